Context: an optimization exercise on an open-source flow, tuned for small area, a short achievable clock period and few clock cycles per item. The choices shown serve that exercise and are no tape-out recipe. Where RTL was checked, it was by simulation tests only, not by an equivalence proof against the original. The runs stand in the order in which they began. Some may have run side by side, so a run need not build on the results above it, and the first need not be the original design. Not every run is shown, and edits may drop behaviour that the tests do not exercise. Only the layout flow was run in run 4; the RTL was not checked for function there.

==> flow/design.v <==
module MAC #(parameter N = 2, parameter QM = 12, parameter QN = 20, parameter WM = 6, parameter WN = 10)(
    input logic signed [QM + QN - 1:0] in,
    input logic signed [WM + WN - 1:0] weights,
    input logic signed [QM + QN + WM + WN + N - 1 : 0] feedback,
    output logic signed [QM + QN + WM + WN + N - 1:0] out
);
localparam SF = 2.0**-QN;
logic signed [QM + QN + WM + WN - 1 : 0] prod;
always_comb begin
    prod = in * weights;
    out = prod + feedback;
end
endmodule
module ReLU #(parameter N = 2, parameter QM = 12, parameter QN = 20) (
  input logic [QM + QN - 1:0] in,
  output logic [QM + QN - 1:0] out
);
  always_comb begin
    out = in[QM + QN - 1] ? 0 : in;
  end
endmodule
module fully_serial #(
    parameter N  = 2,
    parameter QM = 12,
    parameter QN = 20,
    parameter WM = 6,
    parameter WN = 10
) (
    input logic clk,
    rst_n,
    input logic [N-1:0][QM + QN - 1:0] in,
    input logic [N-1:0][WM + WN - 1:0] weights,
    input logic signed [QM + QN - 1:0] bias,
    output logic [QM + QN - 1:0] out,
    output logic done
);
  logic signed [QM + QN + WM + WN + N - 1 : 0] feedback_reg, feedback_next, mac_out;
  logic [$clog2(N):0] i_reg, i_next;
  logic done_next;
  logic [QM + QN - 1:0] out_next;
  enum logic [1:0] {
    MultAcc = 2'b00,
    Bias = 2'b01,
    ActFunc = 2'b10
  }
      curr_state, next_state;
  logic signed [QM + QN - 1:0] mac_in;
  logic signed [WM + WN - 1:0] mac_weight;
  logic no_overflow, no_underflow;
  logic [QM + QN - 1:0] mac_final;
  logic [QM + QN - 1:0] out_not_registered;
  MAC #(N, QM, QN, WM, WN) mac (
      mac_in,
      mac_weight,
      feedback_reg,
      mac_out
  );
  ReLU #(N, QM, QN) my_func (
      mac_final,
      out_not_registered
  );
  always_comb begin
    next_state = curr_state;
    i_next = i_reg;
    done_next = 0;
    case (curr_state)
      MultAcc: begin
        if (i_reg == N - 1) begin
          next_state = Bias;
        end else begin
          next_state = MultAcc;
          i_next = i_reg + 1;
        end
      end
      Bias: begin
        next_state = ActFunc;
      end
      ActFunc: begin
        next_state = MultAcc;
        i_next = 0;
        done_next = 1;
      end
      default: begin
        next_state = MultAcc;
        i_next = 0;
      end
    endcase
  end
  always_comb begin
    no_overflow  = ~|feedback_reg[QM+QN+WM+WN+N-1 : QM+QN+WN-1];
    no_underflow = &feedback_reg[QM+QN+WM+WN+N-1 : QM+QN+WN-1];
    if (no_overflow | no_underflow) begin
      mac_final = feedback_reg[QM+QN+WN-1 : WN];
    end else begin
      if (feedback_reg[QM+QN+WM+WN+N-1]) mac_final = -(2 ** (QM + QN - 1));
      else mac_final = 2 ** (QM + QN - 1) - 1;
    end
  end
  always_comb begin
    out_next = 0;
    mac_in = 0;
    mac_weight = 0;
    feedback_next = feedback_reg;
    case (curr_state)
      MultAcc: begin
        mac_in = in[i_reg];
        mac_weight = weights[i_reg];
        feedback_next = mac_out;
      end
      Bias: begin
        mac_in = bias;
        mac_weight = 1 << WN;
        feedback_next = mac_out;
      end
      ActFunc: begin
        feedback_next = 0;
        out_next = out_not_registered;
      end
      default: begin
        feedback_next = 0;
      end
    endcase
  end
  always_ff @(posedge clk, negedge rst_n) begin
    if (!rst_n) begin
      curr_state <= MultAcc;
      feedback_reg <= 0;
      i_reg <= 0;
      done <= 0;
      out <= 0;
    end else begin
      curr_state <= next_state;
      feedback_reg <= feedback_next;
      i_reg <= i_next;
      done <= done_next;
      out <= out_next;
    end
  end
endmodule
module neuron_top (
    input  logic         clk,
    input  logic         rst_n,
    input  logic [511:0] in_vec,
    input  logic [255:0] weights_vec,
    input  logic [31:0]  bias,
    output logic [31:0]  out,
    output logic         done
);
  localparam int N  = 16;
  localparam int QM = 12;
  localparam int QN = 20;
  localparam int WM = 6;
  localparam int WN = 10;
  logic [N-1:0][QM + QN - 1:0] in_arr;
  logic [N-1:0][WM + WN - 1:0] w_arr;
  assign in_arr = in_vec;
  assign w_arr  = weights_vec;
  fully_serial #(
      .N (N),
      .QM(QM),
      .QN(QN),
      .WM(WM),
      .WN(WN)
  ) u_neuron (
      .clk    (clk),
      .rst_n  (rst_n),
      .in     (in_arr),
      .weights(w_arr),
      .bias   (bias),
      .out    (out),
      .done   (done)
  );
endmodule
==> flow/run.sh <==
#!/bin/bash
# synth_recipe.tcl (not shown) runs the flow's synth.tcl, then flattens the netlist and writes it again
# the make line also repeats each setting of config.mk as NAME=value (left out here)
make -C /OpenROAD-flow-scripts/flow DESIGN_CONFIG=/design/flow/config.mk WORK_HOME=/design/flow/orfs CLKGATE_MAP_FILE= SYNTH_SCRIPT=/design/flow/synth_recipe.tcl finish
==> flow/config.mk <==
export PLATFORM = sky130hd
export DESIGN_NAME = neuron_top
export DESIGN_NICKNAME = neuron_top
export VERILOG_FILES = /design/flow/design.v
export SDC_FILE = /design/flow/constraint.sdc
export NUM_CORES = 4
export LEC_CHECK = 0
export CAP_MARGIN = 20
export CORE_MARGIN = 2
export CORE_UTILIZATION = 40
export SLEW_MARGIN = 20
==> flow/constraint.sdc <==
create_clock -name core_clock -period 12.0 [get_ports {clk}]
set_input_delay 2.4000 -clock core_clock [delete_from_list [all_inputs] [get_ports {clk}]]
set_output_delay 2.4000 -clock core_clock [all_outputs]
set_load 0.01 [all_outputs]
==> flow_summary.yaml, run 1 <==
cts:
  cts_tree: "yes"
  cts_resized: 0
  holdBufCountCts: 0
  cts_inserted_buffers: 9
  clk_path_buf_depth: 2
  h-tree-depth: 3
  postCtsSetupBuffers: 0
  root_buffer: "clkbuf_16"
  clk_pin_slew_ns: 0.08
  clk_latency_ns: 0.39
  clkSinkCount: 103
logic_synthesis:
  synth_edf_count: 0
  async_reset_ff_frac: 1.00
  synthDominantCellAreaShare: 0.381
  ys_top_cells_by_area: "fa_1 38%, mux4_2 17%, dfrtp_1 8.1%"
  syn-instance-count: 3117
  ys_warn_count: 3
  avgSynthCellArea_um2: 10.2
  netlist_top_cells_count: "684 x inv_1, 603 x fa_1, 343 x nor2_1"
  ys_ff_latch: 103
  synth_ff_type: "dfrtp_1"
  yosysMostFrequentCell: "inv_1"
  yosysUniqueCellTypes: 69
  netlist_area_um2: 31700
  seq_area_frac_synth: 0.0813
  synth_top_area_cell: "fa_1"
timing:
  tns_ns: 0
  post-route-min-period_ns: 11.02
  rsz0062_at_grt: "no"
  fin_crit_sh: 0.919
  setup_viol: 0
  max_freq_mhz: 90.7
  slew_headroom: 0.372
  worst_slew_pin_slew_ns: 0.942
  final.setup_skew_ns: 0.0180
  finalHoldViolCount: 0
  drv_slew: 0
global_routing:
  grt_start_max_net_pins: 87
  grt_first_pass_wirelength_mm: 218
  grt_antenna_before_repair: 82
  grt.total_usage: 0.384
  grt-ovfl-total: 0
  grt_pass1_vias: 29500
die:
  core_area_um2: 78700
  die_x_um: 286
  die_height_um: 286
  rows: 103
  io_pins: 835
  start_util: 0.403
  die_area_um2: 81600
detailed_routing:
  drt-pass1-iter-count: 5
  wl_per_cell_um: 31.0
  drtIter0Drc: 2281
  drc: 0
  ant_nets: 0
  vias_per_cell: 5.62
  totalWireLength_mm: 153
  vias: 27700
finish:
  regArea_um2: 2590
  num-fill-cells: 7213
  syn_to_final_growth_pct: 30.9
  fin_util: 0.527
  layout-drive-gt1-share: 0.0944
  largest_register_ffs: 64
  layoutNonFillerInstCount: 4939
  multiInputGateArea_um2: 25800
  finalNetCount: 5418
critical_path:
  r2r-end: "u_neuron.feedback_reg[36]"
  timing.rr.start: "u_neuron.i_reg[0]"
  critical_path_class: "in2reg"
  required_ns: 12.25
  cp.arrival_ns: 11.28
  worst_setup_path_start_kind: "primary input"
  crit_path_max_fanout: 10
  r2r_cells: 25
  ff2ff_setup_slack_ns: 1.87
  endpoint_kind: "register"
flow_run:
  drv_cap: 0
min_path:
  min_path_type: "reg2reg"
  min_to: "u_neuron.out[1]"
  hold-path-cell-count: 1
  holdCritStartpoint: "u_neuron.feedback_reg[11]"
run_status:
  status: "no timing/DRC/antenna violations"
place:
  place_congestion: 0.979
  port_buffers: 833
  dp_cells: 4888
  dp_hpwl_mm: 133
[worst max path at each step]
stage / startpoint / to / slack, ns / depth (start not counted)
after floorplan: in_vec[447] / u_neuron.feedback_reg[62] / 2.08 / 25
after global placement: weights_vec[180] / u_neuron.feedback_reg[36] / 0.70 / 26
after detailed placement: weights_vec[180] / u_neuron.feedback_reg[36] / 0.72 / 26
after CTS: weights_vec[180] / u_neuron.feedback_reg[36] / 1.06 / 26
after global routing: in_vec[389] / u_neuron.feedback_reg[44] / 0.49 / 25
final: weights_vec[180] / u_neuron.feedback_reg[36] / 0.98 / 26
[placed cells by master (no fill, tap or decap), types with 47 or more instances in the layout]
master	instances
clkdlybuf4s50_1	832
buf_4	47
ha_1	164
nor2b_1	51
a21oi_1	62
fa_1	603
mux4_2	239
nand3_1	52
inv_1	683
dfrtp_1	98
nor2_1	343
nand2_1	224
[per-layer routing]
metal  up-vias  GRT usage  share of wire
li1      11500          -              -
met1     14300      0.455           0.36
met2      1484      0.619           0.47
met3       354      0.114          0.095
met4        46      0.229          0.076
met5         -          0         0.0020
[critical path, stage by stage]
cell and delay [ns]:
clkdlybuf4s50_1 0.48, mux4_2 0.55, mux4_2 0.54, nand2_1 0.64, buf_4 0.28, nor2_1 0.07, fa_1 0.56, inv_1 0.05
fa_1 0.39, fa_1 0.52, fa_1 0.56, inv_1 0.06, fa_1 0.49, inv_1 0.06, fa_1 0.49, inv_1 0.05
ha_1 0.36, a21oi_1 0.11, o21ai_0 0.46, nor3_1 0.09, a211oi_1 0.69, o21ai_0 0.41, o21ai_1 0.50, a41oi_1 0.19
xor2_1 0.21, nor2_1 0.06
[cells by family after synthesis]
| group | synth area share |
|---|---|
| AO/OA/AOI/OAI | 0.0733 |
| AND/OR/NAND/NOR | 0.107 |
| other | 0.000118 |
| XOR/XNOR | 0.0165 |
| buffers and inverters | 0.105 |
| multiplexers | 0.171 |
| adder cells (fa/ha/maj) | 0.445 |
| flip-flops | 0.0813 |
[final cells by class]
type	count	area share
Timing Repair Buffer	886	0.212
Inverter	685	0.0619
Clock buffer	9	0.00542
Antenna cell	35	0.00211
Tap cell	1050	0.0316
Sequential cell	103	0.0624
Multi-Input combinational cell	2164	0.622
Clock inverter	7	0.00190
[stage by stage]
| step | setup WS (ns) | area [um^2] | hold WS (ns) |
|---|---|---|---|
| 2_1_floorplan | 2.08 | 31700 | 0.471 |
| 3_3_place_gp | 0.702 | 41100 | 0.543 |
| 3_5_place_dp | 0.717 | 41100 | 0.528 |
| 4_1_cts | 1.06 | 41400 | 0.553 |
| 5_1_grt | 0.493 | 41500 | 0.582 |
| 6_report | 0.977 | 41500 | 0.560 |
Testbench counts, summed over its fixed seeds: cycles 17,280, items 960.
Power of run 1 is not shown: default switching activity piles up to over one toggle a cycle in this logic, so the estimate is an artifact.
--- run 2: outline of the changes from run 1 ---
flow/design.v: 173 -> 1764 lines; modules unchanged: 0
  csa_fa: new, 10 lines
  csa_ha: new, 9 lines
  ReLU: edited, 8 -> 17 lines
  fully_serial: edited, 118 -> 1709 lines, shown in part
  neuron_top: edited, 34 -> 19 lines
  removed: MAC
==> module csa_fa as of run 2 <==
module csa_fa (
    input  logic a,
    input  logic b,
    input  logic ci,
    output logic s,
    output logic co
);
  assign s  = a ^ b ^ ci;
  assign co = (a & b) | (a & ci) | (b & ci);
endmodule
==> module csa_ha as of run 2 <==
module csa_ha (
    input  logic a,
    input  logic b,
    output logic s,
    output logic co
);
  assign s  = a ^ b;
  assign co = a & b;
endmodule
==> module ReLU as of run 2 <==
module ReLU #(parameter AW = 39, parameter M = 38) (
  input  logic [AW-1:0] s,
  input  logic [AW-1:0] c,
  input  logic [3:0] low,
  output logic [31:0] out
);
  logic [AW-1:0] t;
  logic negative, big;
  assign t = s + c;
  assign negative = ~t[M];
  assign big = t[M] & (|t[M-1:27]);
  always_comb begin
    if (negative) out = 32'd0;
    else if (big) out = 32'h7fffffff;
    else out = {1'b0, t[26:0], low};
  end
endmodule
==> module fully_serial, changes in run 2, first 67 of 1816 lines <==
@@ -1,118 +1,1709 @@
-module fully_serial #(
-    parameter N  = 2,
-    parameter QM = 12,
-    parameter QN = 20,
-    parameter WM = 6,
-    parameter WN = 10
-) (
-    input logic clk,
-    rst_n,
-    input logic [N-1:0][QM + QN - 1:0] in,
-    input logic [N-1:0][WM + WN - 1:0] weights,
-    input logic signed [QM + QN - 1:0] bias,
-    output logic [QM + QN - 1:0] out,
-    output logic done
+module fully_serial (
+    input  logic         clk,
+    input  logic         rst_n,
+    input  logic [511:0] in_vec,
+    input  logic [255:0] weights_vec,
+    input  logic [31:0]  bias,
+    output logic [31:0]  out,
+    output logic         done
 );
-  logic signed [QM + QN + WM + WN + N - 1 : 0] feedback_reg, feedback_next, mac_out;
-  logic [$clog2(N):0] i_reg, i_next;
-  logic done_next;
-  logic [QM + QN - 1:0] out_next;
-  enum logic [1:0] {
-    MultAcc = 2'b00,
-    Bias = 2'b01,
-    ActFunc = 2'b10
-  }
-      curr_state, next_state;
-  logic signed [QM + QN - 1:0] mac_in;
-  logic signed [WM + WN - 1:0] mac_weight;
-  logic no_overflow, no_underflow;
-  logic [QM + QN - 1:0] mac_final;
-  logic [QM + QN - 1:0] out_not_registered;
-  MAC #(N, QM, QN, WM, WN) mac (
-      mac_in,
-      mac_weight,
-      feedback_reg,
-      mac_out
-  );
-  ReLU #(N, QM, QN) my_func (
-      mac_final,
-      out_not_registered
-  );
-  always_comb begin
-    next_state = curr_state;
-    i_next = i_reg;
-    done_next = 0;
-    case (curr_state)
-      MultAcc: begin
-        if (i_reg == N - 1) begin
-          next_state = Bias;
-        end else begin
-          next_state = MultAcc;
-          i_next = i_reg + 1;
-        end
-      end
-      Bias: begin
-        next_state = ActFunc;
-      end
-      ActFunc: begin
-        next_state = MultAcc;
==> module neuron_top as of run 2 <==
module neuron_top (
    input  logic         clk,
    input  logic         rst_n,
    input  logic [511:0] in_vec,
    input  logic [255:0] weights_vec,
    input  logic [31:0]  bias,
    output logic [31:0]  out,
    output logic         done
);
  fully_serial u_neuron (
      .clk        (clk),
      .rst_n      (rst_n),
      .in_vec     (in_vec),
      .weights_vec(weights_vec),
      .bias       (bias),
      .out        (out),
      .done       (done)
  );
endmodule
--- a/flow/config.mk
+++ b/flow/config.mk
@@ -7,5 +7,6 @@
 export LEC_CHECK = 0
 export CAP_MARGIN = 20
 export CORE_MARGIN = 2
-export CORE_UTILIZATION = 40
+export CORE_UTILIZATION = 50
 export SLEW_MARGIN = 20
+export SYNTH_HIERARCHICAL = 1
==> flow_summary.yaml, run 2 <==
run_status:
  status: "no timing/DRC/antenna violations"
timing:
  worst_slew_pin_slew_ns: 1.22
  drv_slew: 0
  finalHoldViolCount: 0
  final.setup_skew_ns: 0.0203
  slew_headroom: 0.186
  max_freq_mhz: 129
  post-route-min-period_ns: 7.76
  rsz0062_at_grt: "no"
  timing.final.ws_setup_ns: 4.24
  tns_ns: 0
  setup_viol: 0
  fin_crit_sh: 0.647
global_routing:
  grt.total_usage: 0.451
  grt_pass1_vias: 35100
  busiest_layer: "met2"
  grt-ovfl-total: 0
  grtUsageMet3: 0.128
  grt_start_max_net_pins: 60
  grt_first_pass_wirelength_mm: 247
  gr-usage-met2: 0.725
  grt.met1_usage: 0.542
  grt_antenna_before_repair: 48
logic_synthesis:
  avgSynthCellArea_um2: 10.4
  synthAdderAreaFrac: 0.436
  synth_ff_type: "dfxtp_1"
  ys_ff_latch: 144
  synth_compound_area_frac: 0.180
  yosys.area_share.simple: 0.0565
  netlist_area_um2: 37100
  yosysMostFrequentCell: "fa_1"
  synth_top_area_cell: "fa_1"
  netlist_top_cells_count: "621 x fa_1, 558 x xnor2_1, 530 x a22oi_1"
  yosys.area_share.xor_xnor: 0.134
  synth_top_family_by_area: "adder cells"
  seq_area_frac_synth: 0.0783
  synthDominantCellAreaShare: 0.335
  async_reset_ff_frac: 0.0278
  ys_top_cells_by_area: "fa_1 34%, xnor2_1 13%, a22oi_1 11%"
  ys_warn_count: 9
  syn-instance-count: 3579
  yosysUniqueCellTypes: 80
  synth_edf_count: 0
  yosys-mux-area-fraction: 0.0571
critical_path:
  r2r_cells: 14
  critical_path_class: "in2reg"
  cp.arrival_ns: 8.11
  required_ns: 12.35
  endpoint_kind: "register"
  ff2ff_setup_slack_ns: 4.35
  r2r-end: "u_neuron.ac_q[33]"
  timing.rr.start: "u_neuron.ph[2]"
  crit_path_max_fanout: 32
  worst_setup_path_start_kind: "primary input"
min_path:
  hold-path-cell-count: 0
  min_path_type: "reg2reg"
  min_to: "u_neuron.low_q[1]"
  holdCritStartpoint: "u_neuron.low_q[3]"
detailed_routing:
  wl_per_cell_um: 33.3
  totalWireLength_mm: 174
  ant_nets: 0
  drtIter0Drc: 4377
  drc: 0
  vias: 33900
  drt-pass1-iter-count: 9
  vias_per_cell: 6.47
finish:
  finalNetCount: 5955
  syn_to_final_growth_pct: 25.4
  layout-drive-gt1-share: 0.0565
  largest_register_ffs: 39
  layout_common_cells: "833 x clkdlybuf4s50_1, 621 x fa_1, 557 x xnor2_1"
  layout_commonest_cell: "clkdlybuf4s50_1"
cts:
  clk_pin_slew_ns: 0.07
  clk_path_buf_depth: 2
  cts_inserted_buffers: 17
  holdBufCountCts: 0
  cts_tree: "yes"
  clk_latency_ns: 0.48
  h-tree-depth: 4
  clkSinkCount: 144
  postCtsSetupBuffers: 0
  root_buffer: "clkbuf_16"
  cts_resized: 0
place:
  post-place-ws_ns: 3.85
  place_congestion: 1.04
  port_buffers: 833
  dp_hpwl_mm: 140
die:
  die_x_um: 276
  rows: 99
  start_util: 0.506
  die_area_um2: 76300
  io_pins: 835
  core_area_um2: 73200
  die_height_um: 276
flow_run:
  drv_cap: 0
[run 2: cell types whose count changed after synthesis, sizes merged, moves of 100 or more]
cell / previous run / this run
buf: 73 / 173
inv: 685 / 255
ha: 164 / 298
a22oi: 27 / 530
xnor2: 38 / 558
nor2: 343 / 72
nand2: 224 / 100
mux4: 240 / 0
dfxtp: 0 / 140
[run 2: layout make-up]
type                       count  area, um^2
multi-input combinational   2945       32100
sequential                   144        2910
fill                        6246       26700
tap                          959        1200
inverter                     255         957
clock buffer                  20         447
clock inverter                12         158
timing repair buffer         871        8620
antenna                       35        87.6
[run 2: through the flow]
stage           util  hold WS [ns]  cell area [um^2]  instances
2_1_floorplan      -         0.331             37100       3585
6_report       0.635         0.358             46500       5241
5_1_grt        0.635         0.367             46500       5237
4_1_cts        0.634         0.358             46400       5206
3_5_place_dp   0.625         0.339             45800       5174
3_3_place_gp   0.625         0.338             45800       5174
[run 2: kinds of logic after synthesis]
kind of cell    count (synthesis)
flops                         144
simple gates                  399
fa+ha+maj                     919
buf+inv                       496
xor+xnor                      567
compound gates                859
other cells                     2
mux                           193
[run 2: worst max-delay path, cell delays in order]
cell and delay (ns):
clkdlybuf4s50_1 0.55, nor2b_1 0.15, mux2_2 0.87, o21ai_0 0.60
xnor2_1 0.57, fa_1 0.51, fa_1 0.52, fa_1 0.41
fa_1 0.58, fa_1 0.46, fa_1 0.48
[run 2: how the worst max path moves through the flow]
stage | start | to
floorplan | u_neuron.ph[0] | u_neuron.ac_q[5]
global placement | weights_vec[33] | u_neuron.ac_q[34]
detailed placement | weights_vec[33] | u_neuron.ac_q[34]
CTS | weights_vec[33] | u_neuron.ac_q[34]
global route | u_neuron.ph[2] | u_neuron.ac_q[33]
finish | weights_vec[33] | u_neuron.ac_q[34]
[run 2: Yosys stat by module, one instance, submodules excluded, a selection]
module	cell area (um^2)	flip-flops and latches	times used	cells
fully_serial	21000	144	1	2489
csa_ha	12.5	0	29	1
csa_fa	20.0	0	620	1
[run 2: layer usage]
layer  part of all wire  up-vias
li1                   -    13800
met3               0.11      568
met2               0.46     2431
met5            0.00093        -
met1               0.36    17100
met4              0.067       26
Testbench counts for the RTL of run 2, summed over its fixed seeds: cycles 7,680, items 960.
Power of run 2 is not shown: the default activity estimate is doubtful for this run.
==> run 3: changes to the inputs <==
--- a/flow/design.v
+++ b/flow/design.v
@@ -23,7 +23,7 @@
   input  logic [3:0] low,
   output logic [31:0] out
 );
-  logic [AW-1:0] t;
+  logic [AW-1:0] t, g, p;
   logic negative, big;
   assign t = s + c;
   assign negative = ~t[M];
@@ -45,216 +45,249 @@
 );
   logic [2:0] ph;
   logic first, is_last, is_bias, is_prelast;
-  assign first      = (ph == 3'd0);
   assign is_last    = (ph == 3'd7);
   assign is_prelast = (ph == 3'd6);
   assign is_bias    = (ph == 3'd5);
   always_ff @(posedge clk or negedge rst_n) begin
     if (!rst_n) begin
-      ph   <= '0;
-      done <= 1'b0;
+      ph    <= '0;
+      done  <= 1'b0;
+      first <= 1'b1;
     end else begin
-      ph   <= is_last ? 3'd0 : ph + 3'd1;
-      done <= is_last;
+      ph    <= is_last ? 3'd0 : ph + 3'd1;
+      done  <= is_last;
+      first <= is_last;
     end
   end
-  logic [2:0] ctl_cur_0_0, ctl_nxt_0_0, ctl_r_0_0;
-  logic [2:0] ctl_cur_1_0, ctl_nxt_1_0, ctl_r_1_0;
-  logic [2:0] ctl_cur_2_0, ctl_nxt_2_0, ctl_r_2_0;
-  logic [2:0] ctl_cur_3_0, ctl_nxt_3_0, ctl_r_3_0;
-  logic [2:0] ctl_cur_4_0, ctl_nxt_4_0, ctl_r_4_0;
-  logic [2:0] ctl_cur_5_0, ctl_nxt_5_0, ctl_r_5_0;
-  logic [2:0] ctl_cur_6_0, ctl_nxt_6_0, ctl_r_6_0;
-  logic [2:0] ctl_cur_7_0, ctl_nxt_7_0, ctl_r_7_0;
-  logic [2:0] ctl_cur_8_0, ctl_nxt_8_0, ctl_r_8_0;
-  logic [2:0] ctl_cur_9_0, ctl_nxt_9_0, ctl_r_9_0;
-  logic [2:0] ctl_cur_10_0, ctl_nxt_10_0, ctl_r_10_0;
-  logic [2:0] ctl_cur_11_0, ctl_nxt_11_0, ctl_r_11_0;
-  logic [2:0] ctl_cur_12_0, ctl_nxt_12_0, ctl_r_12_0;
-  logic [2:0] ctl_cur_13_0, ctl_nxt_13_0, ctl_r_13_0;
-  logic [2:0] ctl_cur_14_0, ctl_nxt_14_0, ctl_r_14_0;
-  logic [2:0] ctl_cur_15_0, ctl_nxt_15_0, ctl_r_15_0;
-  assign ctl_cur_0_0 = first ? booth_enc({weights_vec[1], weights_vec[0], 1'b0}) : ctl_r_0_0;
-  assign ctl_cur_1_0 = first ? booth_enc({weights_vec[17], weights_vec[16], 1'b0}) : ctl_r_1_0;
-  assign ctl_cur_2_0 = first ? booth_enc({weights_vec[33], weights_vec[32], 1'b0}) : ctl_r_2_0;
-  assign ctl_cur_3_0 = first ? booth_enc({weights_vec[49], weights_vec[48], 1'b0}) : ctl_r_3_0;
-  assign ctl_cur_4_0 = first ? booth_enc({weights_vec[65], weights_vec[64], 1'b0}) : ctl_r_4_0;
-  assign ctl_cur_5_0 = first ? booth_enc({weights_vec[81], weights_vec[80], 1'b0}) : ctl_r_5_0;
-  assign ctl_cur_6_0 = first ? booth_enc({weights_vec[97], weights_vec[96], 1'b0}) : ctl_r_6_0;
-  assign ctl_cur_7_0 = first ? booth_enc({weights_vec[113], weights_vec[112], 1'b0}) : ctl_r_7_0;
-  assign ctl_cur_8_0 = first ? booth_enc({weights_vec[129], weights_vec[128], 1'b0}) : ctl_r_8_0;
-  assign ctl_cur_9_0 = first ? booth_enc({weights_vec[145], weights_vec[144], 1'b0}) : ctl_r_9_0;
-  assign ctl_cur_10_0 = first ? booth_enc({weights_vec[161], weights_vec[160], 1'b0}) : ctl_r_10_0;
-  assign ctl_cur_11_0 = first ? booth_enc({weights_vec[177], weights_vec[176], 1'b0}) : ctl_r_11_0;
-  assign ctl_cur_12_0 = first ? booth_enc({weights_vec[193], weights_vec[192], 1'b0}) : ctl_r_12_0;
-  assign ctl_cur_13_0 = first ? booth_enc({weights_vec[209], weights_vec[208], 1'b0}) : ctl_r_13_0;
-  assign ctl_cur_14_0 = first ? booth_enc({weights_vec[225], weights_vec[224], 1'b0}) : ctl_r_14_0;
-  assign ctl_cur_15_0 = first ? booth_enc({weights_vec[241], weights_vec[240], 1'b0}) : ctl_r_15_0;
+  logic [2:0] ctl_cur_0_0, win_nxt_0_0, win_r_0_0;
+  logic [2:0] ctl_nxt_0_0;
+  logic [2:0] ctl_cur_1_0, win_nxt_1_0, win_r_1_0;
+  logic [2:0] ctl_nxt_1_0;
+  logic [2:0] ctl_cur_2_0, win_nxt_2_0, win_r_2_0;
+  logic [2:0] ctl_nxt_2_0;
+  logic [2:0] ctl_cur_3_0, win_nxt_3_0, win_r_3_0;
+  logic [2:0] ctl_nxt_3_0;
+  logic [2:0] ctl_cur_4_0, win_nxt_4_0, win_r_4_0;
+  logic [2:0] ctl_nxt_4_0;
+  logic [2:0] ctl_cur_5_0, win_nxt_5_0, win_r_5_0;
+  logic [2:0] ctl_nxt_5_0;
+  logic [2:0] ctl_cur_6_0, win_nxt_6_0, win_r_6_0;
+  logic [2:0] ctl_nxt_6_0;
+  logic [2:0] ctl_cur_7_0, win_nxt_7_0, win_r_7_0;
+  logic [2:0] ctl_nxt_7_0;
+  logic [2:0] ctl_cur_8_0, win_nxt_8_0, win_r_8_0;
+  logic [2:0] ctl_nxt_8_0;
+  logic [2:0] ctl_cur_9_0, win_nxt_9_0, win_r_9_0;
+  logic [2:0] ctl_nxt_9_0;
+  logic [2:0] ctl_cur_10_0, win_nxt_10_0, win_r_10_0;
+  logic [2:0] ctl_nxt_10_0;
+  logic [2:0] ctl_cur_11_0, win_nxt_11_0, win_r_11_0;
+  logic [2:0] ctl_nxt_11_0;
+  logic [2:0] ctl_cur_12_0, win_nxt_12_0, win_r_12_0;
+  logic [2:0] ctl_nxt_12_0;
+  logic [2:0] ctl_cur_13_0, win_nxt_13_0, win_r_13_0;
+  logic [2:0] ctl_nxt_13_0;
+  logic [2:0] ctl_cur_14_0, win_nxt_14_0, win_r_14_0;
+  logic [2:0] ctl_nxt_14_0;
+  logic [2:0] ctl_cur_15_0, win_nxt_15_0, win_r_15_0;
+  logic [2:0] ctl_nxt_15_0;
+  assign ctl_cur_0_0 = first ? booth_enc({weights_vec[1], weights_vec[0], 1'b0}) : booth_enc(win_r_0_0);
+  assign ctl_nxt_0_0 = booth_enc(win_nxt_0_0);
+  assign ctl_cur_1_0 = first ? booth_enc({weights_vec[17], weights_vec[16], 1'b0}) : booth_enc(win_r_1_0);
+  assign ctl_nxt_1_0 = booth_enc(win_nxt_1_0);
+  assign ctl_cur_2_0 = first ? booth_enc({weights_vec[33], weights_vec[32], 1'b0}) : booth_enc(win_r_2_0);
+  assign ctl_nxt_2_0 = booth_enc(win_nxt_2_0);
+  assign ctl_cur_3_0 = first ? booth_enc({weights_vec[49], weights_vec[48], 1'b0}) : booth_enc(win_r_3_0);
+  assign ctl_nxt_3_0 = booth_enc(win_nxt_3_0);
+  assign ctl_cur_4_0 = first ? booth_enc({weights_vec[65], weights_vec[64], 1'b0}) : booth_enc(win_r_4_0);
+  assign ctl_nxt_4_0 = booth_enc(win_nxt_4_0);
+  assign ctl_cur_5_0 = first ? booth_enc({weights_vec[81], weights_vec[80], 1'b0}) : booth_enc(win_r_5_0);
+  assign ctl_nxt_5_0 = booth_enc(win_nxt_5_0);
+  assign ctl_cur_6_0 = first ? booth_enc({weights_vec[97], weights_vec[96], 1'b0}) : booth_enc(win_r_6_0);
+  assign ctl_nxt_6_0 = booth_enc(win_nxt_6_0);
+  assign ctl_cur_7_0 = first ? booth_enc({weights_vec[113], weights_vec[112], 1'b0}) : booth_enc(win_r_7_0);
+  assign ctl_nxt_7_0 = booth_enc(win_nxt_7_0);
+  assign ctl_cur_8_0 = first ? booth_enc({weights_vec[129], weights_vec[128], 1'b0}) : booth_enc(win_r_8_0);
+  assign ctl_nxt_8_0 = booth_enc(win_nxt_8_0);
+  assign ctl_cur_9_0 = first ? booth_enc({weights_vec[145], weights_vec[144], 1'b0}) : booth_enc(win_r_9_0);
+  assign ctl_nxt_9_0 = booth_enc(win_nxt_9_0);
+  assign ctl_cur_10_0 = first ? booth_enc({weights_vec[161], weights_vec[160], 1'b0}) : booth_enc(win_r_10_0);
+  assign ctl_nxt_10_0 = booth_enc(win_nxt_10_0);
+  assign ctl_cur_11_0 = first ? booth_enc({weights_vec[177], weights_vec[176], 1'b0}) : booth_enc(win_r_11_0);
+  assign ctl_nxt_11_0 = booth_enc(win_nxt_11_0);
+  assign ctl_cur_12_0 = first ? booth_enc({weights_vec[193], weights_vec[192], 1'b0}) : booth_enc(win_r_12_0);
+  assign ctl_nxt_12_0 = booth_enc(win_nxt_12_0);
+  assign ctl_cur_13_0 = first ? booth_enc({weights_vec[209], weights_vec[208], 1'b0}) : booth_enc(win_r_13_0);
+  assign ctl_nxt_13_0 = booth_enc(win_nxt_13_0);
+  assign ctl_cur_14_0 = first ? booth_enc({weights_vec[225], weights_vec[224], 1'b0}) : booth_enc(win_r_14_0);
+  assign ctl_nxt_14_0 = booth_enc(win_nxt_14_0);
+  assign ctl_cur_15_0 = first ? booth_enc({weights_vec[241], weights_vec[240], 1'b0}) : booth_enc(win_r_15_0);
+  assign ctl_nxt_15_0 = booth_enc(win_nxt_15_0);
   always_comb begin
     case (ph)
       3'd0: begin
-        ctl_nxt_0_0 = booth_enc({weights_vec[3], weights_vec[2], weights_vec[1]});
-        ctl_nxt_1_0 = booth_enc({weights_vec[19], weights_vec[18], weights_vec[17]});
-        ctl_nxt_2_0 = booth_enc({weights_vec[35], weights_vec[34], weights_vec[33]});
-        ctl_nxt_3_0 = booth_enc({weights_vec[51], weights_vec[50], weights_vec[49]});
-        ctl_nxt_4_0 = booth_enc({weights_vec[67], weights_vec[66], weights_vec[65]});
-        ctl_nxt_5_0 = booth_enc({weights_vec[83], weights_vec[82], weights_vec[81]});
-        ctl_nxt_6_0 = booth_enc({weights_vec[99], weights_vec[98], weights_vec[97]});
-        ctl_nxt_7_0 = booth_enc({weights_vec[115], weights_vec[114], weights_vec[113]});
-        ctl_nxt_8_0 = booth_enc({weights_vec[131], weights_vec[130], weights_vec[129]});
-        ctl_nxt_9_0 = booth_enc({weights_vec[147], weights_vec[146], weights_vec[145]});
-        ctl_nxt_10_0 = booth_enc({weights_vec[163], weights_vec[162], weights_vec[161]});
-        ctl_nxt_11_0 = booth_enc({weights_vec[179], weights_vec[178], weights_vec[177]});
-        ctl_nxt_12_0 = booth_enc({weights_vec[195], weights_vec[194], weights_vec[193]});
-        ctl_nxt_13_0 = booth_enc({weights_vec[211], weights_vec[210], weights_vec[209]});
-        ctl_nxt_14_0 = booth_enc({weights_vec[227], weights_vec[226], weights_vec[225]});
-        ctl_nxt_15_0 = booth_enc({weights_vec[243], weights_vec[242], weights_vec[241]});
+        win_nxt_0_0 = {weights_vec[3], weights_vec[2], weights_vec[1]};
+        win_nxt_1_0 = {weights_vec[19], weights_vec[18], weights_vec[17]};
+        win_nxt_2_0 = {weights_vec[35], weights_vec[34], weights_vec[33]};
+        win_nxt_3_0 = {weights_vec[51], weights_vec[50], weights_vec[49]};
+        win_nxt_4_0 = {weights_vec[67], weights_vec[66], weights_vec[65]};
+        win_nxt_5_0 = {weights_vec[83], weights_vec[82], weights_vec[81]};
+        win_nxt_6_0 = {weights_vec[99], weights_vec[98], weights_vec[97]};
+        win_nxt_7_0 = {weights_vec[115], weights_vec[114], weights_vec[113]};
+        win_nxt_8_0 = {weights_vec[131], weights_vec[130], weights_vec[129]};
+        win_nxt_9_0 = {weights_vec[147], weights_vec[146], weights_vec[145]};
+        win_nxt_10_0 = {weights_vec[163], weights_vec[162], weights_vec[161]};
+        win_nxt_11_0 = {weights_vec[179], weights_vec[178], weights_vec[177]};
+        win_nxt_12_0 = {weights_vec[195], weights_vec[194], weights_vec[193]};
+        win_nxt_13_0 = {weights_vec[211], weights_vec[210], weights_vec[209]};
+        win_nxt_14_0 = {weights_vec[227], weights_vec[226], weights_vec[225]};
+        win_nxt_15_0 = {weights_vec[243], weights_vec[242], weights_vec[241]};
       end
       3'd1: begin
-        ctl_nxt_0_0 = booth_enc({weights_vec[5], weights_vec[4], weights_vec[3]});
-        ctl_nxt_1_0 = booth_enc({weights_vec[21], weights_vec[20], weights_vec[19]});
-        ctl_nxt_2_0 = booth_enc({weights_vec[37], weights_vec[36], weights_vec[35]});
-        ctl_nxt_3_0 = booth_enc({weights_vec[53], weights_vec[52], weights_vec[51]});
-        ctl_nxt_4_0 = booth_enc({weights_vec[69], weights_vec[68], weights_vec[67]});
-        ctl_nxt_5_0 = booth_enc({weights_vec[85], weights_vec[84], weights_vec[83]});
-        ctl_nxt_6_0 = booth_enc({weights_vec[101], weights_vec[100], weights_vec[99]});
-        ctl_nxt_7_0 = booth_enc({weights_vec[117], weights_vec[116], weights_vec[115]});
-        ctl_nxt_8_0 = booth_enc({weights_vec[133], weights_vec[132], weights_vec[131]});
-        ctl_nxt_9_0 = booth_enc({weights_vec[149], weights_vec[148], weights_vec[147]});
-        ctl_nxt_10_0 = booth_enc({weights_vec[165], weights_vec[164], weights_vec[163]});
-        ctl_nxt_11_0 = booth_enc({weights_vec[181], weights_vec[180], weights_vec[179]});
-        ctl_nxt_12_0 = booth_enc({weights_vec[197], weights_vec[196], weights_vec[195]});
-        ctl_nxt_13_0 = booth_enc({weights_vec[213], weights_vec[212], weights_vec[211]});
-        ctl_nxt_14_0 = booth_enc({weights_vec[229], weights_vec[228], weights_vec[227]});
-        ctl_nxt_15_0 = booth_enc({weights_vec[245], weights_vec[244], weights_vec[243]});
+        win_nxt_0_0 = {weights_vec[5], weights_vec[4], win_r_0_0[2]};
+        win_nxt_1_0 = {weights_vec[21], weights_vec[20], win_r_1_0[2]};
+        win_nxt_2_0 = {weights_vec[37], weights_vec[36], win_r_2_0[2]};
+        win_nxt_3_0 = {weights_vec[53], weights_vec[52], win_r_3_0[2]};
+        win_nxt_4_0 = {weights_vec[69], weights_vec[68], win_r_4_0[2]};
+        win_nxt_5_0 = {weights_vec[85], weights_vec[84], win_r_5_0[2]};
+        win_nxt_6_0 = {weights_vec[101], weights_vec[100], win_r_6_0[2]};
+        win_nxt_7_0 = {weights_vec[117], weights_vec[116], win_r_7_0[2]};
+        win_nxt_8_0 = {weights_vec[133], weights_vec[132], win_r_8_0[2]};
+        win_nxt_9_0 = {weights_vec[149], weights_vec[148], win_r_9_0[2]};
+        win_nxt_10_0 = {weights_vec[165], weights_vec[164], win_r_10_0[2]};
+        win_nxt_11_0 = {weights_vec[181], weights_vec[180], win_r_11_0[2]};
+        win_nxt_12_0 = {weights_vec[197], weights_vec[196], win_r_12_0[2]};
+        win_nxt_13_0 = {weights_vec[213], weights_vec[212], win_r_13_0[2]};
+        win_nxt_14_0 = {weights_vec[229], weights_vec[228], win_r_14_0[2]};
+        win_nxt_15_0 = {weights_vec[245], weights_vec[244], win_r_15_0[2]};
       end
       3'd2: begin
-        ctl_nxt_0_0 = booth_enc({weights_vec[7], weights_vec[6], weights_vec[5]});
-        ctl_nxt_1_0 = booth_enc({weights_vec[23], weights_vec[22], weights_vec[21]});
-        ctl_nxt_2_0 = booth_enc({weights_vec[39], weights_vec[38], weights_vec[37]});
-        ctl_nxt_3_0 = booth_enc({weights_vec[55], weights_vec[54], weights_vec[53]});
-        ctl_nxt_4_0 = booth_enc({weights_vec[71], weights_vec[70], weights_vec[69]});
-        ctl_nxt_5_0 = booth_enc({weights_vec[87], weights_vec[86], weights_vec[85]});
-        ctl_nxt_6_0 = booth_enc({weights_vec[103], weights_vec[102], weights_vec[101]});
-        ctl_nxt_7_0 = booth_enc({weights_vec[119], weights_vec[118], weights_vec[117]});
-        ctl_nxt_8_0 = booth_enc({weights_vec[135], weights_vec[134], weights_vec[133]});
-        ctl_nxt_9_0 = booth_enc({weights_vec[151], weights_vec[150], weights_vec[149]});
-        ctl_nxt_10_0 = booth_enc({weights_vec[167], weights_vec[166], weights_vec[165]});
-        ctl_nxt_11_0 = booth_enc({weights_vec[183], weights_vec[182], weights_vec[181]});
-        ctl_nxt_12_0 = booth_enc({weights_vec[199], weights_vec[198], weights_vec[197]});
-        ctl_nxt_13_0 = booth_enc({weights_vec[215], weights_vec[214], weights_vec[213]});
-        ctl_nxt_14_0 = booth_enc({weights_vec[231], weights_vec[230], weights_vec[229]});
-        ctl_nxt_15_0 = booth_enc({weights_vec[247], weights_vec[246], weights_vec[245]});
+        win_nxt_0_0 = {weights_vec[7], weights_vec[6], win_r_0_0[2]};
+        win_nxt_1_0 = {weights_vec[23], weights_vec[22], win_r_1_0[2]};
+        win_nxt_2_0 = {weights_vec[39], weights_vec[38], win_r_2_0[2]};
+        win_nxt_3_0 = {weights_vec[55], weights_vec[54], win_r_3_0[2]};
+        win_nxt_4_0 = {weights_vec[71], weights_vec[70], win_r_4_0[2]};
+        win_nxt_5_0 = {weights_vec[87], weights_vec[86], win_r_5_0[2]};
+        win_nxt_6_0 = {weights_vec[103], weights_vec[102], win_r_6_0[2]};
+        win_nxt_7_0 = {weights_vec[119], weights_vec[118], win_r_7_0[2]};
+        win_nxt_8_0 = {weights_vec[135], weights_vec[134], win_r_8_0[2]};
+        win_nxt_9_0 = {weights_vec[151], weights_vec[150], win_r_9_0[2]};
+        win_nxt_10_0 = {weights_vec[167], weights_vec[166], win_r_10_0[2]};
+        win_nxt_11_0 = {weights_vec[183], weights_vec[182], win_r_11_0[2]};
+        win_nxt_12_0 = {weights_vec[199], weights_vec[198], win_r_12_0[2]};
+        win_nxt_13_0 = {weights_vec[215], weights_vec[214], win_r_13_0[2]};
+        win_nxt_14_0 = {weights_vec[231], weights_vec[230], win_r_14_0[2]};
+        win_nxt_15_0 = {weights_vec[247], weights_vec[246], win_r_15_0[2]};
       end
       3'd3: begin
-        ctl_nxt_0_0 = booth_enc({weights_vec[9], weights_vec[8], weights_vec[7]});
-        ctl_nxt_1_0 = booth_enc({weights_vec[25], weights_vec[24], weights_vec[23]});
-        ctl_nxt_2_0 = booth_enc({weights_vec[41], weights_vec[40], weights_vec[39]});
-        ctl_nxt_3_0 = booth_enc({weights_vec[57], weights_vec[56], weights_vec[55]});
-        ctl_nxt_4_0 = booth_enc({weights_vec[73], weights_vec[72], weights_vec[71]});
-        ctl_nxt_5_0 = booth_enc({weights_vec[89], weights_vec[88], weights_vec[87]});
-        ctl_nxt_6_0 = booth_enc({weights_vec[105], weights_vec[104], weights_vec[103]});
-        ctl_nxt_7_0 = booth_enc({weights_vec[121], weights_vec[120], weights_vec[119]});
-        ctl_nxt_8_0 = booth_enc({weights_vec[137], weights_vec[136], weights_vec[135]});
-        ctl_nxt_9_0 = booth_enc({weights_vec[153], weights_vec[152], weights_vec[151]});
-        ctl_nxt_10_0 = booth_enc({weights_vec[169], weights_vec[168], weights_vec[167]});
-        ctl_nxt_11_0 = booth_enc({weights_vec[185], weights_vec[184], weights_vec[183]});
-        ctl_nxt_12_0 = booth_enc({weights_vec[201], weights_vec[200], weights_vec[199]});
-        ctl_nxt_13_0 = booth_enc({weights_vec[217], weights_vec[216], weights_vec[215]});
-        ctl_nxt_14_0 = booth_enc({weights_vec[233], weights_vec[232], weights_vec[231]});
-        ctl_nxt_15_0 = booth_enc({weights_vec[249], weights_vec[248], weights_vec[247]});
+        win_nxt_0_0 = {weights_vec[9], weights_vec[8], win_r_0_0[2]};
+        win_nxt_1_0 = {weights_vec[25], weights_vec[24], win_r_1_0[2]};
+        win_nxt_2_0 = {weights_vec[41], weights_vec[40], win_r_2_0[2]};
+        win_nxt_3_0 = {weights_vec[57], weights_vec[56], win_r_3_0[2]};
+        win_nxt_4_0 = {weights_vec[73], weights_vec[72], win_r_4_0[2]};
+        win_nxt_5_0 = {weights_vec[89], weights_vec[88], win_r_5_0[2]};
+        win_nxt_6_0 = {weights_vec[105], weights_vec[104], win_r_6_0[2]};
+        win_nxt_7_0 = {weights_vec[121], weights_vec[120], win_r_7_0[2]};
+        win_nxt_8_0 = {weights_vec[137], weights_vec[136], win_r_8_0[2]};
+        win_nxt_9_0 = {weights_vec[153], weights_vec[152], win_r_9_0[2]};
+        win_nxt_10_0 = {weights_vec[169], weights_vec[168], win_r_10_0[2]};
+        win_nxt_11_0 = {weights_vec[185], weights_vec[184], win_r_11_0[2]};
+        win_nxt_12_0 = {weights_vec[201], weights_vec[200], win_r_12_0[2]};
+        win_nxt_13_0 = {weights_vec[217], weights_vec[216], win_r_13_0[2]};
+        win_nxt_14_0 = {weights_vec[233], weights_vec[232], win_r_14_0[2]};
+        win_nxt_15_0 = {weights_vec[249], weights_vec[248], win_r_15_0[2]};
       end
       3'd4: begin
-        ctl_nxt_0_0 = booth_enc({weights_vec[11], weights_vec[10], weights_vec[9]});
-        ctl_nxt_1_0 = booth_enc({weights_vec[27], weights_vec[26], weights_vec[25]});
-        ctl_nxt_2_0 = booth_enc({weights_vec[43], weights_vec[42], weights_vec[41]});
-        ctl_nxt_3_0 = booth_enc({weights_vec[59], weights_vec[58], weights_vec[57]});
-        ctl_nxt_4_0 = booth_enc({weights_vec[75], weights_vec[74], weights_vec[73]});
-        ctl_nxt_5_0 = booth_enc({weights_vec[91], weights_vec[90], weights_vec[89]});
-        ctl_nxt_6_0 = booth_enc({weights_vec[107], weights_vec[106], weights_vec[105]});
-        ctl_nxt_7_0 = booth_enc({weights_vec[123], weights_vec[122], weights_vec[121]});
-        ctl_nxt_8_0 = booth_enc({weights_vec[139], weights_vec[138], weights_vec[137]});
-        ctl_nxt_9_0 = booth_enc({weights_vec[155], weights_vec[154], weights_vec[153]});
-        ctl_nxt_10_0 = booth_enc({weights_vec[171], weights_vec[170], weights_vec[169]});
-        ctl_nxt_11_0 = booth_enc({weights_vec[187], weights_vec[186], weights_vec[185]});
-        ctl_nxt_12_0 = booth_enc({weights_vec[203], weights_vec[202], weights_vec[201]});
-        ctl_nxt_13_0 = booth_enc({weights_vec[219], weights_vec[218], weights_vec[217]});
-        ctl_nxt_14_0 = booth_enc({weights_vec[235], weights_vec[234], weights_vec[233]});
-        ctl_nxt_15_0 = booth_enc({weights_vec[251], weights_vec[250], weights_vec[249]});
+        win_nxt_0_0 = {weights_vec[11], weights_vec[10], win_r_0_0[2]};
+        win_nxt_1_0 = {weights_vec[27], weights_vec[26], win_r_1_0[2]};
+        win_nxt_2_0 = {weights_vec[43], weights_vec[42], win_r_2_0[2]};
+        win_nxt_3_0 = {weights_vec[59], weights_vec[58], win_r_3_0[2]};
+        win_nxt_4_0 = {weights_vec[75], weights_vec[74], win_r_4_0[2]};
+        win_nxt_5_0 = {weights_vec[91], weights_vec[90], win_r_5_0[2]};
+        win_nxt_6_0 = {weights_vec[107], weights_vec[106], win_r_6_0[2]};
+        win_nxt_7_0 = {weights_vec[123], weights_vec[122], win_r_7_0[2]};
+        win_nxt_8_0 = {weights_vec[139], weights_vec[138], win_r_8_0[2]};
+        win_nxt_9_0 = {weights_vec[155], weights_vec[154], win_r_9_0[2]};
+        win_nxt_10_0 = {weights_vec[171], weights_vec[170], win_r_10_0[2]};
+        win_nxt_11_0 = {weights_vec[187], weights_vec[186], win_r_11_0[2]};
+        win_nxt_12_0 = {weights_vec[203], weights_vec[202], win_r_12_0[2]};
+        win_nxt_13_0 = {weights_vec[219], weights_vec[218], win_r_13_0[2]};
+        win_nxt_14_0 = {weights_vec[235], weights_vec[234], win_r_14_0[2]};
+        win_nxt_15_0 = {weights_vec[251], weights_vec[250], win_r_15_0[2]};
       end
       3'd5: begin
-        ctl_nxt_0_0 = booth_enc({weights_vec[13], weights_vec[12], weights_vec[11]});
-        ctl_nxt_1_0 = booth_enc({weights_vec[29], weights_vec[28], weights_vec[27]});
-        ctl_nxt_2_0 = booth_enc({weights_vec[45], weights_vec[44], weights_vec[43]});
-        ctl_nxt_3_0 = booth_enc({weights_vec[61], weights_vec[60], weights_vec[59]});
-        ctl_nxt_4_0 = booth_enc({weights_vec[77], weights_vec[76], weights_vec[75]});
-        ctl_nxt_5_0 = booth_enc({weights_vec[93], weights_vec[92], weights_vec[91]});
-        ctl_nxt_6_0 = booth_enc({weights_vec[109], weights_vec[108], weights_vec[107]});
-        ctl_nxt_7_0 = booth_enc({weights_vec[125], weights_vec[124], weights_vec[123]});
-        ctl_nxt_8_0 = booth_enc({weights_vec[141], weights_vec[140], weights_vec[139]});
-        ctl_nxt_9_0 = booth_enc({weights_vec[157], weights_vec[156], weights_vec[155]});
-        ctl_nxt_10_0 = booth_enc({weights_vec[173], weights_vec[172], weights_vec[171]});
-        ctl_nxt_11_0 = booth_enc({weights_vec[189], weights_vec[188], weights_vec[187]});
-        ctl_nxt_12_0 = booth_enc({weights_vec[205], weights_vec[204], weights_vec[203]});
-        ctl_nxt_13_0 = booth_enc({weights_vec[221], weights_vec[220], weights_vec[219]});
-        ctl_nxt_14_0 = booth_enc({weights_vec[237], weights_vec[236], weights_vec[235]});
-        ctl_nxt_15_0 = booth_enc({weights_vec[253], weights_vec[252], weights_vec[251]});
+        win_nxt_0_0 = {weights_vec[13], weights_vec[12], win_r_0_0[2]};
+        win_nxt_1_0 = {weights_vec[29], weights_vec[28], win_r_1_0[2]};
+        win_nxt_2_0 = {weights_vec[45], weights_vec[44], win_r_2_0[2]};
+        win_nxt_3_0 = {weights_vec[61], weights_vec[60], win_r_3_0[2]};
+        win_nxt_4_0 = {weights_vec[77], weights_vec[76], win_r_4_0[2]};
+        win_nxt_5_0 = {weights_vec[93], weights_vec[92], win_r_5_0[2]};
+        win_nxt_6_0 = {weights_vec[109], weights_vec[108], win_r_6_0[2]};
+        win_nxt_7_0 = {weights_vec[125], weights_vec[124], win_r_7_0[2]};
+        win_nxt_8_0 = {weights_vec[141], weights_vec[140], win_r_8_0[2]};
+        win_nxt_9_0 = {weights_vec[157], weights_vec[156], win_r_9_0[2]};
+        win_nxt_10_0 = {weights_vec[173], weights_vec[172], win_r_10_0[2]};
+        win_nxt_11_0 = {weights_vec[189], weights_vec[188], win_r_11_0[2]};
+        win_nxt_12_0 = {weights_vec[205], weights_vec[204], win_r_12_0[2]};
+        win_nxt_13_0 = {weights_vec[221], weights_vec[220], win_r_13_0[2]};
+        win_nxt_14_0 = {weights_vec[237], weights_vec[236], win_r_14_0[2]};
+        win_nxt_15_0 = {weights_vec[253], weights_vec[252], win_r_15_0[2]};
       end
       3'd6: begin
-        ctl_nxt_0_0 = booth_enc({weights_vec[15], weights_vec[14], weights_vec[13]});
-        ctl_nxt_1_0 = booth_enc({weights_vec[31], weights_vec[30], weights_vec[29]});
-        ctl_nxt_2_0 = booth_enc({weights_vec[47], weights_vec[46], weights_vec[45]});
-        ctl_nxt_3_0 = booth_enc({weights_vec[63], weights_vec[62], weights_vec[61]});
-        ctl_nxt_4_0 = booth_enc({weights_vec[79], weights_vec[78], weights_vec[77]});
-        ctl_nxt_5_0 = booth_enc({weights_vec[95], weights_vec[94], weights_vec[93]});
-        ctl_nxt_6_0 = booth_enc({weights_vec[111], weights_vec[110], weights_vec[109]});
-        ctl_nxt_7_0 = booth_enc({weights_vec[127], weights_vec[126], weights_vec[125]});
-        ctl_nxt_8_0 = booth_enc({weights_vec[143], weights_vec[142], weights_vec[141]});
-        ctl_nxt_9_0 = booth_enc({weights_vec[159], weights_vec[158], weights_vec[157]});
-        ctl_nxt_10_0 = booth_enc({weights_vec[175], weights_vec[174], weights_vec[173]});
-        ctl_nxt_11_0 = booth_enc({weights_vec[191], weights_vec[190], weights_vec[189]});
-        ctl_nxt_12_0 = booth_enc({weights_vec[207], weights_vec[206], weights_vec[205]});
-        ctl_nxt_13_0 = booth_enc({weights_vec[223], weights_vec[222], weights_vec[221]});
-        ctl_nxt_14_0 = booth_enc({weights_vec[239], weights_vec[238], weights_vec[237]});
-        ctl_nxt_15_0 = booth_enc({weights_vec[255], weights_vec[254], weights_vec[253]});
+        win_nxt_0_0 = {weights_vec[15], weights_vec[14], win_r_0_0[2]};
+        win_nxt_1_0 = {weights_vec[31], weights_vec[30], win_r_1_0[2]};
+        win_nxt_2_0 = {weights_vec[47], weights_vec[46], win_r_2_0[2]};
+        win_nxt_3_0 = {weights_vec[63], weights_vec[62], win_r_3_0[2]};
+        win_nxt_4_0 = {weights_vec[79], weights_vec[78], win_r_4_0[2]};
+        win_nxt_5_0 = {weights_vec[95], weights_vec[94], win_r_5_0[2]};
+        win_nxt_6_0 = {weights_vec[111], weights_vec[110], win_r_6_0[2]};
+        win_nxt_7_0 = {weights_vec[127], weights_vec[126], win_r_7_0[2]};
+        win_nxt_8_0 = {weights_vec[143], weights_vec[142], win_r_8_0[2]};
+        win_nxt_9_0 = {weights_vec[159], weights_vec[158], win_r_9_0[2]};
+        win_nxt_10_0 = {weights_vec[175], weights_vec[174], win_r_10_0[2]};
+        win_nxt_11_0 = {weights_vec[191], weights_vec[190], win_r_11_0[2]};
+        win_nxt_12_0 = {weights_vec[207], weights_vec[206], win_r_12_0[2]};
+        win_nxt_13_0 = {weights_vec[223], weights_vec[222], win_r_13_0[2]};
+        win_nxt_14_0 = {weights_vec[239], weights_vec[238], win_r_14_0[2]};
+        win_nxt_15_0 = {weights_vec[255], weights_vec[254], win_r_15_0[2]};
       end
       default: begin
-        ctl_nxt_0_0 = 3'b000;
-        ctl_nxt_1_0 = 3'b000;
-        ctl_nxt_2_0 = 3'b000;
-        ctl_nxt_3_0 = 3'b000;
-        ctl_nxt_4_0 = 3'b000;
-        ctl_nxt_5_0 = 3'b000;
-        ctl_nxt_6_0 = 3'b000;
-        ctl_nxt_7_0 = 3'b000;
-        ctl_nxt_8_0 = 3'b000;
-        ctl_nxt_9_0 = 3'b000;
-        ctl_nxt_10_0 = 3'b000;
-        ctl_nxt_11_0 = 3'b000;
-        ctl_nxt_12_0 = 3'b000;
-        ctl_nxt_13_0 = 3'b000;
-        ctl_nxt_14_0 = 3'b000;
-        ctl_nxt_15_0 = 3'b000;
+        win_nxt_0_0 = 3'b000;
+        win_nxt_1_0 = 3'b000;
+        win_nxt_2_0 = 3'b000;
+        win_nxt_3_0 = 3'b000;
+        win_nxt_4_0 = 3'b000;
+        win_nxt_5_0 = 3'b000;
+        win_nxt_6_0 = 3'b000;
+        win_nxt_7_0 = 3'b000;
+        win_nxt_8_0 = 3'b000;
+        win_nxt_9_0 = 3'b000;
+        win_nxt_10_0 = 3'b000;
+        win_nxt_11_0 = 3'b000;
+        win_nxt_12_0 = 3'b000;
+        win_nxt_13_0 = 3'b000;
+        win_nxt_14_0 = 3'b000;
+        win_nxt_15_0 = 3'b000;
       end
     endcase
   end
   always_ff @(posedge clk) begin
-    ctl_r_0_0 <= ctl_nxt_0_0;
-    ctl_r_1_0 <= ctl_nxt_1_0;
-    ctl_r_2_0 <= ctl_nxt_2_0;
-    ctl_r_3_0 <= ctl_nxt_3_0;
-    ctl_r_4_0 <= ctl_nxt_4_0;
-    ctl_r_5_0 <= ctl_nxt_5_0;
-    ctl_r_6_0 <= ctl_nxt_6_0;
-    ctl_r_7_0 <= ctl_nxt_7_0;
-    ctl_r_8_0 <= ctl_nxt_8_0;
-    ctl_r_9_0 <= ctl_nxt_9_0;
-    ctl_r_10_0 <= ctl_nxt_10_0;
-    ctl_r_11_0 <= ctl_nxt_11_0;
-    ctl_r_12_0 <= ctl_nxt_12_0;
-    ctl_r_13_0 <= ctl_nxt_13_0;
-    ctl_r_14_0 <= ctl_nxt_14_0;
-    ctl_r_15_0 <= ctl_nxt_15_0;
+    win_r_0_0 <= win_nxt_0_0;
+    win_r_1_0 <= win_nxt_1_0;
+    win_r_2_0 <= win_nxt_2_0;
+    win_r_3_0 <= win_nxt_3_0;
+    win_r_4_0 <= win_nxt_4_0;
+    win_r_5_0 <= win_nxt_5_0;
+    win_r_6_0 <= win_nxt_6_0;
+    win_r_7_0 <= win_nxt_7_0;
+    win_r_8_0 <= win_nxt_8_0;
+    win_r_9_0 <= win_nxt_9_0;
+    win_r_10_0 <= win_nxt_10_0;
+    win_r_11_0 <= win_nxt_11_0;
+    win_r_12_0 <= win_nxt_12_0;
+    win_r_13_0 <= win_nxt_13_0;
+    win_r_14_0 <= win_nxt_14_0;
+    win_r_15_0 <= win_nxt_15_0;
   end
   logic [7:0] rs_n, rc_n, rs_q, rc_q, rs_g, rc_g;
   logic [15:0] negn_g;
@@ -1011,8 +1044,8 @@
   csa_ha u_ha1 (.a(fs15), .b(fc8), .s(hs1), .co(hc1));
   csa_fa u_fa17 (.a(fc9), .b(fc10), .ci(fc11), .s(fs17), .co(fc17));
   csa_fa u_fa18 (.a(fc12), .b(fc13), .ci(fc14), .s(fs18), .co(fc18));
-  csa_fa u_fa19 (.a(fc15), .b(fs17), .ci(fc16), .s(fs19), .co(fc19));
-  csa_ha u_ha2 (.a(hc1), .b(fs18), .s(hs2), .co(hc2));
+  csa_fa u_fa19 (.a(fc15), .b(fs17), .ci(hc1), .s(fs19), .co(fc19));
+  csa_ha u_ha2 (.a(fc16), .b(fs18), .s(hs2), .co(hc2));
   csa_fa u_fa20 (.a(fc17), .b(fc18), .ci(hc2), .s(fs20), .co(fc20));
   assign rs_n[0] = fs5;
   assign rc_n[0] = fs6;
@@ -1063,8 +1096,8 @@
   csa_fa u_fa49 (.a(fs45), .b(fs46), .ci(fs47), .s(fs49), .co(fc49));
   csa_fa u_fa50 (.a(as_g[4]), .b(ac_g[4]), .ci(rs_g[4]), .s(fs50), .co(fc50));
   csa_fa u_fa51 (.a(rc_g[4]), .b(fc35), .ci(fs50), .s(fs51), .co(fc51));
-  csa_fa u_fa52 (.a(fc36), .b(fs51), .ci(fc37), .s(fs52), .co(fc52));
-  csa_fa u_fa53 (.a(bias_g[2]), .b(pp0_0[2]), .ci(pp1_0[2]), .s(fs53), .co(fc53));
+  csa_fa u_fa52 (.a(fc36), .b(fs51), .ci(bias_g[2]), .s(fs52), .co(fc52));
+  csa_fa u_fa53 (.a(fc37), .b(pp0_0[2]), .ci(pp1_0[2]), .s(fs53), .co(fc53));
   csa_fa u_fa54 (.a(pp2_0[2]), .b(pp3_0[2]), .ci(pp4_0[2]), .s(fs54), .co(fc54));
   csa_fa u_fa55 (.a(pp5_0[2]), .b(pp6_0[2]), .ci(pp7_0[2]), .s(fs55), .co(fc55));
   csa_fa u_fa56 (.a(pp8_0[2]), .b(pp9_0[2]), .ci(pp10_0[2]), .s(fs56), .co(fc56));
@@ -1092,10 +1125,10 @@
   csa_fa u_fa78 (.a(fs71), .b(fs72), .ci(fs73), .s(fs78), .co(fc78));
   csa_fa u_fa79 (.a(fs74), .b(fc58), .ci(fs75), .s(fs79), .co(fc79));
   csa_fa u_fa80 (.a(fc59), .b(fc60), .ci(fc61), .s(fs80), .co(fc80));
-  csa_fa u_fa81 (.a(fs76), .b(fc62), .ci(fs77), .s(fs81), .co(fc81));
-  csa_fa u_fa82 (.a(fs78), .b(fs79), .ci(fc63), .s(fs82), .co(fc82));
+  csa_fa u_fa81 (.a(fs76), .b(fs77), .ci(fs78), .s(fs81), .co(fc81));
+  csa_fa u_fa82 (.a(fc62), .b(fs79), .ci(fc63), .s(fs82), .co(fc82));
   csa_fa u_fa83 (.a(fc64), .b(fs80), .ci(fs81), .s(fs83), .co(fc83));
-  csa_fa u_fa84 (.a(fc65), .b(fc66), .ci(fs82), .s(fs84), .co(fc84));
+  csa_fa u_fa84 (.a(fc65), .b(fs82), .ci(fc66), .s(fs84), .co(fc84));
   csa_fa u_fa85 (.a(as_g[6]), .b(ac_g[6]), .ci(rs_g[6]), .s(fs85), .co(fc85));
   csa_fa u_fa86 (.a(rc_g[6]), .b(fc67), .ci(fs85), .s(fs86), .co(fc86));
   csa_fa u_fa87 (.a(fc68), .b(fs86), .ci(bias_g[4]), .s(fs87), .co(fc87));
@@ -1135,7 +1168,7 @@
   csa_fa u_fa120 (.a(fc100), .b(fs118), .ci(fc101), .s(fs120), .co(fc120));
   csa_fa u_fa121 (.a(fs119), .b(fc102), .ci(fs120), .s(fs121), .co(fc121));
   csa_fa u_fa122 (.a(as_g[8]), .b(ac_g[8]), .ci(fc103), .s(fs122), .co(fc122));
-  csa_fa u_fa123 (.a(fc104), .b(fs122), .ci(bias_g[6]), .s(fs123), .co(fc123));
+  csa_fa u_fa123 (.a(fs122), .b(fc104), .ci(bias_g[6]), .s(fs123), .co(fc123));
   csa_fa u_fa124 (.a(pp0_0[6]), .b(pp1_0[6]), .ci(pp2_0[6]), .s(fs124), .co(fc124));
   csa_fa u_fa125 (.a(pp3_0[6]), .b(pp4_0[6]), .ci(pp5_0[6]), .s(fs125), .co(fc125));
   csa_fa u_fa126 (.a(pp6_0[6]), .b(pp7_0[6]), .ci(pp8_0[6]), .s(fs126), .co(fc126));
@@ -1171,7 +1204,7 @@
   csa_fa u_fa156 (.a(fc137), .b(fs154), .ci(fs155), .s(fs156), .co(fc156));
   csa_ha u_ha6 (.a(fc138), .b(fs156), .s(hs6), .co(hc6));
   csa_fa u_fa157 (.a(as_g[10]), .b(ac_g[10]), .ci(fc140), .s(fs157), .co(fc157));
-  csa_fa u_fa158 (.a(fs157), .b(bias_g[8]), .ci(pp0_0[8]), .s(fs158), .co(fc158));
+  csa_fa u_fa158 (.a(bias_g[8]), .b(fs157), .ci(pp0_0[8]), .s(fs158), .co(fc158));
   csa_fa u_fa159 (.a(pp1_0[8]), .b(pp2_0[8]), .ci(pp3_0[8]), .s(fs159), .co(fc159));
   csa_fa u_fa160 (.a(pp4_0[8]), .b(pp5_0[8]), .ci(pp6_0[8]), .s(fs160), .co(fc160));
   csa_fa u_fa161 (.a(pp7_0[8]), .b(pp8_0[8]), .ci(pp9_0[8]), .s(fs161), .co(fc161));
@@ -1188,13 +1221,13 @@
   csa_fa u_fa172 (.a(fc153), .b(fc154), .ci(fs170), .s(fs172), .co(fc172));
   csa_fa u_fa173 (.a(fs171), .b(fc155), .ci(fs172), .s(fs173), .co(fc173));
   csa_ha u_ha7 (.a(fc156), .b(fs173), .s(hs7), .co(hc7));
-  csa_fa u_fa174 (.a(as_g[11]), .b(ac_g[11]), .ci(fc157), .s(fs174), .co(fc174));
-  csa_fa u_fa175 (.a(bias_g[9]), .b(fs174), .ci(pp0_0[9]), .s(fs175), .co(fc175));
-  csa_fa u_fa176 (.a(pp1_0[9]), .b(pp2_0[9]), .ci(pp3_0[9]), .s(fs176), .co(fc176));
-  csa_fa u_fa177 (.a(pp4_0[9]), .b(pp5_0[9]), .ci(pp6_0[9]), .s(fs177), .co(fc177));
-  csa_fa u_fa178 (.a(pp7_0[9]), .b(pp8_0[9]), .ci(pp9_0[9]), .s(fs178), .co(fc178));
-  csa_fa u_fa179 (.a(pp10_0[9]), .b(pp11_0[9]), .ci(pp12_0[9]), .s(fs179), .co(fc179));
-  csa_fa u_fa180 (.a(pp13_0[9]), .b(pp14_0[9]), .ci(pp15_0[9]), .s(fs180), .co(fc180));
+  csa_fa u_fa174 (.a(as_g[11]), .b(ac_g[11]), .ci(bias_g[9]), .s(fs174), .co(fc174));
+  csa_fa u_fa175 (.a(fc157), .b(pp0_0[9]), .ci(pp1_0[9]), .s(fs175), .co(fc175));
+  csa_fa u_fa176 (.a(pp2_0[9]), .b(pp3_0[9]), .ci(pp4_0[9]), .s(fs176), .co(fc176));
+  csa_fa u_fa177 (.a(pp5_0[9]), .b(pp6_0[9]), .ci(pp7_0[9]), .s(fs177), .co(fc177));
+  csa_fa u_fa178 (.a(pp8_0[9]), .b(pp9_0[9]), .ci(pp10_0[9]), .s(fs178), .co(fc178));
+  csa_fa u_fa179 (.a(pp11_0[9]), .b(pp12_0[9]), .ci(pp13_0[9]), .s(fs179), .co(fc179));
+  csa_fa u_fa180 (.a(pp14_0[9]), .b(pp15_0[9]), .ci(fs174), .s(fs180), .co(fc180));
   csa_fa u_fa181 (.a(fc158), .b(fc159), .ci(fc160), .s(fs181), .co(fc181));
   csa_fa u_fa182 (.a(fc161), .b(fc162), .ci(fc163), .s(fs182), .co(fc182));
   csa_fa u_fa183 (.a(fs175), .b(fs176), .ci(fs177), .s(fs183), .co(fc183));
@@ -1203,25 +1236,25 @@
   csa_fa u_fa186 (.a(fc167), .b(fs181), .ci(fs182), .s(fs186), .co(fc186));
   csa_fa u_fa187 (.a(fs183), .b(fs184), .ci(fc168), .s(fs187), .co(fc187));
   csa_fa u_fa188 (.a(fc169), .b(fs185), .ci(fs186), .s(fs188), .co(fc188));
-  csa_fa u_fa189 (.a(fc170), .b(fc171), .ci(fs187), .s(fs189), .co(fc189));
+  csa_fa u_fa189 (.a(fc170), .b(fs187), .ci(fc171), .s(fs189), .co(fc189));
   csa_fa u_fa190 (.a(fs188), .b(fc172), .ci(fs189), .s(fs190), .co(fc190));
   csa_ha u_ha8 (.a(fc173), .b(fs190), .s(hs8), .co(hc8));
   csa_fa u_fa191 (.a(as_g[12]), .b(ac_g[12]), .ci(bias_g[10]), .s(fs191), .co(fc191));
-  csa_fa u_fa192 (.a(fc174), .b(pp0_0[10]), .ci(pp1_0[10]), .s(fs192), .co(fc192));
-  csa_fa u_fa193 (.a(pp2_0[10]), .b(pp3_0[10]), .ci(pp4_0[10]), .s(fs193), .co(fc193));
-  csa_fa u_fa194 (.a(pp5_0[10]), .b(pp6_0[10]), .ci(pp7_0[10]), .s(fs194), .co(fc194));
-  csa_fa u_fa195 (.a(pp8_0[10]), .b(pp9_0[10]), .ci(pp10_0[10]), .s(fs195), .co(fc195));
-  csa_fa u_fa196 (.a(pp11_0[10]), .b(pp12_0[10]), .ci(pp13_0[10]), .s(fs196), .co(fc196));
-  csa_fa u_fa197 (.a(pp14_0[10]), .b(pp15_0[10]), .ci(fs191), .s(fs197), .co(fc197));
+  csa_fa u_fa192 (.a(pp0_0[10]), .b(pp1_0[10]), .ci(pp2_0[10]), .s(fs192), .co(fc192));
+  csa_fa u_fa193 (.a(pp3_0[10]), .b(pp4_0[10]), .ci(pp5_0[10]), .s(fs193), .co(fc193));
+  csa_fa u_fa194 (.a(pp6_0[10]), .b(pp7_0[10]), .ci(pp8_0[10]), .s(fs194), .co(fc194));
+  csa_fa u_fa195 (.a(pp9_0[10]), .b(pp10_0[10]), .ci(pp11_0[10]), .s(fs195), .co(fc195));
+  csa_fa u_fa196 (.a(pp12_0[10]), .b(pp13_0[10]), .ci(pp14_0[10]), .s(fs196), .co(fc196));
+  csa_fa u_fa197 (.a(pp15_0[10]), .b(fc174), .ci(fs191), .s(fs197), .co(fc197));
   csa_fa u_fa198 (.a(fc175), .b(fc176), .ci(fc177), .s(fs198), .co(fc198));
-  csa_fa u_fa199 (.a(fc178), .b(fc179), .ci(fc180), .s(fs199), .co(fc199));
-  csa_fa u_fa200 (.a(fs192), .b(fs193), .ci(fs194), .s(fs200), .co(fc200));
-  csa_fa u_fa201 (.a(fs195), .b(fs196), .ci(fs197), .s(fs201), .co(fc201));
+  csa_fa u_fa199 (.a(fc178), .b(fc179), .ci(fs192), .s(fs199), .co(fc199));
+  csa_fa u_fa200 (.a(fs193), .b(fs194), .ci(fs195), .s(fs200), .co(fc200));
+  csa_fa u_fa201 (.a(fs196), .b(fc180), .ci(fs197), .s(fs201), .co(fc201));
   csa_fa u_fa202 (.a(fc181), .b(fc182), .ci(fc183), .s(fs202), .co(fc202));
-  csa_fa u_fa203 (.a(fc184), .b(fs198), .ci(fs199), .s(fs203), .co(fc203));
-  csa_fa u_fa204 (.a(fs200), .b(fs201), .ci(fc185), .s(fs204), .co(fc204));
+  csa_fa u_fa203 (.a(fs198), .b(fs199), .ci(fs200), .s(fs203), .co(fc203));
+  csa_fa u_fa204 (.a(fc184), .b(fs201), .ci(fc185), .s(fs204), .co(fc204));
   csa_fa u_fa205 (.a(fc186), .b(fs202), .ci(fs203), .s(fs205), .co(fc205));
-  csa_fa u_fa206 (.a(fc187), .b(fc188), .ci(fs204), .s(fs206), .co(fc206));
+  csa_fa u_fa206 (.a(fc187), .b(fs204), .ci(fc188), .s(fs206), .co(fc206));
   csa_fa u_fa207 (.a(fs205), .b(fc189), .ci(fs206), .s(fs207), .co(fc207));
   csa_ha u_ha9 (.a(fc190), .b(fs207), .s(hs9), .co(hc9));
   csa_fa u_fa208 (.a(as_g[13]), .b(ac_g[13]), .ci(bias_g[11]), .s(fs208), .co(fc208));
@@ -1239,7 +1272,7 @@
   csa_fa u_fa220 (.a(fs215), .b(fs216), .ci(fs217), .s(fs220), .co(fc220));
   csa_fa u_fa221 (.a(fc201), .b(fs218), .ci(fc202), .s(fs221), .co(fc221));
   csa_fa u_fa222 (.a(fc203), .b(fs219), .ci(fs220), .s(fs222), .co(fc222));
-  csa_fa u_fa223 (.a(fc204), .b(fc205), .ci(fs221), .s(fs223), .co(fc223));
+  csa_fa u_fa223 (.a(fc204), .b(fs221), .ci(fc205), .s(fs223), .co(fc223));
   csa_fa u_fa224 (.a(fs222), .b(fc206), .ci(fs223), .s(fs224), .co(fc224));
   csa_ha u_ha10 (.a(fc207), .b(fs224), .s(hs10), .co(hc10));
   csa_fa u_fa225 (.a(as_g[14]), .b(ac_g[14]), .ci(bias_g[12]), .s(fs225), .co(fc225));
==> flow/flow/run.sh (new file) <==
#!/bin/bash
# Own layout flow: the standard flow (standard.sh, unchanged synthesis and
# steps), except that the port buffers are plain buffers
# (sky130_fd_sc_hd__buf_2) rather than the delay buffers that buffer_ports
# picks by itself.  Each step's full output goes to a log file here.
set -euo pipefail
export BUFFER_PORTS_ARGS="-buffer_cell sky130_fd_sc_hd__buf_2"
bash standard.sh synth > flow_synth.log 2>&1
bash standard.sh finish > flow_finish.log 2>&1
==> flow/standard.sh (new file) <==
#!/bin/bash
# synth_recipe.tcl (not shown) runs the flow's synth.tcl, then flattens the netlist and writes it again
# the make line also repeats each setting of config.mk as NAME=value (left out here)
make -C /OpenROAD-flow-scripts/flow DESIGN_CONFIG=/design/flow/config.mk WORK_HOME=/design/flow/orfs CLKGATE_MAP_FILE= SYNTH_SCRIPT=/design/flow/synth_recipe.tcl "${@:-finish}"
removed: flow/run.sh
==> flow_summary.yaml, run 3 <==
timing:
  finalHoldViolCount: 0
  tns_ns: 0
  fin_crit_sh: 0.586
  worst_slew_pin_slew_ns: 0.949
  drv_slew: 0
  max_freq_mhz: 142
  setup_viol: 0
  final.setup_skew_ns: 0.0139
  rsz0062_at_grt: "no"
  slew_headroom: 0.368
  post-route-min-period_ns: 7.03
  timing.final.ws_setup_ns: 4.97
finish:
  layout_commonest_cell: "buf_2"
  layout-drive-gt1-share: 0.293
  num-fill-cells: 5691
  fin_util: 0.579
  layoutNonFillerInstCount: 4615
  largest_register_ffs: 39
  layout_common_cells: "833 x buf_2, 621 x fa_1, 557 x xnor2_1"
  finalNetCount: 5231
  syn_to_final_growth_pct: 14.8
die:
  die_x_um: 261
  core_area_um2: 65600
  die_area_um2: 68300
  io_pins: 835
  die_height_um: 261
  start_util: 0.505
  rows: 94
critical_path:
  r2r_cells: 12
  ff2ff_setup_slack_ns: 4.97
  worst_setup_path_start_kind: "register"
  required_ns: 12.36
  slowest_stage: "dfstp_4"
  crit_end: "u_neuron.ac_q[12]"
  max_stage_delay_ns: 1.19
  timing.rr.start: "u_neuron.first"
  r2r-end: "u_neuron.ac_q[12]"
  cp.arrival_ns: 7.39
  worstPathCellList: "buf_4, buf_16, mux2_4, a22oi_1, xnor2_1, fa_1, fa_1, fa_1, fa_1, fa_1, fa_1, ha_1"
  critical_path_class: "reg2reg"
  cp-startpoint: "u_neuron.first"
  path_common_cell: "fa_1"
  crit_path_max_fanout: 92
  endpoint_kind: "register"
min_path:
  min_path_type: "reg2reg"
logic_synthesis:
  async_reset_ff_frac: 0.0345
  ys_warn_count: 9
  ys_ff_latch: 145
  synth_top_area_cell: "fa_1"
  syn-instance-count: 3027
  netlist_top_cells_count: "621 x fa_1, 558 x xnor2_1, 523 x a22oi_1"
  ys_top_cells_by_area: "fa_1 38%, xnor2_1 15%, a22oi_1 12%"
  seq_area_frac_synth: 0.0884
  synthDominantCellAreaShare: 0.375
  yosysUniqueCellTypes: 86
  avgSynthCellArea_um2: 10.9
  synth_ff_type: "dfxtp_1"
  yosysMostFrequentCell: "fa_1"
  synth_edf_count: 0
  netlist_area_um2: 33100
cts:
  cts_resized: 0
  h-tree-depth: 4
  clk_pin_slew_ns: 0.08
  cts_tree: "yes"
  holdBufCountCts: 0
  cts_inserted_buffers: 17
  clk_path_buf_depth: 2
  clk_latency_ns: 0.47
  root_buffer: "clkbuf_16"
  postCtsSetupBuffers: 0
  clkSinkCount: 145
global_routing:
  grtUsageMet3: 0.142
  busiest_layer: "met2"
  grt_pass1_vias: 31900
  gr-usage-met2: 0.701
  grt-ovfl-total: 0
  grt_start_max_net_pins: 93
  grt_antenna_before_repair: 53
  grt.met1_usage: 0.558
  grt_first_pass_wirelength_mm: 220
  grt.total_usage: 0.457
detailed_routing:
  drtIter0Drc: 4233
  drc: 0
  totalWireLength_mm: 159
  wl_per_cell_um: 34.5
  drt-pass1-iter-count: 10
  vias: 30900
  ant_nets: 0
  vias_per_cell: 6.71
flow_run:
  drv_cap: 0
place:
  post-place-ws_ns: 4.75
  place_congestion: 1.06
  port_buffers: 833
  dp_hpwl_mm: 128
  dp_cells: 4547
run_status:
  status: "no timing/DRC/antenna violations"
[run 3: cell types whose count changed after synthesis, moves of 32 or more]
cell	change
and2_1	-88
inv_1	-185
ha_1	-193
mux2i_1	-64
buf_6	+55
o22ai_1	-32
clkbuf_1	-32
nor2b_1	+57
buf_2	-63
[run 3: modules after synthesis (local to each module, per instance), excerpt]
module | cells inside | copies in the design
csa_fa | 1 | 620
csa_ha | 1 | 29
fully_serial | 1937 | 1
[run 3: worst min-delay path by stage]
| stage | start | to | cells after the start |
|---|---|---|---|
| 2_1_floorplan | u_neuron.low_q[2] | u_neuron.low_q[0] | 0 |
| 3_3_place_gp | u_neuron.low_q[2] | u_neuron.low_q[0] | 0 |
| 3_5_place_dp | u_neuron.low_q[2] | u_neuron.low_q[0] | 0 |
| 4_1_cts | u_neuron.low_q[2] | u_neuron.low_q[0] | 0 |
| 5_1_grt | u_neuron.low_q[3] | u_neuron.low_q[1] | 0 |
| 6_report | u_neuron.low_q[2] | u_neuron.low_q[0] | 0 |
[run 3: cells by family after synthesis]
kind of cell / after synthesis / share of synthesized area
DFF: 145 / 0.0884
xor gates and xnor gates: 567 / 0.150
adders and majority gates: 726 / 0.415
other: 2 / 0.000227
buffers and inverters: 298 / 0.0558
AOI/OAI and AO/OA: 798 / 0.190
and+or+nand+nor: 373 / 0.0596
muxes: 118 / 0.0408
[run 3: layout make-up]
cell class	instances	area, um^2	area share
timing repair buffer	878	4530	0.119
inverter	71	267	0.00701
antenna	35	87.6	0.00230
sequential	145	2940	0.0772
tap	864	1080	0.0284
multi-input combinational	2590	28500	0.750
clock inverter	13	155	0.00408
clock buffer	19	454	0.0119
[run 3: metrics by stage]
stage	hold slack, ns	cell area [um^2]
after global routing	0.395	38000
final	0.397	38000
after floorplan	0.331	33100
after detailed placement	0.366	37300
after global placement	0.351	37300
after CTS	0.385	37900
[run 3: per-layer routing]
metal | wire length [um] | up-vias
met4 | 12200 | 16
met2 | 71200 | 2670
met3 | 20400 | 685
li1 | - | 12100
met1 | 55600 | 15500
met5 | 109 | -
[run 3: worst max-delay path: cells and delay by family (launching register included)]
kind | cells | cell delay (ns)
AOI/OAI and AO/OA | 1 | 0.60
xor gates and xnor gates | 1 | 0.18
adders and majority gates | 7 | 3.35
buffers and inverters | 2 | 0.88
DFF | 1 | 1.19
muxes | 1 | 0.54
Testbench counts for the RTL of run 3, summed over its fixed seeds: cycles 7,680, items 960.
Power of run 3 is not shown: the default activity estimate is doubtful for this run.
## Run 4: large edit since run 3, in outline
flow/design.v: 1797 -> 3089 lines; modules unchanged: 3
  ReLU: edited, 17 -> 17 lines
  fully_serial: edited, 1742 -> 3034 lines, shown in part
==> module ReLU as of run 4 <==
module ReLU #(parameter AW = 41, parameter M = 40) (
  input  logic [AW-1:0] s,
  input  logic [AW-1:0] c,
  input  logic [1:0] low,
  output logic [31:0] out
);
  logic [AW-1:0] t, g, p;
  logic negative, big;
  assign t = s + c;
  assign negative = ~t[M];
  assign big = t[M] & (|t[M-1:29]);
  always_comb begin
    if (negative) out = 32'd0;
    else if (big) out = 32'h7fffffff;
    else out = {1'b0, t[28:0], low};
  end
endmodule
==> module fully_serial, changes in run 4, first 52 of 3548 lines <==
@@ -7,254 +7,326 @@
     output logic [31:0]  out,
     output logic         done
 );
-  logic [2:0] ph;
+  logic [1:0] ph;
   logic first, is_last, is_bias, is_prelast;
-  assign is_last    = (ph == 3'd7);
-  assign is_prelast = (ph == 3'd6);
-  assign is_bias    = (ph == 3'd5);
+  assign is_last    = (ph == 2'd3);
+  assign is_prelast = (ph == 2'd2);
+  assign is_bias    = (ph == 2'd2);
   always_ff @(posedge clk or negedge rst_n) begin
     if (!rst_n) begin
       ph    <= '0;
       done  <= 1'b0;
       first <= 1'b1;
     end else begin
-      ph    <= is_last ? 3'd0 : ph + 3'd1;
+      ph    <= is_last ? 2'd0 : ph + 2'd1;
       done  <= is_last;
       first <= is_last;
     end
   end
   logic [2:0] ctl_cur_0_0, win_nxt_0_0, win_r_0_0;
   logic [2:0] ctl_nxt_0_0;
+  logic [2:0] ctl_cur_0_1, win_nxt_0_1, win_r_0_1;
+  logic [2:0] ctl_nxt_0_1;
   logic [2:0] ctl_cur_1_0, win_nxt_1_0, win_r_1_0;
   logic [2:0] ctl_nxt_1_0;
+  logic [2:0] ctl_cur_1_1, win_nxt_1_1, win_r_1_1;
+  logic [2:0] ctl_nxt_1_1;
   logic [2:0] ctl_cur_2_0, win_nxt_2_0, win_r_2_0;
   logic [2:0] ctl_nxt_2_0;
+  logic [2:0] ctl_cur_2_1, win_nxt_2_1, win_r_2_1;
+  logic [2:0] ctl_nxt_2_1;
   logic [2:0] ctl_cur_3_0, win_nxt_3_0, win_r_3_0;
   logic [2:0] ctl_nxt_3_0;
+  logic [2:0] ctl_cur_3_1, win_nxt_3_1, win_r_3_1;
+  logic [2:0] ctl_nxt_3_1;
   logic [2:0] ctl_cur_4_0, win_nxt_4_0, win_r_4_0;
   logic [2:0] ctl_nxt_4_0;
+  logic [2:0] ctl_cur_4_1, win_nxt_4_1, win_r_4_1;
+  logic [2:0] ctl_nxt_4_1;
   logic [2:0] ctl_cur_5_0, win_nxt_5_0, win_r_5_0;
   logic [2:0] ctl_nxt_5_0;
+  logic [2:0] ctl_cur_5_1, win_nxt_5_1, win_r_5_1;
+  logic [2:0] ctl_nxt_5_1;
   logic [2:0] ctl_cur_6_0, win_nxt_6_0, win_r_6_0;
   logic [2:0] ctl_nxt_6_0;
+  logic [2:0] ctl_cur_6_1, win_nxt_6_1, win_r_6_1;
==> flow_summary.yaml, run 4 <==
logic_synthesis:
  ys_ff_latch: 185
  ys_top_cells_by_area: "fa_1 43%, xnor2_1 17%, a22oi_1 13%"
  ys_warn_count: 9
  netlist_area_um2: 56200
  synth_ff_type: "dfxtp_1"
  synth_top_area_cell: "fa_1"
  synth_edf_count: 0
  yosysMostFrequentCell: "fa_1"
  syn-instance-count: 5089
  synthDominantCellAreaShare: 0.426
  yosysUniqueCellTypes: 67
  avgSynthCellArea_um2: 11.0
  async_reset_ff_frac: 0.0216
  seq_area_frac_synth: 0.0663
  netlist_top_cells_count: "1196 x fa_1, 1104 x xnor2_1, 1009 x a22oi_1"
global_routing:
  grt_antenna_before_repair: 57
  grt.total_usage: 0.493
  grt_pass1_vias: 51600
  grt_first_pass_wirelength_mm: 393
  grt_start_max_net_pins: 143
  grt-ovfl-total: 0
critical_path:
  cp.arrival_ns: 8.63
  critical_path_class: "in2reg"
  timing.rr.start: "u_neuron.first"
  cp-startpoint: "weights_vec[33]"
  endpoint_kind: "register"
  required_ns: 12.41
  r2r-end: "u_neuron.ac_q[15]"
  worst_setup_path_start_kind: "primary input"
  crit_end: "u_neuron.ac_q[22]"
  r2r_cells: 14
  crit_path_max_fanout: 16
  ff2ff_setup_slack_ns: 3.84
timing:
  drv_slew: 0
  fin_crit_sh: 0.685
  finalHoldViolCount: 0
  final.setup_skew_ns: 0.0189
  post-route-min-period_ns: 8.22
  setup_viol: 0
  tns_ns: 0
  timing.final.ws_setup_ns: 3.78
  slew_headroom: 0.228
  rsz0062_at_grt: "no"
  max_freq_mhz: 122
  worst_slew_pin_slew_ns: 1.16
place:
  place_congestion: 1.03
  dp_hpwl_mm: 227
  port_buffers: 833
  post-place-ws_ns: 3.39
cts:
  clk_pin_slew_ns: 0.08
  cts_inserted_buffers: 17
  clkSinkCount: 185
  clk_latency_ns: 0.52
  holdBufCountCts: 0
  cts_resized: 0
  h-tree-depth: 4
  cts_tree: "yes"
  clk_path_buf_depth: 2
  postCtsSetupBuffers: 0
  root_buffer: "clkbuf_16"
finish:
  regArea_um2: 3730
  finalNetCount: 7824
  multiInputGateArea_um2: 49800
  num-fill-cells: 10400
  syn_to_final_growth_pct: 9.11
  layout_common_cells: "1196 x fa_1, 1103 x xnor2_1, 1009 x a22oi_1"
  layout-drive-gt1-share: 0.189
  layout_commonest_cell: "fa_1"
detailed_routing:
  wl_per_cell_um: 40.2
  drtIter0Drc: 7802
  totalWireLength_mm: 289
  drc: 0
  ant_nets: 0
  vias_per_cell: 6.99
  vias: 50200
  drt-pass1-iter-count: 11
die:
  die_height_um: 339
  start_util: 0.502
  rows: 123
  die_x_um: 339
  die_area_um2: 115000
  core_area_um2: 112000
  io_pins: 835
run_status:
  status: "no timing/DRC/antenna violations"
min_path:
  min_path_type: "reg2reg"
  holdCritStartpoint: "u_neuron.ph[0]"
flow_run:
  drv_cap: 0
## run 4: cell types whose count changed after synthesis, sizes merged, moves of 44 or more
cell    before   now
mux2i       33    96
ha         105   174
a222oi      20    64
inv         70   143
fa         621  1196
mux2        85    32
nor2        76   158
xnor2      558  1104
a22oi      528  1009
buf        191   320
## run 4: modules after synthesis, one instance, submodules excluded, a selection
| module | flops+latches | area (um^2) | cells inside |
|---|---|---|---|
| csa_fa | 0 | 20.0 | 1 |
| csa_ha | 0 | 12.5 | 1 |
| fully_serial | 185 | 29100 | 3451 |
## run 4: critical path, stage by stage
cell     delay, ns
buf_2         0.13
inv_1         0.07
ha_1          0.15
mux2i_1       0.18
mux2i_4       0.78
buf_4         0.45
a22oi_1       0.15
xnor2_1       0.25
fa_1          0.48
fa_1          0.45
fa_1          0.47
fa_1          0.49
fa_1          0.49
fa_1          0.44
fa_1          0.52
fa_1          0.42
ha_1          0.29
## run 4: through the flow
stage               hold slack (ns)  utilization  instance area [um^2]  cells
floorplan                     0.474            -                 56300   5097
finish                        0.526        0.548                 61300   7191
detailed placement            0.518        0.542                 60700   7133
CTS                           0.530        0.547                 61300   7165
global placement              0.507        0.542                 60700   7133
global route                  0.578        0.547                 61300   7181
## run 4: worst min path at each step
| stage | to | slack [ns] | depth (start not counted) |
|---|---|---|---|
| after global routing | u_neuron.ph[0] | 0.58 | 1 |
| after CTS | u_neuron.ph[0] | 0.53 | 1 |
| final | u_neuron.ph[0] | 0.53 | 1 |
| after global placement | u_neuron.ph[0] | 0.51 | 1 |
| after detailed placement | u_neuron.ph[0] | 0.52 | 1 |
| after floorplan | u_neuron.ph[0] | 0.47 | 1 |
## run 4: layout make-up
type | instances | area share
diodes | 26 | 0.00106
clock buffers | 18 | 0.00700
clock inverters | 14 | 0.00275
inverters | 143 | 0.00875
multi-input cells | 4395 | 0.811
flip-flops and latches | 185 | 0.0608
well taps | 1500 | 0.0306
repair buffers | 910 | 0.0776
## run 4: kinds of logic (layout without fill, tap and decap cells)
group / count (synthesis) / in the layout / share of synthesized area
adders and majority gates: 1370 / 1370 / 0.465
other: 2 / 36 / 0.000134
AOI/OAI and AO/OA: 1277 / 1277 / 0.170
DFF: 185 / 185 / 0.0663
buffers and inverters: 517 / 1085 / 0.0551
and+or+nand+nor: 489 / 489 / 0.0440
xor gates and xnor gates: 1121 / 1121 / 0.175
muxes: 128 / 128 / 0.0256
## run 4: routing by layer
| metal | share of wire | vias up | GRT usage |
|---|---|---|---|
| met5 | 0.0010 | - | 0.00204 |
| met4 | 0.080 | 44 | 0.322 |
| met3 | 0.14 | 1153 | 0.192 |
| met2 | 0.43 | 4560 | 0.723 |
| met1 | 0.36 | 25600 | 0.604 |
| li1 | - | 18900 | - |
Power of run 4 is not shown: default switching activity piles up to over one toggle a cycle in this logic, so the estimate is an artifact.
==> run 5: too many edits to list; what changed since run 4 <==
flow/design.v: 3089 -> 1890 lines; modules unchanged: 3
  booth_ctl: new, 12 lines
  ReLU: edited, 17 -> 17 lines
  fully_serial: edited, 3034 -> 1823 lines, shown in part
==> module booth_ctl as of run 5 <==
module booth_ctl (
    input  logic       first,
    input  logic [2:0] ctl0,
    input  logic [2:0] winr,
    output logic [2:0] ctl
);
  logic [2:0] ctlr;
  assign ctlr[2] = winr[1] ^ winr[0];
  assign ctlr[1] = winr[2] ? (~winr[1] & ~winr[0]) : (winr[1] & winr[0]);
  assign ctlr[0] = winr[2];
  assign ctl     = first ? ctl0 : ctlr;
endmodule
==> module ReLU as of run 5 <==
module ReLU #(parameter AW = 39, parameter M = 38) (
  input  logic [AW-1:0] s,
  input  logic [AW-1:0] c,
  input  logic [3:0] low,
  output logic [31:0] out
);
  logic [AW-1:0] t, g, p;
  logic negative, big;
  assign t = s + c;
  assign negative = ~t[M];
  assign big = t[M] & (|t[M-1:27]);
  always_comb begin
    if (negative) out = 32'd0;
    else if (big) out = 32'h7fffffff;
    else out = {1'b0, t[26:0], low};
  end
endmodule
==> module fully_serial, changes in run 5, first 51 of 3652 lines <==
@@ -7,376 +7,289 @@
     output logic [31:0]  out,
     output logic         done
 );
-  logic [1:0] ph;
-  logic first, is_last, is_bias, is_prelast;
-  assign is_last    = (ph == 2'd3);
-  assign is_prelast = (ph == 2'd2);
-  assign is_bias    = (ph == 2'd2);
+  logic [2:0] ph;
+  logic first, ph_zero, is_last, is_bias, is_prelast;
+  assign ph_zero    = (ph == 3'd0);
+  assign is_last    = (ph == 3'd7);
+  assign is_prelast = (ph == 3'd6);
+  assign is_bias    = (ph == 3'd5);
   always_ff @(posedge clk or negedge rst_n) begin
     if (!rst_n) begin
       ph    <= '0;
       done  <= 1'b0;
       first <= 1'b1;
     end else begin
-      ph    <= is_last ? 2'd0 : ph + 2'd1;
+      ph    <= is_last ? 3'd0 : ph + 3'd1;
       done  <= is_last;
       first <= is_last;
     end
   end
   logic [2:0] ctl_cur_0_0, win_nxt_0_0, win_r_0_0;
   logic [2:0] ctl_nxt_0_0;
-  logic [2:0] ctl_cur_0_1, win_nxt_0_1, win_r_0_1;
-  logic [2:0] ctl_nxt_0_1;
   logic [2:0] ctl_cur_1_0, win_nxt_1_0, win_r_1_0;
   logic [2:0] ctl_nxt_1_0;
-  logic [2:0] ctl_cur_1_1, win_nxt_1_1, win_r_1_1;
-  logic [2:0] ctl_nxt_1_1;
   logic [2:0] ctl_cur_2_0, win_nxt_2_0, win_r_2_0;
   logic [2:0] ctl_nxt_2_0;
-  logic [2:0] ctl_cur_2_1, win_nxt_2_1, win_r_2_1;
-  logic [2:0] ctl_nxt_2_1;
   logic [2:0] ctl_cur_3_0, win_nxt_3_0, win_r_3_0;
   logic [2:0] ctl_nxt_3_0;
-  logic [2:0] ctl_cur_3_1, win_nxt_3_1, win_r_3_1;
-  logic [2:0] ctl_nxt_3_1;
   logic [2:0] ctl_cur_4_0, win_nxt_4_0, win_r_4_0;
   logic [2:0] ctl_nxt_4_0;
-  logic [2:0] ctl_cur_4_1, win_nxt_4_1, win_r_4_1;
-  logic [2:0] ctl_nxt_4_1;
   logic [2:0] ctl_cur_5_0, win_nxt_5_0, win_r_5_0;
   logic [2:0] ctl_nxt_5_0;
-  logic [2:0] ctl_cur_5_1, win_nxt_5_1, win_r_5_1;
-  logic [2:0] ctl_nxt_5_1;
==> flow_summary.yaml, run 5 <==
run_status:
  status: "no timing/DRC/antenna violations"
detailed_routing:
  wl_per_cell_um: 37.1
  vias: 32600
  drc: 0
  drt-pass1-iter-count: 10
  vias_per_cell: 6.88
  drtIter0Drc: 4731
  totalWireLength_mm: 176
  ant_nets: 0
finish:
  fin_util: 0.588
  syn_to_final_growth_pct: 15.8
  num-fill-cells: 5564
  layout_commonest_cell: "buf_2"
  layout-drive-gt1-share: 0.278
  finalNetCount: 5400
  regArea_um2: 2940
  multiInputGateArea_um2: 29200
  layout_common_cells: "835 x buf_2, 621 x fa_1, 541 x xnor2_1"
  stdcell_area_um2: 38800
  largest_register_ffs: 39
logic_synthesis:
  yosysUniqueCellTypes: 84
  synthDominantCellAreaShare: 0.371
  synth_top_area_cell: "fa_1"
  ys_ff_latch: 145
  yosysMostFrequentCell: "fa_1"
  syn-instance-count: 3174
  seq_area_frac_synth: 0.0875
  synth_ff_type: "dfxtp_1"
  async_reset_ff_frac: 0.0345
  netlist_top_cells_count: "621 x fa_1, 542 x xnor2_1, 515 x a22oi_1"
  avgSynthCellArea_um2: 10.6
  ys_warn_count: 9
  ys_top_cells_by_area: "fa_1 37%, xnor2_1 14%, a22oi_1 12%"
  synth_edf_count: 0
  netlist_area_um2: 33500
critical_path:
  cp.arrival_ns: 7.68
  critical_path_class: "reg2reg"
  worst_setup_path_start_kind: "register"
  ff2ff_setup_slack_ns: 4.69
  endpoint_kind: "register"
  required_ns: 12.37
  r2r_cells: 16
  crit_path_max_fanout: 93
timing:
  drv_slew: 0
  worst_slew_pin_slew_ns: 1.14
  fin_crit_sh: 0.609
  slew_headroom: 0.242
  rsz0062_at_grt: "no"
  max_freq_mhz: 137
  post-route-min-period_ns: 7.31
  finalHoldViolCount: 0
  setup_viol: 0
  final.setup_skew_ns: 0.0120
  tns_ns: 0
die:
  core_area_um2: 66000
  die_height_um: 263
  die_area_um2: 69100
  die_x_um: 263
  rows: 94
  start_util: 0.508
  io_pins: 835
cts:
  cts_tree: "yes"
  cts_resized: 0
  cts_inserted_buffers: 17
  clk_pin_slew_ns: 0.07
  holdBufCountCts: 0
  clk_latency_ns: 0.48
  h-tree-depth: 4
  root_buffer: "clkbuf_16"
  clkSinkCount: 145
  postCtsSetupBuffers: 0
  clk_path_buf_depth: 2
place:
  place_congestion: 1.12
  dp_hpwl_mm: 153
  dpl-instance-area_um2: 38100
  port_buffers: 833
global_routing:
  grt_start_max_net_pins: 94
  grt_first_pass_wirelength_mm: 245
  grt_antenna_before_repair: 36
  grt-ovfl-total: 0
  grt.total_usage: 0.502
  grt_pass1_vias: 33800
min_path:
  min_path_type: "reg2reg"
  hold-path-cell-count: 0
flow_run:
  drv_cap: 0
run 5: changes by cell type in the layout (fill, tap and decap cells not counted), sizes merged, moves of 37 or more:
cell	before	now
inv	152	97
nor2	158	82
mux2	32	102
mux2i	96	33
fa	1196	621
ha	174	137
a22oi	1009	515
dfxtp	181	140
xnor2	1104	542
run 5: per-stage QoR:
step           setup WS [ns]  std cells  hold WS (ns)
2_1_floorplan           5.28       3180         0.331
3_3_place_gp            4.94       4681         0.344
3_5_place_dp            4.74       4684         0.357
4_1_cts                 4.72       4714         0.365
5_1_grt                 4.45       4729         0.371
6_report                4.69       4739         0.374
run 5: final timing paths:
path                              startpoint                 to
setup reg to reg              u_neuron.ph[0]  u_neuron.ac_q[10]
hold / removal             u_neuron.low_q[3]  u_neuron.low_q[1]
setup / recovery              u_neuron.ph[0]  u_neuron.ac_q[10]
min in group asynchronous              rst_n      u_neuron.done
hold reg to reg            u_neuron.low_q[3]  u_neuron.low_q[1]
max in group asynchronous              rst_n     u_neuron.first
run 5: kinds of logic (layout without fill, tap and decap cells):
| group | after synthesis | count (layout) | synth area share |
|---|---|---|---|
| xor+xnor | 551 | 551 | 0.144 |
| compound gates | 842 | 842 | 0.195 |
| fa+ha+maj | 758 | 758 | 0.422 |
| flops | 145 | 145 | 0.0875 |
| other cells | 2 | 32 | 0.000224 |
| buf+inv | 337 | 1008 | 0.0437 |
| simple gates | 404 | 404 | 0.0619 |
| mux | 135 | 135 | 0.0447 |
run 5: routing by layer:
metal / share of wire / vias up / routed length (um) / track usage
met5: 0.00055 / - / 97 / 0
met4: 0.087 / 12 / 15300 / 0.359
met3: 0.13 / 713 / 22800 / 0.172
met2: 0.44 / 3041 / 77200 / 0.774
met1: 0.34 / 16200 / 60300 / 0.587
li1: - / 12600 / - / -
run 5: layout make-up:
cell class / instances / area share
Antenna cell: 24 / 0.00155
Clock buffer: 19 / 0.0123
Timing Repair Buffer: 883 / 0.117
Clock inverter: 11 / 0.00390
Sequential cell: 145 / 0.0757
Multi-Input combinational cell: 2698 / 0.753
Inverter: 95 / 0.00919
Tap cell: 864 / 0.0279
run 5: worst max-delay path: stages, from the launching register on:
cell and delay [ns]:
dfrtp_1 0.45, inv_1 0.12, ha_2 0.19, nor2b_4 0.45, buf_4 0.80, nor2b_1 0.17, fa_1 0.47, fa_1 0.43
fa_1 0.44, fa_1 0.53, fa_1 0.45, fa_1 0.46, fa_1 0.47, fa_1 0.43, fa_1 0.51, fa_1 0.45
ha_1 0.29
run 5: Yosys stat by module, one instance, submodules excluded, a selection:
module        area [um^2]  flip-flops and latches  cells  copies in the design
booth_ctl            73.8                       0      9                    32
fully_serial        15000                     145   1796                     1
csa_fa               20.0                       0      1                   620
csa_ha               12.5                       0      1                    29
Testbench counts for the RTL of run 5, summed over its fixed seeds: cycles 7,680, items 960.
Power of run 5 is not shown: the default activity estimate is doubtful for this run.
--- run 6: outline of the changes from run 5 ---
flow/design.v: 1890 -> 1931 lines; modules unchanged: 4
  ReLU: edited, 17 -> 19 lines
  fully_serial: edited, 1823 -> 1862 lines, shown in part
==> module ReLU as of run 6 <==
module ReLU #(parameter AW = 39, parameter M = 38, parameter NR = 3) (
  input  logic [NR*AW-1:0] rows,
  input  logic [3:0] low,
  output logic [31:0] out
);
  logic [AW-1:0] t, g, p;
  logic negative, big;
  always_comb begin
    t = '0;
    for (int r = 0; r < NR; r++) t = t + rows[r*AW +: AW];
  end
  assign negative = ~t[M];
  assign big = t[M] & (|t[M-1:27]);
  always_comb begin
    if (negative) out = 32'd0;
    else if (big) out = 32'h7fffffff;
    else out = {1'b0, t[26:0], low};
  end
endmodule
==> module fully_serial, changes in run 6, first 67 of 1743 lines <==
@@ -278,14 +278,16 @@
   assign negn_g[13] = is_prelast & ctl_nxt_13_0[0];
   assign negn_g[14] = is_prelast & ctl_nxt_14_0[0];
   assign negn_g[15] = is_prelast & ctl_nxt_15_0[0];
-  logic [38:0] as_q, ac_q, as_g, ac_g, as_n, ac_n;
   logic [1:0] res;
-  assign as_g = ph_zero ? '0 : as_q;
-  assign ac_g = ph_zero ? '0 : ac_q;
-  always_ff @(posedge clk) begin
-    as_q <= as_n;
-    ac_q <= ac_n;
-  end
+  logic [38:0] a0_q, a0_g, a0_n;
+  assign a0_g = ph_zero ? '0 : a0_q;
+  always_ff @(posedge clk) a0_q <= a0_n;
+  logic [38:0] a1_q, a1_g, a1_n;
+  assign a1_g = ph_zero ? '0 : a1_q;
+  always_ff @(posedge clk) a1_q <= a1_n;
+  logic [38:0] a2_q, a2_g, a2_n;
+  assign a2_g = ph_zero ? '0 : a2_q;
+  always_ff @(posedge clk) a2_q <= a2_n;
   logic [31:0] bias_g;
   assign bias_g = is_bias ? {~bias[31], bias[30:0]} : 32'd0;
   logic [3:0] low_q;
@@ -444,10 +446,8 @@
   logic hs2, hc2;
   logic fs20, fc20;
   logic fs21, fc21;
-  logic hs3, hc3;
   logic fs22, fc22;
   logic fs23, fc23;
-  logic hs4, hc4;
   logic fs24, fc24;
   logic fs25, fc25;
   logic fs26, fc26;
@@ -527,9 +527,9 @@
   logic fs100, fc100;
   logic fs101, fc101;
   logic fs102, fc102;
-  logic hs5, hc5;
   logic fs103, fc103;
   logic fs104, fc104;
+  logic hs3, hc3;
   logic fs105, fc105;
   logic fs106, fc106;
   logic fs107, fc107;
@@ -582,9 +582,9 @@
   logic fs154, fc154;
   logic fs155, fc155;
   logic fs156, fc156;
-  logic hs6, hc6;
   logic fs157, fc157;
   logic fs158, fc158;
+  logic hs4, hc4;
   logic fs159, fc159;
   logic fs160, fc160;
   logic fs161, fc161;
@@ -600,9 +600,9 @@
   logic fs171, fc171;
   logic fs172, fc172;
   logic fs173, fc173;
-  logic hs7, hc7;
   logic fs174, fc174;
   logic fs175, fc175;
+  logic hs5, hc5;
   logic fs176, fc176;
   logic fs177, fc177;
==> flow_summary.yaml, run 6 <==
logic_synthesis:
  yosysUniqueCellTypes: 67
  yosysMostFrequentCell: "fa_1"
  async_reset_ff_frac: 0.0275
  synthDominantCellAreaShare: 0.380
  ys_ff_latch: 182
  synth_ff_type: "dfxtp_1"
  seq_area_frac_synth: 0.105
  synth_edf_count: 0
  ys_top_cells_by_area: "fa_1 38%, xnor2_1 14%, a22oi_1 11%"
  syn-instance-count: 3275
  netlist_top_cells_count: "661 x fa_1, 546 x xnor2_1, 513 x a22oi_1"
  netlist_area_um2: 34800
  ys_warn_count: 9
  synth_top_area_cell: "fa_1"
  avgSynthCellArea_um2: 10.6
timing:
  max_freq_mhz: 135
  rsz0062_at_grt: "no"
  post-route-min-period_ns: 7.39
  drv_slew: 0
  worst_slew_pin_slew_ns: 1.30
  finalHoldViolCount: 0
  slew_headroom: 0.133
  timing.final.ws_setup_ns: 4.61
  setup_viol: 0
  fin_crit_sh: 0.616
  tns_ns: 0
  final.setup_skew_ns: 0.0220
detailed_routing:
  vias_per_cell: 6.67
  drtIter0Drc: 4531
  totalWireLength_mm: 176
  wl_per_cell_um: 35.9
  vias: 32700
  ant_nets: 0
  drc: 0
  drt-pass1-iter-count: 10
global_routing:
  grt_pass1_vias: 33500
  grt-ovfl-total: 0
  grt_start_max_net_pins: 79
  grt_antenna_before_repair: 33
  grt.total_usage: 0.488
  grt_first_pass_wirelength_mm: 242
cts:
  postCtsSetupBuffers: 0
  holdBufCountCts: 0
  root_buffer: "clkbuf_16"
  cts_inserted_buffers: 17
  cts_resized: 0
  clk_path_buf_depth: 2
  cts_tree: "yes"
  h-tree-depth: 4
  clk_latency_ns: 0.50
  clkSinkCount: 182
  clk_pin_slew_ns: 0.09
die:
  die_height_um: 268
  start_util: 0.507
  die_x_um: 268
  core_area_um2: 68700
  io_pins: 835
  die_area_um2: 71700
  rows: 96
critical_path:
  critical_path_class: "reg2reg"
  crit_path_max_fanout: 78
  worst_setup_path_start_kind: "register"
  endpoint_kind: "register"
  required_ns: 12.36
  cp.arrival_ns: 7.76
finish:
  layout_commonest_cell: "buf_2"
  num-fill-cells: 5971
  stdcell_area_um2: 40100
  layout-drive-gt1-share: 0.263
  layout_common_cells: "834 x buf_2, 661 x fa_1, 544 x xnor2_1"
  finalNetCount: 5533
  syn_to_final_growth_pct: 15.3
flow_run:
  drv_cap: 0
place:
  dp_hpwl_mm: 154
  dpl-instance-area_um2: 39500
  place_congestion: 1.10
  port_buffers: 833
  post-place-ws_ns: 4.75
min_path:
  min_path_type: "reg2reg"
run_status:
  status: "no timing/DRC/antenna violations"
[run 6: cell types whose count changed in the layout (fill, tap and decap cells not counted), sizes merged, moves of 5 or more]
| cell | before | now |
|---|---|---|
| fa | 621 | 661 |
| dfxtp | 140 | 177 |
| nor2b | 117 | 147 |
| inv | 97 | 112 |
| a21o | 10 | 20 |
| o21ai | 70 | 78 |
| nand3 | 11 | 4 |
| and3 | 38 | 32 |
| a31oi | 10 | 5 |
| nor2 | 82 | 77 |
| o21a | 7 | 12 |
[run 6: cell families (layout without fill, tap and decap cells)]
family,count (synthesis),after routing,synth area share
buffers and inverters,352,1017,0.0438
multiplexers,133,133,0.0418
AND/OR/NAND/NOR,413,413,0.0604
XOR/XNOR,559,559,0.141
flip-flops,182,182,0.105
AO/OA/AOI/OAI,840,840,0.180
adder cells (fa/ha/maj),794,794,0.428
other,2,37,0.000216
[run 6: worst max-delay path, cell delays in order (launching register included)]
cell	delay, ns
dfrtp_1	0.45
inv_1	0.12
ha_2	0.64
nor2b_4	0.45
buf_4	0.69
buf_4	0.65
nor2b_1	0.16
fa_1	0.49
fa_1	0.46
fa_1	0.46
fa_1	0.50
fa_1	0.58
fa_1	0.48
fa_1	0.59
fa_1	0.44
[run 6: modules after synthesis (local to each module, per instance), excerpt]
| module | flip-flops and latches | times used |
|---|---|---|
| fully_serial | 182 | 1 |
| booth_ctl | 0 | 32 |
| csa_fa | 0 | 622 |
| csa_ha | 0 | 26 |
[run 6: stage by stage]
stage,cells,hold WS [ns],utilization
final,4906,0.415,0.584
after global routing,4895,0.406,0.584
after CTS,4880,0.395,0.583
after detailed placement,4848,0.378,0.575
after global placement,4848,0.368,0.575
after floorplan,3285,0.331,-
[run 6: per-layer routing]
metal,global-route usage,share of wire,vias to the layer above
met5,0,0.0013,-
met4,0.303,0.074,10
met3,0.163,0.13,594
met2,0.728,0.43,2900
met1,0.612,0.36,16400
li1,-,-,12800
[run 6: worst paths after layout]
kind / cells after the start / end / from / slack, ns
setup / recovery: 14 / u_neuron.a2_q[5] / u_neuron.ph[0] / 4.61
max in group asynchronous: 1 / u_neuron.first / rst_n / 10.03
setup reg to reg: 14 / u_neuron.a2_q[5] / u_neuron.ph[0] / 4.61
hold / removal: 0 / u_neuron.low_q[0] / u_neuron.low_q[2] / 0.41
hold reg to reg: 0 / u_neuron.low_q[0] / u_neuron.low_q[2] / 0.41
min in group asynchronous: 1 / u_neuron.ph[2] / rst_n / 1.74
[run 6: area by class of cell]
type | count | area (um^2) | share of cell area
multi-input combinational | 2751 | 29700 | 0.741
timing repair buffer | 881 | 4530 | 0.113
sequential | 182 | 3680 | 0.0916
tap | 931 | 1160 | 0.0290
clock buffer | 17 | 425 | 0.0106
inverter | 104 | 390 | 0.00973
clock inverter | 15 | 160 | 0.00399
antenna | 25 | 62.6 | 0.00156
Testbench counts for the RTL of run 6, summed over its fixed seeds: cycles 7,680, items 960.
Power of run 6 is not shown: the default activity estimate is doubtful for this run.
==> run 7: changes to the inputs <==
--- a/flow/design.v
+++ b/flow/design.v
@@ -58,8 +58,7 @@
     output logic         done
 );
   logic [2:0] ph;
-  logic first, ph_zero, is_last, is_bias, is_prelast;
-  assign ph_zero    = (ph == 3'd0);
+  logic first, nfirst, keep, is_last, is_bias, is_prelast;
   assign is_last    = (ph == 3'd7);
   assign is_prelast = (ph == 3'd6);
   assign is_bias    = (ph == 3'd5);
@@ -68,10 +67,14 @@
       ph    <= '0;
       done  <= 1'b0;
       first <= 1'b1;
+      nfirst <= 1'b0;
+      keep  <= 1'b0;
     end else begin
       ph    <= is_last ? 3'd0 : ph + 3'd1;
       done  <= is_last;
       first <= is_last;
+      nfirst <= ~is_last;
+      keep  <= ~is_last;
     end
   end
   logic [2:0] ctl_cur_0_0, win_nxt_0_0, win_r_0_0;
@@ -310,8 +313,8 @@
     rs_q <= rs_n;
     rc_q <= rc_n;
   end
-  assign rs_g = ph_zero ? '0 : rs_q;
-  assign rc_g = ph_zero ? '0 : rc_q;
+  assign rs_g = keep ? rs_q : '0;
+  assign rc_g = keep ? rc_q : '0;
   assign negn_g[0] = is_prelast & ctl_nxt_0_0[0];
   assign negn_g[1] = is_prelast & ctl_nxt_1_0[0];
   assign negn_g[2] = is_prelast & ctl_nxt_2_0[0];
@@ -330,13 +333,13 @@
   assign negn_g[15] = is_prelast & ctl_nxt_15_0[0];
   logic [1:0] res;
   logic [38:0] a0_q, a0_g, a0_n;
-  assign a0_g = ph_zero ? '0 : a0_q;
+  assign a0_g = keep ? a0_q : '0;
   always_ff @(posedge clk) a0_q <= a0_n;
   logic [38:0] a1_q, a1_g, a1_n;
-  assign a1_g = ph_zero ? '0 : a1_q;
+  assign a1_g = keep ? a1_q : '0;
   always_ff @(posedge clk) a1_q <= a1_n;
   logic [38:0] a2_q, a2_g, a2_n;
-  assign a2_g = ph_zero ? '0 : a2_q;
+  assign a2_g = keep ? a2_q : '0;
   always_ff @(posedge clk) a2_q <= a2_n;
   logic [31:0] bias_g;
   assign bias_g = is_bias ? {~bias[31], bias[30:0]} : 32'd0;
@@ -362,115 +365,67 @@
   logic [33:0] pp0_0;
   logic [2:0] c0_0_0;
   booth_ctl u_bc0_0_0 (.first(first), .ctl0(booth_enc({weights_vec[1], weights_vec[0], 1'b0})), .winr(win_r_0_0), .ctl(c0_0_0));
-  assign pp0_0[16:0] = ((({17{c0_0_0[2]}} & xs[0][17:1]) | ({17{c0_0_0[1]}} & xs[0][16:0])) ^ {17{c0_0_0[0]}});
-  logic [2:0] c0_0_1;
-  booth_ctl u_bc0_0_1 (.first(first), .ctl0(booth_enc({weights_vec[1], weights_vec[0], 1'b0})), .winr(win_r_0_0), .ctl(c0_0_1));
-  assign pp0_0[33:17] = ((({17{c0_0_1[2]}} & xs[0][34:18]) | ({17{c0_0_1[1]}} & xs[0][33:17])) ^ {17{c0_0_1[0]}}) ^ (17'd1 << 16);
+  assign pp0_0[33:0] = ((({34{c0_0_0[2]}} & xs[0][34:1]) | ({34{c0_0_0[1]}} & xs[0][33:0])) ^ {34{c0_0_0[0]}}) ^ (34'd1 << 33);
   logic [33:0] pp1_0;
   logic [2:0] c1_0_0;
   booth_ctl u_bc1_0_0 (.first(first), .ctl0(booth_enc({weights_vec[17], weights_vec[16], 1'b0})), .winr(win_r_1_0), .ctl(c1_0_0));
-  assign pp1_0[16:0] = ((({17{c1_0_0[2]}} & xs[1][17:1]) | ({17{c1_0_0[1]}} & xs[1][16:0])) ^ {17{c1_0_0[0]}});
-  logic [2:0] c1_0_1;
-  booth_ctl u_bc1_0_1 (.first(first), .ctl0(booth_enc({weights_vec[17], weights_vec[16], 1'b0})), .winr(win_r_1_0), .ctl(c1_0_1));
-  assign pp1_0[33:17] = ((({17{c1_0_1[2]}} & xs[1][34:18]) | ({17{c1_0_1[1]}} & xs[1][33:17])) ^ {17{c1_0_1[0]}}) ^ (17'd1 << 16);
+  assign pp1_0[33:0] = ((({34{c1_0_0[2]}} & xs[1][34:1]) | ({34{c1_0_0[1]}} & xs[1][33:0])) ^ {34{c1_0_0[0]}}) ^ (34'd1 << 33);
   logic [33:0] pp2_0;
   logic [2:0] c2_0_0;
   booth_ctl u_bc2_0_0 (.first(first), .ctl0(booth_enc({weights_vec[33], weights_vec[32], 1'b0})), .winr(win_r_2_0), .ctl(c2_0_0));
-  assign pp2_0[16:0] = ((({17{c2_0_0[2]}} & xs[2][17:1]) | ({17{c2_0_0[1]}} & xs[2][16:0])) ^ {17{c2_0_0[0]}});
-  logic [2:0] c2_0_1;
-  booth_ctl u_bc2_0_1 (.first(first), .ctl0(booth_enc({weights_vec[33], weights_vec[32], 1'b0})), .winr(win_r_2_0), .ctl(c2_0_1));
-  assign pp2_0[33:17] = ((({17{c2_0_1[2]}} & xs[2][34:18]) | ({17{c2_0_1[1]}} & xs[2][33:17])) ^ {17{c2_0_1[0]}}) ^ (17'd1 << 16);
+  assign pp2_0[33:0] = ((({34{c2_0_0[2]}} & xs[2][34:1]) | ({34{c2_0_0[1]}} & xs[2][33:0])) ^ {34{c2_0_0[0]}}) ^ (34'd1 << 33);
   logic [33:0] pp3_0;
   logic [2:0] c3_0_0;
   booth_ctl u_bc3_0_0 (.first(first), .ctl0(booth_enc({weights_vec[49], weights_vec[48], 1'b0})), .winr(win_r_3_0), .ctl(c3_0_0));
-  assign pp3_0[16:0] = ((({17{c3_0_0[2]}} & xs[3][17:1]) | ({17{c3_0_0[1]}} & xs[3][16:0])) ^ {17{c3_0_0[0]}});
-  logic [2:0] c3_0_1;
-  booth_ctl u_bc3_0_1 (.first(first), .ctl0(booth_enc({weights_vec[49], weights_vec[48], 1'b0})), .winr(win_r_3_0), .ctl(c3_0_1));
-  assign pp3_0[33:17] = ((({17{c3_0_1[2]}} & xs[3][34:18]) | ({17{c3_0_1[1]}} & xs[3][33:17])) ^ {17{c3_0_1[0]}}) ^ (17'd1 << 16);
+  assign pp3_0[33:0] = ((({34{c3_0_0[2]}} & xs[3][34:1]) | ({34{c3_0_0[1]}} & xs[3][33:0])) ^ {34{c3_0_0[0]}}) ^ (34'd1 << 33);
   logic [33:0] pp4_0;
   logic [2:0] c4_0_0;
   booth_ctl u_bc4_0_0 (.first(first), .ctl0(booth_enc({weights_vec[65], weights_vec[64], 1'b0})), .winr(win_r_4_0), .ctl(c4_0_0));
-  assign pp4_0[16:0] = ((({17{c4_0_0[2]}} & xs[4][17:1]) | ({17{c4_0_0[1]}} & xs[4][16:0])) ^ {17{c4_0_0[0]}});
-  logic [2:0] c4_0_1;
-  booth_ctl u_bc4_0_1 (.first(first), .ctl0(booth_enc({weights_vec[65], weights_vec[64], 1'b0})), .winr(win_r_4_0), .ctl(c4_0_1));
-  assign pp4_0[33:17] = ((({17{c4_0_1[2]}} & xs[4][34:18]) | ({17{c4_0_1[1]}} & xs[4][33:17])) ^ {17{c4_0_1[0]}}) ^ (17'd1 << 16);
+  assign pp4_0[33:0] = ((({34{c4_0_0[2]}} & xs[4][34:1]) | ({34{c4_0_0[1]}} & xs[4][33:0])) ^ {34{c4_0_0[0]}}) ^ (34'd1 << 33);
   logic [33:0] pp5_0;
   logic [2:0] c5_0_0;
   booth_ctl u_bc5_0_0 (.first(first), .ctl0(booth_enc({weights_vec[81], weights_vec[80], 1'b0})), .winr(win_r_5_0), .ctl(c5_0_0));
-  assign pp5_0[16:0] = ((({17{c5_0_0[2]}} & xs[5][17:1]) | ({17{c5_0_0[1]}} & xs[5][16:0])) ^ {17{c5_0_0[0]}});
-  logic [2:0] c5_0_1;
-  booth_ctl u_bc5_0_1 (.first(first), .ctl0(booth_enc({weights_vec[81], weights_vec[80], 1'b0})), .winr(win_r_5_0), .ctl(c5_0_1));
-  assign pp5_0[33:17] = ((({17{c5_0_1[2]}} & xs[5][34:18]) | ({17{c5_0_1[1]}} & xs[5][33:17])) ^ {17{c5_0_1[0]}}) ^ (17'd1 << 16);
+  assign pp5_0[33:0] = ((({34{c5_0_0[2]}} & xs[5][34:1]) | ({34{c5_0_0[1]}} & xs[5][33:0])) ^ {34{c5_0_0[0]}}) ^ (34'd1 << 33);
   logic [33:0] pp6_0;
   logic [2:0] c6_0_0;
   booth_ctl u_bc6_0_0 (.first(first), .ctl0(booth_enc({weights_vec[97], weights_vec[96], 1'b0})), .winr(win_r_6_0), .ctl(c6_0_0));
-  assign pp6_0[16:0] = ((({17{c6_0_0[2]}} & xs[6][17:1]) | ({17{c6_0_0[1]}} & xs[6][16:0])) ^ {17{c6_0_0[0]}});
-  logic [2:0] c6_0_1;
-  booth_ctl u_bc6_0_1 (.first(first), .ctl0(booth_enc({weights_vec[97], weights_vec[96], 1'b0})), .winr(win_r_6_0), .ctl(c6_0_1));
-  assign pp6_0[33:17] = ((({17{c6_0_1[2]}} & xs[6][34:18]) | ({17{c6_0_1[1]}} & xs[6][33:17])) ^ {17{c6_0_1[0]}}) ^ (17'd1 << 16);
+  assign pp6_0[33:0] = ((({34{c6_0_0[2]}} & xs[6][34:1]) | ({34{c6_0_0[1]}} & xs[6][33:0])) ^ {34{c6_0_0[0]}}) ^ (34'd1 << 33);
   logic [33:0] pp7_0;
   logic [2:0] c7_0_0;
   booth_ctl u_bc7_0_0 (.first(first), .ctl0(booth_enc({weights_vec[113], weights_vec[112], 1'b0})), .winr(win_r_7_0), .ctl(c7_0_0));
-  assign pp7_0[16:0] = ((({17{c7_0_0[2]}} & xs[7][17:1]) | ({17{c7_0_0[1]}} & xs[7][16:0])) ^ {17{c7_0_0[0]}});
-  logic [2:0] c7_0_1;
-  booth_ctl u_bc7_0_1 (.first(first), .ctl0(booth_enc({weights_vec[113], weights_vec[112], 1'b0})), .winr(win_r_7_0), .ctl(c7_0_1));
-  assign pp7_0[33:17] = ((({17{c7_0_1[2]}} & xs[7][34:18]) | ({17{c7_0_1[1]}} & xs[7][33:17])) ^ {17{c7_0_1[0]}}) ^ (17'd1 << 16);
+  assign pp7_0[33:0] = ((({34{c7_0_0[2]}} & xs[7][34:1]) | ({34{c7_0_0[1]}} & xs[7][33:0])) ^ {34{c7_0_0[0]}}) ^ (34'd1 << 33);
   logic [33:0] pp8_0;
   logic [2:0] c8_0_0;
   booth_ctl u_bc8_0_0 (.first(first), .ctl0(booth_enc({weights_vec[129], weights_vec[128], 1'b0})), .winr(win_r_8_0), .ctl(c8_0_0));
-  assign pp8_0[16:0] = ((({17{c8_0_0[2]}} & xs[8][17:1]) | ({17{c8_0_0[1]}} & xs[8][16:0])) ^ {17{c8_0_0[0]}});
-  logic [2:0] c8_0_1;
-  booth_ctl u_bc8_0_1 (.first(first), .ctl0(booth_enc({weights_vec[129], weights_vec[128], 1'b0})), .winr(win_r_8_0), .ctl(c8_0_1));
-  assign pp8_0[33:17] = ((({17{c8_0_1[2]}} & xs[8][34:18]) | ({17{c8_0_1[1]}} & xs[8][33:17])) ^ {17{c8_0_1[0]}}) ^ (17'd1 << 16);
+  assign pp8_0[33:0] = ((({34{c8_0_0[2]}} & xs[8][34:1]) | ({34{c8_0_0[1]}} & xs[8][33:0])) ^ {34{c8_0_0[0]}}) ^ (34'd1 << 33);
   logic [33:0] pp9_0;
   logic [2:0] c9_0_0;
   booth_ctl u_bc9_0_0 (.first(first), .ctl0(booth_enc({weights_vec[145], weights_vec[144], 1'b0})), .winr(win_r_9_0), .ctl(c9_0_0));
-  assign pp9_0[16:0] = ((({17{c9_0_0[2]}} & xs[9][17:1]) | ({17{c9_0_0[1]}} & xs[9][16:0])) ^ {17{c9_0_0[0]}});
-  logic [2:0] c9_0_1;
-  booth_ctl u_bc9_0_1 (.first(first), .ctl0(booth_enc({weights_vec[145], weights_vec[144], 1'b0})), .winr(win_r_9_0), .ctl(c9_0_1));
-  assign pp9_0[33:17] = ((({17{c9_0_1[2]}} & xs[9][34:18]) | ({17{c9_0_1[1]}} & xs[9][33:17])) ^ {17{c9_0_1[0]}}) ^ (17'd1 << 16);
+  assign pp9_0[33:0] = ((({34{c9_0_0[2]}} & xs[9][34:1]) | ({34{c9_0_0[1]}} & xs[9][33:0])) ^ {34{c9_0_0[0]}}) ^ (34'd1 << 33);
   logic [33:0] pp10_0;
   logic [2:0] c10_0_0;
   booth_ctl u_bc10_0_0 (.first(first), .ctl0(booth_enc({weights_vec[161], weights_vec[160], 1'b0})), .winr(win_r_10_0), .ctl(c10_0_0));
-  assign pp10_0[16:0] = ((({17{c10_0_0[2]}} & xs[10][17:1]) | ({17{c10_0_0[1]}} & xs[10][16:0])) ^ {17{c10_0_0[0]}});
-  logic [2:0] c10_0_1;
-  booth_ctl u_bc10_0_1 (.first(first), .ctl0(booth_enc({weights_vec[161], weights_vec[160], 1'b0})), .winr(win_r_10_0), .ctl(c10_0_1));
-  assign pp10_0[33:17] = ((({17{c10_0_1[2]}} & xs[10][34:18]) | ({17{c10_0_1[1]}} & xs[10][33:17])) ^ {17{c10_0_1[0]}}) ^ (17'd1 << 16);
+  assign pp10_0[33:0] = ((({34{c10_0_0[2]}} & xs[10][34:1]) | ({34{c10_0_0[1]}} & xs[10][33:0])) ^ {34{c10_0_0[0]}}) ^ (34'd1 << 33);
   logic [33:0] pp11_0;
   logic [2:0] c11_0_0;
   booth_ctl u_bc11_0_0 (.first(first), .ctl0(booth_enc({weights_vec[177], weights_vec[176], 1'b0})), .winr(win_r_11_0), .ctl(c11_0_0));
-  assign pp11_0[16:0] = ((({17{c11_0_0[2]}} & xs[11][17:1]) | ({17{c11_0_0[1]}} & xs[11][16:0])) ^ {17{c11_0_0[0]}});
-  logic [2:0] c11_0_1;
-  booth_ctl u_bc11_0_1 (.first(first), .ctl0(booth_enc({weights_vec[177], weights_vec[176], 1'b0})), .winr(win_r_11_0), .ctl(c11_0_1));
-  assign pp11_0[33:17] = ((({17{c11_0_1[2]}} & xs[11][34:18]) | ({17{c11_0_1[1]}} & xs[11][33:17])) ^ {17{c11_0_1[0]}}) ^ (17'd1 << 16);
+  assign pp11_0[33:0] = ((({34{c11_0_0[2]}} & xs[11][34:1]) | ({34{c11_0_0[1]}} & xs[11][33:0])) ^ {34{c11_0_0[0]}}) ^ (34'd1 << 33);
   logic [33:0] pp12_0;
   logic [2:0] c12_0_0;
   booth_ctl u_bc12_0_0 (.first(first), .ctl0(booth_enc({weights_vec[193], weights_vec[192], 1'b0})), .winr(win_r_12_0), .ctl(c12_0_0));
-  assign pp12_0[16:0] = ((({17{c12_0_0[2]}} & xs[12][17:1]) | ({17{c12_0_0[1]}} & xs[12][16:0])) ^ {17{c12_0_0[0]}});
-  logic [2:0] c12_0_1;
-  booth_ctl u_bc12_0_1 (.first(first), .ctl0(booth_enc({weights_vec[193], weights_vec[192], 1'b0})), .winr(win_r_12_0), .ctl(c12_0_1));
-  assign pp12_0[33:17] = ((({17{c12_0_1[2]}} & xs[12][34:18]) | ({17{c12_0_1[1]}} & xs[12][33:17])) ^ {17{c12_0_1[0]}}) ^ (17'd1 << 16);
+  assign pp12_0[33:0] = ((({34{c12_0_0[2]}} & xs[12][34:1]) | ({34{c12_0_0[1]}} & xs[12][33:0])) ^ {34{c12_0_0[0]}}) ^ (34'd1 << 33);
   logic [33:0] pp13_0;
   logic [2:0] c13_0_0;
   booth_ctl u_bc13_0_0 (.first(first), .ctl0(booth_enc({weights_vec[209], weights_vec[208], 1'b0})), .winr(win_r_13_0), .ctl(c13_0_0));
-  assign pp13_0[16:0] = ((({17{c13_0_0[2]}} & xs[13][17:1]) | ({17{c13_0_0[1]}} & xs[13][16:0])) ^ {17{c13_0_0[0]}});
-  logic [2:0] c13_0_1;
-  booth_ctl u_bc13_0_1 (.first(first), .ctl0(booth_enc({weights_vec[209], weights_vec[208], 1'b0})), .winr(win_r_13_0), .ctl(c13_0_1));
-  assign pp13_0[33:17] = ((({17{c13_0_1[2]}} & xs[13][34:18]) | ({17{c13_0_1[1]}} & xs[13][33:17])) ^ {17{c13_0_1[0]}}) ^ (17'd1 << 16);
+  assign pp13_0[33:0] = ((({34{c13_0_0[2]}} & xs[13][34:1]) | ({34{c13_0_0[1]}} & xs[13][33:0])) ^ {34{c13_0_0[0]}}) ^ (34'd1 << 33);
   logic [33:0] pp14_0;
   logic [2:0] c14_0_0;
   booth_ctl u_bc14_0_0 (.first(first), .ctl0(booth_enc({weights_vec[225], weights_vec[224], 1'b0})), .winr(win_r_14_0), .ctl(c14_0_0));
-  assign pp14_0[16:0] = ((({17{c14_0_0[2]}} & xs[14][17:1]) | ({17{c14_0_0[1]}} & xs[14][16:0])) ^ {17{c14_0_0[0]}});
-  logic [2:0] c14_0_1;
-  booth_ctl u_bc14_0_1 (.first(first), .ctl0(booth_enc({weights_vec[225], weights_vec[224], 1'b0})), .winr(win_r_14_0), .ctl(c14_0_1));
-  assign pp14_0[33:17] = ((({17{c14_0_1[2]}} & xs[14][34:18]) | ({17{c14_0_1[1]}} & xs[14][33:17])) ^ {17{c14_0_1[0]}}) ^ (17'd1 << 16);
+  assign pp14_0[33:0] = ((({34{c14_0_0[2]}} & xs[14][34:1]) | ({34{c14_0_0[1]}} & xs[14][33:0])) ^ {34{c14_0_0[0]}}) ^ (34'd1 << 33);
   logic [33:0] pp15_0;
   logic [2:0] c15_0_0;
   booth_ctl u_bc15_0_0 (.first(first), .ctl0(booth_enc({weights_vec[241], weights_vec[240], 1'b0})), .winr(win_r_15_0), .ctl(c15_0_0));
-  assign pp15_0[16:0] = ((({17{c15_0_0[2]}} & xs[15][17:1]) | ({17{c15_0_0[1]}} & xs[15][16:0])) ^ {17{c15_0_0[0]}});
-  logic [2:0] c15_0_1;
-  booth_ctl u_bc15_0_1 (.first(first), .ctl0(booth_enc({weights_vec[241], weights_vec[240], 1'b0})), .winr(win_r_15_0), .ctl(c15_0_1));
-  assign pp15_0[33:17] = ((({17{c15_0_1[2]}} & xs[15][34:18]) | ({17{c15_0_1[1]}} & xs[15][33:17])) ^ {17{c15_0_1[0]}}) ^ (17'd1 << 16);
+  assign pp15_0[33:0] = ((({34{c15_0_0[2]}} & xs[15][34:1]) | ({34{c15_0_0[1]}} & xs[15][33:0])) ^ {34{c15_0_0[0]}}) ^ (34'd1 << 33);
   logic fs0, fc0;
   logic fs1, fc1;
   logic fs2, fc2;
@@ -1167,7 +1122,7 @@
   csa_fa u_fa26 (.a(a0_g[2]), .b(a1_g[2]), .ci(a2_g[2]), .s(fs26), .co(fc26));
   csa_fa u_fa27 (.a(rs_g[2]), .b(rc_g[2]), .ci(fc23), .s(fs27), .co(fc27));
   csa_fa u_fa28 (.a(fs26), .b(fc24), .ci(fs27), .s(fs28), .co(fc28));
-  csa_fa u_fa29 (.a(fc25), .b(fs28), .ci(bias_g[0]), .s(fs29), .co(fc29));
+  csa_fa u_fa29 (.a(bias_g[0]), .b(fc25), .ci(fs28), .s(fs29), .co(fc29));
   csa_fa u_fa30 (.a(pp0_0[0]), .b(pp1_0[0]), .ci(pp2_0[0]), .s(fs30), .co(fc30));
   csa_fa u_fa31 (.a(pp3_0[0]), .b(pp4_0[0]), .ci(pp5_0[0]), .s(fs31), .co(fc31));
   csa_fa u_fa32 (.a(pp6_0[0]), .b(pp7_0[0]), .ci(pp8_0[0]), .s(fs32), .co(fc32));
@@ -1178,7 +1133,7 @@
   csa_fa u_fa37 (.a(a0_g[3]), .b(a1_g[3]), .ci(a2_g[3]), .s(fs37), .co(fc37));
   csa_fa u_fa38 (.a(rs_g[3]), .b(rc_g[3]), .ci(fc26), .s(fs38), .co(fc38));
   csa_fa u_fa39 (.a(fs37), .b(fc27), .ci(fs38), .s(fs39), .co(fc39));
-  csa_fa u_fa40 (.a(fc28), .b(fs39), .ci(bias_g[1]), .s(fs40), .co(fc40));
+  csa_fa u_fa40 (.a(bias_g[1]), .b(fc28), .ci(fs39), .s(fs40), .co(fc40));
   csa_fa u_fa41 (.a(pp0_0[1]), .b(pp1_0[1]), .ci(pp2_0[1]), .s(fs41), .co(fc41));
   csa_fa u_fa42 (.a(pp3_0[1]), .b(pp4_0[1]), .ci(pp5_0[1]), .s(fs42), .co(fc42));
   csa_fa u_fa43 (.a(pp6_0[1]), .b(pp7_0[1]), .ci(pp8_0[1]), .s(fs43), .co(fc43));
@@ -1193,7 +1148,7 @@
   csa_fa u_fa52 (.a(a0_g[4]), .b(a1_g[4]), .ci(a2_g[4]), .s(fs52), .co(fc52));
   csa_fa u_fa53 (.a(rs_g[4]), .b(rc_g[4]), .ci(fc37), .s(fs53), .co(fc53));
   csa_fa u_fa54 (.a(fs52), .b(fc38), .ci(fs53), .s(fs54), .co(fc54));
-  csa_fa u_fa55 (.a(fc39), .b(fs54), .ci(bias_g[2]), .s(fs55), .co(fc55));
+  csa_fa u_fa55 (.a(bias_g[2]), .b(fc39), .ci(fs54), .s(fs55), .co(fc55));
   csa_fa u_fa56 (.a(pp0_0[2]), .b(pp1_0[2]), .ci(pp2_0[2]), .s(fs56), .co(fc56));
   csa_fa u_fa57 (.a(pp3_0[2]), .b(pp4_0[2]), .ci(pp5_0[2]), .s(fs57), .co(fc57));
   csa_fa u_fa58 (.a(pp6_0[2]), .b(pp7_0[2]), .ci(pp8_0[2]), .s(fs58), .co(fc58));
@@ -1210,7 +1165,7 @@
   csa_fa u_fa69 (.a(a0_g[5]), .b(a1_g[5]), .ci(a2_g[5]), .s(fs69), .co(fc69));
   csa_fa u_fa70 (.a(rs_g[5]), .b(rc_g[5]), .ci(fc52), .s(fs70), .co(fc70));
   csa_fa u_fa71 (.a(fs69), .b(fc53), .ci(fs70), .s(fs71), .co(fc71));
-  csa_fa u_fa72 (.a(fc54), .b(fs71), .ci(bias_g[3]), .s(fs72), .co(fc72));
+  csa_fa u_fa72 (.a(bias_g[3]), .b(fc54), .ci(fs71), .s(fs72), .co(fc72));
   csa_fa u_fa73 (.a(pp0_0[3]), .b(pp1_0[3]), .ci(pp2_0[3]), .s(fs73), .co(fc73));
   csa_fa u_fa74 (.a(pp3_0[3]), .b(pp4_0[3]), .ci(pp5_0[3]), .s(fs74), .co(fc74));
   csa_fa u_fa75 (.a(pp6_0[3]), .b(pp7_0[3]), .ci(pp8_0[3]), .s(fs75), .co(fc75));
@@ -1228,7 +1183,7 @@
   csa_fa u_fa87 (.a(a0_g[6]), .b(a1_g[6]), .ci(a2_g[6]), .s(fs87), .co(fc87));
   csa_fa u_fa88 (.a(rs_g[6]), .b(rc_g[6]), .ci(fc69), .s(fs88), .co(fc88));
   csa_fa u_fa89 (.a(fs87), .b(fc70), .ci(fs88), .s(fs89), .co(fc89));
-  csa_fa u_fa90 (.a(fc71), .b(fs89), .ci(bias_g[4]), .s(fs90), .co(fc90));
+  csa_fa u_fa90 (.a(bias_g[4]), .b(fc71), .ci(fs89), .s(fs90), .co(fc90));
   csa_fa u_fa91 (.a(pp0_0[4]), .b(pp1_0[4]), .ci(pp2_0[4]), .s(fs91), .co(fc91));
   csa_fa u_fa92 (.a(pp3_0[4]), .b(pp4_0[4]), .ci(pp5_0[4]), .s(fs92), .co(fc92));
   csa_fa u_fa93 (.a(pp6_0[4]), .b(pp7_0[4]), .ci(pp8_0[4]), .s(fs93), .co(fc93));
@@ -1247,7 +1202,7 @@
   csa_fa u_fa105 (.a(a0_g[7]), .b(a1_g[7]), .ci(a2_g[7]), .s(fs105), .co(fc105));
   csa_fa u_fa106 (.a(rs_g[7]), .b(rc_g[7]), .ci(fc87), .s(fs106), .co(fc106));
   csa_fa u_fa107 (.a(fs105), .b(fc88), .ci(fs106), .s(fs107), .co(fc107));
-  csa_fa u_fa108 (.a(fc89), .b(fs107), .ci(bias_g[5]), .s(fs108), .co(fc108));
+  csa_fa u_fa108 (.a(bias_g[5]), .b(fc89), .ci(fs107), .s(fs108), .co(fc108));
   csa_fa u_fa109 (.a(pp0_0[5]), .b(pp1_0[5]), .ci(pp2_0[5]), .s(fs109), .co(fc109));
   csa_fa u_fa110 (.a(pp3_0[5]), .b(pp4_0[5]), .ci(pp5_0[5]), .s(fs110), .co(fc110));
   csa_fa u_fa111 (.a(pp6_0[5]), .b(pp7_0[5]), .ci(pp8_0[5]), .s(fs111), .co(fc111));
@@ -1265,7 +1220,7 @@
   csa_fa u_fa123 (.a(fc103), .b(fs121), .ci(fc104), .s(fs123), .co(fc123));
   csa_fa u_fa124 (.a(a0_g[8]), .b(a1_g[8]), .ci(a2_g[8]), .s(fs124), .co(fc124));
   csa_fa u_fa125 (.a(fc105), .b(fs124), .ci(fc106), .s(fs125), .co(fc125));
-  csa_fa u_fa126 (.a(fc107), .b(fs125), .ci(bias_g[6]), .s(fs126), .co(fc126));
+  csa_fa u_fa126 (.a(bias_g[6]), .b(fc107), .ci(fs125), .s(fs126), .co(fc126));
   csa_fa u_fa127 (.a(pp0_0[6]), .b(pp1_0[6]), .ci(pp2_0[6]), .s(fs127), .co(fc127));
   csa_fa u_fa128 (.a(pp3_0[6]), .b(pp4_0[6]), .ci(pp5_0[6]), .s(fs128), .co(fc128));
   csa_fa u_fa129 (.a(pp6_0[6]), .b(pp7_0[6]), .ci(pp8_0[6]), .s(fs129), .co(fc129));
@@ -1282,13 +1237,13 @@
   csa_fa u_fa140 (.a(fc120), .b(fs137), .ci(fs138), .s(fs140), .co(fc140));
   csa_fa u_fa141 (.a(fc121), .b(fs139), .ci(fc122), .s(fs141), .co(fc141));
   csa_fa u_fa142 (.a(a0_g[9]), .b(a1_g[9]), .ci(a2_g[9]), .s(fs142), .co(fc142));
-  csa_fa u_fa143 (.a(fc124), .b(fs142), .ci(fc125), .s(fs143), .co(fc143));
-  csa_fa u_fa144 (.a(bias_g[7]), .b(fs143), .ci(pp0_0[7]), .s(fs144), .co(fc144));
-  csa_fa u_fa145 (.a(pp1_0[7]), .b(pp2_0[7]), .ci(pp3_0[7]), .s(fs145), .co(fc145));
-  csa_fa u_fa146 (.a(pp4_0[7]), .b(pp5_0[7]), .ci(pp6_0[7]), .s(fs146), .co(fc146));
-  csa_fa u_fa147 (.a(pp7_0[7]), .b(pp8_0[7]), .ci(pp9_0[7]), .s(fs147), .co(fc147));
-  csa_fa u_fa148 (.a(pp10_0[7]), .b(pp11_0[7]), .ci(pp12_0[7]), .s(fs148), .co(fc148));
-  csa_fa u_fa149 (.a(pp13_0[7]), .b(pp14_0[7]), .ci(pp15_0[7]), .s(fs149), .co(fc149));
+  csa_fa u_fa143 (.a(fc124), .b(fs142), .ci(bias_g[7]), .s(fs143), .co(fc143));
+  csa_fa u_fa144 (.a(fc125), .b(pp0_0[7]), .ci(pp1_0[7]), .s(fs144), .co(fc144));
+  csa_fa u_fa145 (.a(pp2_0[7]), .b(pp3_0[7]), .ci(pp4_0[7]), .s(fs145), .co(fc145));
+  csa_fa u_fa146 (.a(pp5_0[7]), .b(pp6_0[7]), .ci(pp7_0[7]), .s(fs146), .co(fc146));
+  csa_fa u_fa147 (.a(pp8_0[7]), .b(pp9_0[7]), .ci(pp10_0[7]), .s(fs147), .co(fc147));
+  csa_fa u_fa148 (.a(pp11_0[7]), .b(pp12_0[7]), .ci(pp13_0[7]), .s(fs148), .co(fc148));
+  csa_fa u_fa149 (.a(pp14_0[7]), .b(pp15_0[7]), .ci(fs143), .s(fs149), .co(fc149));
   csa_fa u_fa150 (.a(fc126), .b(fc127), .ci(fc128), .s(fs150), .co(fc150));
   csa_fa u_fa151 (.a(fc129), .b(fc130), .ci(fc131), .s(fs151), .co(fc151));
   csa_fa u_fa152 (.a(fs144), .b(fs145), .ci(fs146), .s(fs152), .co(fc152));
@@ -1301,19 +1256,19 @@
   csa_ha u_ha4 (.a(fc140), .b(fs157), .s(hs4), .co(hc4));
   csa_fa u_fa159 (.a(a0_g[10]), .b(a1_g[10]), .ci(a2_g[10]), .s(fs159), .co(fc159));
   csa_fa u_fa160 (.a(fc142), .b(fs159), .ci(bias_g[8]), .s(fs160), .co(fc160));
-  csa_fa u_fa161 (.a(fc143), .b(pp0_0[8]), .ci(pp1_0[8]), .s(fs161), .co(fc161));
-  csa_fa u_fa162 (.a(pp2_0[8]), .b(pp3_0[8]), .ci(pp4_0[8]), .s(fs162), .co(fc162));
-  csa_fa u_fa163 (.a(pp5_0[8]), .b(pp6_0[8]), .ci(pp7_0[8]), .s(fs163), .co(fc163));
-  csa_fa u_fa164 (.a(pp8_0[8]), .b(pp9_0[8]), .ci(pp10_0[8]), .s(fs164), .co(fc164));
-  csa_fa u_fa165 (.a(pp11_0[8]), .b(pp12_0[8]), .ci(pp13_0[8]), .s(fs165), .co(fc165));
-  csa_fa u_fa166 (.a(pp14_0[8]), .b(pp15_0[8]), .ci(fs160), .s(fs166), .co(fc166));
+  csa_fa u_fa161 (.a(pp0_0[8]), .b(pp1_0[8]), .ci(pp2_0[8]), .s(fs161), .co(fc161));
+  csa_fa u_fa162 (.a(pp3_0[8]), .b(pp4_0[8]), .ci(pp5_0[8]), .s(fs162), .co(fc162));
+  csa_fa u_fa163 (.a(pp6_0[8]), .b(pp7_0[8]), .ci(pp8_0[8]), .s(fs163), .co(fc163));
+  csa_fa u_fa164 (.a(pp9_0[8]), .b(pp10_0[8]), .ci(pp11_0[8]), .s(fs164), .co(fc164));
+  csa_fa u_fa165 (.a(pp12_0[8]), .b(pp13_0[8]), .ci(pp14_0[8]), .s(fs165), .co(fc165));
+  csa_fa u_fa166 (.a(pp15_0[8]), .b(fc143), .ci(fs160), .s(fs166), .co(fc166));
   csa_fa u_fa167 (.a(fc144), .b(fc145), .ci(fc146), .s(fs167), .co(fc167));
-  csa_fa u_fa168 (.a(fc147), .b(fc148), .ci(fc149), .s(fs168), .co(fc168));
-  csa_fa u_fa169 (.a(fs161), .b(fs162), .ci(fs163), .s(fs169), .co(fc169));
-  csa_fa u_fa170 (.a(fs164), .b(fs165), .ci(fs166), .s(fs170), .co(fc170));
+  csa_fa u_fa168 (.a(fc147), .b(fc148), .ci(fs161), .s(fs168), .co(fc168));
+  csa_fa u_fa169 (.a(fs162), .b(fs163), .ci(fs164), .s(fs169), .co(fc169));
+  csa_fa u_fa170 (.a(fs165), .b(fc149), .ci(fs166), .s(fs170), .co(fc170));
   csa_fa u_fa171 (.a(fc150), .b(fc151), .ci(fc152), .s(fs171), .co(fc171));
-  csa_fa u_fa172 (.a(fc153), .b(fs167), .ci(fs168), .s(fs172), .co(fc172));
-  csa_fa u_fa173 (.a(fs169), .b(fs170), .ci(fc154), .s(fs173), .co(fc173));
+  csa_fa u_fa172 (.a(fs167), .b(fs168), .ci(fs169), .s(fs172), .co(fc172));
+  csa_fa u_fa173 (.a(fc153), .b(fs170), .ci(fc154), .s(fs173), .co(fc173));
   csa_fa u_fa174 (.a(fc155), .b(fs171), .ci(fs172), .s(fs174), .co(fc174));
   csa_fa u_fa175 (.a(fc156), .b(fc157), .ci(fs173), .s(fs175), .co(fc175));
   csa_ha u_ha5 (.a(fs174), .b(hc4), .s(hs5), .co(hc5));
@@ -1607,7 +1562,7 @@
   csa_fa u_fa449 (.a(fc429), .b(fs447), .ci(fs448), .s(fs449), .co(fc449));
   csa_fa u_fa450 (.a(a0_g[27]), .b(a1_g[27]), .ci(a2_g[27]), .s(fs450), .co(fc450));
   csa_fa u_fa451 (.a(fc432), .b(fs450), .ci(fc433), .s(fs451), .co(fc451));
-  csa_fa u_fa452 (.a(fs451), .b(bias_g[25]), .ci(pp0_0[25]), .s(fs452), .co(fc452));
+  csa_fa u_fa452 (.a(bias_g[25]), .b(fs451), .ci(pp0_0[25]), .s(fs452), .co(fc452));
   csa_fa u_fa453 (.a(pp1_0[25]), .b(pp2_0[25]), .ci(pp3_0[25]), .s(fs453), .co(fc453));
   csa_fa u_fa454 (.a(pp4_0[25]), .b(pp5_0[25]), .ci(pp6_0[25]), .s(fs454), .co(fc454));
   csa_fa u_fa455 (.a(pp7_0[25]), .b(pp8_0[25]), .ci(pp9_0[25]), .s(fs455), .co(fc455));
@@ -1625,7 +1580,7 @@
   csa_ha u_ha20 (.a(fc448), .b(fs465), .s(hs20), .co(hc20));
   csa_fa u_fa467 (.a(a0_g[28]), .b(a1_g[28]), .ci(a2_g[28]), .s(fs467), .co(fc467));
   csa_fa u_fa468 (.a(is_last), .b(fc450), .ci(fs467), .s(fs468), .co(fc468));
-  csa_fa u_fa469 (.a(fs468), .b(fc451), .ci(bias_g[26]), .s(fs469), .co(fc469));
+  csa_fa u_fa469 (.a(fs468), .b(bias_g[26]), .ci(fc451), .s(fs469), .co(fc469));
   csa_fa u_fa470 (.a(pp0_0[26]), .b(pp1_0[26]), .ci(pp2_0[26]), .s(fs470), .co(fc470));
   csa_fa u_fa471 (.a(pp3_0[26]), .b(pp4_0[26]), .ci(pp5_0[26]), .s(fs471), .co(fc471));
   csa_fa u_fa472 (.a(pp6_0[26]), .b(pp7_0[26]), .ci(pp8_0[26]), .s(fs472), .co(fc472));
@@ -1649,7 +1604,7 @@
   csa_fa u_fa490 (.a(pp6_0[27]), .b(pp7_0[27]), .ci(pp8_0[27]), .s(fs490), .co(fc490));
   csa_fa u_fa491 (.a(pp9_0[27]), .b(pp10_0[27]), .ci(pp11_0[27]), .s(fs491), .co(fc491));
   csa_fa u_fa492 (.a(pp12_0[27]), .b(pp13_0[27]), .ci(pp14_0[27]), .s(fs492), .co(fc492));
-  csa_fa u_fa493 (.a(pp15_0[27]), .b(fc469), .ci(fs487), .s(fs493), .co(fc493));
+  csa_fa u_fa493 (.a(pp15_0[27]), .b(fs487), .ci(fc469), .s(fs493), .co(fc493));
   csa_fa u_fa494 (.a(fc470), .b(fc471), .ci(fc472), .s(fs494), .co(fc494));
   csa_fa u_fa495 (.a(fc473), .b(fc474), .ci(fs488), .s(fs495), .co(fc495));
   csa_fa u_fa496 (.a(fs489), .b(fs490), .ci(fs491), .s(fs496), .co(fc496));
@@ -1661,7 +1616,7 @@
   csa_fa u_fa502 (.a(fc482), .b(fs500), .ci(fs501), .s(fs502), .co(fc502));
   csa_fa u_fa503 (.a(a0_g[30]), .b(a1_g[30]), .ci(a2_g[30]), .s(fs503), .co(fc503));
   csa_fa u_fa504 (.a(fc485), .b(fs503), .ci(fc486), .s(fs504), .co(fc504));
-  csa_fa u_fa505 (.a(fs504), .b(bias_g[28]), .ci(pp0_0[28]), .s(fs505), .co(fc505));
+  csa_fa u_fa505 (.a(bias_g[28]), .b(fs504), .ci(pp0_0[28]), .s(fs505), .co(fc505));
   csa_fa u_fa506 (.a(pp1_0[28]), .b(pp2_0[28]), .ci(pp3_0[28]), .s(fs506), .co(fc506));
   csa_fa u_fa507 (.a(pp4_0[28]), .b(pp5_0[28]), .ci(pp6_0[28]), .s(fs507), .co(fc507));
   csa_fa u_fa508 (.a(pp7_0[28]), .b(pp8_0[28]), .ci(pp9_0[28]), .s(fs508), .co(fc508));
@@ -1678,13 +1633,13 @@
   csa_fa u_fa519 (.a(fs516), .b(fc500), .ci(fs517), .s(fs519), .co(fc519));
   csa_ha u_ha21 (.a(fc501), .b(fs518), .s(hs21), .co(hc21));
   csa_fa u_fa520 (.a(a0_g[31]), .b(a1_g[31]), .ci(a2_g[31]), .s(fs520), .co(fc520));
-  csa_fa u_fa521 (.a(fc503), .b(fs520), .ci(fc504), .s(fs521), .co(fc521));
-  csa_fa u_fa522 (.a(bias_g[29]), .b(fs521), .ci(pp0_0[29]), .s(fs522), .co(fc522));
-  csa_fa u_fa523 (.a(pp1_0[29]), .b(pp2_0[29]), .ci(pp3_0[29]), .s(fs523), .co(fc523));
-  csa_fa u_fa524 (.a(pp4_0[29]), .b(pp5_0[29]), .ci(pp6_0[29]), .s(fs524), .co(fc524));
-  csa_fa u_fa525 (.a(pp7_0[29]), .b(pp8_0[29]), .ci(pp9_0[29]), .s(fs525), .co(fc525));
-  csa_fa u_fa526 (.a(pp10_0[29]), .b(pp11_0[29]), .ci(pp12_0[29]), .s(fs526), .co(fc526));
-  csa_fa u_fa527 (.a(pp13_0[29]), .b(pp14_0[29]), .ci(pp15_0[29]), .s(fs527), .co(fc527));
+  csa_fa u_fa521 (.a(fc503), .b(fs520), .ci(bias_g[29]), .s(fs521), .co(fc521));
+  csa_fa u_fa522 (.a(fc504), .b(pp0_0[29]), .ci(pp1_0[29]), .s(fs522), .co(fc522));
+  csa_fa u_fa523 (.a(pp2_0[29]), .b(pp3_0[29]), .ci(pp4_0[29]), .s(fs523), .co(fc523));
+  csa_fa u_fa524 (.a(pp5_0[29]), .b(pp6_0[29]), .ci(pp7_0[29]), .s(fs524), .co(fc524));
+  csa_fa u_fa525 (.a(pp8_0[29]), .b(pp9_0[29]), .ci(pp10_0[29]), .s(fs525), .co(fc525));
+  csa_fa u_fa526 (.a(pp11_0[29]), .b(pp12_0[29]), .ci(pp13_0[29]), .s(fs526), .co(fc526));
+  csa_fa u_fa527 (.a(pp14_0[29]), .b(pp15_0[29]), .ci(fs521), .s(fs527), .co(fc527));
   csa_fa u_fa528 (.a(fc505), .b(fc506), .ci(fc507), .s(fs528), .co(fc528));
   csa_fa u_fa529 (.a(fc508), .b(fc509), .ci(fc510), .s(fs529), .co(fc529));
   csa_fa u_fa530 (.a(fs522), .b(fs523), .ci(fs524), .s(fs530), .co(fc530));
@@ -1697,25 +1652,25 @@
   csa_ha u_ha22 (.a(fs535), .b(hc21), .s(hs22), .co(hc22));
   csa_fa u_fa537 (.a(a0_g[32]), .b(a1_g[32]), .ci(a2_g[32]), .s(fs537), .co(fc537));
   csa_fa u_fa538 (.a(is_last), .b(fc520), .ci(fs537), .s(fs538), .co(fc538));
-  csa_fa u_fa539 (.a(fs538), .b(bias_g[30]), .ci(fc521), .s(fs539), .co(fc539));
-  csa_fa u_fa540 (.a(pp0_0[30]), .b(pp1_0[30]), .ci(pp2_0[30]), .s(fs540), .co(fc540));
-  csa_fa u_fa541 (.a(pp3_0[30]), .b(pp4_0[30]), .ci(pp5_0[30]), .s(fs541), .co(fc541));
-  csa_fa u_fa542 (.a(pp6_0[30]), .b(pp7_0[30]), .ci(pp8_0[30]), .s(fs542), .co(fc542));
-  csa_fa u_fa543 (.a(pp9_0[30]), .b(pp10_0[30]), .ci(pp11_0[30]), .s(fs543), .co(fc543));
-  csa_fa u_fa544 (.a(pp12_0[30]), .b(pp13_0[30]), .ci(pp14_0[30]), .s(fs544), .co(fc544));
-  csa_fa u_fa545 (.a(pp15_0[30]), .b(fs539), .ci(fc522), .s(fs545), .co(fc545));
-  csa_fa u_fa546 (.a(fc523), .b(fc524), .ci(fc525), .s(fs546), .co(fc546));
-  csa_fa u_fa547 (.a(fc526), .b(fc527), .ci(fs540), .s(fs547), .co(fc547));
-  csa_fa u_fa548 (.a(fs541), .b(fs542), .ci(fs543), .s(fs548), .co(fc548));
-  csa_fa u_fa549 (.a(fs544), .b(fc528), .ci(fc529), .s(fs549), .co(fc549));
-  csa_fa u_fa550 (.a(fc530), .b(fc531), .ci(fs545), .s(fs550), .co(fc550));
-  csa_fa u_fa551 (.a(fs546), .b(fs547), .ci(fs548), .s(fs551), .co(fc551));
+  csa_fa u_fa539 (.a(fs538), .b(bias_g[30]), .ci(pp0_0[30]), .s(fs539), .co(fc539));
+  csa_fa u_fa540 (.a(pp1_0[30]), .b(pp2_0[30]), .ci(pp3_0[30]), .s(fs540), .co(fc540));
+  csa_fa u_fa541 (.a(pp4_0[30]), .b(pp5_0[30]), .ci(pp6_0[30]), .s(fs541), .co(fc541));
+  csa_fa u_fa542 (.a(pp7_0[30]), .b(pp8_0[30]), .ci(pp9_0[30]), .s(fs542), .co(fc542));
+  csa_fa u_fa543 (.a(pp10_0[30]), .b(pp11_0[30]), .ci(pp12_0[30]), .s(fs543), .co(fc543));
+  csa_fa u_fa544 (.a(pp13_0[30]), .b(pp14_0[30]), .ci(pp15_0[30]), .s(fs544), .co(fc544));
+  csa_fa u_fa545 (.a(fc521), .b(fc522), .ci(fc523), .s(fs545), .co(fc545));
+  csa_fa u_fa546 (.a(fc524), .b(fc525), .ci(fc526), .s(fs546), .co(fc546));
+  csa_fa u_fa547 (.a(fs539), .b(fs540), .ci(fs541), .s(fs547), .co(fc547));
+  csa_fa u_fa548 (.a(fs542), .b(fs543), .ci(fs544), .s(fs548), .co(fc548));
+  csa_fa u_fa549 (.a(fc527), .b(fc528), .ci(fc529), .s(fs549), .co(fc549));
+  csa_fa u_fa550 (.a(fc530), .b(fs545), .ci(fs546), .s(fs550), .co(fc550));
+  csa_fa u_fa551 (.a(fs547), .b(fs548), .ci(fc531), .s(fs551), .co(fc551));
   csa_fa u_fa552 (.a(fc532), .b(fc533), .ci(fs549), .s(fs552), .co(fc552));
   csa_fa u_fa553 (.a(fs550), .b(fs551), .ci(fc534), .s(fs553), .co(fc553));
   csa_fa u_fa554 (.a(fc535), .b(fs552), .ci(fc536), .s(fs554), .co(fc554));
   csa_fa u_fa555 (.a(a0_g[33]), .b(a1_g[33]), .ci(a2_g[33]), .s(fs555), .co(fc555));
   csa_fa u_fa556 (.a(fc537), .b(fs555), .ci(fc538), .s(fs556), .co(fc556));
-  csa_fa u_fa557 (.a(fs556), .b(bias_g[31]), .ci(pp0_0[31]), .s(fs557), .co(fc557));
+  csa_fa u_fa557 (.a(bias_g[31]), .b(fs556), .ci(pp0_0[31]), .s(fs557), .co(fc557));
   csa_fa u_fa558 (.a(pp1_0[31]), .b(pp2_0[31]), .ci(pp3_0[31]), .s(fs558), .co(fc558));
   csa_fa u_fa559 (.a(pp4_0[31]), .b(pp5_0[31]), .ci(pp6_0[31]), .s(fs559), .co(fc559));
   csa_fa u_fa560 (.a(pp7_0[31]), .b(pp8_0[31]), .ci(pp9_0[31]), .s(fs560), .co(fc560));
@@ -1728,8 +1683,8 @@
   csa_fa u_fa567 (.a(fc545), .b(fc546), .ci(fc547), .s(fs567), .co(fc567));
   csa_fa u_fa568 (.a(fc548), .b(fs563), .ci(fs564), .s(fs568), .co(fc568));
   csa_fa u_fa569 (.a(fs565), .b(fs566), .ci(fc549), .s(fs569), .co(fc569));
-  csa_fa u_fa570 (.a(fc550), .b(fc551), .ci(fs567), .s(fs570), .co(fc570));
-  csa_fa u_fa571 (.a(fs568), .b(fc552), .ci(fs569), .s(fs571), .co(fc571));
+  csa_fa u_fa570 (.a(fc550), .b(fs567), .ci(fs568), .s(fs570), .co(fc570));
+  csa_fa u_fa571 (.a(fc551), .b(fc552), .ci(fs569), .s(fs571), .co(fc571));
   csa_ha u_ha23 (.a(fs570), .b(fc553), .s(hs23), .co(hc23));
   csa_fa u_fa572 (.a(a0_g[34]), .b(a1_g[34]), .ci(a2_g[34]), .s(fs572), .co(fc572));
   csa_fa u_fa573 (.a(is_last), .b(fc555), .ci(fs572), .s(fs573), .co(fc573));
@@ -1747,7 +1702,7 @@
   csa_fa u_fa585 (.a(fc566), .b(fs580), .ci(fs581), .s(fs585), .co(fc585));
   csa_fa u_fa586 (.a(fs582), .b(fs583), .ci(fc567), .s(fs586), .co(fc586));
   csa_fa u_fa587 (.a(fc568), .b(fs584), .ci(fs585), .s(fs587), .co(fc587));
-  csa_fa u_fa588 (.a(fc569), .b(fc570), .ci(fs586), .s(fs588), .co(fc588));
+  csa_fa u_fa588 (.a(fc569), .b(fs586), .ci(fc570), .s(fs588), .co(fc588));
   csa_ha u_ha24 (.a(fs587), .b(fc571), .s(hs24), .co(hc24));
   csa_fa u_fa589 (.a(a0_g[35]), .b(a1_g[35]), .ci(a2_g[35]), .s(fs589), .co(fc589));
   csa_fa u_fa590 (.a(fc572), .b(fs589), .ci(fc573), .s(fs590), .co(fc590));
@@ -1765,7 +1720,7 @@
   csa_fa u_fa602 (.a(fs597), .b(fs598), .ci(fs599), .s(fs602), .co(fc602));
   csa_fa u_fa603 (.a(fc584), .b(fc585), .ci(fs600), .s(fs603), .co(fc603));
   csa_fa u_fa604 (.a(fs601), .b(fs602), .ci(fc586), .s(fs604), .co(fc604));
-  csa_fa u_fa605 (.a(fc587), .b(fs603), .ci(fc588), .s(fs605), .co(fc605));
+  csa_fa u_fa605 (.a(fc587), .b(fs603), .ci(fs604), .s(fs605), .co(fc605));
   csa_fa u_fa606 (.a(a0_g[36]), .b(a1_g[36]), .ci(a2_g[36]), .s(fs606), .co(fc606));
   csa_fa u_fa607 (.a(is_last), .b(fc589), .ci(fs606), .s(fs607), .co(fc607));
   csa_fa u_fa608 (.a(fs607), .b(fc590), .ci(fc591), .s(fs608), .co(fc608));
@@ -1812,8 +1767,8 @@
   assign a0_n[8] = fc158;
   assign a1_n[8] = fs175;
   assign a2_n[8] = hs5;
-  assign a0_n[9] = fs192;
-  assign a1_n[9] = hc5;
+  assign a0_n[9] = hc5;
+  assign a1_n[9] = fs192;
   assign a2_n[9] = hs6;
   assign a0_n[10] = fs209;
   assign a1_n[10] = hc6;
@@ -1884,7 +1839,7 @@
   assign a0_n[32] = fs588;
   assign a1_n[32] = hc23;
   assign a2_n[32] = hs24;
-  assign a0_n[33] = fs604;
+  assign a0_n[33] = fc588;
   assign a1_n[33] = hc24;
   assign a2_n[33] = fs605;
   assign a0_n[34] = fc604;
==> flow_summary.yaml, run 7 <==
min_path:
  min_to: "u_neuron.low_q[1]"
  holdCritStartpoint: "u_neuron.low_q[3]"
  min_path_type: "reg2reg"
  hold-path-cell-count: 0
timing:
  tns_ns: 0
  worst_slew_pin_slew_ns: 1.29
  post-route-min-period_ns: 7.29
  max_freq_mhz: 137
  setup_viol: 0
  fin_crit_sh: 0.608
  slew_headroom: 0.137
  final.setup_skew_ns: 0.0167
  drv_slew: 0
  rsz0062_at_grt: "no"
  finalHoldViolCount: 0
logic_synthesis:
  ys_top_cells_by_area: "fa_1 40%, xnor2_1 14%, a22oi_1 12%"
  synth_top_area_cell: "fa_1"
  seq_area_frac_synth: 0.111
  synthAdderAreaFrac: 0.435
  yosysMostFrequentCell: "fa_1"
  avgSynthCellArea_um2: 10.8
  yosys.area_share.xor_xnor: 0.147
  ys_ff_latch: 183
  yosys.area_share.simple: 0.0598
  netlist_area_um2: 33300
  yosysUniqueCellTypes: 64
  synthDominantCellAreaShare: 0.397
  netlist_top_cells_count: "661 x fa_1, 543 x xnor2_1, 513 x a22oi_1"
  ys_warn_count: 9
  synth_ff_type: "dfxtp_1"
  async_reset_ff_frac: 0.0328
  syn-instance-count: 3100
  synth_compound_area_frac: 0.175
  yosys-mux-area-fraction: 0.0306
  synth_edf_count: 0
  synth_top_family_by_area: "adder cells"
detailed_routing:
  wl_per_cell_um: 33.8
  vias_per_cell: 6.56
  vias: 30500
  drtIter0Drc: 3855
  drc: 0
  ant_nets: 0
  drt-pass1-iter-count: 9
  totalWireLength_mm: 157
cts:
  holdBufCountCts: 0
  root_buffer: "clkbuf_16"
  h-tree-depth: 4
  cts_inserted_buffers: 17
  cts_resized: 0
  clk_path_buf_depth: 2
  clkSinkCount: 183
  postCtsSetupBuffers: 0
  clk_pin_slew_ns: 0.09
  clk_latency_ns: 0.48
  cts_tree: "yes"
die:
  io_pins: 835
  die_area_um2: 68800
  start_util: 0.506
  core_area_um2: 65900
  die_height_um: 262
  die_x_um: 262
  rows: 94
finish:
  layout_commonest_cell: "buf_2"
  syn_to_final_growth_pct: 16.3
  layout_common_cells: "833 x buf_2, 661 x fa_1, 543 x xnor2_1"
  layout-drive-gt1-share: 0.270
  finalNetCount: 5318
place:
  port_buffers: 833
  place_congestion: 1.06
  dp_hpwl_mm: 129
critical_path:
  cp.arrival_ns: 4.89
  timing.rr.start: "u_neuron.first"
  ff2ff_setup_slack_ns: 5.77
  worst_setup_path_start_kind: "register"
  crit_path_max_fanout: 31
  endpoint_kind: "primary output"
  r2r-end: "u_neuron.a2_q[33]"
  r2r_cells: 10
  critical_path_class: "reg2out"
  required_ns: 9.60
global_routing:
  grt_pass1_vias: 32400
  grt_start_max_net_pins: 126
  grt.total_usage: 0.450
  grt_antenna_before_repair: 34
  grt_first_pass_wirelength_mm: 223
  grt-ovfl-total: 0
flow_run:
  drv_cap: 0
run_status:
  status: "no timing/DRC/antenna violations"
## run 7: changes by cell type in the layout (fill, tap and decap cells not counted), sizes merged, moves of 15 or more
cell   change
inv       -27
o21ai     -23
mux2      -26
a41oi     -28
a21oi     +31
nor2b    -122
and2     +127
mux2i     -15
nor2      -47
ha        -32
## run 7: worst max path at each step
stage / from / end
6_report: u_neuron.a0_q[2] / out[6]
5_1_grt: u_neuron.a0_q[2] / out[3]
4_1_cts: u_neuron.a0_q[2] / out[6]
3_5_place_dp: weights_vec[32] / u_neuron.a2_q[33]
3_3_place_gp: weights_vec[32] / u_neuron.a2_q[30]
2_1_floorplan: weights_vec[1] / u_neuron.a2_q[30]
## run 7: per-layer routing
| layer | vias up | track usage | routed length (um) |
|---|---|---|---|
| li1 | 12100 | - | - |
| met1 | 15500 | 0.550 | 56900 |
| met3 | 522 | 0.144 | 18100 |
| met4 | 16 | 0.275 | 11100 |
| met2 | 2357 | 0.694 | 71000 |
| met5 | - | 0 | 102 |
## run 7: cells by family (layout without fill, tap and decap cells)
family	Yosys count	count (layout)
compound gates	802	802
fa+ha+maj	762	762
xor+xnor	558	558
simple gates	371	371
buf+inv	330	987
flops	183	183
mux	92	92
other cells	2	36
## run 7: area by class of cell
| type | instances | area, um^2 |
|---|---|---|
| Clock buffer | 17 | 425 |
| Fill cell | 5732 | 27100 |
| Timing Repair Buffer | 878 | 4530 |
| Multi-Input combinational cell | 2597 | 28500 |
| Clock inverter | 15 | 191 |
| Antenna cell | 24 | 60.1 |
| Tap cell | 864 | 1080 |
| Sequential cell | 183 | 3700 |
| Inverter | 77 | 289 |
## run 7: worst max-delay path, stage by stage (launching register included)
cell       delay [ns]
dfxtp_1          0.35
inv_1            0.07
fa_1             0.59
inv_1            0.06
ha_1             0.28
a21oi_1          0.08
nand4b_1         0.26
a2111oi_2        0.52
o2111ai_1        0.17
nand2_1          0.22
a311o_1          0.26
a2111o_1         0.16
nand3_2          0.65
a21oi_1          0.51
buf_2            0.21
## run 7: through the flow
step           hold WS [ns]   util  worst slack, ns  area, um^2  std cells
3_3_place_gp          0.344  0.578             5.15       38100       4598
2_1_floorplan         0.331      -             5.90       33400       3110
4_1_cts               0.364  0.588             4.80       38700       4631
5_1_grt               0.370  0.589             4.53       38800       4654
6_report              0.366  0.589             4.71       38800       4655
3_5_place_dp          0.352  0.578             5.18       38100       4599
## run 7: modules after synthesis, one instance, submodules excluded, a selection
module | flip-flops and latches | cell area (um^2) | cells | copies in the design
booth_ctl | 0 | 73.8 | 9 | 16
csa_ha | 0 | 12.5 | 1 | 26
fully_serial | 183 | 16100 | 1896 | 1
csa_fa | 0 | 20.0 | 1 | 622
Testbench counts for the RTL of run 7, summed over its fixed seeds: cycles 7,680, items 960.
Power of run 7 is not shown: the default activity estimate is doubtful for this run.
==> run 8: changes to the inputs <==
--- a/flow/design.v
+++ b/flow/design.v
@@ -365,67 +365,115 @@
   logic [33:0] pp0_0;
   logic [2:0] c0_0_0;
   booth_ctl u_bc0_0_0 (.first(first), .ctl0(booth_enc({weights_vec[1], weights_vec[0], 1'b0})), .winr(win_r_0_0), .ctl(c0_0_0));
-  assign pp0_0[33:0] = ((({34{c0_0_0[2]}} & xs[0][34:1]) | ({34{c0_0_0[1]}} & xs[0][33:0])) ^ {34{c0_0_0[0]}}) ^ (34'd1 << 33);
+  assign pp0_0[16:0] = ((({17{c0_0_0[2]}} & xs[0][17:1]) | ({17{c0_0_0[1]}} & xs[0][16:0])) ^ {17{c0_0_0[0]}});
+  logic [2:0] c0_0_1;
+  booth_ctl u_bc0_0_1 (.first(~nfirst), .ctl0(booth_enc({weights_vec[1], weights_vec[0], 1'b0})), .winr(win_r_0_0), .ctl(c0_0_1));
+  assign pp0_0[33:17] = ((({17{c0_0_1[2]}} & xs[0][34:18]) | ({17{c0_0_1[1]}} & xs[0][33:17])) ^ {17{c0_0_1[0]}}) ^ (17'd1 << 16);
   logic [33:0] pp1_0;
   logic [2:0] c1_0_0;
   booth_ctl u_bc1_0_0 (.first(first), .ctl0(booth_enc({weights_vec[17], weights_vec[16], 1'b0})), .winr(win_r_1_0), .ctl(c1_0_0));
-  assign pp1_0[33:0] = ((({34{c1_0_0[2]}} & xs[1][34:1]) | ({34{c1_0_0[1]}} & xs[1][33:0])) ^ {34{c1_0_0[0]}}) ^ (34'd1 << 33);
+  assign pp1_0[16:0] = ((({17{c1_0_0[2]}} & xs[1][17:1]) | ({17{c1_0_0[1]}} & xs[1][16:0])) ^ {17{c1_0_0[0]}});
+  logic [2:0] c1_0_1;
+  booth_ctl u_bc1_0_1 (.first(~nfirst), .ctl0(booth_enc({weights_vec[17], weights_vec[16], 1'b0})), .winr(win_r_1_0), .ctl(c1_0_1));
+  assign pp1_0[33:17] = ((({17{c1_0_1[2]}} & xs[1][34:18]) | ({17{c1_0_1[1]}} & xs[1][33:17])) ^ {17{c1_0_1[0]}}) ^ (17'd1 << 16);
   logic [33:0] pp2_0;
   logic [2:0] c2_0_0;
   booth_ctl u_bc2_0_0 (.first(first), .ctl0(booth_enc({weights_vec[33], weights_vec[32], 1'b0})), .winr(win_r_2_0), .ctl(c2_0_0));
-  assign pp2_0[33:0] = ((({34{c2_0_0[2]}} & xs[2][34:1]) | ({34{c2_0_0[1]}} & xs[2][33:0])) ^ {34{c2_0_0[0]}}) ^ (34'd1 << 33);
+  assign pp2_0[16:0] = ((({17{c2_0_0[2]}} & xs[2][17:1]) | ({17{c2_0_0[1]}} & xs[2][16:0])) ^ {17{c2_0_0[0]}});
+  logic [2:0] c2_0_1;
+  booth_ctl u_bc2_0_1 (.first(~nfirst), .ctl0(booth_enc({weights_vec[33], weights_vec[32], 1'b0})), .winr(win_r_2_0), .ctl(c2_0_1));
+  assign pp2_0[33:17] = ((({17{c2_0_1[2]}} & xs[2][34:18]) | ({17{c2_0_1[1]}} & xs[2][33:17])) ^ {17{c2_0_1[0]}}) ^ (17'd1 << 16);
   logic [33:0] pp3_0;
   logic [2:0] c3_0_0;
   booth_ctl u_bc3_0_0 (.first(first), .ctl0(booth_enc({weights_vec[49], weights_vec[48], 1'b0})), .winr(win_r_3_0), .ctl(c3_0_0));
-  assign pp3_0[33:0] = ((({34{c3_0_0[2]}} & xs[3][34:1]) | ({34{c3_0_0[1]}} & xs[3][33:0])) ^ {34{c3_0_0[0]}}) ^ (34'd1 << 33);
+  assign pp3_0[16:0] = ((({17{c3_0_0[2]}} & xs[3][17:1]) | ({17{c3_0_0[1]}} & xs[3][16:0])) ^ {17{c3_0_0[0]}});
+  logic [2:0] c3_0_1;
+  booth_ctl u_bc3_0_1 (.first(~nfirst), .ctl0(booth_enc({weights_vec[49], weights_vec[48], 1'b0})), .winr(win_r_3_0), .ctl(c3_0_1));
+  assign pp3_0[33:17] = ((({17{c3_0_1[2]}} & xs[3][34:18]) | ({17{c3_0_1[1]}} & xs[3][33:17])) ^ {17{c3_0_1[0]}}) ^ (17'd1 << 16);
   logic [33:0] pp4_0;
   logic [2:0] c4_0_0;
   booth_ctl u_bc4_0_0 (.first(first), .ctl0(booth_enc({weights_vec[65], weights_vec[64], 1'b0})), .winr(win_r_4_0), .ctl(c4_0_0));
-  assign pp4_0[33:0] = ((({34{c4_0_0[2]}} & xs[4][34:1]) | ({34{c4_0_0[1]}} & xs[4][33:0])) ^ {34{c4_0_0[0]}}) ^ (34'd1 << 33);
+  assign pp4_0[16:0] = ((({17{c4_0_0[2]}} & xs[4][17:1]) | ({17{c4_0_0[1]}} & xs[4][16:0])) ^ {17{c4_0_0[0]}});
+  logic [2:0] c4_0_1;
+  booth_ctl u_bc4_0_1 (.first(~nfirst), .ctl0(booth_enc({weights_vec[65], weights_vec[64], 1'b0})), .winr(win_r_4_0), .ctl(c4_0_1));
+  assign pp4_0[33:17] = ((({17{c4_0_1[2]}} & xs[4][34:18]) | ({17{c4_0_1[1]}} & xs[4][33:17])) ^ {17{c4_0_1[0]}}) ^ (17'd1 << 16);
   logic [33:0] pp5_0;
   logic [2:0] c5_0_0;
   booth_ctl u_bc5_0_0 (.first(first), .ctl0(booth_enc({weights_vec[81], weights_vec[80], 1'b0})), .winr(win_r_5_0), .ctl(c5_0_0));
-  assign pp5_0[33:0] = ((({34{c5_0_0[2]}} & xs[5][34:1]) | ({34{c5_0_0[1]}} & xs[5][33:0])) ^ {34{c5_0_0[0]}}) ^ (34'd1 << 33);
+  assign pp5_0[16:0] = ((({17{c5_0_0[2]}} & xs[5][17:1]) | ({17{c5_0_0[1]}} & xs[5][16:0])) ^ {17{c5_0_0[0]}});
+  logic [2:0] c5_0_1;
+  booth_ctl u_bc5_0_1 (.first(~nfirst), .ctl0(booth_enc({weights_vec[81], weights_vec[80], 1'b0})), .winr(win_r_5_0), .ctl(c5_0_1));
+  assign pp5_0[33:17] = ((({17{c5_0_1[2]}} & xs[5][34:18]) | ({17{c5_0_1[1]}} & xs[5][33:17])) ^ {17{c5_0_1[0]}}) ^ (17'd1 << 16);
   logic [33:0] pp6_0;
   logic [2:0] c6_0_0;
   booth_ctl u_bc6_0_0 (.first(first), .ctl0(booth_enc({weights_vec[97], weights_vec[96], 1'b0})), .winr(win_r_6_0), .ctl(c6_0_0));
-  assign pp6_0[33:0] = ((({34{c6_0_0[2]}} & xs[6][34:1]) | ({34{c6_0_0[1]}} & xs[6][33:0])) ^ {34{c6_0_0[0]}}) ^ (34'd1 << 33);
+  assign pp6_0[16:0] = ((({17{c6_0_0[2]}} & xs[6][17:1]) | ({17{c6_0_0[1]}} & xs[6][16:0])) ^ {17{c6_0_0[0]}});
+  logic [2:0] c6_0_1;
+  booth_ctl u_bc6_0_1 (.first(~nfirst), .ctl0(booth_enc({weights_vec[97], weights_vec[96], 1'b0})), .winr(win_r_6_0), .ctl(c6_0_1));
+  assign pp6_0[33:17] = ((({17{c6_0_1[2]}} & xs[6][34:18]) | ({17{c6_0_1[1]}} & xs[6][33:17])) ^ {17{c6_0_1[0]}}) ^ (17'd1 << 16);
   logic [33:0] pp7_0;
   logic [2:0] c7_0_0;
   booth_ctl u_bc7_0_0 (.first(first), .ctl0(booth_enc({weights_vec[113], weights_vec[112], 1'b0})), .winr(win_r_7_0), .ctl(c7_0_0));
-  assign pp7_0[33:0] = ((({34{c7_0_0[2]}} & xs[7][34:1]) | ({34{c7_0_0[1]}} & xs[7][33:0])) ^ {34{c7_0_0[0]}}) ^ (34'd1 << 33);
+  assign pp7_0[16:0] = ((({17{c7_0_0[2]}} & xs[7][17:1]) | ({17{c7_0_0[1]}} & xs[7][16:0])) ^ {17{c7_0_0[0]}});
+  logic [2:0] c7_0_1;
+  booth_ctl u_bc7_0_1 (.first(~nfirst), .ctl0(booth_enc({weights_vec[113], weights_vec[112], 1'b0})), .winr(win_r_7_0), .ctl(c7_0_1));
+  assign pp7_0[33:17] = ((({17{c7_0_1[2]}} & xs[7][34:18]) | ({17{c7_0_1[1]}} & xs[7][33:17])) ^ {17{c7_0_1[0]}}) ^ (17'd1 << 16);
   logic [33:0] pp8_0;
   logic [2:0] c8_0_0;
   booth_ctl u_bc8_0_0 (.first(first), .ctl0(booth_enc({weights_vec[129], weights_vec[128], 1'b0})), .winr(win_r_8_0), .ctl(c8_0_0));
-  assign pp8_0[33:0] = ((({34{c8_0_0[2]}} & xs[8][34:1]) | ({34{c8_0_0[1]}} & xs[8][33:0])) ^ {34{c8_0_0[0]}}) ^ (34'd1 << 33);
+  assign pp8_0[16:0] = ((({17{c8_0_0[2]}} & xs[8][17:1]) | ({17{c8_0_0[1]}} & xs[8][16:0])) ^ {17{c8_0_0[0]}});
+  logic [2:0] c8_0_1;
+  booth_ctl u_bc8_0_1 (.first(~nfirst), .ctl0(booth_enc({weights_vec[129], weights_vec[128], 1'b0})), .winr(win_r_8_0), .ctl(c8_0_1));
+  assign pp8_0[33:17] = ((({17{c8_0_1[2]}} & xs[8][34:18]) | ({17{c8_0_1[1]}} & xs[8][33:17])) ^ {17{c8_0_1[0]}}) ^ (17'd1 << 16);
   logic [33:0] pp9_0;
   logic [2:0] c9_0_0;
   booth_ctl u_bc9_0_0 (.first(first), .ctl0(booth_enc({weights_vec[145], weights_vec[144], 1'b0})), .winr(win_r_9_0), .ctl(c9_0_0));
-  assign pp9_0[33:0] = ((({34{c9_0_0[2]}} & xs[9][34:1]) | ({34{c9_0_0[1]}} & xs[9][33:0])) ^ {34{c9_0_0[0]}}) ^ (34'd1 << 33);
+  assign pp9_0[16:0] = ((({17{c9_0_0[2]}} & xs[9][17:1]) | ({17{c9_0_0[1]}} & xs[9][16:0])) ^ {17{c9_0_0[0]}});
+  logic [2:0] c9_0_1;
+  booth_ctl u_bc9_0_1 (.first(~nfirst), .ctl0(booth_enc({weights_vec[145], weights_vec[144], 1'b0})), .winr(win_r_9_0), .ctl(c9_0_1));
+  assign pp9_0[33:17] = ((({17{c9_0_1[2]}} & xs[9][34:18]) | ({17{c9_0_1[1]}} & xs[9][33:17])) ^ {17{c9_0_1[0]}}) ^ (17'd1 << 16);
   logic [33:0] pp10_0;
   logic [2:0] c10_0_0;
   booth_ctl u_bc10_0_0 (.first(first), .ctl0(booth_enc({weights_vec[161], weights_vec[160], 1'b0})), .winr(win_r_10_0), .ctl(c10_0_0));
-  assign pp10_0[33:0] = ((({34{c10_0_0[2]}} & xs[10][34:1]) | ({34{c10_0_0[1]}} & xs[10][33:0])) ^ {34{c10_0_0[0]}}) ^ (34'd1 << 33);
+  assign pp10_0[16:0] = ((({17{c10_0_0[2]}} & xs[10][17:1]) | ({17{c10_0_0[1]}} & xs[10][16:0])) ^ {17{c10_0_0[0]}});
+  logic [2:0] c10_0_1;
+  booth_ctl u_bc10_0_1 (.first(~nfirst), .ctl0(booth_enc({weights_vec[161], weights_vec[160], 1'b0})), .winr(win_r_10_0), .ctl(c10_0_1));
+  assign pp10_0[33:17] = ((({17{c10_0_1[2]}} & xs[10][34:18]) | ({17{c10_0_1[1]}} & xs[10][33:17])) ^ {17{c10_0_1[0]}}) ^ (17'd1 << 16);
   logic [33:0] pp11_0;
   logic [2:0] c11_0_0;
   booth_ctl u_bc11_0_0 (.first(first), .ctl0(booth_enc({weights_vec[177], weights_vec[176], 1'b0})), .winr(win_r_11_0), .ctl(c11_0_0));
-  assign pp11_0[33:0] = ((({34{c11_0_0[2]}} & xs[11][34:1]) | ({34{c11_0_0[1]}} & xs[11][33:0])) ^ {34{c11_0_0[0]}}) ^ (34'd1 << 33);
+  assign pp11_0[16:0] = ((({17{c11_0_0[2]}} & xs[11][17:1]) | ({17{c11_0_0[1]}} & xs[11][16:0])) ^ {17{c11_0_0[0]}});
+  logic [2:0] c11_0_1;
+  booth_ctl u_bc11_0_1 (.first(~nfirst), .ctl0(booth_enc({weights_vec[177], weights_vec[176], 1'b0})), .winr(win_r_11_0), .ctl(c11_0_1));
+  assign pp11_0[33:17] = ((({17{c11_0_1[2]}} & xs[11][34:18]) | ({17{c11_0_1[1]}} & xs[11][33:17])) ^ {17{c11_0_1[0]}}) ^ (17'd1 << 16);
   logic [33:0] pp12_0;
   logic [2:0] c12_0_0;
   booth_ctl u_bc12_0_0 (.first(first), .ctl0(booth_enc({weights_vec[193], weights_vec[192], 1'b0})), .winr(win_r_12_0), .ctl(c12_0_0));
-  assign pp12_0[33:0] = ((({34{c12_0_0[2]}} & xs[12][34:1]) | ({34{c12_0_0[1]}} & xs[12][33:0])) ^ {34{c12_0_0[0]}}) ^ (34'd1 << 33);
+  assign pp12_0[16:0] = ((({17{c12_0_0[2]}} & xs[12][17:1]) | ({17{c12_0_0[1]}} & xs[12][16:0])) ^ {17{c12_0_0[0]}});
+  logic [2:0] c12_0_1;
+  booth_ctl u_bc12_0_1 (.first(~nfirst), .ctl0(booth_enc({weights_vec[193], weights_vec[192], 1'b0})), .winr(win_r_12_0), .ctl(c12_0_1));
+  assign pp12_0[33:17] = ((({17{c12_0_1[2]}} & xs[12][34:18]) | ({17{c12_0_1[1]}} & xs[12][33:17])) ^ {17{c12_0_1[0]}}) ^ (17'd1 << 16);
   logic [33:0] pp13_0;
   logic [2:0] c13_0_0;
   booth_ctl u_bc13_0_0 (.first(first), .ctl0(booth_enc({weights_vec[209], weights_vec[208], 1'b0})), .winr(win_r_13_0), .ctl(c13_0_0));
-  assign pp13_0[33:0] = ((({34{c13_0_0[2]}} & xs[13][34:1]) | ({34{c13_0_0[1]}} & xs[13][33:0])) ^ {34{c13_0_0[0]}}) ^ (34'd1 << 33);
+  assign pp13_0[16:0] = ((({17{c13_0_0[2]}} & xs[13][17:1]) | ({17{c13_0_0[1]}} & xs[13][16:0])) ^ {17{c13_0_0[0]}});
+  logic [2:0] c13_0_1;
+  booth_ctl u_bc13_0_1 (.first(~nfirst), .ctl0(booth_enc({weights_vec[209], weights_vec[208], 1'b0})), .winr(win_r_13_0), .ctl(c13_0_1));
+  assign pp13_0[33:17] = ((({17{c13_0_1[2]}} & xs[13][34:18]) | ({17{c13_0_1[1]}} & xs[13][33:17])) ^ {17{c13_0_1[0]}}) ^ (17'd1 << 16);
   logic [33:0] pp14_0;
   logic [2:0] c14_0_0;
   booth_ctl u_bc14_0_0 (.first(first), .ctl0(booth_enc({weights_vec[225], weights_vec[224], 1'b0})), .winr(win_r_14_0), .ctl(c14_0_0));
-  assign pp14_0[33:0] = ((({34{c14_0_0[2]}} & xs[14][34:1]) | ({34{c14_0_0[1]}} & xs[14][33:0])) ^ {34{c14_0_0[0]}}) ^ (34'd1 << 33);
+  assign pp14_0[16:0] = ((({17{c14_0_0[2]}} & xs[14][17:1]) | ({17{c14_0_0[1]}} & xs[14][16:0])) ^ {17{c14_0_0[0]}});
+  logic [2:0] c14_0_1;
+  booth_ctl u_bc14_0_1 (.first(~nfirst), .ctl0(booth_enc({weights_vec[225], weights_vec[224], 1'b0})), .winr(win_r_14_0), .ctl(c14_0_1));
+  assign pp14_0[33:17] = ((({17{c14_0_1[2]}} & xs[14][34:18]) | ({17{c14_0_1[1]}} & xs[14][33:17])) ^ {17{c14_0_1[0]}}) ^ (17'd1 << 16);
   logic [33:0] pp15_0;
   logic [2:0] c15_0_0;
   booth_ctl u_bc15_0_0 (.first(first), .ctl0(booth_enc({weights_vec[241], weights_vec[240], 1'b0})), .winr(win_r_15_0), .ctl(c15_0_0));
-  assign pp15_0[33:0] = ((({34{c15_0_0[2]}} & xs[15][34:1]) | ({34{c15_0_0[1]}} & xs[15][33:0])) ^ {34{c15_0_0[0]}}) ^ (34'd1 << 33);
+  assign pp15_0[16:0] = ((({17{c15_0_0[2]}} & xs[15][17:1]) | ({17{c15_0_0[1]}} & xs[15][16:0])) ^ {17{c15_0_0[0]}});
+  logic [2:0] c15_0_1;
+  booth_ctl u_bc15_0_1 (.first(~nfirst), .ctl0(booth_enc({weights_vec[241], weights_vec[240], 1'b0})), .winr(win_r_15_0), .ctl(c15_0_1));
+  assign pp15_0[33:17] = ((({17{c15_0_1[2]}} & xs[15][34:18]) | ({17{c15_0_1[1]}} & xs[15][33:17])) ^ {17{c15_0_1[0]}}) ^ (17'd1 << 16);
   logic fs0, fc0;
   logic fs1, fc1;
   logic fs2, fc2;
==> flow_summary.yaml, run 8 <==
cts:
  cts_resized: 0
  cts_tree: "yes"
  clk_pin_slew_ns: 0.09
  root_buffer: "clkbuf_16"
  clk_latency_ns: 0.49
  clk_path_buf_depth: 2
  h-tree-depth: 4
  postCtsSetupBuffers: 0
  holdBufCountCts: 0
  clkSinkCount: 183
  cts_inserted_buffers: 17
global_routing:
  grt_antenna_before_repair: 41
  grt-ovfl-total: 0
  grt_pass1_vias: 33400
  grt_start_max_net_pins: 96
  grt_first_pass_wirelength_mm: 241
  grt.total_usage: 0.485
timing:
  drv_slew: 0
  worst_slew_pin_slew_ns: 1.20
  timing.final.ws_setup_ns: 4.79
  setup_viol: 0
  rsz0062_at_grt: "no"
  finalHoldViolCount: 0
  slew_headroom: 0.195
  tns_ns: 0
  fin_crit_sh: 0.601
  max_freq_mhz: 139
  post-route-min-period_ns: 7.21
  final.setup_skew_ns: 0.0241
logic_synthesis:
  ys_ff_latch: 183
  ys_warn_count: 9
  yosysMostFrequentCell: "fa_1"
  yosys.area_share.xor_xnor: 0.140
  avgSynthCellArea_um2: 10.6
  synthDominantCellAreaShare: 0.379
  netlist_top_cells_count: "661 x fa_1, 546 x xnor2_1, 514 x a22oi_1"
  netlist_area_um2: 34900
  synthAdderAreaFrac: 0.427
  syn-instance-count: 3280
  seq_area_frac_synth: 0.106
  ys_top_cells_by_area: "fa_1 38%, xnor2_1 14%, a22oi_1 11%"
  synth_top_family_by_area: "adder cells"
  yosys-mux-area-fraction: 0.0438
  async_reset_ff_frac: 0.0328
  yosysUniqueCellTypes: 67
  synth_top_area_cell: "fa_1"
  synth_compound_area_frac: 0.178
  yosys.area_share.simple: 0.0607
  synth_ff_type: "dfxtp_1"
  synth_edf_count: 0
flow_run:
  drv_cap: 0
detailed_routing:
  wl_met3_mm: 25.9
  ant_nets: 0
  totalWireLength_mm: 177
  routed.top_layer: "met5"
  wl_per_cell_um: 36.0
  wl_met2_mm: 74.7
  drt-pass1-iter-count: 10
  vias: 33000
  met1Wirelength_mm: 64.0
  drc: 0
  vias_per_cell: 6.73
  drtIter0Drc: 4841
finish:
  layout-drive-gt1-share: 0.265
  finalNetCount: 5535
  layout_commonest_cell: "buf_2"
  syn_to_final_growth_pct: 15.3
  layout_common_cells: "833 x buf_2, 661 x fa_1, 544 x xnor2_1"
  stdcell_area_um2: 40200
  num-fill-cells: 5984
critical_path:
  endpoint_kind: "primary output"
  crit_path_max_fanout: 31
  cp-startpoint: "u_neuron.a0_q[0]"
  cp.arrival_ns: 4.81
  timing.rr.start: "u_neuron.nfirst"
  critical_path_class: "reg2out"
  worst_setup_path_start_kind: "register"
  required_ns: 9.60
place:
  place_congestion: 1.09
  post-place-ws_ns: 5.04
  port_buffers: 833
  dp_hpwl_mm: 153
  dpl-instance-area_um2: 39500
die:
  core_area_um2: 68800
  start_util: 0.507
  rows: 96
  die_height_um: 268
  io_pins: 835
  die_area_um2: 71900
  die_x_um: 268
run_status:
  status: "no timing/DRC/antenna violations"
min_path:
  min_path_type: "reg2reg"
  holdCritStartpoint: "u_neuron.low_q[3]"
## run 8: cell count changes in the layout (fill, tap and decap cells not counted), moves of 20 or more
cell,previous run,this run
nor2_1,30,76
a21oi_1,93,62
ha_1,98,129
inv_1,77,105
mux2_2,70,97
o21ai_1,1,26
a41oi_1,2,22
## run 8: Yosys stat by module, one instance, submodules excluded, a selection
module        times used  area, um^2  flops+latches  cells
fully_serial           1       16100            183   1878
booth_ctl             32        73.8              0      9
csa_fa               622        20.0              0      1
csa_ha                26        12.5              0      1
## run 8: stage by stage
stage	util	cells	hold slack, ns
after CTS	0.583	4882	0.365
after global routing	0.584	4895	0.374
final	0.584	4906	0.365
after global placement	0.574	4850	0.360
after floorplan	-	3290	0.331
after detailed placement	0.574	4850	0.365
## run 8: area by class of cell
class,count,area (um^2),share of cell area
Clock inverter,15,184,0.00457
Sequential cell,183,3700,0.0920
Multi-Input combinational cell,2753,29800,0.740
Clock buffer,17,425,0.0106
Tap cell,931,1160,0.0290
Inverter,106,398,0.00990
Antenna cell,23,57.6,0.00143
Timing Repair Buffer,878,4510,0.112
## run 8: per-layer routing
layer / vias to the layer above / global-route usage
met3: 643 / 0.198
met2: 2915 / 0.718
met4: 28 / 0.271
met1: 16600 / 0.602
met5: - / 0
li1: 12800 / -
## run 8: cell families (layout without fill, tap and decap cells)
family                     after synthesis  after routing
AOI/OAI and AO/OA                      834            834
xor gates and xnor gates               559            559
adders and majority gates              794            794
buffers and inverters                  354           1016
DFF                                    183            183
muxes                                  137            137
other                                    2             35
and+or+nand+nor                        417            417
## run 8: worst paths after layout
check                               endpoint  slack (ns)  cells after the start
setup / recovery                     out[16]        4.79                     17
min in group asynchronous      u_neuron.done        1.74                      1
hold / removal             u_neuron.low_q[1]        0.37                      0
max in group asynchronous     u_neuron.first       10.00                      1
hold reg to reg            u_neuron.low_q[1]        0.37                      0
setup reg to reg           u_neuron.a2_q[33]        6.06                     11
## run 8: worst max-delay path, stage by stage, from the launching register on
cell	delay (ns)
dfxtp_1	0.33
inv_1	0.06
fa_1	0.42
inv_1	0.09
ha_1	0.16
inv_1	0.06
fa_1	0.42
nand2b_1	0.22
a21o_1	0.23
a31o_1	0.28
a211o_1	0.37
a2111oi_0	0.58
a311oi_1	0.11
o2111ai_1	0.21
a2111oi_4	0.08
buf_4	0.25
a41oi_1	0.25
buf_2	0.18
Testbench counts for the RTL of run 8, summed over its fixed seeds: cycles 7,680, items 960.
Power of run 8 is not shown: the default activity estimate is doubtful for this run.
## Run 9: large edit since run 8, in outline
flow/design.v: 1934 -> 3364 lines; modules unchanged: 4
  ReLU: edited, 19 -> 19 lines
  fully_serial: edited, 1865 -> 3295 lines, shown in part
==> module ReLU as of run 9 <==
module ReLU #(parameter AW = 41, parameter M = 40, parameter NR = 4) (
  input  logic [NR*AW-1:0] rows,
  input  logic [1:0] low,
  output logic [31:0] out
);
  logic [AW-1:0] t, g, p;
  logic negative, big;
  always_comb begin
    t = '0;
    for (int r = 0; r < NR; r++) t = t + rows[r*AW +: AW];
  end
  assign negative = ~t[M];
  assign big = t[M] & (|t[M-1:29]);
  always_comb begin
    if (negative) out = 32'd0;
    else if (big) out = 32'h7fffffff;
    else out = {1'b0, t[28:0], low};
  end
endmodule
==> module fully_serial, changes in run 9, first 52 of 3822 lines <==
@@ -7,11 +7,11 @@
     output logic [31:0]  out,
     output logic         done
 );
-  logic [2:0] ph;
+  logic [1:0] ph;
   logic first, nfirst, keep, is_last, is_bias, is_prelast;
-  assign is_last    = (ph == 3'd7);
-  assign is_prelast = (ph == 3'd6);
-  assign is_bias    = (ph == 3'd5);
+  assign is_last    = (ph == 2'd3);
+  assign is_prelast = (ph == 2'd2);
+  assign is_bias    = (ph == 2'd2);
   always_ff @(posedge clk or negedge rst_n) begin
     if (!rst_n) begin
       ph    <= '0;
@@ -20,7 +20,7 @@
       nfirst <= 1'b0;
       keep  <= 1'b0;
     end else begin
-      ph    <= is_last ? 3'd0 : ph + 3'd1;
+      ph    <= is_last ? 2'd0 : ph + 2'd1;
       done  <= is_last;
       first <= is_last;
       nfirst <= ~is_last;
@@ -29,236 +29,308 @@
   end
   logic [2:0] ctl_cur_0_0, win_nxt_0_0, win_r_0_0;
   logic [2:0] ctl_nxt_0_0;
+  logic [2:0] ctl_cur_0_1, win_nxt_0_1, win_r_0_1;
+  logic [2:0] ctl_nxt_0_1;
   logic [2:0] ctl_cur_1_0, win_nxt_1_0, win_r_1_0;
   logic [2:0] ctl_nxt_1_0;
+  logic [2:0] ctl_cur_1_1, win_nxt_1_1, win_r_1_1;
+  logic [2:0] ctl_nxt_1_1;
   logic [2:0] ctl_cur_2_0, win_nxt_2_0, win_r_2_0;
   logic [2:0] ctl_nxt_2_0;
+  logic [2:0] ctl_cur_2_1, win_nxt_2_1, win_r_2_1;
+  logic [2:0] ctl_nxt_2_1;
   logic [2:0] ctl_cur_3_0, win_nxt_3_0, win_r_3_0;
   logic [2:0] ctl_nxt_3_0;
+  logic [2:0] ctl_cur_3_1, win_nxt_3_1, win_r_3_1;
+  logic [2:0] ctl_nxt_3_1;
   logic [2:0] ctl_cur_4_0, win_nxt_4_0, win_r_4_0;
   logic [2:0] ctl_nxt_4_0;
+  logic [2:0] ctl_cur_4_1, win_nxt_4_1, win_r_4_1;
+  logic [2:0] ctl_nxt_4_1;
   logic [2:0] ctl_cur_5_0, win_nxt_5_0, win_r_5_0;
   logic [2:0] ctl_nxt_5_0;
+  logic [2:0] ctl_cur_5_1, win_nxt_5_1, win_r_5_1;
+  logic [2:0] ctl_nxt_5_1;
   logic [2:0] ctl_cur_6_0, win_nxt_6_0, win_r_6_0;
--- a/flow/config.mk
+++ b/flow/config.mk
@@ -8,5 +8,6 @@
 export CAP_MARGIN = 20
 export CORE_MARGIN = 2
 export CORE_UTILIZATION = 50
+export SETUP_SLACK_MARGIN = 5
 export SLEW_MARGIN = 20
 export SYNTH_HIERARCHICAL = 1
==> flow_summary.yaml, run 9 <==
run_status:
  status: "no timing/DRC/antenna violations"
cts:
  clk_path_buf_depth: 3
  cts_tree: "yes"
  clk_latency_ns: 0.62
  clk_pin_slew_ns: 0.07
  clkSinkCount: 263
  root_buffer: "clkbuf_16"
  cts_inserted_buffers: 38
  h-tree-depth: 2
logic_synthesis:
  yosysUniqueCellTypes: 63
  seq_area_frac_synth: 0.0849
  netlist_top_cells_count: "1280 x fa_1, 1081 x xnor2_1, 992 x a22oi_1"
  syn-instance-count: 5809
  ys_warn_count: 9
  netlist_area_um2: 62300
  synth_ff_type: "dfxtp_1"
  ys_ff_latch: 263
  yosysMostFrequentCell: "fa_1"
  synth_top_area_cell: "fa_1"
  avgSynthCellArea_um2: 10.7
  synth_edf_count: 0
  ys_top_cells_by_area: "fa_1 41%, xnor2_1 15%, a22oi_1 12%"
  async_reset_ff_frac: 0.0190
  synthDominantCellAreaShare: 0.411
global_routing:
  grt_pass1_vias: 54800
  grt.total_usage: 0.506
  grt_first_pass_wirelength_mm: 439
  grt_antenna_before_repair: 91
  grt_start_max_net_pins: 97
  grt-ovfl-total: 0
critical_path:
  timing.rr.start: "u_neuron.nfirst"
  worst_setup_path_start_kind: "register"
  r2r_cells: 11
  critical_path_class: "reg2out"
  required_ns: 9.60
  cp.arrival_ns: 5.12
  crit_path_max_fanout: 31
  ff2ff_setup_slack_ns: 5.01
  r2r-end: "u_neuron.a3_q[10]"
  endpoint_kind: "primary output"
timing:
  rsz0062_at_grt: "yes"
  post-route-min-period_ns: 7.52
  final.setup_skew_ns: 0.0451
  slew_headroom: 0.194
  drv_slew: 0
  worst_slew_pin_slew_ns: 1.21
  finalHoldViolCount: 0
  setup_viol: 0
  tns_ns: 0
  max_freq_mhz: 133
  fin_crit_sh: 0.627
min_path:
  hold-path-cell-count: 2
  holdCritStartpoint: "u_neuron.win_r_7_1[2]"
  min_to: "u_neuron.win_r_7_0[0]"
  min_path_type: "reg2reg"
die:
  core_area_um2: 124000
  rows: 129
  start_util: 0.504
  die_area_um2: 127000
  die_height_um: 357
  io_pins: 835
  die_x_um: 357
flow_run:
  drv_cap: 0
finish:
  finalNetCount: 8725
  layout-drive-gt1-share: 0.202
  layout_commonest_cell: "fa_1"
  layout_common_cells: "1273 x fa_1, 1077 x xnor2_1, 992 x a22oi_1"
  largest_register_ffs: 40
  syn_to_final_growth_pct: 11.9
detailed_routing:
  vias_per_cell: 6.77
  vias: 54900
  ant_nets: 0
  drt-pass1-iter-count: 10
  drtIter0Drc: 8280
  wl_per_cell_um: 40.3
  drc: 0
  totalWireLength_mm: 327
place:
  place_congestion: 1.07
  port_buffers: 833
  dp_hpwl_mm: 274
[run 9: cell count changes in the layout (fill, tap and decap cells not counted), moves of 74 or more]
cell     change
fa_1       +612
xnor2_1    +533
a22oi_1    +478
inv_1      +250
ha_1        +91
and2_1      +81
mux2_2      +77
dfxtp_1     +74
[run 9: worst max-delay path by stage]
stage,start,end,slack [ns],cells after the start
global route,u_neuron.a0_q[19],out[15],4.35,18
CTS,u_neuron.a2_q[1],out[27],4.66,20
detailed placement,u_neuron.a0_q[1],out[15],4.66,18
floorplan,u_neuron.nfirst,u_neuron.a3_q[25],5.12,12
finish,u_neuron.a0_q[23],out[16],4.48,17
global placement,u_neuron.a0_q[5],out[17],4.73,16
[run 9: per-stage QoR]
step	hold WS, ns	area [um^2]	worst slack (ns)	instances	util
detailed placement	0.586	67300	4.66	7965	0.544
CTS	0.591	69300	4.66	8065	0.560
global route	0.628	69700	4.35	8095	0.563
finish	0.601	69700	4.48	8112	0.564
global placement	0.568	67300	4.73	7965	0.544
floorplan	0.485	62400	5.12	5827	-
[run 9: cells by family after synthesis]
| family | count (synthesis) | share of synthesized area |
|---|---|---|
| adders and majority gates | 1518 | 0.459 |
| AOI/OAI and AO/OA | 1341 | 0.158 |
| xor gates and xnor gates | 1128 | 0.159 |
| buffers and inverters | 769 | 0.0535 |
| and+or+nand+nor | 548 | 0.0434 |
| DFF | 263 | 0.0849 |
| muxes | 240 | 0.0421 |
| other | 2 | 0.000121 |
[run 9: layer usage]
| layer | GRT usage | wire length [um] | vias to the layer above |
|---|---|---|---|
| met2 | 0.726 | 135000 | 4622 |
| met3 | 0.197 | 45600 | 1206 |
| met1 | 0.620 | 116000 | 27900 |
| met4 | 0.364 | 29500 | 82 |
| li1 | - | - | 21100 |
| met5 | 0.00296 | 542 | - |
[run 9: final cells by class]
| cell class | instances | area, um^2 |
|---|---|---|
| antenna | 40 | 100 |
| clock buffer | 51 | 1110 |
| clock inverter | 19 | 314 |
| fill | 11100 | 53900 |
| inverter | 360 | 1350 |
| multi-input combinational | 4795 | 54200 |
| sequential | 263 | 5320 |
| tap | 1637 | 2050 |
| timing repair buffer | 947 | 5220 |
[run 9: repair_timing]
item                                    CTS  global route
setup buffers                            27             5
hold buffers                              0             0
gates cloned                              3             2
pin swaps                                33            17
endpoints found under the setup margin   31            38
resized for setup                        77            35
[run 9: modules after synthesis (local to each module, per instance), a selection]
module,flops+latches,times used,area [um^2]
booth_ctl,0,64,73.8
csa_fa,0,1200,20.0
csa_ha,0,33,12.5
fully_serial,263,1,28100
[run 9: critical path, stage by stage (launching register included)]
cell and delay, ns:
dfxtp_1 0.40, inv_1 0.09, fa_1 0.51, fa_1 0.61
inv_1 0.06, ha_1 0.42, and3_2 0.34, a311oi_2 0.14
o31ai_1 0.33, a31oi_1 0.07, buf_4 0.17, o31ai_2 0.26
buf_4 0.20, o21a_1 0.15, xnor2_2 0.12, buf_6 0.33
a41oi_1 0.11, buf_2 0.17
Testbench counts for the RTL of run 9, summed over its fixed seeds: cycles 3,840, items 960.
Power of run 9 is not shown: default switching activity piles up to over one toggle a cycle in this logic, so the estimate is an artifact.
==> run 10: changes to the inputs <==
==> flow/design.v: back to that of run 3 <==
==> flow_summary.yaml, run 10 <==
critical_path:
  worstPathCellList: "buf_2, nand3b_1, o21ai_4, buf_4, a22oi_1, xnor2_1, fa_1, fa_1, fa_1, fa_1, fa_1, fa_1, ha_1"
  critical_path_class: "in2reg"
  cp.arrival_ns: 7.26
  crit_path_max_fanout: 32
  slowest_stage: "fa_1"
  max_stage_delay_ns: 0.58
  endpoint_kind: "register"
  path_buf_inv: 2
  path_delay_family: "adder cells"
  required_ns: 12.34
  worst_setup_path_start_kind: "primary input"
  path_common_cell: "fa_1"
logic_synthesis:
  ys_warn_count: 9
  yosysUniqueCellTypes: 86
  synth_edf_count: 0
  synthDominantCellAreaShare: 0.375
  seq_area_frac_synth: 0.0884
  netlist_top_cells_count: "621 x fa_1, 558 x xnor2_1, 523 x a22oi_1"
  synth_top_area_cell: "fa_1"
  synth_ff_type: "dfxtp_1"
  ys_ff_latch: 145
  syn-instance-count: 3027
  ys_top_cells_by_area: "fa_1 38%, xnor2_1 15%, a22oi_1 12%"
  netlist_area_um2: 33100
  async_reset_ff_frac: 0.0345
  avgSynthCellArea_um2: 10.9
  yosysMostFrequentCell: "fa_1"
timing:
  drv_slew: 0
  max_freq_mhz: 145
  setup_viol: 0
  finalHoldViolCount: 0
  tns_ns: 0
  worst_slew_pin_slew_ns: 0.953
  timing.final.ws_setup_ns: 5.08
  fin_crit_sh: 0.577
  post-route-min-period_ns: 6.92
  rsz0062_at_grt: "no"
  slew_headroom: 0.365
  final.setup_skew_ns: 0.0219
die:
  die_x_um: 261
  rows: 94
  core_area_um2: 65600
  die_area_um2: 68300
  start_util: 0.505
  io_pins: 835
  die_height_um: 261
detailed_routing:
  vias: 31000
  vias_per_cell: 6.71
  wl_per_cell_um: 34.7
  drc: 0
  drt-pass1-iter-count: 9
  drtIter0Drc: 4351
  ant_nets: 0
  totalWireLength_mm: 160
cts:
  clk_pin_slew_ns: 0.08
  clkSinkCount: 145
  clk_path_buf_depth: 2
  cts_tree: "yes"
  root_buffer: "clkbuf_16"
  h-tree-depth: 4
  clk_latency_ns: 0.47
  cts_inserted_buffers: 17
global_routing:
  grt.total_usage: 0.457
  grt-ovfl-total: 0
  grt_start_max_net_pins: 93
  grt_antenna_before_repair: 53
  grt_first_pass_wirelength_mm: 220
  grt_pass1_vias: 31900
flow_run:
  drv_cap: 0
place:
  place_congestion: 1.06
  dp_hpwl_mm: 128
  port_buffers: 833
  post-place-ws_ns: 4.75
finish:
  finalNetCount: 5231
  layout_common_cells: "833 x buf_2, 621 x fa_1, 557 x xnor2_1"
  largest_register_ffs: 39
  syn_to_final_growth_pct: 14.8
  layout_commonest_cell: "buf_2"
  num-fill-cells: 5692
  layout-drive-gt1-share: 0.293
run_status:
  status: "no timing/DRC/antenna violations"
min_path:
  min_path_type: "reg2reg"
run 10: through the flow:
| step | hold slack [ns] | cell area (um^2) | instances | util |
|---|---|---|---|---|
| floorplan | 0.331 | 33100 | 3033 | - |
| global placement | 0.351 | 37300 | 4547 | 0.568 |
| detailed placement | 0.366 | 37300 | 4547 | 0.568 |
| CTS | 0.385 | 37900 | 4579 | 0.578 |
| global route | 0.395 | 38000 | 4610 | 0.579 |
| finish | 0.405 | 38000 | 4612 | 0.579 |
run 10: path summary, 6_finish.rpt:
check	start	endpoint	slack (ns)	depth (start not counted)
max reg2reg	u_neuron.first	u_neuron.ac_q[15]	5.31	13
min	u_neuron.low_q[3]	u_neuron.low_q[1]	0.40	0
max in group asynchronous	rst_n	u_neuron.first	10.05	1
min reg2reg	u_neuron.low_q[3]	u_neuron.low_q[1]	0.40	0
max	weights_vec[80]	u_neuron.ac_q[15]	5.08	13
min in group asynchronous	rst_n	u_neuron.ph[1]	1.73	1
run 10: layer usage:
metal | share of wire | track usage
met1 | 0.35 | 0.558
met2 | 0.45 | 0.701
met3 | 0.13 | 0.142
met4 | 0.076 | 0.297
met5 | 0.00097 | 0
run 10: kinds of logic after synthesis:
| kind of cell | Yosys count | synth area share |
|---|---|---|
| AO/OA/AOI/OAI | 798 | 0.190 |
| XOR/XNOR | 567 | 0.150 |
| adder cells (fa/ha/maj) | 726 | 0.415 |
| buffers and inverters | 298 | 0.0558 |
| flip-flops | 145 | 0.0884 |
| multiplexers | 118 | 0.0408 |
| other | 2 | 0.000227 |
| AND/OR/NAND/NOR | 373 | 0.0596 |
run 10: repair_timing:
| action | CTS | global route |
|---|---|---|
| resized for setup | 1 | 0 |
| pin swaps | 0 | 0 |
| hold buffers | 0 | 0 |
| buffers inserted | 0 | 1 |
| setup endpoints to repair | 24 | 10 |
run 10: cell type report:
type                            instances  area [um^2]  share of cell area
Antenna cell                           32         80.1             0.00211
Clock buffer                           19          454              0.0119
Multi-Input combinational cell       2590        28500               0.750
Clock inverter                         13          155             0.00408
Timing Repair Buffer                  878         4530               0.119
Inverter                               71          267             0.00701
Tap cell                              864         1080              0.0284
Sequential cell                       145         2940              0.0772
run 10: modules after synthesis (local to each module, per instance), excerpt:
module,times used,cells inside,flip-flops and latches,cell area [um^2]
csa_fa,620,1,0,20.0
csa_ha,29,1,0,12.5
fully_serial,1,1937,145,17000
Testbench counts for the RTL of run 10, summed over its fixed seeds: cycles 7,680, items 960.
Power of run 10 is not shown: the default activity estimate is doubtful for this run.
--- run 11: outline of the changes from run 10 ---
flow/design.v: 1797 -> 1901 lines; modules unchanged: 3
  booth_ctl: new, 12 lines
  ReLU: edited, 17 -> 34 lines
  fully_serial: edited, 1742 -> 1817 lines, shown in part
==> module booth_ctl as of run 11 <==
module booth_ctl (
    input  logic       first,
    input  logic [2:0] ctl0,
    input  logic [2:0] winr,
    output logic [2:0] ctl
);
  logic [2:0] ctlr;
  assign ctlr[2] = winr[1] ^ winr[0];
  assign ctlr[1] = winr[2] ? (~winr[1] & ~winr[0]) : (winr[1] & winr[0]);
  assign ctlr[0] = winr[2];
  assign ctl     = first ? ctl0 : ctlr;
endmodule
==> module ReLU as of run 11 <==
module ReLU #(parameter AW = 39, parameter M = 38, parameter NR = 3) (
  input  logic [NR*AW-1:0] rows,
  input  logic [3:0] low,
  output logic [31:0] out
);
  logic [AW-1:0] t, g, p;
  logic negative, big;
  logic [AW-1:0] s2, c2;
  logic [AW-1:0] ra, rb, rc, cy;
  assign ra = rows[AW-1:0];
  assign rb = rows[2*AW-1:AW];
  assign rc = rows[3*AW-1:2*AW];
  assign s2 = ra ^ rb ^ rc;
  assign cy = (ra & rb) | (ra & rc) | (rb & rc);
  assign c2 = {cy[AW-2:0], 1'b0};
  assign t = s2 + c2;
  logic [M:0] cm;        
  logic [27:0] cl;
  assign cm = {1'b0, s2[M-1:0]} + {1'b0, c2[M-1:0]};
  assign cl = {1'b0, s2[26:0]} + {1'b0, c2[26:0]};
  logic [M-1:27] hx, ho;
  logic e, zero;
  assign hx = s2[M-1:27] ^ c2[M-1:27];
  assign ho = s2[M-1:27] | c2[M-1:27];
  assign e = &(hx[M-1:28] ~^ ho[M-2:27]);
  assign zero = e & ~(hx[27] ^ cl[27]);
  assign negative = ~(s2[M] ^ c2[M] ^ cm[M]);
  assign big = ~negative & ~zero;
  always_comb begin
    if (negative) out = 32'd0;
    else if (big) out = 32'h7fffffff;
    else out = {1'b0, t[26:0], low};
  end
endmodule
==> module fully_serial, changes in run 11, first 57 of 1865 lines <==
@@ -8,7 +8,7 @@
     output logic         done
 );
   logic [2:0] ph;
-  logic first, is_last, is_bias, is_prelast;
+  logic first, nfirst, keep, is_last, is_bias, is_prelast;
   assign is_last    = (ph == 3'd7);
   assign is_prelast = (ph == 3'd6);
   assign is_bias    = (ph == 3'd5);
@@ -17,10 +17,14 @@
       ph    <= '0;
       done  <= 1'b0;
       first <= 1'b1;
+      nfirst <= 1'b0;
+      keep  <= 1'b0;
     end else begin
       ph    <= is_last ? 3'd0 : ph + 3'd1;
       done  <= is_last;
       first <= is_last;
+      nfirst <= ~is_last;
+      keep  <= ~is_last;
     end
   end
   logic [2:0] ctl_cur_0_0, win_nxt_0_0, win_r_0_0;
@@ -259,8 +263,8 @@
     rs_q <= rs_n;
     rc_q <= rc_n;
   end
-  assign rs_g = first ? '0 : rs_q;
-  assign rc_g = first ? '0 : rc_q;
+  assign rs_g = keep ? rs_q : '0;
+  assign rc_g = keep ? rc_q : '0;
   assign negn_g[0] = is_prelast & ctl_nxt_0_0[0];
   assign negn_g[1] = is_prelast & ctl_nxt_1_0[0];
   assign negn_g[2] = is_prelast & ctl_nxt_2_0[0];
@@ -277,14 +281,16 @@
   assign negn_g[13] = is_prelast & ctl_nxt_13_0[0];
   assign negn_g[14] = is_prelast & ctl_nxt_14_0[0];
   assign negn_g[15] = is_prelast & ctl_nxt_15_0[0];
-  logic [38:0] as_q, ac_q, as_g, ac_g, as_n, ac_n;
   logic [1:0] res;
-  assign as_g = first ? '0 : as_q;
-  assign ac_g = first ? '0 : ac_q;
-  always_ff @(posedge clk) begin
-    as_q <= as_n;
-    ac_q <= ac_n;
-  end
+  logic [38:0] a0_q, a0_g, a0_n;
+  assign a0_g = keep ? a0_q : '0;
+  always_ff @(posedge clk) a0_q <= a0_n;
+  logic [38:0] a1_q, a1_g, a1_n;
+  assign a1_g = keep ? a1_q : '0;
+  always_ff @(posedge clk) a1_q <= a1_n;
+  logic [38:0] a2_q, a2_g, a2_n;
+  assign a2_g = keep ? a2_q : '0;
+  always_ff @(posedge clk) a2_q <= a2_n;
   logic [31:0] bias_g;
==> flow_summary.yaml, run 11 <==
run_status:
  status: "no timing/DRC/antenna violations"
detailed_routing:
  vias: 30700
  drtIter0Drc: 4640
  drt-pass1-iter-count: 10
  vias_per_cell: 6.65
  wl_per_cell_um: 35.1
  totalWireLength_mm: 162
  drc: 0
  ant_nets: 0
timing:
  whs_ns: 0.382
  finalHoldViolCount: 0
  timing.final.ws_setup_ns: 5.06
  rsz0062_at_grt: "no"
  drv_slew: 0
  max_freq_mhz: 144
  post-route-min-period_ns: 6.94
  fin_crit_sh: 0.578
  tns_ns: 0
  final.setup_skew_ns: 0.0312
  slew_headroom: 0.231
  worst_slew_pin_slew_ns: 1.15
  setup_viol: 0
global_routing:
  grt-ovfl-total: 0
  grt.total_usage: 0.468
  grt_start_max_net_pins: 126
  grt_antenna_before_repair: 29
  grt_pass1_vias: 31800
  grt_first_pass_wirelength_mm: 224
critical_path:
  crit_path_max_fanout: 30
  cp.arrival_ns: 4.54
  worst_setup_path_start_kind: "register"
  required_ns: 9.60
  critical_path_class: "reg2out"
  endpoint_kind: "primary output"
logic_synthesis:
  synth_top_area_cell: "fa_1"
  ys_ff_latch: 183
  synth_ff_type: "dfxtp_1"
  syn-instance-count: 3060
  yosysUniqueCellTypes: 63
  avgSynthCellArea_um2: 10.9
  netlist_area_um2: 33300
  synth_edf_count: 0
  synthDominantCellAreaShare: 0.397
  seq_area_frac_synth: 0.111
  yosysMostFrequentCell: "fa_1"
  ys_top_cells_by_area: "fa_1 40%, xnor2_1 15%, a22oi_1 12%"
  ys_warn_count: 9
  async_reset_ff_frac: 0.0328
  netlist_top_cells_count: "661 x fa_1, 552 x xnor2_1, 513 x a22oi_1"
cts:
  root_buffer: "clkbuf_16"
  clk_pin_slew_ns: 0.09
  cts_tree: "yes"
  h-tree-depth: 4
  holdBufCountCts: 0
  clkSinkCount: 183
  clk_path_buf_depth: 2
  cts_inserted_buffers: 17
  clk_latency_ns: 0.52
min_path:
  min_path_type: "reg2reg"
finish:
  num-fill-cells: 5686
  layoutNonFillerInstCount: 4621
  finalNetCount: 5297
  multiInputGateArea_um2: 28400
  layout-drive-gt1-share: 0.281
  syn_to_final_growth_pct: 16.7
  regArea_um2: 3700
  layout_common_cells: "833 x buf_2, 661 x fa_1, 551 x xnor2_1"
  layout_commonest_cell: "buf_2"
die:
  core_area_um2: 65900
  start_util: 0.506
  rows: 94
  die_area_um2: 68700
  die_x_um: 262
  io_pins: 835
  die_height_um: 262
place:
  place_congestion: 1.09
  dp_hpwl_mm: 134
  post-place-ws_ns: 5.27
  dp_cells: 4566
  port_buffers: 833
flow_run:
  drv_cap: 0
run 11: path summary, 6_finish.rpt:
check,start,end,slack [ns],depth (start not counted)
worst min register to register,u_neuron.low_q[3],u_neuron.low_q[1],0.38,0
max in group asynchronous,rst_n,u_neuron.first,10.07,1
worst max register to register,u_neuron.first,u_neuron.a2_q[19],5.75,10
min in group asynchronous,rst_n,u_neuron.ph[0],1.70,1
worst min-delay path,u_neuron.low_q[3],u_neuron.low_q[1],0.38,0
worst max-delay path,u_neuron.a0_q[1],out[5],5.06,16
run 11: worst max-delay path, stage by stage (launching register included):
cell      delay [ns]
dfxtp_1         0.39
inv_1           0.08
fa_1            0.46
inv_1           0.10
ha_1            0.21
inv_1           0.07
fa_1            0.45
nand2b_1        0.25
a211oi_4        0.40
nor2_1          0.20
o21ai_2         0.25
o21ai_2         0.17
xnor2_2         0.19
nor2_4          0.10
clkbuf_8        0.36
a21oi_2         0.10
buf_2           0.17
run 11: per-layer routing:
metal | track usage | routed length, um | vias up
met5 | 0 | 266 | -
met4 | 0.285 | 11800 | 16
met3 | 0.168 | 21200 | 656
met2 | 0.698 | 70900 | 2733
met1 | 0.581 | 58100 | 15400
li1 | - | - | 12000
run 11: layout make-up:
type | instances | area share
repair buffers | 879 | 0.118
diodes | 21 | 0.00135
clock inverters | 15 | 0.00589
well taps | 864 | 0.0278
multi-input cells | 2546 | 0.731
clock buffers | 17 | 0.0109
inverters | 96 | 0.00927
flip-flops and latches | 183 | 0.0953
run 11: Yosys stat by module (local to each module, per instance), excerpt:
module / flip-flops and latches / copies in the design / area, um^2
csa_ha: 0 / 26 / 12.5
csa_fa: 0 / 622 / 20.0
fully_serial: 183 / 1 / 16100
booth_ctl: 0 / 16 / 73.8
run 11: kinds of logic (layout without fill, tap and decap cells):
group,Yosys count,after routing,share of synthesized area
AOI/OAI and AO/OA,776,776,0.174
adders and majority gates,772,772,0.439
xor gates and xnor gates,566,566,0.149
buffers and inverters,341,1007,0.0438
and+or+nand+nor,334,334,0.0542
DFF,183,183,0.111
muxes,86,86,0.0285
other,2,33,0.000226
run 11: timing repair:
action	CTS	global route
gates cloned	0	0
gates resized for setup	2	5
setup endpoints to repair	31	31
pin swaps	0	0
endpoints found under the hold margin	0	0
buffers inserted	0	0
run 11: metrics by stage:
step / utilization / instance area [um^2]
after global routing: 0.590 / 38800
final: 0.590 / 38900
after CTS: 0.588 / 38700
after global placement: 0.577 / 38000
after detailed placement: 0.578 / 38100
after floorplan: - / 33300
Testbench counts for the RTL of run 11, summed over its fixed seeds: cycles 7,680, items 960.
Power of run 11 is not shown: the default activity estimate is doubtful for this run.
==> run 12: too many edits to list; what changed since run 11 <==
flow/design.v: 1901 -> 3382 lines; modules unchanged: 4
  ReLU: edited, 34 -> 37 lines
  fully_serial: edited, 1817 -> 3295 lines, shown in part
==> module ReLU as of run 12 <==
module ReLU #(parameter AW = 41, parameter M = 40, parameter NR = 4) (
  input  logic [NR*AW-1:0] rows,
  input  logic [1:0] low,
  output logic [31:0] out
);
  logic [AW-1:0] t, g, p;
  logic negative, big;
  logic [AW-1:0] s2, c2;
  logic [AW-1:0] ra, rb, rc, rd, sa, ca, cb;
  assign ra = rows[AW-1:0];
  assign rb = rows[2*AW-1:AW];
  assign rc = rows[3*AW-1:2*AW];
  assign rd = rows[4*AW-1:3*AW];
  assign sa = ra ^ rb ^ rc;
  assign ca = {((ra[AW-2:0] & rb[AW-2:0]) | (ra[AW-2:0] & rc[AW-2:0]) | (rb[AW-2:0] & rc[AW-2:0])), 1'b0};
  assign s2 = sa ^ ca ^ rd;
  assign cb = (sa & ca) | (sa & rd) | (ca & rd);
  assign c2 = {cb[AW-2:0], 1'b0};
  assign t = s2 + c2;
  logic [M:0] cm;        
  logic [29:0] cl;
  assign cm = {1'b0, s2[M-1:0]} + {1'b0, c2[M-1:0]};
  assign cl = {1'b0, s2[28:0]} + {1'b0, c2[28:0]};
  logic [M-1:29] hx, ho;
  logic e, zero;
  assign hx = s2[M-1:29] ^ c2[M-1:29];
  assign ho = s2[M-1:29] | c2[M-1:29];
  assign e = &(hx[M-1:30] ~^ ho[M-2:29]);
  assign zero = e & ~(hx[29] ^ cl[29]);
  assign negative = ~(s2[M] ^ c2[M] ^ cm[M]);
  assign big = ~negative & ~zero;
  always_comb begin
    if (negative) out = 32'd0;
    else if (big) out = 32'h7fffffff;
    else out = {1'b0, t[28:0], low};
  end
endmodule
==> module fully_serial, changes in run 12, first 52 of 3842 lines <==
@@ -7,11 +7,11 @@
     output logic [31:0]  out,
     output logic         done
 );
-  logic [2:0] ph;
+  logic [1:0] ph;
   logic first, nfirst, keep, is_last, is_bias, is_prelast;
-  assign is_last    = (ph == 3'd7);
-  assign is_prelast = (ph == 3'd6);
-  assign is_bias    = (ph == 3'd5);
+  assign is_last    = (ph == 2'd3);
+  assign is_prelast = (ph == 2'd2);
+  assign is_bias    = (ph == 2'd2);
   always_ff @(posedge clk or negedge rst_n) begin
     if (!rst_n) begin
       ph    <= '0;
@@ -20,7 +20,7 @@
       nfirst <= 1'b0;
       keep  <= 1'b0;
     end else begin
-      ph    <= is_last ? 3'd0 : ph + 3'd1;
+      ph    <= is_last ? 2'd0 : ph + 2'd1;
       done  <= is_last;
       first <= is_last;
       nfirst <= ~is_last;
@@ -29,236 +29,308 @@
   end
   logic [2:0] ctl_cur_0_0, win_nxt_0_0, win_r_0_0;
   logic [2:0] ctl_nxt_0_0;
+  logic [2:0] ctl_cur_0_1, win_nxt_0_1, win_r_0_1;
+  logic [2:0] ctl_nxt_0_1;
   logic [2:0] ctl_cur_1_0, win_nxt_1_0, win_r_1_0;
   logic [2:0] ctl_nxt_1_0;
+  logic [2:0] ctl_cur_1_1, win_nxt_1_1, win_r_1_1;
+  logic [2:0] ctl_nxt_1_1;
   logic [2:0] ctl_cur_2_0, win_nxt_2_0, win_r_2_0;
   logic [2:0] ctl_nxt_2_0;
+  logic [2:0] ctl_cur_2_1, win_nxt_2_1, win_r_2_1;
+  logic [2:0] ctl_nxt_2_1;
   logic [2:0] ctl_cur_3_0, win_nxt_3_0, win_r_3_0;
   logic [2:0] ctl_nxt_3_0;
+  logic [2:0] ctl_cur_3_1, win_nxt_3_1, win_r_3_1;
+  logic [2:0] ctl_nxt_3_1;
   logic [2:0] ctl_cur_4_0, win_nxt_4_0, win_r_4_0;
   logic [2:0] ctl_nxt_4_0;
+  logic [2:0] ctl_cur_4_1, win_nxt_4_1, win_r_4_1;
+  logic [2:0] ctl_nxt_4_1;
   logic [2:0] ctl_cur_5_0, win_nxt_5_0, win_r_5_0;
   logic [2:0] ctl_nxt_5_0;
+  logic [2:0] ctl_cur_5_1, win_nxt_5_1, win_r_5_1;
+  logic [2:0] ctl_nxt_5_1;
   logic [2:0] ctl_cur_6_0, win_nxt_6_0, win_r_6_0;
==> flow_summary.yaml, run 12 <==
global_routing:
  grtUsageMet3: 0.142
  grt.total_usage: 0.500
  grt_pass1_vias: 54800
  busiest_layer: "met2"
  gr-usage-met2: 0.740
  grt_first_pass_wirelength_mm: 434
  grt-ovfl-total: 0
  grt.met1_usage: 0.606
  grt_start_max_net_pins: 109
  grt_antenna_before_repair: 71
die:
  die_height_um: 356
  die_x_um: 356
  die_area_um2: 127000
  core_area_um2: 123000
  rows: 129
  io_pins: 835
  start_util: 0.502
critical_path:
  worstPathCellList: "inv_2, fa_2, inv_2, fa_2, ha_4, fa_2, a211oi_2, o21ai_2, buf_6, o21a_4, o22ai_4, o21a_4, xnor2_4, nor2_8, buf_12, a21oi_2, buf_2"
  critical_path_class: "reg2out"
  r2r-end: "u_neuron.a3_q[12]"
  crit_end: "out[1]"
  slowest_stage: "fa_2"
  cp-startpoint: "u_neuron.a0_q[1]"
  r2r_cells: 10
  required_ns: 9.60
  timing.rr.start: "u_neuron.first"
  endpoint_kind: "primary output"
  max_stage_delay_ns: 0.56
  ff2ff_setup_slack_ns: 5.12
  path_buf_inv: 5
  cp.arrival_ns: 4.55
  path_depth: 17
  crit_path_max_fanout: 16
  path_delay_family: "adder cells"
  path_common_cell: "fa_2"
  worst_setup_path_start_kind: "register"
logic_synthesis:
  avgSynthCellArea_um2: 10.9
  yosys-mux-area-fraction: 0.0423
  yosys.area_share.simple: 0.0402
  ys_warn_count: 9
  synth_top_family_by_area: "adder cells"
  async_reset_ff_frac: 0.0190
  yosysMostFrequentCell: "fa_1"
  synth_compound_area_frac: 0.156
  ys_top_cells_by_area: "fa_1 41%, xnor2_1 15%, a22oi_1 12%"
  synthAdderAreaFrac: 0.463
  yosysUniqueCellTypes: 65
  synth_ff_type: "dfxtp_1"
  ys_ff_latch: 263
  yosys.area_share.xor_xnor: 0.160
  seq_area_frac_synth: 0.0853
  netlist_area_um2: 62000
  syn-instance-count: 5710
  netlist_top_cells_count: "1280 x fa_1, 1084 x xnor2_1, 992 x a22oi_1"
  synth_top_area_cell: "fa_1"
  synth_edf_count: 0
  synthDominantCellAreaShare: 0.413
timing:
  max_freq_mhz: 144
  finalHoldViolCount: 0
  whs_ns: 0.594
  tns_ns: 0
  worst_slew_pin_slew_ns: 1.36
  post-route-min-period_ns: 6.95
  drv_slew: 0
  rsz0062_at_grt: "yes"
  final.setup_skew_ns: 0.0594
  slew_headroom: 0.0964
  setup_viol: 0
  fin_crit_sh: 0.579
min_path:
  min_path_type: "reg2reg"
  holdCritStartpoint: "u_neuron.ph[0]"
finish:
  stdcell_area_um2: 68900
  layout_commonest_cell: "fa_1"
  finalNetCount: 8623
  syn_to_final_growth_pct: 11.0
  largest_register_ffs: 40
  layout-drive-gt1-share: 0.201
  layout_common_cells: "1275 x fa_1, 1084 x xnor2_1, 992 x a22oi_1"
  num-fill-cells: 11100
detailed_routing:
  drc: 0
  totalWireLength_mm: 322
  ant_nets: 0
  drt-pass1-iter-count: 10
  drtIter0Drc: 8397
  vias_per_cell: 6.76
  wl_per_cell_um: 40.2
  vias: 54200
run_status:
  status: "no timing/DRC/antenna violations"
cts:
  clkSinkCount: 263
  root_buffer: "clkbuf_16"
  clk_path_buf_depth: 3
  clk_pin_slew_ns: 0.06
  clk_latency_ns: 0.64
  cts_tree: "yes"
  h-tree-depth: 2
  cts_inserted_buffers: 37
place:
  place_congestion: 1.09
  dp_hpwl_mm: 269
  port_buffers: 833
  dpl-instance-area_um2: 67000
flow_run:
  drv_cap: 0
## run 12: metrics by stage
| step | setup WS [ns] | utilization | std cells |
|---|---|---|---|
| final | 5.05 | 0.558 | 8011 |
| after detailed placement | 4.78 | 0.543 | 7869 |
| after CTS | 4.99 | 0.554 | 7947 |
| after global placement | 4.78 | 0.542 | 7868 |
| after global routing | 4.96 | 0.557 | 7983 |
| after floorplan | 5.12 | - | 5728 |
## run 12: Yosys stat by module, one instance, submodules excluded, a selection
module        area (um^2)  cells
fully_serial        28100   3348
booth_ctl            73.8      9
csa_ha               12.5      1
csa_fa               20.0      1
## run 12: kinds of logic after synthesis
kind of cell,count (synthesis)
adders and majority gates,1528
AOI/OAI and AO/OA,1308
xor gates and xnor gates,1131
buffers and inverters,737
and+or+nand+nor,501
DFF,263
muxes,240
other,2
## run 12: final cells by class
class,instances,area (um^2),area share
multi-input cells,4729,53900,0.783
diodes,54,135,0.00196
inverters,339,1270,0.0185
well taps,1637,2050,0.0297
repair buffers,923,4970,0.0722
clock inverters,13,173,0.00251
clock buffers,53,1050,0.0152
flip-flops and latches,263,5300,0.0770
## run 12: timing repair
| item | CTS | global route |
|---|---|---|
| resized for setup | 18 | 32 |
| buffers inserted | 11 | 7 |
| endpoints found under the setup margin | 31 | 31 |
| cloned | 1 | 3 |
| hold buffers | 0 | 0 |
| pin swaps | 8 | 21 |
## run 12: worst min path at each step
stage	depth (start not counted)	slack (ns)	end
6_report	1	0.59	u_neuron.ph[0]
5_1_grt	1	0.62	u_neuron.ph[0]
4_1_cts	1	0.58	u_neuron.ph[0]
3_5_place_dp	1	0.57	u_neuron.ph[0]
3_3_place_gp	1	0.56	u_neuron.ph[0]
2_1_floorplan	1	0.49	u_neuron.ph[0]
## run 12: routing by layer
layer / wire (um) / share of wire / up-vias
met2: 136000 / 0.42 / 4691
met3: 38000 / 0.12 / 1357
met1: 113000 / 0.35 / 27500
met5: 322 / 0.0010 / -
li1: - / - / 20700
met4: 34600 / 0.11 / 36
Testbench counts for the RTL of run 12, summed over its fixed seeds: cycles 3,840, items 960.
Power of run 12 is left out: the tool's default activity adds up to more than one toggle a clock period on the data nets, which glitch-free logic cannot reach.
==> run 13: changes to the inputs <==
==> flow/design.v: back to that of run 11 <==
==> flow/flow/run.sh (replaced) <==
#!/bin/bash
set -euo pipefail
export BUFFER_PORTS_ARGS="-buffer_cell sky130_fd_sc_hd__buf_2"
export SETUP_SLACK_MARGIN=5.8
bash standard.sh synth > flow_synth.log 2>&1
bash standard.sh finish > flow_finish.log 2>&1
--- a/flow/config.mk
+++ b/flow/config.mk
@@ -8,6 +8,5 @@
 export CAP_MARGIN = 20
 export CORE_MARGIN = 2
 export CORE_UTILIZATION = 50
-export SETUP_SLACK_MARGIN = 5
 export SLEW_MARGIN = 20
 export SYNTH_HIERARCHICAL = 1
==> flow_summary.yaml, run 13 <==
run_status:
  status: "no timing/DRC/antenna violations"
logic_synthesis:
  ys_ff_latch: 183
  synth_edf_count: 0
  yosysMostFrequentCell: "fa_1"
  async_reset_ff_frac: 0.0328
  synth_ff_type: "dfxtp_1"
  netlist_top_cells_count: "661 x fa_1, 552 x xnor2_1, 513 x a22oi_1"
  ys_top_cells_by_area: "fa_1 40%, xnor2_1 15%, a22oi_1 12%"
  seq_area_frac_synth: 0.111
  netlist_area_um2: 33300
  synthDominantCellAreaShare: 0.397
  synth_top_area_cell: "fa_1"
  yosysUniqueCellTypes: 63
  syn-instance-count: 3060
  avgSynthCellArea_um2: 10.9
  ys_warn_count: 9
finish:
  layout-drive-gt1-share: 0.295
  layout_commonest_cell: "buf_2"
  finalNetCount: 5331
  fin_util: 0.601
  layout_common_cells: "829 x buf_2, 658 x fa_1, 550 x xnor2_1"
  syn_to_final_growth_pct: 18.9
detailed_routing:
  totalWireLength_mm: 166
  drc: 0
  ant_nets: 0
  wl_per_cell_um: 35.6
  drtIter0Drc: 4686
  drt-pass1-iter-count: 9
  vias_per_cell: 6.64
  vias: 30900
cts:
  clk_latency_ns: 0.52
  clk_path_buf_depth: 2
  clkSinkCount: 183
  root_buffer: "clkbuf_16"
  cts_inserted_buffers: 17
  h-tree-depth: 4
  clk_pin_slew_ns: 0.09
  cts_tree: "yes"
global_routing:
  grt.total_usage: 0.472
  grt-ovfl-total: 0
  gr-usage-met2: 0.699
  grt_pass1_vias: 31900
  busiest_layer: "met2"
  grt_start_max_net_pins: 126
  grt.met1_usage: 0.584
  grt_antenna_before_repair: 31
  grtUsageMet3: 0.170
  grt_first_pass_wirelength_mm: 225
critical_path:
  max_stage_delay_ns: 0.47
  crit_path_max_fanout: 8
  path_common_cell: "nand3_4"
  worstPathCellList: "fa_1, ha_1, a21oi_1, o21ai_0, a22oi_1, nand3b_1, nand3_4, nand3_4, xnor2_4, buf_6, clkbuf_16, a21oi_4, buf_2"
  critical_path_class: "reg2out"
  required_ns: 9.60
  endpoint_kind: "primary output"
  slowest_stage: "a22oi_1"
  worst_setup_path_start_kind: "register"
  cp.arrival_ns: 3.90
place:
  dp_hpwl_mm: 134
  place_congestion: 1.09
  port_buffers: 833
die:
  rows: 94
  die_area_um2: 68700
  core_area_um2: 65900
  io_pins: 835
  start_util: 0.506
  die_x_um: 262
  die_height_um: 262
timing:
  max_freq_mhz: 159
  setup_viol: 0
  tns_ns: 0
  fin_crit_sh: 0.525
  rsz0062_at_grt: "yes"
  slew_headroom: 0.191
  whs_ns: 0.379
  post-route-min-period_ns: 6.30
  drv_slew: 0
  worst_slew_pin_slew_ns: 1.18
  final.setup_skew_ns: 0.0312
  finalHoldViolCount: 0
flow_run:
  drv_cap: 0
min_path:
  min_path_type: "reg2reg"
==> run 13: cell count changes after synthesis, moves of 104 or more <==
cell,delta
fa_1,-619
xnor2_1,-532
a22oi_1,-479
inv_1,-244
buf_2,-224
ha_1,-137
mux2_2,-104
==> run 13: worst paths after layout <==
path / startpoint / end / slack [ns] / cells past startpoint
min: u_neuron.low_q[3] / u_neuron.low_q[1] / 0.38 / 0
max reg2reg: u_neuron.first / u_neuron.a2_q[19] / 5.89 / 10
max: u_neuron.a1_q[7] / out[12] / 5.70 / 13
max in group asynchronous: rst_n / u_neuron.first / 10.08 / 1
min reg2reg: u_neuron.low_q[3] / u_neuron.low_q[1] / 0.38 / 0
min in group asynchronous: rst_n / u_neuron.ph[0] / 1.70 / 1
==> run 13: cells by family after synthesis <==
logic type / after synthesis / synth area share
other cells: 2 / 0.000226
compound gates: 776 / 0.174
mux: 86 / 0.0285
simple gates: 334 / 0.0542
fa+ha+maj: 772 / 0.439
buf+inv: 341 / 0.0438
xor+xnor: 566 / 0.149
flops: 183 / 0.111
==> run 13: area by class of cell <==
type	count	area, um^2
timing repair buffer	912	5080
clock inverter	15	229
sequential	183	3710
inverter	96	360
fill	5622	26300
antenna	23	57.6
tap	864	1080
multi-input combinational	2547	28700
clock buffer	17	425
==> run 13: metrics by stage <==
stage / setup WS (ns) / cells / area [um^2]
after global placement: 5.26 / 4564 / 38000
final: 5.70 / 4657 / 39600
after floorplan: 5.90 / 3070 / 33300
after CTS: 5.68 / 4610 / 39000
after global routing: 5.67 / 4652 / 39600
after detailed placement: 5.27 / 4566 / 38100
==> run 13: critical path, delay by kind of cell (launching register included) <==
| family | cells | cell delay [ns] |
|---|---|---|
| compound gates | 4 | 0.91 |
| buf+inv | 3 | 0.48 |
| simple gates | 3 | 0.61 |
| fa+ha+maj | 2 | 0.80 |
| flops | 1 | 0.40 |
| xor+xnor | 1 | 0.16 |
==> run 13: layer usage <==
layer	part of all wire	wire [um]
met5	0.00075	125
met4	0.078	12900
met3	0.14	22800
met2	0.43	71800
met1	0.35	58000
==> run 13: modules after synthesis, one instance, submodules excluded, excerpt <==
module / cells inside / flip-flops and latches / copies in the design / area [um^2]
booth_ctl: 9 / 0 / 16 / 73.8
csa_fa: 1 / 0 / 622 / 20.0
csa_ha: 1 / 0 / 26 / 12.5
fully_serial: 1893 / 183 / 1 / 16100
==> run 13: what timing repair did <==
item,4_1_cts,5_1_grt
buffers inserted,9,18
cloned,3,4
hold buffers,0,0
resized for setup,37,48
pin swaps,16,23
endpoints found under the setup margin,32,52
Testbench counts for the RTL of run 13, summed over its fixed seeds: cycles 7,680, items 960.
Power of run 13 is not shown: the default activity estimate is doubtful for this run.
==> run 14: changes to the inputs <==
==> flow/flow/run.sh (replaced) <==
#!/bin/bash
set -euo pipefail
export BUFFER_PORTS_ARGS="-buffer_cell sky130_fd_sc_hd__buf_2"
export SETUP_SLACK_MARGIN=6.4
bash standard.sh synth > flow_synth.log 2>&1
bash standard.sh finish > flow_finish.log 2>&1
==> flow_summary.yaml, run 14 <==
run_status:
  status: "no timing/DRC/antenna violations"
detailed_routing:
  totalWireLength_mm: 181
  drtIter0Drc: 4741
  ant_nets: 0
  wl_per_cell_um: 37.7
  vias_per_cell: 6.82
  drc: 0
  vias: 32800
  drt-pass1-iter-count: 10
die:
  rows: 94
  start_util: 0.506
  die_x_um: 262
  die_area_um2: 68700
  core_area_um2: 65900
  die_height_um: 262
  io_pins: 835
critical_path:
  critical_path_class: "reg2out"
  r2r-end: "u_neuron.a2_q[33]"
  required_ns: 9.60
  timing.rr.start: "u_neuron.first"
  worst_setup_path_start_kind: "register"
  cp.arrival_ns: 3.96
  ff2ff_setup_slack_ns: 6.40
  r2r_cells: 9
  crit_path_max_fanout: 3
  endpoint_kind: "primary output"
timing:
  max_freq_mhz: 157
  worst_slew_pin_slew_ns: 1.04
  slew_headroom: 0.305
  drv_slew: 0
  rsz0062_at_grt: "yes"
  setup_viol: 0
  final.setup_skew_ns: 0.0275
  timing.final.ws_setup_ns: 5.64
  post-route-min-period_ns: 6.36
  whs_ns: 0.372
  fin_crit_sh: 0.530
  finalHoldViolCount: 0
  tns_ns: 0
cts:
  clk_path_buf_depth: 2
  cts_tree: "yes"
  cts_inserted_buffers: 17
  h-tree-depth: 4
  clkSinkCount: 183
  root_buffer: "clkbuf_16"
  clk_latency_ns: 0.51
  holdBufCountCts: 0
  clk_pin_slew_ns: 0.09
finish:
  layout-drive-gt1-share: 0.477
  layout_commonest_cell: "buf_2"
  layoutNonFillerInstCount: 4813
  num-fill-cells: 4908
  layout_common_cells: "804 x buf_2, 432 x fa_1, 431 x xnor2_1"
  finalNetCount: 5477
  syn_to_final_growth_pct: 36.3
global_routing:
  grt_pass1_vias: 33300
  grt_first_pass_wirelength_mm: 239
  grt-ovfl-total: 0
  grt_start_max_net_pins: 126
  grt.total_usage: 0.505
  grt_antenna_before_repair: 41
flow_run:
  drv_cap: 0
min_path:
  holdCritStartpoint: "u_neuron.low_q[3]"
  hold-path-cell-count: 0
  min_to: "u_neuron.low_q[1]"
  min_path_type: "reg2reg"
logic_synthesis:
  netlist_area_um2: 33300
  yosysMostFrequentCell: "fa_1"
  syn-instance-count: 3060
  async_reset_ff_frac: 0.0328
  synth_ff_type: "dfxtp_1"
  ys_warn_count: 9
  synthDominantCellAreaShare: 0.397
  avgSynthCellArea_um2: 10.9
  synth_edf_count: 0
  ys_ff_latch: 183
  ys_top_cells_by_area: "fa_1 40%, xnor2_1 15%, a22oi_1 12%"
  synth_top_area_cell: "fa_1"
  seq_area_frac_synth: 0.111
  yosysUniqueCellTypes: 63
  netlist_top_cells_count: "661 x fa_1, 552 x xnor2_1, 513 x a22oi_1"
place:
  place_congestion: 1.07
  post-place-ws_ns: 5.14
  dp_cells: 4568
  port_buffers: 833
  dp_hpwl_mm: 130
run 14: changes by cell type in the layout (fill, tap and decap cells not counted), sizes merged:
cell,delta
bufbuf,+1
clkbuf,+8
bufinv,-1
o21ai,-1
clkinv,-3
diode,+10
inv,+1
clkinvlp,+1
buf,+138
mux2,+2
run 14: per-module statistics from Yosys, one instance, submodules excluded, excerpt:
module        times used  flip-flops and latches
booth_ctl             16                       0
csa_fa               622                       0
fully_serial           1                     183
csa_ha                26                       0
run 14: cells by family (layout without fill, tap and decap cells):
kind of cell               after synthesis  in the layout  synth area share
AOI/OAI and AO/OA                      776            776             0.174
xor gates and xnor gates               566            566             0.149
adders and majority gates              772            772             0.439
buffers and inverters                  341           1185            0.0438
DFF                                    183            183             0.111
muxes                                   86             88            0.0285
other                                    2             45          0.000226
and+or+nand+nor                        334            334            0.0542
run 14: per-stage QoR:
stage	utilization	cell area, um^2
after floorplan	-	34900
after global placement	0.593	39100
after detailed placement	0.594	39100
after CTS	0.653	43000
after global routing	0.689	45400
final	0.689	45400
run 14: area by class of cell:
type	instances	area (um^2)	area share
antenna	33	82.6	0.00182
clock buffer	19	453	0.00998
clock inverter	13	171	0.00378
inverter	96	362	0.00797
multi-input combinational	2548	31800	0.701
sequential	183	3700	0.0817
tap	864	1080	0.0238
timing repair buffer	1057	7720	0.170
run 14: worst max-delay path by stage:
| stage | from | endpoint | slack [ns] |
|---|---|---|---|
| after global placement | weights_vec[96] | u_neuron.a2_q[16] | 5.18 |
| after detailed placement | weights_vec[96] | u_neuron.a2_q[17] | 5.14 |
| after floorplan | weights_vec[0] | u_neuron.a2_q[18] | 6.14 |
| after CTS | u_neuron.a2_q[1] | out[28] | 5.72 |
| final | u_neuron.a2_q[1] | out[19] | 5.64 |
| after global routing | u_neuron.a2_q[1] | out[10] | 5.65 |
run 14: routing by layer:
layer / track usage / wire length [um] / vias up
li1: - / - / 12400
met5: 0.00556 / 139 / -
met3: 0.188 / 27200 / 835
met2: 0.722 / 75700 / 3097
met1: 0.625 / 61800 / 16500
met4: 0.374 / 16600 / 16
run 14: critical path, stage by stage (launching register included):
cell	delay (ns)
dfxtp_2	0.35
inv_2	0.04
fa_1	0.50
inv_2	0.11
ha_4	0.14
inv_2	0.04
fa_2	0.36
nand2b_4	0.16
a211oi_4	0.34
buf_4	0.17
o21ai_1	0.16
nand2_1	0.19
a31oi_1	0.17
xor2_1	0.46
a21oi_2	0.11
buf_2	0.15
run 14: repair_timing:
action | in CTS | in global routing
pin swaps | 196 | 229
buffers inserted | 84 | 64
setup endpoints to repair | 132 | 107
resized for setup | 377 | 281
gates cloned | 23 | 9
Power of run 14 is not shown: the default activity estimate is doubtful for this run.
==> run 15: changes to the inputs <==
==> flow/design.v: back to that of run 12 <==
==> flow/flow/run.sh (replaced) <==
#!/bin/bash
set -euo pipefail
export BUFFER_PORTS_ARGS="-buffer_cell sky130_fd_sc_hd__buf_2"
export SETUP_SLACK_MARGIN=5.6
bash standard.sh synth > flow_synth.log 2>&1
bash standard.sh finish > flow_finish.log 2>&1
==> flow_summary.yaml, run 15 <==
finish:
  finalNetCount: 8643
  layout-drive-gt1-share: 0.286
  layoutNonFillerInstCount: 8048
  layout_commonest_cell: "xnor2_1"
  largest_register_ffs: 40
  layout_common_cells: "1081 x xnor2_1, 978 x fa_1, 830 x buf_2"
  syn_to_final_growth_pct: 15.1
critical_path:
  max_stage_delay_ns: 0.52
  critical_path_class: "reg2out"
  ff2ff_setup_slack_ns: 5.56
  endpoint_kind: "primary output"
  required_ns: 9.60
  worst_setup_path_start_kind: "register"
  cp.arrival_ns: 4.64
  slowest_stage: "fa_1"
  crit_path_max_fanout: 8
  worstPathCellList: "inv_2, fa_1, inv_1, fa_2, ha_4, fa_2, a211oi_4, o21ai_4, o21a_4, o22ai_4, o21a_4, xnor2_4, nor2_8, buf_12, buf_16, a21oi_2, buf_2"
cts:
  clk_latency_ns: 0.65
  cts_inserted_buffers: 38
  cts_tree: "yes"
  holdBufCountCts: 0
  h-tree-depth: 2
  clkSinkCount: 263
  root_buffer: "clkbuf_16"
  clk_path_buf_depth: 3
  clk_pin_slew_ns: 0.06
timing:
  rsz0062_at_grt: "yes"
  tns_ns: 0
  setup_viol: 0
  final.setup_skew_ns: 0.0388
  finalHoldViolCount: 0
  max_freq_mhz: 142
  worst_slew_pin_slew_ns: 1.40
  post-route-min-period_ns: 7.04
  slew_headroom: 0.0390
  fin_crit_sh: 0.587
  drv_slew: 0
place:
  place_congestion: 1.10
  port_buffers: 833
  dp_hpwl_mm: 265
  dp_cells: 7863
global_routing:
  grt.total_usage: 0.501
  grt_start_max_net_pins: 88
  grt_first_pass_wirelength_mm: 434
  grt_antenna_before_repair: 91
  grt_pass1_vias: 54900
  grt-ovfl-total: 0
die:
  core_area_um2: 123000
  die_area_um2: 127000
  die_height_um: 356
  io_pins: 835
  rows: 129
  start_util: 0.502
  die_x_um: 356
logic_synthesis:
  synth_edf_count: 0
  avgSynthCellArea_um2: 10.9
  synth_top_area_cell: "fa_1"
  netlist_top_cells_count: "1280 x fa_1, 1084 x xnor2_1, 992 x a22oi_1"
  ys_ff_latch: 263
  ys_top_cells_by_area: "fa_1 41%, xnor2_1 15%, a22oi_1 12%"
  synthDominantCellAreaShare: 0.413
  ys_warn_count: 9
  async_reset_ff_frac: 0.0190
  syn-instance-count: 5710
  yosysUniqueCellTypes: 65
  yosysMostFrequentCell: "fa_1"
  synth_ff_type: "dfxtp_1"
  seq_area_frac_synth: 0.0853
  netlist_area_um2: 62000
detailed_routing:
  ant_nets: 0
  totalWireLength_mm: 322
  wl_met3_mm: 38.6
  wl_per_cell_um: 40.0
  vias_per_cell: 6.73
  routed.top_layer: "met5"
  met1Wirelength_mm: 111
  wl_met2_mm: 137
  vias: 54100
  drtIter0Drc: 7499
  drt-pass1-iter-count: 10
  drc: 0
run_status:
  status: "no timing/DRC/antenna violations"
flow_run:
  drv_cap: 0
min_path:
  min_path_type: "reg2reg"
[run 15: changes by cell type in the layout (fill, tap and decap cells not counted), sizes merged, moves of 37 or more]
cell | before | now
a22oi | 513 | 992
and2 | 129 | 210
buf | 1048 | 933
dfxtp | 177 | 258
diode | 33 | 70
fa | 661 | 1280
ha | 111 | 248
inv | 102 | 343
mux2 | 72 | 176
mux2i | 16 | 64
nand2 | 87 | 137
nor2 | 31 | 125
o21ai | 57 | 129
xnor2 | 553 | 1086
[run 15: per-layer routing]
metal	global-route usage	vias up
met5	0	-
met4	0.422	48
met3	0.161	1328
met2	0.743	4413
met1	0.592	27600
li1	-	20700
[run 15: cell families (layout without fill, tap and decap cells)]
logic type,Yosys count,in the layout,synth area share
other,2,90,0.000121
and+or+nand+nor,501,502,0.0402
buffers and inverters,737,1348,0.0528
muxes,240,240,0.0423
DFF,263,263,0.0853
adders and majority gates,1528,1528,0.463
AOI/OAI and AO/OA,1308,1309,0.156
xor gates and xnor gates,1131,1131,0.160
[run 15: timing repair]
item	4_1_cts	5_1_grt
resized for setup	79	114
pin swaps	34	16
endpoints found under the setup margin	133	104
cloned	5	3
buffers inserted	19	18
[run 15: worst max-delay path, delay by kind of cell (launching register included)]
| kind | cells | cell delay (ns) |
|---|---|---|
| compound gates | 6 | 1.33 |
| xor+xnor | 1 | 0.16 |
| fa+ha+maj | 4 | 1.53 |
| buf+inv | 5 | 0.57 |
| flops | 1 | 0.33 |
| simple gates | 1 | 0.06 |
[run 15: layout make-up]
cell class | count | area (um^2)
clock inverters | 18 | 131
well taps | 1637 | 2050
repair buffers | 940 | 5340
inverters | 339 | 1330
multi-input cells | 4730 | 56000
flip-flops and latches | 263 | 5310
fillers | 10800 | 52100
repair inverters | 1 | 5.00
clock buffers | 50 | 1070
diodes | 70 | 175
[run 15: final timing paths]
kind,start,end,cells after the start
worst max-delay path,u_neuron.a2_q[1],out[0],17
worst min-delay path,u_neuron.ph[0],u_neuron.ph[0],1
worst max register to register,u_neuron.nfirst,u_neuron.a2_q[10],11
worst min register to register,u_neuron.ph[0],u_neuron.ph[0],1
max in group asynchronous,rst_n,u_neuron.first,1
min in group asynchronous,rst_n,u_neuron.nfirst,1
[run 15: per-module statistics from Yosys (local to each module, per instance), excerpt]
module	area, um^2	cells inside	flip-flops and latches
booth_ctl	73.8	9	0
csa_fa	20.0	1	0
csa_ha	12.5	1	0
fully_serial	28100	3348	263
[run 15: stage by stage]
step	hold WS [ns]	instance area, um^2	utilization	setup slack (ns)
global route	0.615	71300	0.577	4.89
global placement	0.557	68600	0.556	4.81
CTS	0.584	70600	0.572	5.01
floorplan	0.485	63900	-	5.44
detailed placement	0.578	68600	0.556	4.75
finish	0.584	71400	0.578	4.96
Testbench counts for the RTL of run 15, summed over its fixed seeds: cycles 3,840, items 960.
Power of run 15 is left out: the tool's default activity adds up to more than one toggle a clock period on the data nets, which glitch-free logic cannot reach.
--- run 16: outline of the changes from run 15 ---
flow/design.v: 3382 -> 6070 lines; modules unchanged: 4
  ReLU: edited, 37 -> 37 lines
  fully_serial: edited, 3295 -> 5983 lines, shown in part
==> module ReLU as of run 16 <==
module ReLU #(parameter AW = 45, parameter M = 44, parameter NR = 4) (
  input  logic [NR*AW-1:0] rows,
  input  logic low,
  output logic [31:0] out
);
  logic [AW-1:0] t, g, p;
  logic negative, big;
  logic [AW-1:0] s2, c2;
  logic [AW-1:0] ra, rb, rc, rd, sa, ca, cb;
  assign ra = rows[AW-1:0];
  assign rb = rows[2*AW-1:AW];
  assign rc = rows[3*AW-1:2*AW];
  assign rd = rows[4*AW-1:3*AW];
  assign sa = ra ^ rb ^ rc;
  assign ca = {((ra[AW-2:0] & rb[AW-2:0]) | (ra[AW-2:0] & rc[AW-2:0]) | (rb[AW-2:0] & rc[AW-2:0])), 1'b0};
  assign s2 = sa ^ ca ^ rd;
  assign cb = (sa & ca) | (sa & rd) | (ca & rd);
  assign c2 = {cb[AW-2:0], 1'b0};
  assign t = s2 + c2;
  logic [M:0] cm;        
  logic [33:0] cl;
  assign cm = {1'b0, s2[M-1:0]} + {1'b0, c2[M-1:0]};
  assign cl = {1'b0, s2[32:0]} + {1'b0, c2[32:0]};
  logic [M-1:33] hx, ho;
  logic e, zero;
  assign hx = s2[M-1:33] ^ c2[M-1:33];
  assign ho = s2[M-1:33] | c2[M-1:33];
  assign e = &(hx[M-1:34] ~^ ho[M-2:33]);
  assign zero = e & ~(hx[33] ^ cl[33]);
  assign negative = ~(s2[M] ^ c2[M] ^ cm[M]);
  assign big = ~negative & ~zero;
  always_comb begin
    if (negative) out = 32'd0;
    else if (big) out = 32'h7fffffff;
    else out = {1'b0, t[32:2]};
  end
endmodule
==> module fully_serial, changes in run 16, first 51 of 6448 lines <==
@@ -7,11 +7,11 @@
     output logic [31:0]  out,
     output logic         done
 );
-  logic [1:0] ph;
+  logic [0:0] ph;
   logic first, nfirst, keep, is_last, is_bias, is_prelast;
-  assign is_last    = (ph == 2'd3);
-  assign is_prelast = (ph == 2'd2);
-  assign is_bias    = (ph == 2'd2);
+  assign is_last    = (ph == 1'd1);
+  assign is_prelast = (ph == 1'd0);
+  assign is_bias    = (ph == 1'd1);
   always_ff @(posedge clk or negedge rst_n) begin
     if (!rst_n) begin
       ph    <= '0;
@@ -20,7 +20,7 @@
       nfirst <= 1'b0;
       keep  <= 1'b0;
     end else begin
-      ph    <= is_last ? 2'd0 : ph + 2'd1;
+      ph    <= is_last ? 1'd0 : ph + 1'd1;
       done  <= is_last;
       first <= is_last;
       nfirst <= ~is_last;
@@ -31,306 +31,396 @@
   logic [2:0] ctl_nxt_0_0;
   logic [2:0] ctl_cur_0_1, win_nxt_0_1, win_r_0_1;
   logic [2:0] ctl_nxt_0_1;
+  logic [2:0] ctl_cur_0_2, win_nxt_0_2, win_r_0_2;
+  logic [2:0] ctl_nxt_0_2;
+  logic [2:0] ctl_cur_0_3, win_nxt_0_3, win_r_0_3;
+  logic [2:0] ctl_nxt_0_3;
   logic [2:0] ctl_cur_1_0, win_nxt_1_0, win_r_1_0;
   logic [2:0] ctl_nxt_1_0;
   logic [2:0] ctl_cur_1_1, win_nxt_1_1, win_r_1_1;
   logic [2:0] ctl_nxt_1_1;
+  logic [2:0] ctl_cur_1_2, win_nxt_1_2, win_r_1_2;
+  logic [2:0] ctl_nxt_1_2;
+  logic [2:0] ctl_cur_1_3, win_nxt_1_3, win_r_1_3;
+  logic [2:0] ctl_nxt_1_3;
   logic [2:0] ctl_cur_2_0, win_nxt_2_0, win_r_2_0;
   logic [2:0] ctl_nxt_2_0;
   logic [2:0] ctl_cur_2_1, win_nxt_2_1, win_r_2_1;
   logic [2:0] ctl_nxt_2_1;
+  logic [2:0] ctl_cur_2_2, win_nxt_2_2, win_r_2_2;
+  logic [2:0] ctl_nxt_2_2;
+  logic [2:0] ctl_cur_2_3, win_nxt_2_3, win_r_2_3;
+  logic [2:0] ctl_nxt_2_3;
   logic [2:0] ctl_cur_3_0, win_nxt_3_0, win_r_3_0;
   logic [2:0] ctl_nxt_3_0;
==> flow/flow/run.sh (replaced) <==
#!/bin/bash
set -euo pipefail
export BUFFER_PORTS_ARGS="-buffer_cell sky130_fd_sc_hd__buf_2"
export SETUP_SLACK_MARGIN=5.0
bash standard.sh synth > flow_synth.log 2>&1
bash standard.sh finish > flow_finish.log 2>&1
==> flow_summary.yaml, run 16 <==
critical_path:
  crit_path_max_fanout: 8
  cp.arrival_ns: 5.09
  timing.rr.start: "u_neuron.ph"
  cp-startpoint: "u_neuron.a2_q[35]"
  critical_path_class: "reg2out"
  worst_setup_path_start_kind: "register"
  required_ns: 9.60
  endpoint_kind: "primary output"
detailed_routing:
  vias_per_cell: 6.80
  wl_per_cell_um: 43.9
  drc: 0
  drt-pass1-iter-count: 7
  vias: 94600
  totalWireLength_mm: 610
  ant_nets: 0
  drtIter0Drc: 14000
place:
  dp_hpwl_mm: 515
  port_buffers: 833
  place_congestion: 1.09
cts:
  clkSinkCount: 353
  h-tree-depth: 2
  cts_inserted_buffers: 53
  clk_path_buf_depth: 3
  clk_pin_slew_ns: 0.07
  root_buffer: "clkbuf_16"
  holdBufCountCts: 0
  clk_latency_ns: 0.78
  cts_tree: "yes"
timing:
  max_freq_mhz: 133
  slew_headroom: 0.0665
  worst_slew_pin_slew_ns: 1.39
  drv_slew: 0
  fin_crit_sh: 0.624
  tns_ns: 0
  whs_ns: 0.976
  setup_viol: 0
  finalHoldViolCount: 0
  final.setup_skew_ns: 0.0535
  post-route-min-period_ns: 7.49
  rsz0062_at_grt: "yes"
logic_synthesis:
  netlist_top_cells_count: "2438 x fa_1, 2137 x xnor2_1, 1366 x a22oi_1"
  synthDominantCellAreaShare: 0.408
  yosysMostFrequentCell: "fa_1"
  synth_edf_count: 0
  async_reset_ff_frac: 0.00850
  yosysUniqueCellTypes: 65
  avgSynthCellArea_um2: 11.3
  synth_compound_area_frac: 0.166
  synth_ff_type: "dfxtp_1"
  netlist_area_um2: 120000
  yosys.area_share.xor_xnor: 0.162
  yosys-mux-area-fraction: 0.0454
  synthAdderAreaFrac: 0.454
  yosys.area_share.simple: 0.0264
  syn-instance-count: 10600
  seq_area_frac_synth: 0.0592
  ys_top_cells_by_area: "fa_1 41%, xnor2_1 16%, a22oi_1 8.6%"
  ys_ff_latch: 353
  synth_top_family_by_area: "adder cells"
  synth_top_area_cell: "fa_1"
  ys_warn_count: 9
finish:
  fin_util: 0.549
  layout_commonest_cell: "xnor2_1"
  layout_common_cells: "2068 x xnor2_1, 1429 x fa_1, 1212 x a22oi_1"
  multiInputGateArea_um2: 108000
  regArea_um2: 7110
  num-fill-cells: 20400
  syn_to_final_growth_pct: 9.08
  layout-drive-gt1-share: 0.346
  finalNetCount: 14300
die:
  core_area_um2: 238000
  io_pins: 835
  die_area_um2: 243000
  rows: 179
  die_x_um: 493
  die_height_um: 493
  start_util: 0.503
global_routing:
  grt_pass1_vias: 95900
  grt_antenna_before_repair: 178
  grt_start_max_net_pins: 113
  grt.total_usage: 0.485
  grt-ovfl-total: 0
  grt_first_pass_wirelength_mm: 804
min_path:
  min_path_type: "reg2reg"
  holdCritStartpoint: "u_neuron.ph"
run_status:
  status: "no timing/DRC/antenna violations"
flow_run:
  drv_cap: 0
## run 16: cell types whose count changed in the layout (fill, tap and decap cells not counted), moves of 87 or more
cell,previous run,this run
a22oi_1,817,1212
mux2_2,141,290
nor2_1,122,35
a22oi_2,175,772
fa_1,978,1429
ha_1,218,405
inv_1,325,528
fa_2,302,1009
xnor2_1,1081,2068
## run 16: area by class of cell
cell class,count,area share
multi-input cells,8538,0.827
repair buffers,1104,0.0559
flip-flops and latches,353,0.0544
well taps,3167,0.0303
inverters,547,0.0159
clock buffers,58,0.0105
clock inverters,41,0.00393
diodes,113,0.00216
## run 16: worst paths after layout
path	cells after the start	endpoint	slack [ns]
max in group asynchronous	1	u_neuron.first	10.36
setup / recovery	14	out[13]	4.51
hold reg to reg	1	u_neuron.done	0.98
hold / removal	1	u_neuron.done	0.98
min in group asynchronous	1	u_neuron.done	1.44
setup reg to reg	13	u_neuron.a3_q[34]	5.01
## run 16: kinds of logic (layout without fill, tap and decap cells)
| family | Yosys count | after routing |
|---|---|---|
| compound gates | 2314 | 2318 |
| xor+xnor | 2220 | 2220 |
| fa+ha+maj | 2879 | 2879 |
| buf+inv | 1737 | 1750 |
| flops | 353 | 353 |
| mux | 497 | 497 |
| other cells | 2 | 137 |
| simple gates | 600 | 600 |
## run 16: Yosys stat by module (local to each module, per instance), a selection
module / times used / flip-flops and latches / cell area (um^2)
csa_ha: 37 / 0 / 12.5
csa_fa: 2350 / 0 / 20.0
fully_serial: 1 / 353 / 57700
booth_ctl: 128 / 0 / 73.8
## run 16: critical path: stages (launching register included)
cell and delay, ns:
dfxtp_1 0.37, fa_1 0.61, inv_1 0.08, fa_1 0.54
inv_1 0.05, ha_2 0.42, xnor2_4 0.14, nor4_2 0.33
nand4_1 0.69, a21oi_4 0.40, buf_12 0.19, buf_12 0.13
buf_16 0.14, a21oi_2 0.06, buf_2 0.16
## run 16: repair_timing
action	CTS	global route
setup buffers	20	98
endpoints found under the setup margin	152	139
pin swaps	62	381
gates resized for setup	349	798
gates cloned	5	16
## run 16: through the flow
step	std cells	setup slack, ns	instance area (um^2)
finish	13900	4.51	131000
global route	13900	4.56	131000
CTS	13700	4.62	126000
detailed placement	13600	3.77	123000
global placement	13600	3.42	123000
floorplan	10600	3.31	122000
## run 16: layer usage
layer / vias to the layer above / track usage / share of wire
met3: 2299 / 0.101 / 0.10
met1: 48800 / 0.556 / 0.33
met2: 7889 / 0.718 / 0.43
li1: 35500 / - / -
met4: 72 / 0.545 / 0.14
met5: - / 0 / 0.00074
Testbench counts for the RTL of run 16, summed over its fixed seeds: cycles 1,920, items 960.
Power of run 16 is left out for the same reason.
==> run 17: too many edits to list; what changed since run 16 <==
flow/design.v: 6070 -> 3382 lines; modules unchanged: 4
  ReLU: edited, 37 -> 37 lines
  fully_serial: edited, 5983 -> 3295 lines, shown in part
==> module ReLU as of run 17 <==
module ReLU #(parameter AW = 41, parameter M = 40, parameter NR = 4) (
  input  logic [NR*AW-1:0] rows,
  input  logic [1:0] low,
  output logic [31:0] out
);
  logic [AW-1:0] t, g, p;
  logic negative, big;
  logic [AW-1:0] s2, c2;
  logic [AW-1:0] ra, rb, rc, rd, sa, ca, cb;
  assign ra = rows[AW-1:0];
  assign rb = rows[2*AW-1:AW];
  assign rc = rows[3*AW-1:2*AW];
  assign rd = rows[4*AW-1:3*AW];
  assign sa = ra ^ rb ^ rc;
  assign ca = {((ra[AW-2:0] & rb[AW-2:0]) | (ra[AW-2:0] & rc[AW-2:0]) | (rb[AW-2:0] & rc[AW-2:0])), 1'b0};
  assign s2 = sa ^ ca ^ rd;
  assign cb = (sa & ca) | (sa & rd) | (ca & rd);
  assign c2 = {cb[AW-2:0], 1'b0};
  assign t = s2 + c2;
  logic [M:0] cm;        
  logic [29:0] cl;
  assign cm = {1'b0, s2[M-1:0]} + {1'b0, c2[M-1:0]};
  assign cl = {1'b0, s2[28:0]} + {1'b0, c2[28:0]};
  logic [M-1:29] hx, ho;
  logic e, zero;
  assign hx = s2[M-1:29] ^ c2[M-1:29];
  assign ho = s2[M-1:29] | c2[M-1:29];
  assign e = &(hx[M-1:30] ~^ ho[M-2:29]);
  assign zero = e & ~(hx[29] ^ cl[29]);
  assign negative = ~(s2[M] ^ c2[M] ^ cm[M]);
  assign big = ~negative & ~zero;
  always_comb begin
    if (negative) out = 32'd0;
    else if (big) out = 32'h7fffffff;
    else out = {1'b0, t[28:0], low};
  end
endmodule
==> module fully_serial, changes in run 17, first 51 of 6448 lines <==
@@ -7,11 +7,11 @@
     output logic [31:0]  out,
     output logic         done
 );
-  logic [0:0] ph;
+  logic [1:0] ph;
   logic first, nfirst, keep, is_last, is_bias, is_prelast;
-  assign is_last    = (ph == 1'd1);
-  assign is_prelast = (ph == 1'd0);
-  assign is_bias    = (ph == 1'd1);
+  assign is_last    = (ph == 2'd3);
+  assign is_prelast = (ph == 2'd2);
+  assign is_bias    = (ph == 2'd2);
   always_ff @(posedge clk or negedge rst_n) begin
     if (!rst_n) begin
       ph    <= '0;
@@ -20,7 +20,7 @@
       nfirst <= 1'b0;
       keep  <= 1'b0;
     end else begin
-      ph    <= is_last ? 1'd0 : ph + 1'd1;
+      ph    <= is_last ? 2'd0 : ph + 2'd1;
       done  <= is_last;
       first <= is_last;
       nfirst <= ~is_last;
@@ -31,396 +31,306 @@
   logic [2:0] ctl_nxt_0_0;
   logic [2:0] ctl_cur_0_1, win_nxt_0_1, win_r_0_1;
   logic [2:0] ctl_nxt_0_1;
-  logic [2:0] ctl_cur_0_2, win_nxt_0_2, win_r_0_2;
-  logic [2:0] ctl_nxt_0_2;
-  logic [2:0] ctl_cur_0_3, win_nxt_0_3, win_r_0_3;
-  logic [2:0] ctl_nxt_0_3;
   logic [2:0] ctl_cur_1_0, win_nxt_1_0, win_r_1_0;
   logic [2:0] ctl_nxt_1_0;
   logic [2:0] ctl_cur_1_1, win_nxt_1_1, win_r_1_1;
   logic [2:0] ctl_nxt_1_1;
-  logic [2:0] ctl_cur_1_2, win_nxt_1_2, win_r_1_2;
-  logic [2:0] ctl_nxt_1_2;
-  logic [2:0] ctl_cur_1_3, win_nxt_1_3, win_r_1_3;
-  logic [2:0] ctl_nxt_1_3;
   logic [2:0] ctl_cur_2_0, win_nxt_2_0, win_r_2_0;
   logic [2:0] ctl_nxt_2_0;
   logic [2:0] ctl_cur_2_1, win_nxt_2_1, win_r_2_1;
   logic [2:0] ctl_nxt_2_1;
-  logic [2:0] ctl_cur_2_2, win_nxt_2_2, win_r_2_2;
-  logic [2:0] ctl_nxt_2_2;
-  logic [2:0] ctl_cur_2_3, win_nxt_2_3, win_r_2_3;
-  logic [2:0] ctl_nxt_2_3;
   logic [2:0] ctl_cur_3_0, win_nxt_3_0, win_r_3_0;
   logic [2:0] ctl_nxt_3_0;
==> flow/flow/run.sh (replaced) <==
#!/bin/bash
set -euo pipefail
export BUFFER_PORTS_ARGS="-buffer_cell sky130_fd_sc_hd__buf_1"
export SETUP_SLACK_MARGIN=5.0
bash standard.sh synth > flow_synth.log 2>&1
bash standard.sh finish > flow_finish.log 2>&1
==> flow_summary.yaml, run 17 <==
die:
  rows: 130
  die_x_um: 360
  core_area_um2: 126000
  io_pins: 835
  die_height_um: 360
  die_area_um2: 129000
  start_util: 0.504
timing:
  setup_viol: 0
  final.setup_skew_ns: 0.0334
  post-route-min-period_ns: 7.05
  max_freq_mhz: 142
  fin_crit_sh: 0.587
  timing.final.ws_setup_ns: 4.95
  worst_slew_pin_slew_ns: 1.30
  rsz0062_at_grt: "yes"
  slew_headroom: 0.132
  tns_ns: 0
  drv_slew: 0
  whs_ns: 0.559
  finalHoldViolCount: 0
critical_path:
  crit_path_max_fanout: 71
  cp.arrival_ns: 7.53
  max_stage_delay_ns: 0.76
  critical_path_class: "reg2reg"
  worstPathCellList: "clkinvlp_4, buf_4, buf_4, mux2_2, a22oi_1, xnor2_1, fa_1, fa_1, fa_1, fa_1, fa_1, fa_1"
  worst_setup_path_start_kind: "register"
  path_buf_inv: 3
  endpoint_kind: "register"
  ff2ff_setup_slack_ns: 4.95
  path_delay_family: "adder cells"
  required_ns: 12.48
  path_common_cell: "fa_1"
  slowest_stage: "xnor2_1"
finish:
  largest_register_ffs: 40
  finalNetCount: 8716
  layoutNonFillerInstCount: 8145
  layout-drive-gt1-share: 0.0712
  syn_to_final_growth_pct: 8.36
  layout_common_cells: "1276 x fa_1, 1083 x xnor2_1, 1024 x a22oi_1"
  layout_commonest_cell: "fa_1"
global_routing:
  grt-ovfl-total: 0
  grt_antenna_before_repair: 121
  grt_first_pass_wirelength_mm: 432
  grt_start_max_net_pins: 101
  grt.total_usage: 0.485
  grt_pass1_vias: 53400
logic_synthesis:
  ys_top_cells_by_area: "fa_1 40%, xnor2_1 15%, a22oi_1 12%"
  netlist_area_um2: 63300
  seq_area_frac_synth: 0.0836
  ys_warn_count: 9
  synth_top_area_cell: "fa_1"
  ys_ff_latch: 263
  yosysUniqueCellTypes: 67
  synth_edf_count: 0
  syn-instance-count: 5811
  synthDominantCellAreaShare: 0.405
  netlist_top_cells_count: "1280 x fa_1, 1084 x xnor2_1, 1024 x a22oi_1"
  yosysMostFrequentCell: "fa_1"
  avgSynthCellArea_um2: 10.9
  synth_ff_type: "dfxtp_1"
  async_reset_ff_frac: 0.0190
run_status:
  status: "no timing/DRC/antenna violations"
cts:
  clk_path_buf_depth: 3
  clk_pin_slew_ns: 0.06
  clkSinkCount: 263
  h-tree-depth: 2
  cts_inserted_buffers: 37
  clk_latency_ns: 0.62
  root_buffer: "clkbuf_16"
  cts_tree: "yes"
place:
  post-place-ws_ns: 4.65
  place_congestion: 1.08
  dp_hpwl_mm: 272
  port_buffers: 833
  dp_cells: 7984
flow_run:
  drv_cap: 0
detailed_routing:
  vias: 53800
  drtIter0Drc: 7727
  ant_nets: 0
  totalWireLength_mm: 319
  drt-pass1-iter-count: 6
  wl_per_cell_um: 39.1
  vias_per_cell: 6.61
  drc: 0
min_path:
  min_path_type: "reg2reg"
-- run 17: cell count changes after synthesis, sizes merged, moves of 38 or more --
cell	change
ha	-195
clkbuf	-193
buf	-592
mux2i	-65
mux2	-192
inv	-207
xnor2	-1051
dfxtp	-92
a22oi	-960
fa	-1158
a211oi	+38
xor2	-38
nand2	-40
-- run 17: final timing paths --
path / cells past startpoint / from / endpoint
worst max register to register: 12 / u_neuron.nfirst / u_neuron.a1_q[20]
worst min-delay path: 1 / u_neuron.ph[0] / u_neuron.ph[0]
worst min register to register: 1 / u_neuron.ph[0] / u_neuron.ph[0]
max in group asynchronous: 1 / rst_n / u_neuron.nfirst
min in group asynchronous: 1 / rst_n / u_neuron.done
worst max-delay path: 12 / u_neuron.nfirst / u_neuron.a1_q[20]
-- run 17: modules after synthesis (local to each module, per instance), a selection --
module / cells inside / flops+latches
csa_ha: 1 / 0
csa_fa: 1 / 0
fully_serial: 3449 / 263
booth_ctl: 9 / 0
-- run 17: layer usage --
metal  wire, um  track usage
met1     117000        0.609
met2     135000        0.711
met3      42700        0.182
met4      23600        0.293
met5        575            0
-- run 17: through the flow --
step | cell area, um^2 | util
after floorplan | 63400 | -
after global placement | 66800 | 0.532
after detailed placement | 66800 | 0.532
after CTS | 68200 | 0.543
after global routing | 68500 | 0.546
final | 68600 | 0.546
-- run 17: area by class of cell --
| type | instances | area [um^2] |
|---|---|---|
| diodes | 80 | 200 |
| clock buffers | 48 | 1020 |
| clock inverters | 18 | 164 |
| fillers | 11500 | 57000 |
| inverters | 340 | 1280 |
| multi-input cells | 4822 | 54600 |
| flip-flops and latches | 263 | 5300 |
| well taps | 1650 | 2060 |
| repair buffers | 924 | 3930 |
-- run 17: cell families after synthesis --
kind of cell               Yosys count  share of synthesized area
adders and majority gates         1526                      0.453
buffers and inverters              745                     0.0586
muxes                              240                     0.0414
other                                2                   0.000119
AOI/OAI and AO/OA                 1372                      0.160
and+or+nand+nor                    532                     0.0453
DFF                                263                     0.0836
xor gates and xnor gates          1131                      0.157
-- run 17: worst reg2reg max path, cell delays in order (launching register included) --
cell and delay [ns]:
dfrtp_4 0.65, clkinvlp_4 0.17, buf_4 0.67, buf_4 0.72, mux2_2 0.71, a22oi_1 0.23, xnor2_1 0.76, fa_1 0.60
fa_1 0.43, fa_1 0.46, fa_1 0.47, fa_1 0.63, fa_1 0.42
-- run 17: what timing repair did --
item | CTS | global route
hold endpoints to repair | 0 | 0
hold buffers | 0 | 0
setup endpoints to repair | 31 | 31
setup buffers | 10 | 4
pin swaps | 6 | 11
cloned | 1 | 0
gates resized for setup | 14 | 49
Testbench counts for the RTL of run 17, summed over its fixed seeds: cycles 3,840, items 960.
Power of run 17 is left out for the same reason.
==> run 18: changes to the inputs <==
--- a/flow/config.mk
+++ b/flow/config.mk
@@ -7,6 +7,6 @@
 export LEC_CHECK = 0
 export CAP_MARGIN = 20
 export CORE_MARGIN = 2
-export CORE_UTILIZATION = 50
+export CORE_UTILIZATION = 60
 export SLEW_MARGIN = 20
 export SYNTH_HIERARCHICAL = 1
==> flow_summary.yaml, run 18 <==
logic_synthesis:
  yosys.area_share.xor_xnor: 0.157
  seq_area_frac_synth: 0.0836
  synth_top_family_by_area: "adder cells"
  yosys-mux-area-fraction: 0.0414
  synth_compound_area_frac: 0.160
  synth_top_area_cell: "fa_1"
  ys_warn_count: 9
  synth_ff_type: "dfxtp_1"
  synthDominantCellAreaShare: 0.405
  ys_ff_latch: 263
  netlist_top_cells_count: "1280 x fa_1, 1084 x xnor2_1, 1024 x a22oi_1"
  synth_edf_count: 0
  syn-instance-count: 5811
  async_reset_ff_frac: 0.0190
  netlist_area_um2: 63300
  avgSynthCellArea_um2: 10.9
  synthAdderAreaFrac: 0.453
  yosysMostFrequentCell: "fa_1"
  yosys.area_share.simple: 0.0453
  yosysUniqueCellTypes: 67
  ys_top_cells_by_area: "fa_1 40%, xnor2_1 15%, a22oi_1 12%"
timing:
  drv_slew: 0
  fin_crit_sh: 0.603
  final.setup_skew_ns: 0.0519
  finalHoldViolCount: 0
  tns_ns: 0
  whs_ns: 0.582
  rsz0062_at_grt: "yes"
  post-route-min-period_ns: 7.24
  setup_viol: 0
  slew_headroom: 0.135
  max_freq_mhz: 138
  worst_slew_pin_slew_ns: 1.30
global_routing:
  grt_first_pass_wirelength_mm: 422
  grt.total_usage: 0.570
  grt_start_max_net_pins: 107
  grt_antenna_before_repair: 124
  grt_pass1_vias: 55700
  grt-ovfl-total: 0
place:
  dp_hpwl_mm: 258
  place_congestion: 1.09
  port_buffers: 833
finish:
  finalNetCount: 8718
  layout_common_cells: "1275 x fa_1, 1084 x xnor2_1, 1023 x a22oi_1"
  layout_commonest_cell: "fa_1"
  syn_to_final_growth_pct: 8.14
  layout-drive-gt1-share: 0.0718
  multiInputGateArea_um2: 54600
  largest_register_ffs: 40
  num-fill-cells: 8495
  regArea_um2: 5310
critical_path:
  required_ns: 9.60
  worst_setup_path_start_kind: "register"
  critical_path_class: "reg2out"
  cp.arrival_ns: 4.84
  crit_path_max_fanout: 16
  endpoint_kind: "primary output"
cts:
  h-tree-depth: 2
  clk_latency_ns: 0.68
  cts_tree: "yes"
  cts_inserted_buffers: 38
  holdBufCountCts: 0
  clk_pin_slew_ns: 0.06
  clk_path_buf_depth: 3
  clkSinkCount: 263
  root_buffer: "clkbuf_16"
detailed_routing:
  drt-pass1-iter-count: 12
  ant_nets: 0
  drc: 0
  drtIter0Drc: 9066
  vias_per_cell: 7.11
  wl_per_cell_um: 39.5
  vias: 56100
  totalWireLength_mm: 311
die:
  io_pins: 835
  die_area_um2: 108000
  start_util: 0.603
  die_height_um: 329
  core_area_um2: 105000
  rows: 119
  die_x_um: 329
flow_run:
  drv_cap: 0
min_path:
  min_path_type: "reg2reg"
run_status:
  status: "no timing/DRC/antenna violations"
[run 18: logic make-up after synthesis]
group,Yosys count
adder cells (fa/ha/maj),1526
AO/OA/AOI/OAI,1372
XOR/XNOR,1131
buffers and inverters,745
AND/OR/NAND/NOR,532
flip-flops,263
multiplexers,240
other,2
[run 18: per-layer routing]
layer,share of wire,track usage
met1,0.32,0.652
met2,0.40,0.791
met3,0.17,0.314
met4,0.10,0.433
met5,0.0020,0.00311
[run 18: per-stage QoR]
stage	util	area (um^2)	setup slack [ns]	cells
final	0.652	68500	4.76	7894
after global routing	0.651	68400	4.82	7857
after CTS	0.648	68000	5.01	7797
after detailed placement	0.633	66400	4.73	7719
after global placement	0.633	66400	4.56	7719
after floorplan	-	63400	5.30	5829
[run 18: timing repair]
item / in CTS / in global routing
endpoints found under the setup margin: 31 / 44
pin swaps: 8 / 10
buffers inserted: 10 / 8
resized for setup: 17 / 67
cloned: 1 / 2
[run 18: critical path, stage by stage (launching register included)]
cell and delay [ns]:
dfxtp_2 0.35, fa_2 0.22, clkinvlp_4 0.31, fa_2 0.90
inv_2 0.09, ha_4 0.32, nand4_1 0.14, a21oi_2 0.18
o21a_4 0.35, o22ai_4 0.13, o21a_4 0.25, xnor2_4 0.28
nor2_8 0.05, buf_12 0.18, a21oi_2 0.17, buf_1 0.17
[run 18: per-module statistics from Yosys, one instance, submodules excluded, excerpt]
module,times used,flip-flops and latches,cells,area [um^2]
csa_fa,1200,0,1,20.0
csa_ha,33,0,1,12.5
booth_ctl,64,0,9,73.8
fully_serial,1,263,3449,29400
[run 18: worst paths after layout]
kind	start	depth (start not counted)	end	slack (ns)
worst min register to register	u_neuron.win_r_5_1[2]	2	u_neuron.win_r_5_0[0]	0.58
worst min-delay path	u_neuron.win_r_5_1[2]	2	u_neuron.win_r_5_0[0]	0.58
worst max-delay path	u_neuron.a2_q[10]	15	out[6]	4.76
worst max register to register	u_neuron.nfirst	12	u_neuron.a3_q[35]	5.19
min in group asynchronous	rst_n	1	u_neuron.done	1.66
max in group asynchronous	rst_n	1	u_neuron.nfirst	9.98
[run 18: final cells by class]
type,instances,share of cell area
clock inverter,20,0.00450
timing repair buffer,925,0.0579
antenna,86,0.00314
multi-input combinational,4822,0.798
clock buffer,47,0.0147
inverter,340,0.0188
sequential,263,0.0776
tap,1391,0.0254
Power of run 18 is left out for the same reason.
==> run 19: changes to the inputs <==
==> flow/design.v: back to that of run 12 <==
==> flow/flow/run.sh (replaced) <==
#!/bin/bash
set -euo pipefail
export BUFFER_PORTS_ARGS="-buffer_cell sky130_fd_sc_hd__buf_2"
export SETUP_SLACK_MARGIN=5.3
bash standard.sh synth > flow_synth.log 2>&1
bash standard.sh finish > flow_finish.log 2>&1
--- a/flow/config.mk
+++ b/flow/config.mk
@@ -7,6 +7,6 @@
 export LEC_CHECK = 0
 export CAP_MARGIN = 20
 export CORE_MARGIN = 2
-export CORE_UTILIZATION = 60
+export CORE_UTILIZATION = 50
 export SLEW_MARGIN = 20
 export SYNTH_HIERARCHICAL = 1
==> flow_summary.yaml, run 19 <==
timing:
  rsz0062_at_grt: "yes"
  fin_crit_sh: 0.580
  slew_headroom: 0.197
  finalHoldViolCount: 0
  drv_slew: 0
  worst_slew_pin_slew_ns: 1.20
  final.setup_skew_ns: 0.0501
  max_freq_mhz: 144
  whs_ns: 0.588
  setup_viol: 0
  tns_ns: 0
  post-route-min-period_ns: 6.95
die:
  io_pins: 835
  core_area_um2: 123000
  rows: 129
  start_util: 0.502
  die_height_um: 356
  die_x_um: 356
  die_area_um2: 127000
global_routing:
  grt_start_max_net_pins: 100
  grt_antenna_before_repair: 90
  grt_pass1_vias: 54800
  grt_first_pass_wirelength_mm: 433
  grt.total_usage: 0.500
  grt-ovfl-total: 0
finish:
  layoutNonFillerInstCount: 8033
  layout_common_cells: "1269 x fa_1, 1082 x xnor2_1, 991 x a22oi_1"
  finalNetCount: 8634
  layout_commonest_cell: "fa_1"
  layout-drive-gt1-share: 0.205
  largest_register_ffs: 40
  syn_to_final_growth_pct: 11.5
logic_synthesis:
  ys_ff_latch: 263
  avgSynthCellArea_um2: 10.9
  yosysMostFrequentCell: "fa_1"
  ys_top_cells_by_area: "fa_1 41%, xnor2_1 15%, a22oi_1 12%"
  netlist_area_um2: 62000
  synth_ff_type: "dfxtp_1"
  synthDominantCellAreaShare: 0.413
  yosysUniqueCellTypes: 65
  async_reset_ff_frac: 0.0190
  ys_warn_count: 9
  netlist_top_cells_count: "1280 x fa_1, 1084 x xnor2_1, 992 x a22oi_1"
  synth_edf_count: 0
  syn-instance-count: 5710
  synth_top_area_cell: "fa_1"
  seq_area_frac_synth: 0.0853
detailed_routing:
  ant_nets: 0
  drc: 0
  totalWireLength_mm: 321
  vias_per_cell: 6.75
  drtIter0Drc: 8508
  vias: 54200
  drt-pass1-iter-count: 20
  wl_per_cell_um: 40.0
cts:
  clk_latency_ns: 0.64
  cts_inserted_buffers: 37
  clkSinkCount: 263
  holdBufCountCts: 0
  cts_tree: "yes"
  h-tree-depth: 2
  clk_pin_slew_ns: 0.07
  root_buffer: "clkbuf_16"
  clk_path_buf_depth: 3
critical_path:
  r2r_cells: 10
  crit_path_max_fanout: 16
  worst_setup_path_start_kind: "register"
  critical_path_class: "reg2out"
  cp.arrival_ns: 4.55
  required_ns: 9.60
  endpoint_kind: "primary output"
place:
  dp_hpwl_mm: 266
  dp_cells: 7874
  port_buffers: 833
  place_congestion: 1.07
run_status:
  status: "no timing/DRC/antenna violations"
min_path:
  min_path_type: "reg2reg"
  hold-path-cell-count: 2
flow_run:
  drv_cap: 0
==> run 19: layout make-up <==
| type | instances | area (um^2) |
|---|---|---|
| Antenna cell | 70 | 175 |
| Clock buffer | 47 | 1010 |
| Clock inverter | 14 | 229 |
| Fill cell | 11000 | 54300 |
| Inverter | 339 | 1280 |
| Multi-Input combinational cell | 4729 | 54000 |
| Sequential cell | 263 | 5300 |
| Tap cell | 1637 | 2050 |
| Timing Repair Buffer | 934 | 5090 |
==> run 19: logic make-up after synthesis <==
group / count (synthesis) / share of synthesized area
adder cells (fa/ha/maj): 1528 / 0.463
AO/OA/AOI/OAI: 1308 / 0.156
XOR/XNOR: 1131 / 0.160
buffers and inverters: 737 / 0.0528
AND/OR/NAND/NOR: 501 / 0.0402
flip-flops: 263 / 0.0853
multiplexers: 240 / 0.0423
other: 2 / 0.000121
==> run 19: worst max-delay path, stage by stage (launching register included) <==
cell	delay (ns)
dfxtp_1	0.32
inv_1	0.06
fa_1	0.51
fa_1	0.53
inv_1	0.07
ha_4	0.35
o211ai_1	0.17
o21ai_4	0.30
o21a_4	0.26
o22ai_4	0.09
buf_12	0.15
o21a_4	0.21
xnor2_4	0.29
nor2_8	0.04
buf_12	0.18
a21oi_2	0.16
buf_2	0.16
==> run 19: final timing paths <==
check                                              to  slack [ns]                  start
worst max-delay path                           out[8]        5.05       u_neuron.a2_q[6]
worst min-delay path            u_neuron.win_r_4_0[0]        0.59  u_neuron.win_r_4_1[2]
worst max register to register      u_neuron.a2_q[10]        5.40         u_neuron.first
worst min register to register  u_neuron.win_r_4_0[0]        0.59  u_neuron.win_r_4_1[2]
max in group asynchronous              u_neuron.first       10.17                  rst_n
min in group asynchronous             u_neuron.nfirst        1.62                  rst_n
==> run 19: modules after synthesis (local to each module, per instance), a selection <==
module	flops+latches	cell area, um^2	cells inside
csa_fa	0	20.0	1
booth_ctl	0	73.8	9
csa_ha	0	12.5	1
fully_serial	263	28100	3348
==> run 19: routing by layer <==
metal	track usage	vias up	wire length [um]
li1	-	20700	-
met1	0.605	27400	111000
met2	0.738	4685	137000
met3	0.150	1301	39600
met4	0.413	50	33500
met5	0	-	341
==> run 19: through the flow <==
| stage | utilization | worst slack [ns] | cell area [um^2] |
|---|---|---|---|
| after floorplan | - | 5.31 | 62100 |
| after CTS | 0.557 | 5.09 | 68700 |
| final | 0.560 | 5.05 | 69200 |
| after detailed placement | 0.543 | 4.74 | 67000 |
| after global routing | 0.559 | 4.98 | 69100 |
| after global placement | 0.543 | 4.78 | 67000 |
==> run 19: what timing repair did <==
item	in CTS	in global routing
gates resized for setup	43	41
endpoints found under the setup margin	35	76
pin swaps	19	23
gates cloned	3	0
setup buffers	17	8
Testbench counts for the RTL of run 19, summed over its fixed seeds: cycles 3,840, items 960.
Power of run 19 is left out for the same reason.
==> run 20: changes to the inputs <==
--- a/flow/design.v
+++ b/flow/design.v
@@ -474,227 +474,131 @@
   logic [33:0] pp0_0;
   logic [2:0] c0_0_0;
   booth_ctl u_bc0_0_0 (.first(first), .ctl0(booth_enc({weights_vec[1], weights_vec[0], 1'b0})), .winr(win_r_0_0), .ctl(c0_0_0));
-  assign pp0_0[16:0] = ((({17{c0_0_0[2]}} & xs[0][17:1]) | ({17{c0_0_0[1]}} & xs[0][16:0])) ^ {17{c0_0_0[0]}});
-  logic [2:0] c0_0_1;
-  booth_ctl u_bc0_0_1 (.first(~nfirst), .ctl0(booth_enc({weights_vec[1], weights_vec[0], 1'b0})), .winr(win_r_0_0), .ctl(c0_0_1));
-  assign pp0_0[33:17] = ((({17{c0_0_1[2]}} & xs[0][34:18]) | ({17{c0_0_1[1]}} & xs[0][33:17])) ^ {17{c0_0_1[0]}}) ^ (17'd1 << 16);
+  assign pp0_0[33:0] = ((({34{c0_0_0[2]}} & xs[0][34:1]) | ({34{c0_0_0[1]}} & xs[0][33:0])) ^ {34{c0_0_0[0]}}) ^ (34'd1 << 33);
   logic [33:0] pp0_1;
   logic [2:0] c0_1_0;
   booth_ctl u_bc0_1_0 (.first(first), .ctl0(booth_enc({weights_vec[3], weights_vec[2], weights_vec[1]})), .winr(win_r_0_1), .ctl(c0_1_0));
-  assign pp0_1[16:0] = ((({17{c0_1_0[2]}} & xs[0][17:1]) | ({17{c0_1_0[1]}} & xs[0][16:0])) ^ {17{c0_1_0[0]}});
-  logic [2:0] c0_1_1;
-  booth_ctl u_bc0_1_1 (.first(~nfirst), .ctl0(booth_enc({weights_vec[3], weights_vec[2], weights_vec[1]})), .winr(win_r_0_1), .ctl(c0_1_1));
-  assign pp0_1[33:17] = ((({17{c0_1_1[2]}} & xs[0][34:18]) | ({17{c0_1_1[1]}} & xs[0][33:17])) ^ {17{c0_1_1[0]}}) ^ (17'd1 << 16);
+  assign pp0_1[33:0] = ((({34{c0_1_0[2]}} & xs[0][34:1]) | ({34{c0_1_0[1]}} & xs[0][33:0])) ^ {34{c0_1_0[0]}}) ^ (34'd1 << 33);
   logic [33:0] pp1_0;
   logic [2:0] c1_0_0;
   booth_ctl u_bc1_0_0 (.first(first), .ctl0(booth_enc({weights_vec[17], weights_vec[16], 1'b0})), .winr(win_r_1_0), .ctl(c1_0_0));
-  assign pp1_0[16:0] = ((({17{c1_0_0[2]}} & xs[1][17:1]) | ({17{c1_0_0[1]}} & xs[1][16:0])) ^ {17{c1_0_0[0]}});
-  logic [2:0] c1_0_1;
-  booth_ctl u_bc1_0_1 (.first(~nfirst), .ctl0(booth_enc({weights_vec[17], weights_vec[16], 1'b0})), .winr(win_r_1_0), .ctl(c1_0_1));
-  assign pp1_0[33:17] = ((({17{c1_0_1[2]}} & xs[1][34:18]) | ({17{c1_0_1[1]}} & xs[1][33:17])) ^ {17{c1_0_1[0]}}) ^ (17'd1 << 16);
+  assign pp1_0[33:0] = ((({34{c1_0_0[2]}} & xs[1][34:1]) | ({34{c1_0_0[1]}} & xs[1][33:0])) ^ {34{c1_0_0[0]}}) ^ (34'd1 << 33);
   logic [33:0] pp1_1;
   logic [2:0] c1_1_0;
   booth_ctl u_bc1_1_0 (.first(first), .ctl0(booth_enc({weights_vec[19], weights_vec[18], weights_vec[17]})), .winr(win_r_1_1), .ctl(c1_1_0));
-  assign pp1_1[16:0] = ((({17{c1_1_0[2]}} & xs[1][17:1]) | ({17{c1_1_0[1]}} & xs[1][16:0])) ^ {17{c1_1_0[0]}});
-  logic [2:0] c1_1_1;
-  booth_ctl u_bc1_1_1 (.first(~nfirst), .ctl0(booth_enc({weights_vec[19], weights_vec[18], weights_vec[17]})), .winr(win_r_1_1), .ctl(c1_1_1));
-  assign pp1_1[33:17] = ((({17{c1_1_1[2]}} & xs[1][34:18]) | ({17{c1_1_1[1]}} & xs[1][33:17])) ^ {17{c1_1_1[0]}}) ^ (17'd1 << 16);
+  assign pp1_1[33:0] = ((({34{c1_1_0[2]}} & xs[1][34:1]) | ({34{c1_1_0[1]}} & xs[1][33:0])) ^ {34{c1_1_0[0]}}) ^ (34'd1 << 33);
   logic [33:0] pp2_0;
   logic [2:0] c2_0_0;
   booth_ctl u_bc2_0_0 (.first(first), .ctl0(booth_enc({weights_vec[33], weights_vec[32], 1'b0})), .winr(win_r_2_0), .ctl(c2_0_0));
-  assign pp2_0[16:0] = ((({17{c2_0_0[2]}} & xs[2][17:1]) | ({17{c2_0_0[1]}} & xs[2][16:0])) ^ {17{c2_0_0[0]}});
-  logic [2:0] c2_0_1;
-  booth_ctl u_bc2_0_1 (.first(~nfirst), .ctl0(booth_enc({weights_vec[33], weights_vec[32], 1'b0})), .winr(win_r_2_0), .ctl(c2_0_1));
-  assign pp2_0[33:17] = ((({17{c2_0_1[2]}} & xs[2][34:18]) | ({17{c2_0_1[1]}} & xs[2][33:17])) ^ {17{c2_0_1[0]}}) ^ (17'd1 << 16);
+  assign pp2_0[33:0] = ((({34{c2_0_0[2]}} & xs[2][34:1]) | ({34{c2_0_0[1]}} & xs[2][33:0])) ^ {34{c2_0_0[0]}}) ^ (34'd1 << 33);
   logic [33:0] pp2_1;
   logic [2:0] c2_1_0;
   booth_ctl u_bc2_1_0 (.first(first), .ctl0(booth_enc({weights_vec[35], weights_vec[34], weights_vec[33]})), .winr(win_r_2_1), .ctl(c2_1_0));
-  assign pp2_1[16:0] = ((({17{c2_1_0[2]}} & xs[2][17:1]) | ({17{c2_1_0[1]}} & xs[2][16:0])) ^ {17{c2_1_0[0]}});
-  logic [2:0] c2_1_1;
-  booth_ctl u_bc2_1_1 (.first(~nfirst), .ctl0(booth_enc({weights_vec[35], weights_vec[34], weights_vec[33]})), .winr(win_r_2_1), .ctl(c2_1_1));
-  assign pp2_1[33:17] = ((({17{c2_1_1[2]}} & xs[2][34:18]) | ({17{c2_1_1[1]}} & xs[2][33:17])) ^ {17{c2_1_1[0]}}) ^ (17'd1 << 16);
+  assign pp2_1[33:0] = ((({34{c2_1_0[2]}} & xs[2][34:1]) | ({34{c2_1_0[1]}} & xs[2][33:0])) ^ {34{c2_1_0[0]}}) ^ (34'd1 << 33);
   logic [33:0] pp3_0;
   logic [2:0] c3_0_0;
   booth_ctl u_bc3_0_0 (.first(first), .ctl0(booth_enc({weights_vec[49], weights_vec[48], 1'b0})), .winr(win_r_3_0), .ctl(c3_0_0));
-  assign pp3_0[16:0] = ((({17{c3_0_0[2]}} & xs[3][17:1]) | ({17{c3_0_0[1]}} & xs[3][16:0])) ^ {17{c3_0_0[0]}});
-  logic [2:0] c3_0_1;
-  booth_ctl u_bc3_0_1 (.first(~nfirst), .ctl0(booth_enc({weights_vec[49], weights_vec[48], 1'b0})), .winr(win_r_3_0), .ctl(c3_0_1));
-  assign pp3_0[33:17] = ((({17{c3_0_1[2]}} & xs[3][34:18]) | ({17{c3_0_1[1]}} & xs[3][33:17])) ^ {17{c3_0_1[0]}}) ^ (17'd1 << 16);
+  assign pp3_0[33:0] = ((({34{c3_0_0[2]}} & xs[3][34:1]) | ({34{c3_0_0[1]}} & xs[3][33:0])) ^ {34{c3_0_0[0]}}) ^ (34'd1 << 33);
   logic [33:0] pp3_1;
   logic [2:0] c3_1_0;
   booth_ctl u_bc3_1_0 (.first(first), .ctl0(booth_enc({weights_vec[51], weights_vec[50], weights_vec[49]})), .winr(win_r_3_1), .ctl(c3_1_0));
-  assign pp3_1[16:0] = ((({17{c3_1_0[2]}} & xs[3][17:1]) | ({17{c3_1_0[1]}} & xs[3][16:0])) ^ {17{c3_1_0[0]}});
-  logic [2:0] c3_1_1;
-  booth_ctl u_bc3_1_1 (.first(~nfirst), .ctl0(booth_enc({weights_vec[51], weights_vec[50], weights_vec[49]})), .winr(win_r_3_1), .ctl(c3_1_1));
-  assign pp3_1[33:17] = ((({17{c3_1_1[2]}} & xs[3][34:18]) | ({17{c3_1_1[1]}} & xs[3][33:17])) ^ {17{c3_1_1[0]}}) ^ (17'd1 << 16);
+  assign pp3_1[33:0] = ((({34{c3_1_0[2]}} & xs[3][34:1]) | ({34{c3_1_0[1]}} & xs[3][33:0])) ^ {34{c3_1_0[0]}}) ^ (34'd1 << 33);
   logic [33:0] pp4_0;
   logic [2:0] c4_0_0;
   booth_ctl u_bc4_0_0 (.first(first), .ctl0(booth_enc({weights_vec[65], weights_vec[64], 1'b0})), .winr(win_r_4_0), .ctl(c4_0_0));
-  assign pp4_0[16:0] = ((({17{c4_0_0[2]}} & xs[4][17:1]) | ({17{c4_0_0[1]}} & xs[4][16:0])) ^ {17{c4_0_0[0]}});
-  logic [2:0] c4_0_1;
-  booth_ctl u_bc4_0_1 (.first(~nfirst), .ctl0(booth_enc({weights_vec[65], weights_vec[64], 1'b0})), .winr(win_r_4_0), .ctl(c4_0_1));
-  assign pp4_0[33:17] = ((({17{c4_0_1[2]}} & xs[4][34:18]) | ({17{c4_0_1[1]}} & xs[4][33:17])) ^ {17{c4_0_1[0]}}) ^ (17'd1 << 16);
+  assign pp4_0[33:0] = ((({34{c4_0_0[2]}} & xs[4][34:1]) | ({34{c4_0_0[1]}} & xs[4][33:0])) ^ {34{c4_0_0[0]}}) ^ (34'd1 << 33);
   logic [33:0] pp4_1;
   logic [2:0] c4_1_0;
   booth_ctl u_bc4_1_0 (.first(first), .ctl0(booth_enc({weights_vec[67], weights_vec[66], weights_vec[65]})), .winr(win_r_4_1), .ctl(c4_1_0));
-  assign pp4_1[16:0] = ((({17{c4_1_0[2]}} & xs[4][17:1]) | ({17{c4_1_0[1]}} & xs[4][16:0])) ^ {17{c4_1_0[0]}});
-  logic [2:0] c4_1_1;
-  booth_ctl u_bc4_1_1 (.first(~nfirst), .ctl0(booth_enc({weights_vec[67], weights_vec[66], weights_vec[65]})), .winr(win_r_4_1), .ctl(c4_1_1));
-  assign pp4_1[33:17] = ((({17{c4_1_1[2]}} & xs[4][34:18]) | ({17{c4_1_1[1]}} & xs[4][33:17])) ^ {17{c4_1_1[0]}}) ^ (17'd1 << 16);
+  assign pp4_1[33:0] = ((({34{c4_1_0[2]}} & xs[4][34:1]) | ({34{c4_1_0[1]}} & xs[4][33:0])) ^ {34{c4_1_0[0]}}) ^ (34'd1 << 33);
   logic [33:0] pp5_0;
   logic [2:0] c5_0_0;
   booth_ctl u_bc5_0_0 (.first(first), .ctl0(booth_enc({weights_vec[81], weights_vec[80], 1'b0})), .winr(win_r_5_0), .ctl(c5_0_0));
-  assign pp5_0[16:0] = ((({17{c5_0_0[2]}} & xs[5][17:1]) | ({17{c5_0_0[1]}} & xs[5][16:0])) ^ {17{c5_0_0[0]}});
-  logic [2:0] c5_0_1;
-  booth_ctl u_bc5_0_1 (.first(~nfirst), .ctl0(booth_enc({weights_vec[81], weights_vec[80], 1'b0})), .winr(win_r_5_0), .ctl(c5_0_1));
-  assign pp5_0[33:17] = ((({17{c5_0_1[2]}} & xs[5][34:18]) | ({17{c5_0_1[1]}} & xs[5][33:17])) ^ {17{c5_0_1[0]}}) ^ (17'd1 << 16);
+  assign pp5_0[33:0] = ((({34{c5_0_0[2]}} & xs[5][34:1]) | ({34{c5_0_0[1]}} & xs[5][33:0])) ^ {34{c5_0_0[0]}}) ^ (34'd1 << 33);
   logic [33:0] pp5_1;
   logic [2:0] c5_1_0;
   booth_ctl u_bc5_1_0 (.first(first), .ctl0(booth_enc({weights_vec[83], weights_vec[82], weights_vec[81]})), .winr(win_r_5_1), .ctl(c5_1_0));
-  assign pp5_1[16:0] = ((({17{c5_1_0[2]}} & xs[5][17:1]) | ({17{c5_1_0[1]}} & xs[5][16:0])) ^ {17{c5_1_0[0]}});
-  logic [2:0] c5_1_1;
-  booth_ctl u_bc5_1_1 (.first(~nfirst), .ctl0(booth_enc({weights_vec[83], weights_vec[82], weights_vec[81]})), .winr(win_r_5_1), .ctl(c5_1_1));
-  assign pp5_1[33:17] = ((({17{c5_1_1[2]}} & xs[5][34:18]) | ({17{c5_1_1[1]}} & xs[5][33:17])) ^ {17{c5_1_1[0]}}) ^ (17'd1 << 16);
+  assign pp5_1[33:0] = ((({34{c5_1_0[2]}} & xs[5][34:1]) | ({34{c5_1_0[1]}} & xs[5][33:0])) ^ {34{c5_1_0[0]}}) ^ (34'd1 << 33);
   logic [33:0] pp6_0;
   logic [2:0] c6_0_0;
   booth_ctl u_bc6_0_0 (.first(first), .ctl0(booth_enc({weights_vec[97], weights_vec[96], 1'b0})), .winr(win_r_6_0), .ctl(c6_0_0));
-  assign pp6_0[16:0] = ((({17{c6_0_0[2]}} & xs[6][17:1]) | ({17{c6_0_0[1]}} & xs[6][16:0])) ^ {17{c6_0_0[0]}});
-  logic [2:0] c6_0_1;
-  booth_ctl u_bc6_0_1 (.first(~nfirst), .ctl0(booth_enc({weights_vec[97], weights_vec[96], 1'b0})), .winr(win_r_6_0), .ctl(c6_0_1));
-  assign pp6_0[33:17] = ((({17{c6_0_1[2]}} & xs[6][34:18]) | ({17{c6_0_1[1]}} & xs[6][33:17])) ^ {17{c6_0_1[0]}}) ^ (17'd1 << 16);
+  assign pp6_0[33:0] = ((({34{c6_0_0[2]}} & xs[6][34:1]) | ({34{c6_0_0[1]}} & xs[6][33:0])) ^ {34{c6_0_0[0]}}) ^ (34'd1 << 33);
   logic [33:0] pp6_1;
   logic [2:0] c6_1_0;
   booth_ctl u_bc6_1_0 (.first(first), .ctl0(booth_enc({weights_vec[99], weights_vec[98], weights_vec[97]})), .winr(win_r_6_1), .ctl(c6_1_0));
-  assign pp6_1[16:0] = ((({17{c6_1_0[2]}} & xs[6][17:1]) | ({17{c6_1_0[1]}} & xs[6][16:0])) ^ {17{c6_1_0[0]}});
-  logic [2:0] c6_1_1;
-  booth_ctl u_bc6_1_1 (.first(~nfirst), .ctl0(booth_enc({weights_vec[99], weights_vec[98], weights_vec[97]})), .winr(win_r_6_1), .ctl(c6_1_1));
-  assign pp6_1[33:17] = ((({17{c6_1_1[2]}} & xs[6][34:18]) | ({17{c6_1_1[1]}} & xs[6][33:17])) ^ {17{c6_1_1[0]}}) ^ (17'd1 << 16);
+  assign pp6_1[33:0] = ((({34{c6_1_0[2]}} & xs[6][34:1]) | ({34{c6_1_0[1]}} & xs[6][33:0])) ^ {34{c6_1_0[0]}}) ^ (34'd1 << 33);
   logic [33:0] pp7_0;
   logic [2:0] c7_0_0;
   booth_ctl u_bc7_0_0 (.first(first), .ctl0(booth_enc({weights_vec[113], weights_vec[112], 1'b0})), .winr(win_r_7_0), .ctl(c7_0_0));
-  assign pp7_0[16:0] = ((({17{c7_0_0[2]}} & xs[7][17:1]) | ({17{c7_0_0[1]}} & xs[7][16:0])) ^ {17{c7_0_0[0]}});
-  logic [2:0] c7_0_1;
-  booth_ctl u_bc7_0_1 (.first(~nfirst), .ctl0(booth_enc({weights_vec[113], weights_vec[112], 1'b0})), .winr(win_r_7_0), .ctl(c7_0_1));
-  assign pp7_0[33:17] = ((({17{c7_0_1[2]}} & xs[7][34:18]) | ({17{c7_0_1[1]}} & xs[7][33:17])) ^ {17{c7_0_1[0]}}) ^ (17'd1 << 16);
+  assign pp7_0[33:0] = ((({34{c7_0_0[2]}} & xs[7][34:1]) | ({34{c7_0_0[1]}} & xs[7][33:0])) ^ {34{c7_0_0[0]}}) ^ (34'd1 << 33);
   logic [33:0] pp7_1;
   logic [2:0] c7_1_0;
   booth_ctl u_bc7_1_0 (.first(first), .ctl0(booth_enc({weights_vec[115], weights_vec[114], weights_vec[113]})), .winr(win_r_7_1), .ctl(c7_1_0));
-  assign pp7_1[16:0] = ((({17{c7_1_0[2]}} & xs[7][17:1]) | ({17{c7_1_0[1]}} & xs[7][16:0])) ^ {17{c7_1_0[0]}});
-  logic [2:0] c7_1_1;
-  booth_ctl u_bc7_1_1 (.first(~nfirst), .ctl0(booth_enc({weights_vec[115], weights_vec[114], weights_vec[113]})), .winr(win_r_7_1), .ctl(c7_1_1));
-  assign pp7_1[33:17] = ((({17{c7_1_1[2]}} & xs[7][34:18]) | ({17{c7_1_1[1]}} & xs[7][33:17])) ^ {17{c7_1_1[0]}}) ^ (17'd1 << 16);
+  assign pp7_1[33:0] = ((({34{c7_1_0[2]}} & xs[7][34:1]) | ({34{c7_1_0[1]}} & xs[7][33:0])) ^ {34{c7_1_0[0]}}) ^ (34'd1 << 33);
   logic [33:0] pp8_0;
   logic [2:0] c8_0_0;
   booth_ctl u_bc8_0_0 (.first(first), .ctl0(booth_enc({weights_vec[129], weights_vec[128], 1'b0})), .winr(win_r_8_0), .ctl(c8_0_0));
-  assign pp8_0[16:0] = ((({17{c8_0_0[2]}} & xs[8][17:1]) | ({17{c8_0_0[1]}} & xs[8][16:0])) ^ {17{c8_0_0[0]}});
-  logic [2:0] c8_0_1;
-  booth_ctl u_bc8_0_1 (.first(~nfirst), .ctl0(booth_enc({weights_vec[129], weights_vec[128], 1'b0})), .winr(win_r_8_0), .ctl(c8_0_1));
-  assign pp8_0[33:17] = ((({17{c8_0_1[2]}} & xs[8][34:18]) | ({17{c8_0_1[1]}} & xs[8][33:17])) ^ {17{c8_0_1[0]}}) ^ (17'd1 << 16);
+  assign pp8_0[33:0] = ((({34{c8_0_0[2]}} & xs[8][34:1]) | ({34{c8_0_0[1]}} & xs[8][33:0])) ^ {34{c8_0_0[0]}}) ^ (34'd1 << 33);
   logic [33:0] pp8_1;
   logic [2:0] c8_1_0;
   booth_ctl u_bc8_1_0 (.first(first), .ctl0(booth_enc({weights_vec[131], weights_vec[130], weights_vec[129]})), .winr(win_r_8_1), .ctl(c8_1_0));
-  assign pp8_1[16:0] = ((({17{c8_1_0[2]}} & xs[8][17:1]) | ({17{c8_1_0[1]}} & xs[8][16:0])) ^ {17{c8_1_0[0]}});
-  logic [2:0] c8_1_1;
-  booth_ctl u_bc8_1_1 (.first(~nfirst), .ctl0(booth_enc({weights_vec[131], weights_vec[130], weights_vec[129]})), .winr(win_r_8_1), .ctl(c8_1_1));
-  assign pp8_1[33:17] = ((({17{c8_1_1[2]}} & xs[8][34:18]) | ({17{c8_1_1[1]}} & xs[8][33:17])) ^ {17{c8_1_1[0]}}) ^ (17'd1 << 16);
+  assign pp8_1[33:0] = ((({34{c8_1_0[2]}} & xs[8][34:1]) | ({34{c8_1_0[1]}} & xs[8][33:0])) ^ {34{c8_1_0[0]}}) ^ (34'd1 << 33);
   logic [33:0] pp9_0;
   logic [2:0] c9_0_0;
   booth_ctl u_bc9_0_0 (.first(first), .ctl0(booth_enc({weights_vec[145], weights_vec[144], 1'b0})), .winr(win_r_9_0), .ctl(c9_0_0));
-  assign pp9_0[16:0] = ((({17{c9_0_0[2]}} & xs[9][17:1]) | ({17{c9_0_0[1]}} & xs[9][16:0])) ^ {17{c9_0_0[0]}});
-  logic [2:0] c9_0_1;
-  booth_ctl u_bc9_0_1 (.first(~nfirst), .ctl0(booth_enc({weights_vec[145], weights_vec[144], 1'b0})), .winr(win_r_9_0), .ctl(c9_0_1));
-  assign pp9_0[33:17] = ((({17{c9_0_1[2]}} & xs[9][34:18]) | ({17{c9_0_1[1]}} & xs[9][33:17])) ^ {17{c9_0_1[0]}}) ^ (17'd1 << 16);
+  assign pp9_0[33:0] = ((({34{c9_0_0[2]}} & xs[9][34:1]) | ({34{c9_0_0[1]}} & xs[9][33:0])) ^ {34{c9_0_0[0]}}) ^ (34'd1 << 33);
   logic [33:0] pp9_1;
   logic [2:0] c9_1_0;
   booth_ctl u_bc9_1_0 (.first(first), .ctl0(booth_enc({weights_vec[147], weights_vec[146], weights_vec[145]})), .winr(win_r_9_1), .ctl(c9_1_0));
-  assign pp9_1[16:0] = ((({17{c9_1_0[2]}} & xs[9][17:1]) | ({17{c9_1_0[1]}} & xs[9][16:0])) ^ {17{c9_1_0[0]}});
-  logic [2:0] c9_1_1;
-  booth_ctl u_bc9_1_1 (.first(~nfirst), .ctl0(booth_enc({weights_vec[147], weights_vec[146], weights_vec[145]})), .winr(win_r_9_1), .ctl(c9_1_1));
-  assign pp9_1[33:17] = ((({17{c9_1_1[2]}} & xs[9][34:18]) | ({17{c9_1_1[1]}} & xs[9][33:17])) ^ {17{c9_1_1[0]}}) ^ (17'd1 << 16);
+  assign pp9_1[33:0] = ((({34{c9_1_0[2]}} & xs[9][34:1]) | ({34{c9_1_0[1]}} & xs[9][33:0])) ^ {34{c9_1_0[0]}}) ^ (34'd1 << 33);
   logic [33:0] pp10_0;
   logic [2:0] c10_0_0;
   booth_ctl u_bc10_0_0 (.first(first), .ctl0(booth_enc({weights_vec[161], weights_vec[160], 1'b0})), .winr(win_r_10_0), .ctl(c10_0_0));
-  assign pp10_0[16:0] = ((({17{c10_0_0[2]}} & xs[10][17:1]) | ({17{c10_0_0[1]}} & xs[10][16:0])) ^ {17{c10_0_0[0]}});
-  logic [2:0] c10_0_1;
-  booth_ctl u_bc10_0_1 (.first(~nfirst), .ctl0(booth_enc({weights_vec[161], weights_vec[160], 1'b0})), .winr(win_r_10_0), .ctl(c10_0_1));
-  assign pp10_0[33:17] = ((({17{c10_0_1[2]}} & xs[10][34:18]) | ({17{c10_0_1[1]}} & xs[10][33:17])) ^ {17{c10_0_1[0]}}) ^ (17'd1 << 16);
+  assign pp10_0[33:0] = ((({34{c10_0_0[2]}} & xs[10][34:1]) | ({34{c10_0_0[1]}} & xs[10][33:0])) ^ {34{c10_0_0[0]}}) ^ (34'd1 << 33);
   logic [33:0] pp10_1;
   logic [2:0] c10_1_0;
   booth_ctl u_bc10_1_0 (.first(first), .ctl0(booth_enc({weights_vec[163], weights_vec[162], weights_vec[161]})), .winr(win_r_10_1), .ctl(c10_1_0));
-  assign pp10_1[16:0] = ((({17{c10_1_0[2]}} & xs[10][17:1]) | ({17{c10_1_0[1]}} & xs[10][16:0])) ^ {17{c10_1_0[0]}});
-  logic [2:0] c10_1_1;
-  booth_ctl u_bc10_1_1 (.first(~nfirst), .ctl0(booth_enc({weights_vec[163], weights_vec[162], weights_vec[161]})), .winr(win_r_10_1), .ctl(c10_1_1));
-  assign pp10_1[33:17] = ((({17{c10_1_1[2]}} & xs[10][34:18]) | ({17{c10_1_1[1]}} & xs[10][33:17])) ^ {17{c10_1_1[0]}}) ^ (17'd1 << 16);
+  assign pp10_1[33:0] = ((({34{c10_1_0[2]}} & xs[10][34:1]) | ({34{c10_1_0[1]}} & xs[10][33:0])) ^ {34{c10_1_0[0]}}) ^ (34'd1 << 33);
   logic [33:0] pp11_0;
   logic [2:0] c11_0_0;
   booth_ctl u_bc11_0_0 (.first(first), .ctl0(booth_enc({weights_vec[177], weights_vec[176], 1'b0})), .winr(win_r_11_0), .ctl(c11_0_0));
-  assign pp11_0[16:0] = ((({17{c11_0_0[2]}} & xs[11][17:1]) | ({17{c11_0_0[1]}} & xs[11][16:0])) ^ {17{c11_0_0[0]}});
-  logic [2:0] c11_0_1;
-  booth_ctl u_bc11_0_1 (.first(~nfirst), .ctl0(booth_enc({weights_vec[177], weights_vec[176], 1'b0})), .winr(win_r_11_0), .ctl(c11_0_1));
-  assign pp11_0[33:17] = ((({17{c11_0_1[2]}} & xs[11][34:18]) | ({17{c11_0_1[1]}} & xs[11][33:17])) ^ {17{c11_0_1[0]}}) ^ (17'd1 << 16);
+  assign pp11_0[33:0] = ((({34{c11_0_0[2]}} & xs[11][34:1]) | ({34{c11_0_0[1]}} & xs[11][33:0])) ^ {34{c11_0_0[0]}}) ^ (34'd1 << 33);
   logic [33:0] pp11_1;
   logic [2:0] c11_1_0;
   booth_ctl u_bc11_1_0 (.first(first), .ctl0(booth_enc({weights_vec[179], weights_vec[178], weights_vec[177]})), .winr(win_r_11_1), .ctl(c11_1_0));
-  assign pp11_1[16:0] = ((({17{c11_1_0[2]}} & xs[11][17:1]) | ({17{c11_1_0[1]}} & xs[11][16:0])) ^ {17{c11_1_0[0]}});
-  logic [2:0] c11_1_1;
-  booth_ctl u_bc11_1_1 (.first(~nfirst), .ctl0(booth_enc({weights_vec[179], weights_vec[178], weights_vec[177]})), .winr(win_r_11_1), .ctl(c11_1_1));
-  assign pp11_1[33:17] = ((({17{c11_1_1[2]}} & xs[11][34:18]) | ({17{c11_1_1[1]}} & xs[11][33:17])) ^ {17{c11_1_1[0]}}) ^ (17'd1 << 16);
+  assign pp11_1[33:0] = ((({34{c11_1_0[2]}} & xs[11][34:1]) | ({34{c11_1_0[1]}} & xs[11][33:0])) ^ {34{c11_1_0[0]}}) ^ (34'd1 << 33);
   logic [33:0] pp12_0;
   logic [2:0] c12_0_0;
   booth_ctl u_bc12_0_0 (.first(first), .ctl0(booth_enc({weights_vec[193], weights_vec[192], 1'b0})), .winr(win_r_12_0), .ctl(c12_0_0));
-  assign pp12_0[16:0] = ((({17{c12_0_0[2]}} & xs[12][17:1]) | ({17{c12_0_0[1]}} & xs[12][16:0])) ^ {17{c12_0_0[0]}});
-  logic [2:0] c12_0_1;
-  booth_ctl u_bc12_0_1 (.first(~nfirst), .ctl0(booth_enc({weights_vec[193], weights_vec[192], 1'b0})), .winr(win_r_12_0), .ctl(c12_0_1));
-  assign pp12_0[33:17] = ((({17{c12_0_1[2]}} & xs[12][34:18]) | ({17{c12_0_1[1]}} & xs[12][33:17])) ^ {17{c12_0_1[0]}}) ^ (17'd1 << 16);
+  assign pp12_0[33:0] = ((({34{c12_0_0[2]}} & xs[12][34:1]) | ({34{c12_0_0[1]}} & xs[12][33:0])) ^ {34{c12_0_0[0]}}) ^ (34'd1 << 33);
   logic [33:0] pp12_1;
   logic [2:0] c12_1_0;
   booth_ctl u_bc12_1_0 (.first(first), .ctl0(booth_enc({weights_vec[195], weights_vec[194], weights_vec[193]})), .winr(win_r_12_1), .ctl(c12_1_0));
-  assign pp12_1[16:0] = ((({17{c12_1_0[2]}} & xs[12][17:1]) | ({17{c12_1_0[1]}} & xs[12][16:0])) ^ {17{c12_1_0[0]}});
-  logic [2:0] c12_1_1;
-  booth_ctl u_bc12_1_1 (.first(~nfirst), .ctl0(booth_enc({weights_vec[195], weights_vec[194], weights_vec[193]})), .winr(win_r_12_1), .ctl(c12_1_1));
-  assign pp12_1[33:17] = ((({17{c12_1_1[2]}} & xs[12][34:18]) | ({17{c12_1_1[1]}} & xs[12][33:17])) ^ {17{c12_1_1[0]}}) ^ (17'd1 << 16);
+  assign pp12_1[33:0] = ((({34{c12_1_0[2]}} & xs[12][34:1]) | ({34{c12_1_0[1]}} & xs[12][33:0])) ^ {34{c12_1_0[0]}}) ^ (34'd1 << 33);
   logic [33:0] pp13_0;
   logic [2:0] c13_0_0;
   booth_ctl u_bc13_0_0 (.first(first), .ctl0(booth_enc({weights_vec[209], weights_vec[208], 1'b0})), .winr(win_r_13_0), .ctl(c13_0_0));
-  assign pp13_0[16:0] = ((({17{c13_0_0[2]}} & xs[13][17:1]) | ({17{c13_0_0[1]}} & xs[13][16:0])) ^ {17{c13_0_0[0]}});
-  logic [2:0] c13_0_1;
-  booth_ctl u_bc13_0_1 (.first(~nfirst), .ctl0(booth_enc({weights_vec[209], weights_vec[208], 1'b0})), .winr(win_r_13_0), .ctl(c13_0_1));
-  assign pp13_0[33:17] = ((({17{c13_0_1[2]}} & xs[13][34:18]) | ({17{c13_0_1[1]}} & xs[13][33:17])) ^ {17{c13_0_1[0]}}) ^ (17'd1 << 16);
+  assign pp13_0[33:0] = ((({34{c13_0_0[2]}} & xs[13][34:1]) | ({34{c13_0_0[1]}} & xs[13][33:0])) ^ {34{c13_0_0[0]}}) ^ (34'd1 << 33);
   logic [33:0] pp13_1;
   logic [2:0] c13_1_0;
   booth_ctl u_bc13_1_0 (.first(first), .ctl0(booth_enc({weights_vec[211], weights_vec[210], weights_vec[209]})), .winr(win_r_13_1), .ctl(c13_1_0));
-  assign pp13_1[16:0] = ((({17{c13_1_0[2]}} & xs[13][17:1]) | ({17{c13_1_0[1]}} & xs[13][16:0])) ^ {17{c13_1_0[0]}});
-  logic [2:0] c13_1_1;
-  booth_ctl u_bc13_1_1 (.first(~nfirst), .ctl0(booth_enc({weights_vec[211], weights_vec[210], weights_vec[209]})), .winr(win_r_13_1), .ctl(c13_1_1));
-  assign pp13_1[33:17] = ((({17{c13_1_1[2]}} & xs[13][34:18]) | ({17{c13_1_1[1]}} & xs[13][33:17])) ^ {17{c13_1_1[0]}}) ^ (17'd1 << 16);
+  assign pp13_1[33:0] = ((({34{c13_1_0[2]}} & xs[13][34:1]) | ({34{c13_1_0[1]}} & xs[13][33:0])) ^ {34{c13_1_0[0]}}) ^ (34'd1 << 33);
   logic [33:0] pp14_0;
   logic [2:0] c14_0_0;
   booth_ctl u_bc14_0_0 (.first(first), .ctl0(booth_enc({weights_vec[225], weights_vec[224], 1'b0})), .winr(win_r_14_0), .ctl(c14_0_0));
-  assign pp14_0[16:0] = ((({17{c14_0_0[2]}} & xs[14][17:1]) | ({17{c14_0_0[1]}} & xs[14][16:0])) ^ {17{c14_0_0[0]}});
-  logic [2:0] c14_0_1;
-  booth_ctl u_bc14_0_1 (.first(~nfirst), .ctl0(booth_enc({weights_vec[225], weights_vec[224], 1'b0})), .winr(win_r_14_0), .ctl(c14_0_1));
-  assign pp14_0[33:17] = ((({17{c14_0_1[2]}} & xs[14][34:18]) | ({17{c14_0_1[1]}} & xs[14][33:17])) ^ {17{c14_0_1[0]}}) ^ (17'd1 << 16);
+  assign pp14_0[33:0] = ((({34{c14_0_0[2]}} & xs[14][34:1]) | ({34{c14_0_0[1]}} & xs[14][33:0])) ^ {34{c14_0_0[0]}}) ^ (34'd1 << 33);
   logic [33:0] pp14_1;
   logic [2:0] c14_1_0;
   booth_ctl u_bc14_1_0 (.first(first), .ctl0(booth_enc({weights_vec[227], weights_vec[226], weights_vec[225]})), .winr(win_r_14_1), .ctl(c14_1_0));
-  assign pp14_1[16:0] = ((({17{c14_1_0[2]}} & xs[14][17:1]) | ({17{c14_1_0[1]}} & xs[14][16:0])) ^ {17{c14_1_0[0]}});
-  logic [2:0] c14_1_1;
-  booth_ctl u_bc14_1_1 (.first(~nfirst), .ctl0(booth_enc({weights_vec[227], weights_vec[226], weights_vec[225]})), .winr(win_r_14_1), .ctl(c14_1_1));
-  assign pp14_1[33:17] = ((({17{c14_1_1[2]}} & xs[14][34:18]) | ({17{c14_1_1[1]}} & xs[14][33:17])) ^ {17{c14_1_1[0]}}) ^ (17'd1 << 16);
+  assign pp14_1[33:0] = ((({34{c14_1_0[2]}} & xs[14][34:1]) | ({34{c14_1_0[1]}} & xs[14][33:0])) ^ {34{c14_1_0[0]}}) ^ (34'd1 << 33);
   logic [33:0] pp15_0;
   logic [2:0] c15_0_0;
   booth_ctl u_bc15_0_0 (.first(first), .ctl0(booth_enc({weights_vec[241], weights_vec[240], 1'b0})), .winr(win_r_15_0), .ctl(c15_0_0));
-  assign pp15_0[16:0] = ((({17{c15_0_0[2]}} & xs[15][17:1]) | ({17{c15_0_0[1]}} & xs[15][16:0])) ^ {17{c15_0_0[0]}});
-  logic [2:0] c15_0_1;
-  booth_ctl u_bc15_0_1 (.first(~nfirst), .ctl0(booth_enc({weights_vec[241], weights_vec[240], 1'b0})), .winr(win_r_15_0), .ctl(c15_0_1));
-  assign pp15_0[33:17] = ((({17{c15_0_1[2]}} & xs[15][34:18]) | ({17{c15_0_1[1]}} & xs[15][33:17])) ^ {17{c15_0_1[0]}}) ^ (17'd1 << 16);
+  assign pp15_0[33:0] = ((({34{c15_0_0[2]}} & xs[15][34:1]) | ({34{c15_0_0[1]}} & xs[15][33:0])) ^ {34{c15_0_0[0]}}) ^ (34'd1 << 33);
   logic [33:0] pp15_1;
   logic [2:0] c15_1_0;
   booth_ctl u_bc15_1_0 (.first(first), .ctl0(booth_enc({weights_vec[243], weights_vec[242], weights_vec[241]})), .winr(win_r_15_1), .ctl(c15_1_0));
-  assign pp15_1[16:0] = ((({17{c15_1_0[2]}} & xs[15][17:1]) | ({17{c15_1_0[1]}} & xs[15][16:0])) ^ {17{c15_1_0[0]}});
-  logic [2:0] c15_1_1;
-  booth_ctl u_bc15_1_1 (.first(~nfirst), .ctl0(booth_enc({weights_vec[243], weights_vec[242], weights_vec[241]})), .winr(win_r_15_1), .ctl(c15_1_1));
-  assign pp15_1[33:17] = ((({17{c15_1_1[2]}} & xs[15][34:18]) | ({17{c15_1_1[1]}} & xs[15][33:17])) ^ {17{c15_1_1[0]}}) ^ (17'd1 << 16);
+  assign pp15_1[33:0] = ((({34{c15_1_0[2]}} & xs[15][34:1]) | ({34{c15_1_0[1]}} & xs[15][33:0])) ^ {34{c15_1_0[0]}}) ^ (34'd1 << 33);
   logic fs0, fc0;
   logic fs1, fc1;
   logic fs2, fc2;
==> flow/flow/run.sh (replaced) <==
#!/bin/bash
# Own layout flow: the standard flow (standard.sh, unchanged synthesis and
# steps), except that the port buffers are plain buffers
# (sky130_fd_sc_hd__buf_2) rather than the delay buffers that buffer_ports
# picks by itself.  Each step's full output goes to a log file here.
set -euo pipefail
export BUFFER_PORTS_ARGS="-buffer_cell sky130_fd_sc_hd__buf_2"
bash standard.sh synth > flow_synth.log 2>&1
bash standard.sh finish > flow_finish.log 2>&1
--- a/flow/config.mk
+++ b/flow/config.mk
@@ -8,5 +8,6 @@
 export CAP_MARGIN = 20
 export CORE_MARGIN = 2
 export CORE_UTILIZATION = 50
+export SETUP_SLACK_MARGIN = 5
 export SLEW_MARGIN = 20
 export SYNTH_HIERARCHICAL = 1
==> flow_summary.yaml, run 20 <==
run_status:
  status: "no timing/DRC/antenna violations"
logic_synthesis:
  synth_edf_count: 0
  synth_ff_type: "dfxtp_1"
  syn-instance-count: 5453
  async_reset_ff_frac: 0.0190
  synthDominantCellAreaShare: 0.429
  seq_area_frac_synth: 0.0886
  netlist_area_um2: 59800
  netlist_top_cells_count: "1280 x fa_1, 1084 x xnor2_1, 992 x a22oi_1"
  ys_top_cells_by_area: "fa_1 43%, xnor2_1 16%, a22oi_1 12%"
  yosysMostFrequentCell: "fa_1"
  ys_ff_latch: 263
  ys_warn_count: 9
  yosysUniqueCellTypes: 65
  avgSynthCellArea_um2: 11.0
  synth_top_area_cell: "fa_1"
place:
  port_buffers: 833
  dp_hpwl_mm: 226
  dp_cells: 7509
  post-place-ws_ns: 4.59
  place_congestion: 1.04
cts:
  h-tree-depth: 2
  root_buffer: "clkbuf_16"
  cts_tree: "yes"
  clk_path_buf_depth: 3
  cts_inserted_buffers: 36
  clk_latency_ns: 0.64
  clkSinkCount: 263
  clk_pin_slew_ns: 0.06
timing:
  timing.final.ws_setup_ns: 4.91
  tns_ns: 0
  post-route-min-period_ns: 7.09
  setup_viol: 0
  drv_slew: 0
  max_freq_mhz: 141
  worst_slew_pin_slew_ns: 1.28
  whs_ns: 0.533
  fin_crit_sh: 0.591
  finalHoldViolCount: 0
  final.setup_skew_ns: 0.0682
  slew_headroom: 0.149
  rsz0062_at_grt: "yes"
global_routing:
  grt.total_usage: 0.468
  grt_start_max_net_pins: 95
  grt_first_pass_wirelength_mm: 395
  grt_pass1_vias: 52300
  grt_antenna_before_repair: 100
  grt-ovfl-total: 0
die:
  io_pins: 835
  rows: 126
  core_area_um2: 118000
  start_util: 0.505
  die_area_um2: 122000
  die_x_um: 350
  die_height_um: 350
detailed_routing:
  drt-pass1-iter-count: 12
  totalWireLength_mm: 290
  vias: 51700
  drtIter0Drc: 7923
  vias_per_cell: 6.76
  drc: 0
  wl_per_cell_um: 37.9
  ant_nets: 0
critical_path:
  critical_path_class: "reg2out"
  cp.arrival_ns: 4.69
  crit_path_max_fanout: 11
  required_ns: 9.60
  endpoint_kind: "primary output"
  worst_setup_path_start_kind: "register"
  worstPathCellList: "inv_1, fa_1, fa_1, inv_1, ha_1, o21ai_0, a2bb2oi_1, o21a_4, xnor2_4, buf_12, nor2_8, buf_12, a21oi_2, buf_2"
  max_stage_delay_ns: 0.88
  slowest_stage: "o21ai_0"
finish:
  num-fill-cells: 10500
  syn_to_final_growth_pct: 11.9
  finalNetCount: 8297
  layoutNonFillerInstCount: 7647
  layout-drive-gt1-share: 0.203
  largest_register_ffs: 40
  layout_common_cells: "1277 x fa_1, 1084 x xnor2_1, 992 x a22oi_1"
  layout_commonest_cell: "fa_1"
min_path:
  min_path_type: "reg2reg"
flow_run:
  drv_cap: 0
[run 20: cell types whose count changed in the layout (fill, tap and decap cells not counted), moves of 31 or more]
| cell | before | now |
|---|---|---|
| inv_1 | 336 | 273 |
| nand2_1 | 136 | 105 |
| mux2i_1 | 64 | 32 |
| o21ai_1 | 42 | 2 |
| mux2_2 | 168 | 108 |
| ha_1 | 234 | 176 |
[run 20: per-layer routing]
layer / track usage / up-vias / routed length, um
met1: 0.580 / 26000 / 104000
met3: 0.203 / 1174 / 42900
met4: 0.289 / 88 / 22200
met2: 0.671 / 4744 / 121000
li1: - / 19700 / -
met5: 0.00392 / - / 536
[run 20: worst paths after layout]
path / startpoint / end / slack (ns) / depth (start not counted)
max: u_neuron.a0_q[28] / out[0] / 4.91 / 14
min: u_neuron.win_r_8_1[2] / u_neuron.win_r_8_0[0] / 0.53 / 2
max reg2reg: u_neuron.first / u_neuron.a3_q[32] / 5.33 / 10
min reg2reg: u_neuron.win_r_8_1[2] / u_neuron.win_r_8_0[0] / 0.53 / 2
max in group asynchronous: rst_n / u_neuron.first / 10.19 / 1
min in group asynchronous: rst_n / u_neuron.done / 1.59 / 1
[run 20: cell families (layout without fill, tap and decap cells)]
family,Yosys count,in the layout,share of synthesized area
muxes,144,144,0.0265
adders and majority gates,1464,1464,0.467
other,2,72,0.000126
DFF,263,263,0.0886
xor gates and xnor gates,1131,1131,0.166
buffers and inverters,704,1291,0.0521
and+or+nand+nor,469,470,0.0398
AOI/OAI and AO/OA,1276,1276,0.159
[run 20: through the flow]
stage / cell area [um^2] / utilization
3_3_place_gp: 65000 / 0.549
5_1_grt: 66800 / 0.565
2_1_floorplan: 59800 / -
6_report: 66800 / 0.565
4_1_cts: 66600 / 0.563
3_5_place_dp: 65000 / 0.549
[run 20: timing repair]
item / 4_1_cts / 5_1_grt
hold buffers: 0 / 0
buffers inserted: 14 / 5
pin swaps: 23 / 7
hold endpoints to repair: 0 / 0
gates resized for setup: 34 / 9
setup endpoints to repair: 32 / 64
gates cloned: 1 / 0
[run 20: Yosys stat by module, one instance, submodules excluded, a selection]
module        cells inside  flip-flops and latches  area (um^2)  times used
csa_fa                   1                       0         20.0        1200
fully_serial          3379                     263        28200           1
csa_ha                   1                       0         12.5          33
booth_ctl                9                       0         73.8          32
[run 20: final cells by class]
class | instances | area, um^2 | share of cell area
Inverter | 274 | 1030 | 0.0154
Antenna cell | 52 | 130 | 0.00195
Clock buffer | 54 | 1070 | 0.0160
Clock inverter | 12 | 190 | 0.00285
Tap cell | 1536 | 1920 | 0.0288
Multi-Input combinational cell | 4505 | 52000 | 0.778
Sequential cell | 263 | 5300 | 0.0793
Timing Repair Buffer | 951 | 5190 | 0.0777
[run 20: worst max-delay path: cells and delay by family (launching register included)]
kind,cells,cell delay (ns)
AO/OA/AOI/OAI,4,1.50
buffers and inverters,5,0.58
adder cells (fa/ha/maj),3,1.46
AND/OR/NAND/NOR,1,0.04
XOR/XNOR,1,0.15
flip-flops,1,0.32
Testbench counts for the RTL of run 20, summed over its fixed seeds: cycles 3,840, items 960.
Power of run 20 is left out for the same reason.
==> run 21: changes to the inputs <==
==> flow/flow/run.sh (replaced) <==
#!/bin/bash
set -euo pipefail
export BUFFER_PORTS_ARGS="-buffer_cell sky130_fd_sc_hd__buf_2"
export SETUP_SLACK_MARGIN=5.3
bash standard.sh synth > flow_synth.log 2>&1
bash standard.sh finish > flow_finish.log 2>&1
--- a/flow/config.mk
+++ b/flow/config.mk
@@ -8,6 +8,5 @@
 export CAP_MARGIN = 20
 export CORE_MARGIN = 2
 export CORE_UTILIZATION = 50
-export SETUP_SLACK_MARGIN = 5
 export SLEW_MARGIN = 20
 export SYNTH_HIERARCHICAL = 1
==> flow_summary.yaml, run 21 <==
run_status:
  status: "no timing/DRC/antenna violations"
finish:
  num-fill-cells: 10400
  multiInputGateArea_um2: 52000
  largest_register_ffs: 40
  fin_util: 0.566
  stdcell_area_um2: 67000
  syn_to_final_growth_pct: 12.1
  finalNetCount: 8298
  layout_commonest_cell: "fa_1"
  layout_common_cells: "1277 x fa_1, 1084 x xnor2_1, 992 x a22oi_1"
  layout-drive-gt1-share: 0.204
  regArea_um2: 5300
logic_synthesis:
  synthDominantCellAreaShare: 0.429
  yosysUniqueCellTypes: 65
  synth_top_area_cell: "fa_1"
  synth_edf_count: 0
  yosysMostFrequentCell: "fa_1"
  seq_area_frac_synth: 0.0886
  avgSynthCellArea_um2: 11.0
  syn-instance-count: 5453
  ys_warn_count: 9
  netlist_area_um2: 59800
  netlist_top_cells_count: "1280 x fa_1, 1084 x xnor2_1, 992 x a22oi_1"
  ys_ff_latch: 263
  async_reset_ff_frac: 0.0190
  ys_top_cells_by_area: "fa_1 43%, xnor2_1 16%, a22oi_1 12%"
  synth_ff_type: "dfxtp_1"
place:
  port_buffers: 833
  dpl-instance-area_um2: 65000
  place_congestion: 1.04
  dp_hpwl_mm: 226
global_routing:
  grt.total_usage: 0.468
  grt_start_max_net_pins: 95
  grt_first_pass_wirelength_mm: 395
  grt_pass1_vias: 52300
  grt-ovfl-total: 0
  grt_antenna_before_repair: 98
die:
  die_area_um2: 122000
  die_x_um: 350
  core_area_um2: 118000
  io_pins: 835
  rows: 126
  start_util: 0.505
  die_height_um: 350
timing:
  finalHoldViolCount: 0
  post-route-min-period_ns: 7.07
  slew_headroom: 0.254
  setup_viol: 0
  fin_crit_sh: 0.590
  max_freq_mhz: 141
  worst_slew_pin_slew_ns: 1.11
  whs_ns: 0.532
  final.setup_skew_ns: 0.0601
  tns_ns: 0
  rsz0062_at_grt: "yes"
  drv_slew: 0
flow_run:
  drv_cap: 0
detailed_routing:
  vias: 51800
  ant_nets: 0
  drtIter0Drc: 7862
  totalWireLength_mm: 291
  drt-pass1-iter-count: 11
  wl_per_cell_um: 38.0
  vias_per_cell: 6.78
  drc: 0
critical_path:
  crit_path_max_fanout: 11
  required_ns: 9.60
  crit_end: "out[0]"
  critical_path_class: "reg2out"
  cp-startpoint: "u_neuron.a0_q[28]"
  ff2ff_setup_slack_ns: 5.32
  r2r-end: "u_neuron.a3_q[32]"
  r2r_cells: 10
  worst_setup_path_start_kind: "register"
  cp.arrival_ns: 4.67
  timing.rr.start: "u_neuron.first"
  endpoint_kind: "primary output"
cts:
  clkSinkCount: 263
  cts_tree: "yes"
  root_buffer: "clkbuf_16"
  holdBufCountCts: 0
  clk_path_buf_depth: 3
  cts_inserted_buffers: 36
  clk_pin_slew_ns: 0.06
  h-tree-depth: 2
  clk_latency_ns: 0.63
min_path:
  hold-path-cell-count: 2
  min_path_type: "reg2reg"
  holdCritStartpoint: "u_neuron.win_r_2_1[2]"
-- run 21: cell types whose count changed in the layout (fill, tap and decap cells not counted), moves of 7 or more --
cell,before,now
buf_6,4,19
mux2_4,2,9
mux2_2,108,101
buf_4,107,92
-- run 21: repair_timing --
item	in CTS	in global routing
pin swaps	23	7
setup buffers	15	5
setup endpoints to repair	104	79
gates cloned	1	0
resized for setup	41	29
-- run 21: layout make-up --
| cell class | count | share of cell area |
|---|---|---|
| clock inverter | 12 | 0.00284 |
| antenna | 52 | 0.00194 |
| clock buffer | 54 | 0.0160 |
| timing repair buffer | 952 | 0.0789 |
| sequential | 263 | 0.0792 |
| multi-input combinational | 4505 | 0.777 |
| inverter | 274 | 0.0154 |
| tap | 1536 | 0.0287 |
-- run 21: logic make-up after synthesis --
family / synth area share
XOR/XNOR: 0.166
AO/OA/AOI/OAI: 0.159
AND/OR/NAND/NOR: 0.0398
multiplexers: 0.0265
other: 0.000126
buffers and inverters: 0.0521
flip-flops: 0.0886
adder cells (fa/ha/maj): 0.467
-- run 21: modules after synthesis, one instance, submodules excluded, excerpt --
module	flip-flops and latches	area, um^2
booth_ctl	0	73.8
csa_fa	0	20.0
fully_serial	263	28200
csa_ha	0	12.5
-- run 21: how the worst min path moves through the flow --
| stage | end | slack (ns) |
|---|---|---|
| after global routing | u_neuron.win_r_2_0[0] | 0.55 |
| final | u_neuron.win_r_2_0[0] | 0.53 |
| after global placement | u_neuron.win_r_8_0[0] | 0.51 |
| after floorplan | u_neuron.ph[0] | 0.49 |
| after detailed placement | u_neuron.win_r_8_0[0] | 0.52 |
| after CTS | u_neuron.win_r_8_0[0] | 0.53 |
-- run 21: metal layers --
metal	share of wire	global-route usage	up-vias
met4	0.076	0.292	72
met1	0.36	0.582	26300
met2	0.42	0.671	4640
li1	-	-	19700
met3	0.15	0.199	1093
met5	0.0014	0	-
-- run 21: metrics by stage --
stage | cells | setup WS (ns)
2_1_floorplan | 5471 | 5.35
3_3_place_gp | 7509 | 4.64
3_5_place_dp | 7509 | 4.59
4_1_cts | 7591 | 4.94
5_1_grt | 7623 | 4.87
6_report | 7648 | 4.93
-- run 21: worst max-delay path: stages, from the launching register on --
cell and delay [ns]:
dfxtp_1 0.32, inv_1 0.05, fa_1 0.50, fa_1 0.51, inv_1 0.04, ha_1 0.45, o21ai_0 0.87, a2bb2oi_1 0.23
o21a_4 0.24, xnor2_4 0.15, buf_12 0.16, nor2_8 0.04, buf_12 0.19, a21oi_2 0.15, buf_2 0.14
Power of run 21 is left out for the same reason.
==> run 22: changes to the inputs <==
==> flow/flow/run.sh (replaced) <==
#!/bin/bash
set -euo pipefail
export BUFFER_PORTS_ARGS="-buffer_cell sky130_fd_sc_hd__buf_1"
export SETUP_SLACK_MARGIN=5.3
bash standard.sh synth > flow_synth.log 2>&1
bash standard.sh finish > flow_finish.log 2>&1
==> flow_summary.yaml, run 22 <==
global_routing:
  grt.total_usage: 0.483
  grt_pass1_vias: 52600
  grt-ovfl-total: 0
  grt_start_max_net_pins: 134
  grt_first_pass_wirelength_mm: 406
  grt_antenna_before_repair: 82
detailed_routing:
  ant_nets: 0
  drtIter0Drc: 7565
  drt-pass1-iter-count: 9
  drc: 0
  vias: 51900
  vias_per_cell: 6.79
  totalWireLength_mm: 301
  wl_per_cell_um: 39.3
logic_synthesis:
  synth_edf_count: 0
  async_reset_ff_frac: 0.0190
  ys_ff_latch: 263
  netlist_area_um2: 59800
  yosysUniqueCellTypes: 65
  avgSynthCellArea_um2: 11.0
  ys_warn_count: 9
  synth_ff_type: "dfxtp_1"
  seq_area_frac_synth: 0.0886
  netlist_top_cells_count: "1280 x fa_1, 1084 x xnor2_1, 992 x a22oi_1"
  synthDominantCellAreaShare: 0.429
  synth_top_area_cell: "fa_1"
  yosysMostFrequentCell: "fa_1"
  ys_top_cells_by_area: "fa_1 43%, xnor2_1 16%, a22oi_1 12%"
  syn-instance-count: 5453
finish:
  num-fill-cells: 10600
  regArea_um2: 5300
  largest_register_ffs: 40
  layoutNonFillerInstCount: 7646
  layout-drive-gt1-share: 0.0749
  syn_to_final_growth_pct: 10.9
  multiInputGateArea_um2: 52100
  finalNetCount: 8302
  layout_commonest_cell: "fa_1"
  layout_common_cells: "1274 x fa_1, 1081 x xnor2_1, 986 x a22oi_1"
die:
  die_area_um2: 122000
  start_util: 0.505
  rows: 126
  die_height_um: 350
  core_area_um2: 118000
  die_x_um: 350
  io_pins: 835
critical_path:
  crit_path_max_fanout: 7
  cp-startpoint: "u_neuron.a0_q[6]"
  required_ns: 9.60
  endpoint_kind: "primary output"
  cp.arrival_ns: 4.75
  worst_setup_path_start_kind: "register"
  critical_path_class: "reg2out"
  timing.rr.start: "u_neuron.first"
cts:
  clk_path_buf_depth: 3
  clk_latency_ns: 0.63
  root_buffer: "clkbuf_16"
  cts_inserted_buffers: 36
  cts_tree: "yes"
  clkSinkCount: 263
  holdBufCountCts: 0
  h-tree-depth: 2
  clk_pin_slew_ns: 0.06
min_path:
  min_path_type: "reg2reg"
  holdCritStartpoint: "u_neuron.ph[0]"
timing:
  max_freq_mhz: 140
  drv_slew: 0
  finalHoldViolCount: 0
  worst_slew_pin_slew_ns: 1.16
  final.setup_skew_ns: 0.0359
  fin_crit_sh: 0.596
  whs_ns: 0.535
  tns_ns: 0
  setup_viol: 0
  post-route-min-period_ns: 7.15
  rsz0062_at_grt: "yes"
  slew_headroom: 0.225
place:
  place_congestion: 1.03
  dp_cells: 7510
  port_buffers: 833
  dp_hpwl_mm: 229
flow_run:
  drv_cap: 0
run_status:
  status: "no timing/DRC/antenna violations"
==> run 22: cell counts after synthesis <==
Identical to the previous run, type by type.
==> run 22: per-module statistics from Yosys, one instance, submodules excluded, excerpt <==
module	cell area [um^2]	flops+latches	copies in the design	cells
booth_ctl	73.8	0	32	9
csa_ha	12.5	0	33	1
csa_fa	20.0	0	1200	1
fully_serial	28200	263	1	3379
==> run 22: worst paths after layout <==
path                                      to  slack [ns]  cells past startpoint
hold / removal                u_neuron.ph[0]        0.53                      1
min in group asynchronous      u_neuron.done        1.75                      1
hold reg to reg               u_neuron.ph[0]        0.53                      1
max in group asynchronous      u_neuron.keep        9.75                      1
setup reg to reg           u_neuron.a3_q[32]        5.29                     11
setup / recovery                     out[21]        4.85                     16
==> run 22: logic make-up after synthesis <==
logic type,share of synthesized area
muxes,0.0265
xor gates and xnor gates,0.166
other,0.000126
adders and majority gates,0.467
buffers and inverters,0.0521
AOI/OAI and AO/OA,0.159
and+or+nand+nor,0.0398
DFF,0.0886
==> run 22: critical path, stage by stage (launching register included) <==
cell and delay (ns):
dfxtp_1 0.33, inv_1 0.06, fa_1 0.54, fa_1 0.52, inv_1 0.05, ha_2 0.48
o211ai_1 0.21, o21ai_4 0.38, o21a_4 0.21, o22ai_4 0.12, o21a_4 0.27, xnor2_4 0.14
buf_12 0.15, nor2_4 0.17, clkbuf_16 0.27, a21oi_2 0.07, buf_2 0.14
==> run 22: timing repair <==
action | 4_1_cts | 5_1_grt
setup endpoints to repair | 114 | 97
pin swaps | 9 | 18
gates resized for setup | 42 | 110
gates cloned | 1 | 4
setup buffers | 5 | 14
==> run 22: final cells by class <==
type | instances | share of cell area
tap | 1536 | 0.0290
multi-input combinational | 4505 | 0.786
clock inverter | 19 | 0.00449
sequential | 263 | 0.0800
timing repair buffer | 956 | 0.0675
clock buffer | 45 | 0.0153
antenna | 48 | 0.00181
inverter | 274 | 0.0155
==> run 22: through the flow <==
step	worst slack [ns]	util	area (um^2)
finish	4.85	0.560	66300
floorplan	5.35	-	59800
global placement	4.45	0.541	63900
global route	4.83	0.560	66200
detailed placement	4.34	0.541	63900
CTS	4.91	0.554	65500
==> run 22: metal layers <==
layer	up-vias	global-route usage	wire length (um)
li1	19700	-	-
met1	26400	0.606	108000
met2	4511	0.691	125000
met5	-	0.0106	508
met3	1186	0.206	44200
met4	76	0.287	22800
Power of run 22 is left out for the same reason.
==> run 23: changes to the inputs <==
--- a/flow/config.mk
+++ b/flow/config.mk
@@ -5,8 +5,8 @@
 export SDC_FILE = /design/flow/constraint.sdc
 export NUM_CORES = 4
 export LEC_CHECK = 0
-export CAP_MARGIN = 20
+export CAP_MARGIN = 10
 export CORE_MARGIN = 2
 export CORE_UTILIZATION = 50
-export SLEW_MARGIN = 20
+export SLEW_MARGIN = 10
 export SYNTH_HIERARCHICAL = 1
==> flow_summary.yaml, run 23 <==
run_status:
  status: "no timing/DRC/antenna violations"
logic_synthesis:
  yosys.area_share.simple: 0.0398
  synth_top_family_by_area: "adder cells"
  synth_compound_area_frac: 0.159
  synth_top_area_cell: "fa_1"
  ys_top_cells_by_area: "fa_1 43%, xnor2_1 16%, a22oi_1 12%"
  netlist_top_cells_count: "1280 x fa_1, 1084 x xnor2_1, 992 x a22oi_1"
  yosysMostFrequentCell: "fa_1"
  ys_ff_latch: 263
  avgSynthCellArea_um2: 11.0
  netlist_area_um2: 59800
  yosys.area_share.xor_xnor: 0.166
  seq_area_frac_synth: 0.0886
  synthDominantCellAreaShare: 0.429
  syn-instance-count: 5453
  synth_ff_type: "dfxtp_1"
  synth_edf_count: 0
  yosys-mux-area-fraction: 0.0265
  synthAdderAreaFrac: 0.467
  ys_warn_count: 9
  yosysUniqueCellTypes: 65
  async_reset_ff_frac: 0.0190
detailed_routing:
  drc: 0
  vias_per_cell: 6.79
  totalWireLength_mm: 301
  wl_per_cell_um: 39.3
  ant_nets: 0
  drtIter0Drc: 7643
  vias: 52100
  drt-pass1-iter-count: 12
finish:
  layout_common_cells: "1270 x fa_1, 1080 x xnor2_1, 986 x a22oi_1"
  layout_commonest_cell: "fa_1"
  largest_register_ffs: 40
  finalNetCount: 8310
  num-fill-cells: 10600
  syn_to_final_growth_pct: 11.3
  layout-drive-gt1-share: 0.0791
die:
  start_util: 0.505
  core_area_um2: 118000
  io_pins: 835
  rows: 126
  die_height_um: 350
  die_x_um: 350
  die_area_um2: 122000
cts:
  clk_latency_ns: 0.63
  holdBufCountCts: 0
  clk_path_buf_depth: 3
  clkSinkCount: 263
  cts_inserted_buffers: 36
  clk_pin_slew_ns: 0.06
  root_buffer: "clkbuf_16"
  cts_tree: "yes"
  h-tree-depth: 2
flow_run:
  drv_cap: 0
timing:
  setup_viol: 0
  final.setup_skew_ns: 0.0422
  drv_slew: 0
  finalHoldViolCount: 0
  worst_slew_pin_slew_ns: 1.12
  post-route-min-period_ns: 7.14
  max_freq_mhz: 140
  fin_crit_sh: 0.595
  tns_ns: 0
  slew_headroom: 0.253
  rsz0062_at_grt: "yes"
global_routing:
  grt_start_max_net_pins: 134
  grt_first_pass_wirelength_mm: 406
  grt_pass1_vias: 52400
  grt.total_usage: 0.483
  grt-ovfl-total: 0
  grt_antenna_before_repair: 87
critical_path:
  ff2ff_setup_slack_ns: 5.33
  critical_path_class: "reg2out"
  required_ns: 9.60
  endpoint_kind: "primary output"
  r2r_cells: 11
  r2r-end: "u_neuron.a3_q[32]"
  worst_setup_path_start_kind: "register"
  timing.rr.start: "u_neuron.first"
  crit_end: "out[5]"
  crit_path_max_fanout: 7
  cp.arrival_ns: 4.74
  cp-startpoint: "u_neuron.a0_q[6]"
place:
  dp_hpwl_mm: 229
  port_buffers: 833
  place_congestion: 1.03
min_path:
  min_path_type: "reg2reg"
run 23: worst min path at each step:
stage / start / endpoint / slack (ns) / cells past startpoint
floorplan: u_neuron.ph[0] / u_neuron.ph[0] / 0.49 / 1
global placement: u_neuron.ph[0] / u_neuron.ph[0] / 0.52 / 1
detailed placement: u_neuron.win_r_2_1[2] / u_neuron.win_r_2_0[0] / 0.52 / 2
CTS: u_neuron.win_r_2_1[2] / u_neuron.win_r_2_0[0] / 0.54 / 2
global route: u_neuron.ph[0] / u_neuron.ph[0] / 0.56 / 1
finish: u_neuron.ph[0] / u_neuron.ph[0] / 0.54 / 1
run 23: worst max-delay path, stage by stage (launching register included):
cell	delay (ns)
dfxtp_1	0.33
inv_1	0.06
fa_1	0.54
fa_1	0.53
inv_1	0.05
ha_2	0.48
o211ai_1	0.21
o21ai_4	0.37
o21a_4	0.21
o22ai_4	0.12
o21a_4	0.28
xnor2_4	0.15
buf_12	0.15
nor2_4	0.17
clkbuf_16	0.26
a21oi_2	0.06
buf_2	0.15
run 23: cell families (layout without fill, tap and decap cells):
family / after synthesis / after routing
xor+xnor: 1131 / 1131
compound gates: 1276 / 1276
mux: 144 / 144
simple gates: 469 / 470
fa+ha+maj: 1464 / 1464
flops: 263 / 263
other cells: 2 / 77
buf+inv: 704 / 1302
run 23: per-module statistics from Yosys (local to each module, per instance), excerpt:
module	times used	area [um^2]	flops+latches
csa_fa	1200	20.0	0
fully_serial	1	28200	263
csa_ha	33	12.5	0
booth_ctl	32	73.8	0
run 23: final cells by class:
cell class / instances / area (um^2) / share of cell area
Clock inverter: 19 / 298 / 0.00448
Tap cell: 1536 / 1920 / 0.0289
Inverter: 274 / 1030 / 0.0155
Sequential cell: 263 / 5310 / 0.0798
Multi-Input combinational cell: 4505 / 52300 / 0.786
Timing Repair Buffer: 964 / 4550 / 0.0684
Clock buffer: 45 / 1020 / 0.0153
Antenna cell: 57 / 143 / 0.00214
run 23: metrics by stage:
| stage | area [um^2] | utilization | hold WS, ns | setup WS, ns | instances |
|---|---|---|---|---|---|
| final | 66500 | 0.563 | 0.536 | 4.86 | 7663 |
| after global routing | 66500 | 0.562 | 0.559 | 4.82 | 7636 |
| after CTS | 65500 | 0.554 | 0.535 | 4.92 | 7580 |
| after detailed placement | 63900 | 0.541 | 0.524 | 4.34 | 7510 |
| after global placement | 63900 | 0.541 | 0.518 | 4.45 | 7510 |
| after floorplan | 59800 | - | 0.485 | 5.35 | 5471 |
run 23: layer usage:
layer / global-route usage / vias up / wire length [um]
met3: 0.206 / 1161 / 44100
li1: - / 19700 / -
met1: 0.605 / 26500 / 109000
met4: 0.289 / 83 / 22200
met2: 0.689 / 4594 / 126000
met5: 0.0110 / - / 610
run 23: repair_timing:
action / 4_1_cts / 5_1_grt
gates resized for setup: 42 / 144
endpoints found under the setup margin: 116 / 110
cloned: 1 / 5
pin swaps: 9 / 30
buffers inserted: 5 / 21
Power of run 23 is left out for the same reason.

==> afterwards: timing with drivers on the ports <==
No port has a modelled driver above. Below, the same layouts with a new extraction and two added sets of constraints.
Step 1, drivers: a clkbuf_16 drives clk and a buf_2 each remaining input, both assumed.
Step 2 adds t to the input delays and takes it off the output delays; t is the mean of the earliest and latest rising clock arrival at the registers after step 1. Input paths then give back, and output paths get back, about the clock's delay inside the block.
a / b / c = ideal ports / drivers / drivers and shift; a / b = the first two.
| run | t (ns) | slack for setup (ns) | hold WS [ns] | latest minus earliest clock arrival (ns) | pins driven straight from the clock port |
|---|---|---|---|---|---|
| run 1 | 0.445 | 0.977 / 0.902 / 0.457 | 0.560 / 0.560 / 0.560 | 0.018 / 0.018 | 1 |
| run 2 | 0.540 | 4.237 / 4.285 / 3.745 | 0.358 / 0.358 / 0.358 | 0.020 / 0.021 | 1 |
| run 3 | 0.531 | 4.967 / 4.967 / 4.528 | 0.397 / 0.397 / 0.397 | 0.014 / 0.014 | 1 |
| run 4 | 0.595 | 3.779 / 3.840 / 3.244 | 0.526 / 0.526 / 0.526 | 0.019 / 0.019 | 1 |
| run 5 | 0.543 | 4.686 / 4.686 / 4.618 | 0.374 / 0.374 / 0.374 | 0.011 / 0.012 | 1 |
| run 6 | 0.551 | 4.609 / 4.609 / 4.609 | 0.415 / 0.415 / 0.415 | 0.022 / 0.023 | 1 |
| run 7 | 0.541 | 4.706 / 4.638 / 5.029 | 0.366 / 0.366 / 0.366 | 0.017 / 0.016 | 1 |
| run 8 | 0.546 | 4.786 / 4.722 / 4.928 | 0.365 / 0.365 / 0.365 | 0.025 / 0.025 | 1 |
| run 9 | 0.666 | 4.481 / 4.414 / 4.405 | 0.601 / 0.601 / 0.601 | 0.048 / 0.048 | 1 |
| run 10 | 0.529 | 5.081 / 5.040 / 4.511 | 0.405 / 0.405 / 0.405 | 0.022 / 0.022 | 1 |
| run 11 | 0.571 | 5.059 / 4.993 / 5.093 | 0.382 / 0.382 / 0.382 | 0.031 / 0.031 | 1 |
| run 12 | 0.698 | 5.049 / 4.964 / 4.482 | 0.594 / 0.594 / 0.594 | 0.060 / 0.060 | 1 |
| run 13 | 0.574 | 5.695 / 5.629 / 5.241 | 0.379 / 0.379 / 0.379 | 0.031 / 0.031 | 1 |
| run 14 | 0.568 | 5.638 / 5.565 / 5.587 | 0.372 / 0.372 / 0.372 | 0.027 / 0.028 | 1 |
| run 15 | 0.715 | 4.957 / 4.876 / 4.814 | 0.584 / 0.584 / 0.584 | 0.038 / 0.038 | 1 |
| run 16 | 0.864 | 4.507 / 4.401 / 4.036 | 0.976 / 0.976 / 0.976 | 0.053 / 0.054 | 1 |
| run 17 | 0.697 | 4.951 / 4.951 / 4.500 | 0.559 / 0.559 / 0.559 | 0.044 / 0.045 | 1 |
| run 18 | 0.740 | 4.763 / 4.678 / 4.375 | 0.582 / 0.582 / 0.582 | 0.052 / 0.052 | 1 |
| run 19 | 0.700 | 5.046 / 4.958 / 4.554 | 0.588 / 0.588 / 0.588 | 0.050 / 0.050 | 1 |
| run 20 | 0.689 | 4.907 / 4.824 / 4.384 | 0.533 / 0.533 / 0.533 | 0.069 / 0.068 | 1 |
| run 21 | 0.686 | 4.926 / 4.840 / 4.629 | 0.532 / 0.532 / 0.532 | 0.061 / 0.061 | 1 |
| run 22 | 0.696 | 4.849 / 4.766 / 4.622 | 0.535 / 0.535 / 0.535 | 0.036 / 0.036 | 1 |
| run 23 | 0.700 | 4.855 / 4.769 / 4.600 | 0.536 / 0.536 / 0.536 | 0.042 / 0.043 | 1 |
After both steps setup and hold are still met in every run listed. The setup slack of run 10, which loses most, moves by -0.041 ns with the drivers and by -0.570 ns with both steps.
